This design comes from an exercise in tuning for small area, a short achievable clock period and few clock cycles on the open sky130 flow, not from production work. RTL that was checked went through simulation tests only; none was proved equivalent to the original. Order is by start time. A run may have started before the one above it ended, and the first run may already hold edits. Some runs may be left out. An edit can pass the tests and still lose a function that they never use. Function not checked in runs 5 to 18, 22, 24 to 26, 37 and 38: the RTL went through the layout flow alone. Power and IR drop assume default switching activity.

`design/flow/design.v`:
```
module alu  (
	input  logic [15:0]	A,
	input  logic [15:0]	B,
	input  logic			s0,
	output logic [15:0]	OUT
	);
	always_comb OUT = s0 ? A + B :  A - B;
endmodule
module rf(
	input  logic 		  W_wr,
	input  logic 		  clk,
	input  logic 		  rst,
	input  logic [3:0]  Rp_addr,
	input  logic		  Rp_rd,
	input  logic [3:0]  Rq_addr,
	input  logic		  Rq_rd,
   input  logic [3:0]  W_addr,
   input  logic [15:0] W_data,
	output logic [15:0] Rp_data,
   output logic [15:0] Rq_data
);
	 logic [255:0] mem;
	 genvar g;
	 generate
		for (g = 0; g <= 15; g = g+1) begin : regs
			always_ff @(posedge clk)
				begin
					if (rst)
						mem[16*g +: 16] <= '0;
					else if (W_wr && (W_addr == g))
						mem[16*g +: 16] <= W_data;
				end
		end
	 endgenerate
		always_comb begin
			Rp_data = mem[16*Rp_addr +: 16];
			Rq_data = mem[16*Rq_addr +: 16];
		end
endmodule
module datapath (
	input  logic			clk,
	input  logic 			rst,
	input  logic			RF_s,
	input  logic [3:0]	RF_W_addr,
	input  logic			RF_W_wr,
	input  logic [3:0]	RF_Rp_addr,
	input  logic			RF_Rp_rd,
	input  logic [3:0]	RF_Rq_addr,
	input  logic 			RF_Rq_rd,
	input  logic 			alu_s0,
	input  logic [15:0]	DM_Din,
	input  logic [7:0]	Val_cons,
	input  logic			RF_cons,
	input  logic			RF_ext,
	output logic         RF_Rp_zero,
	output logic [15:0]	Rp_data
	);
	logic [15:0]	muxout;	
	logic [15:0]	valCte; 
	logic [15:0]	negative; 
	logic [15:0]	Rq_data;
	logic [15:0]	alu_res;
		always_comb muxout = RF_s ? DM_Din : alu_res;
		always_comb valCte = RF_cons ? {8'h00, Val_cons} : muxout;
		always_comb negative = RF_ext ? ~valCte+1'b1 : valCte;
		always_comb RF_Rp_zero = ~(|Rp_data);
	rf	RegBank	(
		.clk(clk),					 
		.rst(rst),					 
		.W_data(negative),			 
		.W_addr(RF_W_addr),		 
		.W_wr(RF_W_wr),			 
		.Rp_addr(RF_Rp_addr),	 
		.Rp_rd(RF_Rp_rd),			 
		.Rq_addr(RF_Rq_addr),	 
		.Rq_rd(RF_Rq_rd),			 
		.Rp_data(Rp_data),		 
		.Rq_data(Rq_data)			 
		);
	alu  ALU (
		.A(Rp_data),
		.B(Rq_data),
		.s0(alu_s0),
		.OUT(alu_res)
		);
endmodule
module controllerfsm (
	input  logic			clk,
	input  logic			rst,
	input	 logic [15:0]	instruction,
	input  logic			RF_Rp_zero,
	output logic			PC_clr,
	output logic			PC_inc,
	output logic			PC_ld,
	output logic			I_rd,
	output logic			IR_ld,
	output logic [7:0] 	D_addr,
	output logic			D_rd,
	output logic			D_wr,
	output logic			RF_s,
	output logic [3:0]	RF_W_addr,
	output logic			RF_W_wr,
	output logic [3:0]	RF_Rp_addr,
	output logic			RF_Rp_rd,
	output logic [3:0]	RF_Rq_addr,
	output logic			RF_Rq_rd,
	output logic			alu_s0,
	output logic [7:0] 	Val_cons,
	output logic			RF_cons,
	output logic			RF_ext,
	output logic			halt
	);
	localparam logic [3:0] INIT   = 4'b0000;
	localparam logic [3:0] FETCH  = 4'b0001;
	localparam logic [3:0] DECODE = 4'b0010;
	localparam logic [3:0] LOAD   = 4'b0011;
	localparam logic [3:0] STORE  = 4'b0100;
	localparam logic [3:0] ADD    = 4'b0101;
	localparam logic [3:0] LOC    = 4'b0110;
	localparam logic [3:0] SUB    = 4'b0111;
	localparam logic [3:0] JMZ    = 4'b1000;
	localparam logic [3:0] NOT    = 4'b1001;
	localparam logic [3:0] JMP    = 4'b1010;
	localparam logic [3:0] HALT   = 4'b1011;
	logic [3:0]	state;   	 
	logic [3:0]	nxtstate;	 
	logic [3:0] opcode;
	assign opcode = instruction[15:12];
		always_comb begin
			case (state)
				INIT	: nxtstate = FETCH;
				FETCH	: nxtstate = DECODE;
				DECODE: begin
							case (opcode)
								4'h0 : nxtstate = LOAD;
								4'h1 : nxtstate = STORE;
								4'h2 : nxtstate = ADD;
								4'h3 : nxtstate = LOC;
								4'h4 : nxtstate = SUB;
								4'h5 : nxtstate = JMZ;
								4'h6 : nxtstate = NOT;
								4'h7 : nxtstate = JMP;
								default : nxtstate = HALT;
							endcase
						  end
				LOAD	: nxtstate = FETCH;
				STORE	: nxtstate = FETCH;
				ADD	: nxtstate = FETCH;
				LOC	: nxtstate = FETCH;
				SUB	: nxtstate = FETCH;
				JMZ	: nxtstate = RF_Rp_zero ? JMP : FETCH;  
				JMP : nxtstate = FETCH;
				NOT	: nxtstate = FETCH;
				HALT	: nxtstate = HALT;
				default : nxtstate = INIT;
			endcase
		end
	always_ff @(posedge clk)
			state <= (rst) ? INIT : nxtstate;
	always_comb begin 
		PC_clr = (state == INIT);
		PC_inc = (state == FETCH);
		halt   = (state == HALT);
	end
	always_comb begin 
		IR_ld  = (state == FETCH);
		I_rd 	 = (state == FETCH);
	end
	always_comb begin
		D_addr = ((state == LOAD) || (state == STORE) || (state == NOT)) ? instruction[7:0] : '0;   
		D_rd	 = ((state == LOAD) || (state == NOT));
		D_wr   = (state == STORE);  
	end
	always_comb begin
		RF_s			= '0;
		RF_W_addr	= '0;
		RF_W_wr		= 1'b0;   
		RF_Rp_addr	= '0;
		RF_Rp_rd		= '0;
		RF_Rq_addr	= '0;
		RF_Rq_rd		= '0;
		RF_cons		= '0;
		RF_ext		= '0;
		PC_ld			= '0;
		case (state)
			ADD	: 	begin
							RF_Rp_addr 	= instruction[7:4];	  
							RF_Rp_rd	  	= 1'b1;
							RF_s		  	= 1'b0;
							RF_Rq_addr 	= instruction[3:0];	  
							RF_Rq_rd   	= 1'b1;
							RF_W_addr	= instruction[11:8];	  
							RF_W_wr		= 1'b1;
							RF_cons		  	= 1'b0;
							RF_ext		  	= 1'b0;
						end
			STORE	:	begin
							RF_Rp_addr	= instruction[11:8];   
							RF_Rp_rd		= 1'b1;
						end
			LOAD  :  begin
							RF_W_addr	= instruction[11:8];	  
							RF_W_wr		= 1'b1;
							RF_s		  	= 1'b1;
							RF_cons		= 1'b0;
							RF_ext		  	= 1'b0;
						end
			LOC :  	begin
							RF_W_addr	= instruction[11:8];	  
							RF_W_wr		= 1'b1;
							RF_cons		= 1'b1;
							RF_ext		= 1'b0;
						end
			SUB	: 	begin
							RF_Rp_addr 	= instruction[7:4];	  
							RF_Rp_rd	  	= 1'b1;
							RF_s		  	= 1'b0;
							RF_Rq_addr 	= instruction[3:0];	  
							RF_Rq_rd   	= 1'b1;
							RF_W_addr	= instruction[11:8];	  
							RF_W_wr		= 1'b1;
							RF_cons		= 1'b0;
							RF_ext		= 1'b0;
						end
			JMZ :  	begin
							RF_Rp_addr	= instruction[11:8];   
							RF_Rp_rd		= 1'b1;
						end
			JMP :	begin
							PC_ld       = 1'b1;
						end
			NOT :  	begin
							RF_W_addr	= instruction[11:8];	  
							RF_W_wr		= 1'b1;
							RF_s		  	= 1'b1;
							RF_cons		= 1'b0;
							RF_ext		= 1'b1;
						end		
			default : ;
		endcase
	end
	always_comb alu_s0 = (state == SUB) ? 1'b0 : 1'b1;
	always_comb begin
		Val_cons = (state == LOC) ? instruction[7:0] : '0;   
	end
endmodule
module controlunit (
	input  logic			clk,
	input  logic 			rst,
	input	 logic [15:0]	inst,
	output logic [15:0]	progcntr,
	output logic			fetch,
	output logic [7:0]	D_addr,
	output logic 			D_rd,
	output logic			D_wr,
	output logic			RF_s,
	output logic [7:0] 	Val_cons,
	output logic			RF_cons,
	output logic			RF_ext,
	output logic [3:0]	RF_W_addr,
	output logic			RF_W_wr,
	output logic [3:0]	RF_Rp_addr,
	output logic			RF_Rp_rd,
	output logic [3:0]	RF_Rq_addr,
	output logic 			RF_Rq_rd,
	input  logic         RF_Rp_zero,
	output logic [7:0] 	RF_W_data,
	output logic 			alu_s0,
	output logic 			halt
	);
	logic 			up;
	logic				ld;
	logic				clr;
	logic [15:0]	instruction_reg;
	logic				PC_ld; 
	logic [9:0]		pc_q;	 
	always_ff @ (posedge clk)
		if (rst|clr)
			pc_q <= '0;
		else if (up)
			pc_q <= pc_q + 1'b1;
		else if (PC_ld)
			pc_q <= pc_q + instruction_reg[7:0] - 1'b1;
	assign progcntr = {6'b000000, pc_q};
	always_ff @ (posedge clk)
		if (rst)
			instruction_reg <= '0;
		else if (ld)
			instruction_reg <= inst;
	always_ff @(posedge clk)
	    RF_W_data <= instruction_reg[7:0];
	controllerfsm fsm (
								.clk			(clk),
								.rst			(rst),
								.instruction(instruction_reg),
								.PC_clr		(clr),
								.PC_inc		(up),
								.I_rd			(fetch),
								.IR_ld		(ld),
								.D_addr		(D_addr),
								.D_rd			(D_rd),
								.D_wr			(D_wr),
								.RF_s			(RF_s),
								.RF_W_addr	(RF_W_addr),
								.RF_W_wr		(RF_W_wr),
								.RF_Rp_addr	(RF_Rp_addr),
								.RF_Rp_rd	(RF_Rp_rd),
								.RF_Rq_addr	(RF_Rq_addr),
								.RF_Rq_rd	(RF_Rq_rd),
								.Val_cons	(Val_cons),
								.RF_cons		(RF_cons),
								.RF_ext		(RF_ext),
								.RF_Rp_zero	(RF_Rp_zero),
								.PC_ld		(PC_ld),
								.alu_s0		(alu_s0),
								.halt			(halt)
							);
endmodule
module simplecpu (
	input  logic 			rst,
	input  logic 			clk,
	output logic [9:0]  	pc,
	input  logic [15:0]	inst,
	output logic [7:0]	d_addr,
	output logic 			d_wr,
	output logic [15:0]	d_wdata,
	input  logic [15:0]	d_rdata,
	output logic 			halted);
	logic [15:0] addr;
	logic [15:0] data;
	logic 		 rd;
	logic [7:0]	 D_addr;
	logic 		 D_rd;
	logic			 D_wr;
	logic [15:0] D_dataout;
	logic [15:0] D_datain;
	logic			 RF_s;
	logic [3:0]	 RF_W_addr;
	logic			 RF_W_wr;
	logic [3:0]	 RF_Rp_addr;
	logic			 RF_Rp_rd;
	logic [3:0]	 RF_Rq_addr;
	logic 		 RF_Rq_rd;
	logic 		 alu_s0;
	logic			 RF_Rp_zero; 
	logic [7:0]	 RF_W_data; 
	logic [7:0]	 Val_cons; 
	logic			 RF_cons; 
	logic			 RF_ext; 
	logic			 halt;
	assign data = inst;
	controlunit 	controller	(	
											.clk			(clk),	 
											.rst			(rst),	 
											.inst			(data),	 
											.progcntr	(addr),	 
											.fetch		(rd),		 
											.*						 
											);
	datapath			execunit		(
											.*,									 
											.DM_Din		(D_dataout),		 
											.Rp_data		(D_datain)			 
										);
	assign d_addr    = D_addr;
	assign d_wr      = D_wr;
	assign d_wdata   = D_datain;
	assign D_dataout = d_rdata;
	assign halted = halt;
	assign pc = addr[9:0];		 
endmodule
```
`design/flow/constraint.sdc`:
```
create_clock -name core_clock -period 7.0 [get_ports {clk}]
set_input_delay 1.4000 -clock core_clock [delete_from_list [all_inputs] [get_ports {clk}]]
set_output_delay 1.4000 -clock core_clock [all_outputs]
set_load 0.01 [all_outputs]
```
`design/flow/run.sh`:
```
#!/bin/bash
# synth_recipe.tcl (not shown) runs the flow's synth.tcl, then flattens the netlist and writes it again
# the make line also repeats each setting of config.mk as NAME=value (left out here)
make -C /OpenROAD-flow-scripts/flow DESIGN_CONFIG=/design/flow/config.mk WORK_HOME=/design/flow/orfs CLKGATE_MAP_FILE= SYNTH_SCRIPT=/design/flow/synth_recipe.tcl finish
```
`design/flow/config.mk`:
```
export PLATFORM = sky130hd
export DESIGN_NAME = simplecpu
export DESIGN_NICKNAME = simplecpu
export VERILOG_FILES = /design/flow/design.v
export SDC_FILE = /design/flow/constraint.sdc
export NUM_CORES = 4
export LEC_CHECK = 0
export CAP_MARGIN = 20
export CORE_MARGIN = 2
export CORE_UTILIZATION = 40
export PLACE_DENSITY = 0.6
export SLEW_MARGIN = 20
```
==> results of run 1 <==
## logic make-up after synthesis
| group | count (synthesis) | share of synthesized area |
|---|---|---|
| flip-flops | 290 | 0.328 |
| adder cells (fa/ha/maj) | 41 | 0.0298 |
| XOR/XNOR | 44 | 0.0234 |
| multiplexers | 51 | 0.0320 |
| buffers and inverters | 254 | 0.0697 |
| AND/OR/NAND/NOR | 1184 | 0.297 |
| AO/OA/AOI/OAI | 582 | 0.220 |
## repair_timing
item	4_1_cts	5_1_grt
buffers inserted	0	3
gates resized for setup	0	2
setup endpoints to repair	0	36
## routing by layer
layer	vias to the layer above	wire (um)
li1	8598	-
met1	8943	30900
met2	948	31500
met3	234	7330
met4	0	3250
met5	-	0
## metrics by stage
step	util	std cells	instance area (um2)	hold WS, ps
6_report	0.462	3072	20300	457
3_3_place_gp	0.432	3005	19000	443
5_1_grt	0.462	3072	20300	477
2_1_floorplan	-	2446	17700	436
4_1_cts	0.461	3069	20200	457
3_5_place_dp	0.432	3005	19000	448
## path summary, 6_finish.rpt
path / from / end / slack (ps) / cells after the start
setup / recovery: controller.fsm.state[2] / execunit.RegBank.mem[95] / 390 / 22
hold reg to reg: execunit.RegBank.mem[78] / execunit.RegBank.mem[78] / 460 / 2
hold / removal: execunit.RegBank.mem[78] / execunit.RegBank.mem[78] / 460 / 2
setup reg to reg: controller.fsm.state[2] / execunit.RegBank.mem[95] / 390 / 22
## area by class of cell
class	instances	area, um2
Timing Repair Buffer	167	1470
Inverter	57	214
Clock inverter	15	226
Clock buffer	49	1040
Multi-Input combinational cell	1902	10800
Fill cell	4471	23700
Tap cell	592	741
Sequential cell	290	5810
## placed cells by master (no fill, tap or decap), drive strengths merged, types with 10 or more instances in the layout
cell           synthesis  final
nand4                 10     10
o221ai                17     17
a31oi                 35     35
ha                    39     39
nor2b                 16     16
nand3                139    139
mux2i                 42     42
nor3                  68     68
nor4                  11     11
dfxtp                290    290
nand3b                19     19
buf                  104     98
and3                  25     25
o21ai                 76     76
clkdlybuf4s50          0     68
o211ai                11     11
inv                   57     59
nand2                440    440
xnor2                 27     27
a311oi                35     35
nor2                 402    402
xor2                  17     17
clkbuf                93     50
a211oi               142    142
a21oi                186    186
## report_power, final
part	total, mW	switching (mW)	leakage, nW	internal [mW]
Clock	2.02	0.788	0.621	1.23
Sequential	1.72	0.0398	2.34	1.68
Combinational	2.08	1.44	4.03	0.645
## worst max-delay path, stage by stage (launching register included)
cell,delay [ps]
dfxtp_1,630
and4b_1,520
mux2i_1,330
nor3_1,70
a2111oi_0,620
nor3_2,220
inv_1,100
ha_1,170
nand3_1,100
nor2_1,200
a21oi_1,120
xnor2_1,190
ha_1,430
nand2_1,130
a211oi_1,360
o2111ai_1,260
a21o_1,240
and2_1,140
o21ai_0,220
xnor2_1,160
xnor2_1,110
o211ai_2,880
o21ai_0,220
==> impl_metrics.json, run 1 <==
{
  "tns_ps": 0,
  "dp_slack_ps": 144,
  "synth_seq_cells": 290,
  "grt_pass1_vias": 17200,
  "period_needed_ps": 6610,
  "grt.met2_usage": 0.470,
  "syn2layout_area_growth_pct": 14.5,
  "rsz0062_at_grt": "false",
  "antenna_found_initial": 0,
  "ant_nets": 0,
  "worstHoldPathType": "flop to flop",
  "p_total_mw": 5.82,
  "ys.flop_type": "dfxtp_1",
  "path_class": "flop to flop",
  "clockBufferDepth": 3,
  "grt_util_met1": 0.422,
  "largest_reg_flops": 256,
  "dieArea_um2": 46000,
  "synthTopCellsByCount": "438 x nand2_1, 401 x nor2_1, 290 x dfxtp_1, 183 x a21oi_1, 141 x a211oi_1",
  "fin_worst_skew_ps": 25.1,
  "initialDrtViolationCount": 2267,
  "p_leak_nw": 6.99,
  "synth_area_leaders": "dfxtp_1 33%, nand2_1 9.3%, nor2_1 8.5%",
  "routed_wl_um": 73000,
  "drive_gt1_frac": 0.0960,
  "gr-total-overflow": 0,
  "final_nets": 2528,
  "via_per_inst": 6.09,
  "ir_drop_v": 0.000258,
  "setup_viol": 0,
  "setup_ws_ps": 391,
  "hpwl_um": 49500,
  "synth.distinct_cells": 91,
  "htreeDepth": 2,
  "wl_per_cell_um": 23.8,
  "p_per_area_nw_per_um2": 287,
  "pin_count": 70,
  "end_kind": "flop",
  "slew_headroom": 0.244,
  "via_count": 18700,
  "start_util": 0.403,
  "syn_area_per_cell_um2": 7.24,
  "outcome": "timing/DRC/antenna clean",
  "row_count": 77,
  "use_met3": 0.0574,
  "drt-pass1-iter-count": 7,
  "drc": 0,
  "slew_violations": 0,
  "cts.sinks": 290,
  "async_flop_share": 0,
  "finalHoldViolations": 0,
  "place.gp.congestion": 0.980,
  "worstPathArrival_ps": 7000,
  "crit_path_start_kind": "flop",
  "fmax_mhz": 151,
  "grt_start_max_net_pins": 100,
  "worstMarginPinSlew_ps": 1130,
  "n_antenna_cell": 0,
  "synthCells": 2446,
  "yosysWarnings": 5,
  "numCtsBuffers": 35,
  "dieHeight_um": 214,
  "post-synth-top-area-fraction": 0.328,
  "die_w_um": 214,
  "clock_latency_ps": 570,
  "yosysTopAreaCell": "dfxtp_1",
  "synth-edff-count": 0,
  "portBuffers": 69,
  "grt_pass1_wl_um": 109000,
  "yosysMostFrequentCell": "nand2_1",
  "cts_root_buffer": "clkbuf_16",
  "cp_data_required_time_ps": 7390,
  "period_share": 0.944,
  "synth_seq_area_share": 0.328,
  "drv_cap": 0,
  "cts_tree": "yes",
  "grt.busiest_layer": "met2",
  "path_clk_slew_ps": 60,
  "grt_use_total": 0.307,
  "ctsHoldBuffers": 0,
  "crit_path_max_fanout": 16,
  "synth_area_um2": 17700,
  "fp.coreArea_um2": 43900
}
Testbench counts, summed over its fixed seeds: cycles 218,765.
==> run 2: changes to the inputs <==
==> design/flow/design.v (replaced) <==
module simplecpu (
	input  logic        rst,
	input  logic        clk,
	output logic [9:0]  pc,
	input  logic [15:0] inst,
	output logic [7:0]  d_addr,
	output logic        d_wr,
	output logic [15:0] d_wdata,
	input  logic [15:0] d_rdata,
	output logic        halted);
	logic [9:0]   pc_q;
	logic         halt_q;
	logic [255:0] regs;     
	logic [15:0]  valid;    
	logic [3:0]  op, ra, rb, rc, pa;
	logic [7:0]  d;
	logic [15:0] p_data, q_data, w_data;
	logic        we, jump;
	assign op = inst[15:12];
	assign ra = inst[11:8];
	assign rb = inst[7:4];
	assign rc = inst[3:0];
	assign d  = inst[7:0];
	assign pa = (op == 4'h1 || op == 4'h5) ? ra : rb;
	assign p_data = valid[pa] ? regs[16*pa +: 16] : 16'h0000;
	assign q_data = valid[rc] ? regs[16*rc +: 16] : 16'h0000;
	always_comb begin
		case (op[2:0])
			3'h0:    w_data = d_rdata;
			3'h2:    w_data = p_data + q_data;
			3'h3:    w_data = {8'h00, d};
			3'h4:    w_data = p_data - q_data;
			default: w_data = -d_rdata;
		endcase
	end
	assign we   = ~halt_q & ~op[3] & (op[2:0] == 3'h0 || op[2:0] == 3'h2 || op[2:0] == 3'h3 ||
	                                  op[2:0] == 3'h4 || op[2:0] == 3'h6);
	assign jump = (op == 4'h7) || (op == 4'h5 && p_data == 16'h0000);
	always_ff @(posedge clk) begin
		if (rst) begin
			pc_q   <= '0;
			halt_q <= 1'b0;
		end else if (~halt_q) begin
			if (op[3]) halt_q <= 1'b1;
			else pc_q <= pc_q + (jump ? {2'b00, d} : 10'd1);
		end
	end
	always_ff @(posedge clk) begin
		if (rst) valid <= '0;
		else if (we) valid[ra] <= 1'b1;
	end
	genvar g;
	generate
		for (g = 0; g < 16; g = g + 1) begin : rf
			always_ff @(posedge clk)
				if (we && ra == g) regs[16*g +: 16] <= w_data;
		end
	endgenerate
	assign pc      = pc_q;
	assign d_addr  = d;
	assign d_wr    = ~halt_q & (op == 4'h1);
	assign d_wdata = p_data;
	assign halted  = halt_q;
endmodule
==> impl_metrics.json, run 2 <==
{
  "clock_latency_ps": 570,
  "grt_start_max_net_pins": 38,
  "final_util": 0.482,
  "worstMarginPinSlew_ps": 1110,
  "crit_chain": "clkdlybuf4s50_1, or3b_1, buf_4, a21o_2, buf_12, a211oi_1, a311oi_1, a31oi_1, o22ai_1, buf_4, ha_1, inv_1, a21oi_1, o41ai_1, o21ai_0, o41ai_1, buf_4, o21ai_0, xnor2_1, a221oi_1, buf_4",
  "regMostFlops": "regs",
  "gr-total-overflow": 0,
  "die_w_um": 205,
  "ant_nets": 0,
  "cts_resized": 0,
  "finalHoldViolations": 0,
  "pin_count": 70,
  "yosysTopAreaCell": "edfxtp_1",
  "placed_cells": 1952,
  "reg2reg_slack_ps": 1990,
  "row_count": 73,
  "grt_pass1_wl_um": 75200,
  "drv_cap": 0,
  "ys.flop_type": "edfxtp_1",
  "grt_use_total": 0.243,
  "largest_reg_flops": 256,
  "synthTopCellsByCount": "256 x edfxtp_1, 196 x nand2_1, 92 x mux4_2, 89 x nor2_1, 82 x mux2i_1",
  "period_share": 0.941,
  "cts.sinks": 283,
  "fin_worst_skew_ps": 11.2,
  "routed_wl_um": 51100,
  "cts_root_buffer": "clkbuf_16",
  "hpwl_um": 35600,
  "dieHeight_um": 205,
  "path_class": "input pin to flop",
  "synth-edff-count": 256,
  "numCtsBuffers": 30,
  "tns_ps": 0,
  "synth_area_um2": 16100,
  "via_count": 12200,
  "crit_slowest_cell": "or3b_1",
  "drc": 0,
  "period_needed_ps": 6590,
  "drive_gt1_frac": 0.209,
  "worst_path_most_repeated_cell": "buf_4",
  "slew_violations": 0,
  "antenna_found_initial": 1,
  "fp.coreArea_um2": 39700,
  "fmax_mhz": 152,
  "htreeDepth": 1,
  "start_util": 0.406,
  "crit_path_start_kind": "input pin",
  "cts_setup_buffers": 0,
  "outcome": "timing/DRC/antenna clean",
  "instances_no_fill": 2006,
  "grt_pass1_vias": 11700,
  "yosysWarnings": 1,
  "synth.distinct_cells": 71,
  "synth_area_leaders": "edfxtp_1 48%, mux4_2 13%, mux2i_1 5.1%",
  "path_clk_slew_ps": 60,
  "final_nets": 1526,
  "portBuffers": 69,
  "rsz0062_at_grt": "false",
  "p_leak_nw": 6.85,
  "initialDrtViolationCount": 1425,
  "synthCells": 1324,
  "worstPathArrival_ps": 6980,
  "cp_data_required_time_ps": 7390,
  "syn2layout_area_growth_pct": 18.8,
  "ir_drop_v": 0.000180,
  "final_common_cell": "edfxtp_1",
  "yosysMostFrequentCell": "edfxtp_1",
  "ctsHoldBuffers": 0,
  "final_cell_mix": "256 x edfxtp_1, 196 x nand2_1, 119 x buf_4",
  "wl_per_cell_um": 25.5,
  "p_total_mw": 4.14,
  "async_flop_share": 0,
  "worstHoldPathType": "flop to flop",
  "synth_seq_area_share": 0.510,
  "synth_seq_cells": 283,
  "dieArea_um2": 42000,
  "slew_headroom": 0.258,
  "setup_viol": 0,
  "max_stage_delay_ps": 620,
  "crit_path_max_fanout": 30,
  "n_antenna_cell": 0,
  "end_kind": "flop",
  "place.gp.congestion": 0.944,
  "post-synth-top-area-fraction": 0.476,
  "drt-pass1-iter-count": 6,
  "via_per_inst": 6.08,
  "p_per_area_nw_per_um2": 216,
  "syn_area_per_cell_um2": 12.2,
  "clockBufferDepth": 3,
  "cts_tree": "yes"
}
## run 2: final cells by class
cell class | instances | area, um2
Timing Repair Buffer | 196 | 1760
Clock inverter | 20 | 179
Tap cell | 525 | 657
Multi-Input combinational cell | 920 | 7450
Fill cell | 3549 | 20600
Inverter | 29 | 109
Clock buffer | 33 | 783
Sequential cell | 283 | 8230
## run 2: cells by family after synthesis
family	after synthesis	share of synthesized area
XOR/XNOR	41	0.0223
adder cells (fa/ha/maj)	32	0.0257
AND/OR/NAND/NOR	406	0.112
flip-flops	283	0.510
multiplexers	186	0.188
buffers and inverters	121	0.0355
AO/OA/AOI/OAI	255	0.107
## run 2: power by group
group          internal, mW  total, mW  switching, mW
combinational         0.276      0.677          0.401
clock                 0.909       1.55          0.643
sequential             1.90       1.91        0.00981
total                  3.09       4.14           1.05
## run 2: through the flow
stage,cell area [um2],worst slack (ps),hold slack (ps)
finish,19200,412,482
global route,19200,106,521
CTS,19100,435,480
detailed placement,18200,-134,473
global placement,18200,-80.4,472
floorplan,16100,120,473
## run 2: final timing paths
path	start	to	cells past startpoint
worst max-delay path	inst[15]	regs[94]	21
worst min-delay path	pc_q[7]	pc_q[7]	2
worst min register to register	pc_q[7]	pc_q[7]	2
worst max register to register	regs[196]	regs[94]	18
## run 2: critical path, delay by kind of cell
kind | cells | cell delay, ps
adders and majority gates | 1 | 300
buffers and inverters | 7 | 1760
and+or+nand+nor | 1 | 620
xor gates and xnor gates | 1 | 150
AOI/OAI and AO/OA | 11 | 2710
## run 2: metal layers
metal  vias up  GRT usage  part of all wire
li1       5397          -                 -
met1      6095      0.330              0.41
met2       603      0.396              0.47
met3        96     0.0437             0.088
met4         0     0.0795             0.031
met5         -          0                 0
Testbench counts for the RTL of run 2, summed over its fixed seeds: cycles 71,743.
==> run 3: changes to the inputs <==
==> design/flow/design.v (replaced) <==
module addsub16 (
	input  logic [15:0] a,
	input  logic [15:0] b,
	input  logic        sub,
	output logic [15:0] s);
	logic [15:0] bb;
	logic [15:0] g0, p0, g1, p1, g2, p2, g3, p3, g4;
	logic [15:0] c;
	assign bb = b ^ {16{sub}};
	assign g0 = (a & bb) | {15'b0, (a[0] ^ bb[0]) & sub};
	assign p0 = a ^ bb;
	genvar i;
	generate
		for (i = 0; i < 16; i = i + 1) begin : pfx
			if (i >= 1) begin
				assign g1[i] = g0[i] | (p0[i] & g0[i-1]);
				assign p1[i] = p0[i] & p0[i-1];
			end else begin
				assign g1[i] = g0[i];
				assign p1[i] = p0[i];
			end
			if (i >= 2) begin
				assign g2[i] = g1[i] | (p1[i] & g1[i-2]);
				assign p2[i] = p1[i] & p1[i-2];
			end else begin
				assign g2[i] = g1[i];
				assign p2[i] = p1[i];
			end
			if (i >= 4) begin
				assign g3[i] = g2[i] | (p2[i] & g2[i-4]);
				assign p3[i] = p2[i] & p2[i-4];
			end else begin
				assign g3[i] = g2[i];
				assign p3[i] = p2[i];
			end
			if (i >= 8) assign g4[i] = g3[i] | (p3[i] & g3[i-8]);
			else        assign g4[i] = g3[i];
		end
	endgenerate
	assign c = {g4[14:0], sub};
	assign s = p0 ^ c;
endmodule
module simplecpu (
	input  logic        rst,
	input  logic        clk,
	output logic [9:0]  pc,
	input  logic [15:0] inst,
	output logic [7:0]  d_addr,
	output logic        d_wr,
	output logic [15:0] d_wdata,
	input  logic [15:0] d_rdata,
	output logic        halted);
	logic [9:0]   pc_q;
	logic         f_halt;             
	logic [255:0] regs;               
	logic [15:0]  valid;              
	logic [15:0]  nz;                 
	logic         r_we, r_st, r_ld, r_not, r_loc, r_sub, r_halt;
	logic [3:0]   r_pa, r_qa, r_wa;
	logic [7:0]   r_d;
	logic         x_we, x_st, x_ld, x_not, x_alu, x_loc, x_sub, x_halt;
	logic [3:0]   x_wa;
	logic [15:0]  x_a, x_b;
	logic [3:0]  op, ra;
	logic [7:0]  d;
	logic        is_jmp, is_jmz, is_halt, busy_ra, stall, taken, hold;
	logic [15:0] busy;                
	assign op = inst[15:12];
	assign ra = inst[11:8];
	assign d  = inst[7:0];
	assign is_halt = op[3];
	assign is_jmp  = (op == 4'h7);
	assign is_jmz  = (op == 4'h5);
	always_comb begin
		busy = '0;
		if (r_we) busy[r_wa] = 1'b1;
		if (x_we) busy[x_wa] = 1'b1;
	end
	assign busy_ra = busy[ra];
	assign stall   = is_jmz & busy_ra;
	assign taken   = is_jmp | (is_jmz & ~nz[ra]);
	assign hold    = f_halt | is_halt | stall;
	always_ff @(posedge clk) begin
		if (rst) begin
			pc_q   <= '0;
			f_halt <= 1'b0;
		end else begin
			if (~hold) pc_q <= pc_q + (taken ? {2'b00, d} : 10'd1);
			if (is_halt) f_halt <= 1'b1;
		end
	end
	logic f_ok;
	assign f_ok = ~f_halt & ~op[3];
	always_ff @(posedge clk) begin
		if (rst) begin
			r_we   <= 1'b0;
			r_st   <= 1'b0;
			r_halt <= 1'b0;
		end else begin
			r_we   <= f_ok & (op == 4'h0 || op == 4'h2 || op == 4'h3 || op == 4'h4 || op == 4'h6);
			r_st   <= f_ok & (op == 4'h1);
			r_halt <= f_halt | is_halt;
		end
	end
	always_ff @(posedge clk) begin
		r_ld  <= (op[2:0] == 3'h0);
		r_not <= (op[2:0] == 3'h6);
		r_loc <= (op[2:0] == 3'h3) | (op[2:0] == 3'h0) | (op[2:0] == 3'h1) | (op[2:0] == 3'h6);
		r_sub <= (op[2:0] == 3'h4);
		r_pa  <= (op[2:0] == 3'h1) ? ra : inst[7:4];
		r_qa  <= inst[3:0];
		r_wa  <= ra;
		r_d   <= d;
	end
	logic [15:0] w_data;              
	logic [15:0] p_rd, q_rd;
	assign p_rd = valid[r_pa] ? regs[16*r_pa +: 16] : 16'h0000;
	assign q_rd = valid[r_qa] ? regs[16*r_qa +: 16] : 16'h0000;
	always_ff @(posedge clk) begin
		if (rst) begin
			x_we   <= 1'b0;
			x_st   <= 1'b0;
			x_halt <= 1'b0;
		end else begin
			x_we   <= r_we;
			x_st   <= r_st;
			x_halt <= r_halt;
		end
	end
	always_ff @(posedge clk) begin
		x_ld  <= r_ld;
		x_not <= r_not;
		x_loc <= r_loc & ~r_ld & ~r_not;
		x_alu <= ~r_loc;
		x_sub <= r_sub;
		x_wa  <= r_wa;
		x_a   <= (x_we && x_wa == r_pa) ? w_data : p_rd;
		x_b   <= r_loc ? {8'h00, r_d} : (x_we && x_wa == r_qa) ? w_data : q_rd;
	end
	logic [15:0] sum, neg;
	addsub16 alu (.a(x_a), .b(x_b), .sub(x_sub), .s(sum));
	assign neg = -d_rdata;
	assign w_data = ({16{x_alu}} & sum) | ({16{x_ld}} & d_rdata) |
	                ({16{x_not}} & neg) | ({16{x_loc}} & x_b);
	always_ff @(posedge clk) begin
		if (rst) begin
			valid <= '0;
			nz    <= '0;
		end else if (x_we) begin
			valid[x_wa] <= 1'b1;
			nz[x_wa]    <= |w_data;
		end
	end
	genvar g;
	generate
		for (g = 0; g < 16; g = g + 1) begin : rf
			always_ff @(posedge clk)
				if (x_we && x_wa == g) regs[16*g +: 16] <= w_data;
		end
	endgenerate
	assign pc      = pc_q;
	assign d_addr  = x_b[7:0];
	assign d_wr    = x_st;
	assign d_wdata = x_a;
	assign halted  = x_halt;
endmodule
==> impl_metrics.json, run 3 <==
{
  "fin_worst_skew_ps": 22.4,
  "p_total_mw": 5.01,
  "synth.distinct_cells": 69,
  "period_needed_ps": 5560,
  "rsz0062_at_grt": "false",
  "min_from": "r_sub",
  "setup_viol": 0,
  "crit_chain": "clkdlybuf4s50_1, mux4_2, mux4_2, a211oi_1, nand2_1, fa_1, nor2b_1, o21ai_0, a21boi_0, o21ai_0, nand2b_1, a31oi_1, or4_1, a21oi_1",
  "synth-edff-count": 256,
  "ir_drop_v": 0.000154,
  "ctsHoldBuffers": 0,
  "yosysTopAreaCell": "edfxtp_1",
  "portBuffers": 69,
  "syn2layout_area_growth_pct": 14.3,
  "async_flop_share": 0,
  "synthAdderAreaFrac": 0.0259,
  "initialDrtViolationCount": 1353,
  "cp_data_required_time_ps": 7500,
  "cts_setup_buffers": 0,
  "path_delay_family": "compound AO/OA/AOI/OAI gates",
  "finalHoldViolations": 0,
  "synthTopCellsByCount": "256 x edfxtp_1, 175 x mux4_2, 110 x dfxtp_1, 81 x nor2_1, 63 x o21ai_0",
  "path_buf_inv": 1,
  "place.gp.congestion": 0.867,
  "start_util": 0.406,
  "final_cell_mix": "256 x edfxtp_1, 175 x mux4_2, 104 x dfxtp_1",
  "ys.flop_type": "edfxtp_1",
  "n_fill_cell": 4035,
  "wl_per_cell_um": 25.7,
  "crit_path_start_kind": "input pin",
  "htreeDepth": 2,
  "largest_reg_flops": 256,
  "p_leak_nw": 7.13,
  "fmax_mhz": 180,
  "multiInputGateArea_um2": 8060,
  "grt_pass1_vias": 12000,
  "grt_start_max_net_pins": 52,
  "synth_area_leaders": "edfxtp_1 42%, mux4_2 21%, dfxtp_1 12%",
  "drc": 0,
  "reg2reg_slack_ps": 2330,
  "post-synth-top-area-fraction": 0.416,
  "gr-total-overflow": 0,
  "regMostFlops": "regs",
  "slew_violations": 0,
  "synth-xor-area-share": 0.0204,
  "drv_cap": 0,
  "slew_headroom": 0.311,
  "synth_top_family_by_area": "multiplexers",
  "crit_path_max_fanout": 14,
  "yosysWarnings": 1,
  "syn_area_per_cell_um2": 14.2,
  "grt_use_total": 0.216,
  "dieHeight_um": 219,
  "tns_ps": 0,
  "period_share": 0.795,
  "hold-path-endpoint": "x_sub",
  "area.sequential_um2": 9900,
  "hpwl_um": 33100,
  "die_w_um": 219,
  "final_nets": 1430,
  "drive_gt1_frac": 0.209,
  "p_per_area_nw_per_um2": 237,
  "r2r-end": "nz[5]",
  "fin_hold_ws_ps": 332,
  "synthCells": 1302,
  "synth_compound_area_frac": 0.0805,
  "via_per_inst": 6.05,
  "drt-pass1-iter-count": 5,
  "cts_resized": 0,
  "yosys.area_share.simple": 0.0880,
  "grt_pass1_wl_um": 76300,
  "n_antenna_cell": 0,
  "worstHoldPathType": "flop to flop",
  "numCtsBuffers": 40,
  "worstPathArrival_ps": 6060,
  "path_class": "input pin to flop",
  "end_kind": "flop",
  "worstMarginPinSlew_ps": 1030,
  "ant_nets": 0,
  "worstReg2RegStart": "x_sub",
  "pin_count": 70,
  "crit_slowest_cell": "clkdlybuf4s50_1",
  "cts_root_buffer": "clkbuf_16",
  "cts_tree": "yes",
  "via_count": 12000,
  "path_clk_slew_ps": 60,
  "reg2reg_depth": 14,
  "cts.sinks": 366,
  "fp.coreArea_um2": 45500,
  "dieArea_um2": 47900,
  "max_stage_delay_ps": 840,
  "synth_seq_area_share": 0.536,
  "row_count": 78,
  "holdPathStages": 0,
  "clockBufferDepth": 3,
  "synth_mux_area_frac": 0.220,
  "routed_wl_um": 51100,
  "yosysMostFrequentCell": "edfxtp_1",
  "synth_area_um2": 18500,
  "antenna_found_initial": 0,
  "synth_seq_cells": 366,
  "outcome": "timing/DRC/antenna clean",
  "clock_latency_ps": 570,
  "final_common_cell": "edfxtp_1"
}
==> run 3: changes by cell type in the layout (fill, tap and decap cells not counted), sizes merged, moves of 18 or more <==
cell / before / now
mux4: 92 / 175
a21oi: 70 / 46
o21ai: 32 / 66
inv: 28 / 49
xnor2: 30 / 12
buf: 129 / 33
a22oi: 30 / 2
xor2: 11 / 31
nand2: 196 / 50
dfxtp: 27 / 110
mux2i: 83 / 6
nand2b: 4 / 23
==> run 3: layout make-up <==
class,instances,area share
sequential,366,0.469
multi-input combinational,803,0.382
clock buffer,49,0.0500
timing repair buffer,102,0.0446
tap,600,0.0356
clock inverter,24,0.0105
inverter,46,0.00818
==> run 3: logic make-up after synthesis <==
group | Yosys count
AO/OA/AOI/OAI | 228
XOR/XNOR | 43
AND/OR/NAND/NOR | 308
flip-flops | 366
adder cells (fa/ha/maj) | 37
multiplexers | 187
buffers and inverters | 133
==> run 3: stage by stage <==
stage          worst slack [ps]   util  cells  cell area (um2)
3_3_place_gp                924  0.436   1916            19800
4_1_cts                    1440  0.464   1990            21100
6_report                   1440  0.464   1990            21100
3_5_place_dp                827  0.436   1917            19800
5_1_grt                    1040  0.464   1990            21100
2_1_floorplan              1880      -   1302            18500
==> run 3: worst register-to-register path: cells and delay by family (launching register included) <==
kind | cells | cell delay (ps)
and+or+nand+nor | 4 | 1450
buffers and inverters | 4 | 1090
AOI/OAI and AO/OA | 4 | 1020
adders and majority gates | 1 | 400
DFF | 1 | 310
xor gates and xnor gates | 1 | 230
==> run 3: where the power goes <==
| part | leakage (nW) | internal [mW] | total, mW | switching, mW |
|---|---|---|---|---|
| sequential | 3.23 | 2.38 | 2.43 | 0.0581 |
| combinational | 3.28 | 0.218 | 0.491 | 0.273 |
| clock | 0.619 | 1.19 | 2.08 | 0.888 |
| total | 7.13 | 3.79 | 5.01 | 1.22 |
==> run 3: worst max-delay path by stage <==
stage	depth (start not counted)	slack [ps]	end	start
6_report	14	1440	pc_q[8]	inst[8]
3_3_place_gp	14	920	pc_q[8]	inst[8]
3_5_place_dp	14	830	pc_q[8]	inst[8]
4_1_cts	14	1440	pc_q[8]	inst[8]
5_1_grt	14	1040	pc_q[8]	inst[8]
2_1_floorplan	14	1880	pc_q[8]	inst[8]
==> run 3: routing by layer <==
layer  GRT usage  share of wire
met5           0              0
met1       0.299           0.43
met2       0.355           0.49
met4      0.0651          0.027
met3      0.0298          0.054
Testbench counts for the RTL of run 3, summed over its fixed seeds: cycles 74,336.
==> run 4: changes to the inputs <==
--- a/design/flow/config.mk
+++ b/design/flow/config.mk
@@ -9,4 +9,5 @@
 export CORE_MARGIN = 2
 export CORE_UTILIZATION = 40
 export PLACE_DENSITY = 0.6
+export SETUP_SLACK_MARGIN = 3.0
 export SLEW_MARGIN = 20
==> impl_metrics.json, run 4 <==
{
  "grt_start_max_net_pins": 52,
  "crit_path_start_kind": "input pin",
  "row_count": 78,
  "synthCells": 1302,
  "initialDrtViolationCount": 1424,
  "fp.coreArea_um2": 45500,
  "worstHoldPathType": "flop to flop",
  "synth_area_leaders": "edfxtp_1 42%, mux4_2 21%, dfxtp_1 12%",
  "end_kind": "flop",
  "reg2reg_slack_ps": 3100,
  "routed_wl_um": 51600,
  "antenna_found_initial": 0,
  "p_int_mw": 3.78,
  "final_cell_mix": "256 x edfxtp_1, 175 x mux4_2, 103 x dfxtp_1",
  "ant_nets": 0,
  "yosysTopAreaCell": "edfxtp_1",
  "cts_root_buffer": "clkbuf_16",
  "fin_hold_ws_ps": 330,
  "cts.sinks": 366,
  "slew_violations": 0,
  "cp_data_required_time_ps": 7470,
  "grt_use_total": 0.214,
  "crit_path_max_fanout": 6,
  "syn_area_per_cell_um2": 14.2,
  "ir_drop_v": 0.000156,
  "worstPathArrival_ps": 4650,
  "die_w_um": 219,
  "drc": 0,
  "finalHoldViolations": 0,
  "synth_seq_area_share": 0.536,
  "yosysMostFrequentCell": "edfxtp_1",
  "via_per_inst": 6.07,
  "pwr-share-clk": 0.401,
  "place.gp.congestion": 0.884,
  "clockBufferDepth": 3,
  "grt_pass1_wl_um": 76000,
  "period_share": 0.598,
  "setup_viol": 0,
  "async_flop_share": 0,
  "drt-pass1-iter-count": 8,
  "comb_power_share": 0.108,
  "pin_count": 70,
  "n_antenna_cell": 0,
  "path_clk_slew_ps": 60,
  "drv_cap": 0,
  "worstMarginPinSlew_ps": 926,
  "p_per_area_nw_per_um2": 229,
  "path_class": "input pin to flop",
  "dieHeight_um": 219,
  "synth_seq_cells": 366,
  "start_util": 0.406,
  "p_sw_frac": 0.237,
  "largest_reg_flops": 256,
  "fin_worst_skew_ps": 16.0,
  "htreeDepth": 2,
  "synth-edff-count": 256,
  "portBuffers": 69,
  "syn2layout_area_growth_pct": 17.3,
  "multiInputGateArea_um2": 8420,
  "wl_per_cell_um": 25.6,
  "fmax_mhz": 239,
  "p_switching_mw": 1.17,
  "setup_ws_ps": 2810,
  "synth_area_um2": 18500,
  "hpwl_um": 31900,
  "final_util": 0.476,
  "synthTopCellsByCount": "256 x edfxtp_1, 175 x mux4_2, 110 x dfxtp_1, 81 x nor2_1, 63 x o21ai_0",
  "area.sequential_um2": 9900,
  "drive_gt1_frac": 0.275,
  "numCtsBuffers": 38,
  "post-synth-top-area-fraction": 0.416,
  "outcome": "timing/DRC/antenna clean",
  "dp_slack_ps": 1600,
  "final_nets": 1460,
  "gr-total-overflow": 0,
  "cts_tree": "yes",
  "slew_headroom": 0.383,
  "power.share.sequential": 0.491,
  "period_needed_ps": 4190,
  "yosysWarnings": 1,
  "dieArea_um2": 47900,
  "n_fill_cell": 3922,
  "tns_ps": 0,
  "p_leak_nw": 7.34,
  "grt_pass1_vias": 12000,
  "ys.flop_type": "edfxtp_1",
  "rsz0062_at_grt": "true",
  "via_count": 12200,
  "final_common_cell": "edfxtp_1",
  "dpl_cell_area_um2": 19900,
  "synth.distinct_cells": 69,
  "stdcell_area_um2": 21700,
  "clock_latency_ps": 540,
  "regMostFlops": "regs"
}
-- run 4: final timing paths --
| kind | endpoint | start | cells after the start |
|---|---|---|---|
| max | pc_q[8] | inst[8] | 15 |
| min | x_sub | r_sub | 0 |
| min reg2reg | x_sub | r_sub | 0 |
| max reg2reg | nz[7] | x_sub | 16 |
-- run 4: cell type report --
| class | count | area share |
|---|---|---|
| timing repair buffer | 133 | 0.0552 |
| tap | 600 | 0.0347 |
| multi-input combinational | 804 | 0.389 |
| inverter | 46 | 0.00837 |
| sequential | 366 | 0.457 |
| clock buffer | 54 | 0.0486 |
| clock inverter | 15 | 0.00728 |
-- run 4: metal layers --
metal	vias up	global-route usage	wire, um
met5	-	0	0
met1	6306	0.300	21600
met2	507	0.352	25100
met3	67	0.0322	3780
li1	5362	-	-
met4	0	0.0527	1030
-- run 4: power groups by stage --
stage          clock [mW]  combinational, mW  sequential (mW)
2_1_floorplan           0              0.356             2.44
3_3_place_gp            0              0.481             2.48
3_5_place_dp            0              0.486             2.48
4_1_cts              2.02              0.498             2.43
5_1_grt              2.10              0.573             2.44
6_report             1.99              0.536             2.43
-- run 4: kinds of logic (layout without fill, tap and decap cells) --
logic type / Yosys count / count (layout) / synth area share
flops: 366 / 366 / 0.536
buf+inv: 133 / 248 / 0.0291
compound gates: 228 / 229 / 0.0805
mux: 187 / 187 / 0.220
simple gates: 308 / 308 / 0.0880
fa+ha+maj: 37 / 37 / 0.0259
xor+xnor: 43 / 43 / 0.0204
-- run 4: timing repair --
action,in CTS,in global routing
buffers inserted,11,18
endpoints found under the setup margin,58,26
resized for setup,74,46
hold buffers,0,0
hold endpoints to repair,0,0
cloned,1,1
pin swaps,28,26
-- run 4: worst max-delay path: stages --
cell	delay (ps)
buf_6	70
buf_8	120
mux4_2	490
mux4_2	530
a211oi_4	300
nand2_2	110
fa_2	390
nor2b_4	120
o21ai_2	80
a21boi_2	140
o21ai_1	80
nand2b_1	100
a31oi_1	100
or4_1	480
a21oi_1	130
-- run 4: per-stage QoR --
step	total power [mW]	instances
after global placement	2.96	1918
after detailed placement	2.97	1918
after global routing	5.11	2018
after floorplan	2.79	1302
after CTS	4.95	1999
final	4.96	2018
==> run 5: changes to the inputs <==
--- a/design/flow/design.v
+++ b/design/flow/design.v
@@ -2,7 +2,8 @@
 	input  logic [15:0] a,
 	input  logic [15:0] b,
 	input  logic        sub,
-	output logic [15:0] s);
+	output logic [15:0] s,
+	output logic        zero);    
 	logic [15:0] bb;
 	logic [15:0] g0, p0, g1, p1, g2, p2, g3, p3, g4;
 	logic [15:0] c;
@@ -39,6 +40,28 @@
 	endgenerate
 	assign c = {g4[14:0], sub};
 	assign s = p0 ^ c;
+	assign zero = ~|(p0 ^ {a[14:0] | bb[14:0], sub});
+endmodule
+module pcadd (
+	input  logic [9:0] pc,
+	input  logic [7:0] d,
+	output logic [9:0] pc_inc,
+	output logic [9:0] pc_jmp);
+	assign pc_inc = pc + 10'd1;
+	assign pc_jmp = pc + {2'b00, d};
+endmodule
+module neg16 (
+	input  logic [15:0] a,
+	output logic [15:0] n);
+	logic [15:0] lo;    
+	genvar i;
+	generate
+		for (i = 0; i < 16; i = i + 1) begin : b
+			if (i == 0) assign lo[i] = 1'b0;
+			else        assign lo[i] = |a[i-1:0];
+		end
+	endgenerate
+	assign n = a ^ lo;
 endmodule
 module simplecpu (
 	input  logic        rst,
@@ -63,29 +86,32 @@
 	logic [15:0]  x_a, x_b;
 	logic [3:0]  op, ra;
 	logic [7:0]  d;
-	logic        is_jmp, is_jmz, is_halt, busy_ra, stall, taken, hold;
-	logic [15:0] busy;                
+	logic        is_jmp, is_jmz, is_halt, stall, taken, hold;
+	logic        x_zero;              
 	assign op = inst[15:12];
 	assign ra = inst[11:8];
 	assign d  = inst[7:0];
 	assign is_halt = op[3];
 	assign is_jmp  = (op == 4'h7);
 	assign is_jmz  = (op == 4'h5);
-	always_comb begin
-		busy = '0;
-		if (r_we) busy[r_wa] = 1'b1;
-		if (x_we) busy[x_wa] = 1'b1;
-	end
-	assign busy_ra = busy[ra];
-	assign stall   = is_jmz & busy_ra;
-	assign taken   = is_jmp | (is_jmz & ~nz[ra]);
+	logic [15:0] zflag;
+	logic        r_hit, x_hit, r_known, z_ra, pc_step;
+	logic [9:0]  pc_inc, pc_jmp;
+	assign zflag   = ~nz;
+	assign r_hit   = r_we & (r_wa == ra);
+	assign x_hit   = x_we & (x_wa == ra);
+	assign r_known = r_loc & ~r_ld & ~r_not & ~r_st;           
+	assign z_ra    = r_hit ? (r_d == 8'h00) : x_hit ? x_zero : zflag[ra];
+	assign stall   = is_jmz & r_hit & ~r_known;
+	assign taken   = is_jmp | (is_jmz & z_ra);
 	assign hold    = f_halt | is_halt | stall;
+	pcadd pcadd (.pc(pc_q), .d(d), .pc_inc(pc_inc), .pc_jmp(pc_jmp));
 	always_ff @(posedge clk) begin
 		if (rst) begin
 			pc_q   <= '0;
 			f_halt <= 1'b0;
 		end else begin
-			if (~hold) pc_q <= pc_q + (taken ? {2'b00, d} : 10'd1);
+			if (~hold) pc_q <= taken ? pc_jmp : pc_inc;
 			if (is_halt) f_halt <= 1'b1;
 		end
 	end
@@ -138,17 +164,19 @@
 		x_b   <= r_loc ? {8'h00, r_d} : (x_we && x_wa == r_qa) ? w_data : q_rd;
 	end
 	logic [15:0] sum, neg;
-	addsub16 alu (.a(x_a), .b(x_b), .sub(x_sub), .s(sum));
-	assign neg = -d_rdata;
+	logic sum_zero;
+	addsub16 alu (.a(x_a), .b(x_b), .sub(x_sub), .s(sum), .zero(sum_zero));
+	neg16 negu (.a(d_rdata), .n(neg));
 	assign w_data = ({16{x_alu}} & sum) | ({16{x_ld}} & d_rdata) |
 	                ({16{x_not}} & neg) | ({16{x_loc}} & x_b);
+	assign x_zero = x_alu ? sum_zero : (x_ld | x_not) ? (d_rdata == 16'h0000) : (x_b[7:0] == 8'h00);
 	always_ff @(posedge clk) begin
 		if (rst) begin
 			valid <= '0;
 			nz    <= '0;
 		end else if (x_we) begin
 			valid[x_wa] <= 1'b1;
-			nz[x_wa]    <= |w_data;
+			nz[x_wa]    <= ~x_zero;
 		end
 	end
 	genvar g;
--- a/design/flow/config.mk
+++ b/design/flow/config.mk
@@ -5,9 +5,11 @@
 export SDC_FILE = /design/flow/constraint.sdc
 export NUM_CORES = 4
 export LEC_CHECK = 0
+export ABC_AREA = 1
 export CAP_MARGIN = 20
 export CORE_MARGIN = 2
 export CORE_UTILIZATION = 40
 export PLACE_DENSITY = 0.6
-export SETUP_SLACK_MARGIN = 3.0
+export SETUP_SLACK_MARGIN = 3.5
 export SLEW_MARGIN = 20
+export SYNTH_HIERARCHICAL = 1
==> impl_metrics.json, run 5 <==
{
  "dpl_cell_area_um2": 21300,
  "fin_worst_skew_ps": 32.2,
  "yosysMostFrequentCell": "nand2_1",
  "numCtsBuffers": 40,
  "crit_slowest_cell": "clkdlybuf4s50_1",
  "path_clk_slew_ps": 60,
  "place.gp.congestion": 0.926,
  "cts.sinks": 366,
  "crit_chain": "clkdlybuf4s50_1, inv_1, ha_1, nand2_2, nor2_4, ha_1, a22o_1, nor2_1, inv_1, nand2_1, a21oi_1",
  "placed_cells": 3027,
  "worstPathArrival_ps": 3780,
  "synth_area_um2": 20300,
  "via_count": 17500,
  "pin_count": 70,
  "grt_start_max_net_pins": 214,
  "via_per_inst": 5.62,
  "regMostFlops": "regs",
  "worstHoldPathType": "flop to flop",
  "path_class": "input pin to flop",
  "htreeDepth": 2,
  "synth_area_leaders": "edfxtp_1 38%, dfxtp_1 11%, o21ai_0 8.1%",
  "post-synth-top-area-fraction": 0.379,
  "worstMarginPinSlew_ps": 1080,
  "hpwl_um": 38600,
  "crit_path_start_kind": "input pin",
  "grt_pass1_vias": 16400,
  "row_count": 82,
  "ir_drop_v": 0.000172,
  "cts_tree": "yes",
  "path_delay_family": "buffers and inverters",
  "crit_path_max_fanout": 17,
  "ant_nets": 0,
  "cp_data_required_time_ps": 7420,
  "final_common_cell": "nand2_1",
  "synth.distinct_cells": 51,
  "portBuffers": 69,
  "stdcell_area_um2": 22600,
  "instances_no_fill": 3108,
  "dieHeight_um": 229,
  "multiInputGateArea_um2": 8590,
  "period_share": 0.480,
  "fin_hold_ws_ps": 325,
  "clockBufferDepth": 3,
  "synth_seq_cells": 366,
  "ys.flop_type": "edfxtp_1",
  "synthTopCellsByCount": "340 x nand2_1, 328 x o21ai_0, 263 x inv_1, 256 x edfxtp_1, 253 x nor2_1",
  "die_w_um": 229,
  "area.sequential_um2": 9910,
  "setup_viol": 0,
  "startpoint": "d_rdata[0]",
  "start_util": 0.405,
  "n_antenna_cell": 0,
  "dieArea_um2": 52500,
  "drc": 0,
  "outcome": "timing/DRC/antenna clean",
  "drt-pass1-iter-count": 6,
  "fp.coreArea_um2": 50100,
  "gr-total-overflow": 0,
  "slew_violations": 0,
  "tns_ps": 0,
  "finalHoldViolations": 0,
  "path_buf_inv": 3,
  "end_kind": "flop",
  "final_nets": 2490,
  "wl_per_cell_um": 20.5,
  "synth-edff-count": 256,
  "period_needed_ps": 3360,
  "slew_headroom": 0.281,
  "syn2layout_area_growth_pct": 11.5,
  "cts_root_buffer": "clkbuf_16",
  "initialDrtViolationCount": 1775,
  "grt_pass1_wl_um": 95600,
  "reg2reg_slack_ps": 3740,
  "yosysTopAreaCell": "edfxtp_1",
  "ctsHoldBuffers": 0,
  "yosysWarnings": 7,
  "max_stage_delay_ps": 470,
  "p_per_area_nw_per_um2": 250,
  "async_flop_share": 0,
  "grt_use_total": 0.235,
  "synthCells": 2409,
  "syn_area_per_cell_um2": 8.41,
  "fmax_mhz": 297,
  "drive_gt1_frac": 0.0714,
  "rsz0062_at_grt": "true",
  "worstReg2RegStart": "x_sub",
  "routed_wl_um": 63600,
  "antenna_found_initial": 0,
  "clock_latency_ps": 570,
  "n_fill_cell": 4906,
  "p_leak_nw": 8.69,
  "synth_seq_area_share": 0.488,
  "final_cell_mix": "339 x nand2_1, 328 x o21ai_0, 262 x inv_1",
  "largest_reg_flops": 256,
  "drv_cap": 0,
  "min_from": "r_sub"
}
## run 5: cell types whose count changed after synthesis, moves of 50 or more
cell / change
nand2_1: +290
o21ai_0: +265
inv_1: +217
mux4_2: -175
nor2_1: +172
a21oi_1: +168
nand3_1: +96
o211ai_1: +50
## run 5: area by class of cell
type,count,share of cell area
Clock buffer,55,0.0482
Tap cell,672,0.0372
Sequential cell,366,0.439
Clock inverter,17,0.00731
Timing Repair Buffer,106,0.0434
Inverter,270,0.0450
Multi-Input combinational cell,1622,0.380
## run 5: final timing paths
check        cells after the start      end
max                             11   x_b[8]
min                              0    x_sub
max reg2reg                     18  pc_q[3]
min reg2reg                      0    x_sub
## run 5: worst reg2reg max path: stages, from the launching register on
cell	delay [ps]
dfxtp_4	530
xnor2_1	160
ha_1	410
xor2_1	290
nand4_1	120
nor2_1	110
nand2_1	50
nor2_1	110
inv_1	50
nand2_1	250
nand2_1	180
nand2_1	100
nand3_1	100
nand2_2	200
nand2_2	200
nand2_1	110
nand3_1	70
nand2_1	100
inv_1	40
## run 5: per-stage QoR
stage,power [mW],setup WS [ps],utilization
2_1_floorplan,3.25,3960,-
3_3_place_gp,3.59,3000,0.425
3_5_place_dp,3.60,2960,0.425
4_1_cts,5.64,3510,0.450
5_1_grt,5.85,3440,0.451
6_report,5.64,3640,0.451
## run 5: repair_timing
action / CTS / global route
setup endpoints to repair: 1 / 59
pin swaps: 0 / 2
resized for setup: 1 / 3
buffers inserted: 0 / 9
cloned: 0 / 0
## run 5: power by group
group | switching, mW | internal (mW) | total [mW]
clock | 0.885 | 1.17 | 2.06
combinational | 0.697 | 0.334 | 1.03
sequential | 0.0857 | 2.47 | 2.55
## run 5: routing by layer
metal,up-vias,GRT usage,part of all wire
met3,138,0.0308,0.082
li1,8211,-,-
met5,-,0,0
met4,0,0.0854,0.032
met1,8322,0.325,0.43
met2,804,0.379,0.46
## run 5: cell families (layout without fill, tap and decap cells)
logic type | count (synthesis) | in the layout | synth area share
fa+ha+maj | 50 | 50 | 0.0316
buf+inv | 421 | 448 | 0.0918
simple gates | 793 | 793 | 0.164
xor+xnor | 55 | 55 | 0.0251
flops | 366 | 366 | 0.488
compound gates | 724 | 724 | 0.199
## run 5: per-module statistics from Yosys, one instance, submodules excluded
module / copies in the design / cells / cell area [um2] / flops+latches
neg16: 1 / 69 / 365 / 0
addsub16: 1 / 248 / 1540 / 0
pcadd: 1 / 109 / 613 / 0
simplecpu: 1 / 1983 / 17700 / 366
==> run 6: changes to the inputs <==
--- a/design/flow/config.mk
+++ b/design/flow/config.mk
@@ -5,7 +5,6 @@
 export SDC_FILE = /design/flow/constraint.sdc
 export NUM_CORES = 4
 export LEC_CHECK = 0
-export ABC_AREA = 1
 export CAP_MARGIN = 20
 export CORE_MARGIN = 2
 export CORE_UTILIZATION = 40
==> impl_metrics.json, run 6 <==
{
  "synthCells": 1357,
  "grt_use_total": 0.203,
  "htreeDepth": 2,
  "initialDrtViolationCount": 1148,
  "r2r-end": "regs[156]",
  "ys.flop_type": "edfxtp_1",
  "start_util": 0.405,
  "pin_count": 70,
  "fin_worst_skew_ps": 9.45,
  "grt_pass1_wl_um": 75700,
  "cp_data_required_time_ps": 7420,
  "crit_chain": "dlygate4sd2_1, mux4_2, a311o_1, nor4b_4, o32ai_4, a221o_1",
  "cts.sinks": 366,
  "setup_viol": 0,
  "worstHoldPathType": "flop to flop",
  "end_kind": "flop",
  "numCtsBuffers": 37,
  "ir_drop_v": 0.000181,
  "antenna_found_initial": 0,
  "clockBufferDepth": 3,
  "yosysTopAreaCell": "edfxtp_1",
  "syn2layout_area_growth_pct": 14.6,
  "path_buf_inv": 1,
  "comb_power_share": 0.106,
  "period_needed_ps": 3440,
  "worstPathArrival_ps": 3850,
  "slew_violations": 0,
  "grt_start_max_net_pins": 66,
  "pwr-share-clk": 0.396,
  "setup_ws_ps": 3560,
  "final_cell_mix": "256 x edfxtp_1, 154 x mux4_2, 102 x dfxtp_1",
  "path_clk_slew_ps": 60,
  "via_count": 12100,
  "cts_root_buffer": "clkbuf_16",
  "routed_wl_um": 49800,
  "crit_slowest_cell": "mux4_2",
  "gr-total-overflow": 0,
  "largest_reg_flops": 256,
  "portBuffers": 69,
  "synth_area_um2": 18800,
  "clock_latency_ps": 530,
  "crit_path_start_kind": "input pin",
  "reg2reg_depth": 12,
  "period_share": 0.491,
  "hold-path-endpoint": "x_sub",
  "synth_seq_area_share": 0.526,
  "post-synth-top-area-fraction": 0.409,
  "row_count": 79,
  "ant_nets": 0,
  "p_leak_nw": 7.29,
  "p_per_area_nw_per_um2": 227,
  "finalHoldViolations": 0,
  "n_fill_cell": 4048,
  "synth_area_leaders": "edfxtp_1 41%, mux4_2 18%, dfxtp_1 12%",
  "drv_cap": 0,
  "ctsHoldBuffers": 0,
  "worstMarginPinSlew_ps": 1050,
  "async_flop_share": 0,
  "rsz0062_at_grt": "true",
  "fmax_mhz": 291,
  "tns_ps": 0,
  "synth.distinct_cells": 69,
  "crit_path_max_fanout": 10,
  "dieHeight_um": 221,
  "drc": 0,
  "holdPathStages": 0,
  "max_stage_delay_ps": 590,
  "syn_area_per_cell_um2": 13.9,
  "hpwl_um": 31200,
  "die_w_um": 221,
  "dieArea_um2": 48800,
  "path_class": "input pin to flop",
  "path_delay_family": "compound AO/OA/AOI/OAI gates",
  "slew_headroom": 0.297,
  "p_int_mw": 3.73,
  "grt_pass1_vias": 12200,
  "via_per_inst": 5.95,
  "n_antenna_cell": 0,
  "power.share.sequential": 0.498,
  "p_sw_frac": 0.237,
  "drt-pass1-iter-count": 5,
  "place.gp.congestion": 0.866,
  "cts_tree": "yes",
  "worstReg2RegStart": "x_sub",
  "synth-edff-count": 256,
  "min_from": "r_sub",
  "drive_gt1_frac": 0.233,
  "yosysWarnings": 7,
  "fp.coreArea_um2": 46500,
  "outcome": "timing/DRC/antenna clean",
  "p_switching_mw": 1.16,
  "regMostFlops": "regs",
  "final_nets": 1479,
  "reg2reg_slack_ps": 3580,
  "final_common_cell": "edfxtp_1",
  "dp_slack_ps": 2320,
  "yosysMostFrequentCell": "edfxtp_1",
  "wl_per_cell_um": 24.6,
  "synth_seq_cells": 366,
  "synthTopCellsByCount": "256 x edfxtp_1, 154 x mux4_2, 110 x dfxtp_1, 72 x nor2_1, 69 x inv_1"
}
run 6: changes by cell type in the layout (fill, tap and decap cells not counted), moves of 46 or more:
cell,delta
a21oi_1,-174
inv_1,-202
mux4_2,+154
nand2_1,-278
nand3_1,-105
nor2_1,-180
o211ai_1,-46
o21ai_0,-303
run 6: power groups by stage:
stage | clock, mW | combinational [mW] | sequential (mW)
finish | 1.94 | 0.518 | 2.43
global route | 2.06 | 0.559 | 2.43
CTS | 1.98 | 0.508 | 2.43
detailed placement | 0 | 0.495 | 2.48
global placement | 0 | 0.489 | 2.48
floorplan | 0 | 0.379 | 2.43
run 6: worst max-delay path by stage:
stage                from   endpoint  slack, ps  depth (start not counted)
2_1_floorplan       x_sub  regs[108]       3600                         14
3_3_place_gp        x_sub  regs[191]       2330                         11
3_5_place_dp   d_rdata[0]  regs[239]       2320                          8
4_1_cts             x_sub  regs[108]       3500                         12
5_1_grt             x_sub   regs[92]       3440                         12
6_report          inst[8]    pc_q[6]       3560                          6
run 6: area by class of cell:
class	instances	area (um2)	share of cell area
Clock buffer	52	1090	0.0504
Clock inverter	14	97.6	0.00453
Inverter	70	268	0.0124
Multi-Input combinational cell	818	8480	0.393
Sequential cell	366	9910	0.460
Tap cell	607	759	0.0352
Timing Repair Buffer	101	945	0.0438
Timing Repair inverter	1	7.51	0.000348
run 6: cell families (layout without fill, tap and decap cells):
group                      after synthesis  in the layout  share of synthesized area
AOI/OAI and AO/OA                      193            193                     0.0718
xor gates and xnor gates                89             89                     0.0414
adders and majority gates               50             50                     0.0341
buffers and inverters                  173            238                     0.0392
DFF                                    366            366                      0.526
muxes                                  201            201                      0.211
and+or+nand+nor                        285            285                     0.0768
run 6: Yosys stat by module, one instance, submodules excluded:
module	cells	flops+latches
pcadd	68	0
neg16	37	0
addsub16	194	0
simplecpu	1058	366
run 6: through the flow:
stage | area, um2 | hold WS [ps] | total power [mW] | util | cells
global route | 21500 | 337 | 5.05 | 0.464 | 2029
floorplan | 18800 | 310 | 2.81 | - | 1357
finish | 21500 | 325 | 4.88 | 0.464 | 2029
CTS | 21400 | 326 | 4.91 | 0.461 | 2021
global placement | 20000 | 322 | 2.97 | 0.431 | 1951
detailed placement | 20000 | 314 | 2.97 | 0.431 | 1951
run 6: repair_timing:
action,in CTS,in global routing
gates resized for setup,29,22
endpoints found under the hold margin,0,0
cloned,0,1
setup endpoints to repair,238,143
pin swaps,1,7
setup buffers,4,7
run 6: routing by layer:
layer	part of all wire	vias up	track usage
met5	0	-	0
met4	0.028	0	0.0576
met3	0.060	92	0.0309
met2	0.51	398	0.357
met1	0.40	6225	0.260
li1	-	5353	-
==> run 7: changes to the inputs <==
--- a/design/flow/config.mk
+++ b/design/flow/config.mk
@@ -9,6 +9,6 @@
 export CORE_MARGIN = 2
 export CORE_UTILIZATION = 40
 export PLACE_DENSITY = 0.6
-export SETUP_SLACK_MARGIN = 3.5
+export SETUP_SLACK_MARGIN = 4.3
 export SLEW_MARGIN = 20
 export SYNTH_HIERARCHICAL = 1
==> impl_metrics.json, run 7 <==
{
  "async_flop_share": 0,
  "gr-total-overflow": 0,
  "synth.distinct_cells": 69,
  "synth_area_um2": 18800,
  "antenna_found_initial": 0,
  "syn_area_per_cell_um2": 13.9,
  "hpwl_um": 32100,
  "regMostFlops": "regs",
  "yosysMostFrequentCell": "edfxtp_1",
  "ctsHoldBuffers": 0,
  "via_per_inst": 6.03,
  "outcome": "timing/DRC/antenna clean",
  "synthCells": 1357,
  "grt_pass1_vias": 12700,
  "drv_cap": 0,
  "crit_slowest_cell": "dfxtp_4",
  "tns_ps": 0,
  "cp_data_required_time_ps": 7430,
  "p_per_area_nw_per_um2": 216,
  "path_delay_family": "compound AO/OA/AOI/OAI gates",
  "end_kind": "flop",
  "fmax_mhz": 307,
  "worstPathArrival_ps": 3680,
  "worstHoldPathType": "flop to flop",
  "n_antenna_cell": 0,
  "yosysWarnings": 7,
  "drt-pass1-iter-count": 5,
  "finalHoldViolations": 0,
  "wl_per_cell_um": 25.8,
  "via_count": 12600,
  "path_clk_slew_ps": 60,
  "ir_drop_v": 0.000158,
  "yosysTopAreaCell": "edfxtp_1",
  "syn2layout_area_growth_pct": 22.7,
  "cts_root_buffer": "clkbuf_16",
  "initialDrtViolationCount": 1263,
  "p_leak_nw": 7.99,
  "rsz0062_at_grt": "true",
  "clockBufferDepth": 3,
  "ant_nets": 0,
  "synth-edff-count": 256,
  "slew_violations": 0,
  "start_util": 0.405,
  "numCtsBuffers": 39,
  "path_buf_inv": 3,
  "routed_wl_um": 53700,
  "fp.coreArea_um2": 46500,
  "grt_use_total": 0.216,
  "place.gp.congestion": 0.854,
  "clock_latency_ps": 560,
  "synthTopCellsByCount": "256 x edfxtp_1, 154 x mux4_2, 110 x dfxtp_1, 72 x nor2_1, 69 x inv_1",
  "crit_path_max_fanout": 6,
  "pin_count": 70,
  "cts_tree": "yes",
  "final_nets": 1535,
  "max_stage_delay_ps": 400,
  "multiInputGateArea_um2": 9320,
  "dieArea_um2": 48800,
  "crit_chain": "buf_12, xor2_4, inv_1, ha_4, xnor2_1, nor4_2, nand4_1, nor2_4, a32oi_4, o21ai_2, a311o_1, buf_4, o2111a_2, a221o_1",
  "largest_reg_flops": 256,
  "final_common_cell": "edfxtp_1",
  "dieHeight_um": 221,
  "row_count": 79,
  "setup_viol": 0,
  "synth_seq_area_share": 0.526,
  "crit_path_start_kind": "flop",
  "htreeDepth": 2,
  "grt_pass1_wl_um": 80200,
  "cts.sinks": 366,
  "ys.flop_type": "edfxtp_1",
  "final_cell_mix": "256 x edfxtp_1, 154 x mux4_2, 78 x dfxtp_1",
  "p_total_mw": 4.99,
  "grt_start_max_net_pins": 67,
  "period_needed_ps": 3260,
  "slew_headroom": 0.227,
  "post-synth-top-area-fraction": 0.409,
  "n_fill_cell": 3875,
  "worstMarginPinSlew_ps": 1160,
  "period_share": 0.465,
  "synth_seq_cells": 366,
  "path_class": "flop to flop",
  "drive_gt1_frac": 0.340,
  "synth_area_leaders": "edfxtp_1 41%, mux4_2 18%, dfxtp_1 12%",
  "area.sequential_um2": 9950,
  "drc": 0,
  "portBuffers": 69,
  "die_w_um": 221,
  "fin_worst_skew_ps": 23.6
}
run 7: power breakdown:
part / internal, mW / leakage, nW / switching (mW)
Combinational: 0.302 / 4.18 / 0.342
Clock: 1.08 / 0.566 / 0.841
Sequential: 2.37 / 3.25 / 0.0608
Total: 3.75 / 7.99 / 1.24
run 7: metal layers:
| layer | track usage | up-vias | part of all wire |
|---|---|---|---|
| met5 | 0 | - | 0 |
| met4 | 0.0572 | 0 | 0.021 |
| met3 | 0.0242 | 69 | 0.064 |
| met2 | 0.353 | 511 | 0.49 |
| met1 | 0.309 | 6538 | 0.43 |
| li1 | - | 5468 | - |
run 7: worst register-to-register path: stages, from the launching register on:
cell and delay [ps]:
dfxtp_4 400, buf_12 170, xor2_4 160, inv_1 90
ha_4 260, xnor2_1 300, nor4_2 100, nand4_1 170
nor2_4 80, a32oi_4 220, o21ai_2 110, a311o_1 360
buf_4 170, o2111a_2 290, a221o_1 300
run 7: metrics by stage:
stage | instances | worst slack (ps) | hold WS [ps] | cell area, um2 | utilization
finish | 2086 | 3740 | 328 | 23100 | 0.497
global placement | 1951 | 2640 | 312 | 20200 | 0.434
CTS | 2069 | 3760 | 330 | 22500 | 0.485
global route | 2086 | 3610 | 345 | 23100 | 0.497
floorplan | 1357 | 3750 | 310 | 18900 | -
detailed placement | 1951 | 2600 | 320 | 20200 | 0.434
run 7: Yosys stat by module (local to each module, per instance):
| module | cells inside | flip-flops and latches |
|---|---|---|
| neg16 | 37 | 0 |
| pcadd | 68 | 0 |
| addsub16 | 194 | 0 |
| simplecpu | 1058 | 366 |
run 7: worst paths after layout:
kind / cells after the start / startpoint / endpoint / slack (ps)
setup / recovery: 14 / x_sub / pc_q[9] / 3740
hold / removal: 0 / r_sub / x_sub / 330
setup reg to reg: 14 / x_sub / pc_q[9] / 3740
hold reg to reg: 0 / r_sub / x_sub / 330
run 7: kinds of logic after synthesis:
logic type	after synthesis	share of synthesized area
DFF	366	0.526
and+or+nand+nor	285	0.0768
muxes	201	0.211
AOI/OAI and AO/OA	193	0.0718
buffers and inverters	173	0.0392
xor gates and xnor gates	89	0.0414
adders and majority gates	50	0.0341
run 7: final cells by class:
type / count / share of cell area
flip-flops and latches: 366 / 0.431
inverters: 70 / 0.0133
repair buffers: 150 / 0.0656
multi-input cells: 819 / 0.404
repair inverters: 5 / 0.00179
clock inverters: 16 / 0.00613
clock buffers: 53 / 0.0446
well taps: 607 / 0.0329
run 7: timing repair:
action	in CTS	in global routing
gates cloned	5	3
endpoints found under the setup margin	338	292
buffers inserted	44	14
resized for setup	237	68
pin swaps	39	34
==> run 8: changes to the inputs <==
--- a/design/flow/design.v
+++ b/design/flow/design.v
@@ -63,6 +63,46 @@
 	endgenerate
 	assign n = a ^ lo;
 endmodule
+module pcsel (
+	input  logic [9:0] pc,
+	input  logic [9:0] pc_inc,
+	input  logic [9:0] pc_jmp,
+	input  logic       hold,
+	input  logic       is_jmp,
+	input  logic       is_jmz,
+	input  logic       z_ra,      
+	input  logic       x_ra,      
+	input  logic       x_zero,
+	output logic [9:0] pc_nxt);
+	logic taken;
+	assign taken  = is_jmp | (is_jmz & (x_ra ? x_zero : z_ra));
+	assign pc_nxt = hold ? pc : taken ? pc_jmp : pc_inc;
+endmodule
+module rdsel (
+	input  logic [3:0]  a,
+	input  logic [15:0] valid,
+	output logic [15:0] sel);
+	always_comb begin
+		sel = '0;
+		sel[a] = valid[a];
+	end
+endmodule
+module rdmux (
+	input  logic [255:0] regs,
+	input  logic [15:0]  sel,
+	output logic [15:0]  o);
+	always_comb begin
+		o = '0;
+		for (int r = 0; r < 16; r++)
+			o = o | (regs[16*r +: 16] & {16{sel[r]}});
+	end
+endmodule
+module bitsel16 (
+	input  logic [15:0] v,
+	input  logic [3:0]  a,
+	output logic        o);
+	assign o = v[a];
+endmodule
 module simplecpu (
 	input  logic        rst,
 	input  logic        clk,
@@ -78,45 +118,56 @@
 	logic [255:0] regs;               
 	logic [15:0]  valid;              
 	logic [15:0]  nz;                 
-	logic         r_we, r_st, r_ld, r_not, r_loc, r_sub, r_halt;
-	logic [3:0]   r_pa, r_qa, r_wa;
-	logic [7:0]   r_d;
+	logic         r_we, r_st, r_ld, r_not, r_loc, r_usd, r_sub, r_halt;
+	logic         r_pfwd, r_qfwd;     
+	logic [3:0]   r_pa, r_wa;
+	logic [7:0]   r_d;                
 	logic         x_we, x_st, x_ld, x_not, x_alu, x_loc, x_sub, x_halt;
 	logic [3:0]   x_wa;
 	logic [15:0]  x_a, x_b;
-	logic [3:0]  op, ra;
+	logic         x_zero;             
+	logic [15:0]  w_data;             
+	logic [3:0]  op, ra, pa;
 	logic [7:0]  d;
-	logic        is_jmp, is_jmz, is_halt, stall, taken, hold;
-	logic        x_zero;              
+	logic        is_jmp, is_jmz, is_halt, stall, hold, z_ra, busy_ra;
+	logic [15:0] zr, busy;
+	logic [9:0]  pc_inc, pc_jmp;
 	assign op = inst[15:12];
 	assign ra = inst[11:8];
 	assign d  = inst[7:0];
+	assign pa = (op[2:0] == 3'h1) ? ra : inst[7:4];
 	assign is_halt = op[3];
 	assign is_jmp  = (op == 4'h7);
 	assign is_jmz  = (op == 4'h5);
-	logic [15:0] zflag;
-	logic        r_hit, x_hit, r_known, z_ra, pc_step;
-	logic [9:0]  pc_inc, pc_jmp;
-	assign zflag   = ~nz;
-	assign r_hit   = r_we & (r_wa == ra);
-	assign x_hit   = x_we & (x_wa == ra);
-	assign r_known = r_loc & ~r_ld & ~r_not & ~r_st;           
-	assign z_ra    = r_hit ? (r_d == 8'h00) : x_hit ? x_zero : zflag[ra];
-	assign stall   = is_jmz & r_hit & ~r_known;
-	assign taken   = is_jmp | (is_jmz & z_ra);
-	assign hold    = f_halt | is_halt | stall;
+	logic        x_ra;
+	logic [15:0] xw;
+	always_comb begin
+		for (int r = 0; r < 16; r++) begin
+			zr[r]   = (r_we && r_wa == r) ? (r_d == 8'h00) : ~nz[r];
+			xw[r]   = x_we & (x_wa == r) & ~(r_we & (r_wa == r));
+			busy[r] = r_we & ~r_loc & (r_wa == r);
+		end
+	end
+	bitsel16 zsel (.v(zr),   .a(ra), .o(z_ra));
+	bitsel16 xsel (.v(xw),   .a(ra), .o(x_ra));
+	bitsel16 bsel (.v(busy), .a(ra), .o(busy_ra));
+	assign stall = is_jmz & busy_ra;
+	assign hold  = f_halt | is_halt | stall;
 	pcadd pcadd (.pc(pc_q), .d(d), .pc_inc(pc_inc), .pc_jmp(pc_jmp));
+	logic [9:0] pc_nxt;
+	pcsel pcsel (.pc(pc_q), .pc_inc(pc_inc), .pc_jmp(pc_jmp), .hold(hold), .is_jmp(is_jmp),
+	             .is_jmz(is_jmz), .z_ra(z_ra), .x_ra(x_ra), .x_zero(x_zero), .pc_nxt(pc_nxt));
 	always_ff @(posedge clk) begin
 		if (rst) begin
 			pc_q   <= '0;
 			f_halt <= 1'b0;
 		end else begin
-			if (~hold) pc_q <= taken ? pc_jmp : pc_inc;
+			pc_q <= pc_nxt;
 			if (is_halt) f_halt <= 1'b1;
 		end
 	end
 	logic f_ok;
-	assign f_ok = ~f_halt & ~op[3];
+	assign f_ok = ~f_halt & ~op[3] & ~stall;
 	always_ff @(posedge clk) begin
 		if (rst) begin
 			r_we   <= 1'b0;
@@ -129,19 +180,22 @@
 		end
 	end
 	always_ff @(posedge clk) begin
-		r_ld  <= (op[2:0] == 3'h0);
-		r_not <= (op[2:0] == 3'h6);
-		r_loc <= (op[2:0] == 3'h3) | (op[2:0] == 3'h0) | (op[2:0] == 3'h1) | (op[2:0] == 3'h6);
-		r_sub <= (op[2:0] == 3'h4);
-		r_pa  <= (op[2:0] == 3'h1) ? ra : inst[7:4];
-		r_qa  <= inst[3:0];
-		r_wa  <= ra;
-		r_d   <= d;
-	end
-	logic [15:0] w_data;              
-	logic [15:0] p_rd, q_rd;
-	assign p_rd = valid[r_pa] ? regs[16*r_pa +: 16] : 16'h0000;
-	assign q_rd = valid[r_qa] ? regs[16*r_qa +: 16] : 16'h0000;
+		r_ld   <= (op[2:0] == 3'h0);
+		r_not  <= (op[2:0] == 3'h6);
+		r_loc  <= (op[2:0] == 3'h3);
+		r_usd  <= (op[2:0] == 3'h3) | (op[2:0] == 3'h0) | (op[2:0] == 3'h1) | (op[2:0] == 3'h6);
+		r_sub  <= (op[2:0] == 3'h4);
+		r_pa   <= pa;
+		r_wa   <= ra;
+		r_d    <= d;
+		r_pfwd <= r_we & (r_wa == pa);
+		r_qfwd <= r_we & (r_wa == inst[3:0]);
+	end
+	logic [15:0] p_rd, q_rd, p_sel, q_sel;
+	rdsel psel (.a(r_pa),     .valid(valid), .sel(p_sel));
+	rdsel qsel (.a(r_d[3:0]), .valid(valid), .sel(q_sel));
+	rdmux pmux (.regs(regs), .sel(p_sel), .o(p_rd));
+	rdmux qmux (.regs(regs), .sel(q_sel), .o(q_rd));
 	always_ff @(posedge clk) begin
 		if (rst) begin
 			x_we   <= 1'b0;
@@ -156,15 +210,15 @@
 	always_ff @(posedge clk) begin
 		x_ld  <= r_ld;
 		x_not <= r_not;
-		x_loc <= r_loc & ~r_ld & ~r_not;
-		x_alu <= ~r_loc;
+		x_loc <= r_loc;
+		x_alu <= ~r_usd;
 		x_sub <= r_sub;
 		x_wa  <= r_wa;
-		x_a   <= (x_we && x_wa == r_pa) ? w_data : p_rd;
-		x_b   <= r_loc ? {8'h00, r_d} : (x_we && x_wa == r_qa) ? w_data : q_rd;
+		x_a   <= r_pfwd ? w_data : p_rd;
+		x_b   <= r_usd ? {8'h00, r_d} : r_qfwd ? w_data : q_rd;
 	end
 	logic [15:0] sum, neg;
-	logic sum_zero;
+	logic        sum_zero;
 	addsub16 alu (.a(x_a), .b(x_b), .sub(x_sub), .s(sum), .zero(sum_zero));
 	neg16 negu (.a(d_rdata), .n(neg));
 	assign w_data = ({16{x_alu}} & sum) | ({16{x_ld}} & d_rdata) |
--- a/design/flow/config.mk
+++ b/design/flow/config.mk
@@ -9,6 +9,6 @@
 export CORE_MARGIN = 2
 export CORE_UTILIZATION = 40
 export PLACE_DENSITY = 0.6
-export SETUP_SLACK_MARGIN = 4.3
+export SETUP_SLACK_MARGIN = 3.6
 export SLEW_MARGIN = 20
 export SYNTH_HIERARCHICAL = 1
==> impl_metrics.json, run 8 <==
{
  "period_needed_ps": 3350,
  "syn_area_per_cell_um2": 11.7,
  "final_cell_mix": "256 x edfxtp_1, 143 x a22o_1, 125 x a221oi_1",
  "end_kind": "flop",
  "p_per_area_nw_per_um2": 209,
  "synth.distinct_cells": 86,
  "crit_slowest_cell": "dfxtp_4",
  "n_fill_cell": 4301,
  "synth_area_um2": 19600,
  "path_class": "flop to flop",
  "path_delay_family": "compound AO/OA/AOI/OAI gates",
  "largest_reg_flops": 256,
  "final_nets": 1868,
  "cts_tree": "yes",
  "max_stage_delay_ps": 410,
  "fmax_mhz": 298,
  "synth_seq_cells": 369,
  "htreeDepth": 2,
  "synth_area_leaders": "edfxtp_1 39%, dfxtp_1 12%, a22o_1 6.4%",
  "n_antenna_cell": 0,
  "ctsHoldBuffers": 0,
  "p_int_mw": 3.75,
  "grt_pass1_vias": 15200,
  "finalHoldViolations": 0,
  "cp_data_required_time_ps": 7420,
  "via_per_inst": 6.40,
  "ys.flop_type": "edfxtp_1",
  "pwr-share-clk": 0.407,
  "crit_chain": "buf_12, xor2_2, inv_1, ha_4, xnor2_2, nor4_1, nand4_1, nor2_2, and2_4, a41oi_4, o21ai_4, buf_4, mux2i_4, clkbuf_16, o21ai_0, o31a_1, nor2b_1",
  "wl_per_cell_um": 27.4,
  "fin_worst_skew_ps": 15.3,
  "setup_ws_ps": 3650,
  "grt_pass1_wl_um": 96800,
  "fp.coreArea_um2": 48600,
  "worstPathArrival_ps": 3770,
  "crit_path_start_kind": "flop",
  "numCtsBuffers": 40,
  "drc": 0,
  "start_util": 0.403,
  "worstMarginPinSlew_ps": 1070,
  "clockBufferDepth": 3,
  "pin_count": 70,
  "drv_cap": 0,
  "crit_path_max_fanout": 8,
  "setup_viol": 0,
  "portBuffers": 69,
  "yosysWarnings": 9,
  "slew_headroom": 0.287,
  "die_w_um": 225,
  "p_switching_mw": 1.22,
  "cts.sinks": 369,
  "dieArea_um2": 50800,
  "ant_nets": 0,
  "tns_ps": 0,
  "final_common_cell": "edfxtp_1",
  "drt-pass1-iter-count": 6,
  "slew_violations": 0,
  "period_share": 0.479,
  "p_leak_nw": 8.57,
  "ir_drop_v": 0.000157,
  "path_buf_inv": 4,
  "routed_wl_um": 66600,
  "yosysTopAreaCell": "edfxtp_1",
  "placed_cells": 2279,
  "synthTopCellsByCount": "256 x edfxtp_1, 143 x a22o_1, 142 x a221oi_1, 113 x dfxtp_1, 86 x nor2_1",
  "row_count": 81,
  "dieHeight_um": 225,
  "worstHoldPathType": "flop to flop",
  "dp_slack_ps": 2330,
  "synth-edff-count": 256,
  "initialDrtViolationCount": 2111,
  "hpwl_um": 40300,
  "path_clk_slew_ps": 60,
  "grt_use_total": 0.259,
  "synth_seq_area_share": 0.508,
  "place.gp.congestion": 0.891,
  "p_sw_frac": 0.246,
  "gr-total-overflow": 0,
  "grt_start_max_net_pins": 40,
  "synthCells": 1681,
  "via_count": 15600,
  "drive_gt1_frac": 0.206,
  "instances_no_fill": 2433,
  "async_flop_share": 0,
  "power.share.sequential": 0.493,
  "comb_power_share": 0.100,
  "antenna_found_initial": 1,
  "syn2layout_area_growth_pct": 21.1,
  "clock_latency_ps": 550,
  "post-synth-top-area-fraction": 0.392,
  "rsz0062_at_grt": "true",
  "yosysMostFrequentCell": "edfxtp_1",
  "cts_root_buffer": "clkbuf_16",
  "outcome": "timing/DRC/antenna clean",
  "regMostFlops": "regs"
}
## run 8: cell count changes after synthesis, sizes merged, moves of 21 or more
| cell | change |
|---|---|
| nor2b | +24 |
| nand2b | +26 |
| a221oi | +135 |
| mux4 | -134 |
| a22o | +135 |
| nand4 | +30 |
| nor3 | +28 |
| buf | +21 |
## run 8: worst paths after layout
path,from,endpoint,slack [ps],depth (start not counted)
worst min register to register,r_ld,x_ld,330,0
worst max register to register,x_sub,pc_q[8],3650,17
worst max-delay path,x_sub,pc_q[8],3650,17
worst min-delay path,r_ld,x_ld,330,0
## run 8: cell type report
class                           instances  area, um2  share of cell area
Timing Repair Buffer                  193       1950              0.0822
Multi-Input combinational cell       1094       9480               0.399
Sequential cell                       369       9980               0.421
Clock buffer                           57       1090              0.0458
Timing Repair inverter                  2       15.0            0.000633
Inverter                               82        314              0.0132
Clock inverter                         14        130             0.00548
Tap cell                              622        778              0.0328
## run 8: cells by family after synthesis
group                      synth area share
muxes                                0.0445
adders and majority gates            0.0340
buffers and inverters                0.0620
and+or+nand+nor                       0.117
DFF                                   0.508
xor gates and xnor gates             0.0358
AOI/OAI and AO/OA                     0.199
## run 8: modules after synthesis, one instance, submodules excluded
module	cell area, um2	flip-flops and latches
simplecpu	12700	369
rdmux	1480	0
addsub16	1400	0
pcadd	531	0
pcsel	448	0
rdsel	399	0
neg16	360	0
bitsel16	135	0
## run 8: power groups by stage
stage               Sequential, mW  Clock (mW)  Combinational, mW
floorplan                     2.46           0              0.294
global placement              2.49           0              0.416
detailed placement            2.49           0              0.422
CTS                           2.45        2.04              0.455
global route                  2.45        2.13              0.536
finish                        2.45        2.02              0.499
## run 8: what timing repair did
action / 4_1_cts / 5_1_grt
setup endpoints to repair: 315 / 234
buffers inserted: 64 / 13
cloned: 4 / 2
pin swaps: 27 / 23
resized for setup: 75 / 115
## run 8: metal layers
layer | vias up | routed length, um | track usage
li1 | 6806 | - | -
met1 | 7707 | 27400 | 0.354
met2 | 885 | 29600 | 0.395
met3 | 180 | 6250 | 0.0464
met4 | 2 | 3300 | 0.130
met5 | - | 8 | 0
## run 8: through the flow
step / power, mW / util / hold WS [ps] / instance area, um2
final: 4.97 / 0.488 / 326 / 23700
after global placement: 2.91 / 0.429 / 311 / 20900
after CTS: 4.94 / 0.475 / 327 / 23100
after global routing: 5.12 / 0.488 / 333 / 23700
after detailed placement: 2.91 / 0.430 / 313 / 20900
after floorplan: 2.75 / - / 310 / 19700
==> run 9: changes to the inputs <==
==> design/flow/flow/run.sh (new file) <==
#!/bin/bash
# Standard layout, with each tool's output kept in a log file here.
bash standard.sh > standard.log 2>&1
==> design/flow/standard.sh (new file) <==
#!/bin/bash
# synth_recipe.tcl (not shown) runs the flow's synth.tcl, then flattens the netlist and writes it again
# the make line also repeats each setting of config.mk as NAME=value (left out here)
make -C /OpenROAD-flow-scripts/flow DESIGN_CONFIG=/design/flow/config.mk WORK_HOME=/design/flow/orfs CLKGATE_MAP_FILE= SYNTH_SCRIPT=/design/flow/synth_recipe.tcl "${@:-finish}"
removed: design/flow/run.sh
==> impl_metrics.json, run 9 <==
{
  "place.gp.congestion": 0.891,
  "yosysWarnings": 9,
  "numCtsBuffers": 40,
  "crit_end": "pc_q[8]",
  "fin_hold_ws_ps": 326,
  "drive_gt1_frac": 0.206,
  "worstPathArrival_ps": 3770,
  "htreeDepth": 2,
  "via_count": 15600,
  "synth_seq_cells": 369,
  "multiInputGateArea_um2": 9480,
  "rsz0062_at_grt": "true",
  "ctsHoldBuffers": 0,
  "async_flop_share": 0,
  "p_leak_nw": 8.57,
  "pwr-share-clk": 0.407,
  "drt-pass1-iter-count": 6,
  "fmax_mhz": 298,
  "power.share.sequential": 0.493,
  "antenna_found_initial": 1,
  "grt_start_max_net_pins": 40,
  "cts_root_buffer": "clkbuf_16",
  "holdPathStages": 0,
  "p_switching_mw": 1.22,
  "clockBufferDepth": 3,
  "synth_area_leaders": "edfxtp_1 39%, dfxtp_1 12%, a22o_1 6.4%",
  "cts_tree": "yes",
  "initialDrtViolationCount": 2111,
  "synthCells": 1681,
  "end_kind": "flop",
  "dieArea_um2": 50800,
  "p_sw_frac": 0.246,
  "use_met3": 0.0464,
  "reg2reg_slack_ps": 3650,
  "slew_violations": 0,
  "via_per_inst": 6.40,
  "fin_worst_skew_ps": 15.3,
  "die_w_um": 225,
  "period_share": 0.479,
  "comb_power_share": 0.100,
  "final_cell_mix": "256 x edfxtp_1, 143 x a22o_1, 125 x a221oi_1",
  "n_fill_cell": 4301,
  "pin_count": 70,
  "finalHoldViolations": 0,
  "yosysTopAreaCell": "edfxtp_1",
  "path_clk_slew_ps": 60,
  "hpwl_um": 40300,
  "synth_area_um2": 19600,
  "grt_use_total": 0.259,
  "synth_seq_area_share": 0.508,
  "area.sequential_um2": 9980,
  "tns_ps": 0,
  "grt_pass1_wl_um": 96800,
  "n_antenna_cell": 0,
  "crit_path_max_fanout": 8,
  "syn_area_per_cell_um2": 11.7,
  "p_int_mw": 3.75,
  "start_util": 0.403,
  "routed_wl_um": 66600,
  "period_needed_ps": 3350,
  "reg2reg_depth": 17,
  "largest_reg_flops": 256,
  "grt.busiest_layer": "met2",
  "synth-edff-count": 256,
  "ant_nets": 0,
  "grt.met2_usage": 0.395,
  "ys.flop_type": "edfxtp_1",
  "setup_viol": 0,
  "crit_path_start_kind": "flop",
  "grt_util_met1": 0.354,
  "drv_cap": 0,
  "path_class": "flop to flop",
  "outcome": "timing/DRC/antenna clean",
  "post-synth-top-area-fraction": 0.392,
  "dieHeight_um": 225,
  "worstReg2RegStart": "x_sub",
  "slew_headroom": 0.287,
  "syn2layout_area_growth_pct": 21.1,
  "grt_pass1_vias": 15200,
  "clock_latency_ps": 550,
  "yosysMostFrequentCell": "edfxtp_1",
  "final_nets": 1868,
  "r2r-end": "pc_q[8]",
  "cp_data_required_time_ps": 7420,
  "synth.distinct_cells": 86,
  "row_count": 81,
  "portBuffers": 69,
  "gr-total-overflow": 0,
  "regMostFlops": "regs",
  "ir_drop_v": 0.000157,
  "drc": 0,
  "p_per_area_nw_per_um2": 209,
  "synthTopCellsByCount": "256 x edfxtp_1, 143 x a22o_1, 142 x a221oi_1, 113 x dfxtp_1, 86 x nor2_1",
  "worstHoldPathType": "flop to flop",
  "startpoint": "x_sub",
  "worstMarginPinSlew_ps": 1070,
  "wl_per_cell_um": 27.4,
  "final_common_cell": "edfxtp_1",
  "cts.sinks": 369,
  "fp.coreArea_um2": 48600
}
-- run 9: cell counts after synthesis --
Identical to the previous run, type by type.
-- run 9: layer usage --
| layer | wire length, um | vias to the layer above | part of all wire |
|---|---|---|---|
| li1 | - | 6806 | - |
| met5 | 8 | - | 0.00012 |
| met1 | 27400 | 7707 | 0.41 |
| met2 | 29600 | 885 | 0.44 |
| met3 | 6250 | 180 | 0.094 |
| met4 | 3300 | 2 | 0.050 |
-- run 9: modules after synthesis (local to each module, per instance) --
module	flip-flops and latches	cell area [um2]	copies in the design
simplecpu	369	12700	1
rdmux	0	1480	2
addsub16	0	1400	1
pcadd	0	531	1
pcsel	0	448	1
rdsel	0	399	2
neg16	0	360	1
bitsel16	0	135	3
-- run 9: kinds of logic (layout without fill, tap and decap cells) --
kind of cell,count (synthesis),after routing,share of synthesized area
buffers and inverters,221,348,0.0620
AO/OA/AOI/OAI,485,485,0.199
AND/OR/NAND/NOR,421,423,0.117
XOR/XNOR,80,80,0.0358
adder cells (fa/ha/maj),52,52,0.0340
multiplexers,53,54,0.0445
flip-flops,369,369,0.508
-- run 9: how the worst min path moves through the flow --
stage | startpoint | endpoint | slack (ps)
after floorplan | r_ld | x_ld | 310
after global placement | r_not | x_not | 310
after detailed placement | r_not | x_not | 310
after CTS | r_not | x_not | 330
after global routing | r_not | x_not | 330
final | r_ld | x_ld | 330
-- run 9: metrics by stage --
step	util	total power [mW]	instances	cell area, um2	setup WS (ps)
after floorplan	-	2.75	1681	19700	3600
after global placement	0.429	2.91	2278	20900	2400
after detailed placement	0.430	2.91	2279	20900	2330
after CTS	0.475	4.94	2418	23100	3580
after global routing	0.488	5.12	2433	23700	3560
final	0.488	4.97	2433	23700	3650
-- run 9: cell type report --
class	instances	share of cell area
Sequential cell	369	0.421
Multi-Input combinational cell	1094	0.399
Timing Repair Buffer	193	0.0822
Clock buffer	57	0.0458
Tap cell	622	0.0328
Inverter	82	0.0132
Clock inverter	14	0.00548
Timing Repair inverter	2	0.000633
-- run 9: critical path, cell delays in order, from the launching register on --
cell and delay (ps):
dfxtp_4 410, buf_12 180, xor2_2 170, inv_1 100
ha_4 340, xnor2_2 140, nor4_1 70, nand4_1 110
nor2_2 60, and2_4 180, a41oi_4 270, o21ai_4 130
buf_4 160, mux2i_4 200, clkbuf_16 190, o21ai_0 80
o31a_1 280, nor2b_1 120
-- run 9: repair_timing --
action / CTS / global route
pin swaps: 27 / 23
endpoints found under the setup margin: 315 / 234
gates resized for setup: 75 / 115
buffers inserted: 64 / 13
cloned: 4 / 2
-- run 9: power by group through the flow --
stage / sequential [mW] / clock [mW] / combinational [mW]
3_3_place_gp: 2.49 / 0 / 0.416
6_report: 2.45 / 2.02 / 0.499
4_1_cts: 2.45 / 2.04 / 0.455
5_1_grt: 2.45 / 2.13 / 0.536
3_5_place_dp: 2.49 / 0 / 0.422
2_1_floorplan: 2.46 / 0 / 0.294
==> run 10: changes to the inputs <==
==> design/flow/design.v (replaced) <==
module addsub16 (
	input  logic [15:0] a,
	input  logic [15:0] bb,
	input  logic        sub,
	output logic [15:0] s,
	output logic        zero);    
	logic [15:0] g0, p0, g1, p1, g2, p2, g3, p3, g4;
	logic [15:0] c;
	assign g0 = (a & bb) | {15'b0, (a[0] ^ bb[0]) & sub};
	assign p0 = a ^ bb;
	genvar i;
	generate
		for (i = 0; i < 16; i = i + 1) begin : pfx
			if (i >= 1) begin
				assign g1[i] = g0[i] | (p0[i] & g0[i-1]);
				assign p1[i] = p0[i] & p0[i-1];
			end else begin
				assign g1[i] = g0[i];
				assign p1[i] = p0[i];
			end
			if (i >= 2) begin
				assign g2[i] = g1[i] | (p1[i] & g1[i-2]);
				assign p2[i] = p1[i] & p1[i-2];
			end else begin
				assign g2[i] = g1[i];
				assign p2[i] = p1[i];
			end
			if (i >= 4) begin
				assign g3[i] = g2[i] | (p2[i] & g2[i-4]);
				assign p3[i] = p2[i] & p2[i-4];
			end else begin
				assign g3[i] = g2[i];
				assign p3[i] = p2[i];
			end
			if (i >= 8) assign g4[i] = g3[i] | (p3[i] & g3[i-8]);
			else        assign g4[i] = g3[i];
		end
	endgenerate
	assign c = {g4[14:0], sub};
	assign s = p0 ^ c;
	assign zero = ~|(p0 ^ {a[14:0] | bb[14:0], sub});
endmodule
module pcadd (
	input  logic [9:0] pc,
	input  logic [7:0] d,
	output logic [9:0] pc_inc,
	output logic [9:0] pc_jmp);
	assign pc_inc = pc + 10'd1;
	assign pc_jmp = pc + {2'b00, d};
endmodule
module neg16 (
	input  logic [15:0] a,
	output logic [15:0] n);
	logic [15:0] lo;    
	genvar i;
	generate
		for (i = 0; i < 16; i = i + 1) begin : b
			if (i == 0) assign lo[i] = 1'b0;
			else        assign lo[i] = |a[i-1:0];
		end
	endgenerate
	assign n = a ^ lo;
endmodule
module simplecpu (
	input  logic        rst,
	input  logic        clk,
	output logic [9:0]  pc,
	input  logic [15:0] inst,
	output logic [7:0]  d_addr,
	output logic        d_wr,
	output logic [15:0] d_wdata,
	input  logic [15:0] d_rdata,
	output logic        halted);
	logic [9:0]   pc_q;
	logic         f_halt;             
	logic [255:0] regs;               
	logic [15:0]  valid;              
	logic [15:0]  nz;                 
	logic         r_we, r_st, r_ld, r_not, r_loc, r_sub, r_halt;
	logic [3:0]   r_pa, r_qa, r_wa;
	logic [7:0]   r_d;
	logic         x_we, x_st, x_ld, x_not, x_alu, x_loc, x_sub, x_halt;
	logic [3:0]   x_wa;
	logic [15:0]  x_a, x_b;
	logic [3:0]  op, ra;
	logic [7:0]  d;
	logic        is_jmp, is_jmz, is_halt, stall, taken, hold;
	logic        x_zero;              
	assign op = inst[15:12];
	assign ra = inst[11:8];
	assign d  = inst[7:0];
	assign is_halt = op[3];
	assign is_jmp  = (op == 4'h7);
	assign is_jmz  = (op == 4'h5);
	logic [15:0] zflag;
	logic        r_hit, x_hit, r_known, z_ra, pc_step;
	logic [9:0]  pc_inc, pc_jmp;
	assign zflag   = ~nz;
	assign r_hit   = r_we & (r_wa == ra);
	assign x_hit   = x_we & (x_wa == ra);
	assign r_known = r_loc & ~r_ld & ~r_not & ~r_st;           
	assign z_ra    = r_hit ? (r_d == 8'h00) : x_hit ? x_zero : zflag[ra];
	assign stall   = is_jmz & r_hit & ~r_known;
	assign taken   = is_jmp | (is_jmz & z_ra);
	assign hold    = f_halt | is_halt | stall;
	pcadd pcadd (.pc(pc_q), .d(d), .pc_inc(pc_inc), .pc_jmp(pc_jmp));
	always_ff @(posedge clk) begin
		if (rst) begin
			pc_q   <= '0;
			f_halt <= 1'b0;
		end else begin
			if (~hold) pc_q <= taken ? pc_jmp : pc_inc;
			if (is_halt) f_halt <= 1'b1;
		end
	end
	logic f_ok;
	assign f_ok = ~f_halt & ~op[3];
	always_ff @(posedge clk) begin
		if (rst) begin
			r_we   <= 1'b0;
			r_st   <= 1'b0;
			r_halt <= 1'b0;
		end else begin
			r_we   <= f_ok & (op == 4'h0 || op == 4'h2 || op == 4'h3 || op == 4'h4 || op == 4'h6);
			r_st   <= f_ok & (op == 4'h1);
			r_halt <= f_halt | is_halt;
		end
	end
	always_ff @(posedge clk) begin
		r_ld  <= (op[2:0] == 3'h0);
		r_not <= (op[2:0] == 3'h6);
		r_loc <= (op[2:0] == 3'h3) | (op[2:0] == 3'h0) | (op[2:0] == 3'h1) | (op[2:0] == 3'h6);
		r_sub <= (op[2:0] == 3'h4);
		r_pa  <= (op[2:0] == 3'h1) ? ra : inst[7:4];
		r_qa  <= inst[3:0];
		r_wa  <= ra;
		r_d   <= d;
	end
	logic [15:0] w_data;              
	logic [15:0] p_rd, q_rd;
	assign p_rd = valid[r_pa] ? regs[16*r_pa +: 16] : 16'h0000;
	assign q_rd = valid[r_qa] ? regs[16*r_qa +: 16] : 16'h0000;
	always_ff @(posedge clk) begin
		if (rst) begin
			x_we   <= 1'b0;
			x_st   <= 1'b0;
			x_halt <= 1'b0;
		end else begin
			x_we   <= r_we;
			x_st   <= r_st;
			x_halt <= r_halt;
		end
	end
	always_ff @(posedge clk) begin
		x_ld  <= r_ld;
		x_not <= r_not;
		x_loc <= r_loc & ~r_ld & ~r_not;
		x_alu <= ~r_loc;
		x_sub <= r_sub;
		x_wa  <= r_wa;
		x_a   <= (x_we && x_wa == r_pa) ? w_data : p_rd;
		x_b   <= r_loc ? {8'h00, r_d} : {16{r_sub}} ^ ((x_we && x_wa == r_qa) ? w_data : q_rd);
	end
	logic [15:0] sum, neg;
	logic sum_zero;
	addsub16 alu (.a(x_a), .bb(x_b), .sub(x_sub), .s(sum), .zero(sum_zero));
	neg16 negu (.a(d_rdata), .n(neg));
	assign w_data = ({16{x_alu}} & sum) | ({16{x_ld}} & d_rdata) |
	                ({16{x_not}} & neg) | ({16{x_loc}} & x_b);
	assign x_zero = x_alu ? sum_zero : (x_ld | x_not) ? (d_rdata == 16'h0000) : (x_b[7:0] == 8'h00);
	always_ff @(posedge clk) begin
		if (rst) begin
			valid <= '0;
			nz    <= '0;
		end else if (x_we) begin
			valid[x_wa] <= 1'b1;
			nz[x_wa]    <= ~x_zero;
		end
	end
	genvar g;
	generate
		for (g = 0; g < 16; g = g + 1) begin : rf
			always_ff @(posedge clk)
				if (x_we && x_wa == g) regs[16*g +: 16] <= w_data;
		end
	endgenerate
	assign pc      = pc_q;
	assign d_addr  = x_b[7:0];
	assign d_wr    = x_st;
	assign d_wdata = x_a;
	assign halted  = x_halt;
endmodule
==> design/flow/run.sh (new file) <==
#!/bin/bash
# synth_recipe.tcl (not shown) runs the flow's synth.tcl, then flattens the netlist and writes it again
# the make line also repeats each setting of config.mk as NAME=value (left out here)
make -C /OpenROAD-flow-scripts/flow DESIGN_CONFIG=/design/flow/config.mk WORK_HOME=/design/flow/orfs CLKGATE_MAP_FILE= SYNTH_SCRIPT=/design/flow/synth_recipe.tcl finish
removed: design/flow/flow/run.sh
removed: design/flow/standard.sh
==> impl_metrics.json, run 10 <==
{
  "crit_slowest_cell": "clkdlybuf4s50_1",
  "via_per_inst": 5.84,
  "ir_drop_v": 0.000215,
  "dr.max_layer_used": "met4",
  "wl_met3_um": 3410,
  "outcome": "timing/DRC/antenna clean",
  "yosysWarnings": 7,
  "grt_pass1_vias": 11900,
  "grt_pass1_wl_um": 74300,
  "power.share.sequential": 0.492,
  "post-synth-top-area-fraction": 0.407,
  "die_w_um": 221,
  "p_leak_nw": 7.40,
  "synth_area_um2": 18900,
  "synth-edff-count": 256,
  "grt_start_max_net_pins": 60,
  "cp_data_required_time_ps": 7400,
  "fmax_mhz": 300,
  "final_cell_mix": "256 x edfxtp_1, 153 x mux4_2, 102 x dfxtp_1",
  "numCtsBuffers": 39,
  "p_per_area_nw_per_um2": 230,
  "finalHoldViolations": 0,
  "dieHeight_um": 221,
  "p_switching_mw": 1.19,
  "path_class": "input pin to flop",
  "via_count": 11900,
  "path_delay_family": "compound AO/OA/AOI/OAI gates",
  "yosysMostFrequentCell": "edfxtp_1",
  "syn2layout_area_growth_pct": 14.6,
  "period_needed_ps": 3330,
  "async_flop_share": 0,
  "p_sw_frac": 0.239,
  "drive_gt1_frac": 0.245,
  "tns_ps": 0,
  "yosysTopAreaCell": "edfxtp_1",
  "drv_cap": 0,
  "final_nets": 1481,
  "dp_slack_ps": 2650,
  "reg2reg_depth": 12,
  "cts_tree": "yes",
  "crit_chain": "clkdlybuf4s50_1, nor4_1, o211ai_1, o31a_1, mux2i_1, o21a_2, nor3_4, buf_12, a221o_1",
  "clockBufferDepth": 3,
  "crit_path_start_kind": "input pin",
  "initialDrtViolationCount": 1331,
  "synth_seq_cells": 366,
  "clock_latency_ps": 540,
  "period_share": 0.476,
  "max_stage_delay_ps": 530,
  "fin_hold_ws_ps": 360,
  "gr-total-overflow": 0,
  "cts.sinks": 366,
  "dieArea_um2": 49000,
  "wl_per_cell_um": 24.0,
  "worstPathArrival_ps": 3730,
  "fp.coreArea_um2": 46600,
  "met1Wirelength_um": 20500,
  "end_kind": "flop",
  "ant_nets": 0,
  "path_clk_slew_ps": 60,
  "comb_power_share": 0.103,
  "drc": 0,
  "cts_root_buffer": "clkbuf_16",
  "worstMarginPinSlew_ps": 1010,
  "row_count": 79,
  "hpwl_um": 31100,
  "path_buf_inv": 2,
  "ctsHoldBuffers": 0,
  "start_util": 0.406,
  "p_int_mw": 3.79,
  "portBuffers": 69,
  "routed_wl_um": 48700,
  "htreeDepth": 2,
  "slew_violations": 0,
  "setup_viol": 0,
  "grt_use_total": 0.199,
  "largest_reg_flops": 256,
  "antenna_found_initial": 0,
  "worstHoldPathType": "flop to flop",
  "hold-path-endpoint": "x_wa[2]",
  "rsz0062_at_grt": "false",
  "r2r-end": "pc_q[0]",
  "pwr-share-clk": 0.405,
  "holdPathStages": 0,
  "slew_headroom": 0.323,
  "drt-pass1-iter-count": 5,
  "crit_path_max_fanout": 10,
  "pin_count": 70,
  "final_common_cell": "edfxtp_1",
  "synthCells": 1349,
  "synth_seq_area_share": 0.523,
  "place.gp.congestion": 0.900,
  "reg2reg_slack_ps": 3750,
  "worstReg2RegStart": "x_b[3]",
  "synth_area_leaders": "edfxtp_1 41%, mux4_2 18%, dfxtp_1 12%",
  "ys.flop_type": "edfxtp_1",
  "synthTopCellsByCount": "256 x edfxtp_1, 153 x mux4_2, 110 x dfxtp_1, 74 x nor2_1, 73 x inv_1",
  "met2_length_um": 24000,
  "syn_area_per_cell_um2": 14.0,
  "setup_ws_ps": 3670,
  "synth.distinct_cells": 77,
  "regMostFlops": "regs",
  "min_from": "r_wa[2]",
  "fin_worst_skew_ps": 21.7
}
run 10: cell types whose count changed after synthesis, sizes merged, moves of 11 or more:
| cell | change |
|---|---|
| nand2b | -27 |
| a22o | -128 |
| nor2 | -12 |
| nor3 | -49 |
| buf | -11 |
| a211oi | -12 |
| nand4 | -31 |
| xor2 | +11 |
| mux4 | +133 |
| a221oi | -126 |
| nand3 | +14 |
| o31a | -12 |
| nor2b | -11 |
| clkbuf | -30 |
run 10: cell type report:
class,count,area [um2]
Clock buffer,51,1090
Antenna cell,1,2.50
Sequential cell,366,9900
Timing Repair Buffer,105,988
Multi-Input combinational cell,811,8450
Clock inverter,20,164
Fill cell,4076,24900
Tap cell,607,759
Inverter,74,278
run 10: cell families (layout without fill, tap and decap cells):
kind of cell	after synthesis	in the layout	synth area share
muxes	202	202	0.209
adders and majority gates	50	50	0.0343
other	0	1	0
buffers and inverters	172	250	0.0412
AOI/OAI and AO/OA	204	204	0.0785
and+or+nand+nor	270	270	0.0740
xor gates and xnor gates	85	85	0.0394
DFF	366	366	0.523
run 10: stage by stage:
| stage | instances | cell area [um2] | util | total power [mW] |
|---|---|---|---|---|
| finish | 2035 | 21600 | 0.465 | 4.98 |
| CTS | 2030 | 21500 | 0.462 | 5.01 |
| detailed placement | 1951 | 20100 | 0.432 | 2.98 |
| floorplan | 1349 | 18900 | - | 2.82 |
| global placement | 1951 | 20100 | 0.432 | 2.98 |
| global route | 2034 | 21600 | 0.465 | 5.15 |
run 10: worst max-delay path by stage:
stage                          start  endpoint  slack (ps)  depth (start not counted)
after floorplan           d_rdata[0]    x_b[8]        3600                         11
after global placement    d_rdata[5]   x_b[14]        2650                         10
after detailed placement  d_rdata[5]   x_b[14]        2650                         10
after CTS                     x_b[0]   x_b[12]        3480                         14
after global routing          x_b[0]   x_b[12]        3590                         14
final                     d_rdata[4]   pc_q[0]        3670                          9
run 10: metal layers:
| layer | track usage | vias up |
|---|---|---|
| met3 | 0.0337 | 62 |
| li1 | - | 5307 |
| met1 | 0.267 | 6086 |
| met5 | 0 | - |
| met2 | 0.337 | 438 |
| met4 | 0.0476 | 0 |
run 10: timing repair:
item / 4_1_cts / 5_1_grt
pin swaps: 2 / 3
setup endpoints to repair: 198 / 186
gates resized for setup: 31 / 24
buffers inserted: 8 / 4
run 10: worst reg2reg max path: cells and delay by family, from the launching register on:
kind	cells	cell delay, ps
AND/OR/NAND/NOR	3	580
XOR/XNOR	1	290
AO/OA/AOI/OAI	4	900
flip-flops	1	450
buffers and inverters	2	230
adder cells (fa/ha/maj)	1	430
multiplexers	1	230
run 10: power by group through the flow:
stage	Sequential (mW)	Clock, mW	Combinational [mW]
CTS	2.45	2.06	0.504
floorplan	2.44	0	0.380
detailed placement	2.49	0	0.492
global placement	2.49	0	0.487
global route	2.45	2.14	0.554
finish	2.45	2.02	0.512
run 10: Yosys stat by module (local to each module, per instance):
module / cells inside / flip-flops and latches
addsub16: 179 / 0
pcadd: 68 / 0
simplecpu: 1065 / 366
neg16: 37 / 0
==> run 11: changes to the inputs <==
==> design/flow/flow/run.sh (new file) <==
#!/bin/bash
# Standard ORFS layout (standard.sh, synthesis unchanged), except that the
# input/output port buffers are sky130_fd_sc_hd__buf_2 cells instead of the default
# pick (a slow delay buffer). ORFS keeps each step's log under orfs/logs/; make's
# own output goes to standard.log here.
set -euo pipefail
bash standard.sh "BUFFER_PORTS_ARGS=-buffer_cell sky130_fd_sc_hd__buf_2" finish > standard.log 2>&1
==> design/flow/standard.sh (new file) <==
#!/bin/bash
# synth_recipe.tcl (not shown) runs the flow's synth.tcl, then flattens the netlist and writes it again
# the make line also repeats each setting of config.mk as NAME=value (left out here)
make -C /OpenROAD-flow-scripts/flow DESIGN_CONFIG=/design/flow/config.mk WORK_HOME=/design/flow/orfs CLKGATE_MAP_FILE= SYNTH_SCRIPT=/design/flow/synth_recipe.tcl "${@:-finish}"
removed: design/flow/run.sh
==> impl_metrics.json, run 11 <==
{
  "numCtsBuffers": 38,
  "outcome": "timing/DRC/antenna clean",
  "dieHeight_um": 221,
  "cts_tree": "yes",
  "yosysWarnings": 7,
  "synth-edff-count": 256,
  "syn2layout_area_growth_pct": 12.0,
  "async_flop_share": 0,
  "synth_mux_area_frac": 0.209,
  "grt_pass1_wl_um": 74600,
  "htreeDepth": 2,
  "crit_slowest_cell": "a221oi_1",
  "wl_per_cell_um": 24.2,
  "p_per_area_nw_per_um2": 231,
  "row_count": 79,
  "synth-xor-area-share": 0.0394,
  "yosysTopAreaCell": "edfxtp_1",
  "slew_violations": 0,
  "via_per_inst": 5.88,
  "reg2reg_depth": 12,
  "fmax_mhz": 303,
  "worstHoldPathType": "flop to flop",
  "pin_count": 70,
  "synthTopCellsByCount": "256 x edfxtp_1, 153 x mux4_2, 110 x dfxtp_1, 74 x nor2_1, 73 x inv_1",
  "ant_nets": 0,
  "final_common_cell": "edfxtp_1",
  "grt_start_max_net_pins": 53,
  "drv_cap": 0,
  "dieArea_um2": 49000,
  "ir_drop_v": 0.000185,
  "initialDrtViolationCount": 1240,
  "worstPathArrival_ps": 3720,
  "synth.distinct_cells": 77,
  "yosysMostFrequentCell": "edfxtp_1",
  "fp.coreArea_um2": 46600,
  "routed_wl_um": 49100,
  "final_util": 0.455,
  "antenna_found_initial": 0,
  "p_leak_nw": 7.35,
  "hold-path-endpoint": "x_ld",
  "slew_headroom": 0.296,
  "worstMarginPinSlew_ps": 1050,
  "worstReg2RegStart": "x_a[0]",
  "yosys.area_share.simple": 0.0740,
  "syn_area_per_cell_um2": 14.0,
  "drc": 0,
  "clock_latency_ps": 540,
  "period_share": 0.471,
  "grt_use_total": 0.199,
  "n_fill_cell": 4106,
  "largest_reg_flops": 256,
  "multiInputGateArea_um2": 8420,
  "gr-total-overflow": 0,
  "n_antenna_cell": 0,
  "crit_path_max_fanout": 4,
  "area.sequential_um2": 9900,
  "synthAdderAreaFrac": 0.0343,
  "final_cell_mix": "256 x edfxtp_1, 153 x mux4_2, 103 x dfxtp_1",
  "synth_seq_cells": 366,
  "drive_gt1_frac": 0.282,
  "synth_area_um2": 18900,
  "hpwl_um": 31200,
  "final_nets": 1479,
  "synth_compound_area_frac": 0.0785,
  "synth_seq_area_share": 0.523,
  "portBuffers": 69,
  "crit_chain": "inv_1, fa_1, and2b_1, o2111ai_4, a21oi_4, nor2_1, a22o_1, a221oi_1, nand2_1, o21ai_1, xnor2_1, mux2_2",
  "cts.sinks": 366,
  "end_kind": "flop",
  "synth_area_leaders": "edfxtp_1 41%, mux4_2 18%, dfxtp_1 12%",
  "reg2reg_slack_ps": 3700,
  "start_util": 0.406,
  "setup_viol": 0,
  "tns_ps": 0,
  "cp_data_required_time_ps": 7420,
  "startpoint": "x_a[0]",
  "drt-pass1-iter-count": 5,
  "r2r-end": "x_b[5]",
  "grt_pass1_vias": 11900,
  "period_needed_ps": 3300,
  "regMostFlops": "regs",
  "die_w_um": 221,
  "fin_worst_skew_ps": 14.1,
  "synthCells": 1349,
  "via_count": 11900,
  "finalHoldViolations": 0,
  "ys.flop_type": "edfxtp_1",
  "synth_top_family_by_area": "multiplexers",
  "crit_path_start_kind": "flop",
  "min_from": "r_ld",
  "max_stage_delay_ps": 640,
  "rsz0062_at_grt": "true",
  "post-synth-top-area-fraction": 0.407,
  "path_clk_slew_ps": 60,
  "place.gp.congestion": 0.892,
  "clockBufferDepth": 3,
  "holdPathStages": 0,
  "path_class": "flop to flop",
  "cts_root_buffer": "clkbuf_16"
}
## run 11: cell count changes in the layout (fill, tap and decap cells not counted), sizes merged, moves of 2 or more
cell / previous run / this run
buf: 36 / 104
clkdlybuf4s50: 58 / 0
dlygate4sd2: 5 / 0
dlymetal6s2s: 5 / 0
inv: 74 / 78
clkinv: 13 / 10
clkinvlp: 5 / 3
## run 11: kinds of logic after synthesis
kind of cell,count (synthesis)
AO/OA/AOI/OAI,204
XOR/XNOR,85
AND/OR/NAND/NOR,270
multiplexers,202
flip-flops,366
adder cells (fa/ha/maj),50
buffers and inverters,172
## run 11: layer usage
metal / global-route usage / part of all wire
met1: 0.269 / 0.42
met2: 0.340 / 0.50
met3: 0.0283 / 0.058
met4: 0.0485 / 0.020
met5: 0 / 0
## run 11: how the worst max path moves through the flow
stage | end | slack (ps) | depth (start not counted)
finish | x_b[5] | 3700 | 12
global route | x_b[11] | 3590 | 13
CTS | x_b[14] | 3530 | 13
detailed placement | x_b[14] | 3010 | 10
global placement | x_b[14] | 3020 | 10
floorplan | x_b[8] | 3600 | 11
## run 11: area by class of cell
type | instances | share of cell area
timing repair buffer | 104 | 0.0295
clock buffer | 52 | 0.0489
multi-input combinational | 811 | 0.398
sequential | 366 | 0.468
tap | 607 | 0.0359
inverter | 74 | 0.0132
clock inverter | 18 | 0.00686
## run 11: where the power goes
group | switching, mW | internal (mW)
clock | 0.851 | 1.09
sequential | 0.0621 | 2.38
combinational | 0.288 | 0.215
total | 1.20 | 3.68
## run 11: critical path, delay by kind of cell (launching register included)
family / cells / cell delay (ps)
DFF: 1 / 370
and+or+nand+nor: 3 / 470
xor gates and xnor gates: 1 / 80
buffers and inverters: 1 / 90
adders and majority gates: 1 / 450
muxes: 1 / 290
AOI/OAI and AO/OA: 5 / 1450
## run 11: per-stage QoR
stage | cell area, um2 | std cells | setup WS [ps] | hold WS [ps] | power [mW]
2_1_floorplan | 18900 | 1349 | 3600 | 329 | 2.82
3_3_place_gp | 19800 | 1950 | 3020 | 344 | 2.96
3_5_place_dp | 19800 | 1950 | 3010 | 346 | 2.97
4_1_cts | 21000 | 2023 | 3530 | 357 | 4.90
5_1_grt | 21200 | 2032 | 3590 | 367 | 5.05
6_report | 21200 | 2032 | 3700 | 356 | 4.88
## run 11: modules after synthesis, one instance, submodules excluded
module | flip-flops and latches | area [um2] | cells | copies in the design
simplecpu | 366 | 16800 | 1065 | 1
addsub16 | 0 | 1350 | 179 | 1
pcadd | 0 | 502 | 68 | 1
neg16 | 0 | 282 | 37 | 1
## run 11: repair_timing
item / CTS / global route
endpoints found under the setup margin: 83 / 111
resized for setup: 14 / 19
pin swaps: 0 / 2
setup buffers: 3 / 9
hold buffers: 0 / 0
==> run 12: changes to the inputs <==
--- a/design/flow/config.mk
+++ b/design/flow/config.mk
@@ -9,6 +9,6 @@
 export CORE_MARGIN = 2
 export CORE_UTILIZATION = 40
 export PLACE_DENSITY = 0.6
-export SETUP_SLACK_MARGIN = 3.6
+export SETUP_SLACK_MARGIN = 4.1
 export SLEW_MARGIN = 20
 export SYNTH_HIERARCHICAL = 1
==> impl_metrics.json, run 12 <==
{
  "instances_no_fill": 2059,
  "power.share.sequential": 0.473,
  "ant_nets": 0,
  "yosysWarnings": 7,
  "crit_path_start_kind": "input pin",
  "hold-path-endpoint": "x_wa[0]",
  "setup_viol": 0,
  "end_kind": "flop",
  "antenna_found_initial": 0,
  "period_needed_ps": 3020,
  "final_nets": 1506,
  "portBuffers": 69,
  "p_int_mw": 3.94,
  "htreeDepth": 2,
  "startpoint": "d_rdata[11]",
  "holdPathStages": 0,
  "pwr-share-clk": 0.419,
  "ctsHoldBuffers": 0,
  "regMostFlops": "regs",
  "via_count": 12200,
  "finalHoldViolations": 0,
  "grt_pass1_vias": 12100,
  "dieHeight_um": 221,
  "via_per_inst": 5.91,
  "period_share": 0.432,
  "rsz0062_at_grt": "true",
  "final_cell_mix": "256 x edfxtp_1, 153 x mux4_2, 82 x dfxtp_1",
  "grt_pass1_wl_um": 76600,
  "async_flop_share": 0,
  "yosysTopAreaCell": "edfxtp_1",
  "crit_chain": "buf_2, nor4_2, nand2_1, o31a_1, mux2i_2, o21a_2, nor3_4, buf_12, a221o_1",
  "fp.coreArea_um2": 46600,
  "tns_ps": 0,
  "p_switching_mw": 1.23,
  "reg2reg_depth": 12,
  "worstMarginPinSlew_ps": 1240,
  "crit_slowest_cell": "nor4_2",
  "pin_count": 70,
  "drv_cap": 0,
  "clock_latency_ps": 540,
  "path_buf_inv": 2,
  "path_clk_slew_ps": 60,
  "synth-edff-count": 256,
  "area.sequential_um2": 9940,
  "cts_tree": "yes",
  "fmax_mhz": 331,
  "drive_gt1_frac": 0.355,
  "worstPathArrival_ps": 3460,
  "placed_cells": 1950,
  "largest_reg_flops": 256,
  "die_w_um": 221,
  "p_leak_nw": 7.70,
  "synthCells": 1349,
  "synth_area_leaders": "edfxtp_1 41%, mux4_2 18%, dfxtp_1 12%",
  "synth_area_um2": 18900,
  "path_class": "input pin to flop",
  "syn_area_per_cell_um2": 14.0,
  "r2r-end": "pc_q[0]",
  "row_count": 79,
  "initialDrtViolationCount": 1184,
  "gr-total-overflow": 0,
  "numCtsBuffers": 38,
  "yosysMostFrequentCell": "edfxtp_1",
  "n_antenna_cell": 0,
  "max_stage_delay_ps": 420,
  "fin_worst_skew_ps": 16.2,
  "path_delay_family": "compound AO/OA/AOI/OAI gates",
  "wl_per_cell_um": 24.6,
  "ys.flop_type": "edfxtp_1",
  "multiInputGateArea_um2": 8840,
  "cts_root_buffer": "clkbuf_16",
  "slew_headroom": 0.174,
  "drc": 0,
  "clockBufferDepth": 3,
  "min_from": "r_wa[0]",
  "reg2reg_slack_ps": 4000,
  "synth_seq_area_share": 0.523,
  "worstHoldPathType": "flop to flop",
  "synth.distinct_cells": 77,
  "drt-pass1-iter-count": 5,
  "routed_wl_um": 50600,
  "grt_use_total": 0.205,
  "synth_seq_cells": 366,
  "place.gp.congestion": 0.860,
  "start_util": 0.406,
  "p_sw_frac": 0.238,
  "ir_drop_v": 0.000150,
  "comb_power_share": 0.109,
  "cp_data_required_time_ps": 7430,
  "syn2layout_area_growth_pct": 17.1,
  "outcome": "timing/DRC/antenna clean",
  "crit_path_max_fanout": 10,
  "n_fill_cell": 3999,
  "synthTopCellsByCount": "256 x edfxtp_1, 153 x mux4_2, 110 x dfxtp_1, 74 x nor2_1, 73 x inv_1",
  "cts.sinks": 366,
  "grt_start_max_net_pins": 51,
  "final_common_cell": "edfxtp_1",
  "dieArea_um2": 49000,
  "hpwl_um": 31800,
  "p_total_mw": 5.18,
  "p_per_area_nw_per_um2": 234,
  "post-synth-top-area-fraction": 0.407,
  "slew_violations": 0,
  "worstReg2RegStart": "x_b[4]"
}
## run 12: cell counts after synthesis
No cell type changed its count.
## run 12: worst max path at each step
stage | end | slack [ps] | depth (start not counted)
after floorplan | x_b[14] | 3800 | 11
after global placement | x_b[14] | 3300 | 12
after detailed placement | x_b[14] | 3270 | 12
after CTS | x_b[12] | 4080 | 14
after global routing | pc_q[0] | 3890 | 13
final | pc_q[0] | 3980 | 9
## run 12: worst register-to-register path, cell delays in order, from the launching register on
cell and delay, ps:
dfxtp_2 420, inv_1 110, ha_4 350, xor2_2 180, nand4_1 150, nor4_4 350, a32oi_1 120, o31a_1 220
mux2i_2 260, o21a_2 210, nor3_4 50, buf_12 140, a221o_1 330
## run 12: power by group through the flow
stage | Clock (mW) | Sequential (mW) | Combinational, mW
2_1_floorplan | 0 | 2.44 | 0.390
6_report | 2.17 | 2.45 | 0.563
3_5_place_dp | 0 | 2.50 | 0.478
5_1_grt | 2.29 | 2.45 | 0.603
4_1_cts | 2.20 | 2.44 | 0.533
3_3_place_gp | 0 | 2.50 | 0.472
## run 12: routing by layer
| layer | routed length [um] | track usage | up-vias |
|---|---|---|---|
| met3 | 2720 | 0.0267 | 72 |
| met2 | 24300 | 0.338 | 396 |
| met1 | 22500 | 0.289 | 6355 |
| met5 | 0 | 0 | - |
| li1 | - | - | 5349 |
| met4 | 1130 | 0.0498 | 0 |
## run 12: kinds of logic after synthesis
kind of cell	share of synthesized area
flip-flops	0.523
AND/OR/NAND/NOR	0.0740
AO/OA/AOI/OAI	0.0785
multiplexers	0.209
buffers and inverters	0.0412
XOR/XNOR	0.0394
adder cells (fa/ha/maj)	0.0343
## run 12: repair_timing
item | 4_1_cts | 5_1_grt
resized for setup | 79 | 50
setup endpoints to repair | 297 | 201
pin swaps | 22 | 24
buffers inserted | 23 | 16
## run 12: cell type report
type	count	share of cell area
sequential	366	0.449
multi-input combinational	811	0.399
clock buffer	47	0.0483
timing repair buffer	131	0.0417
tap	607	0.0343
inverter	74	0.0141
clock inverter	23	0.0127
## run 12: modules after synthesis (local to each module, per instance)
module | cells inside | copies in the design | area (um2) | flip-flops and latches
neg16 | 37 | 1 | 282 | 0
addsub16 | 179 | 1 | 1350 | 0
pcadd | 68 | 1 | 502 | 0
simplecpu | 1065 | 1 | 16800 | 366
## run 12: metrics by stage
stage	utilization	setup slack (ps)	hold slack, ps	cell area, um2
after floorplan	-	3800	329	19100
after CTS	0.468	4080	362	21800
after detailed placement	0.427	3270	354	19900
after global placement	0.427	3300	353	19900
final	0.475	3980	362	22100
after global routing	0.475	3890	372	22100
==> run 13: changes to the inputs <==
--- a/design/flow/config.mk
+++ b/design/flow/config.mk
@@ -8,7 +8,8 @@
 export CAP_MARGIN = 20
 export CORE_MARGIN = 2
 export CORE_UTILIZATION = 40
+export CTS_BUF_LIST = sky130_fd_sc_hd__clkbuf_4
 export PLACE_DENSITY = 0.6
-export SETUP_SLACK_MARGIN = 4.1
+export SETUP_SLACK_MARGIN = 3.6
 export SLEW_MARGIN = 20
 export SYNTH_HIERARCHICAL = 1
==> impl_metrics.json, run 13 <==
{
  "htreeDepth": 3,
  "setup_viol": 0,
  "antenna_found_initial": 2,
  "r2r-end": "x_b[6]",
  "reg2reg_depth": 13,
  "ys.flop_type": "edfxtp_1",
  "start_util": 0.406,
  "synth_compound_area_frac": 0.0785,
  "pin_count": 70,
  "async_flop_share": 0,
  "hold-path-endpoint": "x_ld",
  "regMostFlops": "regs",
  "hpwl_um": 31200,
  "place.gp.congestion": 0.892,
  "drive_gt1_frac": 0.322,
  "holdPathStages": 0,
  "numCtsBuffers": 92,
  "final_util": 0.454,
  "end_kind": "flop",
  "drt-pass1-iter-count": 5,
  "slew_violations": 0,
  "fin_hold_ws_ps": 360,
  "crit_slowest_cell": "a221oi_1",
  "path_delay_family": "adder cells",
  "final_nets": 1534,
  "clock_latency_ps": 810,
  "synth_seq_area_share": 0.523,
  "outcome": "timing/DRC/antenna clean",
  "final_cell_mix": "256 x edfxtp_1, 153 x mux4_2, 131 x clkbuf_4",
  "post-synth-top-area-fraction": 0.407,
  "synth_area_um2": 18900,
  "grt_start_max_net_pins": 53,
  "synth_top_family_by_area": "multiplexers",
  "period_needed_ps": 3260,
  "gr-total-overflow": 0,
  "p_leak_nw": 7.46,
  "grt_pass1_vias": 12400,
  "max_stage_delay_ps": 500,
  "via_count": 12200,
  "crit_path_start_kind": "flop",
  "yosysTopAreaCell": "edfxtp_1",
  "worstPathArrival_ps": 3920,
  "synthAdderAreaFrac": 0.0343,
  "path_class": "flop to flop",
  "yosysWarnings": 7,
  "worstReg2RegStart": "x_a[0]",
  "synthTopCellsByCount": "256 x edfxtp_1, 153 x mux4_2, 110 x dfxtp_1, 74 x nor2_1, 73 x inv_1",
  "initialDrtViolationCount": 1216,
  "instances_no_fill": 2126,
  "finalHoldViolations": 0,
  "syn2layout_area_growth_pct": 11.8,
  "synth_area_leaders": "edfxtp_1 41%, mux4_2 18%, dfxtp_1 12%",
  "synth_mux_area_frac": 0.209,
  "crit_path_max_fanout": 4,
  "worstHoldPathType": "flop to flop",
  "path_buf_inv": 1,
  "ant_nets": 0,
  "synth-xor-area-share": 0.0394,
  "routed_wl_um": 49800,
  "stdcell_area_um2": 21100,
  "drc": 0,
  "fin_worst_skew_ps": 51.9,
  "portBuffers": 69,
  "grt_pass1_wl_um": 75700,
  "rsz0062_at_grt": "true",
  "cts.sinks": 366,
  "synth-edff-count": 256,
  "drv_cap": 0,
  "final_common_cell": "edfxtp_1",
  "grt_use_total": 0.203,
  "cp_data_required_time_ps": 7660,
  "fmax_mhz": 307,
  "ctsHoldBuffers": 0,
  "min_from": "r_ld",
  "yosys.area_share.simple": 0.0740,
  "dpl_cell_area_um2": 19800,
  "dieHeight_um": 221,
  "clockBufferDepth": 3,
  "cts_tree": "yes",
  "wl_per_cell_um": 23.4,
  "yosysMostFrequentCell": "edfxtp_1",
  "cts_root_buffer": "clkbuf_4",
  "syn_area_per_cell_um2": 14.0,
  "worstMarginPinSlew_ps": 1090,
  "via_per_inst": 5.75,
  "die_w_um": 221,
  "path_clk_slew_ps": 80,
  "ir_drop_v": 0.000153,
  "reg2reg_slack_ps": 3740,
  "tns_ps": 0,
  "crit_chain": "inv_1, fa_1, fa_1, nor2b_4, o31ai_4, nand2_1, xor2_1, a22o_1, a221oi_1, nand2_1, o21ai_1, xnor2_1, mux2_2",
  "n_fill_cell": 4169,
  "placed_cells": 1950,
  "period_share": 0.465,
  "fp.coreArea_um2": 46600,
  "largest_reg_flops": 256,
  "synthCells": 1349,
  "row_count": 79,
  "p_per_area_nw_per_um2": 223,
  "synth_seq_cells": 366,
  "slew_headroom": 0.270,
  "dieArea_um2": 49000,
  "synth.distinct_cells": 77
}
run 13: through the flow:
step | power [mW] | setup WS (ps)
after floorplan | 2.82 | 3600
after detailed placement | 2.97 | 3010
final | 4.70 | 3740
after CTS | 4.74 | 3480
after global routing | 4.90 | 3550
after global placement | 2.96 | 3020
run 13: cell type report:
| class | count | area, um2 | area share |
|---|---|---|---|
| repair buffers | 105 | 632 | 0.0299 |
| well taps | 607 | 759 | 0.0360 |
| clock inverters | 29 | 154 | 0.00729 |
| diodes | 3 | 7.51 | 0.000355 |
| multi-input cells | 811 | 8400 | 0.398 |
| inverters | 74 | 280 | 0.0133 |
| flip-flops and latches | 366 | 9900 | 0.469 |
| clock buffers | 131 | 983 | 0.0466 |
run 13: kinds of logic after synthesis:
group,Yosys count
flops,366
simple gates,270
compound gates,204
mux,202
buf+inv,172
xor+xnor,85
fa+ha+maj,50
run 13: per-module statistics from Yosys (local to each module, per instance):
module	cells	times used	flops+latches	cell area [um2]
simplecpu	1065	1	366	16800
addsub16	179	1	0	1350
pcadd	68	1	0	502
neg16	37	1	0	282
run 13: what timing repair did:
| action | in CTS | in global routing |
|---|---|---|
| gates resized for setup | 11 | 20 |
| setup buffers | 3 | 10 |
| setup endpoints to repair | 72 | 121 |
| pin swaps | 0 | 2 |
run 13: metal layers:
layer | vias up | part of all wire | GRT usage
met4 | 0 | 0.020 | 0.0699
met5 | - | 0 | 0
li1 | 5464 | - | -
met2 | 431 | 0.50 | 0.342
met1 | 6266 | 0.42 | 0.265
met3 | 68 | 0.058 | 0.0360
run 13: worst max-delay path by stage:
| stage | from | end | slack, ps | depth (start not counted) |
|---|---|---|---|---|
| floorplan | d_rdata[0] | x_b[8] | 3600 | 11 |
| global placement | d_rdata[8] | x_b[14] | 3020 | 10 |
| detailed placement | d_rdata[8] | x_b[14] | 3010 | 10 |
| CTS | x_b[0] | x_b[10] | 3480 | 14 |
| global route | x_a[0] | x_b[13] | 3550 | 13 |
| finish | x_a[0] | x_b[6] | 3740 | 13 |
run 13: power by group:
group          internal, mW  switching (mW)
logic                 0.215           0.287
clock network         0.899           0.863
registers              2.38          0.0615
total                  3.49            1.21
run 13: worst reg2reg max path, delay by kind of cell, from the launching register on:
family          cells  cell delay, ps
xor+xnor            2             180
buf+inv             1              90
fa+ha+maj           2             910
compound gates      4             910
flops               1             360
simple gates        3             390
mux                 1             300
==> run 14: changes to the inputs <==
--- a/design/flow/config.mk
+++ b/design/flow/config.mk
@@ -8,8 +8,9 @@
 export CAP_MARGIN = 20
 export CORE_MARGIN = 2
 export CORE_UTILIZATION = 40
-export CTS_BUF_LIST = sky130_fd_sc_hd__clkbuf_4
+export CTS_BUF_LIST = sky130_fd_sc_hd__clkbuf_8
+export CTS_CLUSTER_SIZE = 30
 export PLACE_DENSITY = 0.6
-export SETUP_SLACK_MARGIN = 3.6
+export SETUP_SLACK_MARGIN = 4.1
 export SLEW_MARGIN = 20
 export SYNTH_HIERARCHICAL = 1
==> impl_metrics.json, run 14 <==
{
  "row_count": 79,
  "synthTopCellsByCount": "256 x edfxtp_1, 153 x mux4_2, 110 x dfxtp_1, 74 x nor2_1, 73 x inv_1",
  "cts.sinks": 366,
  "setup_ws_ps": 3980,
  "ant_nets": 0,
  "grt_use_total": 0.205,
  "synth_area_leaders": "edfxtp_1 41%, mux4_2 18%, dfxtp_1 12%",
  "numCtsBuffers": 58,
  "tns_ps": 0,
  "grt.busiest_layer": "met2",
  "path_clk_slew_ps": 70,
  "synth_seq_area_share": 0.523,
  "grt_pass1_wl_um": 76700,
  "via_per_inst": 5.86,
  "ir_drop_v": 0.000196,
  "routed_wl_um": 50900,
  "period_needed_ps": 3020,
  "clockBufferDepth": 3,
  "cts_root_buffer": "clkbuf_8",
  "grt.met2_usage": 0.333,
  "synth-edff-count": 256,
  "end_kind": "flop",
  "slew_headroom": 0.195,
  "multiInputGateArea_um2": 8840,
  "p_leak_nw": 7.70,
  "clock_latency_ps": 630,
  "place.gp.congestion": 0.860,
  "antenna_found_initial": 2,
  "portBuffers": 69,
  "fmax_mhz": 331,
  "synthCells": 1349,
  "dp_slack_ps": 3270,
  "p_sw_frac": 0.251,
  "final_nets": 1524,
  "dieHeight_um": 221,
  "grt_util_met1": 0.288,
  "comb_power_share": 0.114,
  "largest_reg_flops": 256,
  "drc": 0,
  "synth.distinct_cells": 77,
  "drv_cap": 0,
  "worstPathArrival_ps": 3520,
  "p_per_area_nw_per_um2": 226,
  "gr-total-overflow": 0,
  "dieArea_um2": 49000,
  "final_common_cell": "edfxtp_1",
  "syn_area_per_cell_um2": 14.0,
  "yosysMostFrequentCell": "edfxtp_1",
  "worstMarginPinSlew_ps": 1210,
  "finalHoldViolations": 0,
  "dpl_cell_area_um2": 19900,
  "ys.flop_type": "edfxtp_1",
  "drive_gt1_frac": 0.361,
  "synth_area_um2": 18900,
  "final_cell_mix": "256 x edfxtp_1, 153 x mux4_2, 84 x dfxtp_1",
  "htreeDepth": 2,
  "wl_per_cell_um": 24.3,
  "p_switching_mw": 1.25,
  "grt_pass1_vias": 12200,
  "p_int_mw": 3.73,
  "cts_tree": "yes",
  "rsz0062_at_grt": "true",
  "fin_worst_skew_ps": 26.2,
  "yosysWarnings": 7,
  "setup_viol": 0,
  "synth_seq_cells": 366,
  "ctsHoldBuffers": 0,
  "yosysTopAreaCell": "edfxtp_1",
  "n_fill_cell": 4052,
  "cp_data_required_time_ps": 7500,
  "slew_violations": 0,
  "use_met3": 0.0284,
  "period_share": 0.432,
  "die_w_um": 221,
  "async_flop_share": 0,
  "post-synth-top-area-fraction": 0.407,
  "via_count": 12300,
  "pin_count": 70,
  "crit_path_start_kind": "input pin",
  "worstHoldPathType": "flop to flop",
  "stdcell_area_um2": 22000,
  "fp.coreArea_um2": 46600,
  "pwr-share-clk": 0.394,
  "power.share.sequential": 0.492,
  "crit_path_max_fanout": 10,
  "path_class": "input pin to flop",
  "start_util": 0.406,
  "hpwl_um": 31800,
  "syn2layout_area_growth_pct": 16.5,
  "drt-pass1-iter-count": 7,
  "area.sequential_um2": 9940,
  "grt_start_max_net_pins": 51,
  "initialDrtViolationCount": 1170,
  "outcome": "timing/DRC/antenna clean",
  "regMostFlops": "regs"
}
-- run 14: cell counts after synthesis --
Identical to the previous run, type by type.
-- run 14: modules after synthesis, one instance, submodules excluded --
| module | times used | flops+latches | cells inside |
|---|---|---|---|
| neg16 | 1 | 0 | 37 |
| simplecpu | 1 | 366 | 1065 |
| pcadd | 1 | 0 | 68 |
| addsub16 | 1 | 0 | 179 |
-- run 14: layout make-up --
class / instances / share of cell area
diodes: 2 / 0.000227
clock buffers: 63 / 0.0394
clock inverters: 44 / 0.0173
inverters: 74 / 0.0142
multi-input cells: 811 / 0.401
flip-flops and latches: 366 / 0.451
well taps: 607 / 0.0345
repair buffers: 129 / 0.0417
-- run 14: stage by stage --
stage	hold WS (ps)	total power, mW	util	std cells
after floorplan	329	2.83	-	1349
after global placement	353	2.97	0.427	1950
after detailed placement	354	2.98	0.427	1950
after CTS	362	4.98	0.465	2080
after global routing	371	5.15	0.473	2096
final	360	4.97	0.473	2096
-- run 14: path summary, 6_finish.rpt --
kind,slack (ps),start,cells after the start,end
worst max-delay path,3980,d_rdata[11],9,pc_q[3]
worst min-delay path,360,r_wa[2],0,x_wa[2]
worst max register to register,4010,x_b[0],12,regs[207]
worst min register to register,360,r_wa[2],0,x_wa[2]
-- run 14: power groups by stage --
stage / combinational [mW] / sequential (mW) / clock [mW]
2_1_floorplan: 0.390 / 2.44 / 0
3_3_place_gp: 0.472 / 2.50 / 0
3_5_place_dp: 0.478 / 2.50 / 0
4_1_cts: 0.527 / 2.45 / 2.01
5_1_grt: 0.606 / 2.45 / 2.09
6_report: 0.566 / 2.45 / 1.96
-- run 14: cell families after synthesis --
| logic type | synth area share |
|---|---|
| AOI/OAI and AO/OA | 0.0785 |
| xor gates and xnor gates | 0.0394 |
| muxes | 0.209 |
| DFF | 0.523 |
| and+or+nand+nor | 0.0740 |
| buffers and inverters | 0.0412 |
| adders and majority gates | 0.0343 |
-- run 14: worst max-delay path, cell delays in order --
cell and delay (ps):
buf_2 140, nor4_1 560, nand2_1 150, o31a_1 340, mux2i_2 250, o21a_2 180
nor3_4 50, buf_12 140, a221o_1 310
-- run 14: repair_timing --
item | 4_1_cts | 5_1_grt
resized for setup | 73 | 49
setup buffers | 23 | 13
pin swaps | 14 | 17
cloned | 0 | 1
endpoints found under the setup margin | 282 | 192
-- run 14: layer usage --
layer,routed length [um],up-vias
li1,-,5407
met1,22100,6318
met2,24400,494
met3,3310,72
met4,1120,0
met5,0,-
==> run 15: changes to the inputs <==
--- a/design/flow/design.v
+++ b/design/flow/design.v
@@ -61,6 +61,13 @@
 	endgenerate
 	assign n = a ^ lo;
 endmodule
+module mux16 (
+	input  logic        s,
+	input  logic [15:0] a,
+	input  logic [15:0] b,
+	output logic [15:0] o);
+	assign o = s ? a : b;
+endmodule
 module simplecpu (
 	input  logic        rst,
 	input  logic        clk,
@@ -78,6 +85,7 @@
 	logic [15:0]  nz;                 
 	logic         r_we, r_st, r_ld, r_not, r_loc, r_sub, r_halt;
 	logic [3:0]   r_pa, r_qa, r_wa;
+	logic         r_afwd, r_bfwd;     
 	logic [7:0]   r_d;
 	logic         x_we, x_st, x_ld, x_not, x_alu, x_loc, x_sub, x_halt;
 	logic [3:0]   x_wa;
@@ -133,6 +141,8 @@
 		r_sub <= (op[2:0] == 3'h4);
 		r_pa  <= (op[2:0] == 3'h1) ? ra : inst[7:4];
 		r_qa  <= inst[3:0];
+		r_afwd <= r_we & (r_wa == ((op[2:0] == 3'h1) ? ra : inst[7:4]));
+		r_bfwd <= r_we & (r_wa == inst[3:0]) & ~((op[2:0] == 3'h3) | (op[2:0] == 3'h0) | (op[2:0] == 3'h1) | (op[2:0] == 3'h6));
 		r_wa  <= ra;
 		r_d   <= d;
 	end
@@ -140,6 +150,10 @@
 	logic [15:0] p_rd, q_rd;
 	assign p_rd = valid[r_pa] ? regs[16*r_pa +: 16] : 16'h0000;
 	assign q_rd = valid[r_qa] ? regs[16*r_qa +: 16] : 16'h0000;
+	logic [15:0] a_nxt, b_nxt, b_rd;
+	assign b_rd = r_loc ? {8'h00, r_d} : {16{r_sub}} ^ q_rd;
+	mux16 amux (.s(r_afwd), .a(w_data), .b(p_rd), .o(a_nxt));
+	mux16 bmux (.s(r_bfwd), .a(w_data ^ {16{r_sub}}), .b(b_rd), .o(b_nxt));
 	always_ff @(posedge clk) begin
 		if (rst) begin
 			x_we   <= 1'b0;
@@ -158,8 +172,8 @@
 		x_alu <= ~r_loc;
 		x_sub <= r_sub;
 		x_wa  <= r_wa;
-		x_a   <= (x_we && x_wa == r_pa) ? w_data : p_rd;
-		x_b   <= r_loc ? {8'h00, r_d} : {16{r_sub}} ^ ((x_we && x_wa == r_qa) ? w_data : q_rd);
+		x_a   <= a_nxt;
+		x_b   <= b_nxt;
 	end
 	logic [15:0] sum, neg;
 	logic sum_zero;
--- a/design/flow/config.mk
+++ b/design/flow/config.mk
@@ -8,8 +8,6 @@
 export CAP_MARGIN = 20
 export CORE_MARGIN = 2
 export CORE_UTILIZATION = 40
-export CTS_BUF_LIST = sky130_fd_sc_hd__clkbuf_8
-export CTS_CLUSTER_SIZE = 30
 export PLACE_DENSITY = 0.6
 export SETUP_SLACK_MARGIN = 4.1
 export SLEW_MARGIN = 20
==> impl_metrics.json, run 15 <==
{
  "outcome": "timing/DRC/antenna clean",
  "crit_path_max_fanout": 6,
  "synthCells": 1319,
  "post-synth-top-area-fraction": 0.401,
  "ir_drop_v": 0.000141,
  "fmax_mhz": 350,
  "reg2reg_slack_ps": 4140,
  "synth_seq_area_share": 0.518,
  "hold-path-endpoint": "x_ld",
  "dp_slack_ps": 2910,
  "ant_nets": 0,
  "worstHoldPathType": "flop to flop",
  "grt_pass1_wl_um": 73300,
  "grt_start_max_net_pins": 67,
  "drt-pass1-iter-count": 7,
  "final_cell_mix": "256 x edfxtp_1, 172 x mux4_2, 93 x dfxtp_1",
  "max_stage_delay_ps": 410,
  "drive_gt1_frac": 0.352,
  "cts_tree": "yes",
  "crit_path_start_kind": "flop",
  "gr-total-overflow": 0,
  "crit_chain": "inv_1, ha_2, xor2_2, nand4_1, nor4_2, a32oi_1, o21ai_2, a31oi_4, a31o_4, a221o_1",
  "syn_area_per_cell_um2": 14.5,
  "cts_root_buffer": "clkbuf_16",
  "min_from": "r_ld",
  "via_count": 11800,
  "p_leak_nw": 7.66,
  "slew_violations": 0,
  "tns_ps": 0,
  "yosysMostFrequentCell": "edfxtp_1",
  "fp.coreArea_um2": 47500,
  "synth-edff-count": 256,
  "end_kind": "flop",
  "setup_viol": 0,
  "numCtsBuffers": 39,
  "htreeDepth": 2,
  "synth_area_um2": 19200,
  "start_util": 0.403,
  "path_clk_slew_ps": 60,
  "synthTopCellsByCount": "256 x edfxtp_1, 168 x mux4_2, 112 x dfxtp_1, 84 x nand2_1, 80 x nor2_1",
  "final_common_cell": "edfxtp_1",
  "hpwl_um": 31000,
  "period_needed_ps": 2860,
  "regMostFlops": "regs",
  "dieArea_um2": 49700,
  "n_fill_cell": 4083,
  "ys.flop_type": "edfxtp_1",
  "routed_wl_um": 49000,
  "period_share": 0.409,
  "pin_count": 70,
  "crit_slowest_cell": "dfxtp_1",
  "clock_latency_ps": 550,
  "drc": 0,
  "async_flop_share": 0,
  "grt_use_total": 0.196,
  "largest_reg_flops": 256,
  "finalHoldViolations": 0,
  "path_class": "flop to flop",
  "slew_headroom": 0.316,
  "yosysTopAreaCell": "edfxtp_1",
  "fin_hold_ws_ps": 362,
  "syn2layout_area_growth_pct": 15.0,
  "p_total_mw": 5.15,
  "worstReg2RegStart": "x_a[13]",
  "initialDrtViolationCount": 1099,
  "worstMarginPinSlew_ps": 1030,
  "holdPathStages": 0,
  "final_util": 0.463,
  "yosysWarnings": 7,
  "fin_worst_skew_ps": 20.0,
  "path_buf_inv": 1,
  "p_per_area_nw_per_um2": 234,
  "path_delay_family": "compound AO/OA/AOI/OAI gates",
  "r2r-end": "pc_q[2]",
  "grt_pass1_vias": 11900,
  "ctsHoldBuffers": 0,
  "reg2reg_depth": 10,
  "die_w_um": 223,
  "wl_per_cell_um": 24.1,
  "n_antenna_cell": 0,
  "antenna_found_initial": 0,
  "final_nets": 1476,
  "via_per_inst": 5.80,
  "dieHeight_um": 223,
  "synth_area_leaders": "edfxtp_1 40%, mux4_2 20%, dfxtp_1 12%",
  "cts.sinks": 368,
  "setup_ws_ps": 4140,
  "rsz0062_at_grt": "true",
  "cp_data_required_time_ps": 7420,
  "drv_cap": 0,
  "portBuffers": 69,
  "synth_seq_cells": 368,
  "place.gp.congestion": 0.903,
  "synth.distinct_cells": 71,
  "row_count": 80,
  "worstPathArrival_ps": 3280,
  "clockBufferDepth": 3
}
## run 15: cell count changes in the layout (fill, tap and decap cells not counted), moves of 16 or more
cell	previous run	this run
a22o_1	16	0
a22oi_1	4	34
clkbuf_16	1	41
clkbuf_8	63	1
inv_2	18	2
mux2_4	0	20
mux2i_1	34	7
mux4_2	153	172
nand3_1	34	16
xor2_1	38	64
## run 15: stage by stage
stage	std cells	instance area, um2
6_report	2036	22000
5_1_grt	2036	22000
4_1_cts	2021	21600
3_5_place_dp	1938	20100
3_3_place_gp	1938	20100
2_1_floorplan	1319	19200
## run 15: layer usage
| metal | GRT usage | wire length (um) |
|---|---|---|
| met5 | 0 | 0 |
| met4 | 0.0582 | 1080 |
| met3 | 0.0291 | 3030 |
| met2 | 0.340 | 24700 |
| met1 | 0.255 | 20200 |
## run 15: kinds of logic after synthesis
| family | synth area share |
|---|---|
| flops | 0.518 |
| simple gates | 0.0745 |
| mux | 0.233 |
| buf+inv | 0.0364 |
| compound gates | 0.0573 |
| xor+xnor | 0.0466 |
| fa+ha+maj | 0.0338 |
## run 15: power breakdown
group | switching (mW) | leakage (nW) | internal (mW)
Clock | 0.841 | 0.574 | 1.10
Combinational | 0.405 | 3.83 | 0.320
Sequential | 0.0608 | 3.26 | 2.42
Total | 1.31 | 7.66 | 3.85
## run 15: cell type report
class | instances | area (um2) | share of cell area
flip-flops and latches | 368 | 9970 | 0.452
clock inverters | 23 | 146 | 0.00664
inverters | 58 | 235 | 0.0107
well taps | 615 | 769 | 0.0349
multi-input cells | 805 | 9000 | 0.408
repair buffers | 120 | 872 | 0.0396
clock buffers | 47 | 1050 | 0.0476
## run 15: how the worst max path moves through the flow
stage                startpoint  depth (start not counted)  endpoint  slack (ps)
floorplan               inst[8]                          8   pc_q[9]        3700
global placement    d_rdata[11]                          7   pc_q[5]        2930
detailed placement  d_rdata[11]                          7   pc_q[7]        2910
CTS                      x_b[0]                         11   x_b[13]        4040
global route            x_b[10]                         13    nz[10]        4030
finish                  x_a[13]                         10   pc_q[2]        4140
## run 15: repair_timing
item | in CTS | in global routing
pin swaps | 8 | 23
endpoints found under the setup margin | 112 | 138
buffers inserted | 12 | 15
cloned | 1 | 0
resized for setup | 40 | 61
## run 15: modules after synthesis, one instance, submodules excluded
module	copies in the design	flops+latches
simplecpu	1	368
pcadd	1	0
mux16	2	0
addsub16	1	0
neg16	1	0
==> run 16: changes to the inputs <==
--- a/design/flow/config.mk
+++ b/design/flow/config.mk
@@ -9,6 +9,6 @@
 export CORE_MARGIN = 2
 export CORE_UTILIZATION = 40
 export PLACE_DENSITY = 0.6
-export SETUP_SLACK_MARGIN = 4.1
+export SETUP_SLACK_MARGIN = 4.5
 export SLEW_MARGIN = 20
 export SYNTH_HIERARCHICAL = 1
==> impl_metrics.json, run 16 <==
{
  "crit_path_start_kind": "input pin",
  "instances_no_fill": 2088,
  "period_needed_ps": 2830,
  "clock_latency_ps": 540,
  "synth_mux_area_frac": 0.233,
  "synth_area_um2": 19200,
  "post-synth-top-area-fraction": 0.401,
  "place.gp.congestion": 0.863,
  "final_nets": 1529,
  "dieHeight_um": 223,
  "drive_gt1_frac": 0.430,
  "numCtsBuffers": 37,
  "p_per_area_nw_per_um2": 229,
  "yosysMostFrequentCell": "edfxtp_1",
  "path_clk_slew_ps": 60,
  "yosysTopAreaCell": "edfxtp_1",
  "synth_seq_cells": 368,
  "initialDrtViolationCount": 1174,
  "worstMarginPinSlew_ps": 1030,
  "synthCells": 1319,
  "grt_pass1_vias": 12300,
  "synth-edff-count": 256,
  "hpwl_um": 31200,
  "synth.distinct_cells": 71,
  "syn_area_per_cell_um2": 14.5,
  "worstHoldPathType": "flop to flop",
  "cp_data_required_time_ps": 7420,
  "htreeDepth": 2,
  "cts.sinks": 368,
  "grt_pass1_wl_um": 76100,
  "grt_use_total": 0.204,
  "start_util": 0.403,
  "tns_ps": 0,
  "path_class": "input pin to flop",
  "synth_seq_area_share": 0.518,
  "setup_ws_ps": 4170,
  "regMostFlops": "regs",
  "finalHoldViolations": 0,
  "final_common_cell": "edfxtp_1",
  "fin_hold_ws_ps": 348,
  "via_count": 12200,
  "p_leak_nw": 8.20,
  "synth-xor-area-share": 0.0466,
  "wl_per_cell_um": 24.7,
  "grt_start_max_net_pins": 52,
  "drt-pass1-iter-count": 5,
  "async_flop_share": 0,
  "synth_area_leaders": "edfxtp_1 40%, mux4_2 20%, dfxtp_1 12%",
  "drc": 0,
  "setup_viol": 0,
  "outcome": "timing/DRC/antenna clean",
  "rsz0062_at_grt": "true",
  "worstPathArrival_ps": 3250,
  "pin_count": 70,
  "crit_path_max_fanout": 6,
  "ir_drop_v": 0.000169,
  "drv_cap": 0,
  "synthAdderAreaFrac": 0.0338,
  "row_count": 80,
  "slew_violations": 0,
  "n_antenna_cell": 0,
  "gr-total-overflow": 0,
  "ys.flop_type": "edfxtp_1",
  "antenna_found_initial": 1,
  "synth_compound_area_frac": 0.0573,
  "yosys.area_share.simple": 0.0745,
  "portBuffers": 69,
  "final_cell_mix": "256 x edfxtp_1, 172 x mux4_2, 68 x nand2_1",
  "cts_tree": "yes",
  "placed_cells": 1936,
  "fmax_mhz": 353,
  "ant_nets": 0,
  "slew_headroom": 0.313,
  "via_per_inst": 5.85,
  "largest_reg_flops": 256,
  "dieArea_um2": 49700,
  "synthTopCellsByCount": "256 x edfxtp_1, 168 x mux4_2, 112 x dfxtp_1, 84 x nand2_1, 80 x nor2_1",
  "end_kind": "flop",
  "period_share": 0.404,
  "fp.coreArea_um2": 47500,
  "syn2layout_area_growth_pct": 22.2,
  "cts_root_buffer": "clkbuf_16",
  "dp_slack_ps": 3170,
  "die_w_um": 223,
  "yosysWarnings": 7,
  "synth_top_family_by_area": "multiplexers",
  "clockBufferDepth": 3,
  "fin_worst_skew_ps": 17.5,
  "routed_wl_um": 51700
}
[run 16: worst max-delay path, cell delays in order]
cell	delay, ps
buf_12	90
mux4_2	480
nand3b_1	100
nand4_1	130
or3b_4	440
a31o_4	280
a221o_1	320
[run 16: kinds of logic after synthesis]
logic type | count (synthesis)
xor+xnor | 102
compound gates | 145
mux | 217
fa+ha+maj | 50
simple gates | 290
flops | 368
buf+inv | 147
[run 16: power by group]
part           switching [mW]  leakage, nW  internal, mW
Clock                   0.827        0.609          1.20
Sequential             0.0704         3.27          2.42
Combinational           0.444         4.32         0.411
[run 16: modules after synthesis, one instance, submodules excluded]
module | flops+latches | cells | times used
neg16 | 0 | 37 | 1
simplecpu | 368 | 996 | 1
pcadd | 0 | 71 | 1
addsub16 | 0 | 179 | 1
mux16 | 0 | 18 | 2
[run 16: through the flow]
step                 util  area, um2  total power, mW
floorplan               -      19300             2.98
global placement    0.425      20200             3.17
detailed placement  0.425      20200             3.18
CTS                 0.482      22900             5.35
global route        0.492      23400             5.55
finish              0.492      23400             5.37
[run 16: area by class of cell]
class	count	area [um2]
flip-flops and latches	368	10000
repair buffers	175	1690
clock inverters	13	140
well taps	615	769
inverters	58	243
multi-input cells	805	9440
clock buffers	54	1090
fillers	3934	24100
[run 16: worst paths after layout]
path              startpoint      end  slack [ps]  cells after the start
setup / recovery     inst[8]  pc_q[0]        4170                      7
hold / removal          r_ld     x_ld         350                      0
setup reg to reg      x_b[0]  x_b[14]        4190                     12
hold reg to reg         r_ld     x_ld         350                      0
[run 16: metal layers]
layer  vias to the layer above  track usage  wire length, um  share of wire
met3                       111       0.0349             3780          0.073
met2                       501        0.351            25800           0.50
met1                      6274        0.263            20400           0.39
met4                         0       0.0699             1730          0.033
met5                         -            0                0              0
li1                       5327            -                -              -
[run 16: timing repair]
action,in CTS,in global routing
hold buffers,0,0
cloned,3,4
setup buffers,59,19
pin swaps,47,36
resized for setup,192,73
setup endpoints to repair,272,267
==> run 17: changes to the inputs <==
==> design/flow/design.v (replaced) <==
module addsub16 (
	input  logic [15:0] a,
	input  logic [15:0] bb,
	input  logic        sub,
	output logic [15:0] s,
	output logic        zero);    
	logic [15:0] g0, p0, g1, p1, g2, p2, g3, p3, g4;
	logic [15:0] c;
	assign g0 = (a & bb) | {15'b0, (a[0] ^ bb[0]) & sub};
	assign p0 = a ^ bb;
	genvar i;
	generate
		for (i = 0; i < 16; i = i + 1) begin : pfx
			if (i >= 1) begin
				assign g1[i] = g0[i] | (p0[i] & g0[i-1]);
				assign p1[i] = p0[i] & p0[i-1];
			end else begin
				assign g1[i] = g0[i];
				assign p1[i] = p0[i];
			end
			if (i >= 2) begin
				assign g2[i] = g1[i] | (p1[i] & g1[i-2]);
				assign p2[i] = p1[i] & p1[i-2];
			end else begin
				assign g2[i] = g1[i];
				assign p2[i] = p1[i];
			end
			if (i >= 4) begin
				assign g3[i] = g2[i] | (p2[i] & g2[i-4]);
				assign p3[i] = p2[i] & p2[i-4];
			end else begin
				assign g3[i] = g2[i];
				assign p3[i] = p2[i];
			end
			if (i >= 8) assign g4[i] = g3[i] | (p3[i] & g3[i-8]);
			else        assign g4[i] = g3[i];
		end
	endgenerate
	assign c = {g4[14:0], sub};
	assign s = p0 ^ c;
	assign zero = ~|(p0 ^ {a[14:0] | bb[14:0], sub});
endmodule
module pcadd (
	input  logic [9:0] pc,
	input  logic [7:0] d,
	output logic [9:0] pc_inc,
	output logic [9:0] pc_jmp);
	assign pc_inc = pc + 10'd1;
	assign pc_jmp = pc + {2'b00, d};
endmodule
module neg16 (
	input  logic [15:0] a,
	output logic [15:0] n);
	logic [15:0] lo;    
	genvar i;
	generate
		for (i = 0; i < 16; i = i + 1) begin : b
			if (i == 0) assign lo[i] = 1'b0;
			else        assign lo[i] = |a[i-1:0];
		end
	endgenerate
	assign n = a ^ lo;
endmodule
module mux16 (
	input  logic        s,
	input  logic [15:0] a,
	input  logic [15:0] b,
	output logic [15:0] o);
	assign o = s ? a : b;
endmodule
module simplecpu (
	input  logic        rst,
	input  logic        clk,
	output logic [9:0]  pc,
	input  logic [15:0] inst,
	output logic [7:0]  d_addr,
	output logic        d_wr,
	output logic [15:0] d_wdata,
	input  logic [15:0] d_rdata,
	output logic        halted);
	logic [9:0]   pc_q;
	logic         f_halt;             
	logic [255:0] regs;               
	logic [15:0]  valid;              
	logic [15:0]  nz;                 
	logic         r_we, r_st, r_halt;
	logic         r_mem, r_not, r_sub, r_dsel, r_azero, r_loc;
	logic         r_afwd, r_bfwd;     
	logic [3:0]   r_pa, r_wa;
	logic [7:0]   r_d;                
	logic         x_we, x_st, x_halt, x_cin;
	logic [3:0]   x_wa;
	logic [15:0]  x_a, x_b;
	logic [15:0]  sum;                
	logic         sum_zero;
	logic [3:0]  op, ra, pa;
	logic [7:0]  d;
	logic        is_jmp, is_jmz, is_halt, is_mem, is_st, is_dsel, is_azero, writes;
	logic        r_hit, x_hit, z_ra, stall, taken, hold, f_ok;
	logic [9:0]  pc_inc, pc_jmp;
	assign op = inst[15:12];
	assign ra = inst[11:8];
	assign d  = inst[7:0];
	assign is_halt  = op[3];
	assign is_jmp   = (op == 4'h7);
	assign is_jmz   = (op == 4'h5);
	assign is_st    = (op[2:0] == 3'h1);
	assign is_mem   = (op[2:0] == 3'h0) | (op[2:0] == 3'h6);                  
	assign is_dsel  = (op[2:0] == 3'h3) | is_st;                             
	assign is_azero = (op[2:0] == 3'h3) | is_mem;                            
	assign writes   = is_mem | (op[2:0] == 3'h2) | (op[2:0] == 3'h3) | (op[2:0] == 3'h4);
	assign pa       = is_st ? ra : inst[7:4];
	assign r_hit = r_we & (r_wa == ra);
	assign x_hit = x_we & (x_wa == ra);
	assign z_ra  = r_hit ? (r_d == 8'h00) : x_hit ? sum_zero : ~nz[ra];
	assign stall = (is_jmz & r_hit & ~r_loc) | (is_mem & r_st);
	assign taken = is_jmp | (is_jmz & z_ra);
	assign hold  = f_halt | is_halt | stall;
	assign f_ok  = ~f_halt & ~is_halt & ~stall;
	pcadd pcadd (.pc(pc_q), .d(d), .pc_inc(pc_inc), .pc_jmp(pc_jmp));
	always_ff @(posedge clk) begin
		if (rst) begin
			pc_q   <= '0;
			f_halt <= 1'b0;
		end else begin
			if (~hold) pc_q <= taken ? pc_jmp : pc_inc;
			if (is_halt) f_halt <= 1'b1;
		end
	end
	always_ff @(posedge clk) begin
		if (rst) begin
			r_we   <= 1'b0;
			r_st   <= 1'b0;
			r_halt <= 1'b0;
		end else begin
			r_we   <= f_ok & ~op[3] & writes;
			r_st   <= f_ok & (op == 4'h1);
			r_halt <= f_halt | is_halt;
		end
	end
	always_ff @(posedge clk) begin
		r_mem   <= is_mem;
		r_not   <= (op[2:0] == 3'h6);
		r_sub   <= (op[2:0] == 3'h4);
		r_loc   <= (op[2:0] == 3'h3);
		r_dsel  <= is_dsel;
		r_azero <= is_azero;
		r_pa    <= pa;
		r_wa    <= ra;
		r_d     <= d;
		r_afwd  <= r_we & (r_wa == pa) & ~is_azero;
		r_bfwd  <= r_we & (r_wa == inst[3:0]) & ~is_dsel & ~is_mem;
	end
	logic [15:0] p_rd, q_rd, a_nxt, b_nxt, b_rd;
	assign p_rd = (valid[r_pa] & ~r_azero) ? regs[16*r_pa +: 16] : 16'h0000;
	assign q_rd = valid[r_d[3:0]] ? regs[16*r_d[3:0] +: 16] : 16'h0000;
	assign b_rd = r_mem  ? ({16{r_not}} ^ d_rdata) :
	              r_dsel ? {8'h00, r_d} : ({16{r_sub}} ^ q_rd);
	mux16 amux (.s(r_afwd), .a(sum), .b(p_rd), .o(a_nxt));
	mux16 bmux (.s(r_bfwd), .a(sum ^ {16{r_sub}}), .b(b_rd), .o(b_nxt));
	always_ff @(posedge clk) begin
		if (rst) begin
			x_we   <= 1'b0;
			x_st   <= 1'b0;
			x_halt <= 1'b0;
		end else begin
			x_we   <= r_we;
			x_st   <= r_st;
			x_halt <= r_halt;
		end
	end
	always_ff @(posedge clk) begin
		x_cin <= r_sub | r_not;
		x_wa  <= r_wa;
		x_a   <= a_nxt;
		x_b   <= b_nxt;
	end
	addsub16 alu (.a(x_a), .bb(x_b), .sub(x_cin), .s(sum), .zero(sum_zero));
	always_ff @(posedge clk) begin
		if (rst) begin
			valid <= '0;
			nz    <= '0;
		end else if (x_we) begin
			valid[x_wa] <= 1'b1;
			nz[x_wa]    <= ~sum_zero;
		end
	end
	genvar g;
	generate
		for (g = 0; g < 16; g = g + 1) begin : rf
			always_ff @(posedge clk)
				if (x_we && x_wa == g) regs[16*g +: 16] <= sum;
		end
	endgenerate
	assign pc      = pc_q;
	assign d_addr  = x_st ? x_b[7:0] : r_d;
	assign d_wr    = x_st;
	assign d_wdata = x_a;
	assign halted  = x_halt;
endmodule
--- a/design/flow/config.mk
+++ b/design/flow/config.mk
@@ -9,6 +9,6 @@
 export CORE_MARGIN = 2
 export CORE_UTILIZATION = 40
 export PLACE_DENSITY = 0.6
-export SETUP_SLACK_MARGIN = 4.5
+export SETUP_SLACK_MARGIN = 4.1
 export SLEW_MARGIN = 20
 export SYNTH_HIERARCHICAL = 1
==> impl_metrics.json, run 17 <==
{
  "period_share": 0.414,
  "drc": 0,
  "p_leak_nw": 7.97,
  "final_common_cell": "edfxtp_1",
  "setup_ws_ps": 4100,
  "reg2reg_slack_ps": 4140,
  "dieHeight_um": 223,
  "wl_per_cell_um": 25.1,
  "grt_start_max_net_pins": 40,
  "numCtsBuffers": 38,
  "synth_compound_area_frac": 0.0749,
  "setup_viol": 0,
  "wl_met3_um": 3580,
  "grt_pass1_wl_um": 76900,
  "crit_path_start_kind": "flop",
  "p_per_area_nw_per_um2": 229,
  "grt_pass1_vias": 12000,
  "path_class": "flop to primary output",
  "ir_drop_v": 0.000140,
  "finalHoldViolations": 0,
  "rsz0062_at_grt": "true",
  "holdPathStages": 0,
  "ctsHoldBuffers": 0,
  "fp.coreArea_um2": 47400,
  "yosysMostFrequentCell": "edfxtp_1",
  "place.gp.congestion": 0.833,
  "portBuffers": 69,
  "cts_tree": "yes",
  "clock_latency_ps": 550,
  "syn2layout_area_growth_pct": 16.4,
  "row_count": 80,
  "min_from": "r_wa[1]",
  "fin_worst_skew_ps": 25.7,
  "reg2reg_depth": 10,
  "largest_reg_flops": 256,
  "synth-edff-count": 256,
  "hold-path-endpoint": "x_wa[1]",
  "final_nets": 1513,
  "synth.distinct_cells": 74,
  "gr-total-overflow": 0,
  "post-synth-top-area-fraction": 0.402,
  "initialDrtViolationCount": 1175,
  "synth_area_leaders": "edfxtp_1 40%, mux4_2 17%, dfxtp_1 12%",
  "met1Wirelength_um": 21200,
  "yosysWarnings": 7,
  "via_count": 12200,
  "outcome": "timing/DRC/antenna clean",
  "worstReg2RegStart": "r_d[0]",
  "synth_top_family_by_area": "multiplexers",
  "met2_length_um": 26100,
  "cp_data_required_time_ps": 5600,
  "synthCells": 1345,
  "grt_use_total": 0.208,
  "final_cell_mix": "256 x edfxtp_1, 141 x mux4_2, 102 x dfxtp_1",
  "synth_mux_area_frac": 0.222,
  "ant_nets": 0,
  "via_per_inst": 5.86,
  "period_needed_ps": 2900,
  "synth_area_um2": 19100,
  "n_antenna_cell": 0,
  "slew_violations": 0,
  "clockBufferDepth": 3,
  "antenna_found_initial": 1,
  "dp_slack_ps": 3260,
  "synthAdderAreaFrac": 0.0313,
  "r2r-end": "x_b[12]",
  "regMostFlops": "regs",
  "dieArea_um2": 49500,
  "htreeDepth": 2,
  "syn_area_per_cell_um2": 14.2,
  "synth_seq_area_share": 0.517,
  "worstHoldPathType": "flop to flop",
  "cts.sinks": 366,
  "async_flop_share": 0,
  "die_w_um": 223,
  "fmax_mhz": 345,
  "start_util": 0.403,
  "synth_seq_cells": 366,
  "crit_path_max_fanout": 7,
  "ys.flop_type": "edfxtp_1",
  "worstPathArrival_ps": 1500,
  "worstMarginPinSlew_ps": 1100,
  "tns_ps": 0,
  "end_kind": "primary output",
  "drive_gt1_frac": 0.321,
  "yosysTopAreaCell": "edfxtp_1",
  "yosys.area_share.simple": 0.0721,
  "drt-pass1-iter-count": 5,
  "slew_headroom": 0.266,
  "hpwl_um": 31400,
  "routed_wl_um": 52000,
  "synth-xor-area-share": 0.0412,
  "dr.max_layer_used": "met4",
  "path_clk_slew_ps": 60,
  "pin_count": 70,
  "drv_cap": 0,
  "synthTopCellsByCount": "256 x edfxtp_1, 141 x mux4_2, 110 x dfxtp_1, 77 x nor2_1, 61 x inv_1",
  "cts_root_buffer": "clkbuf_16"
}
[run 17: cell types whose count changed after synthesis, sizes merged, moves of 13 or more]
| cell | before | now |
|---|---|---|
| a221oi | 2 | 28 |
| a22oi | 44 | 26 |
| clkbuf | 35 | 48 |
| mux2i | 7 | 49 |
| mux4 | 172 | 141 |
| nand2 | 85 | 55 |
| nor2b | 21 | 39 |
[run 17: metal layers]
| metal | up-vias | GRT usage |
|---|---|---|
| li1 | 5386 | - |
| met1 | 6204 | 0.278 |
| met2 | 517 | 0.359 |
| met3 | 72 | 0.0261 |
| met4 | 0 | 0.0541 |
| met5 | - | 0 |
[run 17: cell type report]
cell class	instances	area [um2]
Tap cell	615	769
Multi-Input combinational cell	824	8850
Inverter	62	245
Clock buffer	44	973
Timing Repair Buffer	141	1270
Fill cell	4152	25200
Sequential cell	366	9920
Clock inverter	25	224
[run 17: power by group]
group / switching (mW) / internal (mW)
clock network: 0.864 / 1.12
registers: 0.0480 / 2.40
logic: 0.377 / 0.302
total: 1.29 / 3.82
[run 17: worst max-delay path by stage]
stage                       start   endpoint  slack, ps  depth (start not counted)
after global routing       r_d[0]     x_b[6]       4040                         10
after detailed placement  inst[8]    pc_q[9]       3260                          7
after CTS                  r_d[0]  d_addr[0]       4010                          3
after global placement    inst[8]    pc_q[9]       3250                          7
after floorplan           inst[8]    pc_q[0]       3750                          8
final                      r_d[0]  d_addr[0]       4100                          3
[run 17: what timing repair did]
item,in CTS,in global routing
pin swaps,6,3
setup buffers,14,14
cloned,6,4
resized for setup,60,29
setup endpoints to repair,146,51
[run 17: Yosys stat by module (local to each module, per instance)]
module     cell area [um2]  cells inside  flip-flops and latches
simplecpu            16700          1059                     366
addsub16              1350           179                       0
pcadd                  531            71                       0
mux16                  249            18                       0
[run 17: worst max-delay path, stage by stage (launching register included)]
cell and delay, ps:
dfxtp_4 390, buf_16 160, mux2_4 280, buf_6 120
[run 17: stage by stage]
stage | area (um2) | power [mW] | hold slack, ps | std cells | util
3_3_place_gp | 20100 | 3.08 | 422 | 1970 | 0.423
6_report | 22300 | 5.11 | 435 | 2077 | 0.469
4_1_cts | 21900 | 5.12 | 442 | 2059 | 0.462
3_5_place_dp | 20100 | 3.09 | 421 | 1970 | 0.423
5_1_grt | 22300 | 5.29 | 459 | 2077 | 0.469
2_1_floorplan | 19200 | 2.91 | 397 | 1345 | -
[run 17: logic make-up after synthesis]
logic type	after synthesis
DFF	366
AOI/OAI and AO/OA	183
xor gates and xnor gates	90
and+or+nand+nor	268
adders and majority gates	46
muxes	235
buffers and inverters	157
==> run 18: changes to the inputs <==
==> design/flow/design.v (replaced) <==
module addsub16 (
	input  logic [15:0] a,
	input  logic [15:0] bb,
	input  logic        sub,
	output logic [15:0] s,
	output logic        zero);    
	logic [15:0] g0, p0, g1, p1, g2, p2, g3, p3, g4;
	logic [15:0] c;
	assign g0 = (a & bb) | {15'b0, (a[0] ^ bb[0]) & sub};
	assign p0 = a ^ bb;
	genvar i;
	generate
		for (i = 0; i < 16; i = i + 1) begin : pfx
			if (i >= 1) begin
				assign g1[i] = g0[i] | (p0[i] & g0[i-1]);
				assign p1[i] = p0[i] & p0[i-1];
			end else begin
				assign g1[i] = g0[i];
				assign p1[i] = p0[i];
			end
			if (i >= 2) begin
				assign g2[i] = g1[i] | (p1[i] & g1[i-2]);
				assign p2[i] = p1[i] & p1[i-2];
			end else begin
				assign g2[i] = g1[i];
				assign p2[i] = p1[i];
			end
			if (i >= 4) begin
				assign g3[i] = g2[i] | (p2[i] & g2[i-4]);
				assign p3[i] = p2[i] & p2[i-4];
			end else begin
				assign g3[i] = g2[i];
				assign p3[i] = p2[i];
			end
			if (i >= 8) assign g4[i] = g3[i] | (p3[i] & g3[i-8]);
			else        assign g4[i] = g3[i];
		end
	endgenerate
	assign c = {g4[14:0], sub};
	assign s = p0 ^ c;
	assign zero = ~|(p0 ^ {a[14:0] | bb[14:0], sub});
endmodule
module pcadd (
	input  logic [9:0] pc,
	input  logic [7:0] d,
	output logic [9:0] pc_inc,
	output logic [9:0] pc_jmp);
	assign pc_inc = pc + 10'd1;
	assign pc_jmp = pc + {2'b00, d};
endmodule
module neg16 (
	input  logic [15:0] a,
	output logic [15:0] n);
	logic [15:0] lo;    
	genvar i;
	generate
		for (i = 0; i < 16; i = i + 1) begin : b
			if (i == 0) assign lo[i] = 1'b0;
			else        assign lo[i] = |a[i-1:0];
		end
	endgenerate
	assign n = a ^ lo;
endmodule
module mux16 (
	input  logic        s,
	input  logic [15:0] a,
	input  logic [15:0] b,
	output logic [15:0] o);
	assign o = s ? a : b;
endmodule
module rdmux (
	input  logic [255:0] regs,
	input  logic [15:0]  sel,
	output logic [15:0]  o);
	always_comb begin
		o = '0;
		for (int r = 0; r < 16; r++)
			o = o | (regs[16*r +: 16] & {16{sel[r]}});
	end
endmodule
module simplecpu (
	input  logic        rst,
	input  logic        clk,
	output logic [9:0]  pc,
	input  logic [15:0] inst,
	output logic [7:0]  d_addr,
	output logic        d_wr,
	output logic [15:0] d_wdata,
	input  logic [15:0] d_rdata,
	output logic        halted);
	logic [9:0]   pc_q;
	logic         f_halt;             
	logic [255:0] regs;               
	logic [15:0]  valid;              
	logic [15:0]  nz;                 
	logic         r_we, r_st, r_ld, r_not, r_loc, r_sub, r_halt;
	logic [3:0]   r_wa;
	logic [15:0]  r_psel, r_qsel;     
	logic         r_afwd, r_bfwd;     
	logic [7:0]   r_d;
	logic         x_we, x_st, x_ld, x_not, x_alu, x_loc, x_sub, x_halt;
	logic [3:0]   x_wa;
	logic [15:0]  x_a, x_b;
	logic [3:0]  op, ra;
	logic [7:0]  d;
	logic        is_jmp, is_jmz, is_halt, stall, taken, hold;
	logic        x_zero;              
	assign op = inst[15:12];
	assign ra = inst[11:8];
	assign d  = inst[7:0];
	assign is_halt = op[3];
	assign is_jmp  = (op == 4'h7);
	assign is_jmz  = (op == 4'h5);
	logic [15:0] zflag;
	logic        r_hit, x_hit, r_known, z_ra, pc_step;
	logic [9:0]  pc_inc, pc_jmp;
	assign zflag   = ~nz;
	assign r_hit   = r_we & (r_wa == ra);
	assign x_hit   = x_we & (x_wa == ra);
	assign r_known = r_loc & ~r_ld & ~r_not & ~r_st;           
	assign z_ra    = r_hit ? (r_d == 8'h00) : x_hit ? x_zero : zflag[ra];
	assign stall   = is_jmz & r_hit & ~r_known;
	assign taken   = is_jmp | (is_jmz & z_ra);
	assign hold    = f_halt | is_halt | stall;
	pcadd pcadd (.pc(pc_q), .d(d), .pc_inc(pc_inc), .pc_jmp(pc_jmp));
	always_ff @(posedge clk) begin
		if (rst) begin
			pc_q   <= '0;
			f_halt <= 1'b0;
		end else begin
			if (~hold) pc_q <= taken ? pc_jmp : pc_inc;
			if (is_halt) f_halt <= 1'b1;
		end
	end
	logic [15:0] valid_nxt;
	assign valid_nxt = valid | ({15'h0000, x_we} << x_wa);
	logic f_ok;
	assign f_ok = ~f_halt & ~op[3];
	always_ff @(posedge clk) begin
		if (rst) begin
			r_we   <= 1'b0;
			r_st   <= 1'b0;
			r_halt <= 1'b0;
		end else begin
			r_we   <= f_ok & (op == 4'h0 || op == 4'h2 || op == 4'h3 || op == 4'h4 || op == 4'h6);
			r_st   <= f_ok & (op == 4'h1);
			r_halt <= f_halt | is_halt;
		end
	end
	always_ff @(posedge clk) begin
		r_ld  <= (op[2:0] == 3'h0);
		r_not <= (op[2:0] == 3'h6);
		r_loc <= (op[2:0] == 3'h3) | (op[2:0] == 3'h0) | (op[2:0] == 3'h1) | (op[2:0] == 3'h6);
		r_sub <= (op[2:0] == 3'h4);
		r_psel <= valid_nxt & (16'h0001 << ((op[2:0] == 3'h1) ? ra : inst[7:4]));
		r_qsel <= valid_nxt & (16'h0001 << inst[3:0]);
		r_afwd <= r_we & (r_wa == ((op[2:0] == 3'h1) ? ra : inst[7:4]));
		r_bfwd <= r_we & (r_wa == inst[3:0]) & ~((op[2:0] == 3'h3) | (op[2:0] == 3'h0) | (op[2:0] == 3'h1) | (op[2:0] == 3'h6));
		r_wa  <= ra;
		r_d   <= d;
	end
	logic [15:0] w_data;              
	logic [15:0] p_rd, q_rd;
	rdmux pmux (.regs(regs), .sel(r_psel), .o(p_rd));
	rdmux qmux (.regs(regs), .sel(r_qsel), .o(q_rd));
	logic [15:0] a_nxt, b_nxt, b_rd;
	assign b_rd = r_loc ? {8'h00, r_d} : {16{r_sub}} ^ q_rd;
	mux16 amux (.s(r_afwd), .a(w_data), .b(p_rd), .o(a_nxt));
	mux16 bmux (.s(r_bfwd), .a(w_data ^ {16{r_sub}}), .b(b_rd), .o(b_nxt));
	always_ff @(posedge clk) begin
		if (rst) begin
			x_we   <= 1'b0;
			x_st   <= 1'b0;
			x_halt <= 1'b0;
		end else begin
			x_we   <= r_we;
			x_st   <= r_st;
			x_halt <= r_halt;
		end
	end
	always_ff @(posedge clk) begin
		x_ld  <= r_ld;
		x_not <= r_not;
		x_loc <= r_loc & ~r_ld & ~r_not;
		x_alu <= ~r_loc;
		x_sub <= r_sub;
		x_wa  <= r_wa;
		x_a   <= a_nxt;
		x_b   <= b_nxt;
	end
	logic [15:0] sum, neg;
	logic sum_zero;
	addsub16 alu (.a(x_a), .bb(x_b), .sub(x_sub), .s(sum), .zero(sum_zero));
	neg16 negu (.a(d_rdata), .n(neg));
	assign w_data = ({16{x_alu}} & sum) | ({16{x_ld}} & d_rdata) |
	                ({16{x_not}} & neg) | ({16{x_loc}} & x_b);
	assign x_zero = x_alu ? sum_zero : (x_ld | x_not) ? (d_rdata == 16'h0000) : (x_b[7:0] == 8'h00);
	always_ff @(posedge clk) begin
		if (rst) begin
			valid <= '0;
			nz    <= '0;
		end else if (x_we) begin
			valid[x_wa] <= 1'b1;
			nz[x_wa]    <= ~x_zero;
		end
	end
	genvar g;
	generate
		for (g = 0; g < 16; g = g + 1) begin : rf
			always_ff @(posedge clk)
				if (x_we && x_wa == g) regs[16*g +: 16] <= w_data;
		end
	endgenerate
	assign pc      = pc_q;
	assign d_addr  = x_b[7:0];
	assign d_wr    = x_st;
	assign d_wdata = x_a;
	assign halted  = x_halt;
endmodule
==> impl_metrics.json, run 18 <==
{
  "grt_use_total": 0.230,
  "yosysWarnings": 8,
  "final_cell_mix": "256 x edfxtp_1, 132 x dfxtp_1, 129 x a22o_1",
  "synth.distinct_cells": 71,
  "initialDrtViolationCount": 1580,
  "period_share": 0.412,
  "regMostFlops": "regs",
  "routed_wl_um": 58400,
  "min_from": "r_not",
  "async_flop_share": 0,
  "n_fill_cell": 4374,
  "worstHoldPathType": "flop to flop",
  "via_count": 14000,
  "hpwl_um": 38100,
  "pin_count": 70,
  "outcome": "timing/DRC/antenna clean",
  "reg2reg_slack_ps": 4130,
  "start_util": 0.403,
  "synthTopCellsByCount": "256 x edfxtp_1, 140 x dfxtp_1, 129 x a22o_1, 127 x a221oi_1, 76 x nand2_1",
  "dpl_cell_area_um2": 19700,
  "drv_cap": 0,
  "fin_worst_skew_ps": 22.1,
  "drt-pass1-iter-count": 5,
  "holdPathStages": 0,
  "period_needed_ps": 2880,
  "drive_gt1_frac": 0.194,
  "synth-edff-count": 256,
  "row_count": 80,
  "fmax_mhz": 347,
  "setup_viol": 0,
  "largest_reg_flops": 256,
  "portBuffers": 69,
  "final_common_cell": "edfxtp_1",
  "final_nets": 1690,
  "ir_drop_v": 0.000162,
  "worstPathArrival_ps": 3310,
  "htreeDepth": 2,
  "via_per_inst": 6.23,
  "crit_path_start_kind": "input pin",
  "ant_nets": 0,
  "cts.sinks": 396,
  "reg2reg_depth": 12,
  "grt_pass1_wl_um": 85800,
  "slew_violations": 0,
  "grt_start_max_net_pins": 41,
  "clock_latency_ps": 550,
  "wl_per_cell_um": 25.9,
  "worstReg2RegStart": "x_b[3]",
  "cts_root_buffer": "clkbuf_16",
  "yosysMostFrequentCell": "edfxtp_1",
  "drc": 0,
  "path_clk_slew_ps": 60,
  "r2r-end": "x_b[13]",
  "cts_tree": "yes",
  "place.gp.congestion": 0.849,
  "worstMarginPinSlew_ps": 1200,
  "ctsHoldBuffers": 0,
  "synth_area_um2": 19100,
  "startpoint": "d_rdata[9]",
  "clockBufferDepth": 3,
  "grt_pass1_vias": 13500,
  "die_w_um": 223,
  "p_per_area_nw_per_um2": 240,
  "post-synth-top-area-fraction": 0.402,
  "syn2layout_area_growth_pct": 12.6,
  "ys.flop_type": "edfxtp_1",
  "hold-path-endpoint": "x_not",
  "end_kind": "flop",
  "tns_ps": 0,
  "synth_area_leaders": "edfxtp_1 40%, dfxtp_1 15%, a22o_1 5.9%",
  "cp_data_required_time_ps": 7420,
  "stdcell_area_um2": 21600,
  "gr-total-overflow": 0,
  "dieHeight_um": 223,
  "syn_area_per_cell_um2": 12.2,
  "yosysTopAreaCell": "edfxtp_1",
  "rsz0062_at_grt": "true",
  "numCtsBuffers": 41,
  "p_leak_nw": 7.58,
  "dieArea_um2": 49600,
  "slew_headroom": 0.196,
  "finalHoldViolations": 0,
  "n_antenna_cell": 0,
  "fp.coreArea_um2": 47400,
  "path_class": "input pin to flop",
  "synth_seq_area_share": 0.548,
  "crit_path_max_fanout": 6,
  "synth_seq_cells": 396,
  "antenna_found_initial": 1,
  "synthCells": 1572
}
==> run 18: cell count changes after synthesis, moves of 19 or more <==
| cell | before | now |
|---|---|---|
| nand4_1 | 8 | 52 |
| a22oi_1 | 26 | 47 |
| a22o_1 | 0 | 129 |
| mux4_2 | 141 | 4 |
| a221oi_1 | 26 | 127 |
| a21oi_1 | 38 | 57 |
| nor3_1 | 11 | 42 |
| buf_6 | 10 | 33 |
| nor2b_1 | 39 | 8 |
| mux2i_1 | 49 | 8 |
| dfxtp_1 | 110 | 140 |
| nand2_1 | 54 | 76 |
==> run 18: critical path, stage by stage <==
cell     delay, ps
buf_2          170
nor4_1         580
nand4_1        200
xor2_1         180
a22oi_1        210
nand2_2        110
xor2_1         150
mux2_2         290
==> run 18: cell families (layout without fill, tap and decap cells) <==
logic type,after synthesis,count (layout),synth area share
simple gates,356,356,0.0966
buf+inv,194,259,0.0576
compound gates,429,429,0.185
flops,396,396,0.548
mux,46,46,0.0328
fa+ha+maj,50,50,0.0339
xor+xnor,101,101,0.0462
==> run 18: worst max-delay path by stage <==
| stage | to | slack [ps] | cells past startpoint |
|---|---|---|---|
| after CTS | pc_q[2] | 4100 | 5 |
| after global placement | x_b[9] | 3420 | 12 |
| after global routing | x_b[15] | 4030 | 11 |
| final | x_b[15] | 4120 | 8 |
| after detailed placement | x_b[9] | 3380 | 12 |
| after floorplan | x_b[9] | 3880 | 11 |
==> run 18: what timing repair did <==
item,4_1_cts,5_1_grt
gates resized for setup,30,32
pin swaps,15,16
cloned,0,0
endpoints found under the setup margin,144,69
buffers inserted,18,10
endpoints found under the hold margin,0,0
==> run 18: final cells by class <==
class	count	area, um2	share of cell area
flip-flops and latches	396	10500	0.487
multi-input cells	982	7930	0.368
clock buffers	54	1120	0.0518
well taps	615	769	0.0357
repair buffers	117	737	0.0342
inverters	68	273	0.0127
clock inverters	20	235	0.0109
==> run 18: modules after synthesis, one instance, submodules excluded <==
module	cell area (um2)	flops+latches
neg16	282	0
addsub16	1350	0
mux16	249	0
simplecpu	13500	396
rdmux	1480	0
pcadd	531	0
==> run 18: per-layer routing <==
| metal | up-vias | GRT usage | routed length (um) |
|---|---|---|---|
| met2 | 711 | 0.349 | 25600 |
| met5 | - | 0 | 13 |
| li1 | 6188 | - | - |
| met1 | 7016 | 0.332 | 25400 |
| met4 | 2 | 0.0875 | 2150 |
| met3 | 112 | 0.0344 | 5210 |
==> run 18: stage by stage <==
step                      setup WS (ps)  hold slack (ps)  instances  power (mW)  utilization
final                              4120              366       2252        5.18        0.454
after global routing               4030              369       2252        5.33        0.454
after CTS                          4100              365       2241        5.19        0.450
after detailed placement           3380              357       2149        2.97        0.416
after global placement             3420              342       2149        2.97        0.416
after floorplan                    3880              329       1572        2.86            -
==> run 18: power by group <==
group          switching, mW  internal [mW]
Combinational          0.232          0.127
Sequential            0.0511           2.55
Clock                  0.907           1.31
==> run 19: changes to the inputs <==
==> design/flow/design.v (replaced) <==
module addsub16 (
	input  logic [15:0] a,
	input  logic [15:0] bb,
	input  logic        sub,
	output logic [15:0] s,
	output logic        zero);    
	logic [15:0] g0, p0, g1, p1, g2, p2, g3, p3, g4;
	logic [15:0] c;
	assign g0 = (a & bb) | {15'b0, (a[0] ^ bb[0]) & sub};
	assign p0 = a ^ bb;
	genvar i;
	generate
		for (i = 0; i < 16; i = i + 1) begin : pfx
			if (i >= 1) begin
				assign g1[i] = g0[i] | (p0[i] & g0[i-1]);
				assign p1[i] = p0[i] & p0[i-1];
			end else begin
				assign g1[i] = g0[i];
				assign p1[i] = p0[i];
			end
			if (i >= 2) begin
				assign g2[i] = g1[i] | (p1[i] & g1[i-2]);
				assign p2[i] = p1[i] & p1[i-2];
			end else begin
				assign g2[i] = g1[i];
				assign p2[i] = p1[i];
			end
			if (i >= 4) begin
				assign g3[i] = g2[i] | (p2[i] & g2[i-4]);
				assign p3[i] = p2[i] & p2[i-4];
			end else begin
				assign g3[i] = g2[i];
				assign p3[i] = p2[i];
			end
			if (i >= 8) assign g4[i] = g3[i] | (p3[i] & g3[i-8]);
			else        assign g4[i] = g3[i];
		end
	endgenerate
	assign c = {g4[14:0], sub};
	assign s = p0 ^ c;
	assign zero = ~|(p0 ^ {a[14:0] | bb[14:0], sub});
endmodule
module pcadd (
	input  logic [9:0] pc,
	input  logic [7:0] d,
	output logic [9:0] pc_inc,
	output logic [9:0] pc_jmp);
	assign pc_inc = pc + 10'd1;
	assign pc_jmp = pc + {2'b00, d};
endmodule
module neg16 (
	input  logic [15:0] a,
	output logic [15:0] n);
	logic [15:0] lo;    
	genvar i;
	generate
		for (i = 0; i < 16; i = i + 1) begin : b
			if (i == 0) assign lo[i] = 1'b0;
			else        assign lo[i] = |a[i-1:0];
		end
	endgenerate
	assign n = a ^ lo;
endmodule
module mux16 (
	input  logic        s,
	input  logic [15:0] a,
	input  logic [15:0] b,
	output logic [15:0] o);
	assign o = s ? a : b;
endmodule
module rdmux (
	input  logic [255:0] regs,
	input  logic [15:0]  sel,
	output logic [15:0]  o);
	always_comb begin
		o = '0;
		for (int r = 0; r < 16; r++)
			o = o | (regs[16*r +: 16] & {16{sel[r]}});
	end
endmodule
module simplecpu (
	input  logic        rst,
	input  logic        clk,
	output logic [9:0]  pc,
	input  logic [15:0] inst,
	output logic [7:0]  d_addr,
	output logic        d_wr,
	output logic [15:0] d_wdata,
	input  logic [15:0] d_rdata,
	output logic        halted);
	logic [9:0]   pc_q;
	logic         f_halt;             
	logic [255:0] regs;               
	logic [15:0]  valid;              
	logic [15:0]  nz;                 
	logic         r_we, r_st, r_halt;
	logic         r_mem, r_not, r_sub, r_dsel, r_loc;
	logic         r_afwd, r_bfwd;     
	logic [3:0]   r_wa;
	logic [15:0]  r_psel, r_qsel;     
	logic [7:0]   r_d;                
	logic         x_we, x_st, x_halt, x_cin;
	logic [3:0]   x_wa;
	logic [15:0]  x_a, x_b;
	logic [15:0]  sum;                
	logic         sum_zero;
	logic [3:0]  op, ra, pa;
	logic [7:0]  d;
	logic        is_jmp, is_jmz, is_halt, is_mem, is_st, is_dsel, is_azero, writes;
	logic        r_hit, x_hit, z_ra, stall, taken, hold, f_ok;
	logic [9:0]  pc_inc, pc_jmp;
	assign op = inst[15:12];
	assign ra = inst[11:8];
	assign d  = inst[7:0];
	assign is_halt  = op[3];
	assign is_jmp   = (op == 4'h7);
	assign is_jmz   = (op == 4'h5);
	assign is_st    = (op[2:0] == 3'h1);
	assign is_mem   = (op[2:0] == 3'h0) | (op[2:0] == 3'h6);                  
	assign is_dsel  = (op[2:0] == 3'h3) | is_st;                             
	assign is_azero = (op[2:0] == 3'h3) | is_mem;                            
	assign writes   = is_mem | (op[2:0] == 3'h2) | (op[2:0] == 3'h3) | (op[2:0] == 3'h4);
	assign pa       = is_st ? ra : inst[7:4];
	assign r_hit = r_we & (r_wa == ra);
	assign x_hit = x_we & (x_wa == ra);
	assign z_ra  = r_hit ? (r_d == 8'h00) : x_hit ? sum_zero : ~nz[ra];
	assign stall = (is_jmz & r_hit & ~r_loc) | (is_mem & r_st);
	assign taken = is_jmp | (is_jmz & z_ra);
	assign hold  = f_halt | is_halt | stall;
	assign f_ok  = ~f_halt & ~is_halt & ~stall;
	pcadd pcadd (.pc(pc_q), .d(d), .pc_inc(pc_inc), .pc_jmp(pc_jmp));
	always_ff @(posedge clk) begin
		if (rst) begin
			pc_q   <= '0;
			f_halt <= 1'b0;
		end else begin
			if (~hold) pc_q <= taken ? pc_jmp : pc_inc;
			if (is_halt) f_halt <= 1'b1;
		end
	end
	logic [15:0] valid_nxt;
	assign valid_nxt = valid | ({15'h0000, x_we} << x_wa);
	always_ff @(posedge clk) begin
		if (rst) begin
			r_we   <= 1'b0;
			r_st   <= 1'b0;
			r_halt <= 1'b0;
		end else begin
			r_we   <= f_ok & ~op[3] & writes;
			r_st   <= f_ok & (op == 4'h1);
			r_halt <= f_halt | is_halt;
		end
	end
	always_ff @(posedge clk) begin
		r_mem   <= is_mem;
		r_not   <= (op[2:0] == 3'h6);
		r_sub   <= (op[2:0] == 3'h4);
		r_loc   <= (op[2:0] == 3'h3);
		r_dsel  <= is_dsel;
		r_psel  <= is_azero ? 16'h0000 : (valid_nxt & (16'h0001 << pa));
		r_qsel  <= valid_nxt & (16'h0001 << inst[3:0]);
		r_wa    <= ra;
		r_d     <= d;
		r_afwd  <= r_we & (r_wa == pa) & ~is_azero;
		r_bfwd  <= r_we & (r_wa == inst[3:0]) & ~is_dsel & ~is_mem;
	end
	logic [15:0] p_rd, q_rd, a_nxt, b_nxt, b_rd;
	rdmux pmux (.regs(regs), .sel(r_psel), .o(p_rd));
	rdmux qmux (.regs(regs), .sel(r_qsel), .o(q_rd));
	assign b_rd = r_mem  ? ({16{r_not}} ^ d_rdata) :
	              r_dsel ? {8'h00, r_d} : ({16{r_sub}} ^ q_rd);
	mux16 amux (.s(r_afwd), .a(sum), .b(p_rd), .o(a_nxt));
	mux16 bmux (.s(r_bfwd), .a(sum ^ {16{r_sub}}), .b(b_rd), .o(b_nxt));
	always_ff @(posedge clk) begin
		if (rst) begin
			x_we   <= 1'b0;
			x_st   <= 1'b0;
			x_halt <= 1'b0;
		end else begin
			x_we   <= r_we;
			x_st   <= r_st;
			x_halt <= r_halt;
		end
	end
	always_ff @(posedge clk) begin
		x_cin <= r_sub | r_not;
		x_wa  <= r_wa;
		x_a   <= a_nxt;
		x_b   <= b_nxt;
	end
	addsub16 alu (.a(x_a), .bb(x_b), .sub(x_cin), .s(sum), .zero(sum_zero));
	always_ff @(posedge clk) begin
		if (rst) begin
			valid <= '0;
			nz    <= '0;
		end else if (x_we) begin
			valid[x_wa] <= 1'b1;
			nz[x_wa]    <= ~sum_zero;
		end
	end
	genvar g;
	generate
		for (g = 0; g < 16; g = g + 1) begin : rf
			always_ff @(posedge clk)
				if (x_we && x_wa == g) regs[16*g +: 16] <= sum;
		end
	endgenerate
	assign pc      = pc_q;
	assign d_addr  = x_st ? x_b[7:0] : r_d;
	assign d_wr    = x_st;
	assign d_wdata = x_a;
	assign halted  = x_halt;
endmodule
==> impl_metrics.json, run 19 <==
{
  "final_cell_mix": "256 x edfxtp_1, 138 x a22o_1, 135 x dfxtp_1",
  "fin_hold_ws_ps": 434,
  "async_flop_share": 0,
  "htreeDepth": 2,
  "grt_pass1_wl_um": 76400,
  "final_common_cell": "edfxtp_1",
  "antenna_found_initial": 0,
  "syn2layout_area_growth_pct": 11.4,
  "post-synth-top-area-fraction": 0.416,
  "path_clk_slew_ps": 60,
  "rsz0062_at_grt": "true",
  "row_count": 78,
  "outcome": "timing/DRC/antenna clean",
  "ys.flop_type": "edfxtp_1",
  "fmax_mhz": 349,
  "cp_data_required_time_ps": 5600,
  "crit_path_max_fanout": 9,
  "hpwl_um": 35200,
  "initialDrtViolationCount": 1150,
  "reg2reg_slack_ps": 4180,
  "ant_nets": 0,
  "synth_area_leaders": "edfxtp_1 42%, dfxtp_1 15%, a22o_1 6.5%",
  "gr-total-overflow": 0,
  "synth.distinct_cells": 66,
  "grt_use_total": 0.210,
  "clockBufferDepth": 3,
  "synth_seq_area_share": 0.564,
  "dp_slack_ps": 3330,
  "p_per_area_nw_per_um2": 245,
  "syn_area_per_cell_um2": 12.4,
  "worstHoldPathType": "flop to flop",
  "clock_latency_ps": 550,
  "dieArea_um2": 48000,
  "setup_ws_ps": 4140,
  "routed_wl_um": 50600,
  "synthCells": 1485,
  "slew_violations": 0,
  "p_leak_nw": 7.27,
  "pin_count": 70,
  "cts_root_buffer": "clkbuf_16",
  "worstPathArrival_ps": 1460,
  "drv_cap": 0,
  "wl_per_cell_um": 23.6,
  "slew_headroom": 0.268,
  "synth-edff-count": 256,
  "via_count": 12800,
  "die_w_um": 219,
  "yosysMostFrequentCell": "edfxtp_1",
  "end_kind": "primary output",
  "n_antenna_cell": 0,
  "cts.sinks": 393,
  "yosysWarnings": 8,
  "synth_area_um2": 18500,
  "drive_gt1_frac": 0.163,
  "tns_ps": 0,
  "period_needed_ps": 2860,
  "drt-pass1-iter-count": 5,
  "synthTopCellsByCount": "256 x edfxtp_1, 138 x a22o_1, 137 x dfxtp_1, 127 x a221oi_1, 91 x nor2_1",
  "via_per_inst": 5.97,
  "regMostFlops": "regs",
  "fin_worst_skew_ps": 17.7,
  "drc": 0,
  "period_share": 0.409,
  "final_nets": 1595,
  "yosysTopAreaCell": "edfxtp_1",
  "setup_viol": 0,
  "dieHeight_um": 219,
  "start_util": 0.407,
  "ir_drop_v": 0.000191,
  "synth_seq_cells": 393,
  "finalHoldViolations": 0,
  "worstMarginPinSlew_ps": 1100,
  "crit_path_start_kind": "flop",
  "portBuffers": 69,
  "path_class": "flop to primary output",
  "grt_pass1_vias": 12800,
  "grt_start_max_net_pins": 40,
  "numCtsBuffers": 42,
  "cts_tree": "yes",
  "largest_reg_flops": 256,
  "fp.coreArea_um2": 45500,
  "place.gp.congestion": 0.860
}
run 19: cell types whose count changed after synthesis, sizes merged, moves of 8 or more:
cell and change:
a22oi -35, mux2 +9, inv -15, buf -13, o211ai +11, o21ai -9
nand3 -19, a22o +9, xor2 +8, and3 -9, nor2 +27, a211oi +10
nand4 -11
run 19: final timing paths:
kind,depth (start not counted),to,startpoint
worst max-delay path,2,d_addr[5],x_st
worst min-delay path,0,x_wa[3],r_wa[3]
worst min register to register,0,x_wa[3],r_wa[3]
worst max register to register,11,x_b[12],x_a[0]
run 19: timing repair:
item	in CTS	in global routing
resized for setup	15	9
hold buffers	0	0
buffers inserted	5	1
setup endpoints to repair	105	16
pin swaps	6	2
run 19: metal layers:
| metal | GRT usage | vias to the layer above | share of wire | wire, um |
|---|---|---|---|---|
| li1 | - | 5839 | - | - |
| met1 | 0.274 | 6417 | 0.43 | 21900 |
| met2 | 0.353 | 445 | 0.48 | 24500 |
| met3 | 0.0273 | 120 | 0.047 | 2380 |
| met4 | 0.0809 | 0 | 0.037 | 1870 |
| met5 | 0 | - | 0 | 0 |
run 19: Yosys stat by module (local to each module, per instance):
module | cell area (um2) | cells | flops+latches
rdmux | 1480 | 176 | 0
mux16 | 249 | 18 | 0
simplecpu | 13200 | 847 | 393
pcadd | 531 | 71 | 0
addsub16 | 1350 | 179 | 0
run 19: report_power, final:
| part | internal [mW] | switching (mW) |
|---|---|---|
| Sequential | 2.53 | 0.0328 |
| Combinational | 0.131 | 0.230 |
| Clock | 1.21 | 0.905 |
| Total | 3.87 | 1.17 |
run 19: per-stage QoR:
step / std cells / power [mW] / cell area (um2) / util
after detailed placement: 2065 / 2.95 / 19100 / 0.420
final: 2148 / 5.04 / 20600 / 0.453
after floorplan: 1485 / 2.84 / 18600 / -
after CTS: 2147 / 5.06 / 20500 / 0.452
after global placement: 2065 / 2.95 / 19100 / 0.420
after global routing: 2148 / 5.20 / 20600 / 0.453
run 19: worst max-delay path, stage by stage, from the launching register on:
cell     delay [ps]
dfxtp_4         420
mux2_2          360
buf_2           140
run 19: cell type report:
cell class | instances | area, um2
clock buffer | 61 | 1220
clock inverter | 16 | 77.6
fill | 4155 | 24900
inverter | 53 | 199
multi-input combinational | 927 | 7330
sequential | 393 | 10400
tap | 600 | 751
timing repair buffer | 98 | 577
run 19: logic make-up (layout without fill, tap and decap cells):
kind of cell | after synthesis | in the layout | share of synthesized area
DFF | 393 | 393 | 0.564
muxes | 53 | 53 | 0.0377
buffers and inverters | 165 | 228 | 0.0516
and+or+nand+nor | 310 | 310 | 0.0812
xor gates and xnor gates | 109 | 109 | 0.0516
adders and majority gates | 46 | 46 | 0.0324
AOI/OAI and AO/OA | 409 | 409 | 0.181
Testbench counts for the RTL of run 19, summed over its fixed seeds: cycles 74,821.
==> run 20: changes to the inputs <==
--- a/design/flow/config.mk
+++ b/design/flow/config.mk
@@ -9,6 +9,6 @@
 export CORE_MARGIN = 2
 export CORE_UTILIZATION = 40
 export PLACE_DENSITY = 0.6
-export SETUP_SLACK_MARGIN = 4.1
+export SETUP_SLACK_MARGIN = 4.4
 export SLEW_MARGIN = 20
 export SYNTH_HIERARCHICAL = 1
==> impl_metrics.json, run 20 <==
{
  "outcome": "timing/DRC/antenna clean",
  "pin_count": 70,
  "synth_area_leaders": "edfxtp_1 42%, dfxtp_1 15%, a22o_1 6.5%",
  "routed_wl_um": 51600,
  "numCtsBuffers": 41,
  "synthCells": 1485,
  "finalHoldViolations": 0,
  "post-synth-top-area-fraction": 0.416,
  "cts_tree": "yes",
  "hpwl_um": 35200,
  "ir_drop_v": 0.000162,
  "synth.distinct_cells": 66,
  "setup_viol": 0,
  "cp_data_required_time_ps": 5600,
  "grt_pass1_vias": 12700,
  "setup_ws_ps": 4140,
  "regMostFlops": "regs",
  "drt-pass1-iter-count": 5,
  "async_flop_share": 0,
  "period_needed_ps": 2860,
  "end_kind": "primary output",
  "ys.flop_type": "edfxtp_1",
  "grt_use_total": 0.210,
  "drv_cap": 0,
  "path_class": "flop to primary output",
  "grt_start_max_net_pins": 40,
  "synth_area_um2": 18500,
  "path_buf_inv": 2,
  "ctsHoldBuffers": 0,
  "dieArea_um2": 48000,
  "slew_violations": 0,
  "crit_chain": "buf_8, mux2_4, buf_6",
  "max_stage_delay_ps": 360,
  "worstMarginPinSlew_ps": 1120,
  "dpl_cell_area_um2": 19100,
  "via_count": 13000,
  "fin_hold_ws_ps": 432,
  "syn2layout_area_growth_pct": 15.5,
  "rsz0062_at_grt": "true",
  "final_nets": 1621,
  "p_leak_nw": 7.54,
  "clock_latency_ps": 540,
  "p_per_area_nw_per_um2": 241,
  "path_delay_family": "flip-flops",
  "row_count": 78,
  "portBuffers": 69,
  "worstPathArrival_ps": 1460,
  "clockBufferDepth": 3,
  "crit_slowest_cell": "dfxtp_4",
  "largest_reg_flops": 256,
  "syn_area_per_cell_um2": 12.4,
  "synthTopCellsByCount": "256 x edfxtp_1, 138 x a22o_1, 137 x dfxtp_1, 127 x a221oi_1, 91 x nor2_1",
  "tns_ps": 0,
  "die_w_um": 219,
  "final_cell_mix": "256 x edfxtp_1, 138 x a22o_1, 123 x a221oi_1",
  "grt_pass1_wl_um": 77000,
  "fin_worst_skew_ps": 13.8,
  "wl_per_cell_um": 23.7,
  "cts.sinks": 393,
  "initialDrtViolationCount": 1091,
  "drive_gt1_frac": 0.221,
  "cts_root_buffer": "clkbuf_16",
  "ant_nets": 0,
  "synth-edff-count": 256,
  "fp.coreArea_um2": 45500,
  "dp_slack_ps": 3310,
  "n_antenna_cell": 0,
  "stdcell_area_um2": 21400,
  "yosysMostFrequentCell": "edfxtp_1",
  "htreeDepth": 2,
  "path_clk_slew_ps": 60,
  "gr-total-overflow": 0,
  "worstHoldPathType": "flop to flop",
  "via_per_inst": 5.96,
  "yosysTopAreaCell": "edfxtp_1",
  "drc": 0,
  "synth_seq_cells": 393,
  "crit_path_start_kind": "flop",
  "slew_headroom": 0.254,
  "antenna_found_initial": 0,
  "start_util": 0.407,
  "fmax_mhz": 349,
  "place.gp.congestion": 0.889,
  "dieHeight_um": 219,
  "crit_path_max_fanout": 5,
  "period_share": 0.409,
  "yosysWarnings": 8,
  "synth_seq_area_share": 0.564,
  "final_common_cell": "edfxtp_1"
}
[run 20: logic make-up (layout without fill, tap and decap cells)]
| group | Yosys count | count (layout) | synth area share |
|---|---|---|---|
| AND/OR/NAND/NOR | 310 | 311 | 0.0812 |
| adder cells (fa/ha/maj) | 46 | 46 | 0.0324 |
| AO/OA/AOI/OAI | 409 | 409 | 0.181 |
| XOR/XNOR | 109 | 109 | 0.0516 |
| multiplexers | 53 | 53 | 0.0377 |
| buffers and inverters | 165 | 253 | 0.0516 |
| flip-flops | 393 | 393 | 0.564 |
[run 20: final timing paths]
kind / start / endpoint / slack (ps) / cells past startpoint
setup / recovery: x_st / d_addr[0] / 4140 / 3
hold / removal: r_wa[0] / x_wa[0] / 430 / 0
setup reg to reg: x_a[10] / pc_q[8] / 4390 / 13
hold reg to reg: r_wa[0] / x_wa[0] / 430 / 0
[run 20: metal layers]
layer / wire length [um] / global-route usage / vias to the layer above
met5: 0 / 0 / -
met1: 22500 / 0.282 / 6594
met4: 1750 / 0.0730 / 0
li1: - / - / 5886
met2: 25300 / 0.351 / 374
met3: 2120 / 0.0273 / 98
[run 20: worst register-to-register path, delay by kind of cell, from the launching register on]
family	cells	cell delay [ps]
compound gates	3	380
xor+xnor	1	140
fa+ha+maj	1	240
buf+inv	4	570
flops	1	330
simple gates	4	840
[run 20: Yosys stat by module (local to each module, per instance)]
| module | flops+latches | copies in the design | cells inside | area [um2] |
|---|---|---|---|---|
| simplecpu | 393 | 1 | 847 | 13200 |
| rdmux | 0 | 2 | 176 | 1480 |
| addsub16 | 0 | 1 | 179 | 1350 |
| pcadd | 0 | 1 | 71 | 531 |
| mux16 | 0 | 2 | 18 | 249 |
[run 20: layout make-up]
type / instances / area [um2]
well taps: 600 / 751
repair buffers: 124 / 898
clock inverters: 23 / 190
clock buffers: 53 / 1120
fillers: 4099 / 24100
multi-input cells: 928 / 7730
inverters: 53 / 199
flip-flops and latches: 393 / 10500
[run 20: power breakdown]
part	leakage [nW]	internal (mW)	switching (mW)
logic	3.45	0.177	0.250
registers	3.46	2.53	0.0343
clock network	0.628	1.25	0.903
[run 20: through the flow]
step,power (mW),instances,utilization
final,5.14,2174,0.470
after global routing,5.30,2174,0.470
after CTS,5.13,2159,0.461
after detailed placement,2.96,2062,0.421
after global placement,2.95,2062,0.421
after floorplan,2.84,1485,-
[run 20: what timing repair did]
item                                    4_1_cts  5_1_grt
gates cloned                                  2        0
setup buffers                                19       15
endpoints found under the setup margin      187      128
gates resized for setup                      68       68
pin swaps                                    20       23
==> run 21: changes to the inputs <==
--- a/design/flow/design.v
+++ b/design/flow/design.v
@@ -4,19 +4,39 @@
 	input  logic        sub,
 	output logic [15:0] s,
 	output logic        zero);    
-	logic [15:0] g0, p0, g1, p1, g2, p2, g3, p3, g4;
-	logic [15:0] c;
-	assign g0 = (a & bb) | {15'b0, (a[0] ^ bb[0]) & sub};
-	assign p0 = a ^ bb;
+	logic [15:0] p, g, k, c;
+	xor16 px (.a(a), .b(bb), .o(p));
+	and16 gx (.a(a), .b(bb), .o(g));
+	or16  kx (.a(a), .b(bb), .o(k));
+	prefix16 pf (.p(p), .g(g), .cin(sub), .c(c));
+	xor16 sx (.a(p), .b(c), .o(s));
+	assign zero = ~|(p ^ {k[14:0], sub});
+endmodule
+module xor16 (input logic [15:0] a, input logic [15:0] b, output logic [15:0] o);
+	assign o = a ^ b;
+endmodule
+module and16 (input logic [15:0] a, input logic [15:0] b, output logic [15:0] o);
+	assign o = a & b;
+endmodule
+module or16 (input logic [15:0] a, input logic [15:0] b, output logic [15:0] o);
+	assign o = a | b;
+endmodule
+module prefix16 (
+	input  logic [15:0] p,
+	input  logic [15:0] g,
+	input  logic        cin,
+	output logic [15:0] c);
+	logic [15:0] g0, g1, p1, g2, p2, g3, p3, g4;
+	assign g0 = {g[15:1], g[0] | (p[0] & cin)};
 	genvar i;
 	generate
 		for (i = 0; i < 16; i = i + 1) begin : pfx
 			if (i >= 1) begin
-				assign g1[i] = g0[i] | (p0[i] & g0[i-1]);
-				assign p1[i] = p0[i] & p0[i-1];
+				assign g1[i] = g0[i] | (p[i] & g0[i-1]);
+				assign p1[i] = p[i] & p[i-1];
 			end else begin
 				assign g1[i] = g0[i];
-				assign p1[i] = p0[i];
+				assign p1[i] = p[i];
 			end
 			if (i >= 2) begin
 				assign g2[i] = g1[i] | (p1[i] & g1[i-2]);
@@ -36,9 +56,7 @@
 			else        assign g4[i] = g3[i];
 		end
 	endgenerate
-	assign c = {g4[14:0], sub};
-	assign s = p0 ^ c;
-	assign zero = ~|(p0 ^ {a[14:0] | bb[14:0], sub});
+	assign c = {g4[14:0], cin};
 endmodule
 module pcadd (
 	input  logic [9:0] pc,
--- a/design/flow/config.mk
+++ b/design/flow/config.mk
@@ -9,6 +9,6 @@
 export CORE_MARGIN = 2
 export CORE_UTILIZATION = 40
 export PLACE_DENSITY = 0.6
-export SETUP_SLACK_MARGIN = 4.4
+export SETUP_SLACK_MARGIN = 4.1
 export SLEW_MARGIN = 20
 export SYNTH_HIERARCHICAL = 1
==> impl_metrics.json, run 21 <==
{
  "tns_ps": 0,
  "period_share": 0.408,
  "final_cell_mix": "256 x edfxtp_1, 139 x a22o_1, 135 x dfxtp_1",
  "largest_reg_flops": 256,
  "ant_nets": 0,
  "regMostFlops": "regs",
  "start_util": 0.402,
  "path_clk_slew_ps": 60,
  "final_nets": 1528,
  "clock_latency_ps": 540,
  "r2r-end": "x_a[13]",
  "cts_tree": "yes",
  "wl_per_cell_um": 24.5,
  "end_kind": "primary output",
  "synth_area_um2": 18100,
  "grt_start_max_net_pins": 40,
  "routed_wl_um": 51800,
  "clockBufferDepth": 3,
  "stdcell_area_um2": 20400,
  "reg2reg_depth": 9,
  "path_class": "flop to primary output",
  "via_count": 12900,
  "crit_slowest_cell": "dfxtp_4",
  "reg2reg_slack_ps": 4200,
  "setup_viol": 0,
  "cp.depth": 2,
  "final_common_cell": "edfxtp_1",
  "cts.sinks": 393,
  "fp.coreArea_um2": 45100,
  "grt_use_total": 0.215,
  "p_total_mw": 5.05,
  "row_count": 78,
  "grt_pass1_wl_um": 76600,
  "fin_worst_skew_ps": 10.7,
  "p_leak_nw": 7.25,
  "worstReg2RegStart": "x_b[2]",
  "die_w_um": 217,
  "crit_path_max_fanout": 9,
  "dieHeight_um": 217,
  "worstPathArrival_ps": 1450,
  "slew_violations": 0,
  "use_met3": 0.0320,
  "fmax_mhz": 350,
  "crit_end": "d_addr[4]",
  "finalHoldViolations": 0,
  "initialDrtViolationCount": 1174,
  "grt.busiest_layer": "met2",
  "drc": 0,
  "grt_pass1_vias": 12600,
  "syn_area_per_cell_um2": 12.6,
  "cp_data_required_time_ps": 5600,
  "crit_chain": "mux2_2, buf_2",
  "slew_headroom": 0.247,
  "p_per_area_nw_per_um2": 248,
  "hpwl_um": 34700,
  "gr-total-overflow": 0,
  "antenna_found_initial": 2,
  "outcome": "timing/DRC/antenna clean",
  "grt.met2_usage": 0.354,
  "worstHoldPathType": "flop to flop",
  "rsz0062_at_grt": "true",
  "crit_path_start_kind": "flop",
  "grt_util_met1": 0.282,
  "path_delay_family": "flip-flops",
  "syn2layout_area_growth_pct": 12.2,
  "drt-pass1-iter-count": 6,
  "drv_cap": 0,
  "yosysWarnings": 8,
  "dieArea_um2": 47100,
  "dpl_cell_area_um2": 18800,
  "worstMarginPinSlew_ps": 1130,
  "ir_drop_v": 0.000219,
  "portBuffers": 69,
  "numCtsBuffers": 40,
  "synthCells": 1441,
  "path_buf_inv": 1,
  "ctsHoldBuffers": 0,
  "cts_root_buffer": "clkbuf_16",
  "pin_count": 70,
  "htreeDepth": 2,
  "place.gp.congestion": 0.910,
  "period_needed_ps": 2850,
  "drive_gt1_frac": 0.167,
  "max_stage_delay_ps": 420,
  "final_util": 0.451,
  "via_per_inst": 6.09,
  "startpoint": "x_st",
  "n_fill_cell": 4139
}
-- run 21: worst min path at each step --
stage	to	startpoint	slack [ps]	cells past startpoint
5_1_grt	x_wa[2]	r_wa[2]	440	0
3_3_place_gp	x_wa[3]	r_wa[3]	420	0
3_5_place_dp	x_wa[2]	r_wa[2]	420	0
4_1_cts	x_wa[2]	r_wa[2]	430	0
2_1_floorplan	x_wa[0]	r_wa[0]	400	0
6_report	x_wa[2]	r_wa[2]	430	0
-- run 21: final cells by class --
| type | instances | area, um2 | area share |
|---|---|---|---|
| diodes | 2 | 5.00 | 0.000246 |
| clock buffers | 52 | 1110 | 0.0545 |
| repair buffers | 102 | 611 | 0.0300 |
| multi-input cells | 924 | 7190 | 0.353 |
| flip-flops and latches | 393 | 10400 | 0.513 |
| inverters | 18 | 67.6 | 0.00332 |
| clock inverters | 20 | 185 | 0.00910 |
| well taps | 600 | 751 | 0.0369 |
-- run 21: metrics by stage --
step	setup slack [ps]	hold WS (ps)	std cells
4_1_cts	4120	430	2107
3_3_place_gp	3480	422	2031
2_1_floorplan	4040	398	1441
6_report	4150	432	2111
5_1_grt	4090	444	2109
3_5_place_dp	3460	421	2032
-- run 21: power by group --
group / internal (mW) / switching, mW
registers: 2.53 / 0.0433
clock network: 1.23 / 0.906
logic: 0.124 / 0.211
-- run 21: per-layer routing --
metal / part of all wire / wire, um
met1: 0.42 / 21600
met4: 0.041 / 2120
met5: 0.00025 / 13
met2: 0.48 / 24800
met3: 0.064 / 3310
-- run 21: repair_timing --
item / in CTS / in global routing
setup buffers: 3 / 1
setup endpoints to repair: 34 / 20
pin swaps: 2 / 1
resized for setup: 9 / 17
Testbench counts for the RTL of run 21, summed over its fixed seeds: cycles 74,821.
==> run 22: changes to the inputs <==
--- a/design/flow/design.v
+++ b/design/flow/design.v
@@ -182,6 +182,9 @@
 		r_afwd  <= r_we & (r_wa == pa) & ~is_azero;
 		r_bfwd  <= r_we & (r_wa == inst[3:0]) & ~is_dsel & ~is_mem;
 	end
+	logic [7:0] d_addr_q;
+	always_ff @(posedge clk)
+		d_addr_q <= (r_st & ~rst) ? r_d : d;
 	logic [15:0] p_rd, q_rd, a_nxt, b_nxt, b_rd;
 	rdmux pmux (.regs(regs), .sel(r_psel), .o(p_rd));
 	rdmux qmux (.regs(regs), .sel(r_qsel), .o(q_rd));
@@ -224,7 +227,7 @@
 		end
 	endgenerate
 	assign pc      = pc_q;
-	assign d_addr  = x_st ? x_b[7:0] : r_d;
+	assign d_addr  = d_addr_q;
 	assign d_wr    = x_st;
 	assign d_wdata = x_a;
 	assign halted  = x_halt;
==> impl_metrics.json, run 22 <==
{
  "outcome": "timing/DRC/antenna clean",
  "ir_drop_v": 0.000199,
  "hpwl_um": 35000,
  "drc": 0,
  "pwr-share-clk": 0.428,
  "period_needed_ps": 2870,
  "row_count": 78,
  "dieArea_um2": 47600,
  "slew_headroom": 0.263,
  "multiInputGateArea_um2": 7220,
  "finalHoldViolations": 0,
  "pin_count": 70,
  "placed_cells": 2032,
  "drive_gt1_frac": 0.161,
  "clockBufferDepth": 3,
  "p_leak_nw": 7.39,
  "worstMarginPinSlew_ps": 1100,
  "p_switching_mw": 1.18,
  "numCtsBuffers": 41,
  "grt_pass1_vias": 12500,
  "cp_data_required_time_ps": 7440,
  "initialDrtViolationCount": 1058,
  "cts.sinks": 401,
  "via_per_inst": 6.03,
  "largest_reg_flops": 256,
  "crit_path_start_kind": "input pin",
  "grt_use_total": 0.211,
  "portBuffers": 69,
  "p_sw_frac": 0.226,
  "wl_per_cell_um": 24.1,
  "yosysWarnings": 8,
  "worstPathArrival_ps": 3310,
  "period_share": 0.410,
  "regMostFlops": "regs",
  "path_class": "input pin to flop",
  "grt_pass1_wl_um": 76700,
  "routed_wl_um": 50900,
  "syn_area_per_cell_um2": 12.7,
  "power.share.sequential": 0.504,
  "slew_violations": 0,
  "area.sequential_um2": 10600,
  "cts_root_buffer": "clkbuf_16",
  "instances_no_fill": 2108,
  "antenna_found_initial": 0,
  "start_util": 0.405,
  "final_common_cell": "edfxtp_1",
  "place.gp.congestion": 0.900,
  "worstHoldPathType": "flop to flop",
  "grt_start_max_net_pins": 40,
  "n_antenna_cell": 0,
  "via_count": 12700,
  "n_fill_cell": 4138,
  "rsz0062_at_grt": "true",
  "dp_slack_ps": 3300,
  "end_kind": "flop",
  "synth_area_um2": 18400,
  "crit_path_max_fanout": 11,
  "fmax_mhz": 348,
  "drt-pass1-iter-count": 8,
  "path_clk_slew_ps": 60,
  "setup_viol": 0,
  "synthCells": 1446,
  "cts_tree": "yes",
  "ant_nets": 0,
  "fin_hold_ws_ps": 441,
  "fin_worst_skew_ps": 18.7,
  "syn2layout_area_growth_pct": 12.1,
  "final_nets": 1528,
  "setup_ws_ps": 4130,
  "p_int_mw": 4.03,
  "die_w_um": 218,
  "tns_ps": 0,
  "gr-total-overflow": 0,
  "htreeDepth": 2,
  "p_per_area_nw_per_um2": 253,
  "drv_cap": 0,
  "comb_power_share": 0.069,
  "clock_latency_ps": 550,
  "fp.coreArea_um2": 45400,
  "dieHeight_um": 218,
  "final_cell_mix": "256 x edfxtp_1, 140 x dfxtp_1, 138 x a22o_1",
  "p_total_mw": 5.21
}
==> run 22: changes by cell type in the layout (fill, tap and decap cells not counted), moves of 5 or more <==
cell	before	now
nand2_1	63	38
o211ai_1	24	4
and3_1	5	16
nor4b_1	0	11
a221o_1	1	11
inv_1	18	28
xor2_1	60	69
nor2_1	81	75
dfxtp_1	135	140
xor2_2	11	6
==> run 22: power by group through the flow <==
stage	Combinational, mW	Clock, mW	Sequential (mW)
after floorplan	0.231	0	2.65
after global placement	0.336	0	2.67
after detailed placement	0.342	0	2.67
after CTS	0.347	2.25	2.62
after global routing	0.388	2.35	2.63
final	0.358	2.23	2.63
==> run 22: final timing paths <==
check | startpoint | end | slack (ps) | cells after the start
worst min-delay path | r_wa[3] | x_wa[3] | 440 | 0
worst min register to register | r_wa[3] | x_wa[3] | 440 | 0
worst max register to register | x_a[10] | pc_q[1] | 4180 | 10
worst max-delay path | inst[0] | pc_q[8] | 4130 | 11
==> run 22: per-layer routing <==
metal	up-vias	part of all wire	global-route usage
met5	-	0	0
met4	0	0.040	0.0882
met3	107	0.048	0.0267
met2	440	0.48	0.344
met1	6429	0.43	0.284
li1	5731	-	-
==> run 22: what timing repair did <==
item	CTS	global route
pin swaps	1	2
endpoints found under the setup margin	28	13
setup buffers	0	4
gates resized for setup	12	24
hold buffers	0	0
==> run 22: area by class of cell <==
class | instances | area share
clock buffers | 54 | 0.0547
clock inverters | 18 | 0.0106
inverters | 28 | 0.00510
multi-input cells | 909 | 0.351
flip-flops and latches | 401 | 0.515
well taps | 600 | 0.0365
repair buffers | 98 | 0.0278
==> run 22: stage by stage <==
stage	cell area [um2]	utilization
2_1_floorplan	18400	-
3_3_place_gp	19000	0.418
3_5_place_dp	19000	0.418
4_1_cts	20400	0.449
5_1_grt	20600	0.454
6_report	20600	0.454
==> run 22: worst max-delay path, stage by stage <==
cell and delay (ps):
clkbuf_4 190, ha_1 210, inv_1 60, fa_1 400, inv_1 70, a21oi_1 100
o211ai_1 180, o21ai_0 130, xnor2_1 150, nor4b_2 170, a221o_1 260
==> run 23: changes to the inputs <==
--- a/design/flow/design.v
+++ b/design/flow/design.v
@@ -182,9 +182,6 @@
 		r_afwd  <= r_we & (r_wa == pa) & ~is_azero;
 		r_bfwd  <= r_we & (r_wa == inst[3:0]) & ~is_dsel & ~is_mem;
 	end
-	logic [7:0] d_addr_q;
-	always_ff @(posedge clk)
-		d_addr_q <= (r_st & ~rst) ? r_d : d;
 	logic [15:0] p_rd, q_rd, a_nxt, b_nxt, b_rd;
 	rdmux pmux (.regs(regs), .sel(r_psel), .o(p_rd));
 	rdmux qmux (.regs(regs), .sel(r_qsel), .o(q_rd));
@@ -227,7 +224,7 @@
 		end
 	endgenerate
 	assign pc      = pc_q;
-	assign d_addr  = d_addr_q;
+	assign d_addr  = x_st ? x_b[7:0] : r_d;
 	assign d_wr    = x_st;
 	assign d_wdata = x_a;
 	assign halted  = x_halt;
--- a/design/flow/config.mk
+++ b/design/flow/config.mk
@@ -9,6 +9,6 @@
 export CORE_MARGIN = 2
 export CORE_UTILIZATION = 40
 export PLACE_DENSITY = 0.6
-export SETUP_SLACK_MARGIN = 4.1
+export SETUP_SLACK_MARGIN = 4.3
 export SLEW_MARGIN = 20
 export SYNTH_HIERARCHICAL = 1
==> impl_metrics.json, run 23 <==
{
  "drt-pass1-iter-count": 5,
  "clockBufferDepth": 3,
  "instances_no_fill": 2134,
  "pin_count": 70,
  "initialDrtViolationCount": 1288,
  "final_nets": 1549,
  "stdcell_area_um2": 21000,
  "p_leak_nw": 7.50,
  "start_util": 0.402,
  "syn2layout_area_growth_pct": 15.7,
  "drv_cap": 0,
  "p_per_area_nw_per_um2": 247,
  "dieHeight_um": 217,
  "ir_drop_v": 0.000158,
  "max_stage_delay_ps": 360,
  "worstMarginPinSlew_ps": 1130,
  "drive_gt1_frac": 0.202,
  "cts_tree": "yes",
  "regMostFlops": "regs",
  "grt_use_total": 0.216,
  "fin_worst_skew_ps": 15.7,
  "routed_wl_um": 52500,
  "period_needed_ps": 2850,
  "met2_length_um": 25500,
  "gr-total-overflow": 0,
  "synth_area_um2": 18100,
  "final_util": 0.465,
  "row_count": 78,
  "place.gp.congestion": 0.872,
  "via_per_inst": 6.04,
  "path_clk_slew_ps": 60,
  "cp_data_required_time_ps": 5600,
  "slew_violations": 0,
  "hpwl_um": 34600,
  "crit_slowest_cell": "dfxtp_4",
  "setup_viol": 0,
  "worst_path_most_repeated_cell": "buf_6",
  "die_w_um": 217,
  "p_total_mw": 5.19,
  "grt_pass1_wl_um": 77700,
  "via_count": 12900,
  "wl_met3_um": 2980,
  "htreeDepth": 2,
  "numCtsBuffers": 42,
  "n_antenna_cell": 0,
  "placed_cells": 2032,
  "syn_area_per_cell_um2": 12.6,
  "ant_nets": 0,
  "largest_reg_flops": 256,
  "grt_pass1_vias": 12600,
  "crit_chain": "buf_6, mux2_4, buf_6",
  "outcome": "timing/DRC/antenna clean",
  "yosysWarnings": 8,
  "end_kind": "primary output",
  "dieArea_um2": 47100,
  "ctsHoldBuffers": 0,
  "cts.sinks": 393,
  "worstHoldPathType": "flop to flop",
  "tns_ps": 0,
  "dr.max_layer_used": "met4",
  "drc": 0,
  "path_class": "flop to primary output",
  "final_cell_mix": "256 x edfxtp_1, 139 x a22o_1, 125 x a221oi_1",
  "fmax_mhz": 351,
  "finalHoldViolations": 0,
  "period_share": 0.407,
  "slew_headroom": 0.244,
  "met1Wirelength_um": 22400,
  "grt_start_max_net_pins": 40,
  "final_common_cell": "edfxtp_1",
  "rsz0062_at_grt": "true",
  "clock_latency_ps": 540,
  "dpl_cell_area_um2": 18800,
  "wl_per_cell_um": 24.6,
  "synthCells": 1441,
  "path_buf_inv": 2,
  "crit_path_start_kind": "flop",
  "antenna_found_initial": 0,
  "portBuffers": 69,
  "cts_root_buffer": "clkbuf_16",
  "fp.coreArea_um2": 45100,
  "crit_path_max_fanout": 4,
  "worstPathArrival_ps": 1450,
  "path_delay_family": "flip-flops",
  "n_fill_cell": 4073
}
==> run 23: what timing repair did <==
| item | 4_1_cts | 5_1_grt |
|---|---|---|
| gates cloned | 0 | 1 |
| setup buffers | 10 | 13 |
| resized for setup | 54 | 50 |
| endpoints found under the setup margin | 83 | 41 |
| pin swaps | 7 | 18 |
| endpoints found under the hold margin | 0 | 0 |
==> run 23: metrics by stage <==
step	hold WS, ps	worst slack, ps
global route	448	4100
finish	431	4150
detailed placement	427	3460
floorplan	398	4040
global placement	431	3470
CTS	437	4140
==> run 23: routing by layer <==
metal | vias to the layer above | global-route usage
li1 | 5767 | -
met5 | - | 0
met4 | 0 | 0.0703
met2 | 495 | 0.359
met1 | 6526 | 0.292
met3 | 92 | 0.0287
==> run 23: area by class of cell <==
class,instances,area (um2),share of cell area
sequential,393,10500,0.498
multi-input combinational,925,7490,0.357
clock buffer,60,1220,0.0582
timing repair buffer,120,831,0.0396
tap,600,751,0.0358
clock inverter,18,171,0.00817
inverter,18,67.6,0.00322
==> run 23: final timing paths <==
check             startpoint         to  slack, ps  depth (start not counted)
setup reg to reg      x_b[9]    x_b[15]       4370                         10
hold / removal       r_wa[3]    x_wa[3]        430                          0
hold reg to reg      r_wa[3]    x_wa[3]        430                          0
setup / recovery        x_st  d_addr[2]       4150                          3
==> run 23: power by group <==
part	internal [mW]	switching [mW]
combinational	0.150	0.221
clock	1.33	0.910
sequential	2.53	0.0482
total	4.01	1.18
Testbench counts for the RTL of run 23, summed over its fixed seeds: cycles 74,821.
==> run 24: changes to the inputs <==
--- a/design/flow/design.v
+++ b/design/flow/design.v
@@ -63,8 +63,53 @@
 	input  logic [7:0] d,
 	output logic [9:0] pc_inc,
 	output logic [9:0] pc_jmp);
+	logic [9:0] p, g, c;
 	assign pc_inc = pc + 10'd1;
-	assign pc_jmp = pc + {2'b00, d};
+	xor10 px (.a(pc), .b({2'b00, d}), .o(p));
+	and10 gx (.a(pc), .b({2'b00, d}), .o(g));
+	prefix10 pf (.p(p), .g(g), .c(c));
+	xor10 sx (.a(p), .b(c), .o(pc_jmp));
+endmodule
+module xor10 (input logic [9:0] a, input logic [9:0] b, output logic [9:0] o);
+	assign o = a ^ b;
+endmodule
+module and10 (input logic [9:0] a, input logic [9:0] b, output logic [9:0] o);
+	assign o = a & b;
+endmodule
+module prefix10 (
+	input  logic [9:0] p,
+	input  logic [9:0] g,
+	output logic [9:0] c);
+	logic [9:0] g1, p1, g2, p2, g3, p3, g4;
+	genvar i;
+	generate
+		for (i = 0; i < 10; i = i + 1) begin : pfx
+			if (i >= 1) begin
+				assign g1[i] = g[i] | (p[i] & g[i-1]);
+				assign p1[i] = p[i] & p[i-1];
+			end else begin
+				assign g1[i] = g[i];
+				assign p1[i] = p[i];
+			end
+			if (i >= 2) begin
+				assign g2[i] = g1[i] | (p1[i] & g1[i-2]);
+				assign p2[i] = p1[i] & p1[i-2];
+			end else begin
+				assign g2[i] = g1[i];
+				assign p2[i] = p1[i];
+			end
+			if (i >= 4) begin
+				assign g3[i] = g2[i] | (p2[i] & g2[i-4]);
+				assign p3[i] = p2[i] & p2[i-4];
+			end else begin
+				assign g3[i] = g2[i];
+				assign p3[i] = p2[i];
+			end
+			if (i >= 8) assign g4[i] = g3[i] | (p3[i] & g3[i-8]);
+			else        assign g4[i] = g3[i];
+		end
+	endgenerate
+	assign c = {g4[8:0], 1'b0};
 endmodule
 module neg16 (
 	input  logic [15:0] a,
@@ -182,6 +227,9 @@
 		r_afwd  <= r_we & (r_wa == pa) & ~is_azero;
 		r_bfwd  <= r_we & (r_wa == inst[3:0]) & ~is_dsel & ~is_mem;
 	end
+	logic [7:0] d_addr_q;
+	always_ff @(posedge clk)
+		d_addr_q <= (r_st & ~rst) ? r_d : d;
 	logic [15:0] p_rd, q_rd, a_nxt, b_nxt, b_rd;
 	rdmux pmux (.regs(regs), .sel(r_psel), .o(p_rd));
 	rdmux qmux (.regs(regs), .sel(r_qsel), .o(q_rd));
@@ -224,7 +272,7 @@
 		end
 	endgenerate
 	assign pc      = pc_q;
-	assign d_addr  = x_st ? x_b[7:0] : r_d;
+	assign d_addr  = d_addr_q;
 	assign d_wr    = x_st;
 	assign d_wdata = x_a;
 	assign halted  = x_halt;
--- a/design/flow/config.mk
+++ b/design/flow/config.mk
@@ -7,8 +7,8 @@
 export LEC_CHECK = 0
 export CAP_MARGIN = 20
 export CORE_MARGIN = 2
-export CORE_UTILIZATION = 40
-export PLACE_DENSITY = 0.6
+export CORE_UTILIZATION = 60
+export PLACE_DENSITY = 0.75
 export SETUP_SLACK_MARGIN = 4.3
 export SLEW_MARGIN = 20
 export SYNTH_HIERARCHICAL = 1
==> impl_metrics.json, run 24 <==
{
  "dieArea_um2": 32100,
  "period_needed_ps": 2760,
  "worstHoldPathType": "flop to flop",
  "crit_chain": "buf_12, mux4_2, mux2_4, nand2_2, a311oi_1, buf_4, or2_4, a221o_1",
  "fmax_mhz": 362,
  "p_sw_frac": 0.226,
  "regMostFlops": "regs",
  "n_antenna_cell": 0,
  "syn2layout_area_growth_pct": 12.4,
  "routed_wl_um": 49800,
  "worstMarginPinSlew_ps": 1100,
  "dp_slack_ps": 3400,
  "rsz0062_at_grt": "true",
  "htreeDepth": 2,
  "comb_power_share": 0.072,
  "final_cell_mix": "256 x edfxtp_1, 138 x a22o_1, 138 x dfxtp_1",
  "place.gp.congestion": 0.987,
  "drt-pass1-iter-count": 5,
  "grt_use_total": 0.302,
  "reg2reg_depth": 10,
  "yosysWarnings": 8,
  "startpoint": "inst[9]",
  "final_common_cell": "edfxtp_1",
  "initialDrtViolationCount": 1454,
  "largest_reg_flops": 256,
  "ir_drop_v": 0.000188,
  "ant_nets": 0,
  "start_util": 0.605,
  "worstPathArrival_ps": 3190,
  "fp.coreArea_um2": 30400,
  "period_share": 0.395,
  "portBuffers": 69,
  "p_per_area_nw_per_um2": 253,
  "clock_latency_ps": 550,
  "p_switching_mw": 1.18,
  "drc": 0,
  "cts_root_buffer": "clkbuf_16",
  "max_stage_delay_ps": 490,
  "syn_area_per_cell_um2": 12.7,
  "n_fill_cell": 2078,
  "setup_ws_ps": 4240,
  "path_delay_family": "multiplexers",
  "ctsHoldBuffers": 0,
  "synth_area_um2": 18400,
  "final_nets": 1538,
  "path_clk_slew_ps": 60,
  "crit_path_start_kind": "input pin",
  "row_count": 64,
  "p_leak_nw": 7.54,
  "drive_gt1_frac": 0.189,
  "gr-total-overflow": 0,
  "r2r-end": "pc_q[9]",
  "worstReg2RegStart": "x_b[3]",
  "pin_count": 70,
  "p_int_mw": 4.04,
  "slew_headroom": 0.268,
  "power.share.sequential": 0.503,
  "die_w_um": 179,
  "antenna_found_initial": 0,
  "setup_viol": 0,
  "outcome": "timing/DRC/antenna clean",
  "drv_cap": 0,
  "cp.depth": 8,
  "path_buf_inv": 2,
  "wl_per_cell_um": 25.9,
  "slew_violations": 0,
  "fin_worst_skew_ps": 21.5,
  "reg2reg_slack_ps": 4310,
  "via_per_inst": 6.81,
  "end_kind": "flop",
  "crit_slowest_cell": "mux4_2",
  "clockBufferDepth": 3,
  "via_count": 13100,
  "grt_start_max_net_pins": 40,
  "cts_tree": "yes",
  "grt_pass1_wl_um": 72900,
  "synthCells": 1452,
  "dieHeight_um": 179,
  "crit_end": "pc_q[9]",
  "tns_ps": 0,
  "path_class": "input pin to flop",
  "cp_data_required_time_ps": 7430,
  "cts.sinks": 401,
  "pwr-share-clk": 0.424,
  "crit_path_max_fanout": 8,
  "hpwl_um": 32900,
  "finalHoldViolations": 0,
  "grt_pass1_vias": 12500,
  "numCtsBuffers": 41
}
[run 24: repair_timing]
action / 4_1_cts / 5_1_grt
gates cloned: 1 / 1
pin swaps: 7 / 8
setup endpoints to repair: 41 / 83
setup buffers: 7 / 10
gates resized for setup: 27 / 51
[run 24: area by class of cell]
type,count,area [um2],area share
clock inverter,20,204,0.00986
multi-input combinational,922,7440,0.360
timing repair buffer,109,693,0.0335
sequential,401,10600,0.513
tap,396,495,0.0240
inverter,23,86.3,0.00418
clock buffer,53,1150,0.0559
[run 24: power groups by stage]
stage | sequential (mW) | clock, mW | combinational, mW
finish | 2.63 | 2.22 | 0.377
global route | 2.63 | 2.32 | 0.405
CTS | 2.62 | 2.22 | 0.351
detailed placement | 2.67 | 0 | 0.337
global placement | 2.67 | 0 | 0.329
floorplan | 2.65 | 0 | 0.236
[run 24: worst register-to-register path, stage by stage (launching register included)]
cell and delay, ps:
dfxtp_1 440, xor2_4 260, xnor2_1 190, nand4_1 180, nor4_4 300, buf_4 190
and4_1 190, a311oi_1 50, buf_4 170, or2_4 280, a221o_1 320
[run 24: worst min-delay path by stage]
stage	startpoint	end	slack [ps]	cells past startpoint
floorplan	r_wa[3]	x_wa[3]	400	0
global placement	r_wa[0]	x_wa[0]	420	0
detailed placement	r_wa[2]	x_wa[2]	420	0
CTS	r_wa[2]	x_wa[2]	440	0
global route	r_wa[2]	x_wa[2]	450	0
finish	r_wa[2]	x_wa[2]	440	0
[run 24: metal layers]
metal,vias up,routed length (um),GRT usage
met5,-,0,0
met4,0,2570,0.153
met3,142,3290,0.0360
met2,691,25000,0.510
met1,6513,19000,0.386
li1,5754,-,-
[run 24: through the flow]
| step | total power [mW] | utilization | cell area [um2] | hold WS [ps] | cells |
|---|---|---|---|---|---|
| 3_3_place_gp | 3.00 | 0.616 | 18700 | 423 | 1832 |
| 5_1_grt | 5.36 | 0.680 | 20700 | 450 | 1924 |
| 3_5_place_dp | 3.01 | 0.616 | 18700 | 424 | 1832 |
| 4_1_cts | 5.19 | 0.667 | 20300 | 437 | 1913 |
| 2_1_floorplan | 2.89 | - | 18500 | 397 | 1454 |
| 6_report | 5.22 | 0.680 | 20700 | 439 | 1924 |
==> run 25: changes to the inputs <==
--- a/design/flow/config.mk
+++ b/design/flow/config.mk
@@ -7,8 +7,8 @@
 export LEC_CHECK = 0
 export CAP_MARGIN = 20
 export CORE_MARGIN = 2
-export CORE_UTILIZATION = 60
-export PLACE_DENSITY = 0.75
+export CORE_UTILIZATION = 40
+export PLACE_DENSITY = 0.6
 export SETUP_SLACK_MARGIN = 4.3
 export SLEW_MARGIN = 20
 export SYNTH_HIERARCHICAL = 1
==> impl_metrics.json, run 25 <==
{
  "outcome": "timing/DRC/antenna clean",
  "crit_path_max_fanout": 5,
  "via_count": 12800,
  "path_buf_inv": 2,
  "htreeDepth": 2,
  "slew_violations": 0,
  "gr-total-overflow": 0,
  "grt_use_total": 0.209,
  "wl_per_cell_um": 23.9,
  "final_cell_mix": "256 x edfxtp_1, 138 x a22o_1, 129 x dfxtp_1",
  "fmax_mhz": 362,
  "grt_start_max_net_pins": 40,
  "die_w_um": 219,
  "period_needed_ps": 2760,
  "n_fill_cell": 4085,
  "syn2layout_area_growth_pct": 14.2,
  "ir_drop_v": 0.000158,
  "cts.sinks": 401,
  "hpwl_um": 34800,
  "period_share": 0.394,
  "row_count": 78,
  "final_util": 0.463,
  "pin_count": 70,
  "drt-pass1-iter-count": 5,
  "numCtsBuffers": 40,
  "fin_worst_skew_ps": 11.7,
  "path_class": "input pin to flop",
  "worstHoldPathType": "flop to flop",
  "max_stage_delay_ps": 480,
  "start_util": 0.406,
  "dieArea_um2": 47700,
  "fin_hold_ws_ps": 452,
  "yosysWarnings": 8,
  "antenna_found_initial": 0,
  "end_kind": "flop",
  "tns_ps": 0,
  "clock_latency_ps": 540,
  "regMostFlops": "regs",
  "ant_nets": 0,
  "portBuffers": 69,
  "crit_path_start_kind": "input pin",
  "cts_tree": "yes",
  "finalHoldViolations": 0,
  "slew_headroom": 0.256,
  "drc": 0,
  "dieHeight_um": 219,
  "drv_cap": 0,
  "p_leak_nw": 7.56,
  "worstPathArrival_ps": 3180,
  "via_per_inst": 6.00,
  "final_common_cell": "edfxtp_1",
  "routed_wl_um": 51000,
  "cp_data_required_time_ps": 7420,
  "final_nets": 1541,
  "path_delay_family": "multiplexers",
  "synth_area_um2": 18400,
  "p_total_mw": 5.22,
  "crit_slowest_cell": "mux4_2",
  "initialDrtViolationCount": 1042,
  "setup_viol": 0,
  "syn_area_per_cell_um2": 12.7,
  "n_antenna_cell": 0,
  "drive_gt1_frac": 0.201,
  "clockBufferDepth": 3,
  "grt_pass1_vias": 12600,
  "fp.coreArea_um2": 45400,
  "path_clk_slew_ps": 60,
  "p_per_area_nw_per_um2": 248,
  "crit_chain": "buf_12, mux4_2, mux2_4, nand2_2, a311oi_2, buf_4, or2_4, a221o_1",
  "largest_reg_flops": 256,
  "synthCells": 1452,
  "rsz0062_at_grt": "true",
  "worstMarginPinSlew_ps": 1110,
  "place.gp.congestion": 0.933,
  "grt_pass1_wl_um": 76400,
  "cts_root_buffer": "clkbuf_16"
}
-- run 25: final cells by class --
class,instances,area [um2],share of cell area
inverter,23,86.3,0.00411
sequential,401,10600,0.505
timing repair buffer,114,722,0.0343
clock buffer,50,1090,0.0519
multi-input combinational,921,7530,0.358
clock inverter,23,240,0.0114
tap,600,751,0.0357
-- run 25: stage by stage --
stage	setup slack (ps)	instances	cell area (um2)
3_3_place_gp	3360	2036	19000
2_1_floorplan	3880	1454	18500
3_5_place_dp	3310	2036	19000
5_1_grt	4160	2132	21000
4_1_cts	4250	2120	20800
6_report	4240	2132	21000
-- run 25: path summary, 6_finish.rpt --
| check | start | end | slack (ps) | depth (start not counted) |
|---|---|---|---|---|
| setup / recovery | inst[9] | pc_q[0] | 4240 | 8 |
| hold / removal | r_halt | x_halt | 450 | 1 |
| hold reg to reg | r_halt | x_halt | 450 | 1 |
| setup reg to reg | x_b[9] | pc_q[0] | 4260 | 10 |
-- run 25: report_power, final --
group / total, mW / internal [mW] / leakage [nW] / switching, mW
clock: 2.20 / 1.29 / 0.645 / 0.907
sequential: 2.63 / 2.58 / 3.52 / 0.0477
combinational: 0.391 / 0.157 / 3.39 / 0.234
total: 5.22 / 4.03 / 7.56 / 1.19
-- run 25: repair_timing --
item | 4_1_cts | 5_1_grt
cloned | 1 | 0
hold endpoints to repair | 0 | 0
buffers inserted | 10 | 12
pin swaps | 13 | 7
gates resized for setup | 55 | 40
hold buffers | 0 | 0
setup endpoints to repair | 71 | 63
-- run 25: layer usage --
metal	wire length, um	vias to the layer above	global-route usage
li1	-	5758	-
met1	21800	6457	0.278
met2	24900	457	0.351
met3	2360	120	0.0235
met4	2010	0	0.0789
met5	0	-	0
==> run 26: changes to the inputs <==
--- a/design/flow/config.mk
+++ b/design/flow/config.mk
@@ -7,8 +7,8 @@
 export LEC_CHECK = 0
 export CAP_MARGIN = 20
 export CORE_MARGIN = 2
-export CORE_UTILIZATION = 40
-export PLACE_DENSITY = 0.6
-export SETUP_SLACK_MARGIN = 4.3
+export CORE_UTILIZATION = 60
+export PLACE_DENSITY = 0.75
+export SETUP_SLACK_MARGIN = 3.9
 export SLEW_MARGIN = 20
 export SYNTH_HIERARCHICAL = 1
==> impl_metrics.json, run 26 <==
{
  "outcome": "timing/DRC/antenna clean",
  "antenna_found_initial": 0,
  "synthCells": 1452,
  "crit_path_max_fanout": 11,
  "fin_hold_ws_ps": 444,
  "path_buf_inv": 2,
  "slew_violations": 0,
  "cp.depth": 8,
  "htreeDepth": 2,
  "fmax_mhz": 333,
  "place.gp.congestion": 0.924,
  "p_total_mw": 5.19,
  "crit_path_start_kind": "input pin",
  "final_cell_mix": "256 x edfxtp_1, 144 x dfxtp_1, 138 x a22o_1",
  "finalHoldViolations": 0,
  "worstReg2RegStart": "x_a[6]",
  "path_clk_slew_ps": 60,
  "ctsHoldBuffers": 0,
  "cts_root_buffer": "clkbuf_16",
  "fp.coreArea_um2": 30400,
  "stdcell_area_um2": 20200,
  "die_w_um": 179,
  "tns_ps": 0,
  "worstHoldPathType": "flop to flop",
  "slew_headroom": 0.261,
  "row_count": 64,
  "holdPathStages": 0,
  "drive_gt1_frac": 0.153,
  "final_common_cell": "edfxtp_1",
  "multiInputGateArea_um2": 7070,
  "reg2reg_depth": 10,
  "initialDrtViolationCount": 1266,
  "clockBufferDepth": 3,
  "worstMarginPinSlew_ps": 1110,
  "worstPathArrival_ps": 3420,
  "period_share": 0.429,
  "grt_pass1_wl_um": 72600,
  "min_from": "r_wa[3]",
  "grt_start_max_net_pins": 40,
  "routed_wl_um": 48800,
  "portBuffers": 69,
  "p_leak_nw": 7.41,
  "crit_chain": "buf_2, mux4_2, mux2_2, nand2_1, a311oi_1, buf_4, or2_1, a221o_1",
  "fin_worst_skew_ps": 16.4,
  "r2r-end": "pc_q[8]",
  "grt_pass1_vias": 12400,
  "wl_per_cell_um": 25.5,
  "via_count": 12900,
  "drc": 0,
  "via_per_inst": 6.76,
  "regMostFlops": "regs",
  "path_delay_family": "multiplexers",
  "drt-pass1-iter-count": 6,
  "syn_area_per_cell_um2": 12.7,
  "syn2layout_area_growth_pct": 9.59,
  "path_class": "input pin to flop",
  "setup_viol": 0,
  "yosysWarnings": 8,
  "grt_use_total": 0.302,
  "n_fill_cell": 2229,
  "clock_latency_ps": 540,
  "gr-total-overflow": 0,
  "ir_drop_v": 0.000197,
  "dieArea_um2": 32100,
  "end_kind": "flop",
  "max_stage_delay_ps": 520,
  "n_antenna_cell": 0,
  "hpwl_um": 32400,
  "hold-path-endpoint": "x_wa[3]",
  "largest_reg_flops": 256,
  "cts_tree": "yes",
  "dieHeight_um": 179,
  "dpl_cell_area_um2": 18700,
  "crit_slowest_cell": "mux4_2",
  "numCtsBuffers": 41,
  "p_per_area_nw_per_um2": 257,
  "drv_cap": 0,
  "reg2reg_slack_ps": 4000,
  "final_nets": 1523,
  "cts.sinks": 401,
  "synth_area_um2": 18400,
  "cp_data_required_time_ps": 7420,
  "rsz0062_at_grt": "false",
  "start_util": 0.605,
  "period_needed_ps": 3000,
  "pin_count": 70,
  "area.sequential_um2": 10600,
  "final_util": 0.663,
  "ant_nets": 0
}
## run 26: metrics by stage
stage	worst slack [ps]	std cells
floorplan	3870	1454
global placement	3460	1834
detailed placement	3380	1834
CTS	3940	1912
global route	3900	1912
finish	4000	1912
## run 26: repair_timing
action,CTS,global route
setup buffers,2,0
resized for setup,1,6
endpoints found under the setup margin,10,10
pin swaps,1,0
## run 26: where the power goes
group          internal (mW)  switching [mW]
clock network           1.31           0.909
logic                  0.128           0.222
registers               2.58          0.0383
total                   4.02            1.17
## run 26: worst max-delay path by stage
| stage | start | end | slack, ps |
|---|---|---|---|
| global placement | inst[9] | pc_q[8] | 3460 |
| detailed placement | inst[9] | pc_q[9] | 3380 |
| floorplan | inst[8] | pc_q[0] | 3870 |
| finish | inst[9] | pc_q[8] | 4000 |
| CTS | inst[9] | pc_q[8] | 3940 |
| global route | inst[9] | pc_q[8] | 3900 |
## run 26: area by class of cell
type                    instances  area share
inverters                      23     0.00428
multi-input cells             920       0.351
well taps                     396      0.0246
flip-flops and latches        401       0.525
clock buffers                  55      0.0571
clock inverters                21      0.0110
repair buffers                 96      0.0272
## run 26: metal layers
layer | track usage | vias up | routed length [um]
li1 | - | 5750 | -
met1 | 0.387 | 6331 | 19000
met2 | 0.500 | 703 | 23800
met3 | 0.0420 | 149 | 3330
met4 | 0.159 | 0 | 2620
met5 | 0 | - | 0
==> run 27: changes to the inputs <==
--- a/design/flow/design.v
+++ b/design/flow/design.v
@@ -63,53 +63,8 @@
 	input  logic [7:0] d,
 	output logic [9:0] pc_inc,
 	output logic [9:0] pc_jmp);
-	logic [9:0] p, g, c;
 	assign pc_inc = pc + 10'd1;
-	xor10 px (.a(pc), .b({2'b00, d}), .o(p));
-	and10 gx (.a(pc), .b({2'b00, d}), .o(g));
-	prefix10 pf (.p(p), .g(g), .c(c));
-	xor10 sx (.a(p), .b(c), .o(pc_jmp));
-endmodule
-module xor10 (input logic [9:0] a, input logic [9:0] b, output logic [9:0] o);
-	assign o = a ^ b;
-endmodule
-module and10 (input logic [9:0] a, input logic [9:0] b, output logic [9:0] o);
-	assign o = a & b;
-endmodule
-module prefix10 (
-	input  logic [9:0] p,
-	input  logic [9:0] g,
-	output logic [9:0] c);
-	logic [9:0] g1, p1, g2, p2, g3, p3, g4;
-	genvar i;
-	generate
-		for (i = 0; i < 10; i = i + 1) begin : pfx
-			if (i >= 1) begin
-				assign g1[i] = g[i] | (p[i] & g[i-1]);
-				assign p1[i] = p[i] & p[i-1];
-			end else begin
-				assign g1[i] = g[i];
-				assign p1[i] = p[i];
-			end
-			if (i >= 2) begin
-				assign g2[i] = g1[i] | (p1[i] & g1[i-2]);
-				assign p2[i] = p1[i] & p1[i-2];
-			end else begin
-				assign g2[i] = g1[i];
-				assign p2[i] = p1[i];
-			end
-			if (i >= 4) begin
-				assign g3[i] = g2[i] | (p2[i] & g2[i-4]);
-				assign p3[i] = p2[i] & p2[i-4];
-			end else begin
-				assign g3[i] = g2[i];
-				assign p3[i] = p2[i];
-			end
-			if (i >= 8) assign g4[i] = g3[i] | (p3[i] & g3[i-8]);
-			else        assign g4[i] = g3[i];
-		end
-	endgenerate
-	assign c = {g4[8:0], 1'b0};
+	assign pc_jmp = pc + {2'b00, d};
 endmodule
 module neg16 (
 	input  logic [15:0] a,
@@ -227,9 +182,6 @@
 		r_afwd  <= r_we & (r_wa == pa) & ~is_azero;
 		r_bfwd  <= r_we & (r_wa == inst[3:0]) & ~is_dsel & ~is_mem;
 	end
-	logic [7:0] d_addr_q;
-	always_ff @(posedge clk)
-		d_addr_q <= (r_st & ~rst) ? r_d : d;
 	logic [15:0] p_rd, q_rd, a_nxt, b_nxt, b_rd;
 	rdmux pmux (.regs(regs), .sel(r_psel), .o(p_rd));
 	rdmux qmux (.regs(regs), .sel(r_qsel), .o(q_rd));
@@ -272,7 +224,7 @@
 		end
 	endgenerate
 	assign pc      = pc_q;
-	assign d_addr  = d_addr_q;
+	assign d_addr  = x_st ? x_b[7:0] : r_d;
 	assign d_wr    = x_st;
 	assign d_wdata = x_a;
 	assign halted  = x_halt;
--- a/design/flow/config.mk
+++ b/design/flow/config.mk
@@ -9,6 +9,6 @@
 export CORE_MARGIN = 2
 export CORE_UTILIZATION = 60
 export PLACE_DENSITY = 0.75
-export SETUP_SLACK_MARGIN = 3.9
+export SETUP_SLACK_MARGIN = 4.1
 export SLEW_MARGIN = 20
 export SYNTH_HIERARCHICAL = 1
==> impl_metrics.json, run 27 <==
{
  "routed_wl_um": 49600,
  "worstHoldPathType": "flop to flop",
  "end_kind": "primary output",
  "clockBufferDepth": 3,
  "drt-pass1-iter-count": 5,
  "dieArea_um2": 31600,
  "gr-total-overflow": 0,
  "htreeDepth": 2,
  "crit_path_max_fanout": 9,
  "crit_chain": "mux2_2, buf_2",
  "p_per_area_nw_per_um2": 256,
  "grt_pass1_wl_um": 73600,
  "tns_ps": 0,
  "drive_gt1_frac": 0.159,
  "n_antenna_cell": 0,
  "slew_violations": 0,
  "finalHoldViolations": 0,
  "row_count": 63,
  "setup_ws_ps": 4140,
  "cts_root_buffer": "clkbuf_16",
  "cp_data_required_time_ps": 5600,
  "p_leak_nw": 7.23,
  "crit_slowest_cell": "dfxtp_4",
  "ir_drop_v": 0.000202,
  "hpwl_um": 32900,
  "outcome": "timing/DRC/antenna clean",
  "path_class": "flop to primary output",
  "largest_reg_flops": 256,
  "synth_area_um2": 18100,
  "path_delay_family": "flip-flops",
  "wl_per_cell_um": 26.2,
  "numCtsBuffers": 41,
  "initialDrtViolationCount": 1506,
  "stdcell_area_um2": 20000,
  "final_common_cell": "edfxtp_1",
  "fmax_mhz": 350,
  "final_util": 0.672,
  "worstMarginPinSlew_ps": 1140,
  "synthCells": 1441,
  "dp_slack_ps": 3500,
  "cts_tree": "yes",
  "final_cell_mix": "256 x edfxtp_1, 139 x a22o_1, 135 x dfxtp_1",
  "p_total_mw": 5.11,
  "multiInputGateArea_um2": 7060,
  "die_w_um": 178,
  "placed_cells": 1818,
  "n_fill_cell": 2076,
  "dieHeight_um": 178,
  "area.sequential_um2": 10400,
  "portBuffers": 69,
  "grt_pass1_vias": 12500,
  "grt_use_total": 0.310,
  "yosysWarnings": 8,
  "pin_count": 70,
  "regMostFlops": "regs",
  "instances_no_fill": 1897,
  "drv_cap": 0,
  "fin_worst_skew_ps": 25.4,
  "place.gp.congestion": 0.907,
  "syn_area_per_cell_um2": 12.6,
  "cts.sinks": 393,
  "path_clk_slew_ps": 70,
  "via_count": 13000,
  "worstPathArrival_ps": 1460,
  "start_util": 0.611,
  "final_nets": 1524,
  "drc": 0,
  "period_share": 0.408,
  "fin_hold_ws_ps": 433,
  "setup_viol": 0,
  "rsz0062_at_grt": "false",
  "antenna_found_initial": 0,
  "max_stage_delay_ps": 420,
  "grt_start_max_net_pins": 40,
  "clock_latency_ps": 540,
  "fp.coreArea_um2": 29700,
  "slew_headroom": 0.238,
  "period_needed_ps": 2860,
  "syn2layout_area_growth_pct": 10.1,
  "via_per_inst": 6.85,
  "dpl_cell_area_um2": 18500,
  "path_buf_inv": 1,
  "crit_path_start_kind": "flop",
  "ant_nets": 0
}
==> run 27: layout make-up <==
class	instances	share of cell area
Tap cell	390	0.0244
Multi-Input combinational cell	924	0.354
Inverter	18	0.00338
Clock buffer	54	0.0591
Clock inverter	21	0.00939
Timing Repair Buffer	97	0.0278
Sequential cell	393	0.522
==> run 27: final timing paths <==
path / endpoint / slack (ps) / cells past startpoint / from
max reg2reg: pc_q[2] / 4250 / 10 / x_a[13]
max: d_addr[5] / 4140 / 2 / x_st
min: x_wa[2] / 430 / 0 / r_wa[2]
min reg2reg: x_wa[2] / 430 / 0 / r_wa[2]
==> run 27: what timing repair did <==
action / CTS / global route
endpoints found under the setup margin: 25 / 12
pin swaps: 2 / 0
buffers inserted: 2 / 2
hold buffers: 0 / 0
endpoints found under the hold margin: 0 / 0
gates resized for setup: 6 / 5
==> run 27: report_power, final <==
group | internal, mW | switching [mW]
clock network | 1.30 | 0.907
logic | 0.121 | 0.210
registers | 2.53 | 0.0391
==> run 27: routing by layer <==
| metal | vias up | GRT usage | routed length (um) |
|---|---|---|---|
| met3 | 157 | 0.0371 | 3650 |
| met1 | 6418 | 0.398 | 19000 |
| li1 | 5719 | - | - |
| met2 | 696 | 0.511 | 24100 |
| met4 | 0 | 0.175 | 2940 |
| met5 | - | 0 | 0 |
==> run 27: worst reg2reg max path: cells and delay by family (launching register included) <==
| family | cells | cell delay, ps |
|---|---|---|
| simple gates | 4 | 980 |
| xor+xnor | 2 | 620 |
| flops | 1 | 450 |
| buf+inv | 2 | 380 |
| compound gates | 2 | 250 |
Testbench counts for the RTL of run 27, summed over its fixed seeds: cycles 74,821.
==> run 28: changes to the inputs <==
--- a/design/flow/design.v
+++ b/design/flow/design.v
@@ -63,8 +63,53 @@
 	input  logic [7:0] d,
 	output logic [9:0] pc_inc,
 	output logic [9:0] pc_jmp);
+	logic [9:0] p, g, c;
 	assign pc_inc = pc + 10'd1;
-	assign pc_jmp = pc + {2'b00, d};
+	xor10 px (.a(pc), .b({2'b00, d}), .o(p));
+	and10 gx (.a(pc), .b({2'b00, d}), .o(g));
+	prefix10 pf (.p(p), .g(g), .c(c));
+	xor10 sx (.a(p), .b(c), .o(pc_jmp));
+endmodule
+module xor10 (input logic [9:0] a, input logic [9:0] b, output logic [9:0] o);
+	assign o = a ^ b;
+endmodule
+module and10 (input logic [9:0] a, input logic [9:0] b, output logic [9:0] o);
+	assign o = a & b;
+endmodule
+module prefix10 (
+	input  logic [9:0] p,
+	input  logic [9:0] g,
+	output logic [9:0] c);
+	logic [9:0] g1, p1, g2, p2, g3, p3, g4;
+	genvar i;
+	generate
+		for (i = 0; i < 10; i = i + 1) begin : pfx
+			if (i >= 1) begin
+				assign g1[i] = g[i] | (p[i] & g[i-1]);
+				assign p1[i] = p[i] & p[i-1];
+			end else begin
+				assign g1[i] = g[i];
+				assign p1[i] = p[i];
+			end
+			if (i >= 2) begin
+				assign g2[i] = g1[i] | (p1[i] & g1[i-2]);
+				assign p2[i] = p1[i] & p1[i-2];
+			end else begin
+				assign g2[i] = g1[i];
+				assign p2[i] = p1[i];
+			end
+			if (i >= 4) begin
+				assign g3[i] = g2[i] | (p2[i] & g2[i-4]);
+				assign p3[i] = p2[i] & p2[i-4];
+			end else begin
+				assign g3[i] = g2[i];
+				assign p3[i] = p2[i];
+			end
+			if (i >= 8) assign g4[i] = g3[i] | (p3[i] & g3[i-8]);
+			else        assign g4[i] = g3[i];
+		end
+	endgenerate
+	assign c = {g4[8:0], 1'b0};
 endmodule
 module neg16 (
 	input  logic [15:0] a,
@@ -182,13 +227,17 @@
 		r_afwd  <= r_we & (r_wa == pa) & ~is_azero;
 		r_bfwd  <= r_we & (r_wa == inst[3:0]) & ~is_dsel & ~is_mem;
 	end
+	logic [7:0] d_addr_q;
+	always_ff @(posedge clk)
+		d_addr_q <= (r_st & ~rst) ? r_d : d;
 	logic [15:0] p_rd, q_rd, a_nxt, b_nxt, b_rd;
 	rdmux pmux (.regs(regs), .sel(r_psel), .o(p_rd));
 	rdmux qmux (.regs(regs), .sel(r_qsel), .o(q_rd));
-	assign b_rd = r_mem  ? ({16{r_not}} ^ d_rdata) :
-	              r_dsel ? {8'h00, r_d} : ({16{r_sub}} ^ q_rd);
+	assign b_rd = r_mem ? d_rdata : r_dsel ? {8'h00, r_d} : q_rd;
+	logic [15:0] b_sel;
 	mux16 amux (.s(r_afwd), .a(sum), .b(p_rd), .o(a_nxt));
-	mux16 bmux (.s(r_bfwd), .a(sum ^ {16{r_sub}}), .b(b_rd), .o(b_nxt));
+	mux16 bmux (.s(r_bfwd), .a(sum), .b(b_rd), .o(b_sel));
+	assign b_nxt = b_sel ^ {16{r_sub | r_not}};
 	always_ff @(posedge clk) begin
 		if (rst) begin
 			x_we   <= 1'b0;
@@ -224,7 +273,7 @@
 		end
 	endgenerate
 	assign pc      = pc_q;
-	assign d_addr  = x_st ? x_b[7:0] : r_d;
+	assign d_addr  = d_addr_q;
 	assign d_wr    = x_st;
 	assign d_wdata = x_a;
 	assign halted  = x_halt;
--- a/design/flow/config.mk
+++ b/design/flow/config.mk
@@ -8,7 +8,9 @@
 export CAP_MARGIN = 20
 export CORE_MARGIN = 2
 export CORE_UTILIZATION = 60
+export CTS_CLUSTER_DIAMETER = 150
+export CTS_CLUSTER_SIZE = 30
 export PLACE_DENSITY = 0.75
-export SETUP_SLACK_MARGIN = 4.1
+export SETUP_SLACK_MARGIN = 4.3
 export SLEW_MARGIN = 20
 export SYNTH_HIERARCHICAL = 1
==> impl_metrics.json, run 28 <==
{
  "ir_drop_v": 0.000141,
  "yosysWarnings": 8,
  "placed_cells": 1810,
  "worstPathArrival_ps": 1260,
  "drt-pass1-iter-count": 6,
  "max_stage_delay_ps": 530,
  "drive_gt1_frac": 0.147,
  "final_nets": 1483,
  "clockBufferDepth": 3,
  "hpwl_um": 32900,
  "fp.coreArea_um2": 29700,
  "dieHeight_um": 178,
  "via_per_inst": 6.94,
  "pin_count": 70,
  "cts.sinks": 401,
  "period_share": 0.380,
  "n_fill_cell": 2162,
  "rsz0062_at_grt": "true",
  "drv_cap": 0,
  "outcome": "timing/DRC/antenna clean",
  "p_per_area_nw_per_um2": 218,
  "die_w_um": 178,
  "path_delay_family": "flip-flops",
  "path_buf_inv": 1,
  "instances_no_fill": 1843,
  "antenna_found_initial": 0,
  "initialDrtViolationCount": 1589,
  "grt_use_total": 0.304,
  "crit_path_start_kind": "flop",
  "path_clk_slew_ps": 120,
  "crit_chain": "buf_2",
  "setup_viol": 0,
  "gr-total-overflow": 0,
  "setup_ws_ps": 4340,
  "n_antenna_cell": 0,
  "routed_wl_um": 48800,
  "slew_violations": 0,
  "finalHoldViolations": 0,
  "drc": 0,
  "wl_per_cell_um": 26.5,
  "tns_ps": 0,
  "grt_pass1_vias": 12000,
  "fin_worst_skew_ps": 33.2,
  "cts_tree": "yes",
  "grt_pass1_wl_um": 72000,
  "row_count": 63,
  "final_common_cell": "edfxtp_1",
  "slew_headroom": 0.259,
  "worstMarginPinSlew_ps": 1110,
  "fmax_mhz": 375,
  "dieArea_um2": 31700,
  "regMostFlops": "regs",
  "syn2layout_area_growth_pct": 6.15,
  "clock_latency_ps": 530,
  "cts_root_buffer": "clkbuf_16",
  "place.gp.congestion": 0.947,
  "dp_slack_ps": 3600,
  "crit_path_max_fanout": 7,
  "numCtsBuffers": 17,
  "syn_area_per_cell_um2": 12.7,
  "start_util": 0.611,
  "p_total_mw": 4.20,
  "end_kind": "primary output",
  "via_count": 12800,
  "portBuffers": 69,
  "period_needed_ps": 2660,
  "grt_start_max_net_pins": 40,
  "crit_slowest_cell": "dfxtp_1",
  "ctsHoldBuffers": 0,
  "area.sequential_um2": 10600,
  "largest_reg_flops": 256,
  "cp_data_required_time_ps": 5600,
  "synthCells": 1430,
  "multiInputGateArea_um2": 7050,
  "htreeDepth": 1,
  "p_leak_nw": 6.73,
  "final_cell_mix": "256 x edfxtp_1, 139 x a22o_1, 137 x dfxtp_1",
  "worstHoldPathType": "flop to flop",
  "synth_area_um2": 18200,
  "ant_nets": 0,
  "path_class": "flop to primary output"
}
[run 28: timing repair]
| action | CTS | global route |
|---|---|---|
| hold endpoints to repair | 0 | 0 |
| endpoints found under the setup margin | 42 | 150 |
| gates cloned | 0 | 1 |
| pin swaps | 2 | 4 |
| setup buffers | 3 | 0 |
| gates resized for setup | 7 | 28 |
[run 28: power by group]
| part | leakage [nW] | internal [mW] | switching, mW |
|---|---|---|---|
| clock network | 0.232 | 0.475 | 0.715 |
| logic | 2.98 | 0.134 | 0.245 |
| registers | 3.51 | 2.59 | 0.0360 |
[run 28: cell type report]
cell class                 instances  area share
timing repair buffer              99      0.0307
inverter                          15     0.00292
sequential                       401       0.550
clock inverter                     1     0.00104
multi-input combinational        909       0.366
tap                              390      0.0253
clock buffer                      28      0.0242
[run 28: final timing paths]
check | start | endpoint | slack [ps] | cells past startpoint
setup / recovery | pc_q[6] | pc[6] | 4340 | 1
hold / removal | r_wa[3] | x_wa[3] | 440 | 0
setup reg to reg | x_b[2] | x_b[13] | 4380 | 9
hold reg to reg | r_wa[3] | x_wa[3] | 440 | 0
[run 28: per-stage QoR]
stage               instance area [um2]  utilization  hold slack, ps
floorplan                         18300            -             398
global placement                  18500        0.624             422
detailed placement                18600        0.624             425
CTS                               19100        0.643             441
global route                      19300        0.649             455
finish                            19300        0.649             440
[run 28: layer usage]
layer  routed length, um  track usage  part of all wire  vias to the layer above
li1                    -            -                 -                     5602
met2               24200        0.517              0.50                      706
met1               18700        0.400              0.38                     6343
met4                2450        0.125             0.050                        0
met5                   0            0                 0                        -
met3                3470       0.0309             0.071                      136
Testbench counts for the RTL of run 28, summed over its fixed seeds: cycles 74,821.
==> run 29: changes to the inputs <==
--- a/design/flow/config.mk
+++ b/design/flow/config.mk
@@ -8,8 +8,6 @@
 export CAP_MARGIN = 20
 export CORE_MARGIN = 2
 export CORE_UTILIZATION = 60
-export CTS_CLUSTER_DIAMETER = 150
-export CTS_CLUSTER_SIZE = 30
 export PLACE_DENSITY = 0.75
 export SETUP_SLACK_MARGIN = 4.3
 export SLEW_MARGIN = 20
==> impl_metrics.json, run 29 <==
{
  "cts.sinks": 401,
  "grt_pass1_vias": 12500,
  "stdcell_area_um2": 20100,
  "routed_wl_um": 49900,
  "worstHoldPathType": "flop to flop",
  "fmax_mhz": 377,
  "wl_per_cell_um": 26.4,
  "syn_area_per_cell_um2": 12.7,
  "setup_ws_ps": 4340,
  "crit_path_start_kind": "flop",
  "max_stage_delay_ps": 520,
  "place.gp.congestion": 0.947,
  "period_share": 0.379,
  "p_leak_nw": 7.17,
  "antenna_found_initial": 0,
  "row_count": 63,
  "via_per_inst": 6.87,
  "final_cell_mix": "256 x edfxtp_1, 139 x a22o_1, 139 x dfxtp_1",
  "tns_ps": 0,
  "clockBufferDepth": 3,
  "drt-pass1-iter-count": 7,
  "ctsHoldBuffers": 0,
  "yosysWarnings": 8,
  "pin_count": 70,
  "dpl_cell_area_um2": 18600,
  "path_buf_inv": 1,
  "initialDrtViolationCount": 1691,
  "dr.max_layer_used": "met4",
  "portBuffers": 69,
  "n_antenna_cell": 0,
  "ir_drop_v": 0.000177,
  "synth_area_um2": 18200,
  "gr-total-overflow": 0,
  "pwr-share-clk": 0.421,
  "drv_cap": 0,
  "drive_gt1_frac": 0.172,
  "p_int_mw": 4.04,
  "ant_nets": 0,
  "wl_met3_um": 4020,
  "worstMarginPinSlew_ps": 1120,
  "clock_latency_ps": 540,
  "largest_reg_flops": 256,
  "finalHoldViolations": 0,
  "path_clk_slew_ps": 60,
  "cts_tree": "yes",
  "final_util": 0.678,
  "rsz0062_at_grt": "true",
  "setup_viol": 0,
  "p_per_area_nw_per_um2": 258,
  "die_w_um": 178,
  "cp_data_required_time_ps": 5600,
  "final_common_cell": "edfxtp_1",
  "hpwl_um": 32900,
  "period_needed_ps": 2660,
  "path_delay_family": "flip-flops",
  "numCtsBuffers": 42,
  "path_class": "flop to primary output",
  "regMostFlops": "regs",
  "end_kind": "primary output",
  "grt_start_max_net_pins": 40,
  "p_sw_frac": 0.225,
  "met2_length_um": 24700,
  "cts_root_buffer": "clkbuf_16",
  "via_count": 13000,
  "slew_headroom": 0.254,
  "met1Wirelength_um": 18800,
  "power.share.sequential": 0.506,
  "outcome": "timing/DRC/antenna clean",
  "final_nets": 1509,
  "fp.coreArea_um2": 29700,
  "p_switching_mw": 1.17,
  "comb_power_share": 0.073,
  "start_util": 0.611,
  "slew_violations": 0,
  "htreeDepth": 2,
  "synthCells": 1430,
  "fin_worst_skew_ps": 17.2,
  "grt_pass1_wl_um": 73900,
  "grt_use_total": 0.311,
  "drc": 0,
  "dieHeight_um": 178,
  "dp_slack_ps": 3600,
  "dieArea_um2": 31700,
  "worstPathArrival_ps": 1260,
  "crit_chain": "buf_2",
  "crit_path_max_fanout": 8,
  "syn2layout_area_growth_pct": 10.9,
  "crit_slowest_cell": "dfxtp_1"
}
[run 29: layout make-up]
type | instances | area [um2]
sequential | 401 | 10600
fill | 2071 | 9570
timing repair buffer | 100 | 597
multi-input combinational | 909 | 7040
tap | 390 | 488
clock buffer | 56 | 1190
clock inverter | 20 | 180
inverter | 15 | 56.3
[run 29: worst paths after layout]
check,start,to,slack (ps),cells after the start
max,pc_q[0],pc[0],4340,1
min,r_wa[0],x_wa[0],430,0
max reg2reg,r_qsel[1],x_b[10],4380,6
min reg2reg,r_wa[0],x_wa[0],430,0
[run 29: power by group through the flow]
stage,combinational [mW],clock [mW],sequential [mW]
6_report,0.380,2.19,2.63
4_1_cts,0.368,2.21,2.63
3_3_place_gp,0.349,0,2.68
5_1_grt,0.408,2.31,2.64
2_1_floorplan,0.237,0,2.67
3_5_place_dp,0.357,0,2.68
[run 29: through the flow]
step                hold slack, ps  cells  total power [mW]
floorplan                      398   1432              2.91
global placement               422   1809              3.03
detailed placement             425   1810              3.04
CTS                            435   1889              5.20
global route                   441   1891              5.35
finish                         434   1891              5.21
[run 29: repair_timing]
item | CTS | global route
gates resized for setup | 8 | 22
gates cloned | 0 | 1
buffers inserted | 3 | 1
endpoints found under the setup margin | 41 | 146
pin swaps | 2 | 4
[run 29: metal layers]
| layer | vias to the layer above | GRT usage |
|---|---|---|
| met5 | - | 0 |
| met4 | 0 | 0.149 |
| met3 | 141 | 0.0462 |
| met2 | 782 | 0.522 |
| met1 | 6388 | 0.398 |
| li1 | 5679 | - |
==> run 30: changes to the inputs <==
--- a/design/flow/config.mk
+++ b/design/flow/config.mk
@@ -9,6 +9,6 @@
 export CORE_MARGIN = 2
 export CORE_UTILIZATION = 60
 export PLACE_DENSITY = 0.75
-export SETUP_SLACK_MARGIN = 4.3
+export SETUP_SLACK_MARGIN = 4.5
 export SLEW_MARGIN = 20
 export SYNTH_HIERARCHICAL = 1
==> impl_metrics.json, run 30 <==
{
  "path_delay_family": "multiplexers",
  "n_antenna_cell": 0,
  "syn_area_per_cell_um2": 12.7,
  "cts_root_buffer": "clkbuf_16",
  "rsz0062_at_grt": "true",
  "grt_start_max_net_pins": 42,
  "antenna_found_initial": 0,
  "cp_data_required_time_ps": 7440,
  "syn2layout_area_growth_pct": 16.0,
  "reg2reg_depth": 9,
  "crit_chain": "buf_12, mux4_2, mux2_4, nand2_2, a311oi_2, buf_4, or2_4, o211ai_1",
  "max_stage_delay_ps": 510,
  "cts.sinks": 401,
  "n_fill_cell": 1916,
  "cp.depth": 8,
  "pin_count": 70,
  "grt_pass1_wl_um": 74100,
  "via_per_inst": 6.82,
  "clock_latency_ps": 530,
  "fp.coreArea_um2": 29700,
  "grt_use_total": 0.310,
  "fin_worst_skew_ps": 9.08,
  "finalHoldViolations": 0,
  "slew_violations": 0,
  "clockBufferDepth": 3,
  "final_util": 0.709,
  "place.gp.congestion": 0.944,
  "final_cell_mix": "256 x edfxtp_1, 139 x a22o_1, 126 x a221oi_1",
  "initialDrtViolationCount": 1725,
  "crit_path_start_kind": "input pin",
  "regMostFlops": "regs",
  "grt_pass1_vias": 12500,
  "cts_tree": "yes",
  "slew_headroom": 0.285,
  "p_total_mw": 5.37,
  "period_share": 0.373,
  "path_clk_slew_ps": 60,
  "portBuffers": 69,
  "yosysWarnings": 8,
  "drc": 0,
  "numCtsBuffers": 42,
  "final_common_cell": "edfxtp_1",
  "setup_viol": 0,
  "synthCells": 1430,
  "final_nets": 1541,
  "dieHeight_um": 178,
  "htreeDepth": 2,
  "start_util": 0.611,
  "synth_area_um2": 18200,
  "p_leak_nw": 7.51,
  "period_needed_ps": 2610,
  "largest_reg_flops": 256,
  "ir_drop_v": 0.000179,
  "row_count": 63,
  "drive_gt1_frac": 0.231,
  "fmax_mhz": 383,
  "path_buf_inv": 2,
  "via_count": 13100,
  "die_w_um": 178,
  "crit_slowest_cell": "mux4_2",
  "gr-total-overflow": 0,
  "hpwl_um": 32700,
  "wl_per_cell_um": 26.4,
  "outcome": "timing/DRC/antenna clean",
  "worstMarginPinSlew_ps": 1070,
  "end_kind": "flop",
  "worstHoldPathType": "flop to flop",
  "worstPathArrival_ps": 3060,
  "crit_path_max_fanout": 6,
  "holdPathStages": 0,
  "tns_ps": 0,
  "path_class": "input pin to flop",
  "drv_cap": 0,
  "dieArea_um2": 31700,
  "routed_wl_um": 50700,
  "drt-pass1-iter-count": 5,
  "ant_nets": 0,
  "p_per_area_nw_per_um2": 255
}
-- run 30: path summary, 6_finish.rpt --
| path | from | endpoint | slack, ps |
|---|---|---|---|
| worst max register to register | x_b[2] | regs[93] | 4430 |
| worst max-delay path | inst[9] | pc_q[3] | 4390 |
| worst min register to register | r_wa[2] | x_wa[2] | 430 |
| worst min-delay path | r_wa[2] | x_wa[2] | 430 |
-- run 30: final cells by class --
cell class | instances | area, um2 | share of cell area
Multi-Input combinational cell | 912 | 7420 | 0.352
Clock buffer | 51 | 1110 | 0.0527
Inverter | 15 | 56.3 | 0.00267
Tap cell | 390 | 488 | 0.0232
Clock inverter | 26 | 290 | 0.0138
Timing Repair Buffer | 129 | 1040 | 0.0496
Sequential cell | 401 | 10700 | 0.506
-- run 30: stage by stage --
step	hold slack [ps]	instance area (um2)	worst slack, ps	std cells
after floorplan	398	18300	4050	1432
after global placement	419	18500	3650	1805
after detailed placement	424	18600	3560	1806
after CTS	430	20400	4300	1900
after global routing	444	21100	4350	1924
final	433	21100	4390	1924
-- run 30: layer usage --
metal	wire length, um	global-route usage	up-vias
li1	-	-	5751
met1	19500	0.399	6517
met2	24700	0.509	668
met3	3200	0.0435	179
met4	3320	0.170	0
met5	0	0	-
-- run 30: where the power goes --
group	switching [mW]	internal [mW]	leakage (nW)
sequential	0.0457	2.60	3.53
combinational	0.270	0.194	3.29
clock	0.914	1.35	0.691
total	1.23	4.14	7.51
-- run 30: what timing repair did --
| item | 4_1_cts | 5_1_grt |
|---|---|---|
| hold endpoints to repair | 0 | 0 |
| gates resized for setup | 51 | 86 |
| pin swaps | 18 | 27 |
| setup buffers | 13 | 19 |
| hold buffers | 0 | 0 |
| endpoints found under the setup margin | 201 | 200 |
| cloned | 4 | 5 |
==> run 31: changes to the inputs <==
--- a/design/flow/config.mk
+++ b/design/flow/config.mk
@@ -8,7 +8,9 @@
 export CAP_MARGIN = 20
 export CORE_MARGIN = 2
 export CORE_UTILIZATION = 60
+export CTS_CLUSTER_DIAMETER = 120
+export CTS_CLUSTER_SIZE = 22
 export PLACE_DENSITY = 0.75
-export SETUP_SLACK_MARGIN = 4.5
+export SETUP_SLACK_MARGIN = 4.3
 export SLEW_MARGIN = 20
 export SYNTH_HIERARCHICAL = 1
==> impl_metrics.json, run 31 <==
{
  "crit_slowest_cell": "dfxtp_1",
  "ant_nets": 0,
  "dieHeight_um": 178,
  "dieArea_um2": 31700,
  "syn_area_per_cell_um2": 12.7,
  "syn2layout_area_growth_pct": 7.00,
  "die_w_um": 178,
  "via_count": 12900,
  "clockBufferDepth": 3,
  "cts.sinks": 401,
  "fp.coreArea_um2": 29700,
  "crit_path_max_fanout": 7,
  "routed_wl_um": 49000,
  "hpwl_um": 32900,
  "largest_reg_flops": 256,
  "n_antenna_cell": 0,
  "yosysWarnings": 8,
  "wl_per_cell_um": 26.4,
  "fin_worst_skew_ps": 19.5,
  "path_clk_slew_ps": 90,
  "gr-total-overflow": 0,
  "cts_tree": "yes",
  "place.gp.congestion": 0.947,
  "grt_pass1_wl_um": 72200,
  "path_class": "flop to primary output",
  "crit_chain": "buf_2",
  "htreeDepth": 1,
  "path_buf_inv": 1,
  "reg2reg_slack_ps": 4390,
  "start_util": 0.611,
  "via_per_inst": 6.94,
  "initialDrtViolationCount": 1693,
  "instances_no_fill": 1853,
  "final_cell_mix": "256 x edfxtp_1, 139 x a22o_1, 139 x dfxtp_1",
  "regMostFlops": "regs",
  "max_stage_delay_ps": 580,
  "grt_pass1_vias": 12100,
  "pin_count": 70,
  "period_needed_ps": 2730,
  "final_nets": 1489,
  "numCtsBuffers": 22,
  "p_leak_nw": 6.81,
  "drc": 0,
  "worstPathArrival_ps": 1330,
  "worstMarginPinSlew_ps": 1130,
  "ctsHoldBuffers": 0,
  "slew_violations": 0,
  "worstHoldPathType": "flop to flop",
  "grt_util_met1": 0.400,
  "use_met3": 0.0328,
  "outcome": "timing/DRC/antenna clean",
  "cts_root_buffer": "clkbuf_16",
  "grt.busiest_layer": "met2",
  "ir_drop_v": 0.000143,
  "grt.met2_usage": 0.510,
  "path_delay_family": "flip-flops",
  "rsz0062_at_grt": "true",
  "cp_data_required_time_ps": 5600,
  "setup_viol": 0,
  "end_kind": "primary output",
  "tns_ps": 0,
  "placed_cells": 1810,
  "crit_path_start_kind": "flop",
  "final_common_cell": "edfxtp_1",
  "finalHoldViolations": 0,
  "clock_latency_ps": 550,
  "antenna_found_initial": 0,
  "drt-pass1-iter-count": 5,
  "period_share": 0.389,
  "fmax_mhz": 367,
  "slew_headroom": 0.246,
  "drv_cap": 0,
  "p_per_area_nw_per_um2": 226,
  "synth_area_um2": 18200,
  "synthCells": 1430,
  "drive_gt1_frac": 0.150,
  "grt_start_max_net_pins": 40,
  "portBuffers": 69,
  "row_count": 63,
  "grt_use_total": 0.304
}
==> run 31: power breakdown <==
part | switching [mW] | internal [mW]
logic | 0.244 | 0.134
clock network | 0.752 | 0.624
registers | 0.0354 | 2.59
total | 1.03 | 3.35
==> run 31: repair_timing <==
action                                  CTS  global route
pin swaps                                 2             4
gates cloned                              0             1
buffers inserted                          3             1
gates resized for setup                   6            26
endpoints found under the setup margin   41           139
==> run 31: final timing paths <==
| path | from | to | cells past startpoint |
|---|---|---|---|
| setup reg to reg | x_b[2] | x_b[13] | 9 |
| hold / removal | r_wa[2] | x_wa[2] | 0 |
| setup / recovery | pc_q[1] | pc[1] | 1 |
| hold reg to reg | r_wa[2] | x_wa[2] | 0 |
==> run 31: stage by stage <==
step	util	setup WS (ps)	hold slack, ps	instance area (um2)	total power [mW]
CTS	0.648	4270	440	19300	4.36
finish	0.654	4270	440	19400	4.38
global route	0.654	4250	456	19400	4.50
floorplan	-	4050	398	18300	2.91
detailed placement	0.624	3600	425	18600	3.04
global placement	0.624	3660	422	18500	3.03
==> run 31: layer usage <==
layer | vias up | wire length [um]
met5 | - | 0
met4 | 0 | 2540
met3 | 146 | 3470
met2 | 718 | 24100
met1 | 6378 | 18900
li1 | 5624 | -
==> run 31: cell type report <==
cell class                 count  area, um2
multi-input combinational    909       7040
tap                          390        488
clock inverter                 1       20.0
clock buffer                  37        628
fill                        2130      10300
sequential                   401      10600
inverter                      15       56.3
timing repair buffer         100        599
==> run 32: changes to the inputs <==
--- a/design/flow/design.v
+++ b/design/flow/design.v
@@ -221,7 +221,7 @@
 		r_loc   <= (op[2:0] == 3'h3);
 		r_dsel  <= is_dsel;
 		r_psel  <= is_azero ? 16'h0000 : (valid_nxt & (16'h0001 << pa));
-		r_qsel  <= valid_nxt & (16'h0001 << inst[3:0]);
+		r_qsel  <= (is_dsel | is_mem) ? 16'h0000 : (valid_nxt & (16'h0001 << inst[3:0]));
 		r_wa    <= ra;
 		r_d     <= d;
 		r_afwd  <= r_we & (r_wa == pa) & ~is_azero;
@@ -233,7 +233,7 @@
 	logic [15:0] p_rd, q_rd, a_nxt, b_nxt, b_rd;
 	rdmux pmux (.regs(regs), .sel(r_psel), .o(p_rd));
 	rdmux qmux (.regs(regs), .sel(r_qsel), .o(q_rd));
-	assign b_rd = r_mem ? d_rdata : r_dsel ? {8'h00, r_d} : q_rd;
+	assign b_rd = q_rd | ({16{r_mem}} & d_rdata) | ({16{r_dsel}} & {8'h00, r_d});
 	logic [15:0] b_sel;
 	mux16 amux (.s(r_afwd), .a(sum), .b(p_rd), .o(a_nxt));
 	mux16 bmux (.s(r_bfwd), .a(sum), .b(b_rd), .o(b_sel));
--- a/design/flow/config.mk
+++ b/design/flow/config.mk
@@ -8,8 +8,8 @@
 export CAP_MARGIN = 20
 export CORE_MARGIN = 2
 export CORE_UTILIZATION = 60
-export CTS_CLUSTER_DIAMETER = 120
-export CTS_CLUSTER_SIZE = 22
+export CTS_CLUSTER_DIAMETER = 150
+export CTS_CLUSTER_SIZE = 30
 export PLACE_DENSITY = 0.75
 export SETUP_SLACK_MARGIN = 4.3
 export SLEW_MARGIN = 20
==> impl_metrics.json, run 32 <==
{
  "grt_pass1_wl_um": 68400,
  "p_int_mw": 3.21,
  "largest_reg_flops": 256,
  "period_needed_ps": 2630,
  "period_share": 0.376,
  "final_cell_mix": "256 x edfxtp_1, 140 x dfxtp_1, 130 x a22o_1",
  "path_delay_family": "flip-flops",
  "pin_count": 70,
  "synthCells": 1391,
  "gr-total-overflow": 0,
  "startpoint": "pc_q[1]",
  "final_common_cell": "edfxtp_1",
  "drive_gt1_frac": 0.157,
  "yosysWarnings": 8,
  "crit_chain": "buf_2",
  "clockBufferDepth": 3,
  "max_stage_delay_ps": 500,
  "reg2reg_depth": 9,
  "worstMarginPinSlew_ps": 1040,
  "power.share.sequential": 0.628,
  "syn_area_per_cell_um2": 12.9,
  "portBuffers": 69,
  "slew_violations": 0,
  "final_nets": 1454,
  "worstReg2RegStart": "x_a[3]",
  "p_leak_nw": 6.73,
  "finalHoldViolations": 0,
  "n_antenna_cell": 0,
  "hpwl_um": 31800,
  "synth_area_um2": 18000,
  "grt_start_max_net_pins": 40,
  "regMostFlops": "regs",
  "grt_use_total": 0.288,
  "dp_slack_ps": 3370,
  "tns_ps": 0,
  "crit_path_start_kind": "flop",
  "drt-pass1-iter-count": 6,
  "comb_power_share": 0.089,
  "worstHoldPathType": "flop to flop",
  "reg2reg_slack_ps": 4410,
  "path_clk_slew_ps": 110,
  "drv_cap": 0,
  "p_switching_mw": 0.989,
  "slew_headroom": 0.304,
  "numCtsBuffers": 17,
  "crit_end": "pc[1]",
  "via_per_inst": 6.79,
  "ir_drop_v": 0.000148,
  "antenna_found_initial": 0,
  "cts.sinks": 401,
  "syn2layout_area_growth_pct": 6.47,
  "routed_wl_um": 46500,
  "crit_slowest_cell": "dfxtp_1",
  "cp_data_required_time_ps": 5600,
  "end_kind": "primary output",
  "start_util": 0.608,
  "place.gp.congestion": 0.949,
  "row_count": 63,
  "worstPathArrival_ps": 1230,
  "fin_worst_skew_ps": 28.5,
  "fp.coreArea_um2": 29600,
  "ant_nets": 0,
  "cts_tree": "yes",
  "path_class": "flop to primary output",
  "p_sw_frac": 0.236,
  "path_buf_inv": 1,
  "fin_hold_ws_ps": 446,
  "cp.depth": 1,
  "final_util": 0.647,
  "htreeDepth": 1,
  "pwr-share-clk": 0.282,
  "p_total_mw": 4.20,
  "r2r-end": "x_a[12]",
  "crit_path_max_fanout": 7,
  "wl_per_cell_um": 25.6,
  "fmax_mhz": 380,
  "initialDrtViolationCount": 1448,
  "rsz0062_at_grt": "true",
  "grt_pass1_vias": 11600,
  "dieHeight_um": 177,
  "outcome": "timing/DRC/antenna clean",
  "setup_viol": 0,
  "p_per_area_nw_per_um2": 219,
  "clock_latency_ps": 540,
  "cts_root_buffer": "clkbuf_16",
  "via_count": 12300,
  "dieArea_um2": 31400,
  "setup_ws_ps": 4370,
  "drc": 0,
  "die_w_um": 177
}
[run 32: through the flow]
| step | cells | instance area (um2) |
|---|---|---|
| finish | 1814 | 19100 |
| global route | 1814 | 19100 |
| CTS | 1811 | 19000 |
| detailed placement | 1778 | 18400 |
| global placement | 1778 | 18400 |
| floorplan | 1393 | 18000 |
[run 32: how the worst min path moves through the flow]
stage,to,cells after the start,startpoint,slack [ps]
after floorplan,x_wa[3],0,r_wa[3],400
after global placement,x_wa[1],0,r_wa[1],420
after detailed placement,x_wa[1],0,r_wa[1],420
after CTS,x_wa[1],0,r_wa[1],430
after global routing,x_wa[1],0,r_wa[1],440
final,x_wa[1],0,r_wa[1],450
[run 32: cell type report]
class	count	area, um2
flip-flops and latches	401	10600
fillers	2193	10400
multi-input cells	880	6880
repair buffers	102	638
well taps	390	488
clock buffers	27	463
inverters	12	45.0
clock inverters	2	28.8
[run 32: layer usage]
metal	vias to the layer above	routed length, um	global-route usage
met5	-	0	0
met4	0	1940	0.111
met3	109	2700	0.0236
met2	563	23600	0.509
met1	6142	18200	0.370
li1	5504	-	-
[run 32: what timing repair did]
| action | 4_1_cts | 5_1_grt |
|---|---|---|
| resized for setup | 13 | 23 |
| gates cloned | 0 | 0 |
| endpoints found under the setup margin | 66 | 65 |
| hold buffers | 0 | 0 |
| pin swaps | 3 | 7 |
| hold endpoints to repair | 0 | 0 |
| buffers inserted | 4 | 3 |
[run 32: power by group through the flow]
stage / logic [mW] / registers [mW] / clock network, mW
floorplan: 0.233 / 2.67 / 0
global placement: 0.340 / 2.69 / 0
detailed placement: 0.347 / 2.69 / 0
CTS: 0.362 / 2.63 / 1.19
global route: 0.405 / 2.64 / 1.26
finish: 0.376 / 2.64 / 1.19
Testbench counts for the RTL of run 32, summed over its fixed seeds: cycles 74,821.
==> run 33: changes to the inputs <==
--- a/design/flow/config.mk
+++ b/design/flow/config.mk
@@ -9,8 +9,8 @@
 export CORE_MARGIN = 2
 export CORE_UTILIZATION = 60
 export CTS_CLUSTER_DIAMETER = 150
-export CTS_CLUSTER_SIZE = 30
+export CTS_CLUSTER_SIZE = 25
 export PLACE_DENSITY = 0.75
-export SETUP_SLACK_MARGIN = 4.3
+export SETUP_SLACK_MARGIN = 4.4
 export SLEW_MARGIN = 20
 export SYNTH_HIERARCHICAL = 1
==> impl_metrics.json, run 33 <==
{
  "outcome": "timing/DRC/antenna clean",
  "synth_area_um2": 18000,
  "worstPathArrival_ps": 3070,
  "ant_nets": 0,
  "hpwl_um": 32300,
  "setup_viol": 0,
  "cts_root_buffer": "clkbuf_16",
  "stdcell_area_um2": 19600,
  "path_clk_slew_ps": 100,
  "grt_start_max_net_pins": 40,
  "place.gp.congestion": 0.932,
  "cts_tree": "yes",
  "via_per_inst": 6.93,
  "rsz0062_at_grt": "true",
  "crit_path_start_kind": "input pin",
  "routed_wl_um": 47700,
  "n_antenna_cell": 0,
  "crit_slowest_cell": "mux4_2",
  "worstHoldPathType": "flop to flop",
  "pwr-share-clk": 0.303,
  "final_common_cell": "edfxtp_1",
  "die_w_um": 177,
  "antenna_found_initial": 0,
  "drive_gt1_frac": 0.181,
  "drv_cap": 0,
  "portBuffers": 69,
  "slew_headroom": 0.290,
  "clockBufferDepth": 3,
  "finalHoldViolations": 0,
  "numCtsBuffers": 20,
  "path_class": "input pin to flop",
  "dieArea_um2": 31400,
  "fmax_mhz": 383,
  "fp.coreArea_um2": 29600,
  "gr-total-overflow": 0,
  "p_int_mw": 3.32,
  "cts.sinks": 401,
  "period_needed_ps": 2610,
  "cp_data_required_time_ps": 7460,
  "syn2layout_area_growth_pct": 8.92,
  "grt_use_total": 0.300,
  "n_fill_cell": 2105,
  "final_nets": 1464,
  "worstMarginPinSlew_ps": 1060,
  "end_kind": "flop",
  "slew_violations": 0,
  "grt_pass1_wl_um": 71700,
  "largest_reg_flops": 256,
  "crit_path_max_fanout": 9,
  "fin_worst_skew_ps": 35.5,
  "via_count": 12700,
  "period_share": 0.373,
  "comb_power_share": 0.089,
  "regMostFlops": "regs",
  "max_stage_delay_ps": 490,
  "row_count": 63,
  "pin_count": 70,
  "p_sw_frac": 0.237,
  "ir_drop_v": 0.000246,
  "p_switching_mw": 1.03,
  "path_buf_inv": 2,
  "final_cell_mix": "256 x edfxtp_1, 130 x a22o_1, 126 x a221oi_1",
  "start_util": 0.608,
  "drc": 0,
  "initialDrtViolationCount": 1448,
  "p_leak_nw": 6.86,
  "crit_chain": "buf_12, mux4_2, mux2_4, a21oi_4, a221o_2, buf_4, nand4_1, o211ai_1",
  "dieHeight_um": 177,
  "synthCells": 1391,
  "syn_area_per_cell_um2": 12.9,
  "tns_ps": 0,
  "clock_latency_ps": 550,
  "wl_per_cell_um": 26.1,
  "htreeDepth": 1,
  "p_per_area_nw_per_um2": 222,
  "drt-pass1-iter-count": 5,
  "yosysWarnings": 8,
  "grt_pass1_vias": 12300,
  "dpl_cell_area_um2": 18400,
  "power.share.sequential": 0.608,
  "path_delay_family": "multiplexers"
}
==> run 33: path summary, 6_finish.rpt <==
check / from / endpoint / slack (ps) / cells past startpoint
setup reg to reg: x_b[2] / x_b[13] / 4440 / 9
setup / recovery: inst[8] / pc_q[6] / 4390 / 8
hold / removal: r_wa[0] / x_wa[0] / 440 / 0
hold reg to reg: r_wa[0] / x_wa[0] / 440 / 0
==> run 33: final cells by class <==
cell class                 count  area (um2)  area share
clock buffer                  35         578      0.0295
clock inverter                 1        30.0     0.00153
inverter                      12        45.0     0.00230
multi-input combinational    883        7130       0.364
sequential                   401       10600       0.542
tap                          390         488      0.0249
timing repair buffer         106         684      0.0350
==> run 33: per-layer routing <==
layer,GRT usage,wire [um],part of all wire
met5,0,0,0
met4,0.138,2390,0.050
met3,0.0245,2940,0.061
met2,0.523,24300,0.51
met1,0.383,18100,0.38
==> run 33: metrics by stage <==
step / power, mW / util / worst slack (ps) / hold slack (ps) / std cells
floorplan: 2.91 / - / 4050 / 397 / 1393
global placement: 3.03 / 0.621 / 3420 / 434 / 1777
detailed placement: 3.03 / 0.622 / 3380 / 435 / 1777
CTS: 4.33 / 0.651 / 4300 / 449 / 1822
global route: 4.47 / 0.662 / 4330 / 455 / 1828
finish: 4.35 / 0.662 / 4390 / 445 / 1828
==> run 33: power groups by stage <==
stage	sequential (mW)	combinational (mW)	clock [mW]
after global placement	2.69	0.339	0
after CTS	2.64	0.368	1.33
after floorplan	2.67	0.234	0
after detailed placement	2.69	0.346	0
after global routing	2.65	0.419	1.40
final	2.65	0.389	1.32
==> run 33: timing repair <==
action,4_1_cts,5_1_grt
resized for setup,30,54
pin swaps,5,14
setup buffers,7,5
endpoints found under the setup margin,77,67
hold buffers,0,0
gates cloned,2,1
==> run 33: worst register-to-register path, stage by stage (launching register included) <==
cell and delay [ps]:
dfxtp_2 370, xor2_4 210, a21o_1 200, a21oi_4 200
nand2_4 110, a41o_1 300, o41a_1 450, xor2_4 200
mux2_2 300, xnor2_1 120
==> run 34: changes to the inputs <==
==> design/flow/config.mk (replaced) <==
export PLATFORM = sky130hd
export DESIGN_NAME = simplecpu
export DESIGN_NICKNAME = simplecpu
export VERILOG_FILES = /design/flow/design.v
export SDC_FILE = /design/flow/constraint.sdc
export NUM_CORES = 4
export LEC_CHECK = 0
export CAP_MARGIN = 5
export CORE_MARGIN = 2
export CORE_UTILIZATION = 60
export CTS_CLUSTER_DIAMETER = 150
export CTS_CLUSTER_SIZE = 30
export PLACE_DENSITY = 0.75
export SETUP_SLACK_MARGIN = 4.3
export SLEW_MARGIN = 5
export SYNTH_HIERARCHICAL = 1
==> impl_metrics.json, run 34 <==
{
  "htreeDepth": 1,
  "final_util": 0.648,
  "worstReg2RegStart": "x_a[10]",
  "pin_count": 70,
  "clock_latency_ps": 540,
  "portBuffers": 69,
  "final_nets": 1456,
  "min_from": "r_wa[1]",
  "outcome": "timing/DRC/antenna clean",
  "period_needed_ps": 2640,
  "clockBufferDepth": 3,
  "setup_ws_ps": 4360,
  "end_kind": "primary output",
  "synth_area_um2": 18000,
  "cts_tree": "yes",
  "start_util": 0.608,
  "regMostFlops": "regs",
  "place.gp.congestion": 0.949,
  "routed_wl_um": 46300,
  "final_cell_mix": "256 x edfxtp_1, 139 x dfxtp_1, 130 x a22o_1",
  "hpwl_um": 31900,
  "hold-path-endpoint": "x_wa[1]",
  "cts.sinks": 401,
  "dieHeight_um": 177,
  "setup_viol": 0,
  "fp.coreArea_um2": 29600,
  "ir_drop_v": 0.000150,
  "grt_use_total": 0.289,
  "dpl_cell_area_um2": 18400,
  "syn_area_per_cell_um2": 12.9,
  "drc": 0,
  "tns_ps": 0,
  "cp.depth": 1,
  "via_count": 12400,
  "grt_start_max_net_pins": 40,
  "dr.max_layer_used": "met4",
  "initialDrtViolationCount": 1293,
  "dieArea_um2": 31400,
  "antenna_found_initial": 0,
  "p_per_area_nw_per_um2": 219,
  "cp_data_required_time_ps": 5600,
  "ant_nets": 0,
  "path_clk_slew_ps": 120,
  "ctsHoldBuffers": 0,
  "n_antenna_cell": 0,
  "fin_worst_skew_ps": 37.0,
  "dp_slack_ps": 3370,
  "p_leak_nw": 6.74,
  "synthCells": 1391,
  "grt_pass1_vias": 11800,
  "crit_path_max_fanout": 6,
  "met1Wirelength_um": 18300,
  "crit_slowest_cell": "dfxtp_1",
  "met2_length_um": 23300,
  "stdcell_area_um2": 19200,
  "crit_path_start_kind": "flop",
  "reg2reg_slack_ps": 4450,
  "numCtsBuffers": 17,
  "fin_hold_ws_ps": 439,
  "wl_met3_um": 2550,
  "period_share": 0.377,
  "p_total_mw": 4.21,
  "slew_violations": 0,
  "syn2layout_area_growth_pct": 6.65,
  "holdPathStages": 0,
  "via_per_inst": 6.80,
  "slew_headroom": 0.297,
  "die_w_um": 177,
  "gr-total-overflow": 0,
  "largest_reg_flops": 256,
  "startpoint": "pc_q[7]",
  "r2r-end": "nz[14]",
  "drt-pass1-iter-count": 5,
  "max_stage_delay_ps": 510,
  "drive_gt1_frac": 0.161,
  "worstMarginPinSlew_ps": 1050,
  "path_buf_inv": 1,
  "fmax_mhz": 379,
  "cts_root_buffer": "clkbuf_16",
  "reg2reg_depth": 9,
  "row_count": 63,
  "placed_cells": 1778,
  "path_class": "flop to primary output",
  "worstHoldPathType": "flop to flop",
  "finalHoldViolations": 0,
  "final_common_cell": "edfxtp_1",
  "drv_cap": 0,
  "rsz0062_at_grt": "true",
  "worstPathArrival_ps": 1240,
  "wl_per_cell_um": 25.5,
  "grt_pass1_wl_um": 68500,
  "path_delay_family": "flip-flops",
  "instances_no_fill": 1817,
  "crit_chain": "buf_2",
  "yosysWarnings": 8
}
[run 34: final cells by class]
cell class,count,area [um2]
inverter,12,45.0
tap,390,488
timing repair buffer,104,641
clock buffer,28,467
multi-input combinational,880,6900
sequential,401,10600
clock inverter,2,28.8
fill,2175,10400
[run 34: per-layer routing]
layer | up-vias | GRT usage
met5 | - | 0
met4 | 0 | 0.117
met3 | 117 | 0.0217
met2 | 580 | 0.511
met1 | 6148 | 0.369
li1 | 5505 | -
[run 34: how the worst max path moves through the flow]
stage	endpoint	slack [ps]
after detailed placement	pc_q[7]	3370
after CTS	x_b[12]	4270
after global placement	pc_q[9]	3440
final	pc[7]	4360
after global routing	pc_q[8]	4290
after floorplan	pc_q[0]	4050
[run 34: what timing repair did]
item                       CTS  global route
setup buffers                3             6
pin swaps                    3             8
resized for setup           16            29
cloned                       0             0
hold endpoints to repair     0             0
setup endpoints to repair   67            74
[run 34: report_power, final]
group | internal, mW | leakage [nW] | switching [mW]
Sequential | 2.60 | 3.51 | 0.0405
Clock | 0.477 | 0.237 | 0.713
Combinational | 0.138 | 2.99 | 0.239
==> run 35: changes to the inputs <==
--- a/design/flow/config.mk
+++ b/design/flow/config.mk
@@ -5,12 +5,13 @@
 export SDC_FILE = /design/flow/constraint.sdc
 export NUM_CORES = 4
 export LEC_CHECK = 0
-export CAP_MARGIN = 5
+export CAP_MARGIN = 20
 export CORE_MARGIN = 2
 export CORE_UTILIZATION = 60
 export CTS_CLUSTER_DIAMETER = 150
 export CTS_CLUSTER_SIZE = 30
 export PLACE_DENSITY = 0.75
 export SETUP_SLACK_MARGIN = 4.3
-export SLEW_MARGIN = 5
+export SLEW_MARGIN = 20
 export SYNTH_HIERARCHICAL = 1
+export TNS_END_PERCENT = 30
==> impl_metrics.json, run 35 <==
{
  "worstPathArrival_ps": 1360,
  "p_leak_nw": 6.72,
  "path_buf_inv": 1,
  "row_count": 63,
  "drv_cap": 0,
  "synth_area_um2": 18000,
  "cp_data_required_time_ps": 5600,
  "outcome": "timing/DRC/antenna clean",
  "die_w_um": 177,
  "syn_area_per_cell_um2": 12.9,
  "syn2layout_area_growth_pct": 6.59,
  "hpwl_um": 31900,
  "cts_root_buffer": "clkbuf_16",
  "antenna_found_initial": 0,
  "n_antenna_cell": 0,
  "p_int_mw": 3.21,
  "path_class": "flop to primary output",
  "yosysWarnings": 8,
  "tns_ps": 0,
  "final_common_cell": "edfxtp_1",
  "wl_per_cell_um": 25.7,
  "finalHoldViolations": 0,
  "rsz0062_at_grt": "true",
  "period_needed_ps": 2760,
  "comb_power_share": 0.088,
  "crit_slowest_cell": "dfxtp_1",
  "synthCells": 1391,
  "grt_use_total": 0.293,
  "start_util": 0.608,
  "via_count": 12500,
  "drive_gt1_frac": 0.155,
  "min_from": "r_wa[1]",
  "reg2reg_slack_ps": 4360,
  "fmax_mhz": 362,
  "path_clk_slew_ps": 110,
  "ant_nets": 0,
  "crit_path_max_fanout": 8,
  "slew_violations": 0,
  "via_per_inst": 6.87,
  "htreeDepth": 1,
  "holdPathStages": 0,
  "p_sw_frac": 0.236,
  "path_delay_family": "flip-flops",
  "period_share": 0.394,
  "hold-path-endpoint": "x_wa[1]",
  "end_kind": "primary output",
  "worstHoldPathType": "flop to flop",
  "drc": 0,
  "portBuffers": 69,
  "stdcell_area_um2": 19200,
  "cts.sinks": 401,
  "final_cell_mix": "256 x edfxtp_1, 143 x dfxtp_1, 130 x a22o_1",
  "placed_cells": 1776,
  "dpl_cell_area_um2": 18400,
  "gr-total-overflow": 0,
  "crit_chain": "buf_2",
  "n_fill_cell": 2186,
  "r2r-end": "x_b[15]",
  "worstMarginPinSlew_ps": 1020,
  "fp.coreArea_um2": 29600,
  "p_switching_mw": 0.989,
  "reg2reg_depth": 10,
  "pin_count": 70,
  "cts_tree": "yes",
  "clock_latency_ps": 550,
  "p_total_mw": 4.20,
  "setup_viol": 0,
  "ir_drop_v": 0.000156,
  "dieHeight_um": 177,
  "grt_pass1_vias": 11900,
  "clockBufferDepth": 3,
  "drt-pass1-iter-count": 5,
  "instances_no_fill": 1816,
  "grt_pass1_wl_um": 69200,
  "numCtsBuffers": 17,
  "final_util": 0.648,
  "fin_worst_skew_ps": 32.3,
  "slew_headroom": 0.321,
  "largest_reg_flops": 256,
  "dieArea_um2": 31400,
  "max_stage_delay_ps": 600,
  "grt_start_max_net_pins": 40,
  "place.gp.congestion": 0.970,
  "power.share.sequential": 0.629,
  "p_per_area_nw_per_um2": 219,
  "final_nets": 1455,
  "pwr-share-clk": 0.283,
  "crit_path_start_kind": "flop",
  "worstReg2RegStart": "x_b[2]",
  "ctsHoldBuffers": 0,
  "regMostFlops": "regs",
  "routed_wl_um": 46700,
  "initialDrtViolationCount": 1208
}
-- run 35: layout make-up --
class,count,area [um2],area share
clock buffer,28,467,0.0244
clock inverter,2,28.8,0.00150
inverter,12,45.0,0.00235
multi-input combinational,882,6930,0.362
sequential,401,10600,0.553
tap,390,488,0.0255
timing repair buffer,101,609,0.0318
-- run 35: layer usage --
layer / track usage / wire (um)
met4: 0.145 / 2660
met5: 0 / 0
met3: 0.0204 / 2850
met2: 0.503 / 23300
met1: 0.378 / 17900
-- run 35: worst max-delay path by stage --
stage	start	depth (start not counted)	end	slack [ps]
2_1_floorplan	inst[8]	8	pc_q[0]	4050
3_3_place_gp	inst[8]	7	pc_q[9]	3420
3_5_place_dp	inst[8]	7	pc_q[4]	3360
4_1_cts	x_b[2]	9	x_b[13]	4260
5_1_grt	x_b[5]	10	x_b[15]	4200
6_report	pc_q[3]	1	pc[3]	4240
-- run 35: through the flow --
step | hold WS [ps] | worst slack, ps
3_3_place_gp | 428 | 3420
3_5_place_dp | 418 | 3360
5_1_grt | 455 | 4200
4_1_cts | 444 | 4260
6_report | 447 | 4240
2_1_floorplan | 397 | 4050
-- run 35: timing repair --
action	CTS	global route
gates cloned	0	2
gates resized for setup	10	26
pin swaps	2	9
endpoints found under the setup margin	50	94
endpoints found under the hold margin	0	0
buffers inserted	3	5
-- run 35: power by group through the flow --
stage | sequential (mW) | combinational, mW | clock [mW]
final | 2.64 | 0.371 | 1.19
after floorplan | 2.68 | 0.232 | 0
after CTS | 2.64 | 0.351 | 1.19
after detailed placement | 2.69 | 0.345 | 0
after global placement | 2.69 | 0.339 | 0
after global routing | 2.64 | 0.402 | 1.26
==> run 36: changes to the inputs <==
--- a/design/flow/config.mk
+++ b/design/flow/config.mk
@@ -7,11 +7,10 @@
 export LEC_CHECK = 0
 export CAP_MARGIN = 20
 export CORE_MARGIN = 2
-export CORE_UTILIZATION = 60
+export CORE_UTILIZATION = 75
 export CTS_CLUSTER_DIAMETER = 150
 export CTS_CLUSTER_SIZE = 30
-export PLACE_DENSITY = 0.75
+export PLACE_DENSITY = 0.85
 export SETUP_SLACK_MARGIN = 4.3
 export SLEW_MARGIN = 20
 export SYNTH_HIERARCHICAL = 1
-export TNS_END_PERCENT = 30
==> impl_metrics.json, run 36 <==
{
  "cts.sinks": 401,
  "dieArea_um2": 25200,
  "start_util": 0.766,
  "path_buf_inv": 1,
  "numCtsBuffers": 17,
  "dp_slack_ps": 3340,
  "crit_end": "pc[1]",
  "drt-pass1-iter-count": 6,
  "dieHeight_um": 159,
  "ant_nets": 0,
  "p_switching_mw": 0.966,
  "synthCells": 1391,
  "clockBufferDepth": 3,
  "rsz0062_at_grt": "true",
  "syn_area_per_cell_um2": 12.9,
  "finalHoldViolations": 0,
  "final_cell_mix": "256 x edfxtp_1, 140 x dfxtp_1, 130 x a22o_1",
  "worstPathArrival_ps": 1310,
  "antenna_found_initial": 0,
  "pin_count": 70,
  "syn2layout_area_growth_pct": 6.15,
  "place.gp.congestion": 1.06,
  "period_share": 0.387,
  "routed_wl_um": 46900,
  "tns_ps": 0,
  "wl_per_cell_um": 26.9,
  "n_antenna_cell": 0,
  "drc": 0,
  "htreeDepth": 1,
  "worstHoldPathType": "flop to flop",
  "dpl_cell_area_um2": 18300,
  "p_total_mw": 4.17,
  "setup_ws_ps": 4290,
  "drv_cap": 0,
  "instances_no_fill": 1745,
  "largest_reg_flops": 256,
  "regMostFlops": "regs",
  "cp.depth": 1,
  "comb_power_share": 0.090,
  "final_nets": 1456,
  "pwr-share-clk": 0.278,
  "fin_worst_skew_ps": 24.5,
  "max_stage_delay_ps": 580,
  "hpwl_um": 32400,
  "via_count": 12800,
  "slew_headroom": 0.332,
  "drive_gt1_frac": 0.160,
  "row_count": 56,
  "fmax_mhz": 369,
  "ir_drop_v": 0.000277,
  "crit_chain": "buf_2",
  "p_per_area_nw_per_um2": 219,
  "power.share.sequential": 0.632,
  "crit_path_start_kind": "flop",
  "n_fill_cell": 1306,
  "p_int_mw": 3.21,
  "crit_slowest_cell": "dfxtp_1",
  "fin_hold_ws_ps": 456,
  "reg2reg_slack_ps": 4340,
  "worstReg2RegStart": "x_a[4]",
  "cp_data_required_time_ps": 5600,
  "grt_start_max_net_pins": 40,
  "grt_pass1_vias": 12300,
  "worstMarginPinSlew_ps": 1000,
  "path_class": "flop to primary output",
  "final_common_cell": "edfxtp_1",
  "via_per_inst": 7.32,
  "slew_violations": 0,
  "final_util": 0.813,
  "cts_root_buffer": "clkbuf_16",
  "cts_tree": "yes",
  "r2r-end": "x_b[12]",
  "path_delay_family": "flip-flops",
  "path_clk_slew_ps": 110,
  "grt_use_total": 0.367,
  "portBuffers": 69,
  "p_leak_nw": 6.73,
  "crit_path_max_fanout": 7,
  "yosysWarnings": 8,
  "outcome": "timing/DRC/antenna clean",
  "die_w_um": 159,
  "setup_viol": 0,
  "grt_pass1_wl_um": 71500,
  "clock_latency_ps": 520,
  "startpoint": "pc_q[1]",
  "gr-total-overflow": 0,
  "initialDrtViolationCount": 1782,
  "fp.coreArea_um2": 23500,
  "p_sw_frac": 0.231,
  "stdcell_area_um2": 19100,
  "end_kind": "primary output",
  "period_needed_ps": 2710,
  "placed_cells": 1709,
  "synth_area_um2": 18000,
  "ctsHoldBuffers": 0,
  "holdPathStages": 0,
  "reg2reg_depth": 9
}
[run 36: what timing repair did]
| action | CTS | global route |
|---|---|---|
| pin swaps | 2 | 6 |
| endpoints found under the setup margin | 47 | 64 |
| gates resized for setup | 15 | 29 |
| cloned | 0 | 1 |
| setup buffers | 5 | 1 |
[run 36: power groups by stage]
stage | Sequential (mW) | Clock, mW | Combinational (mW)
after floorplan | 2.67 | 0 | 0.233
after global placement | 2.69 | 0 | 0.339
after detailed placement | 2.69 | 0 | 0.346
after CTS | 2.63 | 1.16 | 0.359
after global routing | 2.64 | 1.24 | 0.402
final | 2.64 | 1.16 | 0.375
[run 36: how the worst min path moves through the flow]
stage	startpoint	endpoint	slack, ps
floorplan	r_wa[3]	x_wa[3]	400
global placement	r_wa[2]	x_wa[2]	420
detailed placement	r_wa[2]	x_wa[2]	420
CTS	r_wa[2]	x_wa[2]	450
global route	r_wa[3]	x_wa[3]	460
finish	r_wa[2]	x_wa[2]	460
[run 36: final cells by class]
class                           count  area (um2)  share of cell area
Sequential cell                   401       10600               0.555
Tap cell                          319         399              0.0209
Timing Repair Buffer              103         641              0.0336
Multi-Input combinational cell    881        6910               0.362
Inverter                           12        45.0             0.00236
Clock buffer                       28         467              0.0245
Clock inverter                      1        20.0             0.00105
[run 36: metal layers]
metal	vias to the layer above	global-route usage	wire, um
met3	162	0.0353	3840
met2	893	0.623	23600
met5	-	0	0
met4	0	0.208	3080
met1	6225	0.468	16400
li1	5501	-	-
==> run 37: changes to the inputs <==
--- a/design/flow/design.v
+++ b/design/flow/design.v
@@ -186,8 +186,8 @@
 	assign pa       = is_st ? ra : inst[7:4];
 	assign r_hit = r_we & (r_wa == ra);
 	assign x_hit = x_we & (x_wa == ra);
-	assign z_ra  = r_hit ? (r_d == 8'h00) : x_hit ? sum_zero : ~nz[ra];
-	assign stall = (is_jmz & r_hit & ~r_loc) | (is_mem & r_st);
+	assign z_ra  = r_hit ? (r_mem ? (d_rdata == 16'h0000) : (r_d == 8'h00)) : x_hit ? sum_zero : ~nz[ra];
+	assign stall = (is_jmz & r_hit & ~r_loc & ~r_mem) | (is_mem & r_st);
 	assign taken = is_jmp | (is_jmz & z_ra);
 	assign hold  = f_halt | is_halt | stall;
 	assign f_ok  = ~f_halt & ~is_halt & ~stall;
--- a/design/flow/config.mk
+++ b/design/flow/config.mk
@@ -7,10 +7,10 @@
 export LEC_CHECK = 0
 export CAP_MARGIN = 20
 export CORE_MARGIN = 2
-export CORE_UTILIZATION = 75
+export CORE_UTILIZATION = 60
 export CTS_CLUSTER_DIAMETER = 150
 export CTS_CLUSTER_SIZE = 30
-export PLACE_DENSITY = 0.85
+export PLACE_DENSITY = 0.75
 export SETUP_SLACK_MARGIN = 4.3
 export SLEW_MARGIN = 20
 export SYNTH_HIERARCHICAL = 1
==> impl_metrics.json, run 37 <==
{
  "final_cell_mix": "256 x edfxtp_1, 140 x a22o_1, 134 x dfxtp_1",
  "path_class": "input pin to flop",
  "via_per_inst": 6.95,
  "ir_drop_v": 0.000142,
  "htreeDepth": 1,
  "n_antenna_cell": 0,
  "fin_worst_skew_ps": 25.2,
  "crit_path_start_kind": "input pin",
  "hpwl_um": 33400,
  "end_kind": "flop",
  "syn2layout_area_growth_pct": 7.99,
  "p_per_area_nw_per_um2": 217,
  "numCtsBuffers": 17,
  "synth_area_um2": 18100,
  "p_total_mw": 4.24,
  "clock_latency_ps": 540,
  "worstMarginPinSlew_ps": 1090,
  "finalHoldViolations": 0,
  "dieHeight_um": 178,
  "period_share": 0.402,
  "fp.coreArea_um2": 29700,
  "clockBufferDepth": 3,
  "cts_root_buffer": "clkbuf_16",
  "setup_viol": 0,
  "drt-pass1-iter-count": 6,
  "outcome": "timing/DRC/antenna clean",
  "grt_use_total": 0.304,
  "n_fill_cell": 2110,
  "period_needed_ps": 2820,
  "worstPathArrival_ps": 3250,
  "die_w_um": 178,
  "gr-total-overflow": 0,
  "fmax_mhz": 355,
  "dieArea_um2": 31600,
  "ant_nets": 0,
  "largest_reg_flops": 256,
  "grt_pass1_wl_um": 72500,
  "ctsHoldBuffers": 0,
  "syn_area_per_cell_um2": 12.9,
  "crit_path_max_fanout": 6,
  "multiInputGateArea_um2": 7220,
  "drv_cap": 0,
  "row_count": 63,
  "antenna_found_initial": 0,
  "yosysWarnings": 8,
  "final_common_cell": "edfxtp_1",
  "start_util": 0.610,
  "cts.sinks": 401,
  "place.gp.congestion": 0.932,
  "grt_start_max_net_pins": 40,
  "routed_wl_um": 49000,
  "cp_data_required_time_ps": 7440,
  "tns_ps": 0,
  "initialDrtViolationCount": 1348,
  "p_leak_nw": 6.87,
  "area.sequential_um2": 10600,
  "portBuffers": 69,
  "grt_pass1_vias": 12200,
  "regMostFlops": "regs",
  "slew_violations": 0,
  "path_clk_slew_ps": 110,
  "wl_per_cell_um": 26.7,
  "drive_gt1_frac": 0.178,
  "final_nets": 1477,
  "slew_headroom": 0.273,
  "pin_count": 70,
  "worstHoldPathType": "flop to flop",
  "via_count": 12800,
  "rsz0062_at_grt": "true",
  "synthCells": 1405,
  "drc": 0,
  "cts_tree": "yes"
}
-- run 37: what timing repair did --
item / in CTS / in global routing
pin swaps: 12 / 13
cloned: 1 / 0
resized for setup: 43 / 38
buffers inserted: 9 / 9
setup endpoints to repair: 65 / 34
-- run 37: path summary, 6_finish.rpt --
check / startpoint / end / slack (ps) / cells after the start
max reg2reg: x_wa[3] / pc_q[2] / 4360 / 7
max: inst[9] / pc_q[8] / 4180 / 7
min: r_wa[2] / x_wa[2] / 430 / 0
min reg2reg: r_wa[2] / x_wa[2] / 430 / 0
-- run 37: routing by layer --
layer	vias up	track usage	share of wire
met2	632	0.514	0.49
met1	6374	0.397	0.39
met5	-	0	0
li1	5627	-	-
met4	0	0.148	0.054
met3	125	0.0272	0.064
-- run 37: through the flow --
stage / util / cell area, um2 / instances / hold WS (ps) / setup slack, ps
after global placement: 0.622 / 18500 / 1789 / 416 / 3070
after floorplan: - / 18200 / 1407 / 395 / 3680
after CTS: 0.649 / 19300 / 1828 / 435 / 4210
after global routing: 0.658 / 19600 / 1837 / 448 / 4130
final: 0.658 / 19600 / 1837 / 431 / 4180
after detailed placement: 0.622 / 18500 / 1789 / 421 / 2960
-- run 37: final cells by class --
| class | instances | area share |
|---|---|---|
| Multi-Input combinational cell | 895 | 0.369 |
| Inverter | 10 | 0.00192 |
| Timing Repair Buffer | 112 | 0.0368 |
| Clock inverter | 2 | 0.00147 |
| Clock buffer | 27 | 0.0237 |
| Sequential cell | 401 | 0.542 |
| Tap cell | 390 | 0.0249 |
-- run 37: power breakdown --
group | switching (mW) | total, mW | internal, mW | leakage [nW]
sequential | 0.0430 | 2.64 | 2.60 | 3.51
clock | 0.721 | 1.20 | 0.475 | 0.236
combinational | 0.257 | 0.402 | 0.145 | 3.12
-- run 37: critical path, cell delays in order --
cell,delay [ps]
buf_2,170
xor2_1,220
nor3_2,90
and3_1,260
or4_4,600
and3_4,200
a311o_1,320
==> run 38: changes to the inputs <==
--- a/design/flow/config.mk
+++ b/design/flow/config.mk
@@ -11,6 +11,6 @@
 export CTS_CLUSTER_DIAMETER = 150
 export CTS_CLUSTER_SIZE = 30
 export PLACE_DENSITY = 0.75
-export SETUP_SLACK_MARGIN = 4.3
+export SETUP_SLACK_MARGIN = 4.4
 export SLEW_MARGIN = 20
 export SYNTH_HIERARCHICAL = 1
==> impl_metrics.json, run 38 <==
{
  "via_count": 12800,
  "dp_slack_ps": 3040,
  "regMostFlops": "regs",
  "routed_wl_um": 49200,
  "crit_path_start_kind": "input pin",
  "ir_drop_v": 0.000148,
  "grt_pass1_wl_um": 72200,
  "wl_per_cell_um": 26.8,
  "worstMarginPinSlew_ps": 1080,
  "grt_pass1_vias": 12100,
  "drt-pass1-iter-count": 5,
  "tns_ps": 0,
  "rsz0062_at_grt": "true",
  "final_util": 0.665,
  "outcome": "timing/DRC/antenna clean",
  "die_w_um": 178,
  "final_nets": 1481,
  "via_per_inst": 6.96,
  "final_common_cell": "edfxtp_1",
  "setup_viol": 0,
  "dieArea_um2": 31600,
  "worstHoldPathType": "flop to flop",
  "fmax_mhz": 353,
  "worstPathArrival_ps": 3250,
  "portBuffers": 69,
  "area.sequential_um2": 10600,
  "initialDrtViolationCount": 1665,
  "antenna_found_initial": 0,
  "slew_violations": 0,
  "end_kind": "flop",
  "htreeDepth": 1,
  "dieHeight_um": 178,
  "slew_headroom": 0.281,
  "finalHoldViolations": 0,
  "yosysWarnings": 8,
  "drc": 0,
  "ctsHoldBuffers": 0,
  "crit_path_max_fanout": 5,
  "hpwl_um": 33400,
  "gr-total-overflow": 0,
  "fin_worst_skew_ps": 23.6,
  "pin_count": 70,
  "grt_use_total": 0.304,
  "setup_ws_ps": 4170,
  "p_per_area_nw_per_um2": 216,
  "fp.coreArea_um2": 29700,
  "path_clk_slew_ps": 120,
  "row_count": 63,
  "n_fill_cell": 2069,
  "syn2layout_area_growth_pct": 9.11,
  "cts_tree": "yes",
  "cts_root_buffer": "clkbuf_16",
  "period_share": 0.405,
  "multiInputGateArea_um2": 7350,
  "period_needed_ps": 2830,
  "cp_data_required_time_ps": 7420,
  "place.gp.congestion": 0.917,
  "numCtsBuffers": 17,
  "syn_area_per_cell_um2": 12.9,
  "p_leak_nw": 6.93,
  "path_class": "input pin to flop",
  "final_cell_mix": "256 x edfxtp_1, 140 x a22o_1, 129 x dfxtp_1",
  "cts.sinks": 401,
  "ant_nets": 0,
  "largest_reg_flops": 256,
  "clock_latency_ps": 530,
  "start_util": 0.610,
  "synthCells": 1405,
  "drv_cap": 0,
  "clockBufferDepth": 3,
  "synth_area_um2": 18100,
  "drive_gt1_frac": 0.190,
  "n_antenna_cell": 0,
  "grt_start_max_net_pins": 40
}
[run 38: cell count changes in the layout (fill, tap and decap cells not counted), moves of 3 or more]
cell / previous run / this run
a31oi_2: 5 / 2
a31oi_1: 9 / 12
xor2_2: 14 / 10
dfxtp_2: 11 / 16
xor2_1: 50 / 47
buf_12: 2 / 6
dfxtp_1: 134 / 129
xor2_4: 5 / 12
[run 38: worst paths after layout]
path	startpoint	to	slack, ps	cells past startpoint
max	inst[1]	pc_q[7]	4170	10
max reg2reg	x_a[10]	pc_q[7]	4350	8
min reg2reg	r_wa[2]	x_wa[2]	440	0
min	r_wa[2]	x_wa[2]	440	0
[run 38: layer usage]
layer / GRT usage / wire, um / vias up / share of wire
met2: 0.520 / 24900 / 677 / 0.50
li1: - / - / 5627 / -
met1: 0.395 / 18800 / 6395 / 0.38
met3: 0.0315 / 3360 / 109 / 0.068
met4: 0.129 / 2210 / 0 / 0.045
met5: 0 / 0 / - / 0
[run 38: worst max-delay path: stages]
cell       delay, ps
buf_12           110
xor2_4           180
a211oi_2         260
o21bai_2         150
a2111oi_4        330
nor2_1            90
xor2_1           190
nand4_1          170
a31oi_2           70
a311o_1          320
[run 38: layout make-up]
type                       count  area share
inverter                      10     0.00190
tap                          390      0.0247
clock buffer                  27      0.0234
sequential                   401       0.537
timing repair buffer         116      0.0404
multi-input combinational    895       0.372
clock inverter                 1     0.00101
[run 38: repair_timing]
action | 4_1_cts | 5_1_grt
setup endpoints to repair | 111 | 72
setup buffers | 10 | 13
cloned | 1 | 0
gates resized for setup | 48 | 55
pin swaps | 11 | 20
[run 38: stage by stage]
step / hold WS (ps) / cells / area [um2] / power, mW
2_1_floorplan: 395 / 1407 / 18200 / 2.92
3_3_place_gp: 422 / 1788 / 18500 / 3.04
3_5_place_dp: 418 / 1788 / 18500 / 3.05
4_1_cts: 445 / 1827 / 19300 / 4.22
5_1_grt: 442 / 1840 / 19800 / 4.37
6_report: 441 / 1840 / 19800 / 4.26
[run 38: where the power goes]
group	internal [mW]	total, mW	switching [mW]	leakage, nW
clock	0.472	1.19	0.718	0.231
sequential	2.60	2.64	0.0448	3.52
combinational	0.164	0.427	0.263	3.18
==> run 39: changes to the inputs <==
--- a/design/flow/design.v
+++ b/design/flow/design.v
@@ -186,8 +186,8 @@
 	assign pa       = is_st ? ra : inst[7:4];
 	assign r_hit = r_we & (r_wa == ra);
 	assign x_hit = x_we & (x_wa == ra);
-	assign z_ra  = r_hit ? (r_mem ? (d_rdata == 16'h0000) : (r_d == 8'h00)) : x_hit ? sum_zero : ~nz[ra];
-	assign stall = (is_jmz & r_hit & ~r_loc & ~r_mem) | (is_mem & r_st);
+	assign z_ra  = r_hit ? (r_d == 8'h00) : x_hit ? sum_zero : ~nz[ra];
+	assign stall = (is_jmz & r_hit & ~r_loc) | (is_mem & r_st);
 	assign taken = is_jmp | (is_jmz & z_ra);
 	assign hold  = f_halt | is_halt | stall;
 	assign f_ok  = ~f_halt & ~is_halt & ~stall;
--- a/design/flow/config.mk
+++ b/design/flow/config.mk
@@ -11,6 +11,6 @@
 export CTS_CLUSTER_DIAMETER = 150
 export CTS_CLUSTER_SIZE = 30
 export PLACE_DENSITY = 0.75
-export SETUP_SLACK_MARGIN = 4.4
+export SETUP_SLACK_MARGIN = 4.2
 export SLEW_MARGIN = 20
 export SYNTH_HIERARCHICAL = 1
==> impl_metrics.json, run 39 <==
{
  "outcome": "timing/DRC/antenna clean",
  "max_stage_delay_ps": 610,
  "ant_nets": 0,
  "n_antenna_cell": 0,
  "path_class": "flop to primary output",
  "clock_latency_ps": 540,
  "place.gp.congestion": 0.947,
  "p_total_mw": 4.19,
  "cts_root_buffer": "clkbuf_16",
  "dieArea_um2": 31400,
  "cp_data_required_time_ps": 5600,
  "gr-total-overflow": 0,
  "multiInputGateArea_um2": 6810,
  "syn_area_per_cell_um2": 12.9,
  "holdPathStages": 0,
  "path_clk_slew_ps": 120,
  "fmax_mhz": 360,
  "r2r-end": "x_a[13]",
  "setup_viol": 0,
  "via_per_inst": 6.83,
  "drt-pass1-iter-count": 5,
  "ir_drop_v": 0.000155,
  "cts_tree": "yes",
  "period_needed_ps": 2770,
  "syn2layout_area_growth_pct": 5.74,
  "initialDrtViolationCount": 1162,
  "synthCells": 1391,
  "antenna_found_initial": 0,
  "crit_path_max_fanout": 9,
  "slew_violations": 0,
  "grt_pass1_vias": 11900,
  "drive_gt1_frac": 0.145,
  "regMostFlops": "regs",
  "path_delay_family": "flip-flops",
  "path_buf_inv": 1,
  "hold-path-endpoint": "x_wa[1]",
  "area.sequential_um2": 10600,
  "period_share": 0.396,
  "grt_use_total": 0.290,
  "htreeDepth": 1,
  "row_count": 63,
  "tns_ps": 0,
  "fin_worst_skew_ps": 32.4,
  "crit_slowest_cell": "dfxtp_1",
  "crit_path_start_kind": "flop",
  "p_per_area_nw_per_um2": 220,
  "grt_start_max_net_pins": 40,
  "p_leak_nw": 6.69,
  "drc": 0,
  "final_common_cell": "edfxtp_1",
  "synth_area_um2": 18000,
  "start_util": 0.608,
  "die_w_um": 177,
  "worstMarginPinSlew_ps": 1030,
  "fp.coreArea_um2": 29600,
  "wl_per_cell_um": 25.6,
  "reg2reg_slack_ps": 4350,
  "pin_count": 70,
  "crit_chain": "buf_2",
  "rsz0062_at_grt": "false",
  "instances_no_fill": 1811,
  "min_from": "r_wa[1]",
  "reg2reg_depth": 9,
  "portBuffers": 69,
  "clockBufferDepth": 3,
  "final_nets": 1450,
  "cts.sinks": 401,
  "n_fill_cell": 2180,
  "grt_pass1_wl_um": 68700,
  "worstPathArrival_ps": 1370,
  "dpl_cell_area_um2": 18400,
  "routed_wl_um": 46400,
  "worstHoldPathType": "flop to flop",
  "via_count": 12400,
  "yosysWarnings": 8,
  "end_kind": "primary output",
  "finalHoldViolations": 0,
  "placed_cells": 1777,
  "hpwl_um": 31900,
  "numCtsBuffers": 17,
  "largest_reg_flops": 256,
  "worstReg2RegStart": "x_b[2]",
  "stdcell_area_um2": 19000,
  "ctsHoldBuffers": 0,
  "slew_headroom": 0.314,
  "drv_cap": 0,
  "final_cell_mix": "256 x edfxtp_1, 143 x dfxtp_1, 130 x a22o_1",
  "dieHeight_um": 177
}
==> run 39: how the worst max path moves through the flow <==
stage	startpoint	cells past startpoint	to
after floorplan	inst[8]	8	pc_q[0]
after global placement	inst[8]	7	pc_q[9]
after detailed placement	inst[8]	7	pc_q[9]
after CTS	x_b[2]	9	x_b[13]
after global routing	x_a[7]	10	x_b[15]
final	pc_q[2]	1	pc[2]
==> run 39: power breakdown <==
| part | total, mW | internal [mW] | switching (mW) |
|---|---|---|---|
| Combinational | 0.361 | 0.130 | 0.231 |
| Clock | 1.19 | 0.477 | 0.714 |
| Sequential | 2.64 | 2.60 | 0.0404 |
==> run 39: cell type report <==
class	instances	share of cell area
inverters	12	0.00237
flip-flops and latches	401	0.557
clock inverters	2	0.00151
multi-input cells	880	0.358
repair buffers	98	0.0303
clock buffers	28	0.0246
well taps	390	0.0257
==> run 39: what timing repair did <==
item,CTS,global route
gates resized for setup,6,12
buffers inserted,0,4
setup endpoints to repair,29,38
pin swaps,0,3
==> run 39: per-stage QoR <==
| stage | setup WS, ps | hold WS (ps) | util |
|---|---|---|---|
| floorplan | 4050 | 397 | - |
| global placement | 3450 | 419 | 0.621 |
| detailed placement | 3390 | 411 | 0.622 |
| CTS | 4210 | 431 | 0.639 |
| global route | 4200 | 447 | 0.643 |
| finish | 4230 | 432 | 0.643 |
==> run 39: layer usage <==
layer	wire, um	global-route usage	share of wire
met4	2650	0.152	0.057
met2	22900	0.491	0.49
met5	0	0	0
met3	2630	0.0221	0.057
met1	18300	0.376	0.39
Testbench counts for the RTL of run 39, summed over its fixed seeds: cycles 74,821.
==> run 40: changes to the inputs <==
--- a/design/flow/config.mk
+++ b/design/flow/config.mk
@@ -10,7 +10,8 @@
 export CORE_UTILIZATION = 60
 export CTS_CLUSTER_DIAMETER = 150
 export CTS_CLUSTER_SIZE = 30
+export GPL_ROUTABILITY_DRIVEN = 0
 export PLACE_DENSITY = 0.75
-export SETUP_SLACK_MARGIN = 4.2
+export SETUP_SLACK_MARGIN = 4.3
 export SLEW_MARGIN = 20
 export SYNTH_HIERARCHICAL = 1
==> impl_metrics.json, run 40 <==
{
  "outcome": "timing/DRC/antenna clean",
  "start_util": 0.608,
  "die_w_um": 177,
  "cp_data_required_time_ps": 5600,
  "routed_wl_um": 46500,
  "cts_tree": "yes",
  "hpwl_um": 31800,
  "dr.max_layer_used": "met4",
  "grt_start_max_net_pins": 40,
  "finalHoldViolations": 0,
  "holdPathStages": 0,
  "path_delay_family": "flip-flops",
  "synth_area_um2": 18000,
  "p_per_area_nw_per_um2": 219,
  "final_common_cell": "edfxtp_1",
  "path_clk_slew_ps": 110,
  "path_buf_inv": 1,
  "drv_cap": 0,
  "final_util": 0.647,
  "via_per_inst": 6.79,
  "antenna_found_initial": 0,
  "yosysWarnings": 8,
  "via_count": 12300,
  "met2_length_um": 23600,
  "regMostFlops": "regs",
  "tns_ps": 0,
  "portBuffers": 69,
  "clock_latency_ps": 540,
  "cts.sinks": 401,
  "dp_slack_ps": 3370,
  "worstMarginPinSlew_ps": 1040,
  "grt_use_total": 0.288,
  "final_cell_mix": "256 x edfxtp_1, 140 x dfxtp_1, 130 x a22o_1",
  "crit_path_max_fanout": 7,
  "crit_slowest_cell": "dfxtp_1",
  "setup_ws_ps": 4370,
  "syn2layout_area_growth_pct": 6.47,
  "dieHeight_um": 177,
  "dieArea_um2": 31400,
  "row_count": 63,
  "grt_pass1_vias": 11600,
  "pin_count": 70,
  "period_share": 0.376,
  "end_kind": "primary output",
  "synthCells": 1391,
  "wl_per_cell_um": 25.6,
  "clockBufferDepth": 3,
  "n_antenna_cell": 0,
  "gr-total-overflow": 0,
  "wl_met3_um": 2700,
  "rsz0062_at_grt": "true",
  "largest_reg_flops": 256,
  "met1Wirelength_um": 18200,
  "reg2reg_depth": 9,
  "drt-pass1-iter-count": 6,
  "fin_worst_skew_ps": 28.5,
  "p_leak_nw": 6.73,
  "setup_viol": 0,
  "syn_area_per_cell_um2": 12.9,
  "period_needed_ps": 2630,
  "worstPathArrival_ps": 1230,
  "cts_root_buffer": "clkbuf_16",
  "initialDrtViolationCount": 1448,
  "fmax_mhz": 380,
  "crit_chain": "buf_2",
  "cp.depth": 1,
  "area.sequential_um2": 10600,
  "crit_path_start_kind": "flop",
  "fp.coreArea_um2": 29600,
  "worstHoldPathType": "flop to flop",
  "htreeDepth": 1,
  "drc": 0,
  "n_fill_cell": 2193,
  "ir_drop_v": 0.000148,
  "path_class": "flop to primary output",
  "slew_violations": 0,
  "grt_pass1_wl_um": 68400,
  "multiInputGateArea_um2": 6880,
  "final_nets": 1454,
  "drive_gt1_frac": 0.157,
  "numCtsBuffers": 17,
  "slew_headroom": 0.304,
  "ant_nets": 0,
  "max_stage_delay_ps": 500
}
==> run 40: through the flow <==
| step | hold slack [ps] | instances | instance area [um2] | total power, mW |
|---|---|---|---|---|
| after floorplan | 397 | 1393 | 18000 | 2.91 |
| after global placement | 419 | 1778 | 18400 | 3.03 |
| after detailed placement | 418 | 1778 | 18400 | 3.03 |
| after CTS | 434 | 1811 | 19000 | 4.19 |
| after global routing | 441 | 1814 | 19100 | 4.31 |
| final | 446 | 1814 | 19100 | 4.20 |
==> run 40: power by group <==
group | total, mW | internal (mW) | switching, mW
sequential | 2.64 | 2.60 | 0.0404
clock | 1.19 | 0.475 | 0.711
combinational | 0.376 | 0.138 | 0.237
==> run 40: timing repair <==
item                       in CTS  in global routing
hold buffers                    0                  0
resized for setup              13                 23
buffers inserted                4                  3
pin swaps                       3                  7
setup endpoints to repair      66                 65
==> run 40: worst register-to-register path, delay by kind of cell, from the launching register on <==
| family | cells | cell delay (ps) |
|---|---|---|
| AO/OA/AOI/OAI | 4 | 770 |
| XOR/XNOR | 2 | 600 |
| buffers and inverters | 1 | 180 |
| flip-flops | 1 | 410 |
| multiplexers | 1 | 240 |
| AND/OR/NAND/NOR | 1 | 280 |
==> run 40: area by class of cell <==
type / instances / share of cell area
Timing Repair Buffer: 102 / 0.0333
Clock inverter: 2 / 0.00150
Sequential cell: 401 / 0.554
Multi-Input combinational cell: 880 / 0.359
Tap cell: 390 / 0.0255
Clock buffer: 27 / 0.0242
Inverter: 12 / 0.00235
==> run 40: final timing paths <==
kind	slack [ps]	startpoint	to
max	4370	pc_q[1]	pc[1]
min	450	r_wa[1]	x_wa[1]
max reg2reg	4410	x_a[3]	x_a[12]
min reg2reg	450	r_wa[1]	x_wa[1]
==> run 40: layer usage <==
metal	GRT usage	vias to the layer above
met1	0.370	6142
met4	0.111	0
met2	0.509	563
li1	-	5504
met3	0.0236	109
met5	0	-

[what the ideal ports hide]
In the flow no input, the clock included, has a driving cell. The finished layouts below were timed again as built, in two steps. Step 1, drivers: a clkbuf_16 drives clk and a buf_2 each remaining input, both assumed. Step 2 adds t to the input delays and takes it off the output delays; t is the mean of the earliest and latest rising clock arrival at the registers after step 1. Input paths then give back, and output paths get back, about the clock's delay inside the block. Slacks: no drivers / after step 1 / after step 2; pairs: no drivers / after step 1.
run | shift t [ns] | setup WS [ns] | worst hold slack (ns)
run 1 | 0.615 | 0.391 / 0.391 / 0.391 | 0.457 / 0.457 / 0.457
run 2 | 0.617 | 0.412 / 0.445 / -0.171 | 0.482 / 0.482 / 0.482
run 3 | 0.615 | 1.438 / 1.456 / 0.840 | 0.332 / 0.332 / 0.332
run 4 | 0.589 | 2.813 / 2.830 / 2.242 | 0.330 / 0.330 / 0.330
run 5 | 0.604 | 3.638 / 3.666 / 3.062 | 0.325 / 0.325 / 0.325
run 6 | 0.587 | 3.563 / 3.579 / 3.006 | 0.325 / 0.325 / 0.325
run 7 | 0.601 | 3.745 / 3.745 / 3.209 | 0.328 / 0.328 / 0.328
run 8 | 0.603 | 3.647 / 3.647 / 3.093 | 0.326 / 0.326 / 0.326
run 9 | 0.603 | 3.647 / 3.647 / 3.093 | 0.326 / 0.326 / 0.326
run 10 | 0.587 | 3.670 / 3.700 / 3.114 | 0.360 / 0.360 / 0.360
run 11 | 0.593 | 3.700 / 3.700 / 3.248 | 0.356 / 0.356 / 0.356
run 12 | 0.591 | 3.976 / 3.990 / 3.399 | 0.362 / 0.362 / 0.362
run 13 | 0.830 | 3.742 / 3.742 / 3.223 | 0.360 / 0.360 / 0.360
run 14 | 0.665 | 3.978 / 3.983 / 3.318 | 0.360 / 0.360 / 0.360
run 15 | 0.600 | 4.140 / 4.140 / 3.562 | 0.362 / 0.362 / 0.362
run 16 | 0.588 | 4.170 / 4.165 / 3.577 | 0.348 / 0.348 / 0.348
run 17 | 0.596 | 4.102 / 4.044 / 3.567 | 0.435 / 0.435 / 0.435
run 18 | 0.587 | 4.115 / 4.134 / 3.562 | 0.366 / 0.366 / 0.366
run 19 | 0.599 | 4.136 / 4.079 / 3.646 | 0.434 / 0.434 / 0.434
run 20 | 0.590 | 4.139 / 4.085 / 3.738 | 0.432 / 0.432 / 0.432
run 21 | 0.591 | 4.145 / 4.090 / 3.694 | 0.432 / 0.432 / 0.432
run 22 | 0.599 | 4.130 / 4.156 / 3.557 | 0.441 / 0.441 / 0.441
run 23 | 0.589 | 4.150 / 4.096 / 3.778 | 0.431 / 0.431 / 0.431
run 24 | 0.592 | 4.237 / 4.212 / 3.640 | 0.439 / 0.439 / 0.439
run 25 | 0.592 | 4.240 / 4.199 / 3.642 | 0.452 / 0.452 / 0.452
run 26 | 0.587 | 3.996 / 3.999 / 3.440 | 0.444 / 0.444 / 0.444
run 27 | 0.589 | 4.145 / 4.091 / 3.674 | 0.433 / 0.433 / 0.433
run 28 | 0.572 | 4.337 / 4.281 / 3.851 | 0.440 / 0.440 / 0.440
run 29 | 0.586 | 4.345 / 4.289 / 3.804 | 0.434 / 0.434 / 0.434
run 30 | 0.579 | 4.387 / 4.359 / 3.797 | 0.433 / 0.433 / 0.433
run 31 | 0.588 | 4.274 / 4.221 / 3.820 | 0.440 / 0.440 / 0.440
run 32 | 0.581 | 4.368 / 4.315 / 3.869 | 0.446 / 0.446 / 0.446
run 33 | 0.577 | 4.391 / 4.352 / 3.801 | 0.445 / 0.445 / 0.445
run 34 | 0.578 | 4.361 / 4.308 / 3.884 | 0.439 / 0.439 / 0.439
run 35 | 0.582 | 4.240 / 4.189 / 3.797 | 0.447 / 0.447 / 0.447
run 36 | 0.556 | 4.291 / 4.242 / 3.827 | 0.456 / 0.456 / 0.456
run 37 | 0.582 | 4.183 / 4.215 / 3.633 | 0.431 / 0.431 / 0.431
run 38 | 0.580 | 4.168 / 4.157 / 3.577 | 0.441 / 0.441 / 0.441
run 39 | 0.583 | 4.225 / 4.171 / 3.755 | 0.432 / 0.432 / 0.432
run 40 | 0.581 | 4.368 / 4.315 / 3.869 | 0.446 / 0.446 / 0.446
With both steps, setup timing fails in run 2, where it was met with ideal ports. The setup slack of run 14, which loses most, moves by +0.005 ns with the drivers and by -0.660 ns with both steps.
